Source: an optimization exercise on an open RTL-to-GDS flow (aim: small area). Production flows keep margins and buffers that such runs may drop.
At most, simulation tests tie the RTL to the original design; equivalence was not proved.
The runs stand in the order in which they began. Some may have run side by side, so a run need not build on the results above it, and the first need not be the original design.
Not every run is shown, and edits may drop behaviour that the tests do not exercise.
Only the layout flow was run in runs 3, 4, 8 to 16, 23, 24, 26 and 27; the RTL was not checked for function there.
Power is estimated from default activity; no workload was simulated.

$ cat flow/design.v
`timescale 1ns/ 1ps
module lcd_sync
#(
    parameter IMG_W = 200,  
    parameter IMG_H = 164,
    parameter IMG_X = 0  ,
    parameter IMG_Y = 0
)
(
    input                       clk         ,
    input                       rest_n      ,
    output  wire                lcd_hsync   , 
    output  wire                lcd_vsync   , 
    output  wire                lcd_de      ,
    output  wire [10:0]         hsync_cnt   ,
    output  wire [10:0]         vsync_cnt   ,
    output  wire                img_ack     ,
    output  wire                img_ack0    ,
    output  wire [15:0]         addr
);
localparam TFT_H = 640;  
localparam TFT_V = 480; 
localparam THB   = 160;
localparam TH    = TFT_H + THB;
localparam TVB   = 45;
localparam TV    = TFT_V + TVB;
reg [10:0]           counter_hs       ;
reg [10:0]           counter_vs       ;
reg [15:0]           read_addr        ;   
reg [10:0]           img_hbegin       ;   
reg [10:0]           img_vbegin       ;   
assign lcd_hsync = ( counter_hs >= 5'd16 && counter_hs < 7'd112 ) ?1'b1 :1'b0;
assign lcd_vsync = ( counter_vs >= 4'd10 && counter_vs < 4'd12 ) ?1'b1:1'b0;
assign lcd_de    = ( counter_hs >= THB && counter_hs <= TH && counter_vs >= TVB  && counter_vs < TV) ?1'b1:1'b0;
assign hsync_cnt = counter_hs;
assign vsync_cnt = counter_vs;
assign img_ack   = lcd_de &&((counter_hs - THB) >= IMG_X && (counter_hs - THB) < (IMG_X + IMG_W)) && 
                 ((counter_vs - TVB) >= IMG_Y && (counter_vs - TVB) < (IMG_Y + IMG_H)) ? 1'b1 : 1'b0;
assign img_ack0  = lcd_de &&((counter_hs - THB) >= IMG_X && (counter_hs - THB) < (IMG_X + IMG_W)) && 
                 ((counter_vs - TVB) >= IMG_Y+8'd200 && (counter_vs - TVB) < (IMG_Y + IMG_H+8'd200 )) ? 1'b1 : 1'b0;               
assign addr      = read_addr;
always@(posedge clk or negedge rest_n)begin
    if(rest_n == 1'b0)begin 
        counter_hs <= 11'd0;
    end 
    else if(counter_hs == TH )begin 
        counter_hs <= 11'd0;
    end 
    else begin 
        counter_hs <= counter_hs + 1'b1;
    end 
end
always@(posedge clk or negedge rest_n)begin
    if(rest_n == 1'b0)begin 
        counter_vs <= 11'd0;
    end 
    else if(counter_hs == TH && counter_vs == TV)begin 
        counter_vs <= 11'd0;
    end 
    else if(counter_hs == TH && counter_vs != TV)begin 
        counter_vs <= counter_vs +1'b1;
    end 
end
always@(posedge clk or negedge rest_n)begin
    if(!rest_n)begin 
        read_addr <= 16'd0;
    end 
    else if(img_ack)begin 
        read_addr <= (counter_hs - IMG_X - THB) + (counter_vs - IMG_Y - TVB) * IMG_W;
    end 
    else if(img_ack0)begin 
        read_addr <= (counter_hs - IMG_X - THB) + (counter_vs - IMG_Y - TVB-8'd200) * IMG_W;
    end 
    else begin 
        read_addr <= 16'd0;  
    end 
end
endmodule
`timescale 1ns / 1ps
module	rgb2ycbcr(
    input                            pixelclk   ,
    input          [23:0]            i_rgb      ,
    input                            i_hsync    ,
    input                            i_vsync    ,
    input                            i_de       ,
    input                            i_de0      ,
    output            [23:0]         o_rgb      ,
    output            [23:0]         o_ycbcr    ,
    output                           o_hsync    ,
    output                           o_vsync    ,    
    output                           o_de0      ,                          
    output                           o_de                                                                                               
);
parameter    para_0183_10b = 10'd47     ;    
parameter    para_0614_10b = 10'd157    ;
parameter    para_0062_10b = 10'd16     ;
parameter    para_0101_10b = 10'd26     ;
parameter    para_0338_10b = 10'd86     ;
parameter    para_0439_10b = 10'd112    ;
parameter    para_0399_10b = 10'd102    ;
parameter    para_0040_10b = 10'd10     ;
parameter    para_16_18b   = 18'd4096   ;
parameter    para_128_18b  = 18'd32768  ;
wire [7 : 0]        i_r_8b                  ;
wire [7 : 0]        i_g_8b                  ;
wire [7 : 0]        i_b_8b                  ;
wire [7 : 0]        o_y_8b                  ;
wire [7 : 0]        o_cb_8b                 ;
wire [7 : 0]        o_cr_8b                 ;
reg  [17: 0]        mult_r_for_y_18b ;
reg  [17: 0]        mult_r_for_cb_18b ;
reg  [17: 0]        mult_r_for_cr_18b ;
reg  [17: 0]        mult_g_for_y_18b ;
reg  [17: 0]        mult_g_for_cb_18b ;
reg  [17: 0]        mult_g_for_cr_18b ;
reg  [17: 0]        mult_b_for_y_18b ;
reg  [17: 0]        mult_b_for_cb_18b ;
reg  [17: 0]        mult_b_for_cr_18b ;
reg  [17: 0]        add_y_0_18b ;
reg  [17: 0]        add_cb_0_18b ;
reg  [17: 0]        add_cr_0_18b ;
reg  [17: 0]        add_y_1_18b ;
reg  [17: 0]        add_cb_1_18b ;
reg  [17: 0]        add_cr_1_18b ;
reg  [17: 0]        result_y_18b ;
reg  [17: 0]        result_cb_18b ;
reg  [17: 0]        result_cr_18b ;
reg  [15:0]         y_tmp ;
reg  [15:0]         cb_tmp ;
reg  [15:0]         cr_tmp ;
reg  [23:0]         o_rgb_delay_1           ;
reg  [23:0]         o_rgb_delay_2           ;
reg  [23:0]         o_rgb_delay_3           ;
reg                 i_de0_delay_1           ;
reg                 i_de0_delay_2           ;
reg                 i_de0_delay_3           ;
reg                 i_h_sync_delay_1        ;
reg                 i_v_sync_delay_1        ;
reg                 i_data_en_delay_1       ;
reg                 i_h_sync_delay_2        ;
reg                 i_v_sync_delay_2        ;
reg                 i_data_en_delay_2       ;
reg                 i_h_sync_delay_3        ;
reg                 i_v_sync_delay_3        ;
reg                 i_data_en_delay_3       ;
assign i_r_8b  = i_rgb[23:16];
assign i_g_8b  = i_rgb[15:8];
assign i_b_8b  = i_rgb[7:0];
assign o_ycbcr = {o_y_8b,o_cb_8b,o_cr_8b};
assign o_rgb   = o_rgb_delay_3; 
assign o_y_8b  = y_tmp[15 : 8];
assign o_cb_8b =cb_tmp[15 : 8];
assign o_cr_8b =cr_tmp[15 : 8];
assign o_hsync = i_h_sync_delay_3;
assign o_vsync = i_v_sync_delay_3;
assign o_de    = i_data_en_delay_3;
assign o_de0   = i_de0_delay_3;
always @(posedge   pixelclk)begin
    mult_r_for_y_18b  <= i_r_8b * para_0183_10b;
    mult_r_for_cb_18b <= i_r_8b * para_0101_10b;
    mult_r_for_cr_18b <= i_r_8b * para_0439_10b;
end
always @(posedge   pixelclk)begin
    mult_g_for_y_18b  <= i_g_8b * para_0614_10b;
    mult_g_for_cb_18b <= i_g_8b * para_0338_10b;
    mult_g_for_cr_18b <= i_g_8b * para_0399_10b;
end
always @(posedge   pixelclk)begin
    mult_b_for_y_18b  <= i_b_8b * para_0062_10b;
    mult_b_for_cb_18b <= i_b_8b * para_0439_10b;
    mult_b_for_cr_18b <= i_b_8b * para_0040_10b;
end
always @(posedge   pixelclk)begin
    add_y_0_18b  <= mult_r_for_y_18b + mult_g_for_y_18b;
    add_y_1_18b  <= mult_b_for_y_18b + para_16_18b;
    add_cb_0_18b <= mult_b_for_cb_18b + para_128_18b;
    add_cb_1_18b <= mult_r_for_cb_18b + mult_g_for_cb_18b;
    add_cr_0_18b <= mult_r_for_cr_18b + para_128_18b;
    add_cr_1_18b <= mult_g_for_cr_18b + mult_b_for_cr_18b;
end
always @(posedge   pixelclk)begin
    y_tmp  <= add_y_0_18b + add_y_1_18b;
    cb_tmp <= add_cb_0_18b - add_cb_1_18b ;
    cr_tmp <= add_cr_0_18b - add_cr_1_18b ;
end
always @(posedge    pixelclk)begin
    i_h_sync_delay_1  <= i_hsync;
    i_v_sync_delay_1  <= i_vsync;
    i_data_en_delay_1 <= i_de;
    o_rgb_delay_1     <= i_rgb;
    i_de0_delay_1     <=i_de0;
    i_h_sync_delay_2  <= i_h_sync_delay_1;
    i_v_sync_delay_2  <= i_v_sync_delay_1;
    i_data_en_delay_2 <= i_data_en_delay_1;
    o_rgb_delay_2     <= o_rgb_delay_1;
    i_de0_delay_2     <=i_de0_delay_1;
    i_h_sync_delay_3  <= i_h_sync_delay_2;
    i_v_sync_delay_3  <= i_v_sync_delay_2;
    i_data_en_delay_3 <= i_data_en_delay_2;
    o_rgb_delay_3     <= o_rgb_delay_2;
    i_de0_delay_3     <=i_de0_delay_2;
end	
endmodule 
`timescale 1ns/1ps
module  threshold_binary#(
        parameter DW        = 24 ,
        parameter Y_TH      = 150,
        parameter Y_TL      = 40 ,
        parameter CB_TH     = 155,
        parameter CB_TL     = 100,
        parameter CR_TH     = 240,
        parameter CR_TL     = 160
)(
        input                            pixelclk   ,
        input                            reset_n    ,
        input [DW-1:0]                   i_ycbcr    ,
        input                            i_hsync    ,
        input                            i_vsync    ,
        input                            i_de       ,
        output[DW-1:0]                   o_binary   ,
        output                           o_hsync    ,
        output                           o_vsync    ,   
        output                           o_de                                                                                                
);
reg  [DW-1:0]           binary_r    ;
reg                     h_sync_r    ;
reg                     v_sync_r    ;
reg                     de_r        ;
wire                    en0         ;
wire                    en1         ;
wire                    en2         ;
assign o_binary = binary_r;  
assign o_hsync  = h_sync_r;
assign o_vsync  = v_sync_r;
assign o_de     = de_r;
assign en0      =i_ycbcr[23:16] >=Y_TL  && i_ycbcr[23:16] <= Y_TH;
assign en1      =i_ycbcr[15: 8] >=CB_TL && i_ycbcr[15: 8] <= CB_TH;
assign en2      =i_ycbcr[ 7: 0] >=CR_TL && i_ycbcr[ 7: 0] <= CR_TH;
always @(posedge pixelclk)begin
    h_sync_r<= i_hsync;
    v_sync_r<= i_vsync;
    de_r    <= i_de;
end 
always @(posedge pixelclk or negedge reset_n) begin
    if(!reset_n)begin 
        binary_r <= 24'd0;
    end 
    else begin 
        if(en0==1'b1 && en1 ==1'b1 && en2==1'b1) begin 
            binary_r <= 24'd0;
        end 
        else begin 
            binary_r <= 24'hffffff;
        end 
    end  
end 
endmodule 
`timescale 1ns/ 1ps
module  HVCOUNT#(
    parameter IMG_W   = 200,
    parameter IMG_H   = 164,
    parameter cnt_x0  = 16 ,  
    parameter cnt_x1  = 10 ,
    parameter cnt_y0  = 5  ,
    parameter cnt_y1  = 5  ,
    parameter pixel   = 500
)(
    input                            clk        ,
    input                            rst_n      ,
    input [23:0]                     i_binary   ,
    input                            i_hsync    ,
    input                            i_vsync    ,
    input                            i_de       ,
    output [23:0]                    o_binary   ,
    output signed       [31:0]       mid_y      ,
    output signed       [31:0]       mid_x      ,
    output reg signed   [31:0]       p_sum      ,
    output                           o_hsync    ,
    output                           o_vsync    , 
    output                           o_de                
);
reg [10:0]              hcnt         ;
reg [10:0]              vcnt         ;
reg [23:0]              cnt_delete   ;
reg [9:0]               hcount_begin ;
reg [9:0]               vcount_begin ;
reg [9:0]               hcount_end   ;
reg [9:0]               vcount_end   ;
reg                     delay_de_1   ;
reg                     delay_hsync_1;
reg                     delay_vsync_1;
wire                    flag0        ;
wire                    flag1        ;
reg [10:0]              x0           ;
reg [10:0]              y0           ;
reg [10:0]              x1           ;
reg [10:0]              y1           ;
reg [23:0]              i_binary_r   ;
reg                     flag_delete  ;
reg signed [31:0]       mid_yr       ;
reg signed [31:0]       mid_xr       ;
assign flag0    =(x0<hcnt && hcnt<x1)?1'b1:1'b0;
assign flag1    =(y0<vcnt && vcnt<y1)?1'b1:1'b0;
assign o_binary =i_binary_r;
assign o_de     =delay_de_1;
assign o_hsync  =delay_hsync_1;
assign o_vsync  =delay_vsync_1;
assign mid_y    =mid_yr;
assign mid_x    =mid_xr;
always@(posedge  clk)begin
    delay_de_1   <=i_de;
    delay_hsync_1<=i_hsync;
    delay_vsync_1<=i_vsync;
end
always@(posedge clk or negedge rst_n)begin
    if(!rst_n) begin 
        hcnt<=11'd0;
    end 
    else if (hcnt==IMG_W-1'b1)begin 
        hcnt<=11'd0;
    end 
    else if(i_de==1'b1)begin 
        hcnt<=hcnt+1'b1;
    end 
    else begin 
        hcnt<=11'd0;
    end 
end 
always@(posedge clk or negedge rst_n)begin
    if(!rst_n) begin 
        vcnt<=11'd0;
    end 
    else if ( hcnt==IMG_W-1'b1) begin
        if(vcnt==IMG_H-1'b1 )begin 
            vcnt<=11'd0;
        end 
        else begin 
            vcnt<=vcnt+1'b1;
        end 
     end
end 
always@(posedge clk or negedge rst_n)begin
    if(!rst_n)begin 
        hcount_begin<=10'd0;
    end 
    else if (i_de==1'b1)begin
        if(hcount_begin==cnt_x0)begin 
            hcount_begin<=cnt_x0;
        end 
        else if(i_binary==24'd0)begin 
            hcount_begin<=hcount_begin+1'b1;
        end 
        else begin 
            hcount_begin<=10'd0;
        end 
    end
    else begin 
        hcount_begin<=10'd0;
    end 
end
always@(posedge clk or negedge rst_n)begin
    if(!rst_n)begin 
        vcount_begin<=10'd0;
    end 
    else if(vcnt!=IMG_H-1'b1 )begin
        if (vcount_begin==cnt_y0)begin 
            vcount_begin<=cnt_y0;
        end 
        else if (hcnt==IMG_W-1'b1)begin
            if (hcount_begin==cnt_x0 )begin 
                vcount_begin<=vcount_begin+1'b1;
            end 
            else begin 
                vcount_begin<=10'd0;
            end 
        end
    end
    else begin 
         vcount_begin<=10'd0;
    end 
end
always@(posedge clk or negedge rst_n)begin
    if(!rst_n)begin 
        hcount_end<=10'd0;
    end 
    else if (hcount_begin==cnt_x0)begin
        if(hcount_end==cnt_x1)begin 
            hcount_end<=cnt_x1;
        end 
        else if(i_binary==24'hffffff)begin 
            hcount_end<=hcount_end+1'b1;
        end 
        else begin 
            hcount_end<=10'd0;
        end 
    end
    else begin 
        hcount_end<=10'd0;
    end 
end
always@(posedge clk or negedge rst_n)begin
    if(!rst_n)begin 
        vcount_end<=10'd0;
    end 
    else if (vcount_begin==cnt_y0  )begin
        if(vcount_end==cnt_y1)begin
            vcount_end<=cnt_y1;
        end 
        else if (hcnt==IMG_W-1'b1)begin
             if (hcount_begin==10'd0)begin 
                vcount_end<=vcount_end+1'b1;
             end 
            else begin 
                vcount_end<=10'd0;
            end 
        end
    end
    else begin 
        vcount_end<=10'd0;
    end 
end
always@(posedge clk or negedge rst_n)begin
    if(!rst_n)begin 
        cnt_delete<=24'd0;
    end 
    else if (vcnt==IMG_H-1'b1 && hcnt==IMG_W-1'b1 )begin
        cnt_delete<=24'd0;
    end 
    else if(i_binary==24'h000000)begin 
        cnt_delete<=cnt_delete+1'b1;
    end 
end
always@(posedge clk or negedge rst_n )begin
    if(!rst_n)begin 
        flag_delete<=1'b0;
    end 
    else if( vcnt==IMG_H-3'd5 && hcnt==IMG_W-4'd10)begin
        if(cnt_delete<pixel)begin 
            flag_delete<=1'b1;
        end             
        else begin 
            flag_delete<=1'b0; 
        end 
    end
end
always@(posedge clk or negedge rst_n)begin
    if(!rst_n)begin
        x0<=11'd0;
        y0<=11'd0;
        x1<=11'd0;
    end 
    else if (vcount_begin==cnt_y0-1'b1)begin
        if(hcount_begin==cnt_x0-1'b1)begin
            x0<=hcnt-cnt_x0+1'b1;
            y0<=vcnt-cnt_y0+1'b1;
        end
        else if(hcount_end==cnt_x1-1'b1)begin
            x1<=hcnt-cnt_x1+1'b1;
        end
    end
    else if (flag_delete==1'b1)begin
        x0<=11'd0;
        y0<=11'd0;
        x1<=11'd0;
    end
end
always@(posedge clk or negedge rst_n)begin
    if(!rst_n)begin
        y1<=11'd0;
    end 
    else if(vcount_end==cnt_y1-1'b1  )begin
        y1<=vcnt-cnt_y1+1'b1;
    end
    else if(flag_delete==1'b1)begin 
        y1<=11'd0;
    end 
end
always@(posedge clk or negedge rst_n)begin
    if(!rst_n)begin 
        i_binary_r<=24'd0;
    end 
    else if (flag0==1'b1 && (vcnt==y0 || vcnt==y1))begin 
            i_binary_r<=24'hff0000;
    end 
    else if (flag1==1'b1 &&(hcnt==x0 || hcnt==x1))begin 
            i_binary_r<=24'hff0000;
    end 
    else if ( vcnt==mid_y && hcnt==mid_x)begin 
            i_binary_r<=24'hff0000;
    end 
    else begin 
        i_binary_r<=i_binary;
    end 
end
always@(posedge clk or negedge rst_n)begin
   if(!rst_n)begin      
       mid_yr<=32'd0;
       mid_xr<=32'd0;
       p_sum <=32'd0;
   end 
   else begin
       mid_yr <= (y1+y0)>>1; 
       mid_xr <= (x0+x1)>>1; 
       p_sum  <= (x1-x0)*(y1-y0);
   end 
 end 
endmodule
`timescale 1ns/ 1ps
module color_tracker
(
    input   wire        clk         ,
    input   wire        rst_n       ,
    output  wire [15:0] pix_addr    ,
    output  wire        pix_rden    ,
    input   wire [15:0] pix_data    ,
    output  reg  [7:0]  vga_r       ,
    output  reg  [7:0]  vga_g       ,
    output  reg  [7:0]  vga_b       ,
    output  reg         th_hsync    ,
    output  reg         th_vsync    ,
    output  reg  [31:0] x_error     ,
    output  reg  [31:0] h_error
 ) ;
wire                  clk_lcd        ;
wire [10:0]           hsync_cnt      ;
wire [10:0]           vsync_cnt      ;
wire                  vga_rden       ;
wire                  vga_rden0      ;
wire [15:0]           vga_rddat      ;
wire [15:0]           vga_rdaddr     ;
wire                  vga_den        ;
wire                  vga_hsync      ;
wire                  vga_vsync      ;
wire [23:0]           o_rgb          ;
wire [23:0]           o_ycbcr        ;
wire                  o_hsync        ;
wire                  o_vsync        ;
wire                  o_de           ;
wire                  o_de0          ;
wire [23:0]           i_rgb          ;
wire [23:0]           th_binary      ;
wire                  th_hsyncr      ;
wire                  th_vsyncr      ;
wire                  th_de          ;
wire                  cnt_hsyncr     ;
wire                  cnt_vsyncr     ;
wire [23:0]           cnt_binary     ;
wire [31:0]           mid_x          ;
wire [31:0]           p_sum          ;
wire                  cnt_de         ;
assign clk_lcd     = clk;
assign vga_rddat   = pix_data;
assign pix_addr    = vga_rdaddr;
assign pix_rden    = vga_rden || vga_rden0;
assign i_rgb[23:16]= {vga_rddat[15:11],3'd0};
assign i_rgb[15:8] = {vga_rddat[10:5] ,2'd0};
assign i_rgb[7:0]  = {vga_rddat[4:0]  ,3'd0};
always @(posedge clk_lcd or negedge rst_n)begin
    if(!rst_n)begin
        vga_r   <=8'd0;
        vga_g   <=8'd0;
        vga_b   <=8'd0;
        th_hsync<=1'b0;
        th_vsync<=1'b0;
    end
    else begin
        th_hsync<=cnt_hsyncr;
        th_vsync<=cnt_vsyncr;
        if(th_de==1'b1)begin
            vga_r<=cnt_binary[23:16];
            vga_g<=cnt_binary[15:8];
            vga_b<=cnt_binary[7:0];
        end
        else if(o_de==1'b1)begin
            vga_r<=o_rgb[23:16];
            vga_g<=o_rgb[15:8];
            vga_b<=o_rgb[7:0];
        end
        else begin
            vga_r<=8'd0;
            vga_g<=8'd0;
            vga_b<=8'd0;
        end
    end
end
always@(posedge clk_lcd or negedge rst_n)begin
   if(!rst_n)begin
       x_error<=32'd0;
   end
   else begin
       x_error<=(mid_x-7'd100);
   end
end
always@(posedge clk_lcd or negedge rst_n)begin
   if(!rst_n)begin
       h_error<=32'd0;
   end
   else begin
      h_error<=(p_sum-2000);
   end
end
lcd_sync
#(
    .IMG_W      (200        ),
    .IMG_H      (164        ),
    .IMG_X      (0          ),
    .IMG_Y      (1          )
)
u_vga_sync
(
    .clk        (clk_lcd    ),
    .rest_n     (rst_n      ),
    .lcd_hsync  (vga_hsync  ),
    .lcd_vsync  (vga_vsync  ),
    .lcd_de     (vga_den    ),
    .hsync_cnt  (hsync_cnt  ),
    .vsync_cnt  (vsync_cnt  ),
    .img_ack    (vga_rden   ),
    .img_ack0   (vga_rden0  ),
    .addr       (vga_rdaddr )
);
rgb2ycbcr u_rgb2ycbcr(
    .pixelclk   (clk_lcd   ),
    .i_rgb      (i_rgb     ),
    .i_hsync    (vga_hsync ),
    .i_vsync    (vga_vsync ),
    .i_de       (vga_rden  ),
    .i_de0      (vga_rden0 ),
    .o_rgb      (o_rgb     ),
    .o_ycbcr    (o_ycbcr   ),
    .o_hsync    (o_hsync   ),
    .o_vsync    (o_vsync   ),
    .o_de0      (o_de      ),
    .o_de       (o_de0     )
);
threshold_binary#(
        .DW       (24        ),
        .Y_TH     (150       ),
        .Y_TL     (40        ),
        .CB_TH    (155       ),
        .CB_TL    (100       ),
        .CR_TH    (240       ),
        .CR_TL    (160       )
)u_threshold_binary(
    .pixelclk     (clk_lcd   ),
    .reset_n      (rst_n     ),
    .i_ycbcr      (o_ycbcr   ),
    .i_hsync      (o_hsync   ),
    .i_vsync      (o_vsync   ),
    .i_de         (o_de0     ),
    .o_binary     (th_binary ),
    .o_hsync      (th_hsyncr ),
    .o_vsync      (th_vsyncr ),
    .o_de         (th_de     )
);
HVCOUNT #(
    .IMG_W      (200        ),
    .IMG_H      (164        ),
    .cnt_x0     (16         ),
    .cnt_x1     (16         ),
    .cnt_y0     (5          ),
    .cnt_y1     (5          ),
    .pixel      (500        )
)u_HVCOUNT(
   .clk      (clk_lcd    ),
   .rst_n    (rst_n      ),
   .i_binary (th_binary  ),
   .i_hsync  (th_hsyncr  ),
   .i_vsync  (th_vsyncr  ),
   .i_de     (th_de      ),
   .o_binary (cnt_binary ),
   .o_hsync  (cnt_hsyncr ),
   .o_vsync  (cnt_vsyncr ),
   .mid_y    (           ),
   .mid_x    (mid_x      ),
   .p_sum    (p_sum      ),
   .o_de     (cnt_de     )
);
endmodule
$ cat flow/run.sh
#!/bin/bash
# synth_recipe.tcl (not shown) runs the flow's synth.tcl, then flattens the netlist and writes it again
# the make line also repeats each setting of config.mk as NAME=value (left out here)
make -C /OpenROAD-flow-scripts/flow DESIGN_CONFIG=/design/flow/config.mk WORK_HOME=/design/flow/orfs CLKGATE_MAP_FILE= SYNTH_SCRIPT=/design/flow/synth_recipe.tcl finish
$ cat flow/config.mk
export PLATFORM = sky130hd
export DESIGN_NAME = color_tracker
export DESIGN_NICKNAME = color_tracker
export VERILOG_FILES = /design/flow/design.v
export SDC_FILE = /design/flow/constraint.sdc
export NUM_CORES = 4
export LEC_CHECK = 0
export CAP_MARGIN = 20
export CORE_MARGIN = 2
export CORE_UTILIZATION = 40
export SLEW_MARGIN = 20
$ cat flow/constraint.sdc
create_clock -name core_clock -period 12.0 [get_ports {clk}]
set_input_delay 2.4000 -clock core_clock [delete_from_list [all_inputs] [get_ports {clk}]]
set_output_delay 2.4000 -clock core_clock [all_outputs]
set_load 0.01 [all_outputs]
==> results of run 1 <==
stage by stage:
step | util [%] | hold slack, ps
detailed placement | 42.8 | 312
global route | 44.8 | 289
floorplan | - | 310
global placement | 42.8 | 310
CTS | 44.8 | 281
finish | 44.8 | 286
cells in the final DEF, fill, tap and decap left out, types with 43 or more instances in the layout:
cell / netlist / final
a21o_1: 72 / 72
a21oi_1: 159 / 159
clkbuf_16: 0 / 58
clkdlybuf4s50_1: 0 / 123
dfrtp_1: 297 / 297
dfxtp_1: 202 / 202
fa_1: 313 / 313
ha_1: 481 / 481
inv_1: 662 / 662
nand2_1: 129 / 129
nand3_1: 78 / 78
nor2_1: 280 / 280
nor3_1: 68 / 68
o21a_1: 43 / 43
o21ai_0: 146 / 146
xnor2_1: 260 / 257
xor2_1: 108 / 108
worst reg2reg max path: cells and delay by family, from the launching register on:
kind / cells / cell delay, ps
AND/OR/NAND/NOR: 5 / 1250
flip-flops: 1 / 440
adder cells (fa/ha/maj): 10 / 4960
AO/OA/AOI/OAI: 14 / 3330
buffers and inverters: 7 / 490
state kept, by name (all words and copies together), names as in the netlist, 12 cells and up:
name / count
u_HVCOUNT.cnt_delete: 24
u_HVCOUNT.p_sum: 32
u_rgb2ycbcr.mult_g_for_y_18b: 12
u_rgb2ycbcr.add_cb_1_18b: 12
u_rgb2ycbcr.o_rgb_delay_1: 16
x_error: 19
u_rgb2ycbcr.o_rgb_delay_3: 16
u_rgb2ycbcr.o_rgb_delay_2: 16
u_vga_sync.read_addr: 16
h_error: 32
u_rgb2ycbcr.add_cr_1_18b: 12
power by group through the flow:
stage,registers [mW],logic (mW),clock network (mW)
after floorplan,1.97,0.673,0
after global placement,2.00,0.848,0
after detailed placement,2.00,0.862,0
after CTS,1.97,0.870,1.75
after global routing,1.99,0.998,1.81
final,1.97,0.855,1.69
routing by layer:
| layer | up-vias | track usage [%] | wire length, um | share of wire (%) |
|---|---|---|---|---|
| li1 | 12725 | - | - | - |
| met1 | 12479 | 23.1 | 38100 | 47 |
| met2 | 390 | 28.5 | 38100 | 47 |
| met3 | 112 | 2.59 | 3130 | 3.8 |
| met4 | 2 | 4.70 | 2010 | 2.5 |
| met5 | - | 0 | 13 | 0.016 |
final cells by class:
class	instances	area, sq um	share of cell area, %
well taps	1265	1580	3.74
flip-flops and latches	499	11500	27.1
clock buffers	86	1690	3.98
inverters	667	2500	5.91
multi-input cells	2594	23600	55.6
clock inverters	14	138	0.325
repair buffers	145	1400	3.31
kinds of logic after synthesis:
| logic type | after synthesis | synth area share (%) |
|---|---|---|
| compound gates | 576 | 9.65 |
| flops | 499 | 30.2 |
| fa+ha+maj | 795 | 32.3 |
| simple gates | 841 | 11.0 |
| mux | 11 | 0.316 |
| xor+xnor | 371 | 8.64 |
| buf+inv | 767 | 7.86 |
cell usage after synthesis (all sizes together) (10+ instances only):
master / n
and3: 28
nor4: 40
nor2: 281
ha: 481
o22ai: 10
xnor2: 261
a21o: 72
nor2b: 32
dfxtp: 202
a21oi: 161
or2: 34
clkbuf: 65
nand4: 33
nand3b: 17
or3: 21
buf: 35
nand3: 79
nand2b: 42
fa: 313
nor3: 69
nand2: 129
o21ai: 149
inv: 664
o31ai: 12
o21a: 43
xor2: 108
o21bai: 42
dfrtp: 297
path summary, 6_finish.rpt:
check,end,cells after the start,startpoint,slack [ps]
min in group asynchronous,u_HVCOUNT.p_sum[17],1,rst_n,1760
max in group asynchronous,u_HVCOUNT.cnt_delete[7],3,rst_n,8210
worst max register to register,u_HVCOUNT.p_sum[31],36,u_HVCOUNT.x0[1],1440
worst max-delay path,u_HVCOUNT.p_sum[31],36,u_HVCOUNT.x0[1],1440
worst min-delay path,u_rgb2ycbcr.o_rgb_delay_2[12],0,u_rgb2ycbcr.o_rgb_delay_1[12],290
worst min register to register,u_rgb2ycbcr.o_rgb_delay_2[12],0,u_rgb2ycbcr.o_rgb_delay_1[12],290
==> results.sh, run 1 <==
export IMPL_antenna_cells=0
export IMPL_first_pass_iters=8
export IMPL_portBuffers=124
export IMPL_nFillCells=8968
export IMPL_drtAntennaViolNets=0
export IMPL_area_growth_pct=11.5
export IMPL_syn_area_sq_um=38000
export IMPL_synth_edff_count=0
export IMPL_syn_num_nets=4672
export IMPL_status="finished clean"
export IMPL_cp_top_family="adder cells"
export IMPL_yosys_top_cells_area="dfrtp_1 (20%), fa_1 (16%), ha_1 (16%)"
export IMPL_rsz0062_at_grt="false"
export IMPL_cts_root_buf="clkbuf_16"
export IMPL_dp_hpwl_um=64900
export IMPL_min_path_type="reg2reg"
export IMPL_crit_slowest_cell="fa_1"
export IMPL_cp_end_kind="register"
export IMPL_slew_headroom_pct=22.3
export IMPL_clk_pin_slew_ps=60
export IMPL_layout_min_cycle_time_ps=10560
export IMPL_grt_antenna_before_repair=1
export IMPL_skew_ps=47.0
export IMPL_final_hold_viol_count=0
export IMPL_seq_area_frac_synth_pct=30.2
export IMPL_tns_ps=0
export IMPL_pre_cts_ws_ps=1490
export IMPL_pwr_share_clk_pct=37.5
export IMPL_die_h_um=312
export IMPL_finalCritPeriodShare_pct=88.0
export IMPL_cts_tree="done"
export IMPL_setup_viol=0
export IMPL_die_x_um=312
export IMPL_instances_no_fill=5270
export IMPL_ys_ff_latch=499
export IMPL_dp_cells=5170
export IMPL_drc=0
export IMPL_vias_per_cell=4.88
export IMPL_cts_sinks=499
export IMPL_grt_usage_pct=17.1
export IMPL_cts_resized=0
export IMPL_max_slew_worst_pin_slew_ps=1160
export IMPL_drv_cap=0
export IMPL_cts_made_buffers=56
export IMPL_setup_slack_ps=1440
export IMPL_yosys_warnings=5
export IMPL_drtIter0Drc=1121
export IMPL_fin_nets=4775
export IMPL_synthCells=3860
export IMPL_io_pins=125
export IMPL_place_area_sq_um=40500
export IMPL_vias=25708
export IMPL_grt_first_pass_wirelength_um=136000
export IMPL_grt_overflow_total=0
export IMPL_async_flop_share_pct=59.5
export IMPL_crit_arrival_ps=11110
export IMPL_slew_viol_final=0
export IMPL_ir_drop_mv=0.112
export IMPL_critPathMaxStageDelay_ps=740
export IMPL_initial_core_util_pct=40.2
export IMPL_gp_congestion=0.893
export IMPL_synth_avg_cell_area_sq_um=9.85
export IMPL_synth_cell_types=92
export IMPL_p_comb_share_pct=18.9
export IMPL_wl_per_cell_um=15.4
export IMPL_synth_top_area_cell="dfrtp_1"
export IMPL_drive_gt1_share_pct=4.62
export IMPL_start_kind="register"
export IMPL_postCtsSetupRepairBufs=0
export IMPL_path_class="reg2reg"
export IMPL_cts_max_level=2
export IMPL_grt_start_max_net_pins=76
export IMPL_path_buf_inv=7
export IMPL_switching_share_pct=27.6
export IMPL_grt_pass1_vias=26354
export IMPL_die_area_sq_um=97500
export IMPL_hold_buffers=0
export IMPL_power_density_nw_per_um2=106
export IMPL_p_sw_mw=1.25
export IMPL_intPower_mw=3.27
export IMPL_fmax_ghz=0.0947
export IMPL_synth_ff_type="dfrtp_1"
export IMPL_p_seq_share_pct=43.6
export IMPL_clk_path_buf_depth=3
export IMPL_cpMostUsedCell="fa_1"
export IMPL_num_rows=113
export IMPL_crit_required_ps=12550
export IMPL_p_total_mw=4.51
export IMPL_final_area_sq_um=42400
export IMPL_p_leak_nw=20.7
export IMPL_core_area_sq_um=94600
export IMPL_path_max_fanout=20
export IMPL_clk_insertion_delay_late_ps=660
export IMPL_wl_um=81300
export IMPL_yosysTopAreaCellShare_pct=19.6
==> inputs of run 2 (changes only) <==
==> flow/design.v (replaced) <==
`timescale 1ns/ 1ps
module color_tracker
(
    input   wire        clk         ,
    input   wire        rst_n       ,
    output  wire [15:0] pix_addr    ,
    output  wire        pix_rden    ,
    input   wire [15:0] pix_data    ,
    output  wire [7:0]  vga_r       ,
    output  wire [7:0]  vga_g       ,
    output  wire [7:0]  vga_b       ,
    output  reg         th_hsync    ,
    output  reg         th_vsync    ,
    output  wire [31:0] x_error     ,
    output  wire [31:0] h_error
 ) ;
function [21:0] radd;
    input [20:0] a;
    input [20:0] b;
    input        ci;
    integer i;
    reg c;
    begin
        c = ci;
        for (i = 0; i < 21; i = i + 1) begin
            radd[i] = a[i] ^ b[i] ^ c;
            c = (a[i] & b[i]) | (c & (a[i] ^ b[i]));
        end
        radd[21] = c;
    end
endfunction
function rge;
    input [15:0] a;
    input [15:0] b;
    integer i;
    reg c;
    begin
        c = 1'b1;
        for (i = 0; i < 16; i = i + 1)
            c = (a[i] & ~b[i]) | (~(a[i] ^ b[i]) & c);
        rge = c;
    end
endfunction
function [15:0] rinc;
    input [15:0] a;
    integer i;
    reg c;
    begin
        c = 1'b1;
        for (i = 0; i < 16; i = i + 1) begin
            rinc[i] = a[i] ^ c;
            c = c & a[i];
        end
    end
endfunction
reg [9:0] h;
reg [9:0] v;
wire [9:0] h_inc = rinc({6'd0, h});
wire [9:0] v_inc = rinc({6'd0, v});
wire h_end  = (h == 10'd800);
wire h_199  = (h == 10'd199);
always @(posedge clk or negedge rst_n) begin
    if (!rst_n)     h <= 10'd636;
    else if (h_end) h <= 10'd0;
    else            h <= h_inc;
end
always @(posedge clk or negedge rst_n) begin
    if (!rst_n) v <= 10'd480;
    else if (h_199) v <= (v == 10'd525) ? 10'd0 : v_inc;
end
wire h_lt195 = !rge(h, 195);
wire h_lt196 = !rge(h, 196);
wire h_lt198 = !rge(h, 198);
wire h_lt199 = !rge(h, 199);
wire h_lt200 = !rge(h, 200);
wire h_ge796 = rge(h, 796);
wire h_ge797 = rge(h, 797);
wire h_ge799 = rge(h, 799);
wire r1 = !rge(v, 164);                         
wire r2 = rge(v, 200) && !rge(v, 364);          
assign pix_rden = (h_ge796 || h_lt195) && (r1 || r2);
wire de_a = (h_end || h_lt199) && r1;
wire de_b = (h_ge799 || h_lt198) && r2;
wire de_m = h_lt200 && r1;
reg [15:0] addr;
wire addr_inc = h_ge797 || h_lt196;
wire [15:0] addr_nx = rinc(addr);
always @(posedge clk) begin
    if (!(r1 || r2))   addr <= 16'd0;
    else if (addr_inc) addr <= addr_nx;
end
assign pix_addr = (h == 10'd796) ? 16'd0 : addr;
wire h_ge5 = rge(h, 641) || h_lt200;             
always @(posedge clk or negedge rst_n) begin
    if (!rst_n) begin
        th_hsync <= 1'b0;
        th_vsync <= 1'b0;
    end else begin
        th_hsync <= rge(h, 657) && !rge(h, 753);
        th_vsync <= (v == 10'd491) || (h_ge5 ? (v == 10'd490) : (v == 10'd492));
    end
end
reg [15:0] d1, d2, d3;
always @(posedge clk) begin
    d1 <= pix_data;
    d2 <= d1;
    d3 <= d2;
end
wire [4:0] pr = d3[15:11];
wire [5:0] pg = d3[10:5];
wire [4:0] pb = d3[4:0];
wire [6:0]  r3   = radd({16'd0, pr}, {15'd0, pr, 1'b0}, 1'b0);         
wire [8:0]  g5   = radd({15'd0, pg}, {13'd0, pg, 2'b0}, 1'b0);         
wire [8:0]  s35  = radd({14'd0, r3}, {12'd0, g5}, 1'b0);               
wire [9:0]  sb   = radd({12'd0, s35}, {16'd0, pb}, 1'b0);              
wire [7:0]  b5   = radd({16'd0, pb}, {14'd0, pb, 2'b0}, 1'b0);         
wire [8:0]  b13  = radd({13'd0, b5}, {13'd0, pb, 3'b0}, 1'b0);         
wire [10:0] e3   = radd({12'd0, s35}, {10'd0, ~{2'b0, b13}}, 1'b1);    
wire [10:0] e3o  = radd({10'd0, e3}, 21'd104, 1'b0);                   
wire [7:0]  u2   = radd({16'd0, pr}, {14'd0, pg, 1'b0}, 1'b0);         
wire [8:0]  t7   = radd({14'd0, r3}, {13'd0, pb, 3'b0}, 1'b0);         
wire [8:0]  t7b  = radd({12'd0, t7}, {12'd0, ~{4'b0, pb}}, 1'b1);      
wire [11:0] c19  = radd({9'd0, u2, 4'b0}, {12'd0, t7b}, 1'b0);        
wire [9:0]  l5   = radd({12'd0, g5}, {16'd0, pb}, 1'b0);               
wire [8:0]  m11  = radd({13'd0, pr, 3'b0}, {14'd0, r3}, 1'b0);         
wire [10:0] c11  = radd({11'd0, 1'b0, m11}, {10'd0, ~{1'b0, l5}}, 1'b1);  
wire target = rge({6'd0, sb}, 16'd49) &&
              rge(16'd1764, {4'd0, c19}) &&
              rge(16'd207, {5'd0, e3o}) &&
              !c11[10] && rge({5'd0, c11}, 16'd101);
reg nb_a;        
reg nb;          
always @(posedge clk or negedge rst_n) begin
    if (!rst_n) begin
        nb_a <= 1'b0;
        nb   <= 1'b1;
    end else begin
        nb_a <= !target;
        nb   <= nb_a;
    end
end
wire [7:0] hcnt = de_m ? h[7:0] : 8'd0;
wire [7:0] vcnt = v[7:0];
wire       eol  = de_m && h_199;             
wire       v163 = (v == 10'd163);
reg [4:0] hb;    
reg [2:0] vb;    
reg [4:0] he;    
reg [2:0] ve;    
reg [8:0] cnt;   
reg       fd;
reg [7:0] x0, y0, x1, y1;
wire hb16 = (hb == 5'd16);
wire cnt_sat = (cnt == 9'd500);
wire [4:0] hb_inc  = rinc({11'd0, hb});
wire [4:0] he_inc  = rinc({11'd0, he});
wire [2:0] vb_inc  = rinc({13'd0, vb});
wire [2:0] ve_inc  = rinc({13'd0, ve});
wire [8:0] cnt_inc = rinc({7'd0, cnt});
wire [7:0] hcnt_15 = radd({13'd0, hcnt}, {13'd0, 8'd241}, 1'b0);    
wire [7:0] vcnt_4  = radd({13'd0, vcnt}, {13'd0, 8'd252}, 1'b0);    
always @(posedge clk or negedge rst_n) begin
    if (!rst_n) begin
        hb  <= 5'd0;
        vb  <= 3'd0;
        he  <= 5'd0;
        ve  <= 3'd0;
        cnt <= 9'd0;
        fd  <= 1'b0;
        x0  <= 8'd0;
        y0  <= 8'd0;
        x1  <= 8'd0;
        y1  <= 8'd0;
    end else begin
        if (!de_m)     hb <= 5'd0;
        else if (hb16) hb <= hb;
        else if (!nb)  hb <= hb_inc;
        else           hb <= 5'd0;
        if (v163)            vb <= 3'd0;
        else if (vb == 3'd5) vb <= vb;
        else if (eol)        vb <= hb16 ? vb_inc : 3'd0;
        if (!hb16)            he <= 5'd0;
        else if (he == 5'd16) he <= he;
        else if (nb)          he <= he_inc;
        else                  he <= 5'd0;
        if (vb != 3'd5)      ve <= 3'd0;
        else if (ve == 3'd5) ve <= ve;
        else if (eol)        ve <= (hb == 5'd0) ? ve_inc : 3'd0;
        if (v163 && eol)          cnt <= 9'd0;
        else if (!nb && !cnt_sat) cnt <= cnt_inc;
        if (vcnt == 8'd159 && hcnt == 8'd190) fd <= !cnt_sat;
        if (vb == 3'd4) begin
            if (hb == 5'd15) begin
                x0 <= hcnt_15;
                y0 <= vcnt_4;
            end else if (he == 5'd15) begin
                x1 <= hcnt_15;
            end
        end else if (fd) begin
            x0 <= 8'd0;
            y0 <= 8'd0;
            x1 <= 8'd0;
        end
        if (ve == 3'd4) y1 <= vcnt_4;
        else if (fd)    y1 <= 8'd0;
    end
end
reg [7:0] x0d, x1d, y0d, y1d;
always @(posedge clk or negedge rst_n) begin
    if (!rst_n) begin
        x0d <= 8'd80;
        x1d <= 8'd120;
        y0d <= 8'd0;
        y1d <= 8'd50;
    end else begin
        x0d <= x0;
        x1d <= x1;
        y0d <= y0;
        y1d <= y1;
    end
end
wire        wrap  = &x1d[7:4];                  
wire [8:0]  sx    = radd({13'd0, x0d}, {13'd0, x1d}, 1'b0);
wire [7:0]  midx  = sx[8:1];                    
wire [8:0]  sy2   = radd({13'd0, y0d}, {13'd0, y1d}, 1'b0);
wire [7:0]  midy  = sy2[8:1];
wire [9:0]  xe    = radd({13'd0, midx}, {11'd0, wrap ? 10'd796 : 10'd924}, 1'b0);
assign x_error = {{22{xe[9] & !wrap}}, xe};
wire [8:0]  dxs = radd({13'd0, x1d}, {12'd0, ~{1'b0, x0d}}, 1'b1);
wire [8:0]  dys = radd({13'd0, y1d}, {12'd0, ~{1'b0, y0d}}, 1'b1);
wire [8:0]  ma  = {dxs[8] ^ wrap, dxs[7:0]};
wire [8:0]  mb  = dys;
wire [20:0] mrow [0:8];
genvar gi, gj;
generate
    for (gi = 0; gi < 9; gi = gi + 1) begin : g_row
        wire [8:0] pp;
        for (gj = 0; gj < 9; gj = gj + 1) begin : g_bit
            if ((gi == 8) != (gj == 8)) begin : g_n
                assign pp[gj] = ~(ma[gj] & mb[gi]);
            end else begin : g_p
                assign pp[gj] = ma[gj] & mb[gi];
            end
        end
        assign mrow[gi] = {12'd0, pp} << gi;
    end
endgenerate
wire [20:0] kconst = 21'd512 - 21'd131072 - 21'd2000;
wire [20:0] wrow   = wrap ? {{1{mb[8]}}, mb, 11'd0} : 21'd0;
wire [20:0] k2     = radd(kconst, wrow, 1'b0);
wire [20:0] acc0 = radd(mrow[0], mrow[1], 1'b0);
wire [20:0] acc1 = radd(acc0, mrow[2], 1'b0);
wire [20:0] acc2 = radd(acc1, mrow[3], 1'b0);
wire [20:0] acc3 = radd(acc2, mrow[4], 1'b0);
wire [20:0] acc4 = radd(acc3, mrow[5], 1'b0);
wire [20:0] acc5 = radd(acc4, mrow[6], 1'b0);
wire [20:0] acc6 = radd(acc5, mrow[7], 1'b0);
wire [20:0] acc7 = radd(acc6, mrow[8], 1'b0);
wire [20:0] hv   = radd(acc7, k2, 1'b0);
assign h_error = {{11{hv[20]}}, hv};
wire flag0 = !rge({8'd0, x0}, {8'd0, hcnt}) && !rge({8'd0, hcnt}, {8'd0, x1});
wire flag1 = !rge({8'd0, y0}, {8'd0, vcnt}) && !rge({8'd0, vcnt}, {8'd0, y1});
wire red   = (flag0 && (vcnt == y0 || vcnt == y1)) ||
             (flag1 && (hcnt == x0 || hcnt == x1)) ||
             (!wrap && vcnt == midy && hcnt == midx);
wire white = !red && nb;
wire rw    = red || white;
reg [4:0] or_r;
reg [5:0] or_g;
reg [4:0] or_b;
reg       or_rl, or_gl;
always @(posedge clk or negedge rst_n) begin
    if (!rst_n) begin
        or_r  <= 5'd0;
        or_g  <= 6'd0;
        or_b  <= 5'd0;
        or_rl <= 1'b0;
        or_gl <= 1'b0;
    end else if (de_a) begin
        or_r  <= {5{rw}};
        or_g  <= {6{white}};
        or_b  <= {5{white}};
        or_rl <= rw;
        or_gl <= white;
    end else if (de_b) begin
        or_r  <= d3[15:11];
        or_g  <= d3[10:5];
        or_b  <= d3[4:0];
        or_rl <= 1'b0;
        or_gl <= 1'b0;
    end else begin
        or_r  <= 5'd0;
        or_g  <= 6'd0;
        or_b  <= 5'd0;
        or_rl <= 1'b0;
        or_gl <= 1'b0;
    end
end
assign vga_r = {or_r, {3{or_rl}}};
assign vga_g = {or_g, {2{or_gl}}};
assign vga_b = {or_b, {3{or_gl}}};
endmodule
==> run 2 against run 1 <==
  * Now fails the layout checks on setup timing
  * Die area is 60% lower
  * Sequential cell count decreased by 303
  * Sequential power shrank 65%
  * Critical endpoint is now h_error[29]
  * Highest routed layer is now met4
==> results.sh, run 2 <==
export IMPL_synth_ff_type="dfrtp_1"
export IMPL_start_kind="register"
export IMPL_regArea_sq_um=4610
export IMPL_slew_viol_final=0
export IMPL_grt_pass1_vias=10012
export IMPL_cp_top_family="adder cells"
export IMPL_fmax_ghz=0.0638
export IMPL_final_util_pct=47.4
export IMPL_yosys_warnings=1
export IMPL_finalCritPeriodShare_pct=131
export IMPL_yosysTopAreaCellShare_pct=21.3
export IMPL_grt_usage_pct=16.9
export IMPL_ir_drop_mv=0.0665
export IMPL_yosys_top_cells_area="fa_1 (21%), dfrtp_1 (19%), ha_1 (15%)"
export IMPL_syn_area_sq_um=14900
export IMPL_initial_core_util_pct=40.6
export IMPL_gp_congestion=0.820
export IMPL_switching_share_pct=30.8
export IMPL_synthCells=1401
export IMPL_cts_made_buffers=17
export IMPL_dp_hpwl_um=25100
export IMPL_async_flop_share_pct=67.3
export IMPL_nFillCells=3357
export IMPL_max_slew_worst_pin_slew_ps=1100
export IMPL_cts_sinks=196
export IMPL_clk_path_buf_depth=2
export IMPL_so_violations="setup timing"
export IMPL_synth_common_cells="inv_1 (240), ha_1 (182), fa_1 (158), dfrtp_1 (112), nand2_1 (77)"
export IMPL_die_area_sq_um=38700
export IMPL_wl_um=31300
export IMPL_path_max_fanout=6
export IMPL_power_density_nw_per_um2=95.2
export IMPL_portBuffers=124
export IMPL_die_x_um=197
export IMPL_skew_ps=16.9
export IMPL_vias_per_cell=4.89
export IMPL_ys_ff_latch=196
export IMPL_wl_per_cell_um=15.7
export IMPL_grt_antenna_before_repair=0
export IMPL_drtIter0Drc=475
export IMPL_path_class="reg2out"
export IMPL_area_growth_pct=16.8
export IMPL_num_rows=70
export IMPL_p_comb_share_pct=23.5
export IMPL_grt_first_pass_wirelength_um=52000
export IMPL_cts_tree="done"
export IMPL_setup_viol=22
export IMPL_rsz0062_at_grt="true"
export IMPL_path_buf_inv=7
export IMPL_clk_insertion_delay_late_ps=440
export IMPL_drc=0
export IMPL_pwr_share_clk_pct=34.6
export IMPL_intPower_mw=1.14
export IMPL_grt_overflow_total=0
export IMPL_final_hold_viol_count=0
export IMPL_crit_required_ps=9600
export IMPL_synth_top_area_cell="fa_1"
export IMPL_syn_num_nets=1759
export IMPL_p_seq_share_pct=41.9
export IMPL_multiInputGateArea_sq_um=9060
export IMPL_slew_headroom_pct=26.3
export IMPL_clk_pin_slew_ps=80
export IMPL_drive_gt1_share_pct=15.6
export IMPL_cts_root_buf="clkbuf_16"
export IMPL_io_pins=125
export IMPL_cts_max_level=4
export IMPL_crit_slowest_cell="fa_2"
export IMPL_hold_slack_ps=328
export IMPL_mostFrequentLayoutCells="inv_1 (220), ha_1 (178), dfrtp_1 (112)"
export IMPL_synth_avg_cell_area_sq_um=10.6
export IMPL_p_leak_nw=7.87
export IMPL_drtAntennaViolNets=0
export IMPL_first_pass_iters=5
export IMPL_synth_cell_types=69
export IMPL_cpMostUsedCell="fa_2"
export IMPL_setup_slack_ps=-3670
export IMPL_min_path_type="reg2reg"
export IMPL_yosysMostFrequentCell="inv_1"
export IMPL_layout_min_cycle_time_ps=15670
export IMPL_grt_start_max_net_pins=73
export IMPL_synth_edff_count=0
export IMPL_vias=9748
export IMPL_layout_commonest_cell="inv_1"
export IMPL_critPathMaxStageDelay_ps=580
export IMPL_die_h_um=197
export IMPL_cp_end_kind="output pin"
export IMPL_status="finished with violations"
export IMPL_core_area_sq_um=36600
export IMPL_crit_arrival_ps=13270
export IMPL_p_sw_mw=0.509
export IMPL_fin_nets=1871
export IMPL_seq_area_frac_synth_pct=31.0
export IMPL_antenna_cells=0
export IMPL_drv_cap=0
## run 2: what timing repair did
| action | 4_1_cts | 5_1_grt |
|---|---|---|
| endpoints found under the hold margin | 0 | 0 |
| cloned | 0 | 1 |
| hold buffers | 0 | 0 |
| endpoints found under the setup margin | 23 | 23 |
| buffers inserted | 5 | 3 |
| pin swaps | 26 | 17 |
| gates resized for setup | 83 | 49 |
## run 2: layout make-up
type / count / area share (%)
multi-input cells: 891 / 52.3
flip-flops and latches: 196 / 26.6
repair buffers: 165 / 9.04
inverters: 241 / 5.24
well taps: 468 / 3.38
clock buffers: 18 / 2.47
clock inverters: 14 / 1.01
repair inverters: 1 / 0.0289
## run 2: path summary, 6_finish.rpt
kind / start / end / slack (ps) / cells after the start
setup / recovery: x1d[0] / h_error[29] / -3670 / 37
hold / removal: d2[10] / d3[10] / 330 / 0
setup reg to reg: d3[11] / nb_a / 5510 / 22
hold reg to reg: d2[10] / d3[10] / 330 / 0
max in group asynchronous: rst_n / y1[1] / 8800 / 2
min in group asynchronous: rst_n / cnt[1] / 1970 / 1
## run 2: metal layers
layer | global-route usage [%] | up-vias | share of wire [%]
met5 | 0 | - | 0
met4 | 3.98 | 0 | 1.3
met3 | 2.07 | 22 | 2.9
met2 | 28.4 | 154 | 47
met1 | 23.6 | 4858 | 49
li1 | - | 4714 | -
## run 2: cells by family (layout without fill, tap and decap cells)
group | after synthesis | after routing | share of synthesized area, %
xor gates and xnor gates | 25 | 25 | 1.47
and+or+nand+nor | 373 | 373 | 14.0
muxes | 23 | 23 | 1.56
adders and majority gates | 340 | 340 | 36.6
buffers and inverters | 314 | 439 | 9.39
DFF | 196 | 196 | 31.0
AOI/OAI and AO/OA | 130 | 130 | 5.91
## run 2: through the flow
stage | cells | total power [mW] | instance area (sq um) | setup WS, ps | setup TNS, ps
after floorplan | 1401 | 0.986 | 15000 | -3110 | -52910
after global placement | 1952 | 1.09 | 16600 | -3780 | -67960
after detailed placement | 1952 | 1.10 | 16600 | -3950 | -71180
after CTS | 1989 | 1.68 | 17300 | -3800 | -68150
after global routing | 1994 | 1.77 | 17300 | -4000 | -71000
final | 1994 | 1.65 | 17300 | -3670 | -64020
## run 2: power by group through the flow
stage	Clock [mW]	Combinational (mW)	Sequential, mW
2_1_floorplan	0	0.285	0.701
3_3_place_gp	0	0.385	0.705
3_5_place_dp	0	0.396	0.705
4_1_cts	0.588	0.402	0.692
5_1_grt	0.612	0.468	0.694
6_report	0.572	0.389	0.691
==> inputs of run 3 (changes only) <==
==> flow/design.v (replaced) <==
`timescale 1ns/ 1ps
module color_tracker
(
    input   wire        clk         ,
    input   wire        rst_n       ,
    output  wire [15:0] pix_addr    ,
    output  wire        pix_rden    ,
    input   wire [15:0] pix_data    ,
    output  wire [7:0]  vga_r       ,
    output  wire [7:0]  vga_g       ,
    output  wire [7:0]  vga_b       ,
    output  reg         th_hsync    ,
    output  reg         th_vsync    ,
    output  wire [31:0] x_error     ,
    output  wire [31:0] h_error
 ) ;
function rge;
    input [15:0] a;
    input [15:0] b;
    integer i;
    reg c;
    begin
        c = 1'b1;
        for (i = 0; i < 16; i = i + 1)
            c = (a[i] & ~b[i]) | (~(a[i] ^ b[i]) & c);
        rge = c;
    end
endfunction
function [15:0] radd;
    input [15:0] a;
    input [15:0] b;
    integer i;
    reg c;
    begin
        c = 1'b0;
        for (i = 0; i < 16; i = i + 1) begin
            radd[i] = a[i] ^ b[i] ^ c;
            c = (a[i] & b[i]) | (c & (a[i] ^ b[i]));
        end
    end
endfunction
function [4:0] nx5;
    input [4:0] s;
    nx5 = {s[3:0], ~(s[4] ^ s[2])};
endfunction
function [2:0] nx3;
    input [2:0] s;
    nx3 = {s[1:0], ~(s[2] ^ s[1])};
endfunction
function [8:0] nx9;
    input [8:0] s;
    nx9 = {s[7:0], ~(s[8] ^ s[4])};
endfunction
localparam [4:0] C5_0 = 5'd0, C5_15 = 5'd11, C5_16 = 5'd23;
localparam [2:0] C3_0 = 3'd0, C3_4 = 3'd5, C3_5 = 3'd2;
localparam [8:0] C9_0 = 9'd0, C9_500 = 9'd67;
reg [9:0]  h;
reg [9:0]  v;
reg [15:0] addr;
wire       addr_en;
reg [15:0] d1, d2, d3;
reg [7:0]  x0, y0, x1, y1;
wire       wrap = &x1[7:4];                      
wire [8:0] ma;
wire hs_1;
wire hc_2;
wire fs_3;
wire fc_4;
wire fs_5;
wire fc_6;
wire fs_7;
wire fc_8;
wire hs_9;
wire hc_10;
wire hs_11;
wire hc_12;
wire fs_13;
wire fc_14;
wire fs_15;
wire fc_16;
wire fs_17;
wire fc_18;
wire hs_19;
wire hc_20;
wire hs_21;
wire hc_22;
wire hs_23;
wire hc_24;
wire fs_25;
wire fc_26;
wire fs_27;
wire fc_28;
wire fs_29;
wire fc_30;
wire fs_31;
wire fc_32;
wire fs_33;
wire fc_34;
wire fs_35;
wire fc_36;
wire hs_37;
wire hc_38;
wire hs_39;
wire hc_40;
wire hs_41;
wire hc_42;
wire fs_43;
wire fc_44;
wire fs_45;
wire fc_46;
wire fs_47;
wire fc_48;
wire fs_49;
wire fc_50;
wire hs_51;
wire hc_52;
wire hs_53;
wire hc_54;
wire hs_55;
wire hc_56;
wire hs_57;
wire hc_58;
wire hs_59;
wire hc_60;
wire fs_61;
wire fc_62;
wire fs_63;
wire fc_64;
wire hs_65;
wire hc_66;
wire hs_67;
wire hc_68;
wire hs_69;
wire hc_70;
wire fs_71;
wire fc_72;
wire fs_73;
wire fc_74;
wire fs_75;
wire fc_76;
wire fs_77;
wire fc_78;
wire xs_79;
wire xc_80;
wire fs_81;
wire fc_82;
wire fs_83;
wire fc_84;
wire fs_85;
wire fc_86;
wire fs_87;
wire fc_88;
wire fs_89;
wire fc_90;
wire fs_91;
wire fc_92;
wire fs_93;
wire fc_94;
wire fs_95;
wire fc_96;
wire hs_97;
wire hc_98;
wire fs_99;
wire fc_100;
wire fs_101;
wire fc_102;
wire fs_103;
wire fc_104;
wire hs_105;
wire hc_106;
wire hs_107;
wire hc_108;
wire hs_109;
wire hc_110;
wire fs_111;
wire fc_112;
wire fs_113;
wire fc_114;
wire fs_115;
wire fc_116;
wire hs_117;
wire hc_118;
wire xs_119;
wire xc_120;
wire fs_121;
wire fc_122;
wire fs_123;
wire fc_124;
wire fs_125;
wire fc_126;
wire fs_127;
wire fc_128;
wire xs_129;
wire xc_130;
wire xs_131;
wire xc_132;
wire xs_133;
wire xc_134;
wire xs_135;
wire xc_136;
wire hs_137;
wire hc_138;
wire fs_139;
wire fc_140;
wire fs_141;
wire fc_142;
wire fs_143;
wire fc_144;
wire fs_145;
wire fc_146;
wire hs_147;
wire hc_148;
wire hs_149;
wire hc_150;
wire hs_151;
wire hc_152;
wire hs_153;
wire hc_154;
wire fs_155;
wire fc_156;
wire fs_157;
wire fc_158;
wire fs_159;
wire fc_160;
wire fs_161;
wire fc_162;
wire hs_163;
wire hc_164;
wire hs_165;
wire hc_166;
wire hs_167;
wire hc_168;
wire hs_169;
wire hc_170;
wire hs_171;
wire hc_172;
wire fs_173;
wire fc_174;
wire fs_175;
wire fc_176;
wire fs_177;
wire fc_178;
wire hs_179;
wire hc_180;
wire xs_181;
wire xc_182;
wire fs_183;
wire fc_184;
wire fs_185;
wire fc_186;
wire fs_187;
wire fc_188;
wire fs_189;
wire fc_190;
wire fs_191;
wire fc_192;
wire fs_193;
wire fc_194;
wire fs_195;
wire fc_196;
wire fs_197;
wire fc_198;
wire hs_199;
wire hc_200;
wire [9:0] t_sb;
wire [10:0] t_e3;
wire [11:0] t_c19;
wire [10:0] t_c11;
wire hs_201;
wire hc_202;
wire hs_203;
wire hc_204;
wire hs_205;
wire hc_206;
wire hs_207;
wire hc_208;
wire hs_209;
wire hc_210;
wire hs_211;
wire hc_212;
wire hs_213;
wire hc_214;
wire hs_215;
wire hc_216;
wire hs_217;
wire hc_218;
wire [9:0] h_inc;
wire hs_219;
wire hc_220;
wire hs_221;
wire hc_222;
wire hs_223;
wire hc_224;
wire hs_225;
wire hc_226;
wire hs_227;
wire hc_228;
wire hs_229;
wire hc_230;
wire hs_231;
wire hc_232;
wire hs_233;
wire hc_234;
wire hs_235;
wire hc_236;
wire [9:0] v_inc;
wire hs_237;
wire hc_238;
wire hs_239;
wire hc_240;
wire hs_241;
wire hc_242;
wire hs_243;
wire hc_244;
wire hs_245;
wire hc_246;
wire hs_247;
wire hc_248;
wire hs_249;
wire hc_250;
wire hs_251;
wire hc_252;
wire hs_253;
wire hc_254;
wire hs_255;
wire hc_256;
wire hs_257;
wire hc_258;
wire hs_259;
wire hc_260;
wire hs_261;
wire hc_262;
wire hs_263;
wire hc_264;
wire hs_265;
wire hc_266;
wire hs_267;
wire hc_268;
wire [15:0] addr_nx;
wire cx_269;
wire fs_270;
wire fc_271;
wire fs_272;
wire fc_273;
wire fs_274;
wire fc_275;
wire fs_276;
wire fc_277;
wire fs_278;
wire fc_279;
wire fs_280;
wire fc_281;
wire fs_282;
wire fc_283;
wire [7:0] midx;
wire cy_284;
wire fs_285;
wire fc_286;
wire fs_287;
wire fc_288;
wire fs_289;
wire fc_290;
wire fs_291;
wire fc_292;
wire fs_293;
wire fc_294;
wire fs_295;
wire fc_296;
wire fs_297;
wire fc_298;
wire [7:0] midy;
wire xs_299;
wire xc_300;
wire fs_301;
wire fc_302;
wire fs_303;
wire fc_304;
wire fs_305;
wire fc_306;
wire fs_307;
wire fc_308;
wire fs_309;
wire fc_310;
wire fs_311;
wire fc_312;
wire fs_313;
wire fc_314;
wire xs_315;
wire xc_316;
wire fs_317;
wire fc_318;
wire fs_319;
wire fc_320;
wire fs_321;
wire fc_322;
wire fs_323;
wire fc_324;
wire fs_325;
wire fc_326;
wire fs_327;
wire fc_328;
wire fs_329;
wire fc_330;
wire [8:0] dxs;
wire [8:0] dys;
wire pp_331;
wire pp_332;
wire pp_333;
wire pp_334;
wire pp_335;
wire pp_336;
wire pp_337;
wire pp_338;
wire pp_339;
wire pp_340;
wire pp_341;
wire pp_342;
wire pp_343;
wire pp_344;
wire pp_345;
wire pp_346;
wire pp_347;
wire pp_348;
wire pp_349;
wire pp_350;
wire pp_351;
wire pp_352;
wire pp_353;
wire pp_354;
wire pp_355;
wire pp_356;
wire pp_357;
wire pp_358;
wire pp_359;
wire pp_360;
wire pp_361;
wire pp_362;
wire pp_363;
wire pp_364;
wire pp_365;
wire pp_366;
wire pp_367;
wire pp_368;
wire pp_369;
wire pp_370;
wire pp_371;
wire pp_372;
wire pp_373;
wire pp_374;
wire pp_375;
wire pp_376;
wire pp_377;
wire pp_378;
wire pp_379;
wire pp_380;
wire pp_381;
wire pp_382;
wire pp_383;
wire pp_384;
wire pp_385;
wire pp_386;
wire pp_387;
wire pp_388;
wire pp_389;
wire pp_390;
wire pp_391;
wire pp_392;
wire pp_393;
wire pp_394;
wire pp_395;
wire pp_396;
wire pp_397;
wire pp_398;
wire pp_399;
wire pp_400;
wire pp_401;
wire pp_402;
wire pp_403;
wire pp_404;
wire pp_405;
wire pp_406;
wire pp_407;
wire pp_408;
wire pp_409;
wire pp_410;
wire pp_411;
wire wr_412;
wire wr_413;
wire wr_414;
wire wr_415;
wire wr_416;
wire wr_417;
wire wr_418;
wire wr_419;
wire wr_420;
wire fs_421;
wire fc_422;
wire fs_423;
wire fc_424;
wire hs_425;
wire hc_426;
wire fs_427;
wire fc_428;
wire fs_429;
wire fc_430;
wire hs_431;
wire hc_432;
wire xs_433;
wire xc_434;
wire fs_435;
wire fc_436;
wire fs_437;
wire fc_438;
wire fs_439;
wire fc_440;
wire fs_441;
wire fc_442;
wire xs_443;
wire xc_444;
wire fs_445;
wire fc_446;
wire xs_447;
wire xc_448;
wire hs_449;
wire hc_450;
wire xs_451;
wire xc_452;
wire xs_453;
wire xc_454;
wire fs_455;
wire fc_456;
wire hs_457;
wire hc_458;
wire fs_459;
wire fc_460;
wire fs_461;
wire fc_462;
wire fs_463;
wire fc_464;
wire fs_465;
wire fc_466;
wire fs_467;
wire fc_468;
wire fs_469;
wire fc_470;
wire fs_471;
wire fc_472;
wire fs_473;
wire fc_474;
wire fs_475;
wire fc_476;
wire fs_477;
wire fc_478;
wire fs_479;
wire fc_480;
wire fs_481;
wire fc_482;
wire fs_483;
wire fc_484;
wire fs_485;
wire fc_486;
wire fs_487;
wire fc_488;
wire fs_489;
wire fc_490;
wire xs_491;
wire xc_492;
wire fs_493;
wire fc_494;
wire xs_495;
wire xc_496;
wire hs_497;
wire hc_498;
wire fs_499;
wire fc_500;
wire fs_501;
wire fc_502;
wire fs_503;
wire fc_504;
wire fs_505;
wire fc_506;
wire fs_507;
wire fc_508;
wire fs_509;
wire fc_510;
wire fs_511;
wire fc_512;
wire fs_513;
wire fc_514;
wire fs_515;
wire fc_516;
wire fs_517;
wire fc_518;
wire fs_519;
wire fc_520;
wire fs_521;
wire fc_522;
wire xs_523;
wire xc_524;
wire hs_525;
wire hc_526;
wire fs_527;
wire fc_528;
wire fs_529;
wire fc_530;
wire fs_531;
wire fc_532;
wire fs_533;
wire fc_534;
wire fs_535;
wire fc_536;
wire fs_537;
wire fc_538;
wire fs_539;
wire fc_540;
wire fs_541;
wire fc_542;
wire fs_543;
wire fc_544;
wire fs_545;
wire fc_546;
wire fs_547;
wire fc_548;
wire fs_549;
wire fc_550;
wire fs_551;
wire fc_552;
wire fs_553;
wire fc_554;
wire hs_555;
wire hc_556;
wire hs_557;
wire hc_558;
wire fs_559;
wire fc_560;
wire fs_561;
wire fc_562;
wire fs_563;
wire fc_564;
wire fs_565;
wire fc_566;
wire fs_567;
wire fc_568;
wire fs_569;
wire fc_570;
wire fs_571;
wire fc_572;
wire fs_573;
wire fc_574;
wire fs_575;
wire fc_576;
wire fs_577;
wire fc_578;
wire fs_579;
wire fc_580;
wire fs_581;
wire fc_582;
wire fs_583;
wire fc_584;
wire fs_585;
wire fc_586;
wire fs_587;
wire fc_588;
wire fs_589;
wire fc_590;
wire fs_591;
wire fc_592;
wire fs_593;
wire fc_594;
wire [19:0] hv;
ha u_ha1 (.a(d3[12]), .b(d3[11]), .s(hs_1), .co(hc_2));
fa u_fa1 (.a(d3[13]), .b(d3[12]), .c(hc_2), .s(fs_3), .co(fc_4));
fa u_fa2 (.a(d3[14]), .b(d3[13]), .c(fc_4), .s(fs_5), .co(fc_6));
fa u_fa3 (.a(d3[15]), .b(d3[14]), .c(fc_6), .s(fs_7), .co(fc_8));
ha u_ha2 (.a(d3[15]), .b(fc_8), .s(hs_9), .co(hc_10));
ha u_ha3 (.a(d3[7]), .b(d3[5]), .s(hs_11), .co(hc_12));
fa u_fa4 (.a(d3[8]), .b(d3[6]), .c(hc_12), .s(fs_13), .co(fc_14));
fa u_fa5 (.a(d3[9]), .b(d3[7]), .c(fc_14), .s(fs_15), .co(fc_16));
fa u_fa6 (.a(d3[10]), .b(d3[8]), .c(fc_16), .s(fs_17), .co(fc_18));
ha u_ha4 (.a(d3[9]), .b(fc_18), .s(hs_19), .co(hc_20));
ha u_ha5 (.a(d3[10]), .b(hc_20), .s(hs_21), .co(hc_22));
ha u_ha6 (.a(d3[11]), .b(d3[5]), .s(hs_23), .co(hc_24));
fa u_fa7 (.a(hs_1), .b(d3[6]), .c(hc_24), .s(fs_25), .co(fc_26));
fa u_fa8 (.a(fs_3), .b(hs_11), .c(fc_26), .s(fs_27), .co(fc_28));
fa u_fa9 (.a(fs_5), .b(fs_13), .c(fc_28), .s(fs_29), .co(fc_30));
fa u_fa10 (.a(fs_7), .b(fs_15), .c(fc_30), .s(fs_31), .co(fc_32));
fa u_fa11 (.a(hs_9), .b(fs_17), .c(fc_32), .s(fs_33), .co(fc_34));
fa u_fa12 (.a(hc_10), .b(hs_19), .c(fc_34), .s(fs_35), .co(fc_36));
ha u_ha7 (.a(hs_21), .b(fc_36), .s(hs_37), .co(hc_38));
ha u_ha8 (.a(hc_22), .b(hc_38), .s(hs_39), .co(hc_40));
ha u_ha9 (.a(hs_23), .b(d3[0]), .s(hs_41), .co(hc_42));
fa u_fa13 (.a(fs_25), .b(d3[1]), .c(hc_42), .s(fs_43), .co(fc_44));
fa u_fa14 (.a(fs_27), .b(d3[2]), .c(fc_44), .s(fs_45), .co(fc_46));
fa u_fa15 (.a(fs_29), .b(d3[3]), .c(fc_46), .s(fs_47), .co(fc_48));
fa u_fa16 (.a(fs_31), .b(d3[4]), .c(fc_48), .s(fs_49), .co(fc_50));
ha u_ha10 (.a(fs_33), .b(fc_50), .s(hs_51), .co(hc_52));
ha u_ha11 (.a(fs_35), .b(hc_52), .s(hs_53), .co(hc_54));
ha u_ha12 (.a(hs_37), .b(hc_54), .s(hs_55), .co(hc_56));
ha u_ha13 (.a(hs_39), .b(hc_56), .s(hs_57), .co(hc_58));
ha u_ha14 (.a(d3[2]), .b(d3[0]), .s(hs_59), .co(hc_60));
fa u_fa17 (.a(d3[3]), .b(d3[1]), .c(hc_60), .s(fs_61), .co(fc_62));
fa u_fa18 (.a(d3[4]), .b(d3[2]), .c(fc_62), .s(fs_63), .co(fc_64));
ha u_ha15 (.a(d3[3]), .b(fc_64), .s(hs_65), .co(hc_66));
ha u_ha16 (.a(d3[4]), .b(hc_66), .s(hs_67), .co(hc_68));
ha u_ha17 (.a(fs_61), .b(d3[0]), .s(hs_69), .co(hc_70));
fa u_fa19 (.a(fs_63), .b(d3[1]), .c(hc_70), .s(fs_71), .co(fc_72));
fa u_fa20 (.a(hs_65), .b(d3[2]), .c(fc_72), .s(fs_73), .co(fc_74));
fa u_fa21 (.a(hs_67), .b(d3[3]), .c(fc_74), .s(fs_75), .co(fc_76));
fa u_fa22 (.a(hc_68), .b(d3[4]), .c(fc_76), .s(fs_77), .co(fc_78));
assign xs_79 = ~(hs_23 ^ ~d3[0]);
assign xc_80 = (hs_23 | ~d3[0]);
fa u_fa23 (.a(fs_25), .b(~d3[1]), .c(xc_80), .s(fs_81), .co(fc_82));
fa u_fa24 (.a(fs_27), .b(~hs_59), .c(fc_82), .s(fs_83), .co(fc_84));
fa u_fa25 (.a(fs_29), .b(~hs_69), .c(fc_84), .s(fs_85), .co(fc_86));
fa u_fa26 (.a(fs_31), .b(~fs_71), .c(fc_86), .s(fs_87), .co(fc_88));
fa u_fa27 (.a(fs_33), .b(~fs_73), .c(fc_88), .s(fs_89), .co(fc_90));
fa u_fa28 (.a(fs_35), .b(~fs_75), .c(fc_90), .s(fs_91), .co(fc_92));
fa u_fa29 (.a(hs_37), .b(~fs_77), .c(fc_92), .s(fs_93), .co(fc_94));
fa u_fa30 (.a(hs_39), .b(~fc_78), .c(fc_94), .s(fs_95), .co(fc_96));
ha u_ha18 (.a(d3[12]), .b(d3[5]), .s(hs_97), .co(hc_98));
fa u_fa31 (.a(d3[13]), .b(d3[6]), .c(hc_98), .s(fs_99), .co(fc_100));
fa u_fa32 (.a(d3[14]), .b(d3[7]), .c(fc_100), .s(fs_101), .co(fc_102));
fa u_fa33 (.a(d3[15]), .b(d3[8]), .c(fc_102), .s(fs_103), .co(fc_104));
ha u_ha19 (.a(d3[9]), .b(fc_104), .s(hs_105), .co(hc_106));
ha u_ha20 (.a(d3[10]), .b(hc_106), .s(hs_107), .co(hc_108));
ha u_ha21 (.a(fs_5), .b(d3[0]), .s(hs_109), .co(hc_110));
fa u_fa34 (.a(fs_7), .b(d3[1]), .c(hc_110), .s(fs_111), .co(fc_112));
fa u_fa35 (.a(hs_9), .b(d3[2]), .c(fc_112), .s(fs_113), .co(fc_114));
fa u_fa36 (.a(hc_10), .b(d3[3]), .c(fc_114), .s(fs_115), .co(fc_116));
ha u_ha22 (.a(d3[4]), .b(fc_116), .s(hs_117), .co(hc_118));
assign xs_119 = ~(d3[11] ^ ~d3[0]);
assign xc_120 = (d3[11] | ~d3[0]);
fa u_fa37 (.a(hs_1), .b(~d3[1]), .c(xc_120), .s(fs_121), .co(fc_122));
fa u_fa38 (.a(fs_3), .b(~d3[2]), .c(fc_122), .s(fs_123), .co(fc_124));
fa u_fa39 (.a(hs_109), .b(~d3[3]), .c(fc_124), .s(fs_125), .co(fc_126));
fa u_fa40 (.a(fs_111), .b(~d3[4]), .c(fc_126), .s(fs_127), .co(fc_128));
assign xs_129 = ~(fs_113 ^ fc_128);
assign xc_130 = (fs_113 | fc_128);
assign xs_131 = ~(fs_115 ^ xc_130);
assign xc_132 = (fs_115 | xc_130);
assign xs_133 = ~(hs_117 ^ xc_132);
assign xc_134 = (hs_117 | xc_132);
assign xs_135 = ~(hc_118 ^ xc_134);
assign xc_136 = (hc_118 | xc_134);
ha u_ha23 (.a(d3[11]), .b(fs_127), .s(hs_137), .co(hc_138));
fa u_fa41 (.a(hs_97), .b(xs_129), .c(hc_138), .s(fs_139), .co(fc_140));
fa u_fa42 (.a(fs_99), .b(xs_131), .c(fc_140), .s(fs_141), .co(fc_142));
fa u_fa43 (.a(fs_101), .b(xs_133), .c(fc_142), .s(fs_143), .co(fc_144));
fa u_fa44 (.a(fs_103), .b(xs_135), .c(fc_144), .s(fs_145), .co(fc_146));
ha u_ha24 (.a(hs_105), .b(fc_146), .s(hs_147), .co(hc_148));
ha u_ha25 (.a(hs_107), .b(hc_148), .s(hs_149), .co(hc_150));
ha u_ha26 (.a(hc_108), .b(hc_150), .s(hs_151), .co(hc_152));
ha u_ha27 (.a(d3[5]), .b(d3[0]), .s(hs_153), .co(hc_154));
fa u_fa45 (.a(d3[6]), .b(d3[1]), .c(hc_154), .s(fs_155), .co(fc_156));
fa u_fa46 (.a(hs_11), .b(d3[2]), .c(fc_156), .s(fs_157), .co(fc_158));
fa u_fa47 (.a(fs_13), .b(d3[3]), .c(fc_158), .s(fs_159), .co(fc_160));
fa u_fa48 (.a(fs_15), .b(d3[4]), .c(fc_160), .s(fs_161), .co(fc_162));
ha u_ha28 (.a(fs_17), .b(fc_162), .s(hs_163), .co(hc_164));
ha u_ha29 (.a(hs_19), .b(hc_164), .s(hs_165), .co(hc_166));
ha u_ha30 (.a(hs_21), .b(hc_166), .s(hs_167), .co(hc_168));
ha u_ha31 (.a(hc_22), .b(hc_168), .s(hs_169), .co(hc_170));
ha u_ha32 (.a(d3[11]), .b(fs_5), .s(hs_171), .co(hc_172));
fa u_fa49 (.a(d3[12]), .b(fs_7), .c(hc_172), .s(fs_173), .co(fc_174));
fa u_fa50 (.a(d3[13]), .b(hs_9), .c(fc_174), .s(fs_175), .co(fc_176));
fa u_fa51 (.a(d3[14]), .b(hc_10), .c(fc_176), .s(fs_177), .co(fc_178));
ha u_ha33 (.a(d3[15]), .b(fc_178), .s(hs_179), .co(hc_180));
assign xs_181 = ~(d3[11] ^ ~hs_153);
assign xc_182 = (d3[11] | ~hs_153);
fa u_fa52 (.a(hs_1), .b(~fs_155), .c(xc_182), .s(fs_183), .co(fc_184));
fa u_fa53 (.a(fs_3), .b(~fs_157), .c(fc_184), .s(fs_185), .co(fc_186));
fa u_fa54 (.a(hs_171), .b(~fs_159), .c(fc_186), .s(fs_187), .co(fc_188));
fa u_fa55 (.a(fs_173), .b(~fs_161), .c(fc_188), .s(fs_189), .co(fc_190));
fa u_fa56 (.a(fs_175), .b(~hs_163), .c(fc_190), .s(fs_191), .co(fc_192));
fa u_fa57 (.a(fs_177), .b(~hs_165), .c(fc_192), .s(fs_193), .co(fc_194));
fa u_fa58 (.a(hs_179), .b(~hs_167), .c(fc_194), .s(fs_195), .co(fc_196));
fa u_fa59 (.a(hc_180), .b(~hs_169), .c(fc_196), .s(fs_197), .co(fc_198));
ha u_ha34 (.a(~hc_170), .b(fc_198), .s(hs_199), .co(hc_200));
assign t_sb[0] = hs_41;
assign t_sb[1] = fs_43;
assign t_sb[2] = fs_45;
assign t_sb[3] = fs_47;
assign t_sb[4] = fs_49;
assign t_sb[5] = hs_51;
assign t_sb[6] = hs_53;
assign t_sb[7] = hs_55;
assign t_sb[8] = hs_57;
assign t_sb[9] = hc_58;
assign t_e3[0] = xs_79;
assign t_e3[1] = fs_81;
assign t_e3[2] = fs_83;
assign t_e3[3] = fs_85;
assign t_e3[4] = fs_87;
assign t_e3[5] = fs_89;
assign t_e3[6] = fs_91;
assign t_e3[7] = fs_93;
assign t_e3[8] = fs_95;
assign t_e3[9] = ~fc_96;
assign t_e3[10] = ~fc_96;
assign t_c19[0] = xs_119;
assign t_c19[1] = fs_121;
assign t_c19[2] = fs_123;
assign t_c19[3] = fs_125;
assign t_c19[4] = hs_137;
assign t_c19[5] = fs_139;
assign t_c19[6] = fs_141;
assign t_c19[7] = fs_143;
assign t_c19[8] = fs_145;
assign t_c19[9] = hs_147;
assign t_c19[10] = hs_149;
assign t_c19[11] = hs_151;
assign t_c11[0] = xs_181;
assign t_c11[1] = fs_183;
assign t_c11[2] = fs_185;
assign t_c11[3] = fs_187;
assign t_c11[4] = fs_189;
assign t_c11[5] = fs_191;
assign t_c11[6] = fs_193;
assign t_c11[7] = fs_195;
assign t_c11[8] = fs_197;
assign t_c11[9] = hs_199;
assign t_c11[10] = ~hc_200;
ha u_ha35 (.a(h[1]), .b(h[0]), .s(hs_201), .co(hc_202));
ha u_ha36 (.a(h[2]), .b(hc_202), .s(hs_203), .co(hc_204));
ha u_ha37 (.a(h[3]), .b(hc_204), .s(hs_205), .co(hc_206));
ha u_ha38 (.a(h[4]), .b(hc_206), .s(hs_207), .co(hc_208));
ha u_ha39 (.a(h[5]), .b(hc_208), .s(hs_209), .co(hc_210));
ha u_ha40 (.a(h[6]), .b(hc_210), .s(hs_211), .co(hc_212));
ha u_ha41 (.a(h[7]), .b(hc_212), .s(hs_213), .co(hc_214));
ha u_ha42 (.a(h[8]), .b(hc_214), .s(hs_215), .co(hc_216));
ha u_ha43 (.a(h[9]), .b(hc_216), .s(hs_217), .co(hc_218));
assign h_inc[0] = ~h[0];
assign h_inc[1] = hs_201;
assign h_inc[2] = hs_203;
assign h_inc[3] = hs_205;
assign h_inc[4] = hs_207;
assign h_inc[5] = hs_209;
assign h_inc[6] = hs_211;
assign h_inc[7] = hs_213;
assign h_inc[8] = hs_215;
assign h_inc[9] = hs_217;
ha u_ha44 (.a(v[1]), .b(v[0]), .s(hs_219), .co(hc_220));
ha u_ha45 (.a(v[2]), .b(hc_220), .s(hs_221), .co(hc_222));
ha u_ha46 (.a(v[3]), .b(hc_222), .s(hs_223), .co(hc_224));
ha u_ha47 (.a(v[4]), .b(hc_224), .s(hs_225), .co(hc_226));
ha u_ha48 (.a(v[5]), .b(hc_226), .s(hs_227), .co(hc_228));
ha u_ha49 (.a(v[6]), .b(hc_228), .s(hs_229), .co(hc_230));
ha u_ha50 (.a(v[7]), .b(hc_230), .s(hs_231), .co(hc_232));
ha u_ha51 (.a(v[8]), .b(hc_232), .s(hs_233), .co(hc_234));
ha u_ha52 (.a(v[9]), .b(hc_234), .s(hs_235), .co(hc_236));
assign v_inc[0] = ~v[0];
assign v_inc[1] = hs_219;
assign v_inc[2] = hs_221;
assign v_inc[3] = hs_223;
assign v_inc[4] = hs_225;
assign v_inc[5] = hs_227;
assign v_inc[6] = hs_229;
assign v_inc[7] = hs_231;
assign v_inc[8] = hs_233;
assign v_inc[9] = hs_235;
ha u_ha53 (.a(addr[0]), .b(addr_en), .s(hs_237), .co(hc_238));
ha u_ha54 (.a(addr[1]), .b(hc_238), .s(hs_239), .co(hc_240));
ha u_ha55 (.a(addr[2]), .b(hc_240), .s(hs_241), .co(hc_242));
ha u_ha56 (.a(addr[3]), .b(hc_242), .s(hs_243), .co(hc_244));
ha u_ha57 (.a(addr[4]), .b(hc_244), .s(hs_245), .co(hc_246));
ha u_ha58 (.a(addr[5]), .b(hc_246), .s(hs_247), .co(hc_248));
ha u_ha59 (.a(addr[6]), .b(hc_248), .s(hs_249), .co(hc_250));
ha u_ha60 (.a(addr[7]), .b(hc_250), .s(hs_251), .co(hc_252));
ha u_ha61 (.a(addr[8]), .b(hc_252), .s(hs_253), .co(hc_254));
ha u_ha62 (.a(addr[9]), .b(hc_254), .s(hs_255), .co(hc_256));
ha u_ha63 (.a(addr[10]), .b(hc_256), .s(hs_257), .co(hc_258));
ha u_ha64 (.a(addr[11]), .b(hc_258), .s(hs_259), .co(hc_260));
ha u_ha65 (.a(addr[12]), .b(hc_260), .s(hs_261), .co(hc_262));
ha u_ha66 (.a(addr[13]), .b(hc_262), .s(hs_263), .co(hc_264));
ha u_ha67 (.a(addr[14]), .b(hc_264), .s(hs_265), .co(hc_266));
ha u_ha68 (.a(addr[15]), .b(hc_266), .s(hs_267), .co(hc_268));
assign addr_nx[0] = hs_237;
assign addr_nx[1] = hs_239;
assign addr_nx[2] = hs_241;
assign addr_nx[3] = hs_243;
assign addr_nx[4] = hs_245;
assign addr_nx[5] = hs_247;
assign addr_nx[6] = hs_249;
assign addr_nx[7] = hs_251;
assign addr_nx[8] = hs_253;
assign addr_nx[9] = hs_255;
assign addr_nx[10] = hs_257;
assign addr_nx[11] = hs_259;
assign addr_nx[12] = hs_261;
assign addr_nx[13] = hs_263;
assign addr_nx[14] = hs_265;
assign addr_nx[15] = hs_267;
assign cx_269 = x0[0] & x1[0];
fa u_fa60 (.a(x0[1]), .b(x1[1]), .c(cx_269), .s(fs_270), .co(fc_271));
fa u_fa61 (.a(x0[2]), .b(x1[2]), .c(fc_271), .s(fs_272), .co(fc_273));
fa u_fa62 (.a(x0[3]), .b(x1[3]), .c(fc_273), .s(fs_274), .co(fc_275));
fa u_fa63 (.a(x0[4]), .b(x1[4]), .c(fc_275), .s(fs_276), .co(fc_277));
fa u_fa64 (.a(x0[5]), .b(x1[5]), .c(fc_277), .s(fs_278), .co(fc_279));
fa u_fa65 (.a(x0[6]), .b(x1[6]), .c(fc_279), .s(fs_280), .co(fc_281));
fa u_fa66 (.a(x0[7]), .b(x1[7]), .c(fc_281), .s(fs_282), .co(fc_283));
assign midx[0] = fs_270;
assign midx[1] = fs_272;
assign midx[2] = fs_274;
assign midx[3] = fs_276;
assign midx[4] = fs_278;
assign midx[5] = fs_280;
assign midx[6] = fs_282;
assign midx[7] = fc_283;
assign cy_284 = y0[0] & y1[0];
fa u_fa67 (.a(y0[1]), .b(y1[1]), .c(cy_284), .s(fs_285), .co(fc_286));
fa u_fa68 (.a(y0[2]), .b(y1[2]), .c(fc_286), .s(fs_287), .co(fc_288));
fa u_fa69 (.a(y0[3]), .b(y1[3]), .c(fc_288), .s(fs_289), .co(fc_290));
fa u_fa70 (.a(y0[4]), .b(y1[4]), .c(fc_290), .s(fs_291), .co(fc_292));
fa u_fa71 (.a(y0[5]), .b(y1[5]), .c(fc_292), .s(fs_293), .co(fc_294));
fa u_fa72 (.a(y0[6]), .b(y1[6]), .c(fc_294), .s(fs_295), .co(fc_296));
fa u_fa73 (.a(y0[7]), .b(y1[7]), .c(fc_296), .s(fs_297), .co(fc_298));
assign midy[0] = fs_285;
assign midy[1] = fs_287;
assign midy[2] = fs_289;
assign midy[3] = fs_291;
assign midy[4] = fs_293;
assign midy[5] = fs_295;
assign midy[6] = fs_297;
assign midy[7] = fc_298;
assign xs_299 = ~(x1[0] ^ ~x0[0]);
assign xc_300 = (x1[0] | ~x0[0]);
fa u_fa74 (.a(x1[1]), .b(~x0[1]), .c(xc_300), .s(fs_301), .co(fc_302));
fa u_fa75 (.a(x1[2]), .b(~x0[2]), .c(fc_302), .s(fs_303), .co(fc_304));
fa u_fa76 (.a(x1[3]), .b(~x0[3]), .c(fc_304), .s(fs_305), .co(fc_306));
fa u_fa77 (.a(x1[4]), .b(~x0[4]), .c(fc_306), .s(fs_307), .co(fc_308));
fa u_fa78 (.a(x1[5]), .b(~x0[5]), .c(fc_308), .s(fs_309), .co(fc_310));
fa u_fa79 (.a(x1[6]), .b(~x0[6]), .c(fc_310), .s(fs_311), .co(fc_312));
fa u_fa80 (.a(x1[7]), .b(~x0[7]), .c(fc_312), .s(fs_313), .co(fc_314));
assign xs_315 = ~(y1[0] ^ ~y0[0]);
assign xc_316 = (y1[0] | ~y0[0]);
fa u_fa81 (.a(y1[1]), .b(~y0[1]), .c(xc_316), .s(fs_317), .co(fc_318));
fa u_fa82 (.a(y1[2]), .b(~y0[2]), .c(fc_318), .s(fs_319), .co(fc_320));
fa u_fa83 (.a(y1[3]), .b(~y0[3]), .c(fc_320), .s(fs_321), .co(fc_322));
fa u_fa84 (.a(y1[4]), .b(~y0[4]), .c(fc_322), .s(fs_323), .co(fc_324));
fa u_fa85 (.a(y1[5]), .b(~y0[5]), .c(fc_324), .s(fs_325), .co(fc_326));
fa u_fa86 (.a(y1[6]), .b(~y0[6]), .c(fc_326), .s(fs_327), .co(fc_328));
fa u_fa87 (.a(y1[7]), .b(~y0[7]), .c(fc_328), .s(fs_329), .co(fc_330));
assign dxs[0] = xs_299;
assign dxs[1] = fs_301;
assign dxs[2] = fs_303;
assign dxs[3] = fs_305;
assign dxs[4] = fs_307;
assign dxs[5] = fs_309;
assign dxs[6] = fs_311;
assign dxs[7] = fs_313;
assign dxs[8] = ~fc_314;
assign dys[0] = xs_315;
assign dys[1] = fs_317;
assign dys[2] = fs_319;
assign dys[3] = fs_321;
assign dys[4] = fs_323;
assign dys[5] = fs_325;
assign dys[6] = fs_327;
assign dys[7] = fs_329;
assign dys[8] = ~fc_330;
assign pp_331 = ma[0] & dys[0];
assign pp_332 = ma[1] & dys[0];
assign pp_333 = ma[2] & dys[0];
assign pp_334 = ma[3] & dys[0];
assign pp_335 = ma[4] & dys[0];
assign pp_336 = ma[5] & dys[0];
assign pp_337 = ma[6] & dys[0];
assign pp_338 = ma[7] & dys[0];
assign pp_339 = ~(ma[8] & dys[0]);
assign pp_340 = ma[0] & dys[1];
assign pp_341 = ma[1] & dys[1];
assign pp_342 = ma[2] & dys[1];
assign pp_343 = ma[3] & dys[1];
assign pp_344 = ma[4] & dys[1];
assign pp_345 = ma[5] & dys[1];
assign pp_346 = ma[6] & dys[1];
assign pp_347 = ma[7] & dys[1];
assign pp_348 = ~(ma[8] & dys[1]);
assign pp_349 = ma[0] & dys[2];
assign pp_350 = ma[1] & dys[2];
assign pp_351 = ma[2] & dys[2];
assign pp_352 = ma[3] & dys[2];
assign pp_353 = ma[4] & dys[2];
assign pp_354 = ma[5] & dys[2];
assign pp_355 = ma[6] & dys[2];
assign pp_356 = ma[7] & dys[2];
assign pp_357 = ~(ma[8] & dys[2]);
assign pp_358 = ma[0] & dys[3];
assign pp_359 = ma[1] & dys[3];
assign pp_360 = ma[2] & dys[3];
assign pp_361 = ma[3] & dys[3];
assign pp_362 = ma[4] & dys[3];
assign pp_363 = ma[5] & dys[3];
assign pp_364 = ma[6] & dys[3];
assign pp_365 = ma[7] & dys[3];
assign pp_366 = ~(ma[8] & dys[3]);
assign pp_367 = ma[0] & dys[4];
assign pp_368 = ma[1] & dys[4];
assign pp_369 = ma[2] & dys[4];
assign pp_370 = ma[3] & dys[4];
assign pp_371 = ma[4] & dys[4];
assign pp_372 = ma[5] & dys[4];
assign pp_373 = ma[6] & dys[4];
assign pp_374 = ma[7] & dys[4];
assign pp_375 = ~(ma[8] & dys[4]);
assign pp_376 = ma[0] & dys[5];
assign pp_377 = ma[1] & dys[5];
assign pp_378 = ma[2] & dys[5];
assign pp_379 = ma[3] & dys[5];
assign pp_380 = ma[4] & dys[5];
assign pp_381 = ma[5] & dys[5];
assign pp_382 = ma[6] & dys[5];
assign pp_383 = ma[7] & dys[5];
assign pp_384 = ~(ma[8] & dys[5]);
assign pp_385 = ma[0] & dys[6];
assign pp_386 = ma[1] & dys[6];
assign pp_387 = ma[2] & dys[6];
assign pp_388 = ma[3] & dys[6];
assign pp_389 = ma[4] & dys[6];
assign pp_390 = ma[5] & dys[6];
assign pp_391 = ma[6] & dys[6];
assign pp_392 = ma[7] & dys[6];
assign pp_393 = ~(ma[8] & dys[6]);
assign pp_394 = ma[0] & dys[7];
assign pp_395 = ma[1] & dys[7];
assign pp_396 = ma[2] & dys[7];
assign pp_397 = ma[3] & dys[7];
assign pp_398 = ma[4] & dys[7];
assign pp_399 = ma[5] & dys[7];
assign pp_400 = ma[6] & dys[7];
assign pp_401 = ma[7] & dys[7];
assign pp_402 = ~(ma[8] & dys[7]);
assign pp_403 = ~(ma[0] & dys[8]);
assign pp_404 = ~(ma[1] & dys[8]);
assign pp_405 = ~(ma[2] & dys[8]);
assign pp_406 = ~(ma[3] & dys[8]);
assign pp_407 = ~(ma[4] & dys[8]);
assign pp_408 = ~(ma[5] & dys[8]);
assign pp_409 = ~(ma[6] & dys[8]);
assign pp_410 = ~(ma[7] & dys[8]);
assign pp_411 = ma[8] & dys[8];
assign wr_412 = wrap & dys[0];
assign wr_413 = wrap & dys[1];
assign wr_414 = wrap & dys[2];
assign wr_415 = wrap & dys[3];
assign wr_416 = wrap & dys[4];
assign wr_417 = wrap & dys[5];
assign wr_418 = wrap & dys[6];
assign wr_419 = wrap & dys[7];
assign wr_420 = ~(wrap & dys[8]);
fa u_fa88 (.a(pp_337), .b(pp_345), .c(pp_353), .s(fs_421), .co(fc_422));
fa u_fa89 (.a(pp_338), .b(pp_346), .c(pp_354), .s(fs_423), .co(fc_424));
ha u_ha69 (.a(pp_362), .b(pp_370), .s(hs_425), .co(hc_426));
fa u_fa90 (.a(pp_339), .b(pp_347), .c(pp_355), .s(fs_427), .co(fc_428));
fa u_fa91 (.a(pp_363), .b(pp_371), .c(pp_379), .s(fs_429), .co(fc_430));
ha u_ha70 (.a(pp_387), .b(pp_395), .s(hs_431), .co(hc_432));
assign xs_433 = ~(pp_348 ^ pp_356);
assign xc_434 = (pp_348 | pp_356);
fa u_fa92 (.a(pp_364), .b(pp_372), .c(pp_380), .s(fs_435), .co(fc_436));
fa u_fa93 (.a(pp_388), .b(pp_396), .c(pp_404), .s(fs_437), .co(fc_438));
fa u_fa94 (.a(pp_357), .b(pp_365), .c(pp_373), .s(fs_439), .co(fc_440));
fa u_fa95 (.a(pp_381), .b(pp_389), .c(pp_397), .s(fs_441), .co(fc_442));
assign xs_443 = ~(pp_366 ^ pp_374);
assign xc_444 = (pp_366 | pp_374);
fa u_fa96 (.a(pp_382), .b(pp_390), .c(pp_398), .s(fs_445), .co(fc_446));
assign xs_447 = ~(pp_375 ^ pp_383);
assign xc_448 = (pp_375 | pp_383);
ha u_ha71 (.a(pp_391), .b(pp_399), .s(hs_449), .co(hc_450));
assign xs_451 = ~(pp_384 ^ pp_392);
assign xc_452 = (pp_384 | pp_392);
assign xs_453 = ~(pp_335 ^ pp_343);
assign xc_454 = (pp_335 | pp_343);
fa u_fa97 (.a(~pp_336), .b(pp_344), .c(pp_352), .s(fs_455), .co(fc_456));
ha u_ha72 (.a(pp_360), .b(pp_368), .s(hs_457), .co(hc_458));
fa u_fa98 (.a(fs_421), .b(pp_361), .c(pp_369), .s(fs_459), .co(fc_460));
fa u_fa99 (.a(pp_377), .b(pp_385), .c(pp_336), .s(fs_461), .co(fc_462));
fa u_fa100 (.a(fs_423), .b(hs_425), .c(pp_378), .s(fs_463), .co(fc_464));
fa u_fa101 (.a(pp_386), .b(pp_394), .c(fc_422), .s(fs_465), .co(fc_466));
fa u_fa102 (.a(fs_427), .b(fs_429), .c(hs_431), .s(fs_467), .co(fc_468));
fa u_fa103 (.a(pp_403), .b(fc_424), .c(hc_426), .s(fs_469), .co(fc_470));
fa u_fa104 (.a(xs_433), .b(fs_435), .c(fs_437), .s(fs_471), .co(fc_472));
fa u_fa105 (.a(fc_428), .b(fc_430), .c(hc_432), .s(fs_473), .co(fc_474));
fa u_fa106 (.a(fs_439), .b(fs_441), .c(pp_405), .s(fs_475), .co(fc_476));
fa u_fa107 (.a(xc_434), .b(fc_436), .c(fc_438), .s(fs_477), .co(fc_478));
fa u_fa108 (.a(xs_443), .b(fs_445), .c(pp_406), .s(fs_479), .co(fc_480));
fa u_fa109 (.a(wr_412), .b(fc_440), .c(fc_442), .s(fs_481), .co(fc_482));
fa u_fa110 (.a(xs_447), .b(hs_449), .c(pp_407), .s(fs_483), .co(fc_484));
fa u_fa111 (.a(wr_413), .b(xc_444), .c(fc_446), .s(fs_485), .co(fc_486));
fa u_fa112 (.a(xs_451), .b(pp_400), .c(pp_408), .s(fs_487), .co(fc_488));
fa u_fa113 (.a(wr_414), .b(xc_448), .c(hc_450), .s(fs_489), .co(fc_490));
assign xs_491 = ~(pp_393 ^ pp_401);
assign xc_492 = (pp_393 | pp_401);
fa u_fa114 (.a(pp_409), .b(wr_415), .c(xc_452), .s(fs_493), .co(fc_494));
assign xs_495 = ~(pp_402 ^ pp_410);
assign xc_496 = (pp_402 | pp_410);
ha u_ha73 (.a(pp_334), .b(pp_342), .s(hs_497), .co(hc_498));
fa u_fa115 (.a(xs_453), .b(pp_351), .c(pp_359), .s(fs_499), .co(fc_500));
fa u_fa116 (.a(fs_455), .b(hs_457), .c(pp_376), .s(fs_501), .co(fc_502));
fa u_fa117 (.a(fs_459), .b(fs_461), .c(fc_456), .s(fs_503), .co(fc_504));
fa u_fa118 (.a(fs_463), .b(fs_465), .c(fc_460), .s(fs_505), .co(fc_506));
fa u_fa119 (.a(fs_467), .b(fs_469), .c(fc_464), .s(fs_507), .co(fc_508));
fa u_fa120 (.a(fs_471), .b(fs_473), .c(fc_468), .s(fs_509), .co(fc_510));
fa u_fa121 (.a(fs_475), .b(fs_477), .c(fc_472), .s(fs_511), .co(fc_512));
fa u_fa122 (.a(fs_479), .b(fs_481), .c(fc_476), .s(fs_513), .co(fc_514));
fa u_fa123 (.a(fs_483), .b(fs_485), .c(fc_480), .s(fs_515), .co(fc_516));
fa u_fa124 (.a(fs_487), .b(fs_489), .c(fc_484), .s(fs_517), .co(fc_518));
fa u_fa125 (.a(xs_491), .b(fs_493), .c(fc_488), .s(fs_519), .co(fc_520));
fa u_fa126 (.a(xs_495), .b(wr_416), .c(xc_492), .s(fs_521), .co(fc_522));
assign xs_523 = ~(pp_411 ^ wr_417);
assign xc_524 = (pp_411 | wr_417);
ha u_ha74 (.a(pp_333), .b(pp_341), .s(hs_525), .co(hc_526));
fa u_fa127 (.a(hs_497), .b(pp_350), .c(pp_358), .s(fs_527), .co(fc_528));
fa u_fa128 (.a(fs_499), .b(pp_367), .c(hc_498), .s(fs_529), .co(fc_530));
fa u_fa129 (.a(fs_501), .b(xc_454), .c(fc_500), .s(fs_531), .co(fc_532));
fa u_fa130 (.a(fs_503), .b(hc_458), .c(fc_502), .s(fs_533), .co(fc_534));
fa u_fa131 (.a(fs_505), .b(fc_462), .c(fc_504), .s(fs_535), .co(fc_536));
fa u_fa132 (.a(fs_507), .b(fc_466), .c(fc_506), .s(fs_537), .co(fc_538));
fa u_fa133 (.a(fs_509), .b(fc_470), .c(fc_508), .s(fs_539), .co(fc_540));
fa u_fa134 (.a(fs_511), .b(fc_474), .c(fc_510), .s(fs_541), .co(fc_542));
fa u_fa135 (.a(fs_513), .b(fc_478), .c(fc_512), .s(fs_543), .co(fc_544));
fa u_fa136 (.a(fs_515), .b(fc_482), .c(fc_514), .s(fs_545), .co(fc_546));
fa u_fa137 (.a(fs_517), .b(fc_486), .c(fc_516), .s(fs_547), .co(fc_548));
fa u_fa138 (.a(fs_519), .b(fc_490), .c(fc_518), .s(fs_549), .co(fc_550));
fa u_fa139 (.a(fs_521), .b(fc_494), .c(fc_520), .s(fs_551), .co(fc_552));
fa u_fa140 (.a(xs_523), .b(xc_496), .c(fc_522), .s(fs_553), .co(fc_554));
ha u_ha75 (.a(wr_418), .b(xc_524), .s(hs_555), .co(hc_556));
ha u_ha76 (.a(pp_332), .b(pp_340), .s(hs_557), .co(hc_558));
fa u_fa141 (.a(hs_525), .b(pp_349), .c(hc_558), .s(fs_559), .co(fc_560));
fa u_fa142 (.a(fs_527), .b(hc_526), .c(fc_560), .s(fs_561), .co(fc_562));
fa u_fa143 (.a(fs_529), .b(fc_528), .c(fc_562), .s(fs_563), .co(fc_564));
fa u_fa144 (.a(fs_531), .b(fc_530), .c(fc_564), .s(fs_565), .co(fc_566));
fa u_fa145 (.a(fs_533), .b(fc_532), .c(fc_566), .s(fs_567), .co(fc_568));
fa u_fa146 (.a(fs_535), .b(fc_534), .c(fc_568), .s(fs_569), .co(fc_570));
fa u_fa147 (.a(fs_537), .b(fc_536), .c(fc_570), .s(fs_571), .co(fc_572));
fa u_fa148 (.a(fs_539), .b(fc_538), .c(fc_572), .s(fs_573), .co(fc_574));
fa u_fa149 (.a(fs_541), .b(fc_540), .c(fc_574), .s(fs_575), .co(fc_576));
fa u_fa150 (.a(fs_543), .b(fc_542), .c(fc_576), .s(fs_577), .co(fc_578));
fa u_fa151 (.a(fs_545), .b(fc_544), .c(fc_578), .s(fs_579), .co(fc_580));
fa u_fa152 (.a(fs_547), .b(fc_546), .c(fc_580), .s(fs_581), .co(fc_582));
fa u_fa153 (.a(fs_549), .b(fc_548), .c(fc_582), .s(fs_583), .co(fc_584));
fa u_fa154 (.a(fs_551), .b(fc_550), .c(fc_584), .s(fs_585), .co(fc_586));
fa u_fa155 (.a(fs_553), .b(fc_552), .c(fc_586), .s(fs_587), .co(fc_588));
fa u_fa156 (.a(hs_555), .b(fc_554), .c(fc_588), .s(fs_589), .co(fc_590));
fa u_fa157 (.a(~wr_419), .b(hc_556), .c(fc_590), .s(fs_591), .co(fc_592));
fa u_fa158 (.a(wr_420), .b(wr_419), .c(fc_592), .s(fs_593), .co(fc_594));
assign hv[0] = pp_331;
assign hv[1] = hs_557;
assign hv[2] = fs_559;
assign hv[3] = fs_561;
assign hv[4] = fs_563;
assign hv[5] = fs_565;
assign hv[6] = fs_567;
assign hv[7] = fs_569;
assign hv[8] = fs_571;
assign hv[9] = fs_573;
assign hv[10] = fs_575;
assign hv[11] = fs_577;
assign hv[12] = fs_579;
assign hv[13] = fs_581;
assign hv[14] = fs_583;
assign hv[15] = fs_585;
assign hv[16] = fs_587;
assign hv[17] = fs_589;
assign hv[18] = fs_591;
assign hv[19] = fs_593;
wire h_end = (h == 10'd800);
wire h_200 = (h == 10'd200);
always @(posedge clk or negedge rst_n) begin
    if (!rst_n)     h <= 10'd636;
    else if (h_end) h <= 10'd0;
    else            h <= h_inc;
end
always @(posedge clk or negedge rst_n) begin
    if (!rst_n)     v <= 10'd480;
    else if (h_200) v <= (v == 10'd525) ? 10'd0 : v_inc;
end
wire h_lt195 = !rge(h, 195);
wire h_lt196 = !rge(h, 196);
wire h_lt198 = !rge(h, 198);
wire h_lt199 = !rge(h, 199);
wire h_lt201 = !rge(h, 201);
wire h_ge796 = rge(h, 796);
wire h_ge797 = rge(h, 797);
wire h_ge799 = rge(h, 799);
wire r1 = !rge(v, 164);                         
wire r2 = rge(v, 200) && !rge(v, 364);          
assign pix_rden = (h_ge796 || h_lt195) && (r1 || r2);
wire de_a = (h_end || h_lt199) && r1;
wire de_b = (h_ge799 || h_lt198) && r2;
wire de_l = (h != 10'd0) && h_lt201 && r1;
assign addr_en = h_ge797 || h_lt196;
always @(posedge clk) begin
    if (!(r1 || r2)) addr <= 16'd0;
    else             addr <= addr_nx;
end
assign pix_addr = (h == 10'd796) ? 16'd0 : addr;
wire h_ge5 = rge(h, 641) || h_lt201;             
always @(posedge clk or negedge rst_n) begin
    if (!rst_n) begin
        th_hsync <= 1'b0;
        th_vsync <= 1'b0;
    end else begin
        th_hsync <= rge(h, 657) && !rge(h, 753);
        th_vsync <= (v == 10'd491) || (h_ge5 ? (v == 10'd490) : (v == 10'd492));
    end
end
always @(posedge clk) begin
    d1 <= pix_data;
    d2 <= d1;
    d3 <= d2;
end
wire target = rge({6'd0, t_sb}, 16'd49) &&
              rge(16'd1764, {4'd0, t_c19}) &&
              rge({5'd0, t_e3 ^ 11'h400}, 16'd920) &&       
              rge(16'd1127, {5'd0, t_e3 ^ 11'h400}) &&      
              !t_c11[10] && rge({5'd0, t_c11}, 16'd101);
reg nb0;         
reg nb1;         
reg nb2;         
always @(posedge clk or negedge rst_n) begin
    if (!rst_n) begin
        nb0 <= 1'b0;
        nb1 <= 1'b1;
        nb2 <= 1'b1;
    end else begin
        nb0 <= !target;
        nb1 <= nb0;
        nb2 <= nb1;
    end
end
reg rq1, rq2;
always @(posedge clk or negedge rst_n) begin
    if (!rst_n) begin
        rq1 <= 1'b0;
        rq2 <= 1'b0;
    end else begin
        rq1 <= 1'b1;
        rq2 <= rq1;
    end
end
wire rst_d = !rq2;
wire       eol  = de_l && h_200;             
wire       v163 = (v == 10'd163);
wire [15:0] v_m4  = radd({8'd0, v[7:0]}, 16'hfffc);
wire [15:0] h_m16 = radd({8'd0, h[7:0]}, 16'hfff0);
wire [7:0] vl4  = v_m4[7:0];                         
wire [7:0] hl15 = de_l ? h_m16[7:0] : 8'd241;         
reg [4:0] hb;    
reg [2:0] vb;    
reg [4:0] he;    
reg [2:0] ve;    
reg [8:0] cnt;   
reg       fd;
wire hb16    = (hb == C5_16);
wire cnt_sat = (cnt == C9_500);
reg [7:0] x0n, y0n, x1n, y1n;
always @(*) begin
    x0n = x0;
    y0n = y0;
    x1n = x1;
    y1n = y1;
    if (rst_d) begin
        x0n = 8'd0;
        y0n = 8'd0;
        x1n = 8'd0;
    end else if (vb == C3_4) begin
        if (hb == C5_15) begin
            x0n = hl15;
            y0n = vl4;
        end else if (he == C5_15) begin
            x1n = hl15;
        end
    end else if (fd) begin
        x0n = 8'd0;
        y0n = 8'd0;
        x1n = 8'd0;
    end
    if (rst_d)            y1n = 8'd0;
    else if (ve == C3_4)  y1n = vl4;
    else if (fd)          y1n = 8'd0;
end
always @(posedge clk or negedge rst_n) begin
    if (!rst_n) begin
        hb  <= C5_0;
        vb  <= C3_0;
        he  <= C5_0;
        ve  <= C3_0;
        cnt <= C9_0;
        fd  <= 1'b0;
        x0  <= 8'd80;
        y0  <= 8'd0;
        x1  <= 8'd120;
        y1  <= 8'd50;
    end else begin
        if (!de_l)     hb <= C5_0;
        else if (hb16) hb <= hb;
        else if (!nb2) hb <= nx5(hb);
        else           hb <= C5_0;
        if (v163)             vb <= C3_0;
        else if (vb == C3_5)  vb <= vb;
        else if (eol)         vb <= hb16 ? nx3(vb) : C3_0;
        if (!hb16)             he <= C5_0;
        else if (he == C5_16)  he <= he;
        else if (nb2)          he <= nx5(he);
        else                   he <= C5_0;
        if (vb != C3_5)       ve <= C3_0;
        else if (ve == C3_5)  ve <= ve;
        else if (eol)         ve <= (hb == C5_0) ? nx3(ve) : C3_0;
        if (v163 && eol)           cnt <= C9_0;
        else if (!nb2 && !cnt_sat) cnt <= nx9(cnt);
        if (de_l && h == 10'd191 && v[7:0] == 8'd159) fd <= !cnt_sat;
        x0 <= x0n;
        y0 <= y0n;
        x1 <= x1n;
        y1 <= y1n;
    end
end
wire [15:0] xe = radd({8'd0, midx}, wrap ? 16'd796 : 16'd924);
assign x_error = {{22{xe[9] & !wrap}}, xe[9:0]};
assign ma = {dxs[8] ^ wrap, dxs[7:0]};
assign h_error = {{12{hv[19]}}, hv};
wire [7:0] hd = h[9] ? 8'd0 : h[7:0];        
wire [7:0] vd = v[7:0];
wire flag0 = !rge({8'd0, x0n}, {8'd0, hd}) && !rge({8'd0, hd}, {8'd0, x1n});
wire flag1 = !rge({8'd0, y0n}, {8'd0, vd}) && !rge({8'd0, vd}, {8'd0, y1n});
wire red   = (flag0 && (vd == y0n || vd == y1n)) ||
             (flag1 && (hd == x0n || hd == x1n)) ||
             (!wrap && vd == midy && hd == midx);
wire white = !red && nb1;
wire rw    = red || white;
reg [4:0] or_r;
reg [5:0] or_g;
reg [4:0] or_b;
reg       or_rl, or_gl;
always @(posedge clk or negedge rst_n) begin
    if (!rst_n) begin
        or_r  <= 5'd0;
        or_g  <= 6'd0;
        or_b  <= 5'd0;
        or_rl <= 1'b0;
        or_gl <= 1'b0;
    end else if (de_a) begin
        or_r  <= {5{rw}};
        or_g  <= {6{white}};
        or_b  <= {5{white}};
        or_rl <= rw;
        or_gl <= white;
    end else if (de_b) begin
        or_r  <= d3[15:11];
        or_g  <= d3[10:5];
        or_b  <= d3[4:0];
        or_rl <= 1'b0;
        or_gl <= 1'b0;
    end else begin
        or_r  <= 5'd0;
        or_g  <= 6'd0;
        or_b  <= 5'd0;
        or_rl <= 1'b0;
        or_gl <= 1'b0;
    end
end
assign vga_r = {or_r, {3{or_rl}}};
assign vga_g = {or_g, {2{or_gl}}};
assign vga_b = {or_b, {3{or_gl}}};
endmodule
module fa (input a, input b, input c, output s, output co);
    assign s  = a ^ b ^ c;
    assign co = (a & b) | (c & (a ^ b));
endmodule
module ha (input a, input b, output s, output co);
    assign s  = a ^ b;
    assign co = a & b;
endmodule
--- a/flow/config.mk
+++ b/flow/config.mk
@@ -9,3 +9,4 @@
 export CORE_MARGIN = 2
 export CORE_UTILIZATION = 40
 export SLEW_MARGIN = 20
+export SYNTH_HIERARCHICAL = 1
==> run 3 against run 2 <==
  * Still fails the layout checks on setup timing
  * Count of clock-buffer cells in the layout increased by 2
  * Wire length decreased by 8.2%
  * Via count decreased by 11%
  * Worst hold slack got worse by 0.82 ps
  * Sequential share of layout area decreased by 1.1 points
  * Combinational power decreased by 15%
  * Critical path depth decreased by 6
  * Fmax increased by 19%
  * Non-clock buffer count increased by 2
  * Sequential power decreased by 11%
  * Core utilization decreased by 0.35 points
  * Power decreased by 11%
  * Critical path type unchanged
  * Critical endpoint is now h_error[28]
  * Highest routed layer unchanged
==> results.sh, run 3 <==
export IMPL_status="finished with violations"
export IMPL_so_violations="setup timing"
export IMPL_cts_root_buf="clkbuf_16"
export IMPL_start_kind="register"
export IMPL_multiInputGateArea_sq_um=8290
export IMPL_cts_sinks=167
export IMPL_antenna_cells=0
export IMPL_rsz0062_at_grt="true"
export IMPL_pre_cts_ws_ps=-1190
export IMPL_cts_tree="done"
export IMPL_synth_ff_type="dfrtp_1"
export IMPL_die_area_sq_um=34300
export IMPL_critPathMaxStageDelay_ps=550
export IMPL_cts_made_buffers=17
export IMPL_vias_per_cell=4.94
export IMPL_min_path_type="reg2reg"
export IMPL_num_rows=66
export IMPL_synth_avg_cell_area_sq_um=10.8
export IMPL_syn_num_nets=1534
export IMPL_slew_headroom_pct=43.2
export IMPL_grt_usage_pct=17.9
export IMPL_layout_min_cycle_time_ps=13150
export IMPL_path_max_fanout=5
export IMPL_p_total_mw=1.47
export IMPL_synth_common_cells="fa_1 (159), ha_1 (143), inv_1 (117), dfrtp_1 (82), and2_1 (68)"
export IMPL_die_h_um=185
export IMPL_tns_ps=-15230
export IMPL_finalCritPeriodShare_pct=110
export IMPL_io_pins=125
export IMPL_final_util_pct=47.0
export IMPL_yosys_top_cells_area="fa_1 (24%), dfrtp_1 (16%), ha_1 (14%)"
export IMPL_grt_overflow_total=0
export IMPL_mostFrequentLayoutCells="ha_1 (142), fa_1 (139), inv_1 (115)"
export IMPL_power_density_nw_per_um2=96.4
export IMPL_final_area_sq_um=15300
export IMPL_cpMostUsedCell="fa_2"
export IMPL_drive_gt1_share_pct=12.1
export IMPL_synth_edff_count=0
export IMPL_hold_start="d2[4]"
export IMPL_setup_slack_ps=-1150
export IMPL_grt_antenna_before_repair=0
export IMPL_clk_path_buf_depth=2
export IMPL_setup_viol=15
export IMPL_clk_pin_slew_ps=70
export IMPL_crit_arrival_ps=10750
export IMPL_async_flop_share_pct=61.7
export IMPL_portBuffers=124
export IMPL_fin_nets=1623
export IMPL_r2r_start="d3[11]"
export IMPL_yosysMostFrequentCell="fa_1"
export IMPL_drc=0
export IMPL_cts_max_level=4
export IMPL_grt_start_max_net_pins=77
export IMPL_area_growth_pct=16.1
export IMPL_layout_commonest_cell="ha_1"
export IMPL_slew_viol_final=0
export IMPL_instances_no_fill=1758
export IMPL_final_hold_viol_count=0
export IMPL_gp_congestion=0.858
export IMPL_crit_slowest_cell="fa_1"
export IMPL_synth_top_area_cell="fa_1"
export IMPL_r2r_slack_ps=5810
export IMPL_synthCells=1214
export IMPL_whs_endpoint="d3[4]"
export IMPL_core_area_sq_um=32500
export IMPL_first_pass_iters=5
export IMPL_syn_area_sq_um=13100
export IMPL_hold_slack_ps=327
export IMPL_worstReg2RegEnd="nb0"
export IMPL_drtIter0Drc=392
export IMPL_drv_cap=0
export IMPL_regArea_sq_um=3880
export IMPL_clk_insertion_delay_late_ps=430
export IMPL_initial_core_util_pct=40.5
export IMPL_grt_pass1_vias=9237
export IMPL_vias=8685
export IMPL_fmax_ghz=0.0760
export IMPL_dp_hpwl_um=22900
export IMPL_yosysTopAreaCellShare_pct=24.2
export IMPL_min_path_cells=0
export IMPL_crit_required_ps=9600
export IMPL_path_buf_inv=5
export IMPL_max_slew_worst_pin_slew_ps=849
export IMPL_dp_cells=1723
export IMPL_synth_cell_types=70
export IMPL_ir_drop_mv=0.0975
export IMPL_die_x_um=185
export IMPL_cp_end_kind="output pin"
export IMPL_wl_um=28700
export IMPL_reg2reg_depth=18
export IMPL_cp_top_family="adder cells"
export IMPL_yosys_warnings=7
export IMPL_path_class="reg2out"
export IMPL_drtAntennaViolNets=0
export IMPL_wl_per_cell_um=16.4
export IMPL_seq_area_frac_synth_pct=29.5
export IMPL_p_leak_nw=7.07
export IMPL_grt_first_pass_wirelength_um=48100
export IMPL_skew_ps=7.58
export IMPL_nFillCells=2985
export IMPL_place_area_sq_um=14700
export IMPL_ys_ff_latch=167
==> run 3: kinds of logic after synthesis <==
family          Yosys count  share of synthesized area, %
simple gates            359                          15.3
fa+ha+maj               302                          37.8
buf+inv                 215                          8.16
flops                   167                          29.5
compound gates          144                          7.36
xor+xnor                 17                          1.13
mux                       9                         0.695
other cells               1                        0.0285
==> run 3: per-module statistics from Yosys (local to each module, per instance) <==
module | copies in the design | flops+latches | cells inside
color_tracker | 1 | 167 | 980
fa | 158 | 0 | 1
ha | 76 | 0 | 1
==> run 3: cell type report <==
cell class                      count  area share [%]
Clock buffer                       20            2.93
Clock inverter                     12           0.713
Inverter                          118            2.90
Multi-Input combinational cell    832            54.3
Sequential cell                   167            25.5
Tap cell                          442            3.62
Timing Repair Buffer              167            10.1
==> run 3: routing by layer <==
layer / vias up / wire (um) / GRT usage, %
met2: 187 / 14200 / 30.7
li1: 4149 / - / -
met5: - / 0 / 0
met1: 4325 / 12900 / 23.5
met3: 24 / 1070 / 2.24
met4: 0 / 503 / 5.71
==> run 3: where the power goes <==
| part | internal [mW] | switching, mW |
|---|---|---|
| registers | 0.591 | 0.0265 |
| logic | 0.156 | 0.172 |
| clock network | 0.279 | 0.246 |
==> run 3: how the worst max path moves through the flow <==
stage,start,endpoint,slack [ps],depth (start not counted)
final,x1[0],h_error[28],-1150,31
after global routing,x1[0],h_error[25],-1410,31
after CTS,x1[0],h_error[26],-1250,30
after detailed placement,x1[0],h_error[30],-1190,29
after global placement,x1[0],h_error[22],-1070,29
after floorplan,x1[0],h_error[19],-660,30
==> run 3: worst reg2reg max path, stage by stage, from the launching register on <==
cell and delay, ps:
dfxtp_1 420, ha_1 250, fa_1 380, fa_1 420
fa_1 580, fa_1 470, fa_1 390, fa_1 490
inv_1 40, ha_1 270, inv_1 50, fa_1 400
fa_1 400, fa_1 380, ha_1 190, ha_1 180
ha_1 280, nor4b_1 300, nand4_1 160
==> run 3: what timing repair did <==
item / 4_1_cts / 5_1_grt
setup endpoints to repair: 17 / 16
hold buffers: 0 / 0
resized for setup: 66 / 12
endpoints found under the hold margin: 0 / 0
pin swaps: 1 / 0
buffers inserted: 2 / 1
==> inputs of run 4 (changes only) <==
--- a/flow/design.v
+++ b/flow/design.v
@@ -120,6 +120,8 @@
 wire hc_56;
 wire hs_57;
 wire hc_58;
+wire [8:0] t_p;
+wire [9:0] t_sb;
 wire hs_59;
 wire hc_60;
 wire fs_61;
@@ -158,6 +160,7 @@
 wire fc_94;
 wire fs_95;
 wire fc_96;
+wire [10:0] t_e3;
 wire hs_97;
 wire hc_98;
 wire fs_99;
@@ -214,6 +217,7 @@
 wire hc_150;
 wire hs_151;
 wire hc_152;
+wire [11:0] t_c19;
 wire hs_153;
 wire hc_154;
 wire fs_155;
@@ -262,10 +266,82 @@
 wire fc_198;
 wire hs_199;
 wire hc_200;
-wire [9:0] t_sb;
-wire [10:0] t_e3;
-wire [11:0] t_c19;
 wire [10:0] t_c11;
+function [8:0] t_h14;   
+    input [4:0] r;
+    case (r)
+        5'd0: t_h14 = 9'd0;
+        5'd1: t_h14 = 9'd0;
+        5'd2: t_h14 = 9'd0;
+        5'd3: t_h14 = 9'd0;
+        5'd4: t_h14 = 9'd0;
+        5'd5: t_h14 = 9'd0;
+        5'd6: t_h14 = 9'd0;
+        5'd7: t_h14 = 9'd0;
+        5'd8: t_h14 = 9'd11;
+        5'd9: t_h14 = 9'd25;
+        5'd10: t_h14 = 9'd39;
+        5'd11: t_h14 = 9'd53;
+        5'd12: t_h14 = 9'd67;
+        5'd13: t_h14 = 9'd81;
+        5'd14: t_h14 = 9'd95;
+        5'd15: t_h14 = 9'd109;
+        5'd16: t_h14 = 9'd123;
+        5'd17: t_h14 = 9'd137;
+        5'd18: t_h14 = 9'd151;
+        5'd19: t_h14 = 9'd165;
+        5'd20: t_h14 = 9'd179;
+        5'd21: t_h14 = 9'd193;
+        5'd22: t_h14 = 9'd207;
+        5'd23: t_h14 = 9'd221;
+        5'd24: t_h14 = 9'd235;
+        5'd25: t_h14 = 9'd249;
+        5'd26: t_h14 = 9'd263;
+        5'd27: t_h14 = 9'd277;
+        5'd28: t_h14 = 9'd291;
+        5'd29: t_h14 = 9'd305;
+        5'd30: t_h14 = 9'd319;
+        5'd31: t_h14 = 9'd333;
+        default: t_h14 = 9'd0;
+    endcase
+endfunction
+function [4:0] t_b1;    
+    input [2:0] r;
+    input [2:0] g;
+    case ({r, g})
+        6'd31: t_b1 = 5'd31;
+        6'd24: t_b1 = 5'd31;
+        6'd25: t_b1 = 5'd27;
+        6'd26: t_b1 = 5'd23;
+        6'd27: t_b1 = 5'd18;
+        6'd28: t_b1 = 5'd14;
+        6'd39: t_b1 = 5'd31;
+        6'd32: t_b1 = 5'd29;
+        6'd33: t_b1 = 5'd25;
+        6'd34: t_b1 = 5'd20;
+        6'd35: t_b1 = 5'd16;
+        6'd36: t_b1 = 5'd11;
+        6'd47: t_b1 = 5'd31;
+        6'd40: t_b1 = 5'd27;
+        6'd41: t_b1 = 5'd22;
+        6'd42: t_b1 = 5'd17;
+        6'd43: t_b1 = 5'd13;
+        6'd44: t_b1 = 5'd8;
+        6'd55: t_b1 = 5'd28;
+        6'd48: t_b1 = 5'd24;
+        6'd49: t_b1 = 5'd19;
+        6'd50: t_b1 = 5'd15;
+        6'd51: t_b1 = 5'd10;
+        6'd52: t_b1 = 5'd6;
+        6'd63: t_b1 = 5'd26;
+        6'd56: t_b1 = 5'd21;
+        6'd57: t_b1 = 5'd17;
+        6'd58: t_b1 = 5'd12;
+        6'd59: t_b1 = 5'd7;
+        6'd60: t_b1 = 5'd3;
+        default: t_b1 = 5'd0;
+    endcase
+endfunction
 wire hs_201;
 wire hc_202;
 wire hs_203;
@@ -647,8 +723,8 @@
 wire fc_572;
 wire fs_573;
 wire fc_574;
-wire fs_575;
-wire fc_576;
+wire hs_575;
+wire hc_576;
 wire fs_577;
 wire fc_578;
 wire fs_579;
@@ -667,6 +743,36 @@
 wire fc_592;
 wire fs_593;
 wire fc_594;
+wire xs_595;
+wire xc_596;
+wire fs_597;
+wire fc_598;
+wire fs_599;
+wire fc_600;
+wire fs_601;
+wire fc_602;
+wire fs_603;
+wire fc_604;
+wire fs_605;
+wire fc_606;
+wire fs_607;
+wire fc_608;
+wire fs_609;
+wire fc_610;
+wire fs_611;
+wire fc_612;
+wire fs_613;
+wire fc_614;
+wire cs_615;
+wire cs_616;
+wire cs_617;
+wire cs_618;
+wire cs_619;
+wire cs_620;
+wire cs_621;
+wire cs_622;
+wire cs_623;
+wire cs_624;
 wire [19:0] hv;
 ha u_ha1 (.a(d3[12]), .b(d3[11]), .s(hs_1), .co(hc_2));
 fa u_fa1 (.a(d3[13]), .b(d3[12]), .c(hc_2), .s(fs_3), .co(fc_4));
@@ -697,6 +803,25 @@
 ha u_ha11 (.a(fs_35), .b(hc_52), .s(hs_53), .co(hc_54));
 ha u_ha12 (.a(hs_37), .b(hc_54), .s(hs_55), .co(hc_56));
 ha u_ha13 (.a(hs_39), .b(hc_56), .s(hs_57), .co(hc_58));
+assign t_p[0] = hs_23;
+assign t_p[1] = fs_25;
+assign t_p[2] = fs_27;
+assign t_p[3] = fs_29;
+assign t_p[4] = fs_31;
+assign t_p[5] = fs_33;
+assign t_p[6] = fs_35;
+assign t_p[7] = hs_37;
+assign t_p[8] = hs_39;
+assign t_sb[0] = hs_41;
+assign t_sb[1] = fs_43;
+assign t_sb[2] = fs_45;
+assign t_sb[3] = fs_47;
+assign t_sb[4] = fs_49;
+assign t_sb[5] = hs_51;
+assign t_sb[6] = hs_53;
+assign t_sb[7] = hs_55;
+assign t_sb[8] = hs_57;
+assign t_sb[9] = hc_58;
 ha u_ha14 (.a(d3[2]), .b(d3[0]), .s(hs_59), .co(hc_60));
 fa u_fa17 (.a(d3[3]), .b(d3[1]), .c(hc_60), .s(fs_61), .co(fc_62));
 fa u_fa18 (.a(d3[4]), .b(d3[2]), .c(fc_62), .s(fs_63), .co(fc_64));
@@ -717,6 +842,17 @@
 fa u_fa28 (.a(fs_35), .b(~fs_75), .c(fc_90), .s(fs_91), .co(fc_92));
 fa u_fa29 (.a(hs_37), .b(~fs_77), .c(fc_92), .s(fs_93), .co(fc_94));
 fa u_fa30 (.a(hs_39), .b(~fc_78), .c(fc_94), .s(fs_95), .co(fc_96));
+assign t_e3[0] = xs_79;
+assign t_e3[1] = fs_81;
+assign t_e3[2] = fs_83;
+assign t_e3[3] = fs_85;
+assign t_e3[4] = fs_87;
+assign t_e3[5] = fs_89;
+assign t_e3[6] = fs_91;
+assign t_e3[7] = fs_93;
+assign t_e3[8] = fs_95;
+assign t_e3[9] = ~fc_96;
+assign t_e3[10] = ~fc_96;
 ha u_ha18 (.a(d3[12]), .b(d3[5]), .s(hs_97), .co(hc_98));
 fa u_fa31 (.a(d3[13]), .b(d3[6]), .c(hc_98), .s(fs_99), .co(fc_100));
 fa u_fa32 (.a(d3[14]), .b(d3[7]), .c(fc_100), .s(fs_101), .co(fc_102));
@@ -750,6 +886,18 @@
 ha u_ha24 (.a(hs_105), .b(fc_146), .s(hs_147), .co(hc_148));
 ha u_ha25 (.a(hs_107), .b(hc_148), .s(hs_149), .co(hc_150));
 ha u_ha26 (.a(hc_108), .b(hc_150), .s(hs_151), .co(hc_152));
+assign t_c19[0] = xs_119;
+assign t_c19[1] = fs_121;
+assign t_c19[2] = fs_123;
+assign t_c19[3] = fs_125;
+assign t_c19[4] = hs_137;
+assign t_c19[5] = fs_139;
+assign t_c19[6] = fs_141;
+assign t_c19[7] = fs_143;
+assign t_c19[8] = fs_145;
+assign t_c19[9] = hs_147;
+assign t_c19[10] = hs_149;
+assign t_c19[11] = hs_151;
 ha u_ha27 (.a(d3[5]), .b(d3[0]), .s(hs_153), .co(hc_154));
 fa u_fa45 (.a(d3[6]), .b(d3[1]), .c(hc_154), .s(fs_155), .co(fc_156));
 fa u_fa46 (.a(hs_11), .b(d3[2]), .c(fc_156), .s(fs_157), .co(fc_158));
@@ -775,39 +923,6 @@
 fa u_fa58 (.a(hs_179), .b(~hs_167), .c(fc_194), .s(fs_195), .co(fc_196));
 fa u_fa59 (.a(hc_180), .b(~hs_169), .c(fc_196), .s(fs_197), .co(fc_198));
 ha u_ha34 (.a(~hc_170), .b(fc_198), .s(hs_199), .co(hc_200));
-assign t_sb[0] = hs_41;
-assign t_sb[1] = fs_43;
-assign t_sb[2] = fs_45;
-assign t_sb[3] = fs_47;
-assign t_sb[4] = fs_49;
-assign t_sb[5] = hs_51;
-assign t_sb[6] = hs_53;
-assign t_sb[7] = hs_55;
-assign t_sb[8] = hs_57;
-assign t_sb[9] = hc_58;
-assign t_e3[0] = xs_79;
-assign t_e3[1] = fs_81;
-assign t_e3[2] = fs_83;
-assign t_e3[3] = fs_85;
-assign t_e3[4] = fs_87;
-assign t_e3[5] = fs_89;
-assign t_e3[6] = fs_91;
-assign t_e3[7] = fs_93;
-assign t_e3[8] = fs_95;
-assign t_e3[9] = ~fc_96;
-assign t_e3[10] = ~fc_96;
-assign t_c19[0] = xs_119;
-assign t_c19[1] = fs_121;
-assign t_c19[2] = fs_123;
-assign t_c19[3] = fs_125;
-assign t_c19[4] = hs_137;
-assign t_c19[5] = fs_139;
-assign t_c19[6] = fs_141;
-assign t_c19[7] = fs_143;
-assign t_c19[8] = fs_145;
-assign t_c19[9] = hs_147;
-assign t_c19[10] = hs_149;
-assign t_c19[11] = hs_151;
 assign t_c11[0] = xs_181;
 assign t_c11[1] = fs_183;
 assign t_c11[2] = fs_185;
@@ -1132,16 +1247,37 @@
 fa u_fa146 (.a(fs_535), .b(fc_534), .c(fc_568), .s(fs_569), .co(fc_570));
 fa u_fa147 (.a(fs_537), .b(fc_536), .c(fc_570), .s(fs_571), .co(fc_572));
 fa u_fa148 (.a(fs_539), .b(fc_538), .c(fc_572), .s(fs_573), .co(fc_574));
-fa u_fa149 (.a(fs_541), .b(fc_540), .c(fc_574), .s(fs_575), .co(fc_576));
-fa u_fa150 (.a(fs_543), .b(fc_542), .c(fc_576), .s(fs_577), .co(fc_578));
-fa u_fa151 (.a(fs_545), .b(fc_544), .c(fc_578), .s(fs_579), .co(fc_580));
-fa u_fa152 (.a(fs_547), .b(fc_546), .c(fc_580), .s(fs_581), .co(fc_582));
-fa u_fa153 (.a(fs_549), .b(fc_548), .c(fc_582), .s(fs_583), .co(fc_584));
-fa u_fa154 (.a(fs_551), .b(fc_550), .c(fc_584), .s(fs_585), .co(fc_586));
-fa u_fa155 (.a(fs_553), .b(fc_552), .c(fc_586), .s(fs_587), .co(fc_588));
-fa u_fa156 (.a(hs_555), .b(fc_554), .c(fc_588), .s(fs_589), .co(fc_590));
-fa u_fa157 (.a(~wr_419), .b(hc_556), .c(fc_590), .s(fs_591), .co(fc_592));
-fa u_fa158 (.a(wr_420), .b(wr_419), .c(fc_592), .s(fs_593), .co(fc_594));
+ha u_ha77 (.a(fs_541), .b(fc_540), .s(hs_575), .co(hc_576));
+fa u_fa149 (.a(fs_543), .b(fc_542), .c(hc_576), .s(fs_577), .co(fc_578));
+fa u_fa150 (.a(fs_545), .b(fc_544), .c(fc_578), .s(fs_579), .co(fc_580));
+fa u_fa151 (.a(fs_547), .b(fc_546), .c(fc_580), .s(fs_581), .co(fc_582));
+fa u_fa152 (.a(fs_549), .b(fc_548), .c(fc_582), .s(fs_583), .co(fc_584));
+fa u_fa153 (.a(fs_551), .b(fc_550), .c(fc_584), .s(fs_585), .co(fc_586));
+fa u_fa154 (.a(fs_553), .b(fc_552), .c(fc_586), .s(fs_587), .co(fc_588));
+fa u_fa155 (.a(hs_555), .b(fc_554), .c(fc_588), .s(fs_589), .co(fc_590));
+fa u_fa156 (.a(~wr_419), .b(hc_556), .c(fc_590), .s(fs_591), .co(fc_592));
+fa u_fa157 (.a(wr_420), .b(wr_419), .c(fc_592), .s(fs_593), .co(fc_594));
+assign xs_595 = ~(fs_541 ^ fc_540);
+assign xc_596 = (fs_541 | fc_540);
+fa u_fa158 (.a(fs_543), .b(fc_542), .c(xc_596), .s(fs_597), .co(fc_598));
+fa u_fa159 (.a(fs_545), .b(fc_544), .c(fc_598), .s(fs_599), .co(fc_600));
+fa u_fa160 (.a(fs_547), .b(fc_546), .c(fc_600), .s(fs_601), .co(fc_602));
+fa u_fa161 (.a(fs_549), .b(fc_548), .c(fc_602), .s(fs_603), .co(fc_604));
+fa u_fa162 (.a(fs_551), .b(fc_550), .c(fc_604), .s(fs_605), .co(fc_606));
+fa u_fa163 (.a(fs_553), .b(fc_552), .c(fc_606), .s(fs_607), .co(fc_608));
+fa u_fa164 (.a(hs_555), .b(fc_554), .c(fc_608), .s(fs_609), .co(fc_610));
+fa u_fa165 (.a(~wr_419), .b(hc_556), .c(fc_610), .s(fs_611), .co(fc_612));
+fa u_fa166 (.a(wr_420), .b(wr_419), .c(fc_612), .s(fs_613), .co(fc_614));
+assign cs_615 = fc_574 ? xs_595 : hs_575;
+assign cs_616 = fc_574 ? fs_597 : fs_577;
+assign cs_617 = fc_574 ? fs_599 : fs_579;
+assign cs_618 = fc_574 ? fs_601 : fs_581;
+assign cs_619 = fc_574 ? fs_603 : fs_583;
+assign cs_620 = fc_574 ? fs_605 : fs_585;
+assign cs_621 = fc_574 ? fs_607 : fs_587;
+assign cs_622 = fc_574 ? fs_609 : fs_589;
+assign cs_623 = fc_574 ? fs_611 : fs_591;
+assign cs_624 = fc_574 ? fs_613 : fs_593;
 assign hv[0] = pp_331;
 assign hv[1] = hs_557;
 assign hv[2] = fs_559;
@@ -1152,16 +1288,16 @@
 assign hv[7] = fs_569;
 assign hv[8] = fs_571;
 assign hv[9] = fs_573;
-assign hv[10] = fs_575;
-assign hv[11] = fs_577;
-assign hv[12] = fs_579;
-assign hv[13] = fs_581;
-assign hv[14] = fs_583;
-assign hv[15] = fs_585;
-assign hv[16] = fs_587;
-assign hv[17] = fs_589;
-assign hv[18] = fs_591;
-assign hv[19] = fs_593;
+assign hv[10] = cs_615;
+assign hv[11] = cs_616;
+assign hv[12] = cs_617;
+assign hv[13] = cs_618;
+assign hv[14] = cs_619;
+assign hv[15] = cs_620;
+assign hv[16] = cs_621;
+assign hv[17] = cs_622;
+assign hv[18] = cs_623;
+assign hv[19] = cs_624;
 wire h_end = (h == 10'd800);
 wire h_200 = (h == 10'd200);
 always @(posedge clk or negedge rst_n) begin
@@ -1208,11 +1344,15 @@
     d2 <= d1;
     d3 <= d2;
 end
-wire target = rge({6'd0, t_sb}, 16'd49) &&
-              rge(16'd1764, {4'd0, t_c19}) &&
-              rge({5'd0, t_e3 ^ 11'h400}, 16'd920) &&       
-              rge(16'd1127, {5'd0, t_e3 ^ 11'h400}) &&      
-              !t_c11[10] && rge({5'd0, t_c11}, 16'd101);
+wire [4:0] tR = d3[15:11];
+wire [5:0] tG = d3[10:5];
+wire [4:0] tB = d3[4:0];
+wire t_c0 = rge({6'd0, t_sb}, 16'd49);
+wire t_c4 = !t_c11[10] && rge({5'd0, t_c11}, 16'd101);
+wire t_c1 = rge(16'd1764, {4'd0, t_c19});
+wire t_c23 = rge({5'd0, t_e3 ^ 11'h400}, 16'd920) &&       
+             rge(16'd1127, {5'd0, t_e3 ^ 11'h400});        
+wire target = t_c0 && t_c1 && t_c23 && t_c4;
 reg nb0;         
 reg nb1;         
 reg nb2;         
==> run 4 against run 3 <==
  * The layout still fails its checks (setup timing)
  * Largest cell class unchanged
  * Highest routed layer unchanged
  * Register-to-register slack improved by 60 ps
  * Sequential cell count unchanged
  * Worst hold slack lost 3.2 ps
  * Final cell count rose by 1.3%
  * Synthesized cell count rose by 2.6%
  * Core utilization down 0.59 points
  * Non-clock buffer count fell by 14
  * First-iteration DRC count up 6.4%
  * Power down 0.52%
  * Critical path type unchanged
  * Die area grew 2.4%
==> results.sh, run 4 <==
export IMPL_status="finished with violations"
export IMPL_so_violations="setup timing"
export IMPL_path_class="reg2out"
export IMPL_clk_pin_slew_ps=70
export IMPL_drtAntennaViolNets=0
export IMPL_grt_pass1_vias=9433
export IMPL_layout_commonest_cell="ha_1"
export IMPL_path_max_fanout=7
export IMPL_cp_end_kind="output pin"
export IMPL_yosys_warnings=7
export IMPL_wl_um=29100
export IMPL_synth_edff_count=0
export IMPL_start_kind="register"
export IMPL_portBuffers=124
export IMPL_cts_sinks=167
export IMPL_r2r_slack_ps=5870
export IMPL_hold_buffers=0
export IMPL_min_path_type="reg2reg"
export IMPL_grt_antenna_before_repair=0
export IMPL_die_h_um=188
export IMPL_skew_ps=9.19
export IMPL_first_pass_iters=5
export IMPL_rsz0062_at_grt="true"
export IMPL_final_hold_viol_count=0
export IMPL_ys_ff_latch=167
export IMPL_grt_first_pass_wirelength_um=49000
export IMPL_yosysTopAreaCellShare_pct=24.8
export IMPL_setup_viol=13
export IMPL_hold_slack_ps=324
export IMPL_drv_cap=0
export IMPL_wl_per_cell_um=16.3
export IMPL_die_x_um=188
export IMPL_initial_core_util_pct=40.4
export IMPL_slew_viol_final=0
export IMPL_cts_root_buf="clkbuf_16"
export IMPL_layout_min_cycle_time_ps=12080
export IMPL_grt_usage_pct=17.3
export IMPL_cts_made_buffers=17
export IMPL_synthCells=1246
export IMPL_clk_path_buf_depth=2
export IMPL_async_flop_share_pct=61.7
export IMPL_synth_avg_cell_area_sq_um=10.8
export IMPL_die_area_sq_um=35200
export IMPL_io_pins=125
export IMPL_core_area_sq_um=33400
export IMPL_syn_area_sq_um=13500
export IMPL_synth_common_cells="fa_1 (167), ha_1 (145), inv_1 (120), and2_1 (82), dfrtp_1 (82)"
export IMPL_antenna_cells=0
export IMPL_num_rows=67
export IMPL_crit_slowest_cell="fa_1"
export IMPL_max_slew_worst_pin_slew_ps=1030
export IMPL_clk_insertion_delay_late_ps=430
export IMPL_slew_headroom_pct=30.6
export IMPL_dp_cells=1744
export IMPL_finalCritPeriodShare_pct=101
export IMPL_crit_arrival_ps=9680
export IMPL_fmax_ghz=0.0828
export IMPL_cpMostUsedCell="fa_2"
export IMPL_ir_drop_mv=0.0988
export IMPL_syn_num_nets=1576
export IMPL_drive_gt1_share_pct=12.3
export IMPL_tns_ps=-951
export IMPL_p_leak_nw=7.08
export IMPL_mostFrequentLayoutCells="ha_1 (144), fa_1 (131), inv_1 (118)"
export IMPL_gp_congestion=0.884
export IMPL_drc=0
export IMPL_fin_nets=1650
export IMPL_instances_no_fill=1781
export IMPL_synth_cell_types=65
export IMPL_cts_max_level=4
export IMPL_power_density_nw_per_um2=94.4
export IMPL_grt_overflow_total=0
export IMPL_seq_area_frac_synth_pct=28.8
export IMPL_yosysMostFrequentCell="fa_1"
export IMPL_synth_top_area_cell="fa_1"
export IMPL_area_growth_pct=15.0
export IMPL_critPathMaxStageDelay_ps=560
export IMPL_drtIter0Drc=417
export IMPL_grt_start_max_net_pins=78
export IMPL_dp_hpwl_um=22900
export IMPL_cts_tree="done"
export IMPL_setup_slack_ps=-77.5
export IMPL_crit_required_ps=9600
export IMPL_vias=8869
export IMPL_yosys_top_cells_area="fa_1 (25%), dfrtp_1 (15%), ha_1 (13%)"
export IMPL_p_total_mw=1.46
export IMPL_vias_per_cell=4.98
export IMPL_final_util_pct=46.4
export IMPL_synth_ff_type="dfrtp_1"
## run 4: path summary, 6_finish.rpt
kind / startpoint / endpoint / depth (start not counted)
max: x1[0] / h_error[21] / 30
min: d1[6] / d2[6] / 0
max reg2reg: d3[12] / nb0 / 18
min reg2reg: d1[6] / d2[6] / 0
max in group asynchronous: rst_n / y1[6] / 2
min in group asynchronous: rst_n / h[1] / 1
## run 4: power breakdown
part | switching [mW] | internal, mW | total (mW)
sequential | 0.0262 | 0.591 | 0.617
clock | 0.241 | 0.277 | 0.517
combinational | 0.173 | 0.156 | 0.329
total | 0.440 | 1.02 | 1.46
## run 4: stage by stage
step           setup slack (ps)  area [sq um]
3_3_place_gp               -612         14900
3_5_place_dp               -774         14900
6_report                  -77.5         15500
5_1_grt                    -370         15500
4_1_cts                    -262         15500
2_1_floorplan              1.25         13500
## run 4: layout make-up
class	count	area (sq um)
clock buffer	19	443
clock inverter	13	110
timing repair buffer	153	1400
multi-input combinational	860	8650
fill	3201	17900
tap	448	561
sequential	167	3880
inverter	121	454
## run 4: per-module statistics from Yosys (local to each module, per instance)
module         flip-flops and latches  times used  area, sq um  cells
color_tracker                     167           1         9190   1003
fa                                  0         166         20.0      1
ha                                  0          77         12.5      1
## run 4: cells by family after synthesis
family | Yosys count | share of synthesized area (%)
buffers and inverters | 220 | 8.06
adders and majority gates | 312 | 38.3
and+or+nand+nor | 373 | 15.4
other | 1 | 0.0278
AOI/OAI and AO/OA | 135 | 6.73
xor gates and xnor gates | 19 | 1.23
DFF | 167 | 28.8
muxes | 19 | 1.50
## run 4: worst max-delay path, delay by kind of cell (launching register included)
kind / cells / cell delay [ps]
xor+xnor: 1 / 210
fa+ha+maj: 22 / 7870
buf+inv: 5 / 370
flops: 1 / 370
mux: 1 / 310
simple gates: 1 / 90
## run 4: what timing repair did
item | CTS | global route
setup endpoints to repair | 15 | 15
setup buffers | 3 | 1
gates cloned | 1 | 0
resized for setup | 86 | 9
pin swaps | 12 | 8
## run 4: layer usage
layer / wire length, um / GRT usage, % / vias to the layer above
met3: 1090 / 2.26 / 33
met4: 663 / 6.12 / 0
met2: 14200 / 28.8 / 192
li1: - / - / 4219
met5: 0 / 0 / -
met1: 13100 / 23.3 / 4425
==> inputs of run 5 (changes only) <==
--- a/flow/design.v
+++ b/flow/design.v
@@ -719,20 +719,20 @@
 wire fc_568;
 wire fs_569;
 wire fc_570;
-wire fs_571;
-wire fc_572;
+wire hs_571;
+wire hc_572;
 wire fs_573;
 wire fc_574;
-wire hs_575;
-wire hc_576;
+wire fs_575;
+wire fc_576;
 wire fs_577;
 wire fc_578;
 wire fs_579;
 wire fc_580;
 wire fs_581;
 wire fc_582;
-wire fs_583;
-wire fc_584;
+wire xs_583;
+wire xc_584;
 wire fs_585;
 wire fc_586;
 wire fs_587;
@@ -743,36 +743,43 @@
 wire fc_592;
 wire fs_593;
 wire fc_594;
-wire xs_595;
-wire xc_596;
-wire fs_597;
-wire fc_598;
-wire fs_599;
-wire fc_600;
-wire fs_601;
-wire fc_602;
-wire fs_603;
-wire fc_604;
-wire fs_605;
-wire fc_606;
-wire fs_607;
-wire fc_608;
-wire fs_609;
-wire fc_610;
-wire fs_611;
-wire fc_612;
-wire fs_613;
-wire fc_614;
-wire cs_615;
-wire cs_616;
-wire cs_617;
-wire cs_618;
-wire cs_619;
-wire cs_620;
-wire cs_621;
-wire cs_622;
-wire cs_623;
-wire cs_624;
+wire cs_595;
+wire cs_596;
+wire cs_597;
+wire cs_598;
+wire cs_599;
+wire cs_600;
+wire cc_601;
+wire hs_602;
+wire hc_603;
+wire fs_604;
+wire fc_605;
+wire fs_606;
+wire fc_607;
+wire fs_608;
+wire fc_609;
+wire fs_610;
+wire fc_611;
+wire fs_612;
+wire fc_613;
+wire xs_614;
+wire xc_615;
+wire fs_616;
+wire fc_617;
+wire fs_618;
+wire fc_619;
+wire fs_620;
+wire fc_621;
+wire fs_622;
+wire fc_623;
+wire fs_624;
+wire fc_625;
+wire cs_626;
+wire cs_627;
+wire cs_628;
+wire cs_629;
+wire cs_630;
+wire cs_631;
 wire [19:0] hv;
 ha u_ha1 (.a(d3[12]), .b(d3[11]), .s(hs_1), .co(hc_2));
 fa u_fa1 (.a(d3[13]), .b(d3[12]), .c(hc_2), .s(fs_3), .co(fc_4));
@@ -1245,39 +1252,45 @@
 fa u_fa144 (.a(fs_531), .b(fc_530), .c(fc_564), .s(fs_565), .co(fc_566));
 fa u_fa145 (.a(fs_533), .b(fc_532), .c(fc_566), .s(fs_567), .co(fc_568));
 fa u_fa146 (.a(fs_535), .b(fc_534), .c(fc_568), .s(fs_569), .co(fc_570));
-fa u_fa147 (.a(fs_537), .b(fc_536), .c(fc_570), .s(fs_571), .co(fc_572));
-fa u_fa148 (.a(fs_539), .b(fc_538), .c(fc_572), .s(fs_573), .co(fc_574));
-ha u_ha77 (.a(fs_541), .b(fc_540), .s(hs_575), .co(hc_576));
-fa u_fa149 (.a(fs_543), .b(fc_542), .c(hc_576), .s(fs_577), .co(fc_578));
+ha u_ha77 (.a(fs_537), .b(fc_536), .s(hs_571), .co(hc_572));
+fa u_fa147 (.a(fs_539), .b(fc_538), .c(hc_572), .s(fs_573), .co(fc_574));
+fa u_fa148 (.a(fs_541), .b(fc_540), .c(fc_574), .s(fs_575), .co(fc_576));
+fa u_fa149 (.a(fs_543), .b(fc_542), .c(fc_576), .s(fs_577), .co(fc_578));
 fa u_fa150 (.a(fs_545), .b(fc_544), .c(fc_578), .s(fs_579), .co(fc_580));
 fa u_fa151 (.a(fs_547), .b(fc_546), .c(fc_580), .s(fs_581), .co(fc_582));
-fa u_fa152 (.a(fs_549), .b(fc_548), .c(fc_582), .s(fs_583), .co(fc_584));
-fa u_fa153 (.a(fs_551), .b(fc_550), .c(fc_584), .s(fs_585), .co(fc_586));
-fa u_fa154 (.a(fs_553), .b(fc_552), .c(fc_586), .s(fs_587), .co(fc_588));
-fa u_fa155 (.a(hs_555), .b(fc_554), .c(fc_588), .s(fs_589), .co(fc_590));
-fa u_fa156 (.a(~wr_419), .b(hc_556), .c(fc_590), .s(fs_591), .co(fc_592));
-fa u_fa157 (.a(wr_420), .b(wr_419), .c(fc_592), .s(fs_593), .co(fc_594));
-assign xs_595 = ~(fs_541 ^ fc_540);
-assign xc_596 = (fs_541 | fc_540);
-fa u_fa158 (.a(fs_543), .b(fc_542), .c(xc_596), .s(fs_597), .co(fc_598));
-fa u_fa159 (.a(fs_545), .b(fc_544), .c(fc_598), .s(fs_599), .co(fc_600));
-fa u_fa160 (.a(fs_547), .b(fc_546), .c(fc_600), .s(fs_601), .co(fc_602));
-fa u_fa161 (.a(fs_549), .b(fc_548), .c(fc_602), .s(fs_603), .co(fc_604));
-fa u_fa162 (.a(fs_551), .b(fc_550), .c(fc_604), .s(fs_605), .co(fc_606));
-fa u_fa163 (.a(fs_553), .b(fc_552), .c(fc_606), .s(fs_607), .co(fc_608));
-fa u_fa164 (.a(hs_555), .b(fc_554), .c(fc_608), .s(fs_609), .co(fc_610));
-fa u_fa165 (.a(~wr_419), .b(hc_556), .c(fc_610), .s(fs_611), .co(fc_612));
-fa u_fa166 (.a(wr_420), .b(wr_419), .c(fc_612), .s(fs_613), .co(fc_614));
-assign cs_615 = fc_574 ? xs_595 : hs_575;
-assign cs_616 = fc_574 ? fs_597 : fs_577;
-assign cs_617 = fc_574 ? fs_599 : fs_579;
-assign cs_618 = fc_574 ? fs_601 : fs_581;
-assign cs_619 = fc_574 ? fs_603 : fs_583;
-assign cs_620 = fc_574 ? fs_605 : fs_585;
-assign cs_621 = fc_574 ? fs_607 : fs_587;
-assign cs_622 = fc_574 ? fs_609 : fs_589;
-assign cs_623 = fc_574 ? fs_611 : fs_591;
-assign cs_624 = fc_574 ? fs_613 : fs_593;
+assign xs_583 = ~(fs_537 ^ fc_536);
+assign xc_584 = (fs_537 | fc_536);
+fa u_fa152 (.a(fs_539), .b(fc_538), .c(xc_584), .s(fs_585), .co(fc_586));
+fa u_fa153 (.a(fs_541), .b(fc_540), .c(fc_586), .s(fs_587), .co(fc_588));
+fa u_fa154 (.a(fs_543), .b(fc_542), .c(fc_588), .s(fs_589), .co(fc_590));
+fa u_fa155 (.a(fs_545), .b(fc_544), .c(fc_590), .s(fs_591), .co(fc_592));
+fa u_fa156 (.a(fs_547), .b(fc_546), .c(fc_592), .s(fs_593), .co(fc_594));
+assign cs_595 = fc_570 ? xs_583 : hs_571;
+assign cs_596 = fc_570 ? fs_585 : fs_573;
+assign cs_597 = fc_570 ? fs_587 : fs_575;
+assign cs_598 = fc_570 ? fs_589 : fs_577;
+assign cs_599 = fc_570 ? fs_591 : fs_579;
+assign cs_600 = fc_570 ? fs_593 : fs_581;
+assign cc_601 = fc_570 ? fc_594 : fc_582;
+ha u_ha78 (.a(fs_549), .b(fc_548), .s(hs_602), .co(hc_603));
+fa u_fa157 (.a(fs_551), .b(fc_550), .c(hc_603), .s(fs_604), .co(fc_605));
+fa u_fa158 (.a(fs_553), .b(fc_552), .c(fc_605), .s(fs_606), .co(fc_607));
+fa u_fa159 (.a(hs_555), .b(fc_554), .c(fc_607), .s(fs_608), .co(fc_609));
+fa u_fa160 (.a(~wr_419), .b(hc_556), .c(fc_609), .s(fs_610), .co(fc_611));
+fa u_fa161 (.a(wr_420), .b(wr_419), .c(fc_611), .s(fs_612), .co(fc_613));
+assign xs_614 = ~(fs_549 ^ fc_548);
+assign xc_615 = (fs_549 | fc_548);
+fa u_fa162 (.a(fs_551), .b(fc_550), .c(xc_615), .s(fs_616), .co(fc_617));
+fa u_fa163 (.a(fs_553), .b(fc_552), .c(fc_617), .s(fs_618), .co(fc_619));
+fa u_fa164 (.a(hs_555), .b(fc_554), .c(fc_619), .s(fs_620), .co(fc_621));
+fa u_fa165 (.a(~wr_419), .b(hc_556), .c(fc_621), .s(fs_622), .co(fc_623));
+fa u_fa166 (.a(wr_420), .b(wr_419), .c(fc_623), .s(fs_624), .co(fc_625));
+assign cs_626 = cc_601 ? xs_614 : hs_602;
+assign cs_627 = cc_601 ? fs_616 : fs_604;
+assign cs_628 = cc_601 ? fs_618 : fs_606;
+assign cs_629 = cc_601 ? fs_620 : fs_608;
+assign cs_630 = cc_601 ? fs_622 : fs_610;
+assign cs_631 = cc_601 ? fs_624 : fs_612;
 assign hv[0] = pp_331;
 assign hv[1] = hs_557;
 assign hv[2] = fs_559;
@@ -1286,18 +1299,18 @@
 assign hv[5] = fs_565;
 assign hv[6] = fs_567;
 assign hv[7] = fs_569;
-assign hv[8] = fs_571;
-assign hv[9] = fs_573;
-assign hv[10] = cs_615;
-assign hv[11] = cs_616;
-assign hv[12] = cs_617;
-assign hv[13] = cs_618;
-assign hv[14] = cs_619;
-assign hv[15] = cs_620;
-assign hv[16] = cs_621;
-assign hv[17] = cs_622;
-assign hv[18] = cs_623;
-assign hv[19] = cs_624;
+assign hv[8] = cs_595;
+assign hv[9] = cs_596;
+assign hv[10] = cs_597;
+assign hv[11] = cs_598;
+assign hv[12] = cs_599;
+assign hv[13] = cs_600;
+assign hv[14] = cs_626;
+assign hv[15] = cs_627;
+assign hv[16] = cs_628;
+assign hv[17] = cs_629;
+assign hv[18] = cs_630;
+assign hv[19] = cs_631;
 wire h_end = (h == 10'd800);
 wire h_200 = (h == 10'd200);
 always @(posedge clk or negedge rst_n) begin
==> flow/flow/run.sh (new file) <==
#!/bin/bash
# The standard layout (standard.sh: the ORFS run, unchanged synthesis),
# with one change: the buffers ORFS puts on every input and output port are
# the platform's smallest buffer, sky130_fd_sc_hd__buf_1.
set -euo pipefail
bash standard.sh "BUFFER_PORTS_ARGS=-buffer_cell sky130_fd_sc_hd__buf_1" finish > standard_flow.log 2>&1
==> flow/standard.sh (new file) <==
#!/bin/bash
# synth_recipe.tcl (not shown) runs the flow's synth.tcl, then flattens the netlist and writes it again
# the make line also repeats each setting of config.mk as NAME=value (left out here)
make -C /OpenROAD-flow-scripts/flow DESIGN_CONFIG=/design/flow/config.mk WORK_HOME=/design/flow/orfs CLKGATE_MAP_FILE= SYNTH_SCRIPT=/design/flow/synth_recipe.tcl "${@:-finish}"
removed: flow/run.sh
==> run 5 against run 4 <==
  * Now clean on timing, DRC and antenna
  * Design area is 4.6% lower
  * Largest power group unchanged
  * Core utilization is 2.5 points lower
  * Highest routed layer unchanged
  * Non-clock buffer count is 18 lower
==> results.sh, run 5 <==
export IMPL_status="finished clean"
export IMPL_gp_congestion=0.822
export IMPL_area_growth_pct=7.93
export IMPL_cts_root_buf="clkbuf_16"
export IMPL_p_total_mw=1.50
export IMPL_grt_antenna_before_repair=0
export IMPL_cts_max_level=4
export IMPL_wl_um=28900
export IMPL_antenna_cells=0
export IMPL_synth_compound_area_share_pct=7.33
export IMPL_skew_ps=14.0
export IMPL_layout_commonest_cell="fa_1"
export IMPL_setup_viol=0
export IMPL_num_rows=67
export IMPL_critPathMaxStageDelay_ps=520
export IMPL_p_leak_nw=6.73
export IMPL_grt_overflow_total=0
export IMPL_slew_viol_final=0
export IMPL_grt_pass1_vias=9452
export IMPL_grt_use_met3_pct=2.71
export IMPL_cts_sinks=167
export IMPL_path_max_fanout=13
export IMPL_core_area_sq_um=33600
export IMPL_vias_per_cell=5.00
export IMPL_finalCritPeriodShare_pct=96.4
export IMPL_place_area_sq_um=14100
export IMPL_synthAdderAreaFrac_pct=37.8
export IMPL_mostFrequentLayoutCells="fa_1 (165), ha_1 (147), buf_1 (123)"
export IMPL_synth_edff_count=0
export IMPL_layout_min_cycle_time_ps=11560
export IMPL_drc=0
export IMPL_yosys_warnings=7
export IMPL_setup_worst_path_start="x1[0]"
export IMPL_grt_first_pass_wirelength_um=48400
export IMPL_cpMostUsedCell="fa_1"
export IMPL_crit_arrival_ps=9160
export IMPL_path_class="reg2out"
export IMPL_met2_usage_pct=30.6
export IMPL_ys_ff_latch=167
export IMPL_tns_ps=0
export IMPL_die_h_um=189
export IMPL_cts_made_buffers=17
export IMPL_syn_area_sq_um=13700
export IMPL_clk_pin_slew_ps=80
export IMPL_dp_cells=1741
export IMPL_nFillCells=3214
export IMPL_clk_insertion_delay_late_ps=440
export IMPL_synth_top_area_cell="fa_1"
export IMPL_r2r_start="d3[12]"
export IMPL_pre_cts_ws_ps=706
export IMPL_vias=8892
export IMPL_synth_cell_types=72
export IMPL_power_density_nw_per_um2=101
export IMPL_wl_per_cell_um=16.2
export IMPL_ir_drop_mv=0.104
export IMPL_async_flop_share_pct=61.7
export IMPL_drive_gt1_share_pct=7.22
export IMPL_min_path_cells=0
export IMPL_start_kind="register"
export IMPL_synthCells=1267
export IMPL_die_area_sq_um=35700
export IMPL_crit_slowest_cell="fa_1"
export IMPL_initial_core_util_pct=40.7
export IMPL_final_hold_viol_count=0
export IMPL_seq_area_frac_synth_pct=28.4
export IMPL_crit_required_ps=9600
export IMPL_synth_ff_type="dfrtp_1"
export IMPL_drtAntennaViolNets=0
export IMPL_instances_no_fill=1778
export IMPL_setup_slack_ps=437
export IMPL_grt_start_max_net_pins=66
export IMPL_synth_xor_area_share_pct=1.28
export IMPL_yosysTopAreaCellShare_pct=24.4
export IMPL_yosys_top_cells_area="fa_1 (24%), dfrtp_1 (15%), ha_1 (13%)"
export IMPL_hold_buffers=0
export IMPL_drtIter0Drc=543
export IMPL_hold_slack_ps=327
export IMPL_synth_top_family_by_area="adder cells"
export IMPL_portBuffers=124
export IMPL_slew_headroom_pct=31.5
export IMPL_yosysMostFrequentCell="fa_1"
export IMPL_rsz0062_at_grt="false"
export IMPL_die_x_um=189
export IMPL_fin_nets=1649
export IMPL_grt_busiest_layer="met2"
export IMPL_final_area_sq_um=14800
export IMPL_hold_start="d2[4]"
export IMPL_cts_tree="done"
export IMPL_synth_simple_area_share_pct=15.5
export IMPL_max_slew_worst_pin_slew_ps=1020
export IMPL_syn_num_nets=1599
export IMPL_cp_end_kind="output pin"
export IMPL_min_path_type="reg2reg"
export IMPL_io_pins=125
export IMPL_synth_common_cells="fa_1 (167), ha_1 (147), inv_1 (119), dfrtp_1 (82), and2_1 (78)"
export IMPL_final_util_pct=44.0
export IMPL_clk_path_buf_depth=2
export IMPL_grt_util_met1_pct=21.3
export IMPL_dp_hpwl_um=22800
export IMPL_first_pass_iters=5
export IMPL_fmax_ghz=0.0865
export IMPL_synth_avg_cell_area_sq_um=10.8
export IMPL_grt_usage_pct=17.1
export IMPL_drv_cap=0
export IMPL_reg2reg_depth=18
export IMPL_synthMuxAreaShare_pct=1.64
[run 5: cell count changes in the layout (fill, tap and decap cells not counted), moves of 20 or more]
| cell | change |
|---|---|
| nor2b_1 | +20 |
| fa_2 | -34 |
| fa_1 | +34 |
| buf_1 | +123 |
| clkdlybuf4s50_1 | -109 |
| o21ai_0 | +26 |
[run 5: final cells by class]
type | instances | area, sq um | share of cell area [%]
timing repair buffer | 135 | 557 | 3.77
sequential | 167 | 3880 | 26.3
clock inverter | 15 | 193 | 1.30
tap | 448 | 561 | 3.79
clock buffer | 17 | 425 | 2.88
multi-input combinational | 877 | 8720 | 59.0
inverter | 119 | 447 | 3.02
[run 5: worst max-delay path: cells and delay by family (launching register included)]
family | cells | cell delay (ps)
xor+xnor | 1 | 150
fa+ha+maj | 18 | 6900
buf+inv | 7 | 680
flops | 1 | 400
mux | 2 | 500
simple gates | 1 | 70
[run 5: cells by family after synthesis]
family	Yosys count
AOI/OAI and AO/OA	152
xor gates and xnor gates	20
adders and majority gates	314
buffers and inverters	223
DFF	167
muxes	21
other	1
and+or+nand+nor	369
[run 5: what timing repair did]
item | 4_1_cts | 5_1_grt
buffers inserted | 0 | 5
setup endpoints to repair | 0 | 17
resized for setup | 0 | 3
[run 5: worst paths after layout]
path	endpoint	slack (ps)
setup / recovery	h_error[23]	440
hold / removal	d3[4]	330
setup reg to reg	nb0	5780
hold reg to reg	d3[4]	330
max in group asynchronous	or_r[0]	8790
min in group asynchronous	y1[6]	1970
[run 5: metal layers]
layer	share of wire [%]	vias to the layer above
met1	43	4435
met3	3.4	31
met4	1.7	0
met2	52	163
li1	-	4263
met5	0	-
[run 5: power breakdown]
group	internal (mW)	switching, mW
Clock	0.286	0.280
Sequential	0.590	0.0258
Combinational	0.144	0.171
[run 5: modules after synthesis, one instance, submodules excluded]
module | cells | area, sq um | times used | flip-flops and latches
color_tracker | 1023 | 9400 | 1 | 167
fa | 1 | 20.0 | 166 | 0
ha | 1 | 12.5 | 78 | 0
==> inputs of run 6 (changes only) <==
==> flow/run.sh (new file) <==
#!/bin/bash
# synth_recipe.tcl (not shown) runs the flow's synth.tcl, then flattens the netlist and writes it again
# the make line also repeats each setting of config.mk as NAME=value (left out here)
make -C /OpenROAD-flow-scripts/flow DESIGN_CONFIG=/design/flow/config.mk WORK_HOME=/design/flow/orfs CLKGATE_MAP_FILE= SYNTH_SCRIPT=/design/flow/synth_recipe.tcl finish
removed: flow/flow/run.sh
removed: flow/standard.sh
==> run 6 against run 5 <==
  * Non-clock buffer count up 1
  * Area after synthesis unchanged
  * Critical path depth down 4
  * Critical endpoint unchanged
  * Final cell count about the same
  * Fmax down 1.1%
  * Sequential cell count unchanged
  * Critical path type unchanged
  * Design area up 5.6%
  * Still clean
==> results.sh, run 6 <==
export IMPL_r2r_start="d3[12]"
export IMPL_cts_made_buffers=17
export IMPL_clk_pin_slew_ps=70
export IMPL_grt_pass1_vias=9492
export IMPL_portBuffers=124
export IMPL_first_pass_iters=6
export IMPL_instances_no_fill=1779
export IMPL_cp_top_family="adder cells"
export IMPL_core_area_sq_um=33600
export IMPL_clk_insertion_delay_late_ps=440
export IMPL_synthMuxAreaShare_pct=1.64
export IMPL_mostFrequentLayoutCells="fa_1 (164), ha_1 (147), inv_1 (119)"
export IMPL_dp_cells=1741
export IMPL_slew_viol_final=0
export IMPL_drc=0
export IMPL_cp_endpoint="h_error[23]"
export IMPL_async_flop_share_pct=61.7
export IMPL_cts_tree="done"
export IMPL_dp_hpwl_um=23400
export IMPL_synth_avg_cell_area_sq_um=10.8
export IMPL_yosys_warnings=7
export IMPL_hold_buffers=0
export IMPL_crit_required_ps=9600
export IMPL_die_area_sq_um=35700
export IMPL_skew_ps=13.2
export IMPL_io_pins=125
export IMPL_final_hold_viol_count=0
export IMPL_cp_end_kind="output pin"
export IMPL_grt_usage_pct=17.3
export IMPL_synth_edff_count=0
export IMPL_synth_top_area_cell="fa_1"
export IMPL_die_x_um=189
export IMPL_reg2reg_depth=18
export IMPL_worstReg2RegEnd="nb0"
export IMPL_synthAdderAreaFrac_pct=37.8
export IMPL_place_area_sq_um=14900
export IMPL_cts_sinks=167
export IMPL_synth_simple_area_share_pct=15.5
export IMPL_synth_xor_area_share_pct=1.28
export IMPL_min_path_cells=0
export IMPL_ir_drop_mv=0.135
export IMPL_crit_arrival_ps=9290
export IMPL_min_path_type="reg2reg"
export IMPL_wl_um=29600
export IMPL_grt_antenna_before_repair=0
export IMPL_path_depth=25
export IMPL_layout_min_cycle_time_ps=11690
export IMPL_path_class="reg2out"
export IMPL_finalCritPeriodShare_pct=97.4
export IMPL_grt_start_max_net_pins=59
export IMPL_setup_worst_path_start="y1[0]"
export IMPL_synth_top_family_by_area="adder cells"
export IMPL_fmax_ghz=0.0855
export IMPL_seq_area_frac_synth_pct=28.4
export IMPL_layout_commonest_cell="fa_1"
export IMPL_path_buf_inv=5
export IMPL_syn_num_nets=1599
export IMPL_grt_overflow_total=0
export IMPL_syn_area_sq_um=13700
export IMPL_start_kind="register"
export IMPL_vias_per_cell=5.04
export IMPL_vias=8962
export IMPL_setup_viol=0
export IMPL_final_area_sq_um=15600
export IMPL_power_density_nw_per_um2=96.9
export IMPL_crit_slowest_cell="fa_2"
export IMPL_initial_core_util_pct=40.7
export IMPL_ys_ff_latch=167
export IMPL_drtIter0Drc=520
export IMPL_clk_path_buf_depth=2
export IMPL_r2r_slack_ps=5810
export IMPL_synthCells=1267
export IMPL_synth_common_cells="fa_1 (167), ha_1 (147), inv_1 (119), dfrtp_1 (82), and2_1 (78)"
export IMPL_synth_cell_types=72
export IMPL_drv_cap=0
export IMPL_p_total_mw=1.51
export IMPL_yosysTopAreaCellShare_pct=24.4
export IMPL_drtAntennaViolNets=0
export IMPL_area_growth_pct=14.0
export IMPL_fin_nets=1650
export IMPL_nFillCells=3137
export IMPL_final_util_pct=46.5
export IMPL_max_slew_worst_pin_slew_ps=1020
export IMPL_yosys_top_cells_area="fa_1 (24%), dfrtp_1 (15%), ha_1 (13%)"
export IMPL_critPathMaxStageDelay_ps=590
export IMPL_cts_max_level=4
export IMPL_antenna_cells=0
export IMPL_path_max_fanout=13
export IMPL_status="finished clean"
export IMPL_wl_per_cell_um=16.7
export IMPL_num_rows=67
export IMPL_gp_congestion=0.840
export IMPL_cpMostUsedCell="fa_1"
export IMPL_die_h_um=189
export IMPL_p_leak_nw=7.08
export IMPL_cts_root_buf="clkbuf_16"
export IMPL_drive_gt1_share_pct=7.66
export IMPL_synth_compound_area_share_pct=7.33
export IMPL_slew_headroom_pct=31.4
export IMPL_yosysMostFrequentCell="fa_1"
export IMPL_synth_ff_type="dfrtp_1"
export IMPL_grt_first_pass_wirelength_um=49200
## run 6: cell type report
type / count / area [sq um] / area share, %
inverter: 119 / 447 / 2.86
clock buffer: 17 / 425 / 2.72
clock inverter: 15 / 199 / 1.27
tap: 448 / 561 / 3.59
timing repair buffer: 136 / 1370 / 8.77
multi-input combinational: 877 / 8730 / 55.9
sequential: 167 / 3880 / 24.9
## run 6: per-layer routing
layer,vias to the layer above,global-route usage (%),wire length [um]
met5,-,0,0
met4,0,4.18,462
met3,28,2.59,908
met2,157,31.7,15500
met1,4513,21.2,12700
li1,4264,-,-
## run 6: Yosys stat by module (local to each module, per instance)
module         flops+latches  times used
color_tracker            167           1
fa                         0         166
ha                         0          78
## run 6: worst min-delay path by stage
stage / endpoint / startpoint / slack (ps)
6_report: d2[10] / d1[10] / 330
2_1_floorplan: d2[0] / d1[0] / 310
4_1_cts: d2[0] / d1[0] / 330
3_3_place_gp: d3[10] / d2[10] / 310
5_1_grt: d2[10] / d1[10] / 330
3_5_place_dp: d2[3] / d1[3] / 310
## run 6: logic make-up (layout without fill, tap and decap cells)
logic type | Yosys count | after routing
buffers and inverters | 223 | 287
muxes | 21 | 21
xor gates and xnor gates | 20 | 20
AOI/OAI and AO/OA | 152 | 152
and+or+nand+nor | 369 | 369
other | 1 | 1
adders and majority gates | 314 | 314
DFF | 167 | 167
## run 6: where the power goes
| group | switching, mW | leakage [nW] | internal, mW | total [mW] |
|---|---|---|---|---|
| Sequential | 0.0261 | 1.78 | 0.590 | 0.616 |
| Clock | 0.281 | 0.301 | 0.289 | 0.570 |
| Combinational | 0.170 | 5.00 | 0.158 | 0.328 |
| Total | 0.478 | 7.08 | 1.04 | 1.51 |
## run 6: repair_timing
action,CTS,global route
setup endpoints to repair,17,18
gates resized for setup,4,20
setup buffers,1,5
gates cloned,0,0
pin swaps,1,3
## run 6: metrics by stage
step           TNS [ps]  hold WS [ps]  worst slack [ps]
2_1_floorplan         0           310               693
6_report              0           328               307
5_1_grt           -11.5           332             -11.5
3_5_place_dp          0           312               282
4_1_cts               0           326             0.669
3_3_place_gp          0           310               400
==> inputs of run 7 (changes only) <==
==> flow/flow/run.sh (new file) <==
#!/bin/bash
# The standard layout (standard.sh: the ORFS run, unchanged synthesis),
# with one change: the buffers ORFS puts on every input and output port are
# the platform's smallest buffer, sky130_fd_sc_hd__buf_1.
set -euo pipefail
bash standard.sh "BUFFER_PORTS_ARGS=-buffer_cell sky130_fd_sc_hd__buf_1" finish > standard_flow.log 2>&1
==> flow/standard.sh (new file) <==
#!/bin/bash
# synth_recipe.tcl (not shown) runs the flow's synth.tcl, then flattens the netlist and writes it again
# the make line also repeats each setting of config.mk as NAME=value (left out here)
make -C /OpenROAD-flow-scripts/flow DESIGN_CONFIG=/design/flow/config.mk WORK_HOME=/design/flow/orfs CLKGATE_MAP_FILE= SYNTH_SCRIPT=/design/flow/synth_recipe.tcl "${@:-finish}"
--- a/flow/config.mk
+++ b/flow/config.mk
@@ -7,6 +7,7 @@
 export LEC_CHECK = 0
 export CAP_MARGIN = 20
 export CORE_MARGIN = 2
-export CORE_UTILIZATION = 40
+export CORE_UTILIZATION = 65
+export CTS_BUF_LIST = sky130_fd_sc_hd__clkbuf_8
 export SLEW_MARGIN = 20
 export SYNTH_HIERARCHICAL = 1
removed: flow/run.sh
==> run 7 against run 6 <==
  * Non-clock buffer count down 5
  * Highest routed layer unchanged
  * Power down 11%
  * Critical endpoint is now h_error[19]
  * Combinational power down 4%
==> results.sh, run 7 <==
export IMPL_status="finished clean"
export IMPL_min_path_type="reg2reg"
export IMPL_wl_um=27800
export IMPL_die_x_um=149
export IMPL_drtAntennaViolNets=0
export IMPL_fmax_ghz=0.0858
export IMPL_vias_per_cell=5.60
export IMPL_crit_arrival_ps=9250
export IMPL_layout_commonest_cell="fa_1"
export IMPL_cts_root_buf="clkbuf_8"
export IMPL_nFillCells=1649
export IMPL_cts_sinks=167
export IMPL_final_hold_viol_count=0
export IMPL_die_h_um=149
export IMPL_drive_gt1_share_pct=7.32
export IMPL_grt_first_pass_wirelength_um=46300
export IMPL_fin_nets=1645
export IMPL_portBuffers=124
export IMPL_die_area_sq_um=22300
export IMPL_drv_cap=0
export IMPL_layout_min_cycle_time_ps=11650
export IMPL_async_flop_share_pct=61.7
export IMPL_slew_viol_final=0
export IMPL_syn_num_nets=1599
export IMPL_yosys_top_cells_area="fa_1 (24%), dfrtp_1 (15%), ha_1 (13%)"
export IMPL_path_max_fanout=13
export IMPL_drc=0
export IMPL_path_class="reg2out"
export IMPL_grt_start_max_net_pins=67
export IMPL_wl_per_cell_um=17.4
export IMPL_tns_ps=0
export IMPL_synth_cell_types=72
export IMPL_mostFrequentLayoutCells="fa_1 (162), ha_1 (147), buf_1 (123)"
export IMPL_p_leak_nw=6.60
export IMPL_synth_edff_count=0
export IMPL_setup_slack_ps=350
export IMPL_hold_buffers=0
export IMPL_skew_ps=20.5
export IMPL_reg2reg_depth=18
export IMPL_synthCells=1267
export IMPL_num_rows=53
export IMPL_pre_cts_ws_ps=514
export IMPL_synth_common_cells="fa_1 (167), ha_1 (147), inv_1 (119), dfrtp_1 (82), and2_1 (78)"
export IMPL_finalCritPeriodShare_pct=97.1
export IMPL_first_pass_iters=7
export IMPL_antenna_cells=0
export IMPL_synth_top_area_cell="fa_1"
export IMPL_slew_headroom_pct=28.4
export IMPL_hold_slack_ps=331
export IMPL_drtIter0Drc=445
export IMPL_initial_core_util_pct=65.8
export IMPL_setup_viol=0
export IMPL_clk_path_buf_depth=2
export IMPL_vias=8967
export IMPL_core_area_sq_um=20800
export IMPL_crit_required_ps=9600
export IMPL_start_kind="register"
export IMPL_io_pins=125
export IMPL_grt_usage_pct=26.6
export IMPL_ys_ff_latch=167
export IMPL_synth_avg_cell_area_sq_um=10.8
export IMPL_clk_insertion_delay_late_ps=480
export IMPL_syn_area_sq_um=13700
export IMPL_grt_overflow_total=0
export IMPL_grt_pass1_vias=9227
export IMPL_cts_tree="done"
export IMPL_power_density_nw_per_um2=93.7
export IMPL_min_path_cells=0
export IMPL_clk_pin_slew_ps=110
export IMPL_area_growth_pct=4.64
export IMPL_rsz0062_at_grt="false"
export IMPL_yosysMostFrequentCell="fa_1"
export IMPL_yosys_warnings=7
export IMPL_cts_max_level=4
export IMPL_max_slew_worst_pin_slew_ps=1070
export IMPL_yosysTopAreaCellShare_pct=24.4
export IMPL_gp_congestion=0.911
export IMPL_ir_drop_mv=0.164
export IMPL_seq_area_frac_synth_pct=28.4
export IMPL_grt_antenna_before_repair=0
export IMPL_cp_end_kind="output pin"
export IMPL_synth_ff_type="dfrtp_1"
export IMPL_dp_hpwl_um=21900
export IMPL_cts_made_buffers=17
==> run 7: cell counts after synthesis <==
Identical to the previous run, type by type.
==> run 7: final timing paths <==
check | startpoint | endpoint | slack (ps)
max | y1[0] | h_error[19] | 350
min | d2[3] | d3[3] | 330
max reg2reg | d3[12] | nb0 | 5880
min reg2reg | d2[3] | d3[3] | 330
max in group asynchronous | rst_n | hb[2] | 8790
min in group asynchronous | rst_n | x0[3] | 1930
==> run 7: cells by family after synthesis <==
kind of cell	after synthesis	synth area share [%]
AO/OA/AOI/OAI	152	7.33
XOR/XNOR	20	1.28
adder cells (fa/ha/maj)	314	37.8
buffers and inverters	223	8.07
flip-flops	167	28.4
multiplexers	21	1.64
other	1	0.0274
AND/OR/NAND/NOR	369	15.5
==> run 7: metrics by stage <==
step                      power [mW]  instances  cell area [sq um]  util, %
after floorplan                0.863       1267              13700        -
after global placement         0.933       1568              13900     66.7
after detailed placement       0.946       1568              13900     66.7
after CTS                       1.36       1600              14300     68.7
after global routing            1.43       1601              14300     68.8
final                           1.34       1601              14300     68.8
==> run 7: worst max-delay path, stage by stage (launching register included) <==
cell and delay (ps):
dfrtp_1 390, inv_1 70, ha_1 130, inv_1 40, fa_1 380, fa_1 390
fa_1 400, fa_1 400, fa_1 390, fa_1 390, fa_1 720, and2_1 210
fa_1 440, fa_1 480, fa_1 530, fa_1 570, fa_1 470, fa_1 400
fa_1 420, fa_1 390, fa_1 360, mux2i_1 130, buf_4 170, mux2_4 360
buf_1 140
==> run 7: cell type report <==
cell class | count | area, sq um | area share, %
Sequential cell | 167 | 3880 | 27.1
Clock buffer | 17 | 234 | 1.63
Timing Repair Buffer | 131 | 522 | 3.64
Inverter | 119 | 447 | 3.12
Tap cell | 275 | 344 | 2.40
Clock inverter | 15 | 175 | 1.22
Multi-Input combinational cell | 877 | 8730 | 60.9
==> run 7: power breakdown <==
part	internal, mW	switching, mW	total (mW)
Combinational	0.144	0.172	0.316
Clock	0.160	0.250	0.411
Sequential	0.590	0.0255	0.616
==> run 7: modules after synthesis, one instance, submodules excluded <==
module / flops+latches / cell area (sq um)
fa: 0 / 20.0
color_tracker: 167 / 9400
ha: 0 / 12.5
==> run 7: repair_timing <==
item	in CTS	in global routing
endpoints found under the setup margin	13	17
pin swaps	0	2
buffers inserted	0	1
gates resized for setup	1	5
hold endpoints to repair	0	0
==> run 7: layer usage <==
layer / track usage, % / wire length, um / vias to the layer above
li1: - / - / 4245
met1: 33.8 / 11600 / 4467
met4: 10.0 / 893 / 0
met3: 3.94 / 869 / 60
met2: 46.3 / 14500 / 195
met5: 0 / 0 / -
==> run 8: too many edits to list; what changed since run 7 <==
flow/design.v: 1525 -> 1475 lines; modules unchanged: 2
  color_tracker: edited, 1516 -> 1466 lines, shown in part
==> module color_tracker, changes in run 8, first 121 of 1447 lines <==
@@ -233,39 +233,7 @@
 wire hc_166;
 wire hs_167;
 wire hc_168;
-wire hs_169;
-wire hc_170;
-wire hs_171;
-wire hc_172;
-wire fs_173;
-wire fc_174;
-wire fs_175;
-wire fc_176;
-wire fs_177;
-wire fc_178;
-wire hs_179;
-wire hc_180;
-wire xs_181;
-wire xc_182;
-wire fs_183;
-wire fc_184;
-wire fs_185;
-wire fc_186;
-wire fs_187;
-wire fc_188;
-wire fs_189;
-wire fc_190;
-wire fs_191;
-wire fc_192;
-wire fs_193;
-wire fc_194;
-wire fs_195;
-wire fc_196;
-wire fs_197;
-wire fc_198;
-wire hs_199;
-wire hc_200;
-wire [10:0] t_c11;
+wire [8:0] t_k5;
 function [8:0] t_h14;   
     input [4:0] r;
     case (r)
@@ -341,10 +309,44 @@
         default: t_b1 = 5'd0;
     endcase
 endfunction
+wire hs_169;
+wire hc_170;
+wire hs_171;
+wire hc_172;
+wire hs_173;
+wire hc_174;
+wire hs_175;
+wire hc_176;
+wire hs_177;
+wire hc_178;
+wire hs_179;
+wire hc_180;
+wire hs_181;
+wire hc_182;
+wire hs_183;
+wire hc_184;
+wire hs_185;
+wire hc_186;
+wire [9:0] h_inc;
+wire hs_187;
+wire hc_188;
+wire hs_189;
+wire hc_190;
+wire hs_191;
+wire hc_192;
+wire hs_193;
+wire hc_194;
+wire hs_195;
+wire hc_196;
+wire hs_197;
+wire hc_198;
+wire hs_199;
+wire hc_200;
 wire hs_201;
 wire hc_202;
 wire hs_203;
 wire hc_204;
+wire [9:0] v_inc;
 wire hs_205;
 wire hc_206;
 wire hs_207;
@@ -359,7 +361,6 @@
 wire hc_216;
 wire hs_217;
 wire hc_218;
-wire [9:0] h_inc;
 wire hs_219;
 wire hc_220;
 wire hs_221;
@@ -378,57 +379,57 @@
 wire hc_234;
 wire hs_235;
 wire hc_236;
-wire [9:0] v_inc;
-wire hs_237;
-wire hc_238;
-wire hs_239;
-wire hc_240;
-wire hs_241;
-wire hc_242;
-wire hs_243;
-wire hc_244;
-wire hs_245;
-wire hc_246;
-wire hs_247;
-wire hc_248;
-wire hs_249;
-wire hc_250;
-wire hs_251;
-wire hc_252;
-wire hs_253;
-wire hc_254;
-wire hs_255;
-wire hc_256;
-wire hs_257;
-wire hc_258;
==> run 8 against run 7 <==
  * Still clean
  * Global-route usage shrank 0.093 points
  * Area after synthesis shrank 1.8%
  * Count of clock-buffer cells in the layout grew 1
  * Synthesized cell count shrank 0.95%
  * Register-to-register slack is essentially flat
  * First-iteration DRC count grew 1.3%
  * Critical path depth is the same
  * Fmax grew 0.34%
  * Die area shrank 1.8%
  * Critical endpoint unchanged
==> results.sh, run 8 <==
export IMPL_status="finished clean"
export IMPL_yosysMostFrequentCell="fa_1"
export IMPL_drtIter0Drc=451
export IMPL_num_rows=52
export IMPL_min_path_cells=0
export IMPL_place_area_sq_um=13700
export IMPL_synth_avg_cell_area_sq_um=10.7
export IMPL_max_slew_worst_pin_slew_ps=930
export IMPL_portBuffers=124
export IMPL_drv_cap=0
export IMPL_wl_um=27600
export IMPL_r2r_slack_ps=5890
export IMPL_p_comb_share_pct=26.5
export IMPL_p_total_mw=1.40
export IMPL_power_density_nw_per_um2=98.7
export IMPL_path_max_fanout=10
export IMPL_crit_slowest_cell="fa_1"
export IMPL_final_area_sq_um=14100
export IMPL_reg2reg_depth=18
export IMPL_layout_min_cycle_time_ps=11610
export IMPL_vias_per_cell=5.62
export IMPL_setup_viol=0
export IMPL_synth_ff_type="dfxtp_1"
export IMPL_initial_core_util_pct=66.2
export IMPL_cpMostUsedCell="fa_1"
export IMPL_cp_cell_sequence="inv_1 > ha_1 > inv_1 > fa_1 > fa_1 > fa_1 > fa_1 > fa_1 > fa_1 > fa_1 > and2_1 > fa_1 > fa_1 > fa_1 > fa_1 > fa_1 > fa_1 > fa_1 > fa_1 > fa_1 > mux2i_1 > buf_4 > mux2_2 > buf_1"
export IMPL_min_path_type="reg2reg"
export IMPL_hold_slack_ps=330
export IMPL_antenna_cells=0
export IMPL_drtAntennaViolNets=0
export IMPL_ir_drop_mv=0.0921
export IMPL_rsz0062_at_grt="false"
export IMPL_synth_top_area_cell="fa_1"
export IMPL_cp_top_family="adder cells"
export IMPL_fmax_ghz=0.0861
export IMPL_first_pass_iters=5
export IMPL_core_area_sq_um=20300
export IMPL_synthCells=1255
export IMPL_yosys_top_cells_area="fa_1 (23%), ha_1 (14%), dfrtp_1 (13%)"
export IMPL_path_buf_inv=4
export IMPL_grt_usage_pct=26.5
export IMPL_worstReg2RegEnd="nb0"
export IMPL_switching_share_pct=32.7
export IMPL_grt_overflow_total=0
export IMPL_drive_gt1_share_pct=7.06
export IMPL_io_pins=125
export IMPL_syn_num_nets=1580
export IMPL_p_leak_nw=6.47
export IMPL_yosysTopAreaCellShare_pct=23.2
export IMPL_grt_pass1_vias=8907
export IMPL_slew_headroom_pct=37.5
export IMPL_cts_tree="done"
export IMPL_async_flop_share_pct=55.7
export IMPL_intPower_mw=0.939
export IMPL_synth_cell_types=66
export IMPL_gp_congestion=0.886
export IMPL_skew_ps=21.5
export IMPL_hold_buffers=0
export IMPL_grt_antenna_before_repair=0
export IMPL_die_area_sq_um=21900
export IMPL_whs_endpoint="d3[5]"
export IMPL_start_kind="register"
export IMPL_fin_nets=1629
export IMPL_wl_per_cell_um=17.4
export IMPL_clk_pin_slew_ps=100
export IMPL_die_x_um=148
export IMPL_cts_max_level=4
export IMPL_hold_start="d2[5]"
export IMPL_grt_first_pass_wirelength_um=45800
export IMPL_p_seq_share_pct=43.8
export IMPL_r2r_start="d3[12]"
export IMPL_drc=0
export IMPL_path_depth=24
export IMPL_syn_area_sq_um=13400
export IMPL_mostFrequentLayoutCells="fa_1 (153), ha_1 (151), buf_1 (123)"
export IMPL_final_hold_viol_count=0
export IMPL_slew_viol_final=0
export IMPL_cts_sinks=167
export IMPL_crit_arrival_ps=9210
export IMPL_crit_required_ps=9600
export IMPL_yosys_warnings=7
export IMPL_clk_path_buf_depth=2
export IMPL_die_h_um=148
export IMPL_synth_common_cells="fa_1 (156), ha_1 (151), inv_1 (118), and2_1 (96), dfxtp_1 (74)"
export IMPL_finalCritPeriodShare_pct=96.8
export IMPL_pwr_share_clk_pct=29.7
export IMPL_synth_edff_count=0
export IMPL_ys_ff_latch=167
export IMPL_area_growth_pct=5.10
export IMPL_final_util_pct=69.6
export IMPL_cp_end_kind="output pin"
export IMPL_seq_area_frac_synth_pct=28.5
export IMPL_cts_made_buffers=17
export IMPL_tns_ps=0
export IMPL_clk_insertion_delay_late_ps=460
export IMPL_cts_root_buf="clkbuf_8"
export IMPL_critPathMaxStageDelay_ps=730
export IMPL_vias=8917
export IMPL_layout_commonest_cell="fa_1"
export IMPL_p_sw_mw=0.456
export IMPL_dp_hpwl_um=21300
export IMPL_path_class="reg2out"
export IMPL_grt_start_max_net_pins=62
run 8: changes by cell type after synthesis, moves of 6 or more:
cell / delta
and2_1: +18
nor2b_1: -18
o21ai_0: -16
fa_1: -11
dfrtp_1: -10
dfxtp_1: +10
nand3_1: +7
a21boi_0: +6
clkbuf_1: +6
run 8: modules after synthesis (local to each module, per instance):
module	area, sq um	times used
ha	12.5	74
fa	20.0	155
color_tracker	9420	1
run 8: layout make-up:
cell class,count,area (sq um)
inverters,118,443
clock inverters,14,158
fillers,1593,6170
repair buffers,134,544
flip-flops and latches,167,3830
well taps,270,338
multi-input cells,866,8570
clock buffers,18,248
run 8: what timing repair did:
action / CTS / global route
endpoints found under the hold margin: 0 / 0
buffers inserted: 0 / 3
setup endpoints to repair: 0 / 18
gates resized for setup: 0 / 6
run 8: power groups by stage:
stage	clock network, mW	registers (mW)	logic (mW)
global placement	0	0.622	0.363
detailed placement	0	0.623	0.374
CTS	0.424	0.612	0.377
floorplan	0	0.617	0.289
finish	0.415	0.611	0.369
global route	0.447	0.616	0.436
run 8: through the flow:
stage	instances	worst slack, ps
2_1_floorplan	1255	689
3_3_place_gp	1551	780
3_5_place_dp	1551	616
4_1_cts	1583	112
5_1_grt	1587	0.511
6_report	1587	389
run 8: logic make-up (layout without fill, tap and decap cells):
family / count (synthesis) / after routing / share of synthesized area, %
xor+xnor: 18 / 18 / 1.17
fa+ha+maj: 307 / 307 / 37.3
flops: 167 / 167 / 28.5
simple gates: 368 / 368 / 15.5
other cells: 1 / 1 / 0.0279
mux: 20 / 21 / 1.59
compound gates: 151 / 151 / 7.78
buf+inv: 223 / 284 / 8.17
run 8: worst register-to-register path, cell delays in order, from the launching register on:
cell and delay (ps):
dfxtp_1 410, ha_1 260, fa_1 380, fa_1 380
fa_1 520, fa_1 460, fa_1 490, inv_1 40
ha_1 270, inv_1 50, fa_1 400, fa_1 380
fa_1 390, fa_1 370, ha_1 190, ha_1 180
ha_1 300, nor4_1 290, nand4_1 200
run 8: layer usage:
metal  up-vias  global-route usage, %  part of all wire [%]
li1       4226                      -                     -
met1      4425                   36.3                    44
met2       238                   45.3                    50
met3        28                   4.04                   4.6
met4         0                   5.86                   1.4
met5         -                      0                     0
run 8: how the worst max path moves through the flow:
stage,from,to,slack [ps]
floorplan,x1[0],h_error[19],690
global placement,x1[0],h_error[19],780
detailed placement,x1[0],h_error[27],620
CTS,x1[0],h_error[27],110
global route,y1[0],h_error[19],0.5
finish,y1[0],h_error[19],390
==> inputs of run 9 (changes only) <==
--- a/flow/design.v
+++ b/flow/design.v
@@ -768,7 +768,7 @@
 fa u_fa11 (.a(hs_9), .b(fs_17), .c(fc_32), .s(fs_33), .co(fc_34));
 fa u_fa12 (.a(hc_10), .b(hs_19), .c(fc_34), .s(fs_35), .co(fc_36));
 ha u_ha7 (.a(hs_21), .b(fc_36), .s(hs_37), .co(hc_38));
-ha u_ha8 (.a(hc_22), .b(hc_38), .s(hs_39), .co(hc_40));
+assign hs_39 = hc_22 ^ hc_38;
 ha u_ha9 (.a(hs_23), .b(d3[0]), .s(hs_41), .co(hc_42));
 fa u_fa13 (.a(fs_25), .b(d3[1]), .c(hc_42), .s(fs_43), .co(fc_44));
 fa u_fa14 (.a(fs_27), .b(d3[2]), .c(fc_44), .s(fs_45), .co(fc_46));
@@ -860,7 +860,7 @@
 fa u_fa44 (.a(fs_103), .b(xs_135), .c(fc_144), .s(fs_145), .co(fc_146));
 ha u_ha24 (.a(hs_105), .b(fc_146), .s(hs_147), .co(hc_148));
 ha u_ha25 (.a(hs_107), .b(hc_148), .s(hs_149), .co(hc_150));
-ha u_ha26 (.a(hc_108), .b(hc_150), .s(hs_151), .co(hc_152));
+assign hs_151 = hc_108 ^ hc_150;
 assign t_c19[0] = xs_119;
 assign t_c19[1] = fs_121;
 assign t_c19[2] = fs_123;
@@ -880,7 +880,7 @@
 fa u_fa48 (.a(hs_51), .b(d3[15]), .c(fc_160), .s(fs_161), .co(fc_162));
 ha u_ha28 (.a(hs_53), .b(fc_162), .s(hs_163), .co(hc_164));
 ha u_ha29 (.a(hs_55), .b(hc_164), .s(hs_165), .co(hc_166));
-ha u_ha30 (.a(hs_57), .b(hc_166), .s(hs_167), .co(hc_168));
+assign hs_167 = hs_57 ^ hc_166;
 assign t_k5[0] = hs_41;
 assign t_k5[1] = hs_153;
 assign t_k5[2] = fs_155;
@@ -898,7 +898,7 @@
 ha u_ha36 (.a(h[6]), .b(hc_178), .s(hs_179), .co(hc_180));
 ha u_ha37 (.a(h[7]), .b(hc_180), .s(hs_181), .co(hc_182));
 ha u_ha38 (.a(h[8]), .b(hc_182), .s(hs_183), .co(hc_184));
-ha u_ha39 (.a(h[9]), .b(hc_184), .s(hs_185), .co(hc_186));
+assign hs_185 = h[9] ^ hc_184;
 assign h_inc[0] = ~h[0];
 assign h_inc[1] = hs_169;
 assign h_inc[2] = hs_171;
@@ -917,7 +917,7 @@
 ha u_ha45 (.a(v[6]), .b(hc_196), .s(hs_197), .co(hc_198));
 ha u_ha46 (.a(v[7]), .b(hc_198), .s(hs_199), .co(hc_200));
 ha u_ha47 (.a(v[8]), .b(hc_200), .s(hs_201), .co(hc_202));
-ha u_ha48 (.a(v[9]), .b(hc_202), .s(hs_203), .co(hc_204));
+assign hs_203 = v[9] ^ hc_202;
 assign v_inc[0] = ~v[0];
 assign v_inc[1] = hs_187;
 assign v_inc[2] = hs_189;
@@ -943,7 +943,7 @@
 ha u_ha61 (.a(addr[12]), .b(hc_228), .s(hs_229), .co(hc_230));
 ha u_ha62 (.a(addr[13]), .b(hc_230), .s(hs_231), .co(hc_232));
 ha u_ha63 (.a(addr[14]), .b(hc_232), .s(hs_233), .co(hc_234));
-ha u_ha64 (.a(addr[15]), .b(hc_234), .s(hs_235), .co(hc_236));
+assign hs_235 = addr[15] ^ hc_234;
 assign addr_nx[0] = hs_205;
 assign addr_nx[1] = hs_207;
 assign addr_nx[2] = hs_209;
@@ -1226,14 +1226,14 @@
 fa u_fa147 (.a(fs_521), .b(fc_520), .c(fc_573), .s(fs_574), .co(fc_575));
 fa u_fa148 (.a(hs_523), .b(fc_522), .c(fc_575), .s(fs_576), .co(fc_577));
 fa u_fa149 (.a(~wr_387), .b(hc_524), .c(fc_577), .s(fs_578), .co(fc_579));
-fa u_fa150 (.a(wr_388), .b(wr_387), .c(fc_579), .s(fs_580), .co(fc_581));
+assign fs_580 = wr_388 ^ wr_387 ^ fc_579;
 assign xs_582 = ~(fs_517 ^ fc_516);
 assign xc_583 = (fs_517 | fc_516);
 fa u_fa151 (.a(fs_519), .b(fc_518), .c(xc_583), .s(fs_584), .co(fc_585));
 fa u_fa152 (.a(fs_521), .b(fc_520), .c(fc_585), .s(fs_586), .co(fc_587));
 fa u_fa153 (.a(hs_523), .b(fc_522), .c(fc_587), .s(fs_588), .co(fc_589));
 fa u_fa154 (.a(~wr_387), .b(hc_524), .c(fc_589), .s(fs_590), .co(fc_591));
-fa u_fa155 (.a(wr_388), .b(wr_387), .c(fc_591), .s(fs_592), .co(fc_593));
+assign fs_592 = wr_388 ^ wr_387 ^ fc_591;
 assign cs_594 = cc_569 ? xs_582 : hs_570;
 assign cs_595 = cc_569 ? fs_584 : fs_572;
 assign cs_596 = cc_569 ? fs_586 : fs_574;
==> flow/flow/run.sh (replaced) <==
#!/bin/bash
# The standard layout (standard.sh: the ORFS run, unchanged synthesis),
# with two changes: the buffers ORFS puts on every input and output port are
# the platform's smallest buffer, sky130_fd_sc_hd__buf_1, and clock tree
# synthesis uses clkbuf_8 and inserts no dummy loads.
set -euo pipefail
bash standard.sh "BUFFER_PORTS_ARGS=-buffer_cell sky130_fd_sc_hd__buf_1" \
  "CTS_ARGS=-sink_clustering_enable -repair_clock_nets -buf_list sky130_fd_sc_hd__clkbuf_8 -dont_use_dummy_load" \
  finish > standard_flow.log 2>&1
==> run 9 against run 8 <==
  * Global-route usage rose by 0.39 points
  * Final cell count fell by 0.57%
  * Largest power group unchanged
  * Highest routed layer unchanged
  * Clock power fell by 27%
  * First-iteration DRC count rose by 10%
==> results.sh, run 9 <==
export IMPL_wl_per_cell_um=17.2
export IMPL_cts_max_level=4
export IMPL_antenna_cells=0
export IMPL_ys_ff_latch=167
export IMPL_io_pins=125
export IMPL_nFillCells=1614
export IMPL_crit_arrival_ps=9220
export IMPL_path_max_fanout=9
export IMPL_hold_start="d2[9]"
export IMPL_finalCritPeriodShare_pct=96.8
export IMPL_whs_endpoint="d3[9]"
export IMPL_crit_slowest_cell="fa_1"
export IMPL_wl_um=27200
export IMPL_power_density_nw_per_um2=93.2
export IMPL_vias=8733
export IMPL_synthCells=1255
export IMPL_synth_ff_type="dfxtp_1"
export IMPL_yosysMostFrequentCell="fa_1"
export IMPL_mostFrequentLayoutCells="fa_1 (147), ha_1 (145), inv_1 (117)"
export IMPL_min_path_type="reg2reg"
export IMPL_r2r_slack_ps=5690
export IMPL_grt_overflow_total=0
export IMPL_syn_area_sq_um=13300
export IMPL_layout_commonest_cell="fa_1"
export IMPL_gp_congestion=0.894
export IMPL_max_slew_worst_pin_slew_ps=952
export IMPL_die_h_um=147
export IMPL_synthAdderAreaFrac_pct=36.9
export IMPL_clk_path_buf_depth=2
export IMPL_synth_edff_count=0
export IMPL_synth_compound_area_share_pct=7.14
export IMPL_drv_cap=0
export IMPL_async_flop_share_pct=55.7
export IMPL_setup_viol=0
export IMPL_core_area_sq_um=20200
export IMPL_area_growth_pct=4.26
export IMPL_p_total_mw=1.29
export IMPL_cts_sinks=167
export IMPL_layout_min_cycle_time_ps=11620
export IMPL_crit_required_ps=9600
export IMPL_start_kind="register"
export IMPL_synth_cell_types=58
export IMPL_synth_top_family_by_area="adder cells"
export IMPL_cp_end_kind="output pin"
export IMPL_rsz0062_at_grt="false"
export IMPL_slew_headroom_pct=36.3
export IMPL_yosys_warnings=7
export IMPL_reg2reg_depth=19
export IMPL_grt_antenna_before_repair=0
export IMPL_first_pass_iters=5
export IMPL_initial_core_util_pct=65.9
export IMPL_synth_xor_area_share_pct=1.91
export IMPL_die_x_um=147
export IMPL_portBuffers=124
export IMPL_r2r_start="d3[12]"
export IMPL_grt_pass1_vias=9247
export IMPL_fin_nets=1627
export IMPL_synth_top_area_cell="fa_1"
export IMPL_synth_simple_area_share_pct=15.5
export IMPL_grt_start_max_net_pins=68
export IMPL_yosysTopAreaCellShare_pct=23.2
export IMPL_drtIter0Drc=497
export IMPL_dp_hpwl_um=21600
export IMPL_drtAntennaViolNets=0
export IMPL_synth_avg_cell_area_sq_um=10.6
export IMPL_fmax_ghz=0.0861
export IMPL_yosys_top_cells_area="fa_1 (23%), ha_1 (14%), dfrtp_1 (14%)"
export IMPL_path_class="reg2out"
export IMPL_drive_gt1_share_pct=7.19
export IMPL_vias_per_cell=5.53
export IMPL_status="finished clean"
export IMPL_die_area_sq_um=21600
export IMPL_cts_made_buffers=17
export IMPL_p_leak_nw=6.36
export IMPL_ir_drop_mv=0.154
export IMPL_hold_buffers=0
export IMPL_path_buf_inv=4
export IMPL_drc=0
export IMPL_seq_area_frac_synth_pct=28.9
export IMPL_worstReg2RegEnd="nb0"
export IMPL_num_rows=52
export IMPL_cpMostUsedCell="fa_1"
export IMPL_slew_viol_final=0
export IMPL_min_path_cells=0
export IMPL_tns_ps=0
export IMPL_final_hold_viol_count=0
export IMPL_clk_pin_slew_ps=80
export IMPL_clk_insertion_delay_late_ps=450
export IMPL_cts_tree="done"
export IMPL_cp_top_family="adder cells"
export IMPL_grt_first_pass_wirelength_um=45900
export IMPL_synth_common_cells="fa_1 (154), ha_1 (145), inv_1 (117), and2_1 (94), dfxtp_1 (74)"
export IMPL_syn_num_nets=1572
export IMPL_critPathMaxStageDelay_ps=590
export IMPL_skew_ps=25.7
export IMPL_synthMuxAreaShare_pct=1.68
export IMPL_grt_usage_pct=26.9
export IMPL_cts_root_buf="clkbuf_8"
## run 9: cells by family after synthesis
logic type               Yosys count
multiplexers                      21
AND/OR/NAND/NOR                  367
AO/OA/AOI/OAI                    153
other                              1
flip-flops                       167
XOR/XNOR                          29
buffers and inverters            218
adder cells (fa/ha/maj)          299
## run 9: worst max path at each step
stage / start / cells past startpoint / slack, ps / end
final: x1[0] / 26 / 380 / h_error[29]
after detailed placement: x1[0] / 27 / 200 / h_error[27]
after CTS: x1[0] / 28 / 40 / h_error[30]
after global placement: x1[0] / 27 / 320 / h_error[21]
after global routing: x1[0] / 29 / 3 / h_error[29]
after floorplan: x1[0] / 28 / 320 / h_error[19]
## run 9: cell type report
class	count	area (sq um)	area share [%]
Clock buffer	17	234	1.69
Inverter	117	439	3.17
Multi-Input combinational cell	870	8430	60.9
Sequential cell	167	3830	27.7
Tap cell	270	338	2.44
Timing Repair Buffer	137	577	4.16
## run 9: timing repair
action | 4_1_cts | 5_1_grt
pin swaps | 1 | 4
setup endpoints to repair | 13 | 18
resized for setup | 3 | 17
buffers inserted | 2 | 3
## run 9: modules after synthesis (local to each module, per instance)
module         cell area [sq um]  flip-flops and latches  times used
color_tracker               9370                     167           1
fa                          20.0                       0         153
ha                          12.5                       0          68
## run 9: metal layers
layer / share of wire, % / up-vias / track usage [%] / routed length [um]
met1: 43 / 4315 / 34.9 / 11600
met2: 52 / 204 / 47.3 / 14100
met4: 2.1 / 0 / 8.89 / 562
li1: - / 4180 / - / -
met5: 0 / - / 0 / 0
met3: 3.4 / 34 / 3.29 / 930
## run 9: report_power, final
group	leakage [nW]	switching, mW	internal (mW)
Combinational	4.52	0.202	0.173
Clock	0.122	0.178	0.125
Sequential	1.72	0.0246	0.588
Total	6.36	0.404	0.886
## run 9: stage by stage
step	area (sq um)	setup slack (ps)	util, %	cells	hold WS, ps
detailed placement	13500	205	67.1	1556	312
CTS	13800	44.9	68.4	1575	326
global placement	13500	324	67.1	1556	310
finish	13900	380	68.7	1578	329
floorplan	13300	318	-	1255	310
global route	13900	2.92	68.7	1578	333
==> inputs of run 10 (changes only) <==
==> flow/flow/run.sh (replaced) <==
#!/bin/bash
# The standard layout (standard.sh: the ORFS run, unchanged synthesis),
# with two changes: the buffers ORFS puts on every input and output port are
# the platform's smallest buffer, sky130_fd_sc_hd__buf_1, and clock tree
# synthesis uses clkbuf_8, larger sink clusters and no dummy loads.
set -euo pipefail
bash standard.sh "BUFFER_PORTS_ARGS=-buffer_cell sky130_fd_sc_hd__buf_1" \
  "CTS_ARGS=-sink_clustering_enable -repair_clock_nets -buf_list sky130_fd_sc_hd__clkbuf_8 -dont_use_dummy_load -sink_clustering_size 30 -sink_clustering_max_diameter 150" \
  finish > standard_flow.log 2>&1
==> run 10 against run 9 <==
  * Fmax unchanged
  * Global-route usage unchanged
  * Sequential cell count unchanged
  * Area after synthesis unchanged
  * Critical endpoint unchanged
  * Final cell count unchanged
  * Wire length unchanged
  * Still clean
  * Synthesized cell count unchanged
==> results.sh, run 10 <==
export IMPL_portBuffers=124
export IMPL_r2r_slack_ps=5690
export IMPL_start_kind="register"
export IMPL_slew_viol_final=0
export IMPL_tns_ps=0
export IMPL_nFillCells=1614
export IMPL_min_path_type="reg2reg"
export IMPL_seq_area_frac_synth_pct=28.9
export IMPL_whs_endpoint="d3[9]"
export IMPL_cpMostUsedCell="fa_1"
export IMPL_cts_made_buffers=17
export IMPL_max_slew_worst_pin_slew_ps=952
export IMPL_yosys_top_cells_area="fa_1 (23%), ha_1 (14%), dfrtp_1 (14%)"
export IMPL_highest_signal_layer="met4"
export IMPL_reg2reg_depth=19
export IMPL_grt_antenna_before_repair=0
export IMPL_p_leak_nw=6.36
export IMPL_setup_viol=0
export IMPL_grt_start_max_net_pins=68
export IMPL_ir_drop_mv=0.154
export IMPL_io_pins=125
export IMPL_grt_overflow_total=0
export IMPL_layout_min_cycle_time_ps=11620
export IMPL_async_flop_share_pct=55.7
export IMPL_crit_slowest_cell="fa_1"
export IMPL_fmax_ghz=0.0861
export IMPL_grt_usage_pct=26.9
export IMPL_antenna_cells=0
export IMPL_drive_gt1_share_pct=7.19
export IMPL_area_growth_pct=4.26
export IMPL_crit_arrival_ps=9220
export IMPL_synth_edff_count=0
export IMPL_grt_pass1_vias=9247
export IMPL_cts_tree="done"
export IMPL_syn_area_sq_um=13300
export IMPL_num_rows=52
export IMPL_worstReg2RegEnd="nb0"
export IMPL_ys_ff_latch=167
export IMPL_grt_first_pass_wirelength_um=45900
export IMPL_final_hold_viol_count=0
export IMPL_finalCritPeriodShare_pct=96.8
export IMPL_cts_max_level=4
export IMPL_yosys_warnings=7
export IMPL_clk_insertion_delay_late_ps=450
export IMPL_core_area_sq_um=20200
export IMPL_cts_root_buf="clkbuf_8"
export IMPL_syn_num_nets=1572
export IMPL_hold_buffers=0
export IMPL_synth_ff_type="dfxtp_1"
export IMPL_clk_path_buf_depth=2
export IMPL_cts_sinks=167
export IMPL_critPathMaxStageDelay_ps=590
export IMPL_met2_length_um=14100
export IMPL_layout_commonest_cell="fa_1"
export IMPL_synth_top_area_cell="fa_1"
export IMPL_met3_length_um=930
export IMPL_die_area_sq_um=21600
export IMPL_path_class="reg2out"
export IMPL_power_density_nw_per_um2=93.2
export IMPL_crit_required_ps=9600
export IMPL_status="finished clean"
export IMPL_dp_hpwl_um=21600
export IMPL_yosysTopAreaCellShare_pct=23.2
export IMPL_rsz0062_at_grt="false"
export IMPL_yosysMostFrequentCell="fa_1"
export IMPL_synth_avg_cell_area_sq_um=10.6
export IMPL_initial_core_util_pct=65.9
export IMPL_drv_cap=0
export IMPL_vias_per_cell=5.53
export IMPL_slew_headroom_pct=36.3
export IMPL_fin_nets=1627
export IMPL_synth_cell_types=58
export IMPL_wl_per_cell_um=17.2
export IMPL_die_x_um=147
export IMPL_wirelength_met1_um=11600
export IMPL_mostFrequentLayoutCells="fa_1 (147), ha_1 (145), inv_1 (117)"
export IMPL_path_max_fanout=9
export IMPL_r2r_start="d3[12]"
export IMPL_cp_end_kind="output pin"
export IMPL_drc=0
export IMPL_drtAntennaViolNets=0
export IMPL_synthCells=1255
export IMPL_hold_slack_ps=329
export IMPL_first_pass_iters=5
export IMPL_wl_um=27200
export IMPL_gp_congestion=0.894
export IMPL_clk_pin_slew_ps=80
export IMPL_skew_ps=25.7
export IMPL_synth_common_cells="fa_1 (154), ha_1 (145), inv_1 (117), and2_1 (94), dfxtp_1 (74)"
export IMPL_hold_start="d2[9]"
export IMPL_vias=8733
export IMPL_die_h_um=147
export IMPL_min_path_cells=0
export IMPL_drtIter0Drc=497
## run 10: cell counts after synthesis
No cell type changed its count.
## run 10: critical path: cells and delay by family (launching register included)
family / cells / cell delay (ps)
fa+ha+maj: 18 / 7100
mux: 2 / 500
buf+inv: 4 / 420
flops: 1 / 400
simple gates: 1 / 190
xor+xnor: 1 / 150
## run 10: worst max path at each step
| stage | start | end | slack, ps | cells past startpoint |
|---|---|---|---|---|
| 4_1_cts | x1[0] | h_error[30] | 40 | 28 |
| 3_3_place_gp | x1[0] | h_error[21] | 320 | 27 |
| 2_1_floorplan | x1[0] | h_error[19] | 320 | 28 |
| 5_1_grt | x1[0] | h_error[29] | 3 | 29 |
| 3_5_place_dp | x1[0] | h_error[27] | 200 | 27 |
| 6_report | x1[0] | h_error[29] | 380 | 26 |
## run 10: what timing repair did
action / CTS / global route
endpoints found under the setup margin: 13 / 18
pin swaps: 1 / 4
resized for setup: 3 / 17
buffers inserted: 2 / 3
## run 10: through the flow
step	cells	total power, mW	worst slack [ps]	util [%]	area [sq um]
after CTS	1575	1.30	44.9	68.4	13800
final	1578	1.29	380	68.7	13900
after detailed placement	1556	0.996	205	67.1	13500
after global routing	1578	1.39	2.92	68.7	13900
after floorplan	1255	0.900	318	-	13300
after global placement	1556	0.977	324	67.1	13500
## run 10: cells by family (layout without fill, tap and decap cells)
kind of cell    count (synthesis)  in the layout  share of synthesized area [%]
compound gates                153            153                           7.14
xor+xnor                       29             29                           1.91
fa+ha+maj                     299            299                           36.9
buf+inv                       218            271                           8.07
flops                         167            167                           28.9
mux                            21             21                           1.68
other cells                     1              1                         0.0282
simple gates                  367            367                           15.5
## run 10: final cells by class
class	instances	area, sq um	share of cell area (%)
clock buffer	17	234	1.69
inverter	117	439	3.17
multi-input combinational	870	8430	60.9
sequential	167	3830	27.7
tap	270	338	2.44
timing repair buffer	137	577	4.16
## run 10: modules after synthesis (local to each module, per instance)
module,flip-flops and latches,copies in the design
ha,0,68
fa,0,153
color_tracker,167,1
## run 10: metal layers
| layer | vias up | global-route usage [%] |
|---|---|---|
| li1 | 4180 | - |
| met1 | 4315 | 34.9 |
| met2 | 204 | 47.3 |
| met3 | 34 | 3.29 |
| met4 | 0 | 8.89 |
| met5 | - | 0 |
## run 10: power breakdown
group | leakage [nW] | switching (mW) | total, mW | internal, mW
Sequential | 1.72 | 0.0246 | 0.612 | 0.588
Clock | 0.122 | 0.178 | 0.303 | 0.125
Combinational | 4.52 | 0.202 | 0.375 | 0.173
==> inputs of run 11 (changes only) <==
==> flow/design.v (replaced) <==
`timescale 1ns/ 1ps
module color_tracker
(
    input   wire        clk         ,
    input   wire        rst_n       ,
    output  wire [15:0] pix_addr    ,
    output  wire        pix_rden    ,
    input   wire [15:0] pix_data    ,
    output  wire [7:0]  vga_r       ,
    output  wire [7:0]  vga_g       ,
    output  wire [7:0]  vga_b       ,
    output  reg         th_hsync    ,
    output  reg         th_vsync    ,
    output  wire [31:0] x_error     ,
    output  wire [31:0] h_error
 ) ;
function rge;
    input [15:0] a;
    input [15:0] b;
    integer i;
    reg c;
    begin
        c = 1'b1;
        for (i = 0; i < 16; i = i + 1)
            c = (a[i] & ~b[i]) | (~(a[i] ^ b[i]) & c);
        rge = c;
    end
endfunction
function [15:0] radd;
    input [15:0] a;
    input [15:0] b;
    integer i;
    reg c;
    begin
        c = 1'b0;
        for (i = 0; i < 16; i = i + 1) begin
            radd[i] = a[i] ^ b[i] ^ c;
            c = (a[i] & b[i]) | (c & (a[i] ^ b[i]));
        end
    end
endfunction
function [4:0] nx5;
    input [4:0] s;
    nx5 = {s[3:0], ~(s[4] ^ s[2])};
endfunction
function [2:0] nx3;
    input [2:0] s;
    nx3 = {s[1:0], ~(s[2] ^ s[1])};
endfunction
function [8:0] nx9;
    input [8:0] s;
    nx9 = {s[7:0], ~(s[8] ^ s[4])};
endfunction
localparam [4:0] C5_0 = 5'd0, C5_15 = 5'd11, C5_16 = 5'd23;
localparam [2:0] C3_0 = 3'd0, C3_4 = 3'd5, C3_5 = 3'd2;
localparam [8:0] C9_0 = 9'd0, C9_500 = 9'd67;
reg [9:0]  h;
reg [9:0]  v;
reg [15:0] addr;
wire       addr_en;
reg [15:0] d1, d2, d3;
reg [7:0]  x0, y0, x1, y1;
wire       wrap = &x1[7:4];                      
wire [8:0] ma;
wire hs_1;
wire hc_2;
wire fs_3;
wire fc_4;
wire fs_5;
wire fc_6;
wire fs_7;
wire fc_8;
wire hs_9;
wire hc_10;
wire hs_11;
wire hc_12;
wire fs_13;
wire fc_14;
wire fs_15;
wire fc_16;
wire fs_17;
wire fc_18;
wire hs_19;
wire hc_20;
wire hs_21;
wire hc_22;
wire hs_23;
wire hc_24;
wire fs_25;
wire fc_26;
wire fs_27;
wire fc_28;
wire fs_29;
wire fc_30;
wire fs_31;
wire fc_32;
wire fs_33;
wire fc_34;
wire fs_35;
wire fc_36;
wire hs_37;
wire hc_38;
wire hs_39;
wire hc_40;
wire hs_41;
wire hc_42;
wire fs_43;
wire fc_44;
wire fs_45;
wire fc_46;
wire fs_47;
wire fc_48;
wire fs_49;
wire fc_50;
wire hs_51;
wire hc_52;
wire hs_53;
wire hc_54;
wire hs_55;
wire hc_56;
wire hs_57;
wire hc_58;
wire [8:0] t_p;
wire [9:0] t_sb;
wire hs_59;
wire hc_60;
wire fs_61;
wire fc_62;
wire fs_63;
wire fc_64;
wire fs_65;
wire fc_66;
wire fs_67;
wire fc_68;
wire hs_69;
wire hc_70;
wire hs_71;
wire hc_72;
wire hs_73;
wire hc_74;
wire xs_75;
wire xc_76;
wire fs_77;
wire fc_78;
wire fs_79;
wire fc_80;
wire fs_81;
wire fc_82;
wire fs_83;
wire fc_84;
wire [10:0] t_e3;
wire hs_85;
wire hc_86;
wire fs_87;
wire fc_88;
wire fs_89;
wire fc_90;
wire fs_91;
wire fc_92;
wire hs_93;
wire hc_94;
wire hs_95;
wire hc_96;
wire hs_97;
wire hc_98;
wire fs_99;
wire fc_100;
wire fs_101;
wire fc_102;
wire fs_103;
wire fc_104;
wire hs_105;
wire hc_106;
wire xs_107;
wire xc_108;
wire fs_109;
wire fc_110;
wire fs_111;
wire fc_112;
wire fs_113;
wire fc_114;
wire fs_115;
wire fc_116;
wire xs_117;
wire xc_118;
wire xs_119;
wire xc_120;
wire xs_121;
wire xc_122;
wire xs_123;
wire xc_124;
wire hs_125;
wire hc_126;
wire fs_127;
wire fc_128;
wire fs_129;
wire fc_130;
wire fs_131;
wire fc_132;
wire fs_133;
wire fc_134;
wire hs_135;
wire hc_136;
wire hs_137;
wire hc_138;
wire hs_139;
wire hc_140;
wire [11:0] t_c19;
wire hs_141;
wire hc_142;
wire fs_143;
wire fc_144;
wire fs_145;
wire fc_146;
wire fs_147;
wire fc_148;
wire fs_149;
wire fc_150;
wire hs_151;
wire hc_152;
wire hs_153;
wire hc_154;
wire hs_155;
wire hc_156;
wire [8:0] t_k5;
function [8:0] t_h14;   
    input [4:0] r;
    case (r)
        5'd0: t_h14 = 9'd0;
        5'd1: t_h14 = 9'd0;
        5'd2: t_h14 = 9'd0;
        5'd3: t_h14 = 9'd0;
        5'd4: t_h14 = 9'd0;
        5'd5: t_h14 = 9'd0;
        5'd6: t_h14 = 9'd0;
        5'd7: t_h14 = 9'd0;
        5'd8: t_h14 = 9'd11;
        5'd9: t_h14 = 9'd25;
        5'd10: t_h14 = 9'd39;
        5'd11: t_h14 = 9'd53;
        5'd12: t_h14 = 9'd67;
        5'd13: t_h14 = 9'd81;
        5'd14: t_h14 = 9'd95;
        5'd15: t_h14 = 9'd109;
        5'd16: t_h14 = 9'd123;
        5'd17: t_h14 = 9'd137;
        5'd18: t_h14 = 9'd151;
        5'd19: t_h14 = 9'd165;
        5'd20: t_h14 = 9'd179;
        5'd21: t_h14 = 9'd193;
        5'd22: t_h14 = 9'd207;
        5'd23: t_h14 = 9'd221;
        5'd24: t_h14 = 9'd235;
        5'd25: t_h14 = 9'd249;
        5'd26: t_h14 = 9'd263;
        5'd27: t_h14 = 9'd277;
        5'd28: t_h14 = 9'd291;
        5'd29: t_h14 = 9'd305;
        5'd30: t_h14 = 9'd319;
        5'd31: t_h14 = 9'd333;
        default: t_h14 = 9'd0;
    endcase
endfunction
function [4:0] t_b1;    
    input [2:0] r;
    input [2:0] g;
    case ({r, g})
        6'd31: t_b1 = 5'd31;
        6'd24: t_b1 = 5'd31;
        6'd25: t_b1 = 5'd27;
        6'd26: t_b1 = 5'd23;
        6'd27: t_b1 = 5'd18;
        6'd28: t_b1 = 5'd14;
        6'd39: t_b1 = 5'd31;
        6'd32: t_b1 = 5'd29;
        6'd33: t_b1 = 5'd25;
        6'd34: t_b1 = 5'd20;
        6'd35: t_b1 = 5'd16;
        6'd36: t_b1 = 5'd11;
        6'd47: t_b1 = 5'd31;
        6'd40: t_b1 = 5'd27;
        6'd41: t_b1 = 5'd22;
        6'd42: t_b1 = 5'd17;
        6'd43: t_b1 = 5'd13;
        6'd44: t_b1 = 5'd8;
        6'd55: t_b1 = 5'd28;
        6'd48: t_b1 = 5'd24;
        6'd49: t_b1 = 5'd19;
        6'd50: t_b1 = 5'd15;
        6'd51: t_b1 = 5'd10;
        6'd52: t_b1 = 5'd6;
        6'd63: t_b1 = 5'd26;
        6'd56: t_b1 = 5'd21;
        6'd57: t_b1 = 5'd17;
        6'd58: t_b1 = 5'd12;
        6'd59: t_b1 = 5'd7;
        6'd60: t_b1 = 5'd3;
        default: t_b1 = 5'd0;
    endcase
endfunction
wire hs_157;
wire hc_158;
wire hs_159;
wire hc_160;
wire hs_161;
wire hc_162;
wire hs_163;
wire hc_164;
wire hs_165;
wire hc_166;
wire hs_167;
wire hc_168;
wire hs_169;
wire hc_170;
wire hs_171;
wire hc_172;
wire hs_173;
wire hc_174;
wire [9:0] h_inc;
wire hs_175;
wire hc_176;
wire hs_177;
wire hc_178;
wire hs_179;
wire hc_180;
wire hs_181;
wire hc_182;
wire hs_183;
wire hc_184;
wire hs_185;
wire hc_186;
wire hs_187;
wire hc_188;
wire hs_189;
wire hc_190;
wire hs_191;
wire hc_192;
wire [9:0] v_inc;
wire hs_193;
wire hc_194;
wire hs_195;
wire hc_196;
wire hs_197;
wire hc_198;
wire hs_199;
wire hc_200;
wire hs_201;
wire hc_202;
wire hs_203;
wire hc_204;
wire hs_205;
wire hc_206;
wire hs_207;
wire hc_208;
wire hs_209;
wire hc_210;
wire hs_211;
wire hc_212;
wire hs_213;
wire hc_214;
wire hs_215;
wire hc_216;
wire hs_217;
wire hc_218;
wire hs_219;
wire hc_220;
wire hs_221;
wire hc_222;
wire hs_223;
wire hc_224;
wire [15:0] addr_nx;
wire cx_225;
wire fs_226;
wire fc_227;
wire fs_228;
wire fc_229;
wire fs_230;
wire fc_231;
wire fs_232;
wire fc_233;
wire fs_234;
wire fc_235;
wire fs_236;
wire fc_237;
wire fs_238;
wire fc_239;
wire [7:0] midx;
wire cy_240;
wire fs_241;
wire fc_242;
wire fs_243;
wire fc_244;
wire fs_245;
wire fc_246;
wire fs_247;
wire fc_248;
wire fs_249;
wire fc_250;
wire fs_251;
wire fc_252;
wire fs_253;
wire fc_254;
wire [7:0] midy;
wire xs_255;
wire xc_256;
wire fs_257;
wire fc_258;
wire fs_259;
wire fc_260;
wire fs_261;
wire fc_262;
wire fs_263;
wire fc_264;
wire fs_265;
wire fc_266;
wire fs_267;
wire fc_268;
wire fs_269;
wire fc_270;
wire xs_271;
wire xc_272;
wire fs_273;
wire fc_274;
wire fs_275;
wire fc_276;
wire fs_277;
wire fc_278;
wire fs_279;
wire fc_280;
wire fs_281;
wire fc_282;
wire fs_283;
wire fc_284;
wire fs_285;
wire fc_286;
wire [8:0] dxs;
wire [8:0] dys;
wire pp_287;
wire pp_288;
wire pp_289;
wire pp_290;
wire pp_291;
wire pp_292;
wire pp_293;
wire pp_294;
wire pp_295;
wire pp_296;
wire pp_297;
wire pp_298;
wire pp_299;
wire pp_300;
wire pp_301;
wire pp_302;
wire pp_303;
wire pp_304;
wire pp_305;
wire pp_306;
wire pp_307;
wire pp_308;
wire pp_309;
wire pp_310;
wire pp_311;
wire pp_312;
wire pp_313;
wire pp_314;
wire pp_315;
wire pp_316;
wire pp_317;
wire pp_318;
wire pp_319;
wire pp_320;
wire pp_321;
wire pp_322;
wire pp_323;
wire pp_324;
wire pp_325;
wire pp_326;
wire pp_327;
wire pp_328;
wire pp_329;
wire pp_330;
wire pp_331;
wire pp_332;
wire pp_333;
wire pp_334;
wire pp_335;
wire pp_336;
wire pp_337;
wire pp_338;
wire pp_339;
wire pp_340;
wire pp_341;
wire pp_342;
wire pp_343;
wire pp_344;
wire pp_345;
wire pp_346;
wire pp_347;
wire pp_348;
wire pp_349;
wire pp_350;
wire pp_351;
wire pp_352;
wire pp_353;
wire pp_354;
wire pp_355;
wire pp_356;
wire pp_357;
wire pp_358;
wire pp_359;
wire pp_360;
wire pp_361;
wire pp_362;
wire pp_363;
wire pp_364;
wire pp_365;
wire pp_366;
wire pp_367;
wire wr_368;
wire wr_369;
wire wr_370;
wire wr_371;
wire wr_372;
wire wr_373;
wire wr_374;
wire wr_375;
wire wr_376;
wire fs_377;
wire fc_378;
wire fs_379;
wire fc_380;
wire hs_381;
wire hc_382;
wire fs_383;
wire fc_384;
wire fs_385;
wire fc_386;
wire hs_387;
wire hc_388;
wire xs_389;
wire xc_390;
wire fs_391;
wire fc_392;
wire fs_393;
wire fc_394;
wire fs_395;
wire fc_396;
wire fs_397;
wire fc_398;
wire xs_399;
wire xc_400;
wire fs_401;
wire fc_402;
wire xs_403;
wire xc_404;
wire hs_405;
wire hc_406;
wire xs_407;
wire xc_408;
wire xs_409;
wire xc_410;
wire fs_411;
wire fc_412;
wire hs_413;
wire hc_414;
wire fs_415;
wire fc_416;
wire fs_417;
wire fc_418;
wire fs_419;
wire fc_420;
wire fs_421;
wire fc_422;
wire fs_423;
wire fc_424;
wire fs_425;
wire fc_426;
wire fs_427;
wire fc_428;
wire fs_429;
wire fc_430;
wire fs_431;
wire fc_432;
wire fs_433;
wire fc_434;
wire fs_435;
wire fc_436;
wire fs_437;
wire fc_438;
wire fs_439;
wire fc_440;
wire fs_441;
wire fc_442;
wire fs_443;
wire fc_444;
wire fs_445;
wire fc_446;
wire xs_447;
wire xc_448;
wire fs_449;
wire fc_450;
wire xs_451;
wire xc_452;
wire hs_453;
wire hc_454;
wire fs_455;
wire fc_456;
wire fs_457;
wire fc_458;
wire fs_459;
wire fc_460;
wire fs_461;
wire fc_462;
wire fs_463;
wire fc_464;
wire fs_465;
wire fc_466;
wire fs_467;
wire fc_468;
wire fs_469;
wire fc_470;
wire fs_471;
wire fc_472;
wire fs_473;
wire fc_474;
wire fs_475;
wire fc_476;
wire fs_477;
wire fc_478;
wire xs_479;
wire xc_480;
wire hs_481;
wire hc_482;
wire fs_483;
wire fc_484;
wire fs_485;
wire fc_486;
wire fs_487;
wire fc_488;
wire fs_489;
wire fc_490;
wire fs_491;
wire fc_492;
wire fs_493;
wire fc_494;
wire fs_495;
wire fc_496;
wire fs_497;
wire fc_498;
wire fs_499;
wire fc_500;
wire fs_501;
wire fc_502;
wire fs_503;
wire fc_504;
wire fs_505;
wire fc_506;
wire fs_507;
wire fc_508;
wire fs_509;
wire fc_510;
wire hs_511;
wire hc_512;
wire hs_513;
wire hc_514;
wire fs_515;
wire fc_516;
wire fs_517;
wire fc_518;
wire fs_519;
wire fc_520;
wire fs_521;
wire fc_522;
wire fs_523;
wire fc_524;
wire fs_525;
wire fc_526;
wire hs_527;
wire hc_528;
wire fs_529;
wire fc_530;
wire fs_531;
wire fc_532;
wire fs_533;
wire fc_534;
wire fs_535;
wire fc_536;
wire fs_537;
wire fc_538;
wire xs_539;
wire xc_540;
wire fs_541;
wire fc_542;
wire fs_543;
wire fc_544;
wire fs_545;
wire fc_546;
wire fs_547;
wire fc_548;
wire fs_549;
wire fc_550;
wire cs_551;
wire cs_552;
wire cs_553;
wire cs_554;
wire cs_555;
wire cs_556;
wire cc_557;
wire hs_558;
wire hc_559;
wire fs_560;
wire fc_561;
wire fs_562;
wire fc_563;
wire fs_564;
wire fc_565;
wire fs_566;
wire fc_567;
wire fs_568;
wire fc_569;
wire xs_570;
wire xc_571;
wire fs_572;
wire fc_573;
wire fs_574;
wire fc_575;
wire fs_576;
wire fc_577;
wire fs_578;
wire fc_579;
wire fs_580;
wire fc_581;
wire cs_582;
wire cs_583;
wire cs_584;
wire cs_585;
wire cs_586;
wire cs_587;
wire [19:0] hv;
ha u_ha1 (.a(d3[12]), .b(d3[11]), .s(hs_1), .co(hc_2));
fa u_fa1 (.a(d3[13]), .b(d3[12]), .c(hc_2), .s(fs_3), .co(fc_4));
fa u_fa2 (.a(d3[14]), .b(d3[13]), .c(fc_4), .s(fs_5), .co(fc_6));
fa u_fa3 (.a(d3[15]), .b(d3[14]), .c(fc_6), .s(fs_7), .co(fc_8));
ha u_ha2 (.a(d3[15]), .b(fc_8), .s(hs_9), .co(hc_10));
ha u_ha3 (.a(d3[7]), .b(d3[5]), .s(hs_11), .co(hc_12));
fa u_fa4 (.a(d3[8]), .b(d3[6]), .c(hc_12), .s(fs_13), .co(fc_14));
fa u_fa5 (.a(d3[9]), .b(d3[7]), .c(fc_14), .s(fs_15), .co(fc_16));
fa u_fa6 (.a(d3[10]), .b(d3[8]), .c(fc_16), .s(fs_17), .co(fc_18));
ha u_ha4 (.a(d3[9]), .b(fc_18), .s(hs_19), .co(hc_20));
ha u_ha5 (.a(d3[10]), .b(hc_20), .s(hs_21), .co(hc_22));
ha u_ha6 (.a(d3[11]), .b(d3[5]), .s(hs_23), .co(hc_24));
fa u_fa7 (.a(hs_1), .b(d3[6]), .c(hc_24), .s(fs_25), .co(fc_26));
fa u_fa8 (.a(fs_3), .b(hs_11), .c(fc_26), .s(fs_27), .co(fc_28));
fa u_fa9 (.a(fs_5), .b(fs_13), .c(fc_28), .s(fs_29), .co(fc_30));
fa u_fa10 (.a(fs_7), .b(fs_15), .c(fc_30), .s(fs_31), .co(fc_32));
fa u_fa11 (.a(hs_9), .b(fs_17), .c(fc_32), .s(fs_33), .co(fc_34));
fa u_fa12 (.a(hc_10), .b(hs_19), .c(fc_34), .s(fs_35), .co(fc_36));
ha u_ha7 (.a(hs_21), .b(fc_36), .s(hs_37), .co(hc_38));
assign hs_39 = hc_22 ^ hc_38;
ha u_ha9 (.a(hs_23), .b(d3[0]), .s(hs_41), .co(hc_42));
fa u_fa13 (.a(fs_25), .b(d3[1]), .c(hc_42), .s(fs_43), .co(fc_44));
fa u_fa14 (.a(fs_27), .b(d3[2]), .c(fc_44), .s(fs_45), .co(fc_46));
fa u_fa15 (.a(fs_29), .b(d3[3]), .c(fc_46), .s(fs_47), .co(fc_48));
fa u_fa16 (.a(fs_31), .b(d3[4]), .c(fc_48), .s(fs_49), .co(fc_50));
ha u_ha10 (.a(fs_33), .b(fc_50), .s(hs_51), .co(hc_52));
ha u_ha11 (.a(fs_35), .b(hc_52), .s(hs_53), .co(hc_54));
ha u_ha12 (.a(hs_37), .b(hc_54), .s(hs_55), .co(hc_56));
ha u_ha13 (.a(hs_39), .b(hc_56), .s(hs_57), .co(hc_58));
assign t_p[0] = hs_23;
assign t_p[1] = fs_25;
assign t_p[2] = fs_27;
assign t_p[3] = fs_29;
assign t_p[4] = fs_31;
assign t_p[5] = fs_33;
assign t_p[6] = fs_35;
assign t_p[7] = hs_37;
assign t_p[8] = hs_39;
assign t_sb[0] = hs_41;
assign t_sb[1] = fs_43;
assign t_sb[2] = fs_45;
assign t_sb[3] = fs_47;
assign t_sb[4] = fs_49;
assign t_sb[5] = hs_51;
assign t_sb[6] = hs_53;
assign t_sb[7] = hs_55;
assign t_sb[8] = hs_57;
assign t_sb[9] = hc_58;
ha u_ha14 (.a(fs_43), .b(d3[0]), .s(hs_59), .co(hc_60));
fa u_fa17 (.a(fs_45), .b(d3[1]), .c(hc_60), .s(fs_61), .co(fc_62));
fa u_fa18 (.a(fs_47), .b(d3[2]), .c(fc_62), .s(fs_63), .co(fc_64));
fa u_fa19 (.a(fs_49), .b(d3[3]), .c(fc_64), .s(fs_65), .co(fc_66));
fa u_fa20 (.a(hs_51), .b(d3[4]), .c(fc_66), .s(fs_67), .co(fc_68));
ha u_ha15 (.a(hs_53), .b(fc_68), .s(hs_69), .co(hc_70));
ha u_ha16 (.a(hs_55), .b(hc_70), .s(hs_71), .co(hc_72));
assign hs_73 = hs_57 ^ hc_72;
assign xs_75 = ~(fs_65 ^ ~d3[0]);
assign xc_76 = (fs_65 | ~d3[0]);
fa u_fa21 (.a(fs_67), .b(~d3[1]), .c(xc_76), .s(fs_77), .co(fc_78));
fa u_fa22 (.a(hs_69), .b(~d3[2]), .c(fc_78), .s(fs_79), .co(fc_80));
fa u_fa23 (.a(hs_71), .b(~d3[3]), .c(fc_80), .s(fs_81), .co(fc_82));
fa u_fa24 (.a(hs_73), .b(~d3[4]), .c(fc_82), .s(fs_83), .co(fc_84));
assign t_e3[0] = hs_41;
assign t_e3[1] = hs_59;
assign t_e3[2] = fs_61;
assign t_e3[3] = fs_63;
assign t_e3[4] = xs_75;
assign t_e3[5] = fs_77;
assign t_e3[6] = fs_79;
assign t_e3[7] = fs_81;
assign t_e3[8] = fs_83;
assign t_e3[9] = ~fc_84;
assign t_e3[10] = ~fc_84;
ha u_ha18 (.a(d3[12]), .b(d3[5]), .s(hs_85), .co(hc_86));
fa u_fa25 (.a(d3[13]), .b(d3[6]), .c(hc_86), .s(fs_87), .co(fc_88));
fa u_fa26 (.a(d3[14]), .b(d3[7]), .c(fc_88), .s(fs_89), .co(fc_90));
fa u_fa27 (.a(d3[15]), .b(d3[8]), .c(fc_90), .s(fs_91), .co(fc_92));
ha u_ha19 (.a(d3[9]), .b(fc_92), .s(hs_93), .co(hc_94));
ha u_ha20 (.a(d3[10]), .b(hc_94), .s(hs_95), .co(hc_96));
ha u_ha21 (.a(fs_5), .b(d3[0]), .s(hs_97), .co(hc_98));
fa u_fa28 (.a(fs_7), .b(d3[1]), .c(hc_98), .s(fs_99), .co(fc_100));
fa u_fa29 (.a(hs_9), .b(d3[2]), .c(fc_100), .s(fs_101), .co(fc_102));
fa u_fa30 (.a(hc_10), .b(d3[3]), .c(fc_102), .s(fs_103), .co(fc_104));
ha u_ha22 (.a(d3[4]), .b(fc_104), .s(hs_105), .co(hc_106));
assign xs_107 = ~(d3[11] ^ ~d3[0]);
assign xc_108 = (d3[11] | ~d3[0]);
fa u_fa31 (.a(hs_1), .b(~d3[1]), .c(xc_108), .s(fs_109), .co(fc_110));
fa u_fa32 (.a(fs_3), .b(~d3[2]), .c(fc_110), .s(fs_111), .co(fc_112));
fa u_fa33 (.a(hs_97), .b(~d3[3]), .c(fc_112), .s(fs_113), .co(fc_114));
fa u_fa34 (.a(fs_99), .b(~d3[4]), .c(fc_114), .s(fs_115), .co(fc_116));
assign xs_117 = ~(fs_101 ^ fc_116);
assign xc_118 = (fs_101 | fc_116);
assign xs_119 = ~(fs_103 ^ xc_118);
assign xc_120 = (fs_103 | xc_118);
assign xs_121 = ~(hs_105 ^ xc_120);
assign xc_122 = (hs_105 | xc_120);
assign xs_123 = ~(hc_106 ^ xc_122);
assign xc_124 = (hc_106 | xc_122);
ha u_ha23 (.a(d3[11]), .b(fs_115), .s(hs_125), .co(hc_126));
fa u_fa35 (.a(hs_85), .b(xs_117), .c(hc_126), .s(fs_127), .co(fc_128));
fa u_fa36 (.a(fs_87), .b(xs_119), .c(fc_128), .s(fs_129), .co(fc_130));
fa u_fa37 (.a(fs_89), .b(xs_121), .c(fc_130), .s(fs_131), .co(fc_132));
fa u_fa38 (.a(fs_91), .b(xs_123), .c(fc_132), .s(fs_133), .co(fc_134));
ha u_ha24 (.a(hs_93), .b(fc_134), .s(hs_135), .co(hc_136));
ha u_ha25 (.a(hs_95), .b(hc_136), .s(hs_137), .co(hc_138));
assign hs_139 = hc_96 ^ hc_138;
assign t_c19[0] = xs_107;
assign t_c19[1] = fs_109;
assign t_c19[2] = fs_111;
assign t_c19[3] = fs_113;
assign t_c19[4] = hs_125;
assign t_c19[5] = fs_127;
assign t_c19[6] = fs_129;
assign t_c19[7] = fs_131;
assign t_c19[8] = fs_133;
assign t_c19[9] = hs_135;
assign t_c19[10] = hs_137;
assign t_c19[11] = hs_139;
ha u_ha27 (.a(fs_43), .b(d3[11]), .s(hs_141), .co(hc_142));
fa u_fa39 (.a(fs_45), .b(d3[12]), .c(hc_142), .s(fs_143), .co(fc_144));
fa u_fa40 (.a(fs_47), .b(d3[13]), .c(fc_144), .s(fs_145), .co(fc_146));
fa u_fa41 (.a(fs_49), .b(d3[14]), .c(fc_146), .s(fs_147), .co(fc_148));
fa u_fa42 (.a(hs_51), .b(d3[15]), .c(fc_148), .s(fs_149), .co(fc_150));
ha u_ha28 (.a(hs_53), .b(fc_150), .s(hs_151), .co(hc_152));
ha u_ha29 (.a(hs_55), .b(hc_152), .s(hs_153), .co(hc_154));
assign hs_155 = hs_57 ^ hc_154;
assign t_k5[0] = hs_41;
assign t_k5[1] = hs_141;
assign t_k5[2] = fs_143;
assign t_k5[3] = fs_145;
assign t_k5[4] = fs_147;
assign t_k5[5] = fs_149;
assign t_k5[6] = hs_151;
assign t_k5[7] = hs_153;
assign t_k5[8] = hs_155;
ha u_ha31 (.a(h[1]), .b(h[0]), .s(hs_157), .co(hc_158));
ha u_ha32 (.a(h[2]), .b(hc_158), .s(hs_159), .co(hc_160));
ha u_ha33 (.a(h[3]), .b(hc_160), .s(hs_161), .co(hc_162));
ha u_ha34 (.a(h[4]), .b(hc_162), .s(hs_163), .co(hc_164));
ha u_ha35 (.a(h[5]), .b(hc_164), .s(hs_165), .co(hc_166));
ha u_ha36 (.a(h[6]), .b(hc_166), .s(hs_167), .co(hc_168));
ha u_ha37 (.a(h[7]), .b(hc_168), .s(hs_169), .co(hc_170));
ha u_ha38 (.a(h[8]), .b(hc_170), .s(hs_171), .co(hc_172));
assign hs_173 = h[9] ^ hc_172;
assign h_inc[0] = ~h[0];
assign h_inc[1] = hs_157;
assign h_inc[2] = hs_159;
assign h_inc[3] = hs_161;
assign h_inc[4] = hs_163;
assign h_inc[5] = hs_165;
assign h_inc[6] = hs_167;
assign h_inc[7] = hs_169;
assign h_inc[8] = hs_171;
assign h_inc[9] = hs_173;
ha u_ha40 (.a(v[1]), .b(v[0]), .s(hs_175), .co(hc_176));
ha u_ha41 (.a(v[2]), .b(hc_176), .s(hs_177), .co(hc_178));
ha u_ha42 (.a(v[3]), .b(hc_178), .s(hs_179), .co(hc_180));
ha u_ha43 (.a(v[4]), .b(hc_180), .s(hs_181), .co(hc_182));
ha u_ha44 (.a(v[5]), .b(hc_182), .s(hs_183), .co(hc_184));
ha u_ha45 (.a(v[6]), .b(hc_184), .s(hs_185), .co(hc_186));
ha u_ha46 (.a(v[7]), .b(hc_186), .s(hs_187), .co(hc_188));
ha u_ha47 (.a(v[8]), .b(hc_188), .s(hs_189), .co(hc_190));
assign hs_191 = v[9] ^ hc_190;
assign v_inc[0] = ~v[0];
assign v_inc[1] = hs_175;
assign v_inc[2] = hs_177;
assign v_inc[3] = hs_179;
assign v_inc[4] = hs_181;
assign v_inc[5] = hs_183;
assign v_inc[6] = hs_185;
assign v_inc[7] = hs_187;
assign v_inc[8] = hs_189;
assign v_inc[9] = hs_191;
ha u_ha49 (.a(addr[0]), .b(addr_en), .s(hs_193), .co(hc_194));
ha u_ha50 (.a(addr[1]), .b(hc_194), .s(hs_195), .co(hc_196));
ha u_ha51 (.a(addr[2]), .b(hc_196), .s(hs_197), .co(hc_198));
ha u_ha52 (.a(addr[3]), .b(hc_198), .s(hs_199), .co(hc_200));
ha u_ha53 (.a(addr[4]), .b(hc_200), .s(hs_201), .co(hc_202));
ha u_ha54 (.a(addr[5]), .b(hc_202), .s(hs_203), .co(hc_204));
ha u_ha55 (.a(addr[6]), .b(hc_204), .s(hs_205), .co(hc_206));
ha u_ha56 (.a(addr[7]), .b(hc_206), .s(hs_207), .co(hc_208));
ha u_ha57 (.a(addr[8]), .b(hc_208), .s(hs_209), .co(hc_210));
ha u_ha58 (.a(addr[9]), .b(hc_210), .s(hs_211), .co(hc_212));
ha u_ha59 (.a(addr[10]), .b(hc_212), .s(hs_213), .co(hc_214));
ha u_ha60 (.a(addr[11]), .b(hc_214), .s(hs_215), .co(hc_216));
ha u_ha61 (.a(addr[12]), .b(hc_216), .s(hs_217), .co(hc_218));
ha u_ha62 (.a(addr[13]), .b(hc_218), .s(hs_219), .co(hc_220));
ha u_ha63 (.a(addr[14]), .b(hc_220), .s(hs_221), .co(hc_222));
assign hs_223 = addr[15] ^ hc_222;
assign addr_nx[0] = hs_193;
assign addr_nx[1] = hs_195;
assign addr_nx[2] = hs_197;
assign addr_nx[3] = hs_199;
assign addr_nx[4] = hs_201;
assign addr_nx[5] = hs_203;
assign addr_nx[6] = hs_205;
assign addr_nx[7] = hs_207;
assign addr_nx[8] = hs_209;
assign addr_nx[9] = hs_211;
assign addr_nx[10] = hs_213;
assign addr_nx[11] = hs_215;
assign addr_nx[12] = hs_217;
assign addr_nx[13] = hs_219;
assign addr_nx[14] = hs_221;
assign addr_nx[15] = hs_223;
assign cx_225 = x0[0] & x1[0];
fa u_fa43 (.a(x0[1]), .b(x1[1]), .c(cx_225), .s(fs_226), .co(fc_227));
fa u_fa44 (.a(x0[2]), .b(x1[2]), .c(fc_227), .s(fs_228), .co(fc_229));
fa u_fa45 (.a(x0[3]), .b(x1[3]), .c(fc_229), .s(fs_230), .co(fc_231));
fa u_fa46 (.a(x0[4]), .b(x1[4]), .c(fc_231), .s(fs_232), .co(fc_233));
fa u_fa47 (.a(x0[5]), .b(x1[5]), .c(fc_233), .s(fs_234), .co(fc_235));
fa u_fa48 (.a(x0[6]), .b(x1[6]), .c(fc_235), .s(fs_236), .co(fc_237));
fa u_fa49 (.a(x0[7]), .b(x1[7]), .c(fc_237), .s(fs_238), .co(fc_239));
assign midx[0] = fs_226;
assign midx[1] = fs_228;
assign midx[2] = fs_230;
assign midx[3] = fs_232;
assign midx[4] = fs_234;
assign midx[5] = fs_236;
assign midx[6] = fs_238;
assign midx[7] = fc_239;
assign cy_240 = y0[0] & y1[0];
fa u_fa50 (.a(y0[1]), .b(y1[1]), .c(cy_240), .s(fs_241), .co(fc_242));
fa u_fa51 (.a(y0[2]), .b(y1[2]), .c(fc_242), .s(fs_243), .co(fc_244));
fa u_fa52 (.a(y0[3]), .b(y1[3]), .c(fc_244), .s(fs_245), .co(fc_246));
fa u_fa53 (.a(y0[4]), .b(y1[4]), .c(fc_246), .s(fs_247), .co(fc_248));
fa u_fa54 (.a(y0[5]), .b(y1[5]), .c(fc_248), .s(fs_249), .co(fc_250));
fa u_fa55 (.a(y0[6]), .b(y1[6]), .c(fc_250), .s(fs_251), .co(fc_252));
fa u_fa56 (.a(y0[7]), .b(y1[7]), .c(fc_252), .s(fs_253), .co(fc_254));
assign midy[0] = fs_241;
assign midy[1] = fs_243;
assign midy[2] = fs_245;
assign midy[3] = fs_247;
assign midy[4] = fs_249;
assign midy[5] = fs_251;
assign midy[6] = fs_253;
assign midy[7] = fc_254;
assign xs_255 = ~(x1[0] ^ ~x0[0]);
assign xc_256 = (x1[0] | ~x0[0]);
fa u_fa57 (.a(x1[1]), .b(~x0[1]), .c(xc_256), .s(fs_257), .co(fc_258));
fa u_fa58 (.a(x1[2]), .b(~x0[2]), .c(fc_258), .s(fs_259), .co(fc_260));
fa u_fa59 (.a(x1[3]), .b(~x0[3]), .c(fc_260), .s(fs_261), .co(fc_262));
fa u_fa60 (.a(x1[4]), .b(~x0[4]), .c(fc_262), .s(fs_263), .co(fc_264));
fa u_fa61 (.a(x1[5]), .b(~x0[5]), .c(fc_264), .s(fs_265), .co(fc_266));
fa u_fa62 (.a(x1[6]), .b(~x0[6]), .c(fc_266), .s(fs_267), .co(fc_268));
fa u_fa63 (.a(x1[7]), .b(~x0[7]), .c(fc_268), .s(fs_269), .co(fc_270));
assign xs_271 = ~(y1[0] ^ ~y0[0]);
assign xc_272 = (y1[0] | ~y0[0]);
fa u_fa64 (.a(y1[1]), .b(~y0[1]), .c(xc_272), .s(fs_273), .co(fc_274));
fa u_fa65 (.a(y1[2]), .b(~y0[2]), .c(fc_274), .s(fs_275), .co(fc_276));
fa u_fa66 (.a(y1[3]), .b(~y0[3]), .c(fc_276), .s(fs_277), .co(fc_278));
fa u_fa67 (.a(y1[4]), .b(~y0[4]), .c(fc_278), .s(fs_279), .co(fc_280));
fa u_fa68 (.a(y1[5]), .b(~y0[5]), .c(fc_280), .s(fs_281), .co(fc_282));
fa u_fa69 (.a(y1[6]), .b(~y0[6]), .c(fc_282), .s(fs_283), .co(fc_284));
fa u_fa70 (.a(y1[7]), .b(~y0[7]), .c(fc_284), .s(fs_285), .co(fc_286));
assign dxs[0] = xs_255;
assign dxs[1] = fs_257;
assign dxs[2] = fs_259;
assign dxs[3] = fs_261;
assign dxs[4] = fs_263;
assign dxs[5] = fs_265;
assign dxs[6] = fs_267;
assign dxs[7] = fs_269;
assign dxs[8] = ~fc_270;
assign dys[0] = xs_271;
assign dys[1] = fs_273;
assign dys[2] = fs_275;
assign dys[3] = fs_277;
assign dys[4] = fs_279;
assign dys[5] = fs_281;
assign dys[6] = fs_283;
assign dys[7] = fs_285;
assign dys[8] = ~fc_286;
assign pp_287 = ma[0] & dys[0];
assign pp_288 = ma[1] & dys[0];
assign pp_289 = ma[2] & dys[0];
assign pp_290 = ma[3] & dys[0];
assign pp_291 = ma[4] & dys[0];
assign pp_292 = ma[5] & dys[0];
assign pp_293 = ma[6] & dys[0];
assign pp_294 = ma[7] & dys[0];
assign pp_295 = ~(ma[8] & dys[0]);
assign pp_296 = ma[0] & dys[1];
assign pp_297 = ma[1] & dys[1];
assign pp_298 = ma[2] & dys[1];
assign pp_299 = ma[3] & dys[1];
assign pp_300 = ma[4] & dys[1];
assign pp_301 = ma[5] & dys[1];
assign pp_302 = ma[6] & dys[1];
assign pp_303 = ma[7] & dys[1];
assign pp_304 = ~(ma[8] & dys[1]);
assign pp_305 = ma[0] & dys[2];
assign pp_306 = ma[1] & dys[2];
assign pp_307 = ma[2] & dys[2];
assign pp_308 = ma[3] & dys[2];
assign pp_309 = ma[4] & dys[2];
assign pp_310 = ma[5] & dys[2];
assign pp_311 = ma[6] & dys[2];
assign pp_312 = ma[7] & dys[2];
assign pp_313 = ~(ma[8] & dys[2]);
assign pp_314 = ma[0] & dys[3];
assign pp_315 = ma[1] & dys[3];
assign pp_316 = ma[2] & dys[3];
assign pp_317 = ma[3] & dys[3];
assign pp_318 = ma[4] & dys[3];
assign pp_319 = ma[5] & dys[3];
assign pp_320 = ma[6] & dys[3];
assign pp_321 = ma[7] & dys[3];
assign pp_322 = ~(ma[8] & dys[3]);
assign pp_323 = ma[0] & dys[4];
assign pp_324 = ma[1] & dys[4];
assign pp_325 = ma[2] & dys[4];
assign pp_326 = ma[3] & dys[4];
assign pp_327 = ma[4] & dys[4];
assign pp_328 = ma[5] & dys[4];
assign pp_329 = ma[6] & dys[4];
assign pp_330 = ma[7] & dys[4];
assign pp_331 = ~(ma[8] & dys[4]);
assign pp_332 = ma[0] & dys[5];
assign pp_333 = ma[1] & dys[5];
assign pp_334 = ma[2] & dys[5];
assign pp_335 = ma[3] & dys[5];
assign pp_336 = ma[4] & dys[5];
assign pp_337 = ma[5] & dys[5];
assign pp_338 = ma[6] & dys[5];
assign pp_339 = ma[7] & dys[5];
assign pp_340 = ~(ma[8] & dys[5]);
assign pp_341 = ma[0] & dys[6];
assign pp_342 = ma[1] & dys[6];
assign pp_343 = ma[2] & dys[6];
assign pp_344 = ma[3] & dys[6];
assign pp_345 = ma[4] & dys[6];
assign pp_346 = ma[5] & dys[6];
assign pp_347 = ma[6] & dys[6];
assign pp_348 = ma[7] & dys[6];
assign pp_349 = ~(ma[8] & dys[6]);
assign pp_350 = ma[0] & dys[7];
assign pp_351 = ma[1] & dys[7];
assign pp_352 = ma[2] & dys[7];
assign pp_353 = ma[3] & dys[7];
assign pp_354 = ma[4] & dys[7];
assign pp_355 = ma[5] & dys[7];
assign pp_356 = ma[6] & dys[7];
assign pp_357 = ma[7] & dys[7];
assign pp_358 = ~(ma[8] & dys[7]);
assign pp_359 = ~(ma[0] & dys[8]);
assign pp_360 = ~(ma[1] & dys[8]);
assign pp_361 = ~(ma[2] & dys[8]);
assign pp_362 = ~(ma[3] & dys[8]);
assign pp_363 = ~(ma[4] & dys[8]);
assign pp_364 = ~(ma[5] & dys[8]);
assign pp_365 = ~(ma[6] & dys[8]);
assign pp_366 = ~(ma[7] & dys[8]);
assign pp_367 = ma[8] & dys[8];
assign wr_368 = wrap & dys[0];
assign wr_369 = wrap & dys[1];
assign wr_370 = wrap & dys[2];
assign wr_371 = wrap & dys[3];
assign wr_372 = wrap & dys[4];
assign wr_373 = wrap & dys[5];
assign wr_374 = wrap & dys[6];
assign wr_375 = wrap & dys[7];
assign wr_376 = ~(wrap & dys[8]);
fa u_fa71 (.a(pp_293), .b(pp_301), .c(pp_309), .s(fs_377), .co(fc_378));
fa u_fa72 (.a(pp_294), .b(pp_302), .c(pp_310), .s(fs_379), .co(fc_380));
ha u_ha65 (.a(pp_318), .b(pp_326), .s(hs_381), .co(hc_382));
fa u_fa73 (.a(pp_295), .b(pp_303), .c(pp_311), .s(fs_383), .co(fc_384));
fa u_fa74 (.a(pp_319), .b(pp_327), .c(pp_335), .s(fs_385), .co(fc_386));
ha u_ha66 (.a(pp_343), .b(pp_351), .s(hs_387), .co(hc_388));
assign xs_389 = ~(pp_304 ^ pp_312);
assign xc_390 = (pp_304 | pp_312);
fa u_fa75 (.a(pp_320), .b(pp_328), .c(pp_336), .s(fs_391), .co(fc_392));
fa u_fa76 (.a(pp_344), .b(pp_352), .c(pp_360), .s(fs_393), .co(fc_394));
fa u_fa77 (.a(pp_313), .b(pp_321), .c(pp_329), .s(fs_395), .co(fc_396));
fa u_fa78 (.a(pp_337), .b(pp_345), .c(pp_353), .s(fs_397), .co(fc_398));
assign xs_399 = ~(pp_322 ^ pp_330);
assign xc_400 = (pp_322 | pp_330);
fa u_fa79 (.a(pp_338), .b(pp_346), .c(pp_354), .s(fs_401), .co(fc_402));
assign xs_403 = ~(pp_331 ^ pp_339);
assign xc_404 = (pp_331 | pp_339);
ha u_ha67 (.a(pp_347), .b(pp_355), .s(hs_405), .co(hc_406));
assign xs_407 = ~(pp_340 ^ pp_348);
assign xc_408 = (pp_340 | pp_348);
assign xs_409 = ~(pp_291 ^ pp_299);
assign xc_410 = (pp_291 | pp_299);
fa u_fa80 (.a(~pp_292), .b(pp_300), .c(pp_308), .s(fs_411), .co(fc_412));
ha u_ha68 (.a(pp_316), .b(pp_324), .s(hs_413), .co(hc_414));
fa u_fa81 (.a(fs_377), .b(pp_317), .c(pp_325), .s(fs_415), .co(fc_416));
fa u_fa82 (.a(pp_333), .b(pp_341), .c(pp_292), .s(fs_417), .co(fc_418));
fa u_fa83 (.a(fs_379), .b(hs_381), .c(pp_334), .s(fs_419), .co(fc_420));
fa u_fa84 (.a(pp_342), .b(pp_350), .c(fc_378), .s(fs_421), .co(fc_422));
fa u_fa85 (.a(fs_383), .b(fs_385), .c(hs_387), .s(fs_423), .co(fc_424));
fa u_fa86 (.a(pp_359), .b(fc_380), .c(hc_382), .s(fs_425), .co(fc_426));
fa u_fa87 (.a(xs_389), .b(fs_391), .c(fs_393), .s(fs_427), .co(fc_428));
fa u_fa88 (.a(fc_384), .b(fc_386), .c(hc_388), .s(fs_429), .co(fc_430));
fa u_fa89 (.a(fs_395), .b(fs_397), .c(pp_361), .s(fs_431), .co(fc_432));
fa u_fa90 (.a(xc_390), .b(fc_392), .c(fc_394), .s(fs_433), .co(fc_434));
fa u_fa91 (.a(xs_399), .b(fs_401), .c(pp_362), .s(fs_435), .co(fc_436));
fa u_fa92 (.a(wr_368), .b(fc_396), .c(fc_398), .s(fs_437), .co(fc_438));
fa u_fa93 (.a(xs_403), .b(hs_405), .c(pp_363), .s(fs_439), .co(fc_440));
fa u_fa94 (.a(wr_369), .b(xc_400), .c(fc_402), .s(fs_441), .co(fc_442));
fa u_fa95 (.a(xs_407), .b(pp_356), .c(pp_364), .s(fs_443), .co(fc_444));
fa u_fa96 (.a(wr_370), .b(xc_404), .c(hc_406), .s(fs_445), .co(fc_446));
assign xs_447 = ~(pp_349 ^ pp_357);
assign xc_448 = (pp_349 | pp_357);
fa u_fa97 (.a(pp_365), .b(wr_371), .c(xc_408), .s(fs_449), .co(fc_450));
assign xs_451 = ~(pp_358 ^ pp_366);
assign xc_452 = (pp_358 | pp_366);
ha u_ha69 (.a(pp_290), .b(pp_298), .s(hs_453), .co(hc_454));
fa u_fa98 (.a(xs_409), .b(pp_307), .c(pp_315), .s(fs_455), .co(fc_456));
fa u_fa99 (.a(fs_411), .b(hs_413), .c(pp_332), .s(fs_457), .co(fc_458));
fa u_fa100 (.a(fs_415), .b(fs_417), .c(fc_412), .s(fs_459), .co(fc_460));
fa u_fa101 (.a(fs_419), .b(fs_421), .c(fc_416), .s(fs_461), .co(fc_462));
fa u_fa102 (.a(fs_423), .b(fs_425), .c(fc_420), .s(fs_463), .co(fc_464));
fa u_fa103 (.a(fs_427), .b(fs_429), .c(fc_424), .s(fs_465), .co(fc_466));
fa u_fa104 (.a(fs_431), .b(fs_433), .c(fc_428), .s(fs_467), .co(fc_468));
fa u_fa105 (.a(fs_435), .b(fs_437), .c(fc_432), .s(fs_469), .co(fc_470));
fa u_fa106 (.a(fs_439), .b(fs_441), .c(fc_436), .s(fs_471), .co(fc_472));
fa u_fa107 (.a(fs_443), .b(fs_445), .c(fc_440), .s(fs_473), .co(fc_474));
fa u_fa108 (.a(xs_447), .b(fs_449), .c(fc_444), .s(fs_475), .co(fc_476));
fa u_fa109 (.a(xs_451), .b(wr_372), .c(xc_448), .s(fs_477), .co(fc_478));
assign xs_479 = ~(pp_367 ^ wr_373);
assign xc_480 = (pp_367 | wr_373);
ha u_ha70 (.a(pp_289), .b(pp_297), .s(hs_481), .co(hc_482));
fa u_fa110 (.a(hs_453), .b(pp_306), .c(pp_314), .s(fs_483), .co(fc_484));
fa u_fa111 (.a(fs_455), .b(pp_323), .c(hc_454), .s(fs_485), .co(fc_486));
fa u_fa112 (.a(fs_457), .b(xc_410), .c(fc_456), .s(fs_487), .co(fc_488));
fa u_fa113 (.a(fs_459), .b(hc_414), .c(fc_458), .s(fs_489), .co(fc_490));
fa u_fa114 (.a(fs_461), .b(fc_418), .c(fc_460), .s(fs_491), .co(fc_492));
fa u_fa115 (.a(fs_463), .b(fc_422), .c(fc_462), .s(fs_493), .co(fc_494));
fa u_fa116 (.a(fs_465), .b(fc_426), .c(fc_464), .s(fs_495), .co(fc_496));
fa u_fa117 (.a(fs_467), .b(fc_430), .c(fc_466), .s(fs_497), .co(fc_498));
fa u_fa118 (.a(fs_469), .b(fc_434), .c(fc_468), .s(fs_499), .co(fc_500));
fa u_fa119 (.a(fs_471), .b(fc_438), .c(fc_470), .s(fs_501), .co(fc_502));
fa u_fa120 (.a(fs_473), .b(fc_442), .c(fc_472), .s(fs_503), .co(fc_504));
fa u_fa121 (.a(fs_475), .b(fc_446), .c(fc_474), .s(fs_505), .co(fc_506));
fa u_fa122 (.a(fs_477), .b(fc_450), .c(fc_476), .s(fs_507), .co(fc_508));
fa u_fa123 (.a(xs_479), .b(xc_452), .c(fc_478), .s(fs_509), .co(fc_510));
ha u_ha71 (.a(wr_374), .b(xc_480), .s(hs_511), .co(hc_512));
ha u_ha72 (.a(pp_288), .b(pp_296), .s(hs_513), .co(hc_514));
fa u_fa124 (.a(hs_481), .b(pp_305), .c(hc_514), .s(fs_515), .co(fc_516));
fa u_fa125 (.a(fs_483), .b(hc_482), .c(fc_516), .s(fs_517), .co(fc_518));
fa u_fa126 (.a(fs_485), .b(fc_484), .c(fc_518), .s(fs_519), .co(fc_520));
fa u_fa127 (.a(fs_487), .b(fc_486), .c(fc_520), .s(fs_521), .co(fc_522));
fa u_fa128 (.a(fs_489), .b(fc_488), .c(fc_522), .s(fs_523), .co(fc_524));
fa u_fa129 (.a(fs_491), .b(fc_490), .c(fc_524), .s(fs_525), .co(fc_526));
ha u_ha73 (.a(fs_493), .b(fc_492), .s(hs_527), .co(hc_528));
fa u_fa130 (.a(fs_495), .b(fc_494), .c(hc_528), .s(fs_529), .co(fc_530));
fa u_fa131 (.a(fs_497), .b(fc_496), .c(fc_530), .s(fs_531), .co(fc_532));
fa u_fa132 (.a(fs_499), .b(fc_498), .c(fc_532), .s(fs_533), .co(fc_534));
fa u_fa133 (.a(fs_501), .b(fc_500), .c(fc_534), .s(fs_535), .co(fc_536));
fa u_fa134 (.a(fs_503), .b(fc_502), .c(fc_536), .s(fs_537), .co(fc_538));
assign xs_539 = ~(fs_493 ^ fc_492);
assign xc_540 = (fs_493 | fc_492);
fa u_fa135 (.a(fs_495), .b(fc_494), .c(xc_540), .s(fs_541), .co(fc_542));
fa u_fa136 (.a(fs_497), .b(fc_496), .c(fc_542), .s(fs_543), .co(fc_544));
fa u_fa137 (.a(fs_499), .b(fc_498), .c(fc_544), .s(fs_545), .co(fc_546));
fa u_fa138 (.a(fs_501), .b(fc_500), .c(fc_546), .s(fs_547), .co(fc_548));
fa u_fa139 (.a(fs_503), .b(fc_502), .c(fc_548), .s(fs_549), .co(fc_550));
assign cs_551 = fc_526 ? xs_539 : hs_527;
assign cs_552 = fc_526 ? fs_541 : fs_529;
assign cs_553 = fc_526 ? fs_543 : fs_531;
assign cs_554 = fc_526 ? fs_545 : fs_533;
assign cs_555 = fc_526 ? fs_547 : fs_535;
assign cs_556 = fc_526 ? fs_549 : fs_537;
assign cc_557 = fc_526 ? fc_550 : fc_538;
ha u_ha74 (.a(fs_505), .b(fc_504), .s(hs_558), .co(hc_559));
fa u_fa140 (.a(fs_507), .b(fc_506), .c(hc_559), .s(fs_560), .co(fc_561));
fa u_fa141 (.a(fs_509), .b(fc_508), .c(fc_561), .s(fs_562), .co(fc_563));
fa u_fa142 (.a(hs_511), .b(fc_510), .c(fc_563), .s(fs_564), .co(fc_565));
fa u_fa143 (.a(~wr_375), .b(hc_512), .c(fc_565), .s(fs_566), .co(fc_567));
assign fs_568 = wr_376 ^ wr_375 ^ fc_567;
assign xs_570 = ~(fs_505 ^ fc_504);
assign xc_571 = (fs_505 | fc_504);
fa u_fa145 (.a(fs_507), .b(fc_506), .c(xc_571), .s(fs_572), .co(fc_573));
fa u_fa146 (.a(fs_509), .b(fc_508), .c(fc_573), .s(fs_574), .co(fc_575));
fa u_fa147 (.a(hs_511), .b(fc_510), .c(fc_575), .s(fs_576), .co(fc_577));
fa u_fa148 (.a(~wr_375), .b(hc_512), .c(fc_577), .s(fs_578), .co(fc_579));
assign fs_580 = wr_376 ^ wr_375 ^ fc_579;
assign cs_582 = cc_557 ? xs_570 : hs_558;
assign cs_583 = cc_557 ? fs_572 : fs_560;
assign cs_584 = cc_557 ? fs_574 : fs_562;
assign cs_585 = cc_557 ? fs_576 : fs_564;
assign cs_586 = cc_557 ? fs_578 : fs_566;
assign cs_587 = cc_557 ? fs_580 : fs_568;
assign hv[0] = pp_287;
assign hv[1] = hs_513;
assign hv[2] = fs_515;
assign hv[3] = fs_517;
assign hv[4] = fs_519;
assign hv[5] = fs_521;
assign hv[6] = fs_523;
assign hv[7] = fs_525;
assign hv[8] = cs_551;
assign hv[9] = cs_552;
assign hv[10] = cs_553;
assign hv[11] = cs_554;
assign hv[12] = cs_555;
assign hv[13] = cs_556;
assign hv[14] = cs_582;
assign hv[15] = cs_583;
assign hv[16] = cs_584;
assign hv[17] = cs_585;
assign hv[18] = cs_586;
assign hv[19] = cs_587;
wire h_end = (h == 10'd800);
wire h_200 = (h == 10'd200);
always @(posedge clk or negedge rst_n) begin
    if (!rst_n)     h <= 10'd636;
    else if (h_end) h <= 10'd0;
    else            h <= h_inc;
end
always @(posedge clk or negedge rst_n) begin
    if (!rst_n)     v <= 10'd480;
    else if (h_200) v <= (v == 10'd525) ? 10'd0 : v_inc;
end
wire h_lt195 = !rge(h, 195);
wire h_lt196 = !rge(h, 196);
wire h_lt198 = !rge(h, 198);
wire h_lt199 = !rge(h, 199);
wire h_lt201 = !rge(h, 201);
wire h_ge796 = rge(h, 796);
wire h_ge797 = rge(h, 797);
wire h_ge799 = rge(h, 799);
wire r1 = !rge(v, 164);                         
wire r2 = rge(v, 200) && !rge(v, 364);          
assign pix_rden = (h_ge796 || h_lt195) && (r1 || r2);
wire de_a = (h_end || h_lt199) && r1;
wire de_b = (h_ge799 || h_lt198) && r2;
wire de_l = (h != 10'd0) && h_lt201 && r1;
assign addr_en = h_ge797 || h_lt196;
always @(posedge clk) begin
    if (!(r1 || r2)) addr <= 16'd0;
    else             addr <= addr_nx;
end
assign pix_addr = (h == 10'd796) ? 16'd0 : addr;
wire h_ge5 = rge(h, 641) || h_lt201;             
always @(posedge clk or negedge rst_n) begin
    if (!rst_n) begin
        th_hsync <= 1'b0;
        th_vsync <= 1'b0;
    end else begin
        th_hsync <= rge(h, 657) && !rge(h, 753);
        th_vsync <= (v == 10'd491) || (h_ge5 ? (v == 10'd490) : (v == 10'd492));
    end
end
always @(posedge clk) begin
    d1 <= pix_data;
    d2 <= d1;
    d3 <= d2;
end
wire [4:0] tR = d3[15:11];
wire [5:0] tG = d3[10:5];
wire [4:0] tB = d3[4:0];
wire t_c0 = rge({6'd0, t_sb}, 16'd49);
wire [15:0] t_r7 = radd({11'd0, tR}, 16'hfff9);           
wire t_c4 = rge({11'd0, tR}, 16'd7) && rge({7'd0, t_r7[4:0], 4'b1011}, {7'd0, t_k5});
wire t_c1 = rge(16'd1764, {4'd0, t_c19});
wire t_c23 = rge({5'd0, t_e3 ^ 11'h400}, 16'd920) &&       
             rge(16'd1127, {5'd0, t_e3 ^ 11'h400});        
wire target = t_c0 && t_c1 && t_c23 && t_c4;
reg nb0;         
reg nb1;         
reg nb2;         
always @(posedge clk or negedge rst_n) begin
    if (!rst_n) begin
        nb0 <= 1'b0;
        nb1 <= 1'b1;
        nb2 <= 1'b1;
    end else begin
        nb0 <= !target;
        nb1 <= nb0;
        nb2 <= nb1;
    end
end
reg rq1, rq2;
always @(posedge clk or negedge rst_n) begin
    if (!rst_n) begin
        rq1 <= 1'b0;
        rq2 <= 1'b0;
    end else begin
        rq1 <= 1'b1;
        rq2 <= rq1;
    end
end
wire rst_d = !rq2;
wire       eol  = de_l && h_200;             
wire       v163 = (v == 10'd163);
wire [15:0] v_m4  = radd({8'd0, v[7:0]}, 16'hfffc);
wire [15:0] h_m16 = radd({8'd0, h[7:0]}, 16'hfff0);
wire [7:0] vl4  = v_m4[7:0];                         
wire [7:0] hl15 = de_l ? h_m16[7:0] : 8'd241;         
reg [4:0] hb;    
reg [2:0] vb;    
reg [4:0] he;    
reg [2:0] ve;    
reg [8:0] cnt;   
reg       fd;
wire hb16    = (hb == C5_16);
wire cnt_sat = (cnt == C9_500);
reg [7:0] x0n, y0n, x1n, y1n;
always @(*) begin
    x0n = x0;
    y0n = y0;
    x1n = x1;
    y1n = y1;
    if (rst_d) begin
        x0n = 8'd0;
        y0n = 8'd0;
        x1n = 8'd0;
    end else if (vb == C3_4) begin
        if (hb == C5_15) begin
            x0n = hl15;
            y0n = vl4;
        end else if (he == C5_15) begin
            x1n = hl15;
        end
    end else if (fd) begin
        x0n = 8'd0;
        y0n = 8'd0;
        x1n = 8'd0;
    end
    if (rst_d)            y1n = 8'd0;
    else if (ve == C3_4)  y1n = vl4;
    else if (fd)          y1n = 8'd0;
end
always @(posedge clk) begin
    if (!de_l)     hb <= C5_0;
    else if (hb16) hb <= hb;
    else if (!nb2) hb <= nx5(hb);
    else           hb <= C5_0;
    if (!hb16)             he <= C5_0;
    else if (he == C5_16)  he <= he;
    else if (nb2)          he <= nx5(he);
    else                   he <= C5_0;
end
always @(posedge clk or negedge rst_n) begin
    if (!rst_n) begin
        vb  <= C3_0;
        ve  <= C3_0;
        cnt <= C9_0;
        fd  <= 1'b0;
        x0  <= 8'd80;
        y0  <= 8'd0;
        x1  <= 8'd120;
        y1  <= 8'd50;
    end else begin
        if (v163)             vb <= C3_0;
        else if (vb == C3_5)  vb <= vb;
        else if (eol)         vb <= hb16 ? nx3(vb) : C3_0;
        if (vb != C3_5)       ve <= C3_0;
        else if (ve == C3_5)  ve <= ve;
        else if (eol)         ve <= (hb == C5_0) ? nx3(ve) : C3_0;
        if (v163 && eol)           cnt <= C9_0;
        else if (!nb2 && !cnt_sat) cnt <= nx9(cnt);
        if (de_l && h == 10'd191 && v[7:0] == 8'd159) fd <= !cnt_sat;
        x0 <= x0n;
        y0 <= y0n;
        x1 <= x1n;
        y1 <= y1n;
    end
end
wire [15:0] xe = radd({8'd0, midx}, wrap ? 16'd796 : 16'd924);
assign x_error = {{22{xe[9] & !wrap}}, xe[9:0]};
assign ma = {dxs[8] ^ wrap, dxs[7:0]};
assign h_error = {{12{hv[19]}}, hv};
wire [7:0] hd = h[9] ? 8'd0 : h[7:0];        
wire [7:0] vd = v[7:0];
wire flag0 = !rge({8'd0, x0n}, {8'd0, hd}) && !rge({8'd0, hd}, {8'd0, x1n});
wire flag1 = !rge({8'd0, y0n}, {8'd0, vd}) && !rge({8'd0, vd}, {8'd0, y1n});
wire red   = (flag0 && (vd == y0n || vd == y1n)) ||
             (flag1 && (hd == x0n || hd == x1n)) ||
             (!wrap && vd == midy && hd == midx);
wire white = !red && nb1;
wire rw    = red || white;
reg [4:0] or_r;
reg [5:0] or_g;
reg [4:0] or_b;
reg       or_rl, or_gl;
always @(posedge clk or negedge rst_n) begin
    if (!rst_n) begin
        or_r  <= 5'd0;
        or_g  <= 6'd0;
        or_b  <= 5'd0;
        or_rl <= 1'b0;
        or_gl <= 1'b0;
    end else if (de_a) begin
        or_r  <= {5{rw}};
        or_g  <= {6{white}};
        or_b  <= {5{white}};
        or_rl <= rw;
        or_gl <= white;
    end else if (de_b) begin
        or_r  <= d3[15:11];
        or_g  <= d3[10:5];
        or_b  <= d3[4:0];
        or_rl <= 1'b0;
        or_gl <= 1'b0;
    end else begin
        or_r  <= 5'd0;
        or_g  <= 6'd0;
        or_b  <= 5'd0;
        or_rl <= 1'b0;
        or_gl <= 1'b0;
    end
end
assign vga_r = {or_r, {3{or_rl}}};
assign vga_g = {or_g, {2{or_gl}}};
assign vga_b = {or_b, {3{or_gl}}};
endmodule
module fa (input a, input b, input c, output s, output co);
    assign s  = a ^ b ^ c;
    assign co = (a & b) | (c & (a ^ b));
endmodule
module ha (input a, input b, output s, output co);
    assign s  = a ^ b;
    assign co = a & b;
endmodule
==> flow/flow/run.sh (replaced) <==
#!/bin/bash
# The standard layout (standard.sh: the ORFS run, unchanged synthesis),
# with two changes: the buffers ORFS puts on every input and output port are
# the platform's smallest buffer, sky130_fd_sc_hd__buf_1, and clock tree
# synthesis uses clkbuf_8 and inserts no dummy loads.
set -euo pipefail
bash standard.sh "BUFFER_PORTS_ARGS=-buffer_cell sky130_fd_sc_hd__buf_1" \
  "CTS_ARGS=-sink_clustering_enable -repair_clock_nets -buf_list sky130_fd_sc_hd__clkbuf_8 -dont_use_dummy_load" \
  finish > standard_flow.log 2>&1
==> run 11 against run 10 <==
  * Largest power group unchanged
  * Still clean on timing, DRC and antenna
  * Sequential share of layout area increased by 0.22 points
  * Power grew 6.8%
  * Largest cell class unchanged
  * Core utilization fell by 0.31 points
  * Critical path depth increased by 4
  * Via count up 0.70%
  * Combinational power up 23%
==> results.sh, run 11 <==
export IMPL_synth_cell_types=67
export IMPL_dp_hpwl_um=21200
export IMPL_portBuffers=124
export IMPL_skew_ps=35.7
export IMPL_clk_path_buf_depth=2
export IMPL_wl_um=26900
export IMPL_seq_area_frac_synth_pct=29.1
export IMPL_crit_slowest_cell="fa_1"
export IMPL_die_area_sq_um=21500
export IMPL_start_kind="register"
export IMPL_layout_min_cycle_time_ps=11640
export IMPL_tns_ps=0
export IMPL_drive_gt1_share_pct=7.55
export IMPL_nFillCells=1586
export IMPL_gp_congestion=0.893
export IMPL_cts_sinks=167
export IMPL_wl_per_cell_um=17.1
export IMPL_regArea_sq_um=3830
export IMPL_slew_headroom_pct=28.1
export IMPL_slew_viol_final=0
export IMPL_cts_made_buffers=17
export IMPL_drc=0
export IMPL_die_h_um=146
export IMPL_drv_cap=0
export IMPL_mostFrequentLayoutCells="ha_1 (145), fa_1 (141), inv_1 (113)"
export IMPL_core_area_sq_um=20100
export IMPL_synth_common_cells="fa_1 (148), ha_1 (145), inv_1 (113), and2_1 (95), dfxtp_1 (74)"
export IMPL_num_rows=52
export IMPL_synth_edff_count=0
export IMPL_crit_required_ps=9600
export IMPL_crit_arrival_ps=9240
export IMPL_setup_slack_ps=360
export IMPL_cts_root_buf="clkbuf_8"
export IMPL_cts_max_level=4
export IMPL_io_pins=125
export IMPL_path_max_fanout=13
export IMPL_fmax_ghz=0.0859
export IMPL_vias_per_cell=5.61
export IMPL_path_class="reg2out"
export IMPL_cts_tree="done"
export IMPL_fin_nets=1611
export IMPL_layout_commonest_cell="ha_1"
export IMPL_die_x_um=146
export IMPL_instances_no_fill=1568
export IMPL_power_density_nw_per_um2=100
export IMPL_grt_usage_pct=26.7
export IMPL_synth_ff_type="dfxtp_1"
export IMPL_clk_insertion_delay_late_ps=460
export IMPL_yosys_warnings=7
export IMPL_final_hold_viol_count=0
export IMPL_area_growth_pct=4.14
export IMPL_yosysTopAreaCellShare_pct=22.4
export IMPL_multiInputGateArea_sq_um=8340
export IMPL_yosys_top_cells_area="fa_1 (22%), ha_1 (14%), dfrtp_1 (14%)"
export IMPL_grt_pass1_vias=9047
export IMPL_p_leak_nw=6.30
export IMPL_grt_overflow_total=0
export IMPL_critPathMaxStageDelay_ps=570
export IMPL_cp_end_kind="output pin"
export IMPL_antenna_cells=0
export IMPL_ys_ff_latch=167
export IMPL_synthCells=1251
export IMPL_ir_drop_mv=0.116
export IMPL_first_pass_iters=6
export IMPL_status="finished clean"
export IMPL_clk_pin_slew_ps=100
export IMPL_max_slew_worst_pin_slew_ps=1080
export IMPL_async_flop_share_pct=55.7
export IMPL_syn_area_sq_um=13200
export IMPL_dp_cells=1548
export IMPL_grt_first_pass_wirelength_um=45200
export IMPL_min_path_type="reg2reg"
export IMPL_synth_top_area_cell="fa_1"
export IMPL_grt_antenna_before_repair=0
export IMPL_r2r_slack_ps=5180
export IMPL_drtIter0Drc=516
export IMPL_initial_core_util_pct=65.6
export IMPL_grt_start_max_net_pins=85
export IMPL_vias=8794
export IMPL_drtAntennaViolNets=0
export IMPL_finalCritPeriodShare_pct=97.0
export IMPL_cpMostUsedCell="fa_1"
export IMPL_setup_viol=0
export IMPL_yosysMostFrequentCell="fa_1"
export IMPL_syn_num_nets=1562
export IMPL_synth_avg_cell_area_sq_um=10.5
export IMPL_pre_cts_ws_ps=96.8
-- run 11: worst max-delay path, delay by kind of cell (launching register included) --
family,cells,cell delay (ps)
flops,1,410
simple gates,1,90
fa+ha+maj,18,6830
xor+xnor,2,310
mux,2,450
buf+inv,7,700
-- run 11: final cells by class --
| cell class | count | area share, % |
|---|---|---|
| Clock buffer | 17 | 1.70 |
| Inverter | 113 | 3.09 |
| Multi-Input combinational cell | 867 | 60.7 |
| Sequential cell | 167 | 27.9 |
| Tap cell | 270 | 2.46 |
| Timing Repair Buffer | 134 | 4.20 |
-- run 11: kinds of logic (layout without fill, tap and decap cells) --
logic type / count (synthesis) / after routing / share of synthesized area, %
xor+xnor: 28 / 28 / 1.86
buf+inv: 217 / 264 / 8.15
mux: 21 / 21 / 1.69
fa+ha+maj: 293 / 293 / 36.2
simple gates: 371 / 371 / 15.8
compound gates: 153 / 153 / 7.21
flops: 167 / 167 / 29.1
other cells: 1 / 1 / 0.0284
-- run 11: modules after synthesis (local to each module, per instance) --
module | cells | copies in the design | area, sq um
color_tracker | 1037 | 1 | 9420
fa | 1 | 147 | 20.0
ha | 1 | 67 | 12.5
-- run 11: what timing repair did --
| action | in CTS | in global routing |
|---|---|---|
| gates cloned | 0 | 0 |
| hold buffers | 0 | 0 |
| buffers inserted | 1 | 2 |
| pin swaps | 2 | 3 |
| setup endpoints to repair | 13 | 18 |
| resized for setup | 3 | 21 |
-- run 11: per-layer routing --
layer	share of wire [%]	routed length, um	track usage, %	vias up
met5	0	0	0	-
met2	47	12600	41.8	236
met4	1.9	501	6.99	0
met3	5.0	1340	5.16	39
li1	-	-	-	4167
met1	46	12500	38.6	4352
-- run 11: final timing paths --
| kind | cells past startpoint | end | from |
|---|---|---|---|
| hold / removal | 0 | d2[0] | d1[0] |
| setup reg to reg | 17 | nb0 | d3[11] |
| setup / recovery | 30 | h_error[20] | x1[0] |
| max in group asynchronous | 2 | y0[5] | rst_n |
| hold reg to reg | 0 | d2[0] | d1[0] |
| min in group asynchronous | 1 | y1[6] | rst_n |
-- run 11: stage by stage --
step	power, mW	hold slack (ps)	util (%)	cell area, sq um
finish	1.38	308	68.4	13700
detailed placement	1.08	312	66.7	13400
floorplan	0.978	310	-	13200
global route	1.50	306	68.4	13700
CTS	1.39	313	68.0	13700
global placement	1.07	310	66.7	13400
-- run 11: power by group --
group,internal [mW],switching (mW)
Sequential,0.586,0.0232
Combinational,0.216,0.248
Clock,0.125,0.180
Total,0.927,0.451
==> inputs of run 12 (changes only) <==
==> flow/flow/run.sh (replaced) <==
#!/bin/bash
set -euo pipefail
bash standard.sh "BUFFER_PORTS_ARGS=-buffer_cell sky130_fd_sc_hd__buf_1" \
  "CTS_ARGS=-sink_clustering_enable -repair_clock_nets -buf_list sky130_fd_sc_hd__clkbuf_8 -dont_use_dummy_load -sink_clustering_size 40 -sink_clustering_max_diameter 300 -distance_between_buffers 200" \
  finish > standard_flow.log 2>&1
==> run 12 against run 11 <==
  * Still clean
  * Wire length up 0.13%
  * Die area unchanged
  * Sequential cell count unchanged
  * Combinational power about the same
  * Design area unchanged
  * Largest power group unchanged
  * Highest routed layer unchanged
==> results.sh, run 12 <==
export IMPL_drtAntennaViolNets=0
export IMPL_cpMostUsedCell="fa_1"
export IMPL_mostFrequentLayoutCells="ha_1 (145), fa_1 (141), inv_1 (113)"
export IMPL_synth_avg_cell_area_sq_um=10.5
export IMPL_cp_end_kind="output pin"
export IMPL_skew_ps=34.9
export IMPL_synth_common_cells="fa_1 (148), ha_1 (145), inv_1 (113), and2_1 (95), dfxtp_1 (74)"
export IMPL_fmax_ghz=0.0858
export IMPL_synth_xor_area_share_pct=1.86
export IMPL_layout_min_cycle_time_ps=11650
export IMPL_hold_buffers=0
export IMPL_yosys_top_cells_area="fa_1 (22%), ha_1 (14%), dfrtp_1 (14%)"
export IMPL_yosys_warnings=7
export IMPL_grt_usage_pct=26.8
export IMPL_min_path_type="reg2reg"
export IMPL_synth_cell_types=67
export IMPL_synth_top_family_by_area="adder cells"
export IMPL_final_area_sq_um=13700
export IMPL_ir_drop_mv=0.131
export IMPL_setup_viol=0
export IMPL_slew_headroom_pct=26.6
export IMPL_synthMuxAreaShare_pct=1.69
export IMPL_crit_slowest_cell="fa_1"
export IMPL_wl_um=26900
export IMPL_grt_pass1_vias=9063
export IMPL_power_density_nw_per_um2=100
export IMPL_antenna_cells=0
export IMPL_grt_first_pass_wirelength_um=45300
export IMPL_async_flop_share_pct=55.7
export IMPL_synthCells=1251
export IMPL_gp_congestion=0.893
export IMPL_seq_area_frac_synth_pct=29.1
export IMPL_final_hold_viol_count=0
export IMPL_finalCritPeriodShare_pct=97.1
export IMPL_yosysMostFrequentCell="fa_1"
export IMPL_grt_antenna_before_repair=0
export IMPL_ys_ff_latch=167
export IMPL_path_max_fanout=13
export IMPL_drc=0
export IMPL_p_leak_nw=6.30
export IMPL_layout_commonest_cell="ha_1"
export IMPL_synth_edff_count=0
export IMPL_place_area_sq_um=13400
export IMPL_clk_insertion_delay_late_ps=470
export IMPL_critPathMaxStageDelay_ps=570
export IMPL_max_slew_worst_pin_slew_ps=1100
export IMPL_initial_core_util_pct=65.6
export IMPL_cts_max_level=4
export IMPL_die_h_um=146
export IMPL_synthAdderAreaFrac_pct=36.2
export IMPL_io_pins=125
export IMPL_status="finished clean"
export IMPL_core_area_sq_um=20100
export IMPL_synth_simple_area_share_pct=15.8
export IMPL_path_class="reg2out"
export IMPL_syn_num_nets=1562
export IMPL_grt_start_max_net_pins=85
export IMPL_crit_arrival_ps=9250
export IMPL_die_area_sq_um=21500
export IMPL_p_total_mw=1.38
export IMPL_synth_compound_area_share_pct=7.21
export IMPL_portBuffers=124
export IMPL_clk_pin_slew_ps=100
export IMPL_first_pass_iters=5
export IMPL_cts_made_buffers=17
export IMPL_vias=8786
export IMPL_start_kind="register"
export IMPL_syn_area_sq_um=13200
export IMPL_cts_tree="done"
export IMPL_dp_hpwl_um=21200
export IMPL_num_rows=52
export IMPL_synth_ff_type="dfxtp_1"
export IMPL_cts_sinks=167
export IMPL_crit_required_ps=9600
export IMPL_fin_nets=1611
export IMPL_yosysTopAreaCellShare_pct=22.4
export IMPL_die_x_um=146
export IMPL_clk_path_buf_depth=2
export IMPL_drtIter0Drc=453
export IMPL_wl_per_cell_um=17.2
export IMPL_synth_top_area_cell="fa_1"
export IMPL_cts_root_buf="clkbuf_8"
export IMPL_slew_viol_final=0
export IMPL_vias_per_cell=5.60
export IMPL_grt_overflow_total=0
export IMPL_area_growth_pct=4.14
export IMPL_drv_cap=0
export IMPL_drive_gt1_share_pct=7.55
[run 12: cell counts in the layout (fill, tap and decap cells not counted)]
Identical to the previous run, type by type.
[run 12: area by class of cell]
type | count | area [sq um]
multi-input cells | 867 | 8340
fillers | 1582 | 6360
flip-flops and latches | 167 | 3830
repair buffers | 134 | 577
inverters | 113 | 424
well taps | 270 | 338
clock buffers | 17 | 234
[run 12: critical path: cells and delay by family, from the launching register on]
family | cells | cell delay (ps)
muxes | 2 | 450
xor gates and xnor gates | 2 | 310
DFF | 1 | 400
adders and majority gates | 18 | 6820
buffers and inverters | 7 | 700
and+or+nand+nor | 1 | 90
[run 12: where the power goes]
| group | total (mW) | switching (mW) | internal [mW] |
|---|---|---|---|
| Clock | 0.304 | 0.179 | 0.125 |
| Sequential | 0.609 | 0.0231 | 0.586 |
| Combinational | 0.463 | 0.248 | 0.215 |
[run 12: layer usage]
layer  share of wire (%)  GRT usage [%]
met4                 2.0           7.57
met2                  46           41.8
met1                  46           38.5
met3                 5.9           5.53
met5                   0              0
[run 12: per-stage QoR]
step | setup slack, ps | utilization (%) | std cells | hold slack, ps | TNS (ps)
2_1_floorplan | 318 | - | 1251 | 310 | 0
3_3_place_gp | 337 | 66.7 | 1548 | 310 | 0
3_5_place_dp | 96.8 | 66.7 | 1548 | 312 | 0
4_1_cts | 0.152 | 68.0 | 1566 | 311 | 0
5_1_grt | -22.7 | 68.4 | 1568 | 304 | -222
6_report | 348 | 68.4 | 1568 | 306 | 0
[run 12: final timing paths]
check / endpoint / startpoint / slack (ps) / cells past startpoint
hold reg to reg: d2[0] / d1[0] / 310 / 0
max in group asynchronous: y0[5] / rst_n / 9190 / 2
min in group asynchronous: y0[0] / rst_n / 1800 / 1
setup / recovery: h_error[20] / x1[0] / 350 / 30
hold / removal: d2[0] / d1[0] / 310 / 0
setup reg to reg: nb0 / d3[11] / 5130 / 17
[run 12: timing repair]
item	4_1_cts	5_1_grt
buffers inserted	1	2
setup endpoints to repair	13	18
pin swaps	2	3
resized for setup	3	21
[run 12: per-module statistics from Yosys (local to each module, per instance)]
module,flops+latches,cell area [sq um],copies in the design
color_tracker,167,9420,1
ha,0,12.5,67
fa,0,20.0,147
[run 12: kinds of logic after synthesis]
kind of cell,count (synthesis)
other,1
muxes,21
xor gates and xnor gates,28
DFF,167
buffers and inverters,217
and+or+nand+nor,371
adders and majority gates,293
AOI/OAI and AO/OA,153
==> inputs of run 13 (changes only) <==
--- a/flow/design.v
+++ b/flow/design.v
@@ -675,20 +675,20 @@
 wire fc_524;
 wire fs_525;
 wire fc_526;
-wire hs_527;
-wire hc_528;
+wire fs_527;
+wire fc_528;
 wire fs_529;
 wire fc_530;
 wire fs_531;
 wire fc_532;
 wire fs_533;
 wire fc_534;
-wire fs_535;
-wire fc_536;
+wire hs_535;
+wire hc_536;
 wire fs_537;
 wire fc_538;
-wire xs_539;
-wire xc_540;
+wire fs_539;
+wire fc_540;
 wire fs_541;
 wire fc_542;
 wire fs_543;
@@ -699,43 +699,30 @@
 wire fc_548;
 wire fs_549;
 wire fc_550;
-wire cs_551;
-wire cs_552;
-wire cs_553;
-wire cs_554;
-wire cs_555;
-wire cs_556;
-wire cc_557;
-wire hs_558;
-wire hc_559;
-wire fs_560;
-wire fc_561;
-wire fs_562;
-wire fc_563;
-wire fs_564;
-wire fc_565;
-wire fs_566;
-wire fc_567;
-wire fs_568;
-wire fc_569;
-wire xs_570;
-wire xc_571;
-wire fs_572;
-wire fc_573;
-wire fs_574;
-wire fc_575;
-wire fs_576;
-wire fc_577;
-wire fs_578;
-wire fc_579;
-wire fs_580;
-wire fc_581;
-wire cs_582;
-wire cs_583;
-wire cs_584;
-wire cs_585;
-wire cs_586;
-wire cs_587;
+wire xs_551;
+wire xc_552;
+wire fs_553;
+wire fc_554;
+wire fs_555;
+wire fc_556;
+wire fs_557;
+wire fc_558;
+wire fs_559;
+wire fc_560;
+wire fs_561;
+wire fc_562;
+wire fs_563;
+wire fc_564;
+wire fs_565;
+wire fc_566;
+wire cs_567;
+wire cs_568;
+wire cs_569;
+wire cs_570;
+wire cs_571;
+wire cs_572;
+wire cs_573;
+wire cs_574;
 wire [19:0] hv;
 ha u_ha1 (.a(d3[12]), .b(d3[11]), .s(hs_1), .co(hc_2));
 fa u_fa1 (.a(d3[13]), .b(d3[12]), .c(hc_2), .s(fs_3), .co(fc_4));
@@ -1100,81 +1087,81 @@
 assign wr_374 = wrap & dys[6];
 assign wr_375 = wrap & dys[7];
 assign wr_376 = ~(wrap & dys[8]);
-fa u_fa71 (.a(pp_293), .b(pp_301), .c(pp_309), .s(fs_377), .co(fc_378));
-fa u_fa72 (.a(pp_294), .b(pp_302), .c(pp_310), .s(fs_379), .co(fc_380));
-ha u_ha65 (.a(pp_318), .b(pp_326), .s(hs_381), .co(hc_382));
-fa u_fa73 (.a(pp_295), .b(pp_303), .c(pp_311), .s(fs_383), .co(fc_384));
-fa u_fa74 (.a(pp_319), .b(pp_327), .c(pp_335), .s(fs_385), .co(fc_386));
-ha u_ha66 (.a(pp_343), .b(pp_351), .s(hs_387), .co(hc_388));
-assign xs_389 = ~(pp_304 ^ pp_312);
-assign xc_390 = (pp_304 | pp_312);
-fa u_fa75 (.a(pp_320), .b(pp_328), .c(pp_336), .s(fs_391), .co(fc_392));
-fa u_fa76 (.a(pp_344), .b(pp_352), .c(pp_360), .s(fs_393), .co(fc_394));
-fa u_fa77 (.a(pp_313), .b(pp_321), .c(pp_329), .s(fs_395), .co(fc_396));
-fa u_fa78 (.a(pp_337), .b(pp_345), .c(pp_353), .s(fs_397), .co(fc_398));
-assign xs_399 = ~(pp_322 ^ pp_330);
-assign xc_400 = (pp_322 | pp_330);
-fa u_fa79 (.a(pp_338), .b(pp_346), .c(pp_354), .s(fs_401), .co(fc_402));
-assign xs_403 = ~(pp_331 ^ pp_339);
-assign xc_404 = (pp_331 | pp_339);
-ha u_ha67 (.a(pp_347), .b(pp_355), .s(hs_405), .co(hc_406));
-assign xs_407 = ~(pp_340 ^ pp_348);
-assign xc_408 = (pp_340 | pp_348);
-assign xs_409 = ~(pp_291 ^ pp_299);
-assign xc_410 = (pp_291 | pp_299);
-fa u_fa80 (.a(~pp_292), .b(pp_300), .c(pp_308), .s(fs_411), .co(fc_412));
-ha u_ha68 (.a(pp_316), .b(pp_324), .s(hs_413), .co(hc_414));
-fa u_fa81 (.a(fs_377), .b(pp_317), .c(pp_325), .s(fs_415), .co(fc_416));
-fa u_fa82 (.a(pp_333), .b(pp_341), .c(pp_292), .s(fs_417), .co(fc_418));
-fa u_fa83 (.a(fs_379), .b(hs_381), .c(pp_334), .s(fs_419), .co(fc_420));
-fa u_fa84 (.a(pp_342), .b(pp_350), .c(fc_378), .s(fs_421), .co(fc_422));
-fa u_fa85 (.a(fs_383), .b(fs_385), .c(hs_387), .s(fs_423), .co(fc_424));
-fa u_fa86 (.a(pp_359), .b(fc_380), .c(hc_382), .s(fs_425), .co(fc_426));
-fa u_fa87 (.a(xs_389), .b(fs_391), .c(fs_393), .s(fs_427), .co(fc_428));
-fa u_fa88 (.a(fc_384), .b(fc_386), .c(hc_388), .s(fs_429), .co(fc_430));
-fa u_fa89 (.a(fs_395), .b(fs_397), .c(pp_361), .s(fs_431), .co(fc_432));
-fa u_fa90 (.a(xc_390), .b(fc_392), .c(fc_394), .s(fs_433), .co(fc_434));
-fa u_fa91 (.a(xs_399), .b(fs_401), .c(pp_362), .s(fs_435), .co(fc_436));
-fa u_fa92 (.a(wr_368), .b(fc_396), .c(fc_398), .s(fs_437), .co(fc_438));
-fa u_fa93 (.a(xs_403), .b(hs_405), .c(pp_363), .s(fs_439), .co(fc_440));
-fa u_fa94 (.a(wr_369), .b(xc_400), .c(fc_402), .s(fs_441), .co(fc_442));
-fa u_fa95 (.a(xs_407), .b(pp_356), .c(pp_364), .s(fs_443), .co(fc_444));
-fa u_fa96 (.a(wr_370), .b(xc_404), .c(hc_406), .s(fs_445), .co(fc_446));
-assign xs_447 = ~(pp_349 ^ pp_357);
-assign xc_448 = (pp_349 | pp_357);
-fa u_fa97 (.a(pp_365), .b(wr_371), .c(xc_408), .s(fs_449), .co(fc_450));
-assign xs_451 = ~(pp_358 ^ pp_366);
-assign xc_452 = (pp_358 | pp_366);
-ha u_ha69 (.a(pp_290), .b(pp_298), .s(hs_453), .co(hc_454));
-fa u_fa98 (.a(xs_409), .b(pp_307), .c(pp_315), .s(fs_455), .co(fc_456));
-fa u_fa99 (.a(fs_411), .b(hs_413), .c(pp_332), .s(fs_457), .co(fc_458));
-fa u_fa100 (.a(fs_415), .b(fs_417), .c(fc_412), .s(fs_459), .co(fc_460));
-fa u_fa101 (.a(fs_419), .b(fs_421), .c(fc_416), .s(fs_461), .co(fc_462));
-fa u_fa102 (.a(fs_423), .b(fs_425), .c(fc_420), .s(fs_463), .co(fc_464));
-fa u_fa103 (.a(fs_427), .b(fs_429), .c(fc_424), .s(fs_465), .co(fc_466));
-fa u_fa104 (.a(fs_431), .b(fs_433), .c(fc_428), .s(fs_467), .co(fc_468));
-fa u_fa105 (.a(fs_435), .b(fs_437), .c(fc_432), .s(fs_469), .co(fc_470));
-fa u_fa106 (.a(fs_439), .b(fs_441), .c(fc_436), .s(fs_471), .co(fc_472));
-fa u_fa107 (.a(fs_443), .b(fs_445), .c(fc_440), .s(fs_473), .co(fc_474));
-fa u_fa108 (.a(xs_447), .b(fs_449), .c(fc_444), .s(fs_475), .co(fc_476));
-fa u_fa109 (.a(xs_451), .b(wr_372), .c(xc_448), .s(fs_477), .co(fc_478));
-assign xs_479 = ~(pp_367 ^ wr_373);
-assign xc_480 = (pp_367 | wr_373);
-ha u_ha70 (.a(pp_289), .b(pp_297), .s(hs_481), .co(hc_482));
-fa u_fa110 (.a(hs_453), .b(pp_306), .c(pp_314), .s(fs_483), .co(fc_484));
-fa u_fa111 (.a(fs_455), .b(pp_323), .c(hc_454), .s(fs_485), .co(fc_486));
-fa u_fa112 (.a(fs_457), .b(xc_410), .c(fc_456), .s(fs_487), .co(fc_488));
-fa u_fa113 (.a(fs_459), .b(hc_414), .c(fc_458), .s(fs_489), .co(fc_490));
-fa u_fa114 (.a(fs_461), .b(fc_418), .c(fc_460), .s(fs_491), .co(fc_492));
-fa u_fa115 (.a(fs_463), .b(fc_422), .c(fc_462), .s(fs_493), .co(fc_494));
-fa u_fa116 (.a(fs_465), .b(fc_426), .c(fc_464), .s(fs_495), .co(fc_496));
-fa u_fa117 (.a(fs_467), .b(fc_430), .c(fc_466), .s(fs_497), .co(fc_498));
-fa u_fa118 (.a(fs_469), .b(fc_434), .c(fc_468), .s(fs_499), .co(fc_500));
-fa u_fa119 (.a(fs_471), .b(fc_438), .c(fc_470), .s(fs_501), .co(fc_502));
-fa u_fa120 (.a(fs_473), .b(fc_442), .c(fc_472), .s(fs_503), .co(fc_504));
-fa u_fa121 (.a(fs_475), .b(fc_446), .c(fc_474), .s(fs_505), .co(fc_506));
-fa u_fa122 (.a(fs_477), .b(fc_450), .c(fc_476), .s(fs_507), .co(fc_508));
-fa u_fa123 (.a(xs_479), .b(xc_452), .c(fc_478), .s(fs_509), .co(fc_510));
+fa u_fa71 (.a(pp_317), .b(pp_309), .c(pp_325), .s(fs_377), .co(fc_378));
+fa u_fa72 (.a(pp_318), .b(pp_326), .c(pp_310), .s(fs_379), .co(fc_380));
+ha u_ha65 (.a(pp_334), .b(pp_302), .s(hs_381), .co(hc_382));
+fa u_fa73 (.a(pp_327), .b(pp_319), .c(pp_335), .s(fs_383), .co(fc_384));
+fa u_fa74 (.a(pp_311), .b(pp_343), .c(pp_359), .s(fs_385), .co(fc_386));
+ha u_ha66 (.a(pp_303), .b(pp_351), .s(hs_387), .co(hc_388));
+assign xs_389 = ~(pp_328 ^ pp_336);
+assign xc_390 = (pp_328 | pp_336);
+fa u_fa75 (.a(pp_320), .b(pp_344), .c(pp_360), .s(fs_391), .co(fc_392));
+fa u_fa76 (.a(pp_312), .b(pp_352), .c(pp_304), .s(fs_393), .co(fc_394));
+fa u_fa77 (.a(pp_337), .b(pp_329), .c(pp_345), .s(fs_395), .co(fc_396));
+fa u_fa78 (.a(pp_361), .b(pp_321), .c(pp_353), .s(fs_397), .co(fc_398));
+assign xs_399 = ~(wr_368 ^ pp_338);
+assign xc_400 = (wr_368 | pp_338);
+fa u_fa79 (.a(pp_346), .b(pp_362), .c(pp_330), .s(fs_401), .co(fc_402));
+assign xs_403 = ~(wr_369 ^ pp_347);
+assign xc_404 = (wr_369 | pp_347);
+ha u_ha67 (.a(pp_363), .b(pp_339), .s(hs_405), .co(hc_406));
+assign xs_407 = ~(wr_370 ^ pp_364);
+assign xc_408 = (wr_370 | pp_364);
+assign xs_409 = ~(pp_307 ^ pp_299);
+assign xc_410 = (pp_307 | pp_299);
+fa u_fa80 (.a(~pp_308), .b(pp_316), .c(pp_300), .s(fs_411), .co(fc_412));
+ha u_ha68 (.a(pp_324), .b(pp_292), .s(hs_413), .co(hc_414));
+fa u_fa81 (.a(pp_308), .b(pp_301), .c(pp_333), .s(fs_415), .co(fc_416));
+fa u_fa82 (.a(fs_377), .b(pp_293), .c(pp_341), .s(fs_417), .co(fc_418));
+fa u_fa83 (.a(fc_378), .b(pp_342), .c(fs_379), .s(fs_419), .co(fc_420));
+fa u_fa84 (.a(hs_381), .b(pp_294), .c(pp_350), .s(fs_421), .co(fc_422));
+fa u_fa85 (.a(fc_380), .b(fs_383), .c(hc_382), .s(fs_423), .co(fc_424));
+fa u_fa86 (.a(pp_295), .b(hs_387), .c(fs_385), .s(fs_425), .co(fc_426));
+fa u_fa87 (.a(xs_389), .b(fc_384), .c(hc_388), .s(fs_427), .co(fc_428));
+fa u_fa88 (.a(fc_386), .b(fs_391), .c(fs_393), .s(fs_429), .co(fc_430));
+fa u_fa89 (.a(xc_390), .b(fs_395), .c(pp_313), .s(fs_431), .co(fc_432));
+fa u_fa90 (.a(fc_392), .b(fs_397), .c(fc_394), .s(fs_433), .co(fc_434));
+fa u_fa91 (.a(xs_399), .b(pp_354), .c(fc_396), .s(fs_435), .co(fc_436));
+fa u_fa92 (.a(pp_322), .b(fc_398), .c(fs_401), .s(fs_437), .co(fc_438));
+fa u_fa93 (.a(xc_400), .b(xs_403), .c(pp_355), .s(fs_439), .co(fc_440));
+fa u_fa94 (.a(pp_331), .b(hs_405), .c(fc_402), .s(fs_441), .co(fc_442));
+fa u_fa95 (.a(xc_404), .b(pp_348), .c(pp_356), .s(fs_443), .co(fc_444));
+fa u_fa96 (.a(pp_340), .b(hc_406), .c(xs_407), .s(fs_445), .co(fc_446));
+assign xs_447 = ~(wr_371 ^ pp_365);
+assign xc_448 = (wr_371 | pp_365);
+fa u_fa97 (.a(pp_357), .b(pp_349), .c(xc_408), .s(fs_449), .co(fc_450));
+assign xs_451 = ~(wr_372 ^ pp_366);
+assign xc_452 = (wr_372 | pp_366);
+ha u_ha69 (.a(pp_298), .b(pp_306), .s(hs_453), .co(hc_454));
+fa u_fa98 (.a(pp_315), .b(xs_409), .c(pp_291), .s(fs_455), .co(fc_456));
+fa u_fa99 (.a(xc_410), .b(pp_332), .c(fs_411), .s(fs_457), .co(fc_458));
+fa u_fa100 (.a(fc_412), .b(hc_414), .c(fs_415), .s(fs_459), .co(fc_460));
+fa u_fa101 (.a(fc_416), .b(fc_418), .c(fs_419), .s(fs_461), .co(fc_462));
+fa u_fa102 (.a(fc_420), .b(fs_423), .c(fc_422), .s(fs_463), .co(fc_464));
+fa u_fa103 (.a(fc_424), .b(fs_427), .c(fc_426), .s(fs_465), .co(fc_466));
+fa u_fa104 (.a(fc_428), .b(fs_431), .c(fs_433), .s(fs_467), .co(fc_468));
+fa u_fa105 (.a(fs_435), .b(fc_432), .c(fc_434), .s(fs_469), .co(fc_470));
+fa u_fa106 (.a(fc_436), .b(fs_439), .c(fs_441), .s(fs_471), .co(fc_472));
+fa u_fa107 (.a(fc_440), .b(fs_443), .c(fs_445), .s(fs_473), .co(fc_474));
+fa u_fa108 (.a(xs_447), .b(fc_444), .c(fc_446), .s(fs_475), .co(fc_476));
+fa u_fa109 (.a(pp_358), .b(xc_448), .c(xs_451), .s(fs_477), .co(fc_478));
+assign xs_479 = ~(wr_373 ^ pp_367);
+assign xc_480 = (wr_373 | pp_367);
+ha u_ha70 (.a(pp_297), .b(pp_289), .s(hs_481), .co(hc_482));
+fa u_fa110 (.a(hs_453), .b(pp_290), .c(pp_314), .s(fs_483), .co(fc_484));
+fa u_fa111 (.a(hc_454), .b(pp_323), .c(fs_455), .s(fs_485), .co(fc_486));
+fa u_fa112 (.a(fc_456), .b(hs_413), .c(fs_457), .s(fs_487), .co(fc_488));
+fa u_fa113 (.a(fc_458), .b(fs_417), .c(fs_459), .s(fs_489), .co(fc_490));
+fa u_fa114 (.a(fc_460), .b(fs_421), .c(fs_461), .s(fs_491), .co(fc_492));
+fa u_fa115 (.a(fc_462), .b(fs_463), .c(fs_425), .s(fs_493), .co(fc_494));
+fa u_fa116 (.a(fc_464), .b(fs_429), .c(fs_465), .s(fs_495), .co(fc_496));
+fa u_fa117 (.a(fc_430), .b(fc_466), .c(fs_467), .s(fs_497), .co(fc_498));
+fa u_fa118 (.a(fs_437), .b(fs_469), .c(fc_468), .s(fs_499), .co(fc_500));
+fa u_fa119 (.a(fc_438), .b(fc_470), .c(fs_471), .s(fs_501), .co(fc_502));
+fa u_fa120 (.a(fc_442), .b(fs_473), .c(fc_472), .s(fs_503), .co(fc_504));
+fa u_fa121 (.a(fs_449), .b(fs_475), .c(fc_474), .s(fs_505), .co(fc_506));
+fa u_fa122 (.a(fc_450), .b(fs_477), .c(fc_476), .s(fs_507), .co(fc_508));
+fa u_fa123 (.a(xc_452), .b(xs_479), .c(fc_478), .s(fs_509), .co(fc_510));
 ha u_ha71 (.a(wr_374), .b(xc_480), .s(hs_511), .co(hc_512));
 ha u_ha72 (.a(pp_288), .b(pp_296), .s(hs_513), .co(hc_514));
 fa u_fa124 (.a(hs_481), .b(pp_305), .c(hc_514), .s(fs_515), .co(fc_516));
@@ -1183,45 +1170,35 @@
 fa u_fa127 (.a(fs_487), .b(fc_486), .c(fc_520), .s(fs_521), .co(fc_522));
 fa u_fa128 (.a(fs_489), .b(fc_488), .c(fc_522), .s(fs_523), .co(fc_524));
 fa u_fa129 (.a(fs_491), .b(fc_490), .c(fc_524), .s(fs_525), .co(fc_526));
-ha u_ha73 (.a(fs_493), .b(fc_492), .s(hs_527), .co(hc_528));
-fa u_fa130 (.a(fs_495), .b(fc_494), .c(hc_528), .s(fs_529), .co(fc_530));
-fa u_fa131 (.a(fs_497), .b(fc_496), .c(fc_530), .s(fs_531), .co(fc_532));
-fa u_fa132 (.a(fs_499), .b(fc_498), .c(fc_532), .s(fs_533), .co(fc_534));
-fa u_fa133 (.a(fs_501), .b(fc_500), .c(fc_534), .s(fs_535), .co(fc_536));
-fa u_fa134 (.a(fs_503), .b(fc_502), .c(fc_536), .s(fs_537), .co(fc_538));
-assign xs_539 = ~(fs_493 ^ fc_492);
-assign xc_540 = (fs_493 | fc_492);
-fa u_fa135 (.a(fs_495), .b(fc_494), .c(xc_540), .s(fs_541), .co(fc_542));
-fa u_fa136 (.a(fs_497), .b(fc_496), .c(fc_542), .s(fs_543), .co(fc_544));
-fa u_fa137 (.a(fs_499), .b(fc_498), .c(fc_544), .s(fs_545), .co(fc_546));
-fa u_fa138 (.a(fs_501), .b(fc_500), .c(fc_546), .s(fs_547), .co(fc_548));
-fa u_fa139 (.a(fs_503), .b(fc_502), .c(fc_548), .s(fs_549), .co(fc_550));
-assign cs_551 = fc_526 ? xs_539 : hs_527;
-assign cs_552 = fc_526 ? fs_541 : fs_529;
-assign cs_553 = fc_526 ? fs_543 : fs_531;
-assign cs_554 = fc_526 ? fs_545 : fs_533;
-assign cs_555 = fc_526 ? fs_547 : fs_535;
-assign cs_556 = fc_526 ? fs_549 : fs_537;
-assign cc_557 = fc_526 ? fc_550 : fc_538;
-ha u_ha74 (.a(fs_505), .b(fc_504), .s(hs_558), .co(hc_559));
-fa u_fa140 (.a(fs_507), .b(fc_506), .c(hc_559), .s(fs_560), .co(fc_561));
-fa u_fa141 (.a(fs_509), .b(fc_508), .c(fc_561), .s(fs_562), .co(fc_563));
-fa u_fa142 (.a(hs_511), .b(fc_510), .c(fc_563), .s(fs_564), .co(fc_565));
-fa u_fa143 (.a(~wr_375), .b(hc_512), .c(fc_565), .s(fs_566), .co(fc_567));
-assign fs_568 = wr_376 ^ wr_375 ^ fc_567;
-assign xs_570 = ~(fs_505 ^ fc_504);
-assign xc_571 = (fs_505 | fc_504);
-fa u_fa145 (.a(fs_507), .b(fc_506), .c(xc_571), .s(fs_572), .co(fc_573));
-fa u_fa146 (.a(fs_509), .b(fc_508), .c(fc_573), .s(fs_574), .co(fc_575));
-fa u_fa147 (.a(hs_511), .b(fc_510), .c(fc_575), .s(fs_576), .co(fc_577));
-fa u_fa148 (.a(~wr_375), .b(hc_512), .c(fc_577), .s(fs_578), .co(fc_579));
-assign fs_580 = wr_376 ^ wr_375 ^ fc_579;
-assign cs_582 = cc_557 ? xs_570 : hs_558;
-assign cs_583 = cc_557 ? fs_572 : fs_560;
-assign cs_584 = cc_557 ? fs_574 : fs_562;
-assign cs_585 = cc_557 ? fs_576 : fs_564;
-assign cs_586 = cc_557 ? fs_578 : fs_566;
-assign cs_587 = cc_557 ? fs_580 : fs_568;
+fa u_fa130 (.a(fs_493), .b(fc_492), .c(fc_526), .s(fs_527), .co(fc_528));
+fa u_fa131 (.a(fs_495), .b(fc_494), .c(fc_528), .s(fs_529), .co(fc_530));
+fa u_fa132 (.a(fs_497), .b(fc_496), .c(fc_530), .s(fs_531), .co(fc_532));
+fa u_fa133 (.a(fs_499), .b(fc_498), .c(fc_532), .s(fs_533), .co(fc_534));
+ha u_ha73 (.a(fs_501), .b(fc_500), .s(hs_535), .co(hc_536));
+fa u_fa134 (.a(fs_503), .b(fc_502), .c(hc_536), .s(fs_537), .co(fc_538));
+fa u_fa135 (.a(fs_505), .b(fc_504), .c(fc_538), .s(fs_539), .co(fc_540));
+fa u_fa136 (.a(fs_507), .b(fc_506), .c(fc_540), .s(fs_541), .co(fc_542));
+fa u_fa137 (.a(fs_509), .b(fc_508), .c(fc_542), .s(fs_543), .co(fc_544));
+fa u_fa138 (.a(hs_511), .b(fc_510), .c(fc_544), .s(fs_545), .co(fc_546));
+fa u_fa139 (.a(~wr_375), .b(hc_512), .c(fc_546), .s(fs_547), .co(fc_548));
+assign fs_549 = wr_376 ^ wr_375 ^ fc_548;
+assign xs_551 = ~(fs_501 ^ fc_500);
+assign xc_552 = (fs_501 | fc_500);
+fa u_fa141 (.a(fs_503), .b(fc_502), .c(xc_552), .s(fs_553), .co(fc_554));
+fa u_fa142 (.a(fs_505), .b(fc_504), .c(fc_554), .s(fs_555), .co(fc_556));
+fa u_fa143 (.a(fs_507), .b(fc_506), .c(fc_556), .s(fs_557), .co(fc_558));
+fa u_fa144 (.a(fs_509), .b(fc_508), .c(fc_558), .s(fs_559), .co(fc_560));
+fa u_fa145 (.a(hs_511), .b(fc_510), .c(fc_560), .s(fs_561), .co(fc_562));
+fa u_fa146 (.a(~wr_375), .b(hc_512), .c(fc_562), .s(fs_563), .co(fc_564));
+assign fs_565 = wr_376 ^ wr_375 ^ fc_564;
+assign cs_567 = fc_534 ? xs_551 : hs_535;
+assign cs_568 = fc_534 ? fs_553 : fs_537;
+assign cs_569 = fc_534 ? fs_555 : fs_539;
+assign cs_570 = fc_534 ? fs_557 : fs_541;
+assign cs_571 = fc_534 ? fs_559 : fs_543;
+assign cs_572 = fc_534 ? fs_561 : fs_545;
+assign cs_573 = fc_534 ? fs_563 : fs_547;
+assign cs_574 = fc_534 ? fs_565 : fs_549;
 assign hv[0] = pp_287;
 assign hv[1] = hs_513;
 assign hv[2] = fs_515;
@@ -1230,18 +1207,18 @@
 assign hv[5] = fs_521;
 assign hv[6] = fs_523;
 assign hv[7] = fs_525;
-assign hv[8] = cs_551;
-assign hv[9] = cs_552;
-assign hv[10] = cs_553;
-assign hv[11] = cs_554;
-assign hv[12] = cs_555;
-assign hv[13] = cs_556;
-assign hv[14] = cs_582;
-assign hv[15] = cs_583;
-assign hv[16] = cs_584;
-assign hv[17] = cs_585;
-assign hv[18] = cs_586;
-assign hv[19] = cs_587;
+assign hv[8] = fs_527;
+assign hv[9] = fs_529;
+assign hv[10] = fs_531;
+assign hv[11] = fs_533;
+assign hv[12] = cs_567;
+assign hv[13] = cs_568;
+assign hv[14] = cs_569;
+assign hv[15] = cs_570;
+assign hv[16] = cs_571;
+assign hv[17] = cs_572;
+assign hv[18] = cs_573;
+assign hv[19] = cs_574;
 wire h_end = (h == 10'd800);
 wire h_200 = (h == 10'd200);
 always @(posedge clk or negedge rst_n) begin
==> flow/flow/run.sh (replaced) <==
#!/bin/bash
# The standard layout (standard.sh: the ORFS run, unchanged synthesis),
# with two changes: the buffers ORFS puts on every input and output port are
# the platform's smallest buffer, sky130_fd_sc_hd__buf_1, and clock tree
# synthesis uses clkbuf_8 and inserts no dummy loads.
set -euo pipefail
bash standard.sh "BUFFER_PORTS_ARGS=-buffer_cell sky130_fd_sc_hd__buf_1" \
  "CTS_ARGS=-sink_clustering_enable -repair_clock_nets -buf_list sky130_fd_sc_hd__clkbuf_8 -dont_use_dummy_load" \
  finish > standard_flow.log 2>&1
==> run 13 against run 12 <==
  * Worst setup slack better by 44 ps
  * Synthesized cell count is 0.16% lower
  * Sequential share of layout area is 0.26 points higher
==> results.sh, run 13 <==
export IMPL_status="finished clean"
export IMPL_grt_start_max_net_pins=64
export IMPL_cts_tree="done"
export IMPL_synth_edff_count=0
export IMPL_setup_viol=0
export IMPL_portBuffers=124
export IMPL_cpMostUsedCell="fa_1"
export IMPL_seq_area_frac_synth_pct=29.3
export IMPL_hold_start="d1[11]"
export IMPL_finalCritPeriodShare_pct=96.7
export IMPL_clk_pin_slew_ps=90
export IMPL_synth_ff_type="dfxtp_1"
export IMPL_rsz0062_at_grt="false"
export IMPL_syn_num_nets=1556
export IMPL_crit_required_ps=9600
export IMPL_drtIter0Drc=552
export IMPL_grt_first_pass_wirelength_um=46100
export IMPL_fin_nets=1606
export IMPL_met2_length_um=13500
export IMPL_synth_avg_cell_area_sq_um=10.5
export IMPL_drv_cap=0
export IMPL_hold_slack_ps=317
export IMPL_synth_common_cells="fa_1 (146), ha_1 (143), inv_1 (112), nand2_1 (80), dfxtp_1 (74)"
export IMPL_instances_no_fill=1562
export IMPL_initial_core_util_pct=66.8
export IMPL_first_pass_iters=5
export IMPL_gp_congestion=0.877
export IMPL_synth_cell_types=67
export IMPL_dp_cells=1539
export IMPL_power_density_nw_per_um2=100
export IMPL_yosysTopAreaCellShare_pct=22.3
export IMPL_start_kind="register"
export IMPL_path_buf_inv=3
export IMPL_grt_overflow_total=0
export IMPL_path_class="reg2out"
export IMPL_yosys_warnings=7
export IMPL_highest_signal_layer="met4"
export IMPL_r2r_start="d3[12]"
export IMPL_final_hold_viol_count=0
export IMPL_io_pins=125
export IMPL_fmax_ghz=0.0861
export IMPL_ys_ff_latch=167
export IMPL_cts_root_buf="clkbuf_8"
export IMPL_yosys_top_cells_area="fa_1 (22%), dfrtp_1 (14%), ha_1 (14%)"
export IMPL_mostFrequentLayoutCells="ha_1 (143), fa_1 (141), buf_1 (120)"
export IMPL_met3_length_um=1280
export IMPL_cp_end_kind="output pin"
export IMPL_max_slew_worst_pin_slew_ps=980
export IMPL_hold_buffers=0
export IMPL_ir_drop_mv=0.118
export IMPL_grt_antenna_before_repair=0
export IMPL_setup_worst_path_start="y1[0]"
export IMPL_cts_sinks=167
export IMPL_p_leak_nw=6.22
export IMPL_syn_area_sq_um=13100
export IMPL_vias=8836
export IMPL_critPathMaxStageDelay_ps=510
export IMPL_die_area_sq_um=21300
export IMPL_nFillCells=1567
export IMPL_dp_hpwl_um=21400
export IMPL_cp_top_family="adder cells"
export IMPL_yosysMostFrequentCell="fa_1"
export IMPL_layout_commonest_cell="ha_1"
export IMPL_synthCells=1249
export IMPL_layout_min_cycle_time_ps=11610
export IMPL_slew_headroom_pct=34.4
export IMPL_min_path_type="reg2reg"
export IMPL_die_x_um=146
export IMPL_grt_usage_pct=27.0
export IMPL_num_rows=51
export IMPL_drive_gt1_share_pct=6.09
export IMPL_die_h_um=146
export IMPL_drc=0
export IMPL_wl_um=27200
export IMPL_crit_slowest_cell="fa_1"
export IMPL_wirelength_met1_um=11800
export IMPL_path_max_fanout=10
export IMPL_skew_ps=29.0
export IMPL_antenna_cells=0
export IMPL_slew_viol_final=0
export IMPL_wl_per_cell_um=17.4
export IMPL_min_path_cells=0
export IMPL_synth_top_area_cell="fa_1"
export IMPL_drtAntennaViolNets=0
export IMPL_tns_ps=0
export IMPL_core_area_sq_um=19600
export IMPL_crit_arrival_ps=9210
export IMPL_vias_per_cell=5.66
export IMPL_clk_path_buf_depth=2
export IMPL_reg2reg_depth=17
export IMPL_clk_insertion_delay_late_ps=450
export IMPL_async_flop_share_pct=55.7
export IMPL_grt_pass1_vias=9069
export IMPL_area_growth_pct=4.09
export IMPL_cts_max_level=4
export IMPL_cts_made_buffers=17
export IMPL_path_depth=25
[run 13: changes by cell type after synthesis, sizes merged, moves of 4 or more]
cell   before  now
a21o       17   13
a21oi      40   32
and2       95   72
nand2      68   80
nand3      28   32
nor2b      34   57
o21ai      45   50
or4         7    3
[run 13: kinds of logic after synthesis]
group                    after synthesis  synth area share [%]
multiplexers                          17                  1.37
other                                  1                0.0287
AND/OR/NAND/NOR                      384                  16.2
buffers and inverters                217                  8.18
XOR/XNOR                              27                  1.81
flip-flops                           167                  29.3
AO/OA/AOI/OAI                        147                  7.07
adder cells (fa/ha/maj)              289                  36.0
[run 13: path summary, 6_finish.rpt]
check                         endpoint  slack (ps)
max reg2reg                        nb0        5290
min in group asynchronous        x0[2]        1910
min reg2reg                     d2[11]         320
min                             d2[11]         320
max                        h_error[26]         390
max in group asynchronous          rq2        8890
[run 13: timing repair]
action / 4_1_cts / 5_1_grt
resized for setup: 0 / 14
buffers inserted: 0 / 5
endpoints found under the setup margin: 0 / 13
endpoints found under the hold margin: 0 / 0
[run 13: worst reg2reg max path, stage by stage, from the launching register on]
cell and delay [ps]:
dfxtp_1 540, ha_1 350, fa_1 530, fa_1 450, fa_1 390, fa_1 390
fa_1 540, fa_1 460, fa_1 470, fa_1 440, fa_1 380, fa_1 390
fa_1 510, nand2_1 60, nor3_1 170, a31oi_1 70, nor4_1 180, o311ai_0 200
[run 13: report_power, final]
| group | switching, mW | total, mW | internal [mW] |
|---|---|---|---|
| Sequential | 0.0229 | 0.609 | 0.586 |
| Clock | 0.175 | 0.300 | 0.125 |
| Combinational | 0.246 | 0.459 | 0.213 |
[run 13: cell type report]
type	count	area, sq um	share of cell area (%)
flip-flops and latches	167	3840	28.2
clock buffers	17	234	1.72
inverters	113	424	3.11
repair buffers	134	553	4.06
multi-input cells	866	8250	60.5
well taps	265	332	2.43
[run 13: per-module statistics from Yosys (local to each module, per instance)]
module         cells  flops+latches
color_tracker   1038            167
fa                 1              0
ha                 1              0
[run 13: through the flow]
step	power [mW]	utilization [%]	area, sq um	setup slack (ps)
floorplan	0.978	-	13100	924
global placement	1.07	67.8	13300	753
detailed placement	1.08	67.8	13300	559
CTS	1.39	69.0	13500	38.0
global route	1.49	69.5	13600	26.8
finish	1.37	69.5	13600	392
[run 13: routing by layer]
metal / vias to the layer above / GRT usage [%]
li1: 4162 / -
met1: 4398 / 36.3
met2: 237 / 45.9
met3: 39 / 3.89
met4: 0 / 7.89
met5: - / 0
==> inputs of run 14 (changes only) <==
==> flow/flow/run.sh (replaced) <==
#!/bin/bash
set -euo pipefail
bash standard.sh "BUFFER_PORTS_ARGS=-buffer_cell sky130_fd_sc_hd__buf_1" \
  "CTS_ARGS=-sink_clustering_enable -repair_clock_nets -buf_list sky130_fd_sc_hd__clkbuf_8 -dont_use_dummy_load -sink_buffer_max_cap_derate 0.5" \
  finish > standard_flow.log 2>&1
==> run 14 against run 13 <==
  * Still clean
  * First-iteration DRC count is the same
  * Clock skew unchanged
  * Combinational power hardly changed
  * Power is the same
  * Core utilization unchanged
  * Wire length is the same
  * Sequential cell count unchanged
  * Synthesized cell count unchanged
  * Worst hold slack unchanged
  * Register-to-register slack about the same
  * Critical endpoint unchanged
==> results.sh, run 14 <==
export IMPL_clk_path_buf_depth=2
export IMPL_final_hold_viol_count=0
export IMPL_grt_first_pass_wirelength_um=46100
export IMPL_die_area_sq_um=21300
export IMPL_start_kind="register"
export IMPL_tns_ps=0
export IMPL_path_max_fanout=10
export IMPL_setup_viol=0
export IMPL_max_slew_worst_pin_slew_ps=980
export IMPL_r2r_start="d3[12]"
export IMPL_min_path_type="reg2reg"
export IMPL_grt_antenna_before_repair=0
export IMPL_hold_slack_ps=317
export IMPL_dp_cells=1539
export IMPL_p_sw_mw=0.444
export IMPL_setup_slack_ps=392
export IMPL_r2r_slack_ps=5290
export IMPL_mostFrequentLayoutCells="ha_1 (143), fa_1 (141), buf_1 (120)"
export IMPL_initial_core_util_pct=66.8
export IMPL_vias=8836
export IMPL_drtIter0Drc=552
export IMPL_io_pins=125
export IMPL_layout_min_cycle_time_ps=11610
export IMPL_crit_required_ps=9600
export IMPL_status="finished clean"
export IMPL_final_util_pct=69.5
export IMPL_cts_max_level=4
export IMPL_drc=0
export IMPL_num_rows=51
export IMPL_slew_headroom_pct=34.4
export IMPL_drive_gt1_share_pct=6.09
export IMPL_ys_ff_latch=167
export IMPL_synth_edff_count=0
export IMPL_vias_per_cell=5.66
export IMPL_place_area_sq_um=13300
export IMPL_intPower_mw=0.924
export IMPL_finalCritPeriodShare_pct=96.7
export IMPL_grt_start_max_net_pins=64
export IMPL_ir_drop_mv=0.118
export IMPL_cp_endpoint="h_error[26]"
export IMPL_synth_ff_type="dfxtp_1"
export IMPL_rsz0062_at_grt="false"
export IMPL_area_growth_pct=4.09
export IMPL_p_seq_share_pct=44.5
export IMPL_synthCells=1249
export IMPL_p_comb_share_pct=33.6
export IMPL_grt_overflow_total=0
export IMPL_synth_avg_cell_area_sq_um=10.5
export IMPL_antenna_cells=0
export IMPL_clk_insertion_delay_late_ps=450
export IMPL_yosys_warnings=7
export IMPL_async_flop_share_pct=55.7
export IMPL_fmax_ghz=0.0861
export IMPL_dp_hpwl_um=21400
export IMPL_syn_num_nets=1556
export IMPL_skew_ps=29.0
export IMPL_die_x_um=146
export IMPL_drtAntennaViolNets=0
export IMPL_reg2reg_depth=17
export IMPL_yosysTopAreaCellShare_pct=22.3
export IMPL_switching_share_pct=32.4
export IMPL_portBuffers=124
export IMPL_slew_viol_final=0
export IMPL_cts_made_buffers=17
export IMPL_clk_pin_slew_ps=90
export IMPL_wl_per_cell_um=17.4
export IMPL_core_area_sq_um=19600
export IMPL_fin_nets=1606
export IMPL_cp_end_kind="output pin"
export IMPL_instances_no_fill=1562
export IMPL_synth_top_area_cell="fa_1"
export IMPL_pre_cts_ws_ps=559
export IMPL_seq_area_frac_synth_pct=29.3
export IMPL_power_density_nw_per_um2=100
export IMPL_gp_congestion=0.877
export IMPL_synth_cell_types=67
export IMPL_hold_buffers=0
export IMPL_final_area_sq_um=13600
export IMPL_setup_worst_path_start="y1[0]"
export IMPL_grt_usage_pct=27.0
export IMPL_drv_cap=0
export IMPL_first_pass_iters=5
export IMPL_cts_root_buf="clkbuf_8"
export IMPL_wl_um=27200
export IMPL_path_class="reg2out"
export IMPL_pwr_share_clk_pct=21.9
export IMPL_syn_area_sq_um=13100
export IMPL_cts_sinks=167
export IMPL_yosysMostFrequentCell="fa_1"
export IMPL_crit_arrival_ps=9210
export IMPL_grt_pass1_vias=9069
export IMPL_cts_tree="done"
export IMPL_synth_common_cells="fa_1 (146), ha_1 (143), inv_1 (112), nand2_1 (80), dfxtp_1 (74)"
export IMPL_worstReg2RegEnd="nb0"
export IMPL_p_total_mw=1.37
export IMPL_p_leak_nw=6.22
export IMPL_yosys_top_cells_area="fa_1 (22%), dfrtp_1 (14%), ha_1 (14%)"
export IMPL_layout_commonest_cell="ha_1"
export IMPL_die_h_um=146
## run 14: cell counts after synthesis
Identical to the previous run, type by type.
## run 14: routing by layer
| layer | GRT usage (%) | vias up | share of wire, % |
|---|---|---|---|
| met5 | 0 | - | 0 |
| met2 | 45.9 | 237 | 50 |
| met1 | 36.3 | 4398 | 43 |
| li1 | - | 4162 | - |
| met3 | 3.89 | 39 | 4.7 |
| met4 | 7.89 | 0 | 2.1 |
## run 14: worst max-delay path: stages (launching register included)
cell and delay [ps]:
dfrtp_1 380, inv_1 70, ha_1 130, inv_1 40, fa_1 380, fa_1 400, fa_1 390, fa_1 390
fa_1 390, fa_1 420, fa_2 480, nand2b_1 200, fa_1 420, fa_1 460, fa_1 510, fa_1 430
ha_1 230, fa_1 380, fa_1 400, fa_1 400, fa_1 390, fa_1 390, fa_1 420, mux2i_4 280
xnor2_4 190, clkbuf_2 190
## run 14: power groups by stage
| stage | logic (mW) | clock network [mW] | registers (mW) |
|---|---|---|---|
| 6_report | 0.459 | 0.300 | 0.609 |
| 5_1_grt | 0.544 | 0.334 | 0.613 |
| 4_1_cts | 0.469 | 0.311 | 0.609 |
| 3_5_place_dp | 0.463 | 0 | 0.621 |
| 3_3_place_gp | 0.450 | 0 | 0.620 |
| 2_1_floorplan | 0.364 | 0 | 0.614 |
## run 14: kinds of logic (layout without fill, tap and decap cells)
| kind of cell | count (synthesis) | in the layout | share of synthesized area [%] |
|---|---|---|---|
| simple gates | 384 | 384 | 16.2 |
| xor+xnor | 27 | 28 | 1.81 |
| mux | 17 | 17 | 1.37 |
| flops | 167 | 167 | 29.3 |
| fa+ha+maj | 289 | 289 | 36.0 |
| buf+inv | 217 | 264 | 8.18 |
| compound gates | 147 | 147 | 7.07 |
| other cells | 1 | 1 | 0.0287 |
## run 14: worst min-delay path by stage
stage / from / endpoint / slack, ps / cells after the start
after floorplan: d1[0] / d2[0] / 310 / 0
after CTS: d1[11] / d2[11] / 320 / 0
after detailed placement: d1[1] / d2[1] / 310 / 0
after global placement: d1[1] / d2[1] / 310 / 0
final: d1[11] / d2[11] / 320 / 0
after global routing: d1[10] / d2[10] / 330 / 0
## run 14: repair_timing
action	CTS	global route
setup buffers	0	5
gates resized for setup	0	14
setup endpoints to repair	0	13
## run 14: modules after synthesis, one instance, submodules excluded
module         flops+latches  copies in the design
color_tracker            167                     1
fa                         0                   145
ha                         0                    66
## run 14: area by class of cell
cell class / instances / area, sq um
multi-input cells: 866 / 8250
clock buffers: 17 / 234
well taps: 265 / 332
repair buffers: 134 / 553
fillers: 1567 / 5970
flip-flops and latches: 167 / 3840
inverters: 113 / 424
==> inputs of run 15 (changes only) <==
--- a/flow/design.v
+++ b/flow/design.v
@@ -683,16 +683,16 @@
 wire fc_532;
 wire fs_533;
 wire fc_534;
-wire hs_535;
-wire hc_536;
+wire fs_535;
+wire fc_536;
 wire fs_537;
 wire fc_538;
 wire fs_539;
 wire fc_540;
 wire fs_541;
 wire fc_542;
-wire fs_543;
-wire fc_544;
+wire hs_543;
+wire hc_544;
 wire fs_545;
 wire fc_546;
 wire fs_547;
@@ -707,22 +707,10 @@
 wire fc_556;
 wire fs_557;
 wire fc_558;
-wire fs_559;
-wire fc_560;
-wire fs_561;
-wire fc_562;
-wire fs_563;
-wire fc_564;
-wire fs_565;
-wire fc_566;
-wire cs_567;
-wire cs_568;
-wire cs_569;
-wire cs_570;
-wire cs_571;
-wire cs_572;
-wire cs_573;
-wire cs_574;
+wire cs_559;
+wire cs_560;
+wire cs_561;
+wire cs_562;
 wire [19:0] hv;
 ha u_ha1 (.a(d3[12]), .b(d3[11]), .s(hs_1), .co(hc_2));
 fa u_fa1 (.a(d3[13]), .b(d3[12]), .c(hc_2), .s(fs_3), .co(fc_4));
@@ -1174,31 +1162,23 @@
 fa u_fa131 (.a(fs_495), .b(fc_494), .c(fc_528), .s(fs_529), .co(fc_530));
 fa u_fa132 (.a(fs_497), .b(fc_496), .c(fc_530), .s(fs_531), .co(fc_532));
 fa u_fa133 (.a(fs_499), .b(fc_498), .c(fc_532), .s(fs_533), .co(fc_534));
-ha u_ha73 (.a(fs_501), .b(fc_500), .s(hs_535), .co(hc_536));
-fa u_fa134 (.a(fs_503), .b(fc_502), .c(hc_536), .s(fs_537), .co(fc_538));
-fa u_fa135 (.a(fs_505), .b(fc_504), .c(fc_538), .s(fs_539), .co(fc_540));
-fa u_fa136 (.a(fs_507), .b(fc_506), .c(fc_540), .s(fs_541), .co(fc_542));
-fa u_fa137 (.a(fs_509), .b(fc_508), .c(fc_542), .s(fs_543), .co(fc_544));
-fa u_fa138 (.a(hs_511), .b(fc_510), .c(fc_544), .s(fs_545), .co(fc_546));
+fa u_fa134 (.a(fs_501), .b(fc_500), .c(fc_534), .s(fs_535), .co(fc_536));
+fa u_fa135 (.a(fs_503), .b(fc_502), .c(fc_536), .s(fs_537), .co(fc_538));
+fa u_fa136 (.a(fs_505), .b(fc_504), .c(fc_538), .s(fs_539), .co(fc_540));
+fa u_fa137 (.a(fs_507), .b(fc_506), .c(fc_540), .s(fs_541), .co(fc_542));
+ha u_ha73 (.a(fs_509), .b(fc_508), .s(hs_543), .co(hc_544));
+fa u_fa138 (.a(hs_511), .b(fc_510), .c(hc_544), .s(fs_545), .co(fc_546));
 fa u_fa139 (.a(~wr_375), .b(hc_512), .c(fc_546), .s(fs_547), .co(fc_548));
 assign fs_549 = wr_376 ^ wr_375 ^ fc_548;
-assign xs_551 = ~(fs_501 ^ fc_500);
-assign xc_552 = (fs_501 | fc_500);
-fa u_fa141 (.a(fs_503), .b(fc_502), .c(xc_552), .s(fs_553), .co(fc_554));
-fa u_fa142 (.a(fs_505), .b(fc_504), .c(fc_554), .s(fs_555), .co(fc_556));
-fa u_fa143 (.a(fs_507), .b(fc_506), .c(fc_556), .s(fs_557), .co(fc_558));
-fa u_fa144 (.a(fs_509), .b(fc_508), .c(fc_558), .s(fs_559), .co(fc_560));
-fa u_fa145 (.a(hs_511), .b(fc_510), .c(fc_560), .s(fs_561), .co(fc_562));
-fa u_fa146 (.a(~wr_375), .b(hc_512), .c(fc_562), .s(fs_563), .co(fc_564));
-assign fs_565 = wr_376 ^ wr_375 ^ fc_564;
-assign cs_567 = fc_534 ? xs_551 : hs_535;
-assign cs_568 = fc_534 ? fs_553 : fs_537;
-assign cs_569 = fc_534 ? fs_555 : fs_539;
-assign cs_570 = fc_534 ? fs_557 : fs_541;
-assign cs_571 = fc_534 ? fs_559 : fs_543;
-assign cs_572 = fc_534 ? fs_561 : fs_545;
-assign cs_573 = fc_534 ? fs_563 : fs_547;
-assign cs_574 = fc_534 ? fs_565 : fs_549;
+assign xs_551 = ~(fs_509 ^ fc_508);
+assign xc_552 = (fs_509 | fc_508);
+fa u_fa141 (.a(hs_511), .b(fc_510), .c(xc_552), .s(fs_553), .co(fc_554));
+fa u_fa142 (.a(~wr_375), .b(hc_512), .c(fc_554), .s(fs_555), .co(fc_556));
+assign fs_557 = wr_376 ^ wr_375 ^ fc_556;
+assign cs_559 = fc_542 ? xs_551 : hs_543;
+assign cs_560 = fc_542 ? fs_553 : fs_545;
+assign cs_561 = fc_542 ? fs_555 : fs_547;
+assign cs_562 = fc_542 ? fs_557 : fs_549;
 assign hv[0] = pp_287;
 assign hv[1] = hs_513;
 assign hv[2] = fs_515;
@@ -1211,14 +1191,14 @@
 assign hv[9] = fs_529;
 assign hv[10] = fs_531;
 assign hv[11] = fs_533;
-assign hv[12] = cs_567;
-assign hv[13] = cs_568;
-assign hv[14] = cs_569;
-assign hv[15] = cs_570;
-assign hv[16] = cs_571;
-assign hv[17] = cs_572;
-assign hv[18] = cs_573;
-assign hv[19] = cs_574;
+assign hv[12] = fs_535;
+assign hv[13] = fs_537;
+assign hv[14] = fs_539;
+assign hv[15] = fs_541;
+assign hv[16] = cs_559;
+assign hv[17] = cs_560;
+assign hv[18] = cs_561;
+assign hv[19] = cs_562;
 wire h_end = (h == 10'd800);
 wire h_200 = (h == 10'd200);
 always @(posedge clk or negedge rst_n) begin
==> flow/flow/run.sh (replaced) <==
#!/bin/bash
# The standard layout (standard.sh: the ORFS run, unchanged synthesis),
# with two changes: the buffers ORFS puts on every input and output port are
# the platform's smallest buffer, sky130_fd_sc_hd__buf_1, and clock tree
# synthesis uses clkbuf_8 and inserts no dummy loads.
set -euo pipefail
bash standard.sh "BUFFER_PORTS_ARGS=-buffer_cell sky130_fd_sc_hd__buf_1" \
  "CTS_ARGS=-sink_clustering_enable -repair_clock_nets -buf_list sky130_fd_sc_hd__clkbuf_8 -dont_use_dummy_load" \
  finish > standard_flow.log 2>&1
==> run 15 against run 14 <==
  * Clock power about the same
  * Critical path depth rose by 1
  * Via count is 0.46% higher
  * Count of clock-buffer cells in the layout is the same
  * Area after synthesis down 0.52%
  * Sequential cell count did not move
  * Core utilization rose by 0.064 points
  * Largest cell class unchanged
  * Fmax fell by 0.31%
  * Synthesized cell count increased by 0.40%
  * Critical path type unchanged
  * Register-to-register slack lost 70 ps
  * Wire length rose by 2.2%
  * Worst setup slack got worse by 36 ps
==> results.sh, run 15 <==
export IMPL_wl_um=27800
export IMPL_cts_sinks=167
export IMPL_power_density_nw_per_um2=103
export IMPL_ys_ff_latch=167
export IMPL_finalCritPeriodShare_pct=97.0
export IMPL_clk_insertion_delay_late_ps=480
export IMPL_die_x_um=146
export IMPL_drtAntennaViolNets=0
export IMPL_path_class="reg2out"
export IMPL_vias=8877
export IMPL_synthCells=1254
export IMPL_yosys_warnings=7
export IMPL_path_max_fanout=8
export IMPL_synth_avg_cell_area_sq_um=10.4
export IMPL_synth_edff_count=0
export IMPL_slew_viol_final=0
export IMPL_grt_overflow_total=0
export IMPL_min_path_cells=0
export IMPL_cts_tree="done"
export IMPL_yosysTopAreaCellShare_pct=21.8
export IMPL_cpMostUsedCell="fa_1"
export IMPL_hold_start="d2[12]"
export IMPL_cp_end_kind="output pin"
export IMPL_clk_pin_slew_ps=100
export IMPL_fin_nets=1615
export IMPL_crit_arrival_ps=9240
export IMPL_grt_first_pass_wirelength_um=46300
export IMPL_final_hold_viol_count=0
export IMPL_skew_ps=41.3
export IMPL_syn_num_nets=1557
export IMPL_cts_max_level=4
export IMPL_synth_top_area_cell="fa_1"
export IMPL_cts_root_buf="clkbuf_8"
export IMPL_synth_common_cells="ha_1 (143), fa_1 (142), inv_1 (115), nand2_1 (84), and2_1 (82)"
export IMPL_core_area_sq_um=19600
export IMPL_hold_buffers=0
export IMPL_p_total_mw=1.40
export IMPL_seq_area_frac_synth_pct=29.5
export IMPL_critPathMaxStageDelay_ps=510
export IMPL_antenna_cells=0
export IMPL_first_pass_iters=5
export IMPL_drtIter0Drc=545
export IMPL_setup_worst_path_start="y1[0]"
export IMPL_status="finished clean"
export IMPL_synth_cell_types=58
export IMPL_wl_per_cell_um=17.7
export IMPL_min_path_type="reg2reg"
export IMPL_dp_hpwl_um=22100
export IMPL_place_area_sq_um=13300
export IMPL_synth_ff_type="dfxtp_1"
export IMPL_gp_congestion=0.915
export IMPL_setup_viol=0
export IMPL_die_h_um=146
export IMPL_initial_core_util_pct=66.5
export IMPL_tns_ps=0
export IMPL_grt_usage_pct=27.5
export IMPL_pre_cts_ws_ps=22.9
export IMPL_num_rows=51
export IMPL_layout_min_cycle_time_ps=11640
export IMPL_drv_cap=0
export IMPL_p_leak_nw=6.19
export IMPL_slew_headroom_pct=28.2
export IMPL_start_kind="register"
export IMPL_setup_slack_ps=356
export IMPL_die_area_sq_um=21200
export IMPL_mostFrequentLayoutCells="ha_1 (143), fa_1 (132), inv_1 (115)"
export IMPL_vias_per_cell=5.64
export IMPL_crit_slowest_cell="fa_1"
export IMPL_yosysMostFrequentCell="ha_1"
export IMPL_grt_start_max_net_pins=55
export IMPL_clk_path_buf_depth=2
export IMPL_portBuffers=124
export IMPL_drc=0
export IMPL_grt_antenna_before_repair=0
export IMPL_layout_commonest_cell="ha_1"
export IMPL_crit_required_ps=9600
export IMPL_async_flop_share_pct=55.7
export IMPL_ir_drop_mv=0.156
export IMPL_r2r_start="d3[11]"
export IMPL_yosys_top_cells_area="fa_1 (22%), dfrtp_1 (14%), ha_1 (14%)"
export IMPL_io_pins=125
export IMPL_reg2reg_depth=17
export IMPL_final_area_sq_um=13600
export IMPL_drive_gt1_share_pct=7.63
export IMPL_rsz0062_at_grt="false"
export IMPL_area_growth_pct=4.73
export IMPL_cts_made_buffers=17
export IMPL_grt_pass1_vias=9254
export IMPL_max_slew_worst_pin_slew_ps=1070
export IMPL_fmax_ghz=0.0859
export IMPL_syn_area_sq_um=13000
==> run 15: cell count changes after synthesis, moves of 5 or more <==
cell,before,now
and2_1,71,82
nor2_1,41,33
nor3_1,13,18
o21a_1,1,13
a21o_1,13,2
nor2b_1,57,39
o211ai_1,6,16
clkbuf_1,27,35
a31oi_1,8,14
==> run 15: layout make-up <==
type / instances / area, sq um
clock buffers: 17 / 234
fillers: 1569 / 5950
inverters: 115 / 432
multi-input cells: 868 / 8180
flip-flops and latches: 167 / 3830
well taps: 265 / 332
repair buffers: 143 / 629
==> run 15: repair_timing <==
action / in CTS / in global routing
buffers inserted: 3 / 0
gates resized for setup: 4 / 20
endpoints found under the setup margin: 13 / 16
pin swaps: 2 / 1
==> run 15: kinds of logic (layout without fill, tap and decap cells) <==
logic type / count (synthesis) / after routing / synth area share, %
compound gates: 159 / 159 / 7.66
other cells: 1 / 1 / 0.0288
flops: 167 / 167 / 29.5
simple gates: 384 / 384 / 16.3
xor+xnor: 27 / 27 / 1.82
fa+ha+maj: 285 / 285 / 35.6
mux: 12 / 12 / 0.951
buf+inv: 219 / 275 / 8.20
==> run 15: final timing paths <==
kind / endpoint / slack, ps
setup / recovery: h_error[22] / 360
hold reg to reg: d3[12] / 310
setup reg to reg: nb0 / 5220
min in group asynchronous: h[7] / 1930
hold / removal: d3[12] / 310
max in group asynchronous: y0[4] / 8910
==> run 15: power breakdown <==
part	switching, mW	internal, mW	total (mW)	leakage, nW
Combinational	0.262	0.222	0.484	4.36
Sequential	0.0234	0.588	0.612	1.72
Clock	0.178	0.125	0.303	0.122
Total	0.464	0.935	1.40	6.19
==> run 15: critical path: cells and delay by family, from the launching register on <==
kind	cells	cell delay (ps)
xor gates and xnor gates	1	160
adders and majority gates	19	7280
buffers and inverters	4	430
DFF	1	380
muxes	1	240
and+or+nand+nor	1	300
==> run 15: per-module statistics from Yosys, one instance, submodules excluded <==
module | cells | flip-flops and latches | area [sq um]
ha | 1 | 0 | 12.5
fa | 1 | 0 | 20.0
color_tracker | 1047 | 167 | 9370
==> run 15: routing by layer <==
| layer | wire [um] | GRT usage, % | vias to the layer above |
|---|---|---|---|
| met1 | 11800 | 34.9 | 4379 |
| li1 | - | - | 4222 |
| met5 | 0 | 0 | - |
| met2 | 14000 | 47.2 | 227 |
| met4 | 886 | 10.7 | 0 |
| met3 | 1110 | 4.89 | 49 |
==> run 15: per-stage QoR <==
step	util (%)	hold WS, ps	std cells
2_1_floorplan	-	310	1254
3_3_place_gp	68.0	310	1555
3_5_place_dp	68.0	312	1555
4_1_cts	69.4	319	1575
5_1_grt	69.6	315	1575
6_report	69.6	312	1575
==> inputs of run 16 (changes only) <==
--- a/flow/design.v
+++ b/flow/design.v
@@ -691,26 +691,14 @@
 wire fc_540;
 wire fs_541;
 wire fc_542;
-wire hs_543;
-wire hc_544;
+wire fs_543;
+wire fc_544;
 wire fs_545;
 wire fc_546;
 wire fs_547;
 wire fc_548;
 wire fs_549;
 wire fc_550;
-wire xs_551;
-wire xc_552;
-wire fs_553;
-wire fc_554;
-wire fs_555;
-wire fc_556;
-wire fs_557;
-wire fc_558;
-wire cs_559;
-wire cs_560;
-wire cs_561;
-wire cs_562;
 wire [19:0] hv;
 ha u_ha1 (.a(d3[12]), .b(d3[11]), .s(hs_1), .co(hc_2));
 fa u_fa1 (.a(d3[13]), .b(d3[12]), .c(hc_2), .s(fs_3), .co(fc_4));
@@ -1166,19 +1154,10 @@
 fa u_fa135 (.a(fs_503), .b(fc_502), .c(fc_536), .s(fs_537), .co(fc_538));
 fa u_fa136 (.a(fs_505), .b(fc_504), .c(fc_538), .s(fs_539), .co(fc_540));
 fa u_fa137 (.a(fs_507), .b(fc_506), .c(fc_540), .s(fs_541), .co(fc_542));
-ha u_ha73 (.a(fs_509), .b(fc_508), .s(hs_543), .co(hc_544));
-fa u_fa138 (.a(hs_511), .b(fc_510), .c(hc_544), .s(fs_545), .co(fc_546));
-fa u_fa139 (.a(~wr_375), .b(hc_512), .c(fc_546), .s(fs_547), .co(fc_548));
+fa u_fa138 (.a(fs_509), .b(fc_508), .c(fc_542), .s(fs_543), .co(fc_544));
+fa u_fa139 (.a(hs_511), .b(fc_510), .c(fc_544), .s(fs_545), .co(fc_546));
+fa u_fa140 (.a(~wr_375), .b(hc_512), .c(fc_546), .s(fs_547), .co(fc_548));
 assign fs_549 = wr_376 ^ wr_375 ^ fc_548;
-assign xs_551 = ~(fs_509 ^ fc_508);
-assign xc_552 = (fs_509 | fc_508);
-fa u_fa141 (.a(hs_511), .b(fc_510), .c(xc_552), .s(fs_553), .co(fc_554));
-fa u_fa142 (.a(~wr_375), .b(hc_512), .c(fc_554), .s(fs_555), .co(fc_556));
-assign fs_557 = wr_376 ^ wr_375 ^ fc_556;
-assign cs_559 = fc_542 ? xs_551 : hs_543;
-assign cs_560 = fc_542 ? fs_553 : fs_545;
-assign cs_561 = fc_542 ? fs_555 : fs_547;
-assign cs_562 = fc_542 ? fs_557 : fs_549;
 assign hv[0] = pp_287;
 assign hv[1] = hs_513;
 assign hv[2] = fs_515;
@@ -1195,10 +1174,10 @@
 assign hv[13] = fs_537;
 assign hv[14] = fs_539;
 assign hv[15] = fs_541;
-assign hv[16] = cs_559;
-assign hv[17] = cs_560;
-assign hv[18] = cs_561;
-assign hv[19] = cs_562;
+assign hv[16] = fs_543;
+assign hv[17] = fs_545;
+assign hv[18] = fs_547;
+assign hv[19] = fs_549;
 wire h_end = (h == 10'd800);
 wire h_200 = (h == 10'd200);
 always @(posedge clk or negedge rst_n) begin
==> run 16 against run 15 <==
  * Sequential power barely moved
  * Worst setup slack lost 570 ps
  * Clock skew fell by 8.7 ps
  * Clock power down 1%
  * Via count fell by 3.8%
  * Register-to-register slack improved by 140 ps
  * Design area down 1.1%
  * Now fails the layout checks on setup timing
  * Core utilization shrank 0.061 points
  * Power down 1.8%
  * Sequential cell count is the same
==> results.sh, run 16 <==
export IMPL_cts_max_level=4
export IMPL_min_path_type="reg2reg"
export IMPL_yosysTopAreaCellShare_pct=22.1
export IMPL_slew_headroom_pct=27.6
export IMPL_grt_pass1_vias=8785
export IMPL_io_pins=125
export IMPL_yosys_warnings=7
export IMPL_clk_pin_slew_ps=80
export IMPL_rsz0062_at_grt="true"
export IMPL_dp_hpwl_um=20600
export IMPL_layout_min_cycle_time_ps=12210
export IMPL_grt_overflow_total=0
export IMPL_reg2reg_depth=17
export IMPL_max_slew_worst_pin_slew_ps=1090
export IMPL_num_rows=51
export IMPL_cts_root_buf="clkbuf_8"
export IMPL_final_hold_viol_count=0
export IMPL_mostFrequentLayoutCells="ha_1 (141), fa_1 (114), buf_1 (109)"
export IMPL_cts_tree="done"
export IMPL_area_growth_pct=5.54
export IMPL_skew_ps=32.6
export IMPL_ys_ff_latch=167
export IMPL_power_density_nw_per_um2=102
export IMPL_grt_usage_pct=27.1
export IMPL_die_x_um=144
export IMPL_synth_ff_type="dfxtp_1"
export IMPL_cp_end_kind="output pin"
export IMPL_crit_arrival_ps=9810
export IMPL_die_h_um=144
export IMPL_synth_top_area_cell="fa_1"
export IMPL_antenna_cells=0
export IMPL_die_area_sq_um=20800
export IMPL_path_class="reg2out"
export IMPL_drtAntennaViolNets=0
export IMPL_synth_edff_count=0
export IMPL_ir_drop_mv=0.110
export IMPL_yosys_top_cells_area="fa_1 (22%), dfrtp_1 (14%), ha_1 (14%)"
export IMPL_clk_path_buf_depth=2
export IMPL_tns_ps=-2490
export IMPL_crit_slowest_cell="fa_1"
export IMPL_so_violations="setup timing"
export IMPL_grt_first_pass_wirelength_um=43600
export IMPL_vias_per_cell=5.55
export IMPL_start_kind="register"
export IMPL_core_area_sq_um=19400
export IMPL_setup_viol=13
export IMPL_clk_insertion_delay_late_ps=460
export IMPL_p_leak_nw=6.14
export IMPL_worstReg2RegEnd="nb0"
export IMPL_synthCells=1214
export IMPL_hold_start="d1[0]"
export IMPL_cpMostUsedCell="fa_2"
export IMPL_fin_nets=1576
export IMPL_setup_slack_ps=-212
export IMPL_r2r_start="d3[12]"
export IMPL_portBuffers=124
export IMPL_cts_made_buffers=17
export IMPL_seq_area_frac_synth_pct=30.0
export IMPL_syn_area_sq_um=12800
export IMPL_critPathMaxStageDelay_ps=550
export IMPL_syn_num_nets=1514
export IMPL_layout_commonest_cell="ha_1"
export IMPL_vias=8543
export IMPL_fmax_ghz=0.0819
export IMPL_whs_endpoint="d2[0]"
export IMPL_crit_required_ps=9600
export IMPL_path_max_fanout=7
export IMPL_drv_cap=0
export IMPL_synth_common_cells="fa_1 (141), ha_1 (141), inv_1 (107), and2_1 (84), nand2_1 (84)"
export IMPL_drtIter0Drc=522
export IMPL_status="finished with violations"
export IMPL_synth_cell_types=67
export IMPL_dp_cells=1519
export IMPL_initial_core_util_pct=65.9
export IMPL_nFillCells=1550
export IMPL_grt_start_max_net_pins=60
export IMPL_cts_sinks=167
export IMPL_wl_um=26200
export IMPL_async_flop_share_pct=55.7
export IMPL_wl_per_cell_um=17.0
export IMPL_min_path_cells=0
export IMPL_finalCritPeriodShare_pct=102
export IMPL_drc=0
export IMPL_grt_antenna_before_repair=0
export IMPL_drive_gt1_share_pct=9.58
export IMPL_slew_viol_final=0
export IMPL_first_pass_iters=5
export IMPL_gp_congestion=0.900
export IMPL_instances_no_fill=1539
export IMPL_hold_slack_ps=316
export IMPL_p_total_mw=1.37
export IMPL_r2r_slack_ps=5360
export IMPL_synth_avg_cell_area_sq_um=10.5
run 16: changes by cell type after synthesis, moves of 4 or more:
cell      previous run  this run
a31oi_1             14        10
nor4_1              14         7
nand3_1             32        27
inv_1              115       107
nand2b_1            22        12
a21o_1               2        17
o21a_1              13         3
clkbuf_1            35        27
o211ai_1            16         5
run 16: layer usage:
layer | up-vias | wire length [um] | track usage [%]
met5 | - | 0 | 0
li1 | 4078 | - | -
met2 | 227 | 12800 | 45.3
met4 | 0 | 654 | 9.04
met1 | 4199 | 11600 | 36.3
met3 | 39 | 1110 | 4.34
run 16: where the power goes:
| part | leakage [nW] | total (mW) | switching [mW] | internal (mW) |
|---|---|---|---|---|
| Clock | 0.122 | 0.299 | 0.174 | 0.125 |
| Sequential | 1.72 | 0.613 | 0.0246 | 0.588 |
| Combinational | 4.30 | 0.462 | 0.245 | 0.216 |
run 16: cell families after synthesis:
group / synth area share, %
AOI/OAI and AO/OA: 7.61
xor gates and xnor gates: 1.85
adders and majority gates: 35.9
buffers and inverters: 8.06
DFF: 30.0
muxes: 0.636
other: 0.0293
and+or+nand+nor: 15.9
run 16: metrics by stage:
stage	worst slack, ps	instance area [sq um]	utilization [%]
floorplan	0.869	12900	-
global route	-512	13500	69.5
global placement	21.5	13100	67.6
CTS	-184	13500	69.4
finish	-212	13500	69.5
detailed placement	-75.3	13100	67.6
run 16: critical path: cells and delay by family, from the launching register on:
kind | cells | cell delay [ps]
buffers and inverters | 4 | 430
adders and majority gates | 22 | 8170
and+or+nand+nor | 1 | 130
xor gates and xnor gates | 1 | 240
DFF | 1 | 380
run 16: Yosys stat by module (local to each module, per instance):
| module | copies in the design | flops+latches |
|---|---|---|
| fa | 140 | 0 |
| ha | 65 | 0 |
| color_tracker | 1 | 167 |
run 16: worst max-delay path by stage:
stage	slack (ps)	cells past startpoint	to	startpoint
3_5_place_dp	-80	27	h_error[19]	y1[0]
2_1_floorplan	0.9	28	h_error[19]	y1[0]
3_3_place_gp	20	27	h_error[19]	y1[0]
6_report	-210	28	h_error[30]	x1[0]
4_1_cts	-180	28	h_error[19]	x1[0]
5_1_grt	-510	27	h_error[30]	x1[0]
run 16: final cells by class:
cell class / instances / area (sq um) / share of cell area (%)
flip-flops and latches: 167 / 3830 / 28.4
inverters: 108 / 405 / 3.00
well taps: 265 / 332 / 2.46
repair buffers: 142 / 638 / 4.73
clock buffers: 17 / 234 / 1.73
multi-input cells: 840 / 8050 / 59.6
run 16: what timing repair did:
item / CTS / global route
buffers inserted: 2 / 0
hold buffers: 0 / 0
gates cloned: 1 / 0
resized for setup: 37 / 3
setup endpoints to repair: 15 / 14
pin swaps: 16 / 0
==> inputs of run 17 (changes only) <==
--- a/flow/design.v
+++ b/flow/design.v
@@ -687,8 +687,8 @@
 wire fc_536;
 wire fs_537;
 wire fc_538;
-wire fs_539;
-wire fc_540;
+wire hs_539;
+wire hc_540;
 wire fs_541;
 wire fc_542;
 wire fs_543;
@@ -699,6 +699,24 @@
 wire fc_548;
 wire fs_549;
 wire fc_550;
+wire xs_551;
+wire xc_552;
+wire fs_553;
+wire fc_554;
+wire fs_555;
+wire fc_556;
+wire fs_557;
+wire fc_558;
+wire fs_559;
+wire fc_560;
+wire fs_561;
+wire fc_562;
+wire cs_563;
+wire cs_564;
+wire cs_565;
+wire cs_566;
+wire cs_567;
+wire cs_568;
 wire [19:0] hv;
 ha u_ha1 (.a(d3[12]), .b(d3[11]), .s(hs_1), .co(hc_2));
 fa u_fa1 (.a(d3[13]), .b(d3[12]), .c(hc_2), .s(fs_3), .co(fc_4));
@@ -1152,12 +1170,25 @@
 fa u_fa133 (.a(fs_499), .b(fc_498), .c(fc_532), .s(fs_533), .co(fc_534));
 fa u_fa134 (.a(fs_501), .b(fc_500), .c(fc_534), .s(fs_535), .co(fc_536));
 fa u_fa135 (.a(fs_503), .b(fc_502), .c(fc_536), .s(fs_537), .co(fc_538));
-fa u_fa136 (.a(fs_505), .b(fc_504), .c(fc_538), .s(fs_539), .co(fc_540));
-fa u_fa137 (.a(fs_507), .b(fc_506), .c(fc_540), .s(fs_541), .co(fc_542));
-fa u_fa138 (.a(fs_509), .b(fc_508), .c(fc_542), .s(fs_543), .co(fc_544));
-fa u_fa139 (.a(hs_511), .b(fc_510), .c(fc_544), .s(fs_545), .co(fc_546));
-fa u_fa140 (.a(~wr_375), .b(hc_512), .c(fc_546), .s(fs_547), .co(fc_548));
+ha u_ha73 (.a(fs_505), .b(fc_504), .s(hs_539), .co(hc_540));
+fa u_fa136 (.a(fs_507), .b(fc_506), .c(hc_540), .s(fs_541), .co(fc_542));
+fa u_fa137 (.a(fs_509), .b(fc_508), .c(fc_542), .s(fs_543), .co(fc_544));
+fa u_fa138 (.a(hs_511), .b(fc_510), .c(fc_544), .s(fs_545), .co(fc_546));
+fa u_fa139 (.a(~wr_375), .b(hc_512), .c(fc_546), .s(fs_547), .co(fc_548));
 assign fs_549 = wr_376 ^ wr_375 ^ fc_548;
+assign xs_551 = ~(fs_505 ^ fc_504);
+assign xc_552 = (fs_505 | fc_504);
+fa u_fa141 (.a(fs_507), .b(fc_506), .c(xc_552), .s(fs_553), .co(fc_554));
+fa u_fa142 (.a(fs_509), .b(fc_508), .c(fc_554), .s(fs_555), .co(fc_556));
+fa u_fa143 (.a(hs_511), .b(fc_510), .c(fc_556), .s(fs_557), .co(fc_558));
+fa u_fa144 (.a(~wr_375), .b(hc_512), .c(fc_558), .s(fs_559), .co(fc_560));
+assign fs_561 = wr_376 ^ wr_375 ^ fc_560;
+assign cs_563 = fc_538 ? xs_551 : hs_539;
+assign cs_564 = fc_538 ? fs_553 : fs_541;
+assign cs_565 = fc_538 ? fs_555 : fs_543;
+assign cs_566 = fc_538 ? fs_557 : fs_545;
+assign cs_567 = fc_538 ? fs_559 : fs_547;
+assign cs_568 = fc_538 ? fs_561 : fs_549;
 assign hv[0] = pp_287;
 assign hv[1] = hs_513;
 assign hv[2] = fs_515;
@@ -1172,12 +1203,12 @@
 assign hv[11] = fs_533;
 assign hv[12] = fs_535;
 assign hv[13] = fs_537;
-assign hv[14] = fs_539;
-assign hv[15] = fs_541;
-assign hv[16] = fs_543;
-assign hv[17] = fs_545;
-assign hv[18] = fs_547;
-assign hv[19] = fs_549;
+assign hv[14] = cs_563;
+assign hv[15] = cs_564;
+assign hv[16] = cs_565;
+assign hv[17] = cs_566;
+assign hv[18] = cs_567;
+assign hv[19] = cs_568;
 wire h_end = (h == 10'd800);
 wire h_200 = (h == 10'd200);
 always @(posedge clk or negedge rst_n) begin
==> run 17 against run 16 <==
  * The run now finishes clean
  * Combinational power rose by 5.8%
  * Clock skew rose by 3.9 ps
  * Via count rose by 2.5%
  * Largest cell class unchanged
  * Largest power group unchanged
  * Highest routed layer unchanged
==> results.sh, run 17 <==
export IMPL_hold_buffers=0
export IMPL_vias_per_cell=5.64
export IMPL_synth_common_cells="fa_1 (144), ha_1 (143), inv_1 (113), nand2_1 (84), dfxtp_1 (74)"
export IMPL_grt_overflow_total=0
export IMPL_finalCritPeriodShare_pct=96.6
export IMPL_layout_min_cycle_time_ps=11590
export IMPL_postCtsSetupRepairBufs=0
export IMPL_fmax_ghz=0.0862
export IMPL_num_rows=51
export IMPL_synth_edff_count=0
export IMPL_reg2reg_depth=17
export IMPL_core_area_sq_um=19600
export IMPL_first_pass_iters=5
export IMPL_worstReg2RegEnd="nb0"
export IMPL_drc=0
export IMPL_synth_top_area_cell="fa_1"
export IMPL_crit_required_ps=9600
export IMPL_slew_headroom_pct=30.1
export IMPL_final_util_pct=69.0
export IMPL_start_kind="register"
export IMPL_async_flop_share_pct=55.7
export IMPL_die_h_um=146
export IMPL_fin_nets=1595
export IMPL_setup_viol=0
export IMPL_antenna_cells=0
export IMPL_p_leak_nw=6.20
export IMPL_yosysTopAreaCellShare_pct=22.0
export IMPL_die_x_um=146
export IMPL_wl_per_cell_um=17.9
export IMPL_status="finished clean"
export IMPL_cp_end_kind="output pin"
export IMPL_ys_ff_latch=167
export IMPL_mostFrequentLayoutCells="fa_1 (144), ha_1 (143), buf_1 (123)"
export IMPL_hold_slack_ps=314
export IMPL_synth_cell_types=74
export IMPL_grt_start_max_net_pins=65
export IMPL_syn_area_sq_um=13100
export IMPL_final_hold_viol_count=0
export IMPL_clk_path_buf_depth=2
export IMPL_cts_max_level=4
export IMPL_drtIter0Drc=482
export IMPL_cpMostUsedCell="fa_1"
export IMPL_critPathMaxStageDelay_ps=690
export IMPL_seq_area_frac_synth_pct=29.3
export IMPL_drv_cap=0
export IMPL_path_buf_inv=3
export IMPL_clk_pin_slew_ps=90
export IMPL_grt_usage_pct=27.7
export IMPL_min_path_cells=0
export IMPL_crit_slowest_cell="fa_1"
export IMPL_synth_avg_cell_area_sq_um=10.5
export IMPL_cts_root_buf="clkbuf_8"
export IMPL_grt_first_pass_wirelength_um=46700
export IMPL_wl_um=27800
export IMPL_crit_arrival_ps=9190
export IMPL_cp_cell_sequence="inv_1 > ha_1 > inv_1 > fa_1 > fa_1 > fa_1 > fa_1 > fa_1 > fa_1 > nor2b_1 > fa_1 > fa_1 > fa_1 > fa_1 > fa_1 > fa_1 > fa_1 > fa_1 > fa_1 > fa_1 > mux2i_1 > xnor2_2 > buf_1"
export IMPL_layout_commonest_cell="fa_1"
export IMPL_yosysMostFrequentCell="fa_1"
export IMPL_r2r_start="d3[12]"
export IMPL_setup_worst_path_start="x1[0]"
export IMPL_ir_drop_mv=0.283
export IMPL_cts_made_buffers=17
export IMPL_cts_sinks=167
export IMPL_syn_num_nets=1551
export IMPL_synth_ff_type="dfxtp_1"
export IMPL_hold_start="d1[5]"
export IMPL_whs_endpoint="d2[5]"
export IMPL_r2r_slack_ps=5230
export IMPL_yosys_warnings=7
export IMPL_area_growth_pct=3.27
export IMPL_clk_insertion_delay_late_ps=470
export IMPL_path_class="reg2out"
export IMPL_power_density_nw_per_um2=104
export IMPL_skew_ps=36.6
export IMPL_die_area_sq_um=21300
export IMPL_path_max_fanout=13
export IMPL_drtAntennaViolNets=0
export IMPL_grt_pass1_vias=9269
export IMPL_gp_congestion=0.948
export IMPL_vias=8755
export IMPL_cts_resized=0
export IMPL_slew_viol_final=0
export IMPL_synthCells=1246
export IMPL_drive_gt1_share_pct=5.43
export IMPL_nFillCells=1561
export IMPL_yosys_top_cells_area="fa_1 (22%), dfrtp_1 (14%), ha_1 (14%)"
export IMPL_io_pins=125
export IMPL_max_slew_worst_pin_slew_ps=1050
export IMPL_initial_core_util_pct=66.8
export IMPL_dp_hpwl_um=22000
export IMPL_cts_tree="done"
export IMPL_cp_top_family="adder cells"
export IMPL_min_path_type="reg2reg"
export IMPL_portBuffers=124
export IMPL_grt_antenna_before_repair=0
-- run 17: cell count changes after synthesis, sizes merged, moves of 5 or more --
cell	before	now
and2	84	65
nor2b	41	54
buf	73	82
a21o	17	11
inv	107	113
clkbuf	27	22
nor2	31	36
-- run 17: metal layers --
layer	share of wire (%)	global-route usage, %	vias up
li1	-	-	4152
met1	43	35.7	4288
met2	49	46.7	257
met3	4.6	4.73	58
met4	3.2	11.4	0
met5	0	0	-
-- run 17: report_power, final --
| part | total (mW) | internal [mW] | switching, mW |
|---|---|---|---|
| Clock | 0.301 | 0.125 | 0.176 |
| Combinational | 0.489 | 0.222 | 0.267 |
| Sequential | 0.614 | 0.588 | 0.0258 |
-- run 17: cell families after synthesis --
family | count (synthesis) | synth area share (%)
flops | 167 | 29.3
compound gates | 157 | 7.71
fa+ha+maj | 287 | 35.7
other cells | 1 | 0.0287
xor+xnor | 27 | 1.81
mux | 15 | 1.20
simple gates | 374 | 15.9
buf+inv | 218 | 8.38
-- run 17: stage by stage --
| stage | cells | area (sq um) | total power [mW] | setup slack [ps] | setup TNS (ps) |
|---|---|---|---|---|---|
| finish | 1553 | 13500 | 1.40 | 405 | 0 |
| global route | 1553 | 13500 | 1.52 | -13.1 | -50.8 |
| CTS | 1553 | 13500 | 1.42 | 166 | 0 |
| detailed placement | 1536 | 13300 | 1.10 | 697 | 0 |
| global placement | 1536 | 13300 | 1.08 | 819 | 0 |
| floorplan | 1246 | 13100 | 0.985 | 1070 | 0 |
-- run 17: worst max-delay path by stage --
stage,end,slack [ps],depth (start not counted)
finish,h_error[21],410,23
global route,h_error[21],-10,23
detailed placement,h_error[21],700,23
global placement,h_error[19],820,23
floorplan,h_error[19],1070,25
CTS,h_error[21],170,23
-- run 17: Yosys stat by module (local to each module, per instance) --
| module | area (sq um) | cells | flops+latches |
|---|---|---|---|
| ha | 12.5 | 1 | 0 |
| color_tracker | 9400 | 1037 | 167 |
| fa | 20.0 | 1 | 0 |
-- run 17: cell type report --
class / count / area (sq um) / share of cell area [%]
clock buffer: 17 / 234 / 1.73
tap: 265 / 332 / 2.45
sequential: 167 / 3830 / 28.4
inverter: 114 / 428 / 3.17
multi-input combinational: 861 / 8180 / 60.5
timing repair buffer: 129 / 507 / 3.75
==> inputs of run 18 (changes only) <==
--- a/flow/config.mk
+++ b/flow/config.mk
@@ -5,9 +5,9 @@
 export SDC_FILE = /design/flow/constraint.sdc
 export NUM_CORES = 4
 export LEC_CHECK = 0
-export CAP_MARGIN = 20
+export CAP_MARGIN = 0
 export CORE_MARGIN = 2
 export CORE_UTILIZATION = 65
 export CTS_BUF_LIST = sky130_fd_sc_hd__clkbuf_8
-export SLEW_MARGIN = 20
+export SLEW_MARGIN = 0
 export SYNTH_HIERARCHICAL = 1
==> run 18 against run 17 <==
  * Worst hold slack got worse by 0.96 ps
  * Sequential share of layout area is essentially flat
  * Still clean
  * Critical path depth is the same
  * Sequential power is essentially flat
  * Synthesized cell count is the same
  * Critical path type unchanged
  * Via count grew 0.35%
  * Wire length about the same
  * Critical endpoint unchanged
  * Highest routed layer unchanged
  * Worst setup slack gained 5.1 ps
  * Combinational power barely moved
  * Clock skew about the same
==> results.sh, run 18 <==
export IMPL_slew_viol_final=0
export IMPL_finalCritPeriodShare_pct=96.6
export IMPL_drv_cap=0
export IMPL_status="finished clean"
export IMPL_die_area_sq_um=21300
export IMPL_hold_start="d1[5]"
export IMPL_critPathMaxStageDelay_ps=690
export IMPL_fin_nets=1595
export IMPL_antenna_cells=0
export IMPL_grt_pass1_vias=9269
export IMPL_path_buf_inv=3
export IMPL_power_density_nw_per_um2=104
export IMPL_vias=8786
export IMPL_core_area_sq_um=19600
export IMPL_cts_tree="done"
export IMPL_vias_per_cell=5.66
export IMPL_mostFrequentLayoutCells="fa_1 (144), ha_1 (143), buf_1 (123)"
export IMPL_drtIter0Drc=509
export IMPL_synth_edff_count=0
export IMPL_cts_sinks=167
export IMPL_grt_antenna_before_repair=0
export IMPL_portBuffers=124
export IMPL_setup_viol=0
export IMPL_drtAntennaViolNets=0
export IMPL_clk_pin_slew_ps=90
export IMPL_cpMostUsedCell="fa_1"
export IMPL_crit_required_ps=9600
export IMPL_p_leak_nw=6.20
export IMPL_whs_endpoint="d2[5]"
export IMPL_drive_gt1_share_pct=5.36
export IMPL_cp_cell_sequence="inv_1 > ha_1 > inv_1 > fa_1 > fa_1 > fa_1 > fa_1 > fa_1 > fa_1 > nor2b_1 > fa_1 > fa_1 > fa_1 > fa_1 > fa_1 > fa_1 > fa_1 > fa_1 > fa_1 > fa_1 > mux2i_1 > xnor2_2 > buf_1"
export IMPL_drc=0
export IMPL_synth_top_area_cell="fa_1"
export IMPL_synth_ff_type="dfxtp_1"
export IMPL_p_total_mw=1.40
export IMPL_layout_min_cycle_time_ps=11590
export IMPL_syn_area_sq_um=13100
export IMPL_postCtsSetupRepairBufs=0
export IMPL_worstReg2RegEnd="nb0"
export IMPL_path_max_fanout=13
export IMPL_die_h_um=146
export IMPL_min_path_type="reg2reg"
export IMPL_min_path_cells=0
export IMPL_first_pass_iters=5
export IMPL_max_slew_worst_pin_slew_ps=1110
export IMPL_grt_usage_pct=27.7
export IMPL_synth_common_cells="fa_1 (144), ha_1 (143), inv_1 (113), nand2_1 (84), dfxtp_1 (74)"
export IMPL_wl_um=27800
export IMPL_final_hold_viol_count=0
export IMPL_ir_drop_mv=0.279
export IMPL_synth_cell_types=74
export IMPL_layout_commonest_cell="fa_1"
export IMPL_fmax_ghz=0.0863
export IMPL_crit_slowest_cell="fa_1"
export IMPL_final_util_pct=68.9
export IMPL_syn_num_nets=1551
export IMPL_slew_headroom_pct=26.1
export IMPL_dp_hpwl_um=22000
export IMPL_skew_ps=36.7
export IMPL_cp_top_family="adder cells"
export IMPL_r2r_slack_ps=5250
export IMPL_cts_root_buf="clkbuf_8"
export IMPL_r2r_start="d3[12]"
export IMPL_cts_max_level=4
export IMPL_num_rows=51
export IMPL_hold_slack_ps=313
export IMPL_crit_arrival_ps=9190
export IMPL_ys_ff_latch=167
export IMPL_cts_made_buffers=17
export IMPL_start_kind="register"
export IMPL_hold_buffers=0
export IMPL_die_x_um=146
export IMPL_io_pins=125
export IMPL_yosysTopAreaCellShare_pct=22.0
export IMPL_yosys_top_cells_area="fa_1 (22%), dfrtp_1 (14%), ha_1 (14%)"
export IMPL_grt_start_max_net_pins=65
export IMPL_wl_per_cell_um=17.9
export IMPL_gp_congestion=0.948
export IMPL_cp_end_kind="output pin"
export IMPL_reg2reg_depth=17
export IMPL_path_class="reg2out"
export IMPL_synthCells=1246
export IMPL_synth_avg_cell_area_sq_um=10.5
export IMPL_area_growth_pct=3.19
export IMPL_seq_area_frac_synth_pct=29.3
export IMPL_grt_first_pass_wirelength_um=46700
export IMPL_async_flop_share_pct=55.7
export IMPL_initial_core_util_pct=66.8
export IMPL_yosys_warnings=7
export IMPL_clk_insertion_delay_late_ps=470
export IMPL_clk_path_buf_depth=2
export IMPL_yosysMostFrequentCell="fa_1"
export IMPL_grt_overflow_total=0
[run 18: cell types whose count changed in the layout (fill, tap and decap cells not counted)]
| cell | before | now |
|---|---|---|
| a211oi_2 | 0 | 1 |
| a211oi_4 | 1 | 0 |
| nor2b_1 | 53 | 54 |
| nor2b_2 | 1 | 0 |
[run 18: where the power goes]
group          switching, mW  internal [mW]  leakage [nW]
clock                  0.175          0.125         0.122
sequential            0.0258          0.588          1.72
combinational          0.265          0.222          4.36
[run 18: timing repair]
action | 4_1_cts | 5_1_grt
hold endpoints to repair | 0 | 0
resized for setup | 0 | 1
setup endpoints to repair | 0 | 13
[run 18: worst max-delay path by stage]
stage / from / end / slack (ps) / cells after the start
floorplan: y1[0] / h_error[19] / 1070 / 25
finish: x1[0] / h_error[21] / 410 / 23
global placement: y1[0] / h_error[19] / 820 / 23
detailed placement: y1[0] / h_error[21] / 700 / 23
CTS: x1[0] / h_error[21] / 170 / 23
global route: y1[0] / h_error[21] / -10 / 23
[run 18: per-layer routing]
metal  share of wire [%]  vias up  global-route usage, %
met3                 4.4       58                   4.73
met2                  49      252                   46.7
li1                    -     4161                      -
met4                 3.2        0                   11.4
met5                   0        -                      0
met1                  43     4315                   35.7
[run 18: final cells by class]
type                            instances  area [sq um]
Clock buffer                           17           234
Fill cell                            1560          6090
Inverter                              114           428
Multi-Input combinational cell        861          8170
Sequential cell                       167          3830
Tap cell                              265           332
Timing Repair Buffer                  129           507
[run 18: cell families after synthesis]
logic type | after synthesis | share of synthesized area (%)
AO/OA/AOI/OAI | 157 | 7.71
XOR/XNOR | 27 | 1.81
adder cells (fa/ha/maj) | 287 | 35.7
buffers and inverters | 218 | 8.38
flip-flops | 167 | 29.3
multiplexers | 15 | 1.20
other | 1 | 0.0287
AND/OR/NAND/NOR | 374 | 15.9
[run 18: stage by stage]
stage	TNS [ps]	instance area [sq um]	setup WS, ps	std cells
finish	0	13500	410	1553
global route	-50.8	13500	-13.1	1553
CTS	0	13500	166	1553
detailed placement	0	13300	697	1536
global placement	0	13300	819	1536
floorplan	0	13100	1070	1246
[run 18: modules after synthesis (local to each module, per instance)]
module | cell area, sq um | flops+latches | copies in the design
color_tracker | 9400 | 167 | 1
ha | 12.5 | 0 | 66
fa | 20.0 | 0 | 143
==> inputs of run 19 (changes only) <==
==> flow/flow/run.sh (replaced) <==
#!/bin/bash
# The standard layout (standard.sh: the ORFS run) with these changes:
# - synthesis maps the logic with flow/abc.script, an area-oriented ABC
#   script, in place of ORFS's abc_speed.script (the rest of ORFS's scripts
#   are used as they are, from a copy in ./scripts);
# - the buffers ORFS puts on every input and output port are the
#   platform's smallest buffer, sky130_fd_sc_hd__buf_1;
# - clock tree synthesis uses clkbuf_8 and inserts no dummy loads.
set -euo pipefail
rm -rf scripts
cp -r "$FLOW_HOME/scripts" scripts
cp flow/abc.script scripts/abc_speed.script
bash standard.sh "SCRIPTS_DIR=$PWD/scripts" \
  "BUFFER_PORTS_ARGS=-buffer_cell sky130_fd_sc_hd__buf_1" \
  "CTS_ARGS=-sink_clustering_enable -repair_clock_nets -buf_list sky130_fd_sc_hd__clkbuf_8 -dont_use_dummy_load" \
  finish > standard_flow.log 2>&1
==> flow/flow/abc.script (new file) <==
&get -n
&st
&deepsyn -T 60
&dch
&nf -R 1000
&put
buffer -c
topo
stime -c
upsize -c
dnsize -c
--- a/flow/config.mk
+++ b/flow/config.mk
@@ -5,9 +5,9 @@
 export SDC_FILE = /design/flow/constraint.sdc
 export NUM_CORES = 4
 export LEC_CHECK = 0
-export CAP_MARGIN = 0
+export CAP_MARGIN = 20
 export CORE_MARGIN = 2
 export CORE_UTILIZATION = 65
 export CTS_BUF_LIST = sky130_fd_sc_hd__clkbuf_8
-export SLEW_MARGIN = 0
+export SLEW_MARGIN = 20
 export SYNTH_HIERARCHICAL = 1
==> run 19 against run 18 <==
  * Still clean on timing, DRC and antenna
  * Synthesized cell count is 7.9% lower
  * Critical path depth stayed put
  * Final cell count is 5.7% lower
  * Clock power hardly changed
  * Register-to-register slack hardly changed
  * Power is 2.6% higher
  * Sequential power is 1% higher
  * Wire length is 8.6% lower
  * Die area is 3.6% lower
  * Via count is 7.5% lower
  * Non-clock buffer count is 1 lower
  * Largest cell class unchanged
==> results.sh, run 19 <==
export IMPL_setup_worst_path_start="y1[0]"
export IMPL_wl_um=25400
export IMPL_area_growth_pct=3.84
export IMPL_path_buf_inv=3
export IMPL_path_max_fanout=13
export IMPL_portBuffers=124
export IMPL_cp_cell_sequence="inv_1 > ha_1 > inv_1 > fa_1 > fa_1 > fa_1 > fa_1 > fa_1 > and2_1 > fa_1 > fa_1 > fa_1 > fa_1 > fa_1 > fa_1 > fa_1 > fa_1 > fa_1 > fa_1 > fa_1 > mux2i_1 > xnor2_4 > buf_1"
export IMPL_cp_endpoint="h_error[31]"
export IMPL_drc=0
export IMPL_die_x_um=143
export IMPL_crit_required_ps=9600
export IMPL_synthMuxAreaShare_pct=0.606
export IMPL_synth_top_family_by_area="adder cells"
export IMPL_ys_ff_latch=167
export IMPL_grt_usage_pct=26.9
export IMPL_syn_area_sq_um=12600
export IMPL_final_util_pct=69.3
export IMPL_synth_simple_area_share_pct=13.7
export IMPL_syn_num_nets=1453
export IMPL_instances_no_fill=1465
export IMPL_r2r_slack_ps=5240
export IMPL_synth_xor_area_share_pct=1.74
export IMPL_seq_area_frac_synth_pct=30.4
export IMPL_fmax_ghz=0.0866
export IMPL_dp_hpwl_um=20200
export IMPL_cts_max_level=4
export IMPL_start_kind="register"
export IMPL_clk_pin_slew_ps=110
export IMPL_async_flop_share_pct=55.7
export IMPL_cp_end_kind="output pin"
export IMPL_ir_drop_mv=0.180
export IMPL_yosysTopAreaCellShare_pct=22.9
export IMPL_die_area_sq_um=20500
export IMPL_critPathMaxStageDelay_ps=730
export IMPL_die_h_um=143
export IMPL_wl_per_cell_um=17.4
export IMPL_gp_congestion=0.902
export IMPL_vias_per_cell=5.55
export IMPL_final_hold_viol_count=0
export IMPL_layout_min_cycle_time_ps=11540
export IMPL_min_path_type="reg2reg"
export IMPL_r2r_start="d3[12]"
export IMPL_skew_ps=46.0
export IMPL_p_total_mw=1.44
export IMPL_worstReg2RegEnd="nb0"
export IMPL_slew_headroom_pct=36.4
export IMPL_min_path_cells=0
export IMPL_first_pass_iters=6
export IMPL_drtAntennaViolNets=0
export IMPL_clk_insertion_delay_late_ps=460
export IMPL_core_area_sq_um=18900
export IMPL_layout_commonest_cell="fa_1"
export IMPL_clk_path_buf_depth=2
export IMPL_mostFrequentLayoutCells="fa_1 (144), ha_1 (143), buf_1 (123)"
export IMPL_synth_ff_type="dfxtp_1"
export IMPL_setup_viol=0
export IMPL_drtIter0Drc=417
export IMPL_antenna_cells=0
export IMPL_status="finished clean"
export IMPL_vias=8129
export IMPL_synth_top_area_cell="fa_1"
export IMPL_yosys_warnings=7
export IMPL_p_leak_nw=6.07
export IMPL_cts_root_buf="clkbuf_8"
export IMPL_dp_cells=1448
export IMPL_slew_viol_final=0
export IMPL_path_class="reg2out"
export IMPL_cts_sinks=167
export IMPL_rsz0062_at_grt="false"
export IMPL_crit_arrival_ps=9140
export IMPL_synth_cell_types=71
export IMPL_power_density_nw_per_um2=110
export IMPL_cts_made_buffers=17
export IMPL_tns_ps=0
export IMPL_yosysMostFrequentCell="fa_1"
export IMPL_drv_cap=0
export IMPL_synth_avg_cell_area_sq_um=11.0
export IMPL_grt_overflow_total=0
export IMPL_path_depth=23
export IMPL_synth_common_cells="fa_1 (144), ha_1 (143), inv_1 (120), and2_1 (87), dfxtp_1 (74)"
export IMPL_drive_gt1_share_pct=5.89
export IMPL_initial_core_util_pct=66.7
export IMPL_fin_nets=1512
export IMPL_synthAdderAreaFrac_pct=37.1
export IMPL_grt_pass1_vias=8578
export IMPL_num_rows=50
export IMPL_synthCells=1148
export IMPL_synth_edff_count=0
export IMPL_cp_top_family="adder cells"
export IMPL_cpMostUsedCell="fa_1"
export IMPL_grt_antenna_before_repair=0
export IMPL_io_pins=125
export IMPL_yosys_top_cells_area="fa_1 (23%), dfrtp_1 (14%), ha_1 (14%)"
export IMPL_cts_tree="done"
export IMPL_hold_start="d1[10]"
export IMPL_finalCritPeriodShare_pct=96.2
export IMPL_reg2reg_depth=16
export IMPL_grt_first_pass_wirelength_um=42700
export IMPL_crit_slowest_cell="fa_1"
export IMPL_hold_buffers=0
export IMPL_grt_start_max_net_pins=49
export IMPL_synth_compound_area_share_pct=8.09
export IMPL_max_slew_worst_pin_slew_ps=952
## run 19: cell count changes after synthesis, sizes merged, moves of 9 or more
cell | before | now
nor2b | 54 | 27
o21ai | 48 | 25
and2 | 65 | 87
nand2 | 85 | 65
a22o | 1 | 15
buf | 82 | 72
nor3 | 17 | 7
nand2b | 13 | 22
nand3 | 30 | 21
## run 19: modules after synthesis (local to each module, per instance)
module         copies in the design  flops+latches  area [sq um]
color_tracker                     1            167          8910
fa                              143              0          20.0
ha                               66              0          12.5
## run 19: cell type report
class,count,area [sq um]
sequential,167,3830
tap,260,325
fill,1518,5810
multi-input combinational,773,7740
inverter,120,450
timing repair buffer,128,499
clock buffer,17,234
## run 19: power breakdown
group / total [mW] / leakage [nW] / switching (mW) / internal [mW]
clock: 0.300 / 0.122 / 0.175 / 0.125
sequential: 0.623 / 1.73 / 0.0275 / 0.595
combinational: 0.515 / 4.22 / 0.278 / 0.237
total: 1.44 / 6.07 / 0.480 / 0.957
## run 19: timing repair
action	4_1_cts	5_1_grt
endpoints found under the setup margin	0	13
setup buffers	0	0
resized for setup	0	2
## run 19: metal layers
| layer | vias to the layer above | global-route usage [%] | part of all wire (%) |
|---|---|---|---|
| li1 | 3838 | - | - |
| met1 | 4047 | 36.5 | 44 |
| met2 | 199 | 45.4 | 50 |
| met3 | 45 | 3.49 | 3.6 |
| met4 | 0 | 8.26 | 2.1 |
| met5 | - | 0 | 0 |
## run 19: worst register-to-register path: cells and delay by family (launching register included)
| family | cells | cell delay, ps |
|---|---|---|
| flip-flops | 1 | 550 |
| adder cells (fa/ha/maj) | 12 | 5280 |
| AO/OA/AOI/OAI | 4 | 750 |
## run 19: per-stage QoR
stage | worst slack (ps) | area [sq um] | hold slack [ps]
after global routing | 69.4 | 13100 | 314
after detailed placement | 554 | 12800 | 312
after global placement | 766 | 12800 | 310
final | 457 | 13100 | 308
after floorplan | 1070 | 12600 | 310
after CTS | 85.9 | 13100 | 303
## run 19: how the worst min path moves through the flow
| stage | end | slack (ps) |
|---|---|---|
| 2_1_floorplan | d2[0] | 310 |
| 3_3_place_gp | d3[6] | 310 |
| 3_5_place_dp | d2[7] | 310 |
| 4_1_cts | d2[10] | 300 |
| 5_1_grt | d2[10] | 310 |
| 6_report | d2[10] | 310 |
## run 19: cells by family after synthesis
| group | after synthesis |
|---|---|
| AO/OA/AOI/OAI | 147 |
| XOR/XNOR | 25 |
| adder cells (fa/ha/maj) | 287 |
| buffers and inverters | 208 |
| flip-flops | 167 |
| multiplexers | 7 |
| other | 1 |
| AND/OR/NAND/NOR | 306 |
==> inputs of run 20 (changes only) <==
--- a/flow/design.v
+++ b/flow/design.v
@@ -1382,37 +1382,29 @@
 reg [4:0] or_r;
 reg [5:0] or_g;
 reg [4:0] or_b;
-reg       or_rl, or_gl;
 always @(posedge clk or negedge rst_n) begin
     if (!rst_n) begin
         or_r  <= 5'd0;
         or_g  <= 6'd0;
         or_b  <= 5'd0;
-        or_rl <= 1'b0;
-        or_gl <= 1'b0;
     end else if (de_a) begin
         or_r  <= {5{rw}};
         or_g  <= {6{white}};
         or_b  <= {5{white}};
-        or_rl <= rw;
-        or_gl <= white;
     end else if (de_b) begin
         or_r  <= d3[15:11];
         or_g  <= d3[10:5];
         or_b  <= d3[4:0];
-        or_rl <= 1'b0;
-        or_gl <= 1'b0;
     end else begin
         or_r  <= 5'd0;
         or_g  <= 6'd0;
         or_b  <= 5'd0;
-        or_rl <= 1'b0;
-        or_gl <= 1'b0;
     end
 end
-assign vga_r = {or_r, {3{or_rl}}};
-assign vga_g = {or_g, {2{or_gl}}};
-assign vga_b = {or_b, {3{or_gl}}};
+wire de_p = h_lt201 && r1;
+assign vga_r = {or_r, {3{or_r[0] & de_p}}};
+assign vga_g = {or_g, {2{or_g[0] & de_p}}};
+assign vga_b = {or_b, {3{or_g[0] & de_p}}};
 endmodule
 module fa (input a, input b, input c, output s, output co);
     assign s  = a ^ b ^ c;
==> run 20 against run 19 <==
  * Combinational power decreased by 5.8%
  * Critical path type unchanged
  * Global-route usage decreased by 0.17 points
  * Critical endpoint is now h_error[25]
  * Register-to-register slack about the same
  * Synthesized cell count increased by 0.52%
  * Sequential share of layout area decreased by 0.29 points
==> results.sh, run 20 <==
export IMPL_status="finished clean"
export IMPL_cts_root_buf="clkbuf_8"
export IMPL_tns_ps=0
export IMPL_nFillCells=1552
export IMPL_num_rows=50
export IMPL_cts_max_level=4
export IMPL_drtIter0Drc=382
export IMPL_vias=8195
export IMPL_ir_drop_mv=0.111
export IMPL_first_pass_iters=5
export IMPL_drtAntennaViolNets=0
export IMPL_cts_sinks=165
export IMPL_r2r_start="d3[12]"
export IMPL_max_slew_worst_pin_slew_ps=1040
export IMPL_slew_viol_final=0
export IMPL_core_area_sq_um=18800
export IMPL_die_area_sq_um=20400
export IMPL_grt_start_max_net_pins=64
export IMPL_clk_path_buf_depth=2
export IMPL_slew_headroom_pct=30.3
export IMPL_drive_gt1_share_pct=5.53
export IMPL_drc=0
export IMPL_drv_cap=0
export IMPL_p_leak_nw=6.06
export IMPL_portBuffers=124
export IMPL_die_x_um=143
export IMPL_finalCritPeriodShare_pct=95.9
export IMPL_die_h_um=143
export IMPL_final_hold_viol_count=0
export IMPL_syn_num_nets=1459
export IMPL_synth_common_cells="fa_1 (144), ha_1 (143), inv_1 (117), dfxtp_1 (74), and2_1 (73)"
export IMPL_cp_end_kind="output pin"
export IMPL_r2r_slack_ps=5230
export IMPL_io_pins=125
export IMPL_initial_core_util_pct=66.7
export IMPL_seq_area_frac_synth_pct=30.2
export IMPL_crit_required_ps=9600
export IMPL_power_density_nw_per_um2=106
export IMPL_layout_min_cycle_time_ps=11500
export IMPL_reg2reg_depth=17
export IMPL_fmax_ghz=0.0869
export IMPL_skew_ps=45.9
export IMPL_synth_cell_types=64
export IMPL_hold_buffers=0
export IMPL_fin_nets=1519
export IMPL_path_max_fanout=13
export IMPL_yosysMostFrequentCell="fa_1"
export IMPL_async_flop_share_pct=55.2
export IMPL_setup_viol=0
export IMPL_worstReg2RegEnd="nb0"
export IMPL_synth_edff_count=0
export IMPL_final_util_pct=69.3
export IMPL_path_class="reg2out"
export IMPL_mostFrequentLayoutCells="fa_1 (144), ha_1 (143), buf_1 (123)"
export IMPL_area_growth_pct=3.95
export IMPL_setup_worst_path_start="x1[0]"
export IMPL_p_total_mw=1.39
export IMPL_grt_overflow_total=0
export IMPL_rsz0062_at_grt="false"
export IMPL_clk_pin_slew_ps=110
export IMPL_synth_avg_cell_area_sq_um=10.9
export IMPL_yosys_top_cells_area="fa_1 (23%), ha_1 (14%), dfrtp_1 (14%)"
export IMPL_layout_commonest_cell="fa_1"
export IMPL_dp_hpwl_um=20500
export IMPL_synthCells=1154
export IMPL_gp_congestion=0.922
export IMPL_grt_antenna_before_repair=0
export IMPL_vias_per_cell=5.57
export IMPL_antenna_cells=0
export IMPL_synth_top_area_cell="fa_1"
export IMPL_wl_per_cell_um=17.3
export IMPL_min_path_type="reg2reg"
export IMPL_clk_insertion_delay_late_ps=460
export IMPL_yosys_warnings=7
export IMPL_start_kind="register"
export IMPL_grt_first_pass_wirelength_um=42500
export IMPL_grt_usage_pct=26.7
export IMPL_cts_tree="done"
export IMPL_wl_um=25400
export IMPL_crit_arrival_ps=9100
export IMPL_cts_made_buffers=17
export IMPL_cp_endpoint="h_error[25]"
export IMPL_yosysTopAreaCellShare_pct=23.0
export IMPL_synth_ff_type="dfxtp_1"
export IMPL_grt_pass1_vias=8496
export IMPL_syn_area_sq_um=12600
export IMPL_ys_ff_latch=165
run 20: cell types whose count changed in the layout (fill, tap and decap cells not counted), moves of 4 or more:
cell      change
a21oi_1       -7
xnor2_1       +4
nand3_1       +6
and2_1       -14
nor2b_1      +14
nor3_1        +5
o21ai_0       +6
nand2_1       +8
o22ai_1       -6
o221ai_1      +4
run 20: timing repair:
item                       CTS  global route
setup endpoints to repair    0            13
resized for setup            0             1
buffers inserted             0             0
run 20: through the flow:
stage	hold slack [ps]	setup slack, ps	cells	instance area [sq um]
2_1_floorplan	310	1070	1154	12600
3_3_place_gp	310	782	1455	12800
3_5_place_dp	312	651	1455	12800
4_1_cts	300	173	1472	13000
5_1_grt	303	170	1472	13000
6_report	300	497	1472	13000
run 20: worst max-delay path, stage by stage, from the launching register on:
cell,delay [ps]
dfrtp_1,390
inv_1,60
ha_1,130
inv_1,50
fa_1,380
fa_1,380
fa_1,380
fa_1,390
fa_1,700
and2_1,220
fa_1,450
fa_1,520
fa_1,430
fa_1,470
fa_1,440
fa_1,380
fa_1,390
fa_1,390
fa_1,390
fa_1,390
fa_1,520
mux2i_1,200
xnor2_2,410
buf_1,200
run 20: layout make-up:
type                    instances  area [sq um]  area share (%)
inverters                     117           439            3.37
multi-input cells             784          7760            59.5
flip-flops and latches        165          3780            29.0
well taps                     260           325            2.49
repair buffers                129           507            3.88
clock buffers                  17           234            1.79
run 20: worst min-delay path by stage:
stage	start	end	slack [ps]	cells past startpoint
2_1_floorplan	d1[0]	d2[0]	310	0
3_3_place_gp	d2[13]	d3[13]	310	0
3_5_place_dp	d1[1]	d2[1]	310	0
4_1_cts	d2[12]	d3[12]	300	0
5_1_grt	d2[12]	d3[12]	300	0
6_report	d2[12]	d3[12]	300	0
run 20: routing by layer:
| layer | vias to the layer above | share of wire (%) | track usage [%] |
|---|---|---|---|
| li1 | 3848 | - | - |
| met1 | 4083 | 46 | 37.9 |
| met2 | 232 | 47 | 43.0 |
| met3 | 32 | 5.5 | 5.50 |
| met4 | 0 | 1.4 | 5.37 |
| met5 | - | 0 | 0 |
run 20: cell families after synthesis:
family                     Yosys count  share of synthesized area, %
and+or+nand+nor                    323                          14.1
adders and majority gates          287                          37.2
buffers and inverters              205                          8.21
DFF                                165                          30.2
AOI/OAI and AO/OA                  138                          7.72
xor gates and xnor gates            28                          1.95
muxes                                7                         0.618
other                                1                        0.0299
run 20: Yosys stat by module (local to each module, per instance):
module	times used	area (sq um)	cells inside	flops+latches
color_tracker	1	8860	945	165
fa	143	20.0	1	0
ha	66	12.5	1	0
run 20: report_power, final:
part	switching (mW)	total (mW)	internal, mW	leakage [nW]
combinational	0.255	0.485	0.229	4.23
sequential	0.0230	0.605	0.582	1.71
clock	0.171	0.297	0.125	0.122
total	0.450	1.39	0.936	6.06
==> inputs of run 21 (changes only) <==
==> flow/flow/run.sh (replaced) <==
#!/bin/bash
# The standard layout (standard.sh: the ORFS run) with these changes:
# - synthesis uses a copy of ORFS's scripts in ./scripts in which
#   * the logic is mapped with flow/abc.script, an area-oriented ABC script,
#     in place of abc_speed.script, and
#   * Yosys's adder extraction (extract_fa) runs only on the design's full
#     and half adder modules (fa, ha), not on the rest of the logic;
#   the registers are the standard synthesis's;
# - the buffers ORFS puts on every input and output port are the
#   platform's smallest buffer, sky130_fd_sc_hd__buf_1;
# - clock tree synthesis uses clkbuf_8 and inserts no dummy loads.
set -euo pipefail
rm -rf scripts
cp -r "$FLOW_HOME/scripts" scripts
cp flow/abc.script scripts/abc_speed.script
sed -i 's/^  extract_fa {\*}\[dont_use_extract_fa_args\]$/  extract_fa {*}[dont_use_extract_fa_args] fa ha/' scripts/synth.tcl
grep -q 'dont_use_extract_fa_args\] fa ha$' scripts/synth.tcl
bash standard.sh "SCRIPTS_DIR=$PWD/scripts" \
  "BUFFER_PORTS_ARGS=-buffer_cell sky130_fd_sc_hd__buf_1" \
  "CTS_ARGS=-sink_clustering_enable -repair_clock_nets -buf_list sky130_fd_sc_hd__clkbuf_8 -dont_use_dummy_load" \
  finish > standard_flow.log 2>&1
==> run 21 against run 20 <==
  * Core utilization is 0.73 points lower
  * Critical path depth is 2 lower
  * Worst setup slack better by 14 ps
  * Final cell count is 5.4% lower
  * Sequential share of layout area is 1.7 points higher
  * Critical endpoint unchanged
  * Clock power hardly changed
  * Fmax is 0.12% higher
  * Sequential cell count stayed put
  * Via count is 0.34% lower
  * Combinational power hardly changed
  * Clock skew is 12 ps lower
==> results.sh, run 21 <==
export IMPL_antenna_cells=0
export IMPL_cpMostUsedCell="fa_1"
export IMPL_drtIter0Drc=577
export IMPL_start_kind="register"
export IMPL_initial_core_util_pct=66.3
export IMPL_portBuffers=124
export IMPL_slew_headroom_pct=40.6
export IMPL_area_growth_pct=3.47
export IMPL_ir_drop_mv=0.155
export IMPL_synth_top_area_cell="fa_1"
export IMPL_rsz0062_at_grt="false"
export IMPL_async_flop_share_pct=55.2
export IMPL_fmax_ghz=0.0870
export IMPL_critPathMaxStageDelay_ps=720
export IMPL_drc=0
export IMPL_pwr_share_clk_pct=21.3
export IMPL_instances_no_fill=1392
export IMPL_min_path_type="reg2reg"
export IMPL_max_slew_worst_pin_slew_ps=888
export IMPL_grt_pass1_vias=8192
export IMPL_drtAntennaViolNets=0
export IMPL_dp_cells=1374
export IMPL_first_pass_iters=5
export IMPL_finalCritPeriodShare_pct=95.7
export IMPL_clk_pin_slew_ps=80
export IMPL_p_comb_share_pct=35.1
export IMPL_p_leak_nw=5.41
export IMPL_layout_commonest_cell="fa_1"
export IMPL_path_max_fanout=13
export IMPL_cp_top_family="adder cells"
export IMPL_status="finished clean"
export IMPL_yosys_top_cells_area="fa_1 (24%), dfrtp_1 (15%), dfxtp_1 (12%)"
export IMPL_fin_nets=1392
export IMPL_die_area_sq_um=19400
export IMPL_yosysTopAreaCellShare_pct=24.1
export IMPL_switching_share_pct=32.9
export IMPL_synth_cell_types=72
export IMPL_dp_hpwl_um=19500
export IMPL_postCtsSetupRepairBufs=0
export IMPL_synth_ff_type="dfxtp_1"
export IMPL_grt_usage_pct=27.4
export IMPL_cts_max_level=4
export IMPL_clk_insertion_delay_late_ps=460
export IMPL_syn_num_nets=1343
export IMPL_synth_common_cells="fa_1 (143), and2_1 (80), nand2_1 (78), dfxtp_1 (74), dfrtp_1 (70)"
export IMPL_path_buf_inv=1
export IMPL_crit_arrival_ps=9090
export IMPL_p_seq_share_pct=43.5
export IMPL_slew_viol_final=0
export IMPL_wl_um=25300
export IMPL_setup_viol=0
export IMPL_p_total_mw=1.39
export IMPL_seq_area_frac_synth_pct=31.8
export IMPL_crit_slowest_cell="fa_1"
export IMPL_cts_root_buf="clkbuf_8"
export IMPL_place_area_sq_um=12100
export IMPL_syn_area_sq_um=11900
export IMPL_path_class="reg2out"
export IMPL_nFillCells=1443
export IMPL_grt_start_max_net_pins=56
export IMPL_synth_edff_count=0
export IMPL_tns_ps=0
export IMPL_grt_overflow_total=0
export IMPL_synth_avg_cell_area_sq_um=10.7
export IMPL_die_x_um=139
export IMPL_cp_end_kind="output pin"
export IMPL_core_area_sq_um=18000
export IMPL_io_pins=125
export IMPL_gp_congestion=0.942
export IMPL_grt_antenna_before_repair=0
export IMPL_cts_made_buffers=17
export IMPL_p_sw_mw=0.456
export IMPL_clk_path_buf_depth=2
export IMPL_cp_cell_sequence="nand2b_1 > fa_1 > fa_1 > fa_1 > fa_1 > fa_1 > and2_1 > fa_1 > fa_1 > fa_1 > fa_1 > fa_1 > fa_1 > fa_1 > fa_1 > fa_1 > fa_1 > fa_1 > mux2i_1 > xnor2_2 > buf_1"
export IMPL_ys_ff_latch=165
export IMPL_die_h_um=139
export IMPL_intPower_mw=0.929
export IMPL_power_density_nw_per_um2=112
export IMPL_vias=8167
export IMPL_grt_first_pass_wirelength_um=42100
export IMPL_crit_required_ps=9600
export IMPL_regArea_sq_um=3780
export IMPL_synthCells=1116
export IMPL_skew_ps=34.2
export IMPL_drive_gt1_share_pct=6.19
export IMPL_final_area_sq_um=12300
export IMPL_vias_per_cell=5.87
export IMPL_final_hold_viol_count=0
export IMPL_cts_tree="done"
export IMPL_mostFrequentLayoutCells="fa_1 (143), buf_1 (123), and2_1 (80)"
export IMPL_cts_sinks=165
export IMPL_wl_per_cell_um=18.2
export IMPL_multiInputGateArea_sq_um=7240
export IMPL_num_rows=49
export IMPL_hold_slack_ps=315
export IMPL_drv_cap=0
export IMPL_yosysMostFrequentCell="fa_1"
export IMPL_layout_min_cycle_time_ps=11490
export IMPL_yosys_warnings=7
## run 21: cell type report
type | instances | area share [%]
Multi-Input combinational cell | 784 | 58.8
Sequential cell | 165 | 30.7
Timing Repair Buffer | 130 | 4.18
Tap cell | 229 | 2.33
Inverter | 67 | 2.04
Clock buffer | 17 | 1.90
## run 21: stage by stage
stage / setup WS [ps] / utilization, %
after detailed placement: 741 / 67.2
after CTS: 260 / 68.5
after global routing: 106 / 68.6
final: 510 / 68.6
after floorplan: 1080 / -
after global placement: 849 / 67.2
## run 21: metal layers
metal | part of all wire [%] | wire (um) | global-route usage [%] | vias up
li1 | - | - | - | 3773
met1 | 45 | 11300 | 38.7 | 4021
met2 | 47 | 12000 | 43.9 | 335
met3 | 6.5 | 1650 | 5.16 | 38
met4 | 1.6 | 408 | 7.60 | 0
met5 | 0 | 0 | 0 | -
## run 21: power by group through the flow
stage                     logic [mW]  clock network [mW]  registers, mW
after floorplan                0.379                   0          0.609
after global placement         0.467                   0          0.614
after detailed placement       0.479                   0          0.614
after CTS                      0.484               0.306          0.603
after global routing           0.556               0.329          0.607
final                          0.487               0.295          0.603
## run 21: cells by family after synthesis
kind of cell             count (synthesis)  share of synthesized area (%)
adder cells (fa/ha/maj)                210                           31.1
XOR/XNOR                                42                           3.09
flip-flops                             165                           31.8
AND/OR/NAND/NOR                        344                           15.4
multiplexers                             8                          0.736
AO/OA/AOI/OAI                          179                           10.5
buffers and inverters                  167                           7.45
other                                    1                         0.0315
## run 21: final timing paths
path                                     to   start  slack, ps  cells past startpoint
worst max register to register          nb0  d3[11]       5130                     17
worst min register to register        d2[3]   d1[3]        310                      0
worst min-delay path                  d2[3]   d1[3]        310                      0
worst max-delay path            h_error[25]   x1[0]        510                     21
min in group asynchronous              h[1]   rst_n       1930                      1
max in group asynchronous           or_g[1]   rst_n       8980                      2
## run 21: per-module statistics from Yosys, one instance, submodules excluded
module         cell area, sq um  copies in the design
color_tracker              8210                     1
ha                         12.5                    66
fa                         20.0                   143
## run 21: repair_timing
item	CTS	global route
gates resized for setup	0	1
hold buffers	0	0
setup endpoints to repair	0	13
hold endpoints to repair	0	0
==> run 22: too many edits to list; what changed since run 21 <==
flow/design.v: 1416 -> 1522 lines; modules unchanged: 2
  color_tracker: edited, 1407 -> 1513 lines, shown in part
==> module color_tracker, changes in run 22, first 134 of 1235 lines <==
@@ -61,125 +61,125 @@
 reg [7:0]  x0, y0, x1, y1;
 wire       wrap = &x1[7:4];                      
 wire [8:0] ma;
-wire hs_1;
-wire hc_2;
-wire fs_3;
-wire fc_4;
-wire fs_5;
-wire fc_6;
-wire fs_7;
-wire fc_8;
-wire hs_9;
-wire hc_10;
-wire hs_11;
-wire hc_12;
-wire fs_13;
-wire fc_14;
-wire fs_15;
-wire fc_16;
-wire fs_17;
-wire fc_18;
-wire hs_19;
-wire hc_20;
-wire hs_21;
-wire hc_22;
-wire hs_23;
-wire hc_24;
-wire fs_25;
-wire fc_26;
-wire fs_27;
-wire fc_28;
-wire fs_29;
-wire fc_30;
-wire fs_31;
-wire fc_32;
-wire fs_33;
-wire fc_34;
-wire fs_35;
-wire fc_36;
-wire hs_37;
-wire hc_38;
-wire hs_39;
-wire hc_40;
-wire hs_41;
-wire hc_42;
-wire fs_43;
-wire fc_44;
-wire fs_45;
-wire fc_46;
-wire fs_47;
-wire fc_48;
-wire fs_49;
-wire fc_50;
-wire hs_51;
-wire hc_52;
-wire hs_53;
-wire hc_54;
-wire hs_55;
-wire hc_56;
-wire hs_57;
-wire hc_58;
+wire ps_1;
+wire pc_2;
+wire ps_3;
+wire pc_4;
+wire ps_5;
+wire pc_6;
+wire ps_7;
+wire pc_8;
+wire ps_9;
+wire pc_10;
+wire ps_11;
+wire pc_12;
+wire ps_13;
+wire pc_14;
+wire ps_15;
+wire pc_16;
+wire ps_17;
+wire pc_18;
+wire ps_19;
+wire pc_20;
+wire ps_21;
+wire pc_22;
+wire ps_23;
+wire pc_24;
+wire ps_25;
+wire pc_26;
+wire ps_27;
+wire pc_28;
+wire ps_29;
+wire pc_30;
+wire ps_31;
+wire pc_32;
+wire ps_33;
+wire pc_34;
+wire ps_35;
+wire pc_36;
+wire ps_37;
+wire pc_38;
+wire ps_39;
+wire pc_40;
+wire ps_41;
+wire pc_42;
+wire ps_43;
+wire pc_44;
+wire ps_45;
+wire pc_46;
+wire ps_47;
+wire pc_48;
+wire ps_49;
+wire pc_50;
+wire ps_51;
+wire pc_52;
+wire ps_53;
+wire pc_54;
+wire ps_55;
+wire pc_56;
+wire ps_57;
+wire pc_58;
 wire [8:0] t_p;
 wire [9:0] t_sb;
-wire hs_59;
-wire hc_60;
-wire fs_61;
-wire fc_62;
-wire fs_63;
-wire fc_64;
-wire fs_65;
-wire fc_66;
-wire fs_67;
-wire fc_68;
-wire hs_69;
-wire hc_70;
==> run 22 against run 21 <==
  * Synthesized cell count is 9.4% higher
  * Clock skew fell by 4.0 ps
  * Design area fell by 3.3%
  * Via count grew 7.3%
  * Wire length shrank 0.88%
  * Power decreased by 8.1%
  * Global-route usage rose by 0.53 points
  * Core utilization up 0.33 points
  * Register-to-register slack improved by 1200 ps
  * Sequential share of layout area increased by 1.0 points
  * Critical path type unchanged
  * Largest cell class unchanged
  * Largest power group unchanged
==> results.sh, run 22 <==
export IMPL_tns_ps=0
export IMPL_dp_hpwl_um=19300
export IMPL_p_sw_mw=0.396
export IMPL_portBuffers=124
export IMPL_grt_start_max_net_pins=55
export IMPL_antenna_cells=0
export IMPL_cts_sinks=165
export IMPL_ir_drop_mv=0.119
export IMPL_clk_pin_slew_ps=90
export IMPL_seq_area_frac_synth_pct=32.8
export IMPL_path_class="reg2out"
export IMPL_p_seq_share_pct=48.0
export IMPL_crit_required_ps=9600
export IMPL_grt_first_pass_wirelength_um=41100
export IMPL_switching_share_pct=31.1
export IMPL_drtAntennaViolNets=0
export IMPL_wl_um=25100
export IMPL_area_growth_pct=3.37
export IMPL_p_leak_nw=4.96
export IMPL_synth_ff_type="dfxtp_1"
export IMPL_synth_top_area_cell="fa_1"
export IMPL_nFillCells=1423
export IMPL_cts_root_buf="clkbuf_8"
export IMPL_start_kind="register"
export IMPL_yosysMostFrequentCell="fa_1"
export IMPL_io_pins=125
export IMPL_ys_ff_latch=165
export IMPL_cp_top_family="adder cells"
export IMPL_final_hold_viol_count=0
export IMPL_path_max_fanout=13
export IMPL_multiInputGateArea_sq_um=6850
export IMPL_grt_overflow_total=0
export IMPL_cpMostUsedCell="fa_1"
export IMPL_max_slew_worst_pin_slew_ps=1130
export IMPL_first_pass_iters=7
export IMPL_yosys_warnings=7
export IMPL_vias=8764
export IMPL_pre_cts_ws_ps=679
export IMPL_p_comb_share_pct=28.6
export IMPL_pwr_share_clk_pct=23.4
export IMPL_die_x_um=137
export IMPL_grt_usage_pct=27.9
export IMPL_cts_tree="done"
export IMPL_syn_num_nets=1349
export IMPL_yosys_top_cells_area="fa_1 (18%), dfrtp_1 (15%), dfxtp_1 (13%)"
export IMPL_grt_antenna_before_repair=0
export IMPL_cts_made_buffers=17
export IMPL_skew_ps=30.2
export IMPL_num_rows=48
export IMPL_critPathMaxStageDelay_ps=550
export IMPL_crit_arrival_ps=9150
export IMPL_synth_avg_cell_area_sq_um=9.44
export IMPL_yosysTopAreaCellShare_pct=17.5
export IMPL_mostFrequentLayoutCells="buf_1 (123), fa_1 (101), nand2_1 (98)"
export IMPL_fin_nets=1386
export IMPL_syn_area_sq_um=11500
export IMPL_layout_commonest_cell="buf_1"
export IMPL_setup_viol=0
export IMPL_die_h_um=137
export IMPL_synth_common_cells="fa_1 (101), nand2_1 (98), nor2_1 (94), and2_1 (92), dfxtp_1 (74)"
export IMPL_crit_slowest_cell="fa_1"
export IMPL_synth_edff_count=0
export IMPL_rsz0062_at_grt="false"
export IMPL_cts_max_level=4
export IMPL_drive_gt1_share_pct=5.33
export IMPL_clk_insertion_delay_late_ps=460
export IMPL_min_path_type="reg2reg"
export IMPL_async_flop_share_pct=55.2
export IMPL_clk_path_buf_depth=2
export IMPL_intPower_mw=0.877
export IMPL_layout_min_cycle_time_ps=11550
export IMPL_grt_pass1_vias=8281
export IMPL_drtIter0Drc=701
export IMPL_core_area_sq_um=17300
export IMPL_power_density_nw_per_um2=107
export IMPL_drv_cap=0
export IMPL_drc=0
export IMPL_gp_congestion=0.943
export IMPL_cp_cell_sequence="nand2b_1 > fa_1 > fa_1 > fa_1 > fa_1 > fa_1 > fa_1 > fa_1 > or3_1 > fa_1 > fa_1 > fa_1 > fa_1 > fa_1 > fa_1 > fa_1 > fa_1 > fa_1 > mux2i_1 > xnor2_2 > buf_1"
export IMPL_die_area_sq_um=18800
export IMPL_path_buf_inv=1
export IMPL_setup_slack_ps=450
export IMPL_initial_core_util_pct=66.6
export IMPL_finalCritPeriodShare_pct=96.2
export IMPL_status="finished clean"
export IMPL_synthCells=1221
export IMPL_postCtsSetupRepairBufs=0
export IMPL_vias_per_cell=5.92
export IMPL_slew_headroom_pct=24.5
export IMPL_fmax_ghz=0.0866
export IMPL_synth_cell_types=72
export IMPL_cp_end_kind="output pin"
export IMPL_regArea_sq_um=3780
export IMPL_slew_viol_final=0
export IMPL_p_total_mw=1.27
export IMPL_wl_per_cell_um=16.9
[run 22: stage by stage]
stage                     cells  utilization, %  instance area [sq um]  hold WS, ps
after CTS                  1481            68.8                  11900          321
after detailed placement   1464            67.5                  11700          312
after global routing       1481            68.9                  11900          326
final                      1481            68.9                  11900          321
after floorplan            1221               -                  11500          310
after global placement     1464            67.5                  11700          310
[run 22: Yosys stat by module, one instance, submodules excluded]
| module | cell area, sq um | cells inside |
|---|---|---|
| color_tracker | 9390 | 1111 |
| fa | 20.0 | 1 |
| ha | 12.5 | 1 |
[run 22: cell type report]
type,instances,area share [%]
Tap cell,225,2.36
Inverter,67,2.11
Timing Repair Buffer,130,4.32
Sequential cell,165,31.8
Multi-Input combinational cell,877,57.5
Clock buffer,17,1.96
[run 22: worst register-to-register path, cell delays in order (launching register included)]
cell	delay, ps
dfrtp_1	410
and2_1	210
fa_1	390
fa_1	400
fa_1	390
fa_1	390
fa_1	400
fa_1	390
fa_1	570
xnor2_1	160
o221ai_1	140
nand4b_1	230
nor4_1	200
nand3_1	110
nand3_1	180
nor2_1	90
nor4_2	560
buf_4	280
a21o_1	110
[run 22: cell families (layout without fill, tap and decap cells)]
family | Yosys count | in the layout | synth area share (%)
simple gates | 434 | 434 | 19.1
compound gates | 239 | 239 | 13.9
buf+inv | 179 | 214 | 7.89
flops | 165 | 165 | 32.8
fa+ha+maj | 121 | 121 | 19.5
xor+xnor | 74 | 74 | 5.99
mux | 8 | 8 | 0.738
other cells | 1 | 1 | 0.0325
[run 22: final timing paths]
check / start / end / slack [ps] / depth (start not counted)
max in group asynchronous: rst_n / or_r[0] / 8940 / 2
worst max-delay path: y1[0] / h_error[19] / 450 / 21
worst min-delay path: d1[15] / d2[15] / 320 / 0
min in group asynchronous: rst_n / cnt[5] / 1940 / 1
worst max register to register: x1[0] / or_g[2] / 6330 / 18
worst min register to register: d1[15] / d2[15] / 320 / 0
[run 22: routing by layer]
metal	wire length (um)	track usage, %	vias to the layer above
li1	-	-	4152
met1	11500	41.0	4216
met2	11300	42.7	361
met3	1930	6.00	35
met4	306	6.30	0
met5	0	0	-
[run 22: timing repair]
action                     in CTS  in global routing
hold buffers                    0                  0
setup endpoints to repair       0                 13
resized for setup               0                  1
[run 22: power groups by stage]
stage	clock (mW)	combinational (mW)	sequential, mW
6_report	0.298	0.364	0.612
5_1_grt	0.327	0.405	0.615
4_1_cts	0.306	0.363	0.612
3_5_place_dp	0	0.362	0.622
3_3_place_gp	0	0.356	0.622
2_1_floorplan	0	0.301	0.615
==> inputs of run 23 (changes only) <==
--- a/flow/design.v
+++ b/flow/design.v
@@ -687,12 +687,12 @@
 wire fc_536;
 wire fs_537;
 wire fc_538;
-wire hs_539;
-wire hc_540;
+wire fs_539;
+wire fc_540;
 wire fs_541;
 wire fc_542;
-wire fs_543;
-wire fc_544;
+wire hs_543;
+wire hc_544;
 wire fs_545;
 wire fc_546;
 wire fs_547;
@@ -707,16 +707,10 @@
 wire fc_556;
 wire fs_557;
 wire fc_558;
-wire fs_559;
-wire fc_560;
-wire fs_561;
-wire fc_562;
-wire cs_563;
-wire cs_564;
-wire cs_565;
-wire cs_566;
-wire cs_567;
-wire cs_568;
+wire cs_559;
+wire cs_560;
+wire cs_561;
+wire cs_562;
 wire [19:0] hv;
 assign ps_1 = d3[12] ^ d3[11];
 assign pc_2 = d3[12] & d3[11];
@@ -1276,25 +1270,21 @@
 fa u_fa91 (.a(fs_499), .b(fc_498), .c(fc_532), .s(fs_533), .co(fc_534));
 fa u_fa92 (.a(fs_501), .b(fc_500), .c(fc_534), .s(fs_535), .co(fc_536));
 fa u_fa93 (.a(fs_503), .b(fc_502), .c(fc_536), .s(fs_537), .co(fc_538));
-ha u_ha9 (.a(fs_505), .b(fc_504), .s(hs_539), .co(hc_540));
-fa u_fa94 (.a(fs_507), .b(fc_506), .c(hc_540), .s(fs_541), .co(fc_542));
-fa u_fa95 (.a(fs_509), .b(fc_508), .c(fc_542), .s(fs_543), .co(fc_544));
-fa u_fa96 (.a(hs_511), .b(fc_510), .c(fc_544), .s(fs_545), .co(fc_546));
+fa u_fa94 (.a(fs_505), .b(fc_504), .c(fc_538), .s(fs_539), .co(fc_540));
+fa u_fa95 (.a(fs_507), .b(fc_506), .c(fc_540), .s(fs_541), .co(fc_542));
+ha u_ha9 (.a(fs_509), .b(fc_508), .s(hs_543), .co(hc_544));
+fa u_fa96 (.a(hs_511), .b(fc_510), .c(hc_544), .s(fs_545), .co(fc_546));
 fa u_fa97 (.a(~wr_375), .b(hc_512), .c(fc_546), .s(fs_547), .co(fc_548));
 assign fs_549 = wr_376 ^ wr_375 ^ fc_548;
-assign xs_551 = ~(fs_505 ^ fc_504);
-assign xc_552 = (fs_505 | fc_504);
-fa u_fa99 (.a(fs_507), .b(fc_506), .c(xc_552), .s(fs_553), .co(fc_554));
-fa u_fa100 (.a(fs_509), .b(fc_508), .c(fc_554), .s(fs_555), .co(fc_556));
-fa u_fa101 (.a(hs_511), .b(fc_510), .c(fc_556), .s(fs_557), .co(fc_558));
-fa u_fa102 (.a(~wr_375), .b(hc_512), .c(fc_558), .s(fs_559), .co(fc_560));
-assign fs_561 = wr_376 ^ wr_375 ^ fc_560;
-assign cs_563 = fc_538 ? xs_551 : hs_539;
-assign cs_564 = fc_538 ? fs_553 : fs_541;
-assign cs_565 = fc_538 ? fs_555 : fs_543;
-assign cs_566 = fc_538 ? fs_557 : fs_545;
-assign cs_567 = fc_538 ? fs_559 : fs_547;
-assign cs_568 = fc_538 ? fs_561 : fs_549;
+assign xs_551 = ~(fs_509 ^ fc_508);
+assign xc_552 = (fs_509 | fc_508);
+fa u_fa99 (.a(hs_511), .b(fc_510), .c(xc_552), .s(fs_553), .co(fc_554));
+fa u_fa100 (.a(~wr_375), .b(hc_512), .c(fc_554), .s(fs_555), .co(fc_556));
+assign fs_557 = wr_376 ^ wr_375 ^ fc_556;
+assign cs_559 = fc_542 ? xs_551 : hs_543;
+assign cs_560 = fc_542 ? fs_553 : fs_545;
+assign cs_561 = fc_542 ? fs_555 : fs_547;
+assign cs_562 = fc_542 ? fs_557 : fs_549;
 assign hv[0] = pp_287;
 assign hv[1] = hs_513;
 assign hv[2] = fs_515;
@@ -1309,12 +1299,12 @@
 assign hv[11] = fs_533;
 assign hv[12] = fs_535;
 assign hv[13] = fs_537;
-assign hv[14] = cs_563;
-assign hv[15] = cs_564;
-assign hv[16] = cs_565;
-assign hv[17] = cs_566;
-assign hv[18] = cs_567;
-assign hv[19] = cs_568;
+assign hv[14] = fs_539;
+assign hv[15] = fs_541;
+assign hv[16] = cs_559;
+assign hv[17] = cs_560;
+assign hv[18] = cs_561;
+assign hv[19] = cs_562;
 wire h_end = (h == 10'd800);
 wire h_200 = (h == 10'd200);
 always @(posedge clk or negedge rst_n) begin
==> run 23 against run 22 <==
  * Final cell count is 2.2% higher
  * Sequential cell count unchanged
  * Fmax fell by 1.3%
  * Sequential share of layout area is 0.48 points lower
  * Register-to-register slack worse by 300 ps
  * Still clean on timing, DRC and antenna
  * Via count grew 1.7%
  * Count of clock-buffer cells in the layout unchanged
  * Highest routed layer unchanged
  * Area after synthesis rose by 0.40%
  * First-iteration DRC count is 31% lower
==> results.sh, run 23 <==
export IMPL_status="finished clean"
export IMPL_nFillCells=1411
export IMPL_synth_common_cells="nor2_1 (104), nand2_1 (103), fa_1 (99), and2_1 (81), dfxtp_1 (74)"
export IMPL_synth_top_area_cell="fa_1"
export IMPL_ys_ff_latch=165
export IMPL_path_max_fanout=6
export IMPL_clk_insertion_delay_late_ps=470
export IMPL_drive_gt1_share_pct=8.85
export IMPL_drv_cap=0
export IMPL_cts_root_buf="clkbuf_8"
export IMPL_crit_slowest_cell="fa_2"
export IMPL_async_flop_share_pct=55.2
export IMPL_power_density_nw_per_um2=105
export IMPL_grt_pass1_vias=8697
export IMPL_drtIter0Drc=483
export IMPL_dp_hpwl_um=20000
export IMPL_final_util_pct=69.7
export IMPL_critPathMaxStageDelay_ps=540
export IMPL_hold_slack_ps=298
export IMPL_gp_congestion=0.930
export IMPL_slew_headroom_pct=34.4
export IMPL_syn_area_sq_um=11600
export IMPL_wl_per_cell_um=17.4
export IMPL_synthCells=1244
export IMPL_clk_pin_slew_ps=110
export IMPL_grt_usage_pct=29.1
export IMPL_vias_per_cell=5.89
export IMPL_die_x_um=137
export IMPL_die_h_um=137
export IMPL_skew_ps=53.6
export IMPL_antenna_cells=0
export IMPL_die_area_sq_um=18900
export IMPL_layout_min_cycle_time_ps=11710
export IMPL_wl_um=26300
export IMPL_synth_edff_count=0
export IMPL_area_growth_pct=4.52
export IMPL_synth_avg_cell_area_sq_um=9.30
export IMPL_layout_commonest_cell="buf_1"
export IMPL_yosysTopAreaCellShare_pct=17.1
export IMPL_cts_sinks=165
export IMPL_finalCritPeriodShare_pct=97.6
export IMPL_mostFrequentLayoutCells="buf_1 (110), nor2_1 (104), nand2_1 (103)"
export IMPL_cpMostUsedCell="fa_1"
export IMPL_fmax_ghz=0.0854
export IMPL_grt_start_max_net_pins=77
export IMPL_core_area_sq_um=17400
export IMPL_yosys_warnings=7
export IMPL_portBuffers=124
export IMPL_p_leak_nw=5.13
export IMPL_setup_viol=0
export IMPL_vias=8911
export IMPL_yosys_top_cells_area="fa_1 (17%), dfrtp_1 (15%), dfxtp_1 (13%)"
export IMPL_yosysMostFrequentCell="nor2_1"
export IMPL_crit_required_ps=9600
export IMPL_grt_antenna_before_repair=0
export IMPL_grt_first_pass_wirelength_um=42700
export IMPL_drc=0
export IMPL_ir_drop_mv=0.161
export IMPL_seq_area_frac_synth_pct=32.7
export IMPL_tns_ps=0
export IMPL_max_slew_worst_pin_slew_ps=983
export IMPL_clk_path_buf_depth=2
export IMPL_crit_arrival_ps=9310
export IMPL_first_pass_iters=6
export IMPL_syn_num_nets=1370
export IMPL_io_pins=125
export IMPL_min_path_type="reg2reg"
export IMPL_cts_made_buffers=17
export IMPL_final_hold_viol_count=0
export IMPL_fin_nets=1416
export IMPL_grt_overflow_total=0
export IMPL_slew_viol_final=0
export IMPL_cts_tree="done"
export IMPL_synth_ff_type="dfxtp_1"
export IMPL_num_rows=48
export IMPL_drtAntennaViolNets=0
export IMPL_initial_core_util_pct=66.7
export IMPL_path_class="reg2out"
export IMPL_cp_end_kind="output pin"
export IMPL_synth_cell_types=86
export IMPL_cts_max_level=4
export IMPL_start_kind="register"
[run 23: layer usage]
layer	vias to the layer above	global-route usage, %	part of all wire, %
met4	0	11.6	2.8
met1	4328	37.5	43
li1	4245	-	-
met5	-	0	0
met2	288	49.2	49
met3	50	4.89	5.1
[run 23: worst max-delay path, delay by kind of cell, from the launching register on]
kind,cells,cell delay [ps]
xor+xnor,1,170
fa+ha+maj,18,7210
buf+inv,3,390
flops,1,400
mux,1,240
simple gates,2,470
[run 23: Yosys stat by module (local to each module, per instance)]
module,cells inside,area [sq um]
color_tracker,1136,9480
fa,1,20.0
ha,1,12.5
[run 23: repair_timing]
item | 4_1_cts | 5_1_grt
hold buffers | 0 | 0
cloned | 0 | 1
endpoints found under the setup margin | 13 | 16
pin swaps | 1 | 5
resized for setup | 4 | 24
setup buffers | 1 | 3
[run 23: cell families after synthesis]
group	synth area share, %
other	0.0324
xor gates and xnor gates	5.28
and+or+nand+nor	21.0
adders and majority gates	18.3
AOI/OAI and AO/OA	14.2
buffers and inverters	7.79
DFF	32.7
muxes	0.735
[run 23: through the flow]
step	cell area (sq um)	std cells	power (mW)	setup slack [ps]
2_1_floorplan	11600	1244	0.911	373
4_1_cts	12000	1509	1.28	0.855
6_report	12100	1513	1.28	293
3_3_place_gp	11800	1491	0.981	254
5_1_grt	12100	1513	1.35	-17.6
3_5_place_dp	11800	1491	0.984	44.0
[run 23: layout make-up]
type	instances	area (sq um)	share of cell area, %
Clock buffer	17	234	1.93
Inverter	59	221	1.83
Multi-Input combinational cell	903	6940	57.3
Sequential cell	165	3780	31.3
Tap cell	225	282	2.33
Timing Repair Buffer	144	639	5.29
[run 23: worst paths after layout]
| kind | depth (start not counted) | slack, ps | endpoint | startpoint |
|---|---|---|---|---|
| worst max-delay path | 25 | 290 | h_error[31] | y1[0] |
| worst min-delay path | 0 | 300 | d2[9] | d1[9] |
| worst max register to register | 18 | 6030 | or_b[0] | x1[0] |
| worst min register to register | 0 | 300 | d2[9] | d1[9] |
| max in group asynchronous | 2 | 8940 | y1[6] | rst_n |
| min in group asynchronous | 1 | 1810 | h[0] | rst_n |
[run 23: where the power goes]
group	total (mW)	switching [mW]	leakage, nW	internal (mW)
Clock	0.299	0.174	0.122	0.125
Combinational	0.332	0.190	3.30	0.141
Sequential	0.645	0.0369	1.71	0.608
Total	1.28	0.401	5.13	0.874
==> inputs of run 24 (changes only) <==
--- a/flow/design.v
+++ b/flow/design.v
@@ -691,10 +691,10 @@
 wire fc_540;
 wire fs_541;
 wire fc_542;
-wire hs_543;
-wire hc_544;
-wire fs_545;
-wire fc_546;
+wire fs_543;
+wire fc_544;
+wire hs_545;
+wire hc_546;
 wire fs_547;
 wire fc_548;
 wire fs_549;
@@ -705,12 +705,9 @@
 wire fc_554;
 wire fs_555;
 wire fc_556;
-wire fs_557;
-wire fc_558;
+wire cs_557;
+wire cs_558;
 wire cs_559;
-wire cs_560;
-wire cs_561;
-wire cs_562;
 wire [19:0] hv;
 assign ps_1 = d3[12] ^ d3[11];
 assign pc_2 = d3[12] & d3[11];
@@ -1272,19 +1269,17 @@
 fa u_fa93 (.a(fs_503), .b(fc_502), .c(fc_536), .s(fs_537), .co(fc_538));
 fa u_fa94 (.a(fs_505), .b(fc_504), .c(fc_538), .s(fs_539), .co(fc_540));
 fa u_fa95 (.a(fs_507), .b(fc_506), .c(fc_540), .s(fs_541), .co(fc_542));
-ha u_ha9 (.a(fs_509), .b(fc_508), .s(hs_543), .co(hc_544));
-fa u_fa96 (.a(hs_511), .b(fc_510), .c(hc_544), .s(fs_545), .co(fc_546));
-fa u_fa97 (.a(~wr_375), .b(hc_512), .c(fc_546), .s(fs_547), .co(fc_548));
+fa u_fa96 (.a(fs_509), .b(fc_508), .c(fc_542), .s(fs_543), .co(fc_544));
+ha u_ha9 (.a(hs_511), .b(fc_510), .s(hs_545), .co(hc_546));
+fa u_fa97 (.a(~wr_375), .b(hc_512), .c(hc_546), .s(fs_547), .co(fc_548));
 assign fs_549 = wr_376 ^ wr_375 ^ fc_548;
-assign xs_551 = ~(fs_509 ^ fc_508);
-assign xc_552 = (fs_509 | fc_508);
-fa u_fa99 (.a(hs_511), .b(fc_510), .c(xc_552), .s(fs_553), .co(fc_554));
-fa u_fa100 (.a(~wr_375), .b(hc_512), .c(fc_554), .s(fs_555), .co(fc_556));
-assign fs_557 = wr_376 ^ wr_375 ^ fc_556;
-assign cs_559 = fc_542 ? xs_551 : hs_543;
-assign cs_560 = fc_542 ? fs_553 : fs_545;
-assign cs_561 = fc_542 ? fs_555 : fs_547;
-assign cs_562 = fc_542 ? fs_557 : fs_549;
+assign xs_551 = ~(hs_511 ^ fc_510);
+assign xc_552 = (hs_511 | fc_510);
+fa u_fa99 (.a(~wr_375), .b(hc_512), .c(xc_552), .s(fs_553), .co(fc_554));
+assign fs_555 = wr_376 ^ wr_375 ^ fc_554;
+assign cs_557 = fc_544 ? xs_551 : hs_545;
+assign cs_558 = fc_544 ? fs_553 : fs_547;
+assign cs_559 = fc_544 ? fs_555 : fs_549;
 assign hv[0] = pp_287;
 assign hv[1] = hs_513;
 assign hv[2] = fs_515;
@@ -1301,10 +1296,10 @@
 assign hv[13] = fs_537;
 assign hv[14] = fs_539;
 assign hv[15] = fs_541;
-assign hv[16] = cs_559;
-assign hv[17] = cs_560;
-assign hv[18] = cs_561;
-assign hv[19] = cs_562;
+assign hv[16] = fs_543;
+assign hv[17] = cs_557;
+assign hv[18] = cs_558;
+assign hv[19] = cs_559;
 wire h_end = (h == 10'd800);
 wire h_200 = (h == 10'd200);
 always @(posedge clk or negedge rst_n) begin
==> run 24 against run 23 <==
  * Sequential share of layout area increased by 0.15 points
  * Via count increased by 0.12%
  * Final cell count is 0.99% lower
  * Area after synthesis is 0.58% lower
  * Still clean on timing, DRC and antenna
  * Register-to-register slack better by 250 ps
  * Count of clock-buffer cells in the layout unchanged
  * Worst setup slack improved by 25 ps
  * Fmax grew 0.22%
==> results.sh, run 24 <==
export IMPL_status="finished clean"
export IMPL_yosys_top_cells_area="fa_1 (17%), dfrtp_1 (15%), dfxtp_1 (13%)"
export IMPL_yosysMostFrequentCell="nand2_1"
export IMPL_nFillCells=1462
export IMPL_io_pins=125
export IMPL_syn_num_nets=1351
export IMPL_slew_headroom_pct=22.5
export IMPL_grt_start_max_net_pins=78
export IMPL_synth_cell_types=87
export IMPL_initial_core_util_pct=66.5
export IMPL_path_max_fanout=7
export IMPL_seq_area_frac_synth_pct=32.9
export IMPL_crit_arrival_ps=9280
export IMPL_fin_nets=1400
export IMPL_layout_min_cycle_time_ps=11680
export IMPL_vias=8922
export IMPL_finalCritPeriodShare_pct=97.3
export IMPL_first_pass_iters=5
export IMPL_area_growth_pct=4.64
export IMPL_yosysTopAreaCellShare_pct=17.1
export IMPL_clk_pin_slew_ps=100
export IMPL_core_area_sq_um=17300
export IMPL_async_flop_share_pct=55.2
export IMPL_clk_path_buf_depth=2
export IMPL_start_kind="register"
export IMPL_mostFrequentLayoutCells="buf_1 (110), nand2_1 (102), nor2_1 (90), and2_1 (90), fa_1 (79)"
export IMPL_skew_ps=44.6
export IMPL_gp_congestion=0.900
export IMPL_synth_common_cells="nand2_1 (102), fa_1 (98), and2_1 (90), nor2_1 (90), dfxtp_1 (74)"
export IMPL_dp_hpwl_um=19700
export IMPL_vias_per_cell=5.96
export IMPL_hold_slack_ps=309
export IMPL_slew_viol_final=0
export IMPL_num_rows=48
export IMPL_drive_gt1_share_pct=9.66
export IMPL_crit_required_ps=9600
export IMPL_yosys_warnings=7
export IMPL_cp_end_kind="output pin"
export IMPL_wl_per_cell_um=17.4
export IMPL_layout_commonest_cell="buf_1"
export IMPL_setup_viol=0
export IMPL_min_path_type="reg2reg"
export IMPL_portBuffers=124
export IMPL_fmax_ghz=0.0856
export IMPL_final_hold_viol_count=0
export IMPL_p_leak_nw=5.05
export IMPL_clk_insertion_delay_late_ps=460
export IMPL_synth_ff_type="dfxtp_1"
export IMPL_grt_pass1_vias=8598
export IMPL_syn_area_sq_um=11500
export IMPL_die_h_um=137
export IMPL_rsz0062_at_grt="false"
export IMPL_synthCells=1226
export IMPL_cts_sinks=165
export IMPL_synth_edff_count=0
export IMPL_cts_tree="done"
export IMPL_die_x_um=137
export IMPL_grt_antenna_before_repair=0
export IMPL_ys_ff_latch=165
export IMPL_drv_cap=0
export IMPL_synth_avg_cell_area_sq_um=9.39
export IMPL_grt_overflow_total=0
export IMPL_cts_made_buffers=17
export IMPL_cts_root_buf="clkbuf_8"
export IMPL_wl_um=26000
export IMPL_grt_usage_pct=28.8
export IMPL_grt_first_pass_wirelength_um=42400
export IMPL_cts_max_level=4
export IMPL_power_density_nw_per_um2=103
export IMPL_tns_ps=0
export IMPL_die_area_sq_um=18800
export IMPL_drtAntennaViolNets=0
export IMPL_antenna_cells=0
export IMPL_hold_buffers=0
export IMPL_max_slew_worst_pin_slew_ps=1160
export IMPL_drc=0
export IMPL_synth_top_area_cell="fa_1"
export IMPL_ir_drop_mv=0.122
export IMPL_drtIter0Drc=716
export IMPL_path_class="reg2out"
## run 24: changes by cell type in the layout (fill, tap and decap cells not counted), moves of 7 or more
cell / change
nor2b_1: -17
nand3_1: +8
a21oi_1: +9
fa_1: -10
nand2b_1: -7
xnor2_1: +9
inv_1: +7
and2_1: +9
nor2_1: -14
fa_2: +9
## run 24: layout make-up
class / instances / area (sq um) / area share (%)
multi-input cells: 882 / 6860 / 57.0
flip-flops and latches: 165 / 3780 / 31.4
repair buffers: 142 / 628 / 5.22
well taps: 225 / 282 / 2.34
inverters: 67 / 251 / 2.09
clock buffers: 17 / 234 / 1.94
## run 24: path summary, 6_finish.rpt
check                      start  slack, ps           to  cells past startpoint
max                        x1[0]        320  h_error[29]                     25
min                        d1[8]        310        d2[8]                      0
max reg2reg                y1[0]       6280      or_g[5]                     18
min reg2reg                d1[8]        310        d2[8]                      0
max in group asynchronous  rst_n       8930      or_g[5]                      2
min in group asynchronous  rst_n       1820        y0[3]                      1
## run 24: logic make-up after synthesis
group,synth area share (%)
adder cells (fa/ha/maj),18.7
AND/OR/NAND/NOR,19.1
multiplexers,0.446
other,0.0326
AO/OA/AOI/OAI,14.9
buffers and inverters,8.01
flip-flops,32.9
XOR/XNOR,5.90
## run 24: per-layer routing
| metal | wire length (um) | global-route usage (%) | vias to the layer above |
|---|---|---|---|
| met5 | 0 | 0 | - |
| met4 | 672 | 9.51 | 0 |
| met3 | 1400 | 4.30 | 53 |
| met2 | 12700 | 47.8 | 334 |
| met1 | 11300 | 38.8 | 4355 |
| li1 | - | - | 4180 |
## run 24: power by group
group	switching (mW)	total (mW)	internal (mW)	leakage, nW
sequential	0.0341	0.633	0.599	1.71
combinational	0.177	0.312	0.135	3.22
clock	0.173	0.298	0.125	0.122
total	0.383	1.24	0.859	5.05
## run 24: modules after synthesis, one instance, submodules excluded
module         cells inside  copies in the design
fa                        1                    98
color_tracker          1119                     1
ha                        1                     9
## run 24: critical path, stage by stage, from the launching register on
cell and delay, ps:
dfrtp_1 370, nand2b_1 170, fa_2 350, fa_2 340, fa_2 360, fa_2 340, fa_1 490, and2_1 200
fa_1 460, fa_1 540, fa_1 440, fa_1 480, fa_2 410, fa_2 350, fa_2 350, fa_1 380
fa_2 350, fa_2 350, fa_2 350, fa_2 340, fa_2 340, fa_2 370, mux2i_2 240, xnor2_2 190
buf_6 170, clkbuf_2 140
## run 24: repair_timing
action,CTS,global route
resized for setup,23,15
setup buffers,3,0
pin swaps,6,10
gates cloned,1,0
endpoints found under the hold margin,0,0
endpoints found under the setup margin,15,14
## run 24: through the flow
step	power (mW)	instances	util (%)	instance area, sq um	setup WS (ps)
after floorplan	0.890	1226	-	11500	33.4
after global placement	0.950	1477	67.6	11700	202
after detailed placement	0.953	1477	67.6	11700	7.26
after CTS	1.25	1498	69.4	12000	10.4
after global routing	1.31	1498	69.6	12000	19.3
final	1.24	1498	69.6	12000	318
==> inputs of run 25 (changes only) <==
==> flow/design.v: back to that of run 22 <==
--- a/flow/flow/run.sh
+++ b/flow/flow/run.sh
@@ -17,5 +17,5 @@
 grep -q 'dont_use_extract_fa_args\] fa ha$' scripts/synth.tcl
 bash standard.sh "SCRIPTS_DIR=$PWD/scripts" \
   "BUFFER_PORTS_ARGS=-buffer_cell sky130_fd_sc_hd__buf_1" \
-  "CTS_ARGS=-sink_clustering_enable -repair_clock_nets -buf_list sky130_fd_sc_hd__clkbuf_8 -dont_use_dummy_load" \
+  "CTS_ARGS=-sink_clustering_enable -repair_clock_nets -buf_list {sky130_fd_sc_hd__clkbuf_4 sky130_fd_sc_hd__clkbuf_8} -dont_use_dummy_load" \
   finish > standard_flow.log 2>&1
==> run 25 against run 24 <==
  * Core utilization shrank 0.72 points
  * Power grew 2.5%
  * Critical endpoint is now h_error[19]
  * Worst setup slack gained 130 ps
  * Clock power is essentially flat
  * Sequential share of layout area grew 0.33 points
  * Global-route usage shrank 0.86 points
  * Critical path type unchanged
  * Count of clock-buffer cells in the layout is the same
  * Still clean
  * Critical path depth shrank 4
  * Clock skew shrank 14 ps
  * Area after synthesis grew 0.18%
  * Fmax grew 1.1%
  * Non-clock buffer count shrank 12
==> results.sh, run 25 <==
export IMPL_clk_path_buf_depth=2
export IMPL_dp_hpwl_um=19300
export IMPL_initial_core_util_pct=66.6
export IMPL_drive_gt1_share_pct=5.33
export IMPL_yosys_warnings=7
export IMPL_fmax_ghz=0.0866
export IMPL_p_total_mw=1.27
export IMPL_drtIter0Drc=701
export IMPL_cts_sinks=165
export IMPL_grt_usage_pct=27.9
export IMPL_portBuffers=124
export IMPL_final_area_sq_um=11900
export IMPL_finalCritPeriodShare_pct=96.2
export IMPL_first_pass_iters=7
export IMPL_layout_min_cycle_time_ps=11550
export IMPL_start_kind="register"
export IMPL_cts_made_buffers=17
export IMPL_ir_drop_mv=0.119
export IMPL_wl_um=25100
export IMPL_place_area_sq_um=11700
export IMPL_antenna_cells=0
export IMPL_path_max_fanout=13
export IMPL_die_h_um=137
export IMPL_clk_pin_slew_ps=90
export IMPL_drv_cap=0
export IMPL_yosysTopAreaCellShare_pct=17.5
export IMPL_die_area_sq_um=18800
export IMPL_cts_tree="done"
export IMPL_grt_overflow_total=0
export IMPL_synth_cell_types=72
export IMPL_synth_edff_count=0
export IMPL_cp_end_kind="output pin"
export IMPL_crit_required_ps=9600
export IMPL_core_area_sq_um=17300
export IMPL_setup_viol=0
export IMPL_grt_start_max_net_pins=55
export IMPL_power_density_nw_per_um2=107
export IMPL_wl_per_cell_um=16.9
export IMPL_grt_antenna_before_repair=0
export IMPL_synth_ff_type="dfxtp_1"
export IMPL_layout_commonest_cell="buf_1"
export IMPL_final_hold_viol_count=0
export IMPL_grt_pass1_vias=8281
export IMPL_seq_area_frac_synth_pct=32.8
export IMPL_max_slew_worst_pin_slew_ps=1130
export IMPL_fin_nets=1386
export IMPL_mostFrequentLayoutCells="buf_1 (123), fa_1 (101), nand2_1 (98)"
export IMPL_cts_max_level=4
export IMPL_final_util_pct=68.9
export IMPL_io_pins=125
export IMPL_vias=8764
export IMPL_drtAntennaViolNets=0
export IMPL_slew_viol_final=0
export IMPL_grt_first_pass_wirelength_um=41100
export IMPL_yosys_top_cells_area="fa_1 (18%), dfrtp_1 (15%), dfxtp_1 (13%)"
export IMPL_min_path_type="reg2reg"
export IMPL_synth_avg_cell_area_sq_um=9.44
export IMPL_syn_num_nets=1349
export IMPL_pre_cts_ws_ps=679
export IMPL_skew_ps=30.2
export IMPL_crit_arrival_ps=9150
export IMPL_async_flop_share_pct=55.2
export IMPL_ys_ff_latch=165
export IMPL_cts_root_buf="clkbuf_8"
export IMPL_vias_per_cell=5.92
export IMPL_clk_insertion_delay_late_ps=460
export IMPL_postCtsSetupRepairBufs=0
export IMPL_syn_area_sq_um=11500
export IMPL_path_class="reg2out"
export IMPL_status="finished clean"
export IMPL_area_growth_pct=3.37
export IMPL_drc=0
export IMPL_synth_common_cells="fa_1 (101), nand2_1 (98), nor2_1 (94), and2_1 (92), dfxtp_1 (74)"
export IMPL_die_x_um=137
export IMPL_num_rows=48
export IMPL_r2r_slack_ps=6330
export IMPL_yosysMostFrequentCell="fa_1"
export IMPL_slew_headroom_pct=24.5
export IMPL_p_leak_nw=4.96
export IMPL_synth_top_area_cell="fa_1"
export IMPL_setup_slack_ps=450
export IMPL_rsz0062_at_grt="false"
export IMPL_gp_congestion=0.943
export IMPL_tns_ps=0
export IMPL_synthCells=1221
## run 25: modules after synthesis (local to each module, per instance)
module         times used  cells inside  cell area, sq um  flops+latches
ha                      9             1              12.5              0
color_tracker           1          1111              9390            165
fa                    101             1              20.0              0
## run 25: stage by stage
stage	hold WS (ps)	cells
6_report	321	1481
5_1_grt	326	1481
4_1_cts	321	1481
3_5_place_dp	312	1464
3_3_place_gp	310	1464
2_1_floorplan	310	1221
## run 25: path summary, 6_finish.rpt
path                        start           to  depth (start not counted)
min in group asynchronous   rst_n       cnt[5]                          1
min                        d1[15]       d2[15]                          0
max                         y1[0]  h_error[19]                         21
min reg2reg                d1[15]       d2[15]                          0
max reg2reg                 x1[0]      or_g[2]                         18
max in group asynchronous   rst_n      or_r[0]                          2
## run 25: layout make-up
cell class,count,area [sq um]
well taps,225,282
repair buffers,130,514
multi-input cells,877,6850
inverters,67,251
clock buffers,17,234
fillers,1423,5380
flip-flops and latches,165,3780
## run 25: logic make-up after synthesis
group / count (synthesis) / synth area share (%)
simple gates: 434 / 19.1
compound gates: 239 / 13.9
buf+inv: 179 / 7.89
flops: 165 / 32.8
fa+ha+maj: 121 / 19.5
xor+xnor: 74 / 5.99
mux: 8 / 0.738
other cells: 1 / 0.0325
## run 25: critical path, cell delays in order, from the launching register on
cell	delay, ps
dfrtp_1	430
nand2b_1	180
fa_1	390
fa_1	390
fa_1	390
fa_1	390
fa_1	390
fa_1	400
fa_1	550
or3_1	450
fa_1	530
fa_1	440
fa_1	480
fa_1	440
fa_1	390
fa_1	390
fa_1	380
fa_1	390
fa_1	520
mux2i_1	200
xnor2_2	380
buf_1	200
## run 25: where the power goes
part	switching, mW	internal, mW
clock network	0.173	0.125
logic	0.197	0.166
registers	0.0262	0.586
total	0.396	0.877
## run 25: per-layer routing
metal | GRT usage [%] | up-vias | share of wire, %
met5 | 0 | - | 0
met4 | 6.30 | 0 | 1.2
met3 | 6.00 | 35 | 7.7
met2 | 42.7 | 361 | 45
met1 | 41.0 | 4216 | 46
li1 | - | 4152 | -
## run 25: what timing repair did
action                                  CTS  global route
endpoints found under the setup margin    0            13
hold buffers                              0             0
gates resized for setup                   0             1
hold endpoints to repair                  0             0
==> inputs of run 26 (changes only) <==
--- a/flow/design.v
+++ b/flow/design.v
@@ -1386,14 +1386,9 @@
     end
 end
 reg rq1, rq2;
-always @(posedge clk or negedge rst_n) begin
-    if (!rst_n) begin
-        rq1 <= 1'b0;
-        rq2 <= 1'b0;
-    end else begin
-        rq1 <= 1'b1;
-        rq2 <= rq1;
-    end
+always @(posedge clk) begin
+    rq1 <= rst_n;
+    rq2 <= rq1;
 end
 wire rst_d = !rq2;
 wire       eol  = de_l && h_200;             
@@ -1437,6 +1432,16 @@
     else if (fd)          y1n = 8'd0;
 end
 always @(posedge clk) begin
+    if (v163 || !rst_n)   vb <= C3_0;
+    else if (vb == C3_5)  vb <= vb;
+    else if (eol)         vb <= hb16 ? nx3(vb) : C3_0;
+    if (vb != C3_5)       ve <= C3_0;
+    else if (ve == C3_5)  ve <= ve;
+    else if (eol)         ve <= (hb == C5_0) ? nx3(ve) : C3_0;
+    if ((v163 && eol) || !rst_n) cnt <= C9_0;
+    else if (!nb2 && !cnt_sat)   cnt <= nx9(cnt);
+    if (!rst_n)                                        fd <= 1'b0;
+    else if (de_l && h == 10'd191 && v[7:0] == 8'd159) fd <= !cnt_sat;
     if (!de_l)     hb <= C5_0;
     else if (hb16) hb <= hb;
     else if (!nb2) hb <= nx5(hb);
@@ -1448,24 +1453,11 @@
 end
 always @(posedge clk or negedge rst_n) begin
     if (!rst_n) begin
-        vb  <= C3_0;
-        ve  <= C3_0;
-        cnt <= C9_0;
-        fd  <= 1'b0;
         x0  <= 8'd80;
         y0  <= 8'd0;
         x1  <= 8'd120;
         y1  <= 8'd50;
     end else begin
-        if (v163)             vb <= C3_0;
-        else if (vb == C3_5)  vb <= vb;
-        else if (eol)         vb <= hb16 ? nx3(vb) : C3_0;
-        if (vb != C3_5)       ve <= C3_0;
-        else if (ve == C3_5)  ve <= ve;
-        else if (eol)         ve <= (hb == C5_0) ? nx3(ve) : C3_0;
-        if (v163 && eol)           cnt <= C9_0;
-        else if (!nb2 && !cnt_sat) cnt <= nx9(cnt);
-        if (de_l && h == 10'd191 && v[7:0] == 8'd159) fd <= !cnt_sat;
         x0 <= x0n;
         y0 <= y0n;
         x1 <= x1n;
--- a/flow/flow/run.sh
+++ b/flow/flow/run.sh
@@ -17,5 +17,5 @@
 grep -q 'dont_use_extract_fa_args\] fa ha$' scripts/synth.tcl
 bash standard.sh "SCRIPTS_DIR=$PWD/scripts" \
   "BUFFER_PORTS_ARGS=-buffer_cell sky130_fd_sc_hd__buf_1" \
-  "CTS_ARGS=-sink_clustering_enable -repair_clock_nets -buf_list {sky130_fd_sc_hd__clkbuf_4 sky130_fd_sc_hd__clkbuf_8} -dont_use_dummy_load" \
+  "CTS_ARGS=-sink_clustering_enable -repair_clock_nets -buf_list sky130_fd_sc_hd__clkbuf_8 -dont_use_dummy_load" \
   finish > standard_flow.log 2>&1
==> run 26 against run 25 <==
  * Sequential power decreased by 4.1%
  * Global-route usage rose by 0.20 points
  * Register-to-register slack worse by 460 ps
  * Sequential cell count unchanged
  * Die area increased by 0.36%
  * Worst setup slack better by 80 ps
  * Worst hold slack got worse by 6.9 ps
  * Clock power shrank 1%
  * Power is 2.5% lower
  * Core utilization decreased by 0.10 points
  * Design area up 0.20%
  * Fmax increased by 0.69%
  * Largest cell class unchanged
==> results.sh, run 26 <==
export IMPL_reg2reg_depth=18
export IMPL_min_path_cells=0
export IMPL_power_density_nw_per_um2=104
export IMPL_max_slew_worst_pin_slew_ps=948
export IMPL_cts_max_level=4
export IMPL_grt_usage_pct=28.1
export IMPL_num_rows=48
export IMPL_clk_insertion_delay_late_ps=470
export IMPL_dp_cells=1494
export IMPL_yosysTopAreaCellShare_pct=17.5
export IMPL_yosysMostFrequentCell="nand2_1"
export IMPL_vias=8988
export IMPL_status="finished clean"
export IMPL_p_total_mw=1.24
export IMPL_die_area_sq_um=18900
export IMPL_syn_num_nets=1381
export IMPL_skew_ps=43.8
export IMPL_rsz0062_at_grt="false"
export IMPL_final_hold_viol_count=0
export IMPL_postCtsSetupRepairBufs=0
export IMPL_whs_endpoint="d3[3]"
export IMPL_core_area_sq_um=17400
export IMPL_wl_per_cell_um=17.1
export IMPL_crit_required_ps=9600
export IMPL_wl_um=25800
export IMPL_path_buf_inv=1
export IMPL_r2r_start="y0[0]"
export IMPL_critPathMaxStageDelay_ps=660
export IMPL_cts_made_buffers=17
export IMPL_gp_congestion=0.930
export IMPL_fin_nets=1416
export IMPL_synth_ff_type="dfxtp_1"
export IMPL_async_flop_share_pct=44.2
export IMPL_grt_pass1_vias=8520
export IMPL_tns_ps=0
export IMPL_ir_drop_mv=0.0969
export IMPL_drtAntennaViolNets=0
export IMPL_synth_avg_cell_area_sq_um=9.23
export IMPL_yosys_top_cells_area="fa_1 (17%), dfxtp_1 (16%), dfrtp_1 (11%)"
export IMPL_clk_path_buf_depth=2
export IMPL_drtIter0Drc=603
export IMPL_grt_antenna_before_repair=0
export IMPL_cts_tree="done"
export IMPL_place_area_sq_um=11700
export IMPL_slew_headroom_pct=36.6
export IMPL_path_class="reg2out"
export IMPL_r2r_slack_ps=5870
export IMPL_area_growth_pct=3.19
export IMPL_cp_cell_sequence="nand2b_1 > fa_1 > fa_1 > fa_1 > fa_1 > fa_1 > and2_1 > fa_1 > fa_1 > fa_1 > fa_1 > fa_1 > fa_1 > fa_1 > fa_1 > fa_1 > fa_1 > fa_1 > mux2i_1 > xnor2_2 > buf_1"
export IMPL_pre_cts_ws_ps=764
export IMPL_ys_ff_latch=165
export IMPL_mostFrequentLayoutCells="buf_1 (123), nand2_1 (104), nor2_1 (103)"
export IMPL_grt_start_max_net_pins=43
export IMPL_clk_pin_slew_ps=80
export IMPL_antenna_cells=0
export IMPL_io_pins=125
export IMPL_final_util_pct=68.8
export IMPL_setup_slack_ps=530
export IMPL_slew_viol_final=0
export IMPL_cts_sinks=165
export IMPL_drv_cap=0
export IMPL_p_comb_share_pct=29.1
export IMPL_syn_area_sq_um=11600
export IMPL_portBuffers=124
export IMPL_grt_first_pass_wirelength_um=41400
export IMPL_worstReg2RegEnd="or_g[4]"
export IMPL_first_pass_iters=5
export IMPL_initial_core_util_pct=66.7
export IMPL_min_path_type="reg2reg"
export IMPL_finalCritPeriodShare_pct=95.6
export IMPL_pwr_share_clk_pct=23.7
export IMPL_intPower_mw=0.849
export IMPL_p_seq_share_pct=47.2
export IMPL_crit_arrival_ps=9070
export IMPL_hold_slack_ps=314
export IMPL_final_area_sq_um=11900
export IMPL_synth_top_area_cell="fa_1"
export IMPL_yosys_warnings=7
export IMPL_cts_root_buf="clkbuf_8"
export IMPL_synthCells=1253
export IMPL_start_kind="register"
export IMPL_vias_per_cell=5.95
export IMPL_p_leak_nw=4.93
export IMPL_dp_hpwl_um=19900
export IMPL_drive_gt1_share_pct=5.75
export IMPL_synth_edff_count=0
export IMPL_path_max_fanout=13
export IMPL_synth_cell_types=76
export IMPL_fmax_ghz=0.0872
export IMPL_layout_min_cycle_time_ps=11470
export IMPL_switching_share_pct=31.6
export IMPL_seq_area_frac_synth_pct=31.9
export IMPL_hold_start="d2[3]"
export IMPL_die_x_um=137
export IMPL_setup_viol=0
export IMPL_instances_no_fill=1511
export IMPL_cpMostUsedCell="fa_1"
export IMPL_cp_top_family="adder cells"
export IMPL_die_h_um=137
export IMPL_layout_commonest_cell="buf_1"
export IMPL_p_sw_mw=0.392
export IMPL_grt_overflow_total=0
export IMPL_drc=0
export IMPL_cp_end_kind="output pin"
export IMPL_crit_slowest_cell="fa_1"
export IMPL_synth_common_cells="nand2_1 (104), nor2_1 (103), fa_1 (101), dfxtp_1 (92), and2_1 (91)"
==> run 26: per-layer routing <==
metal	GRT usage, %	vias to the layer above	part of all wire, %
met4	8.48	0	2.1
met5	0	-	0
li1	-	4248	-
met1	36.7	4372	43
met3	5.19	45	5.6
met2	47.6	323	49
==> run 26: final cells by class <==
class | instances | area [sq um]
repair buffers | 130 | 514
clock buffers | 17 | 234
well taps | 225 | 282
flip-flops and latches | 165 | 3690
fillers | 1437 | 5420
inverters | 63 | 236
multi-input cells | 911 | 6980
==> run 26: logic make-up (layout without fill, tap and decap cells) <==
kind of cell | Yosys count | after routing | synth area share (%)
AO/OA/AOI/OAI | 255 | 255 | 14.4
AND/OR/NAND/NOR | 454 | 454 | 19.7
flip-flops | 165 | 165 | 31.9
adder cells (fa/ha/maj) | 114 | 114 | 18.8
multiplexers | 7 | 7 | 0.649
XOR/XNOR | 81 | 81 | 6.52
buffers and inverters | 177 | 210 | 7.92
==> run 26: how the worst max path moves through the flow <==
stage | from | end | slack [ps] | depth (start not counted)
after floorplan | y1[0] | h_error[19] | 1100 | 24
after global placement | x1[0] | h_error[20] | 920 | 21
after detailed placement | x1[0] | h_error[31] | 760 | 21
after CTS | x1[0] | h_error[31] | 290 | 21
after global routing | y1[0] | h_error[28] | 110 | 22
final | x1[0] | h_error[31] | 530 | 21
==> run 26: what timing repair did <==
action | CTS | global route
hold endpoints to repair | 0 | 0
hold buffers | 0 | 0
endpoints found under the setup margin | 0 | 13
resized for setup | 0 | 1
==> run 26: power groups by stage <==
stage | registers, mW | clock network (mW) | logic (mW)
after global placement | 0.597 | 0 | 0.348
after CTS | 0.586 | 0.303 | 0.359
after global routing | 0.589 | 0.326 | 0.403
after detailed placement | 0.597 | 0 | 0.355
after floorplan | 0.591 | 0 | 0.298
final | 0.587 | 0.294 | 0.361
==> run 26: Yosys stat by module (local to each module, per instance) <==
module	area, sq um	copies in the design
ha	12.5	9
fa	20.0	101
color_tracker	9440	1
==> inputs of run 27 (changes only) <==
--- a/flow/design.v
+++ b/flow/design.v
@@ -661,56 +661,56 @@
 wire fc_510;
 wire hs_511;
 wire hc_512;
-wire hs_513;
-wire hc_514;
-wire fs_515;
-wire fc_516;
-wire fs_517;
-wire fc_518;
-wire fs_519;
-wire fc_520;
-wire fs_521;
-wire fc_522;
-wire fs_523;
-wire fc_524;
-wire fs_525;
-wire fc_526;
-wire fs_527;
-wire fc_528;
-wire fs_529;
-wire fc_530;
-wire fs_531;
-wire fc_532;
-wire fs_533;
-wire fc_534;
-wire fs_535;
-wire fc_536;
-wire fs_537;
-wire fc_538;
-wire hs_539;
-wire hc_540;
-wire fs_541;
-wire fc_542;
-wire fs_543;
-wire fc_544;
-wire fs_545;
-wire fc_546;
-wire fs_547;
-wire fc_548;
-wire fs_549;
-wire fc_550;
+wire ps_513;
+wire pc_514;
+wire ps_515;
+wire pc_516;
+wire ps_517;
+wire pc_518;
+wire ps_519;
+wire pc_520;
+wire ps_521;
+wire pc_522;
+wire ps_523;
+wire pc_524;
+wire ps_525;
+wire pc_526;
+wire ps_527;
+wire pc_528;
+wire ps_529;
+wire pc_530;
+wire ps_531;
+wire pc_532;
+wire ps_533;
+wire pc_534;
+wire ps_535;
+wire pc_536;
+wire ps_537;
+wire pc_538;
+wire ps_539;
+wire pc_540;
+wire ps_541;
+wire pc_542;
+wire ps_543;
+wire pc_544;
+wire ps_545;
+wire pc_546;
+wire ps_547;
+wire pc_548;
+wire ps_549;
+wire pc_550;
 wire xs_551;
 wire xc_552;
-wire fs_553;
-wire fc_554;
-wire fs_555;
-wire fc_556;
-wire fs_557;
-wire fc_558;
-wire fs_559;
-wire fc_560;
-wire fs_561;
-wire fc_562;
+wire ps_553;
+wire pc_554;
+wire ps_555;
+wire pc_556;
+wire ps_557;
+wire pc_558;
+wire ps_559;
+wire pc_560;
+wire ps_561;
+wire pc_562;
 wire cs_563;
 wire cs_564;
 wire cs_565;
@@ -1263,52 +1263,76 @@
 fa u_fa80 (.a(fc_450), .b(fs_477), .c(fc_476), .s(fs_507), .co(fc_508));
 fa u_fa81 (.a(xc_452), .b(xs_479), .c(fc_478), .s(fs_509), .co(fc_510));
 ha u_ha7 (.a(wr_374), .b(xc_480), .s(hs_511), .co(hc_512));
-ha u_ha8 (.a(pp_288), .b(pp_296), .s(hs_513), .co(hc_514));
-fa u_fa82 (.a(hs_481), .b(pp_305), .c(hc_514), .s(fs_515), .co(fc_516));
-fa u_fa83 (.a(fs_483), .b(hc_482), .c(fc_516), .s(fs_517), .co(fc_518));
-fa u_fa84 (.a(fs_485), .b(fc_484), .c(fc_518), .s(fs_519), .co(fc_520));
-fa u_fa85 (.a(fs_487), .b(fc_486), .c(fc_520), .s(fs_521), .co(fc_522));
-fa u_fa86 (.a(fs_489), .b(fc_488), .c(fc_522), .s(fs_523), .co(fc_524));
-fa u_fa87 (.a(fs_491), .b(fc_490), .c(fc_524), .s(fs_525), .co(fc_526));
-fa u_fa88 (.a(fs_493), .b(fc_492), .c(fc_526), .s(fs_527), .co(fc_528));
-fa u_fa89 (.a(fs_495), .b(fc_494), .c(fc_528), .s(fs_529), .co(fc_530));
-fa u_fa90 (.a(fs_497), .b(fc_496), .c(fc_530), .s(fs_531), .co(fc_532));
-fa u_fa91 (.a(fs_499), .b(fc_498), .c(fc_532), .s(fs_533), .co(fc_534));
-fa u_fa92 (.a(fs_501), .b(fc_500), .c(fc_534), .s(fs_535), .co(fc_536));
-fa u_fa93 (.a(fs_503), .b(fc_502), .c(fc_536), .s(fs_537), .co(fc_538));
-ha u_ha9 (.a(fs_505), .b(fc_504), .s(hs_539), .co(hc_540));
-fa u_fa94 (.a(fs_507), .b(fc_506), .c(hc_540), .s(fs_541), .co(fc_542));
-fa u_fa95 (.a(fs_509), .b(fc_508), .c(fc_542), .s(fs_543), .co(fc_544));
-fa u_fa96 (.a(hs_511), .b(fc_510), .c(fc_544), .s(fs_545), .co(fc_546));
-fa u_fa97 (.a(~wr_375), .b(hc_512), .c(fc_546), .s(fs_547), .co(fc_548));
-assign fs_549 = wr_376 ^ wr_375 ^ fc_548;
+assign ps_513 = pp_288 ^ pp_296;
+assign pc_514 = pp_288 & pp_296;
+assign ps_515 = hs_481 ^ pp_305 ^ pc_514;
+assign pc_516 = (hs_481 & pp_305) | (pc_514 & (hs_481 ^ pp_305));
+assign ps_517 = fs_483 ^ hc_482 ^ pc_516;
+assign pc_518 = (fs_483 & hc_482) | (pc_516 & (fs_483 ^ hc_482));
+assign ps_519 = fs_485 ^ fc_484 ^ pc_518;
+assign pc_520 = (fs_485 & fc_484) | (pc_518 & (fs_485 ^ fc_484));
+assign ps_521 = fs_487 ^ fc_486 ^ pc_520;
+assign pc_522 = (fs_487 & fc_486) | (pc_520 & (fs_487 ^ fc_486));
+assign ps_523 = fs_489 ^ fc_488 ^ pc_522;
+assign pc_524 = (fs_489 & fc_488) | (pc_522 & (fs_489 ^ fc_488));
+assign ps_525 = fs_491 ^ fc_490 ^ pc_524;
+assign pc_526 = (fs_491 & fc_490) | (pc_524 & (fs_491 ^ fc_490));
+assign ps_527 = fs_493 ^ fc_492 ^ pc_526;
+assign pc_528 = (fs_493 & fc_492) | (pc_526 & (fs_493 ^ fc_492));
+assign ps_529 = fs_495 ^ fc_494 ^ pc_528;
+assign pc_530 = (fs_495 & fc_494) | (pc_528 & (fs_495 ^ fc_494));
+assign ps_531 = fs_497 ^ fc_496 ^ pc_530;
+assign pc_532 = (fs_497 & fc_496) | (pc_530 & (fs_497 ^ fc_496));
+assign ps_533 = fs_499 ^ fc_498 ^ pc_532;
+assign pc_534 = (fs_499 & fc_498) | (pc_532 & (fs_499 ^ fc_498));
+assign ps_535 = fs_501 ^ fc_500 ^ pc_534;
+assign pc_536 = (fs_501 & fc_500) | (pc_534 & (fs_501 ^ fc_500));
+assign ps_537 = fs_503 ^ fc_502 ^ pc_536;
+assign pc_538 = (fs_503 & fc_502) | (pc_536 & (fs_503 ^ fc_502));
+assign ps_539 = fs_505 ^ fc_504;
+assign pc_540 = fs_505 & fc_504;
+assign ps_541 = fs_507 ^ fc_506 ^ pc_540;
+assign pc_542 = (fs_507 & fc_506) | (pc_540 & (fs_507 ^ fc_506));
+assign ps_543 = fs_509 ^ fc_508 ^ pc_542;
+assign pc_544 = (fs_509 & fc_508) | (pc_542 & (fs_509 ^ fc_508));
+assign ps_545 = hs_511 ^ fc_510 ^ pc_544;
+assign pc_546 = (hs_511 & fc_510) | (pc_544 & (hs_511 ^ fc_510));
+assign ps_547 = ~wr_375 ^ hc_512 ^ pc_546;
+assign pc_548 = (~wr_375 & hc_512) | (pc_546 & (~wr_375 ^ hc_512));
+assign ps_549 = wr_376 ^ wr_375 ^ pc_548;
+assign pc_550 = (wr_376 & wr_375) | (pc_548 & (wr_376 ^ wr_375));
 assign xs_551 = ~(fs_505 ^ fc_504);
 assign xc_552 = (fs_505 | fc_504);
-fa u_fa99 (.a(fs_507), .b(fc_506), .c(xc_552), .s(fs_553), .co(fc_554));
-fa u_fa100 (.a(fs_509), .b(fc_508), .c(fc_554), .s(fs_555), .co(fc_556));
-fa u_fa101 (.a(hs_511), .b(fc_510), .c(fc_556), .s(fs_557), .co(fc_558));
-fa u_fa102 (.a(~wr_375), .b(hc_512), .c(fc_558), .s(fs_559), .co(fc_560));
-assign fs_561 = wr_376 ^ wr_375 ^ fc_560;
-assign cs_563 = fc_538 ? xs_551 : hs_539;
-assign cs_564 = fc_538 ? fs_553 : fs_541;
-assign cs_565 = fc_538 ? fs_555 : fs_543;
-assign cs_566 = fc_538 ? fs_557 : fs_545;
-assign cs_567 = fc_538 ? fs_559 : fs_547;
-assign cs_568 = fc_538 ? fs_561 : fs_549;
+assign ps_553 = fs_507 ^ fc_506 ^ xc_552;
+assign pc_554 = (fs_507 & fc_506) | (xc_552 & (fs_507 ^ fc_506));
+assign ps_555 = fs_509 ^ fc_508 ^ pc_554;
+assign pc_556 = (fs_509 & fc_508) | (pc_554 & (fs_509 ^ fc_508));
+assign ps_557 = hs_511 ^ fc_510 ^ pc_556;
+assign pc_558 = (hs_511 & fc_510) | (pc_556 & (hs_511 ^ fc_510));
+assign ps_559 = ~wr_375 ^ hc_512 ^ pc_558;
+assign pc_560 = (~wr_375 & hc_512) | (pc_558 & (~wr_375 ^ hc_512));
+assign ps_561 = wr_376 ^ wr_375 ^ pc_560;
+assign pc_562 = (wr_376 & wr_375) | (pc_560 & (wr_376 ^ wr_375));
+assign cs_563 = pc_538 ? xs_551 : ps_539;
+assign cs_564 = pc_538 ? ps_553 : ps_541;
+assign cs_565 = pc_538 ? ps_555 : ps_543;
+assign cs_566 = pc_538 ? ps_557 : ps_545;
+assign cs_567 = pc_538 ? ps_559 : ps_547;
+assign cs_568 = pc_538 ? ps_561 : ps_549;
 assign hv[0] = pp_287;
-assign hv[1] = hs_513;
-assign hv[2] = fs_515;
-assign hv[3] = fs_517;
-assign hv[4] = fs_519;
-assign hv[5] = fs_521;
-assign hv[6] = fs_523;
-assign hv[7] = fs_525;
-assign hv[8] = fs_527;
-assign hv[9] = fs_529;
-assign hv[10] = fs_531;
-assign hv[11] = fs_533;
-assign hv[12] = fs_535;
-assign hv[13] = fs_537;
+assign hv[1] = ps_513;
+assign hv[2] = ps_515;
+assign hv[3] = ps_517;
+assign hv[4] = ps_519;
+assign hv[5] = ps_521;
+assign hv[6] = ps_523;
+assign hv[7] = ps_525;
+assign hv[8] = ps_527;
+assign hv[9] = ps_529;
+assign hv[10] = ps_531;
+assign hv[11] = ps_533;
+assign hv[12] = ps_535;
+assign hv[13] = ps_537;
 assign hv[14] = cs_563;
 assign hv[15] = cs_564;
 assign hv[16] = cs_565;
@@ -1386,9 +1410,14 @@
     end
 end
 reg rq1, rq2;
-always @(posedge clk) begin
-    rq1 <= rst_n;
-    rq2 <= rq1;
+always @(posedge clk or negedge rst_n) begin
+    if (!rst_n) begin
+        rq1 <= 1'b0;
+        rq2 <= 1'b0;
+    end else begin
+        rq1 <= 1'b1;
+        rq2 <= rq1;
+    end
 end
 wire rst_d = !rq2;
 wire       eol  = de_l && h_200;             
@@ -1432,16 +1461,6 @@
     else if (fd)          y1n = 8'd0;
 end
 always @(posedge clk) begin
-    if (v163 || !rst_n)   vb <= C3_0;
-    else if (vb == C3_5)  vb <= vb;
-    else if (eol)         vb <= hb16 ? nx3(vb) : C3_0;
-    if (vb != C3_5)       ve <= C3_0;
-    else if (ve == C3_5)  ve <= ve;
-    else if (eol)         ve <= (hb == C5_0) ? nx3(ve) : C3_0;
-    if ((v163 && eol) || !rst_n) cnt <= C9_0;
-    else if (!nb2 && !cnt_sat)   cnt <= nx9(cnt);
-    if (!rst_n)                                        fd <= 1'b0;
-    else if (de_l && h == 10'd191 && v[7:0] == 8'd159) fd <= !cnt_sat;
     if (!de_l)     hb <= C5_0;
     else if (hb16) hb <= hb;
     else if (!nb2) hb <= nx5(hb);
@@ -1453,11 +1472,24 @@
 end
 always @(posedge clk or negedge rst_n) begin
     if (!rst_n) begin
+        vb  <= C3_0;
+        ve  <= C3_0;
+        cnt <= C9_0;
+        fd  <= 1'b0;
         x0  <= 8'd80;
         y0  <= 8'd0;
         x1  <= 8'd120;
         y1  <= 8'd50;
     end else begin
+        if (v163)             vb <= C3_0;
+        else if (vb == C3_5)  vb <= vb;
+        else if (eol)         vb <= hb16 ? nx3(vb) : C3_0;
+        if (vb != C3_5)       ve <= C3_0;
+        else if (ve == C3_5)  ve <= ve;
+        else if (eol)         ve <= (hb == C5_0) ? nx3(ve) : C3_0;
+        if (v163 && eol)           cnt <= C9_0;
+        else if (!nb2 && !cnt_sat) cnt <= nx9(cnt);
+        if (de_l && h == 10'd191 && v[7:0] == 8'd159) fd <= !cnt_sat;
         x0 <= x0n;
         y0 <= y0n;
         x1 <= x1n;
==> run 27 against run 26 <==
  * Still clean
  * Non-clock buffer count is 19 higher
  * Wire length up 5.7%
  * Sequential cell count stayed put
==> results.sh, run 27 <==
export IMPL_status="finished clean"
export IMPL_met2_usage_pct=49.2
export IMPL_drc=0
export IMPL_dp_hpwl_um=20300
export IMPL_seq_area_frac_synth_pct=32.8
export IMPL_die_h_um=137
export IMPL_initial_core_util_pct=66.6
export IMPL_num_rows=48
export IMPL_path_buf_inv=2
export IMPL_switching_share_pct=31.4
export IMPL_cpMostUsedCell="maj3_2"
export IMPL_drtAntennaViolNets=0
export IMPL_cp_top_family="adder cells"
export IMPL_grt_overflow_total=0
export IMPL_crit_required_ps=9600
export IMPL_area_growth_pct=5.73
export IMPL_fin_nets=1428
export IMPL_vias=9212
export IMPL_first_pass_iters=5
export IMPL_synth_edff_count=0
export IMPL_layout_min_cycle_time_ps=11870
export IMPL_cts_max_level=4
export IMPL_wl_per_cell_um=17.6
export IMPL_pre_cts_ws_ps=-23.3
export IMPL_nFillCells=1421
export IMPL_max_slew_worst_pin_slew_ps=1050
export IMPL_grt_util_met1_pct=39.8
export IMPL_layout_commonest_cell="nand2_1"
export IMPL_final_hold_viol_count=0
export IMPL_final_area_sq_um=12200
export IMPL_regArea_sq_um=3790
export IMPL_rsz0062_at_grt="true"
export IMPL_synth_common_cells="nand2_1 (126), nor2_1 (91), xnor2_1 (86), fa_1 (81), dfxtp_1 (74)"
export IMPL_min_path_type="reg2reg"
export IMPL_cp_end_kind="output pin"
export IMPL_portBuffers=124
export IMPL_async_flop_share_pct=55.2
export IMPL_crit_slowest_cell="fa_1"
export IMPL_yosys_top_cells_area="dfrtp_1 (15%), fa_1 (14%), dfxtp_1 (13%)"
export IMPL_multiInputGateArea_sq_um=6940
export IMPL_slew_viol_final=0
export IMPL_setup_viol=0
export IMPL_die_x_um=137
export IMPL_start_kind="register"
export IMPL_p_leak_nw=5.02
export IMPL_p_seq_share_pct=49.5
export IMPL_intPower_mw=0.872
export IMPL_ir_drop_mv=0.118
export IMPL_grt_start_max_net_pins=57
export IMPL_critPathMaxStageDelay_ps=590
export IMPL_grt_usage_pct=29.5
export IMPL_cts_tree="done"
export IMPL_clk_insertion_delay_late_ps=460
export IMPL_place_area_sq_um=11700
export IMPL_core_area_sq_um=17300
export IMPL_synth_avg_cell_area_sq_um=9.10
export IMPL_final_util_pct=70.5
export IMPL_mostFrequentLayoutCells="nand2_1 (126), buf_1 (113), nor2_1 (91)"
export IMPL_slew_headroom_pct=29.5
export IMPL_finalCritPeriodShare_pct=98.9
export IMPL_grt_antenna_before_repair=0
export IMPL_pwr_share_clk_pct=23.5
export IMPL_io_pins=125
export IMPL_grt_use_met3_pct=4.37
export IMPL_drv_cap=0
export IMPL_crit_arrival_ps=9470
export IMPL_cts_sinks=165
export IMPL_drtIter0Drc=803
export IMPL_synth_ff_type="dfxtp_1"
export IMPL_synth_cell_types=68
export IMPL_grt_busiest_layer="met2"
export IMPL_grt_pass1_vias=8770
export IMPL_power_density_nw_per_um2=104
export IMPL_p_sw_mw=0.399
export IMPL_fmax_ghz=0.0842
export IMPL_vias_per_cell=5.96
export IMPL_yosys_warnings=7
export IMPL_synthCells=1267
export IMPL_cts_root_buf="clkbuf_8"
export IMPL_p_comb_share_pct=27.0
export IMPL_wl_um=27200
export IMPL_antenna_cells=0
export IMPL_skew_ps=41.8
export IMPL_setup_slack_ps=126
export IMPL_die_area_sq_um=18800
export IMPL_yosysMostFrequentCell="nand2_1"
export IMPL_grt_first_pass_wirelength_um=43300
export IMPL_path_max_fanout=7
export IMPL_gp_congestion=0.940
export IMPL_path_class="reg2out"
export IMPL_clk_pin_slew_ps=100
export IMPL_synth_top_area_cell="dfrtp_1"
export IMPL_drive_gt1_share_pct=9.17
export IMPL_ys_ff_latch=165
export IMPL_clk_path_buf_depth=2
export IMPL_syn_num_nets=1373
export IMPL_syn_area_sq_um=11500
export IMPL_yosysTopAreaCellShare_pct=15.2
export IMPL_cts_made_buffers=17
[run 27: changes by cell type after synthesis, moves of 12 or more]
cell	change
and2_1	-18
clkbuf_1	+12
dfrtp_1	+18
dfxtp_1	-18
fa_1	-20
nand2_1	+22
nor2_1	-12
nor2b_1	+13
o21ai_0	-13
xnor2_1	+32
[run 27: modules after synthesis (local to each module, per instance)]
module | cells inside | cell area (sq um) | copies in the design
fa | 1 | 20.0 | 81
ha | 1 | 12.5 | 7
color_tracker | 1179 | 9820 | 1
[run 27: layer usage]
layer  part of all wire (%)  vias up  wire length (um)
met4                    2.1        0               566
met3                    5.6       48              1530
met1                     43     4480             11800
met5                      0        -                 0
met2                     49      325             13400
li1                       -     4359                 -
[run 27: logic make-up (layout without fill, tap and decap cells)]
kind of cell               count (synthesis)  after routing  synth area share (%)
other                                      1              1                0.0325
adders and majority gates                107            107                  16.6
AOI/OAI and AO/OA                        258            259                  15.0
DFF                                      165            165                  32.8
muxes                                      3              3                 0.261
xor gates and xnor gates                 110            110                  8.36
and+or+nand+nor                          446            446                  19.1
buffers and inverters                    177            229                  7.78
[run 27: layout make-up]
cell class	count	area share (%)
multi-input cells	926	56.9
flip-flops and latches	165	31.1
repair buffers	149	5.85
well taps	225	2.31
inverters	63	1.94
clock buffers	17	1.92
[run 27: path summary, 6_finish.rpt]
kind / from / end / slack (ps) / cells after the start
min in group asynchronous: rst_n / v[1] / 1920 / 1
min: d1[10] / d2[10] / 290 / 0
max reg2reg: x0[0] / or_g[5] / 5940 / 16
max in group asynchronous: rst_n / cnt[5] / 8950 / 2
max: x1[0] / h_error[31] / 130 / 26
min reg2reg: d1[10] / d2[10] / 290 / 0
[run 27: power groups by stage]
stage	Sequential [mW]	Combinational, mW	Clock (mW)
after CTS	0.629	0.344	0.306
after global placement	0.640	0.336	0
after global routing	0.635	0.382	0.328
after floorplan	0.634	0.281	0
final	0.630	0.343	0.298
after detailed placement	0.638	0.342	0
[run 27: through the flow]
stage	TNS, ps	instances	hold WS, ps	power, mW
3_3_place_gp	0	1513	310	0.975
2_1_floorplan	0	1267	310	0.915
5_1_grt	-1300	1545	293	1.35
4_1_cts	0	1536	297	1.28
6_report	0	1545	294	1.27
3_5_place_dp	-66.7	1513	312	0.980
[run 27: what timing repair did]
action                     in CTS  in global routing
pin swaps                       6                 21
setup buffers                   5                  8
setup endpoints to repair      14                 14
gates cloned                    1                  0
hold buffers                    0                  0
gates resized for setup        11                 33
[run 27: worst reg2reg max path: cells and delay by family (launching register included)]
kind	cells	cell delay, ps
and+or+nand+nor	6	1380
AOI/OAI and AO/OA	3	1180
adders and majority gates	7	2990
DFF	1	440
==> inputs of run 28 (changes only) <==
==> flow/design.v: back to that of run 22 <==
--- a/flow/config.mk
+++ b/flow/config.mk
@@ -7,7 +7,7 @@
 export LEC_CHECK = 0
 export CAP_MARGIN = 20
 export CORE_MARGIN = 2
-export CORE_UTILIZATION = 65
+export CORE_UTILIZATION = 80
 export CTS_BUF_LIST = sky130_fd_sc_hd__clkbuf_8
 export SLEW_MARGIN = 20
 export SYNTH_HIERARCHICAL = 1
==> run 28 against run 27 <==
  * Worst hold slack better by 38 ps
  * Non-clock buffer count down 19
  * Wire length grew 6.0%
  * Clock skew is 20 ps lower
  * Critical path depth fell by 4
  * Global-route usage grew 9.2 points
  * Clock power barely moved
  * Via count up 2.9%
  * Critical path type unchanged
  * Fmax grew 1.7%
  * Highest routed layer unchanged
  * Still clean
  * Critical endpoint is now h_error[20]
==> results.sh, run 28 <==
export IMPL_drive_gt1_share_pct=5.57
export IMPL_async_flop_share_pct=55.2
export IMPL_finalCritPeriodShare_pct=97.3
export IMPL_synth_common_cells="fa_1 (101), nand2_1 (98), nor2_1 (94), and2_1 (92), dfxtp_1 (74)"
export IMPL_vias=9483
export IMPL_cts_root_buf="clkbuf_8"
export IMPL_final_area_sq_um=11900
export IMPL_area_growth_pct=3.00
export IMPL_start_kind="register"
export IMPL_skew_ps=22.2
export IMPL_yosys_top_cells_area="fa_1 (18%), dfrtp_1 (15%), dfxtp_1 (13%)"
export IMPL_antenna_cells=0
export IMPL_multiInputGateArea_sq_um=6860
export IMPL_cp_end_kind="output pin"
export IMPL_grt_antenna_before_repair=0
export IMPL_instances_no_fill=1436
export IMPL_cp_cell_sequence="nand2b_1 > fa_1 > fa_1 > fa_1 > fa_1 > fa_1 > and2_1 > fa_1 > fa_1 > fa_1 > fa_1 > fa_1 > fa_1 > fa_1 > fa_1 > fa_1 > fa_1 > fa_1 > mux2i_1 > xnor2_2 > buf_4 > buf_1"
export IMPL_clk_pin_slew_ps=80
export IMPL_crit_required_ps=9600
export IMPL_fin_nets=1386
export IMPL_die_area_sq_um=15400
export IMPL_mostFrequentLayoutCells="buf_1 (123), fa_1 (100), nand2_1 (98)"
export IMPL_portBuffers=124
export IMPL_path_class="reg2out"
export IMPL_grt_usage_pct=38.8
export IMPL_grt_start_max_net_pins=69
export IMPL_seq_area_frac_synth_pct=32.8
export IMPL_crit_slowest_cell="fa_1"
export IMPL_yosysMostFrequentCell="fa_1"
export IMPL_die_x_um=124
export IMPL_vias_per_cell=6.60
export IMPL_synth_top_area_cell="fa_1"
export IMPL_yosys_warnings=7
export IMPL_layout_commonest_cell="buf_1"
export IMPL_cts_sinks=165
export IMPL_core_area_sq_um=14000
export IMPL_fmax_ghz=0.0856
export IMPL_final_hold_viol_count=0
export IMPL_synthCells=1221
export IMPL_gp_congestion=0.954
export IMPL_crit_arrival_ps=9280
export IMPL_grt_first_pass_wirelength_um=45500
export IMPL_slew_viol_final=0
export IMPL_status="finished clean"
export IMPL_regArea_sq_um=3780
export IMPL_clk_insertion_delay_late_ps=470
export IMPL_io_pins=125
export IMPL_min_path_type="reg2reg"
export IMPL_cts_max_level=4
export IMPL_first_pass_iters=7
export IMPL_max_slew_worst_pin_slew_ps=979
export IMPL_dp_hpwl_um=21100
export IMPL_cts_made_buffers=17
export IMPL_setup_viol=0
export IMPL_drc=0
export IMPL_place_area_sq_um=11600
export IMPL_drv_cap=0
export IMPL_dp_cells=1418
export IMPL_drtAntennaViolNets=0
export IMPL_num_rows=43
export IMPL_synth_cell_types=72
export IMPL_drtIter0Drc=1062
export IMPL_cts_tree="done"
export IMPL_path_max_fanout=13
export IMPL_grt_overflow_total=0
export IMPL_critPathMaxStageDelay_ps=810
export IMPL_cpMostUsedCell="fa_1"
export IMPL_die_h_um=124
export IMPL_ir_drop_mv=0.136
export IMPL_wl_um=28900
export IMPL_p_total_mw=1.29
export IMPL_synth_avg_cell_area_sq_um=9.44
export IMPL_clk_path_buf_depth=2
export IMPL_synth_ff_type="dfxtp_1"
export IMPL_syn_area_sq_um=11500
export IMPL_min_path_cells=0
export IMPL_yosysTopAreaCellShare_pct=17.5
export IMPL_power_density_nw_per_um2=109
export IMPL_layout_min_cycle_time_ps=11680
export IMPL_p_leak_nw=4.96
export IMPL_synth_edff_count=0
export IMPL_nFillCells=808
export IMPL_ys_ff_latch=165
export IMPL_reg2reg_depth=20
export IMPL_initial_core_util_pct=82.4
export IMPL_grt_pass1_vias=9266
export IMPL_syn_num_nets=1349
export IMPL_slew_headroom_pct=34.2
export IMPL_wl_per_cell_um=20.1
[run 28: worst paths after layout]
check                        from     endpoint  slack, ps
max                         y1[0]  h_error[20]        320
min                        d2[14]       d3[14]        330
max reg2reg                 d3[5]          nb0       6170
min reg2reg                d2[14]       d3[14]        330
max in group asynchronous   rst_n        x0[3]       8940
min in group asynchronous   rst_n       cnt[4]       1860
[run 28: what timing repair did]
| item | in CTS | in global routing |
|---|---|---|
| gates resized for setup | 0 | 2 |
| hold buffers | 0 | 0 |
| endpoints found under the hold margin | 0 | 0 |
| buffers inserted | 0 | 1 |
| endpoints found under the setup margin | 0 | 13 |
[run 28: routing by layer]
layer  global-route usage (%)  vias to the layer above  share of wire [%]
met5                        0                        -                  0
met4                     14.7                        0                3.4
met3                     9.84                      112                 10
met2                     62.8                      626                 48
met1                     50.5                     4596                 39
li1                         -                     4149                  -
[run 28: kinds of logic after synthesis]
logic type | count (synthesis) | synth area share [%]
AND/OR/NAND/NOR | 434 | 19.1
AO/OA/AOI/OAI | 239 | 13.9
buffers and inverters | 179 | 7.89
flip-flops | 165 | 32.8
adder cells (fa/ha/maj) | 121 | 19.5
XOR/XNOR | 74 | 5.99
multiplexers | 8 | 0.738
other | 1 | 0.0325
[run 28: area by class of cell]
cell class / count / share of cell area (%)
clock buffers: 17 / 1.97
inverters: 67 / 2.12
multi-input cells: 877 / 57.8
flip-flops and latches: 165 / 31.9
well taps: 180 / 1.90
repair buffers: 130 / 4.33
[run 28: Yosys stat by module, one instance, submodules excluded]
module,times used,cells inside
fa,101,1
ha,9,1
color_tracker,1,1111
[run 28: per-stage QoR]
step           utilization, %  hold WS (ps)  worst slack, ps  setup TNS, ps
2_1_floorplan               -           310              999              0
3_3_place_gp             83.0           310              884              0
3_5_place_dp             83.0           312              602              0
4_1_cts                  84.7           328             7.83              0
5_1_grt                  84.9           334            -17.4           -109
6_report                 84.9           331              321              0
[run 28: power by group]
part / switching [mW] / total [mW] / internal [mW]
sequential: 0.0282 / 0.614 / 0.586
clock: 0.172 / 0.297 / 0.125
combinational: 0.213 / 0.380 / 0.167
total: 0.413 / 1.29 / 0.877
[run 28: critical path, delay by kind of cell (launching register included)]
family,cells,cell delay (ps)
adder cells (fa/ha/maj),16,7090
buffers and inverters,2,370
AND/OR/NAND/NOR,2,400
flip-flops,1,420
XOR/XNOR,1,150
multiplexers,1,350

==> re-timing with driven ports <==
The results above use ideal ports. As a check the final layouts listed here were re-extracted and re-timed, cells and wires unchanged. Step 1 (the two cells are an assumption about what drives the block):
set clk [get_ports {clk}]
set_driving_cell -lib_cell sky130_fd_sc_hd__clkbuf_16 $clk
set_driving_cell -lib_cell sky130_fd_sc_hd__buf_2 [delete_from_list [all_inputs] $clk]
Step 2 moves the port delays by t, midway between the first and last clock arrival at a register: inputs arrive t later, outputs are due t later. That takes back most of the time a late clock gives input paths. Slacks: ideal ports / drivers / drivers and shift; pairs: ideal ports / drivers.
| run | t, ns | setup WS [ns] | worst setup path after step 2 | latest minus earliest clock arrival (ns) | cell pins on the clock port's net |
|---|---|---|---|---|---|
| run 1 | 0.705 | 1.444 / 1.444 / 1.444 | register to register | 0.050 / 0.051 | 1 |
| run 2 | 0.481 | -3.672 / -3.720 / -3.238 | register to output | 0.017 / 0.017 | 1 |
| run 3 | 0.472 | -1.151 / -1.197 / -0.726 | register to output | 0.008 / 0.007 | 1 |
| run 4 | 0.474 | -0.078 / -0.127 / 0.347 | register to output | 0.011 / 0.011 | 1 |
| run 5 | 0.483 | 0.437 / 0.391 / 0.874 | register to output | 0.014 / 0.014 | 1 |
| run 6 | 0.477 | 0.307 / 0.262 / 0.739 | register to output | 0.014 / 0.014 | 1 |
| run 7 | 0.506 | 0.350 / 0.312 / 0.818 | register to output | 0.023 / 0.022 | 1 |
| run 8 | 0.492 | 0.389 / 0.346 / 0.839 | register to output | 0.023 / 0.023 | 1 |
| run 9 | 0.482 | 0.380 / 0.337 / 0.819 | register to output | 0.026 / 0.026 | 1 |
| run 10 | 0.482 | 0.380 / 0.337 / 0.819 | register to output | 0.026 / 0.026 | 1 |
| run 11 | 0.481 | 0.360 / 0.320 / 0.801 | register to output | 0.036 / 0.036 | 1 |
| run 12 | 0.493 | 0.348 / 0.309 / 0.802 | register to output | 0.035 / 0.035 | 1 |
| run 13 | 0.475 | 0.392 / 0.354 / 0.829 | register to output | 0.029 / 0.029 | 1 |
| run 14 | 0.475 | 0.392 / 0.354 / 0.829 | register to output | 0.029 / 0.029 | 1 |
| run 15 | 0.497 | 0.356 / 0.314 / 0.811 | register to output | 0.043 / 0.043 | 1 |
| run 16 | 0.480 | -0.212 / -0.251 / 0.228 | register to output | 0.033 / 0.033 | 1 |
| run 17 | 0.491 | 0.405 / 0.365 / 0.856 | register to output | 0.037 / 0.036 | 1 |
| run 18 | 0.489 | 0.410 / 0.370 / 0.860 | register to output | 0.037 / 0.037 | 1 |
| run 19 | 0.486 | 0.457 / 0.413 / 0.899 | register to output | 0.046 / 0.045 | 1 |
| run 20 | 0.473 | 0.497 / 0.462 / 0.935 | register to output | 0.046 / 0.046 | 1 |
| run 21 | 0.486 | 0.510 / 0.469 / 0.955 | register to output | 0.036 / 0.036 | 1 |
| run 22 | 0.475 | 0.450 / 0.415 / 0.890 | register to output | 0.030 / 0.030 | 1 |
| run 23 | 0.481 | 0.293 / 0.252 / 0.733 | register to output | 0.056 / 0.056 | 1 |
| run 24 | 0.477 | 0.318 / 0.277 / 0.754 | register to output | 0.046 / 0.045 | 1 |
| run 25 | 0.475 | 0.450 / 0.415 / 0.890 | register to output | 0.030 / 0.030 | 1 |
| run 26 | 0.480 | 0.530 / 0.492 / 0.972 | register to output | 0.048 / 0.048 | 1 |
| run 27 | 0.479 | 0.126 / 0.085 / 0.564 | register to output | 0.041 / 0.042 | 1 |
| run 28 | 0.499 | 0.321 / 0.283 / 0.783 | register to output | 0.024 / 0.023 | 1 |
